This is an optimization exercise on Yosys and OpenROAD, whose aim is small area and a short achievable clock period, not a production implementation. Function was checked by simulation only, so behaviour that the tests miss may differ from the original. Runs are listed by start time; runs that overlapped did not see each other's results, and the first one shown may already differ from the original design. The series may have gaps, and a smaller design here may also do less where the tests do not look.

**flow/constraint.sdc**
```tcl
create_clock -name core_clock -period 360.0 [get_ports {clk}]
set_input_delay 72.0000 -clock core_clock [delete_from_list [all_inputs] [get_ports {clk}]]
set_output_delay 72.0000 -clock core_clock [all_outputs]
set_load 0.01 [all_outputs]
```
**flow/config.mk**
```make
export PLATFORM = sky130hd
export DESIGN_NAME = RNN_Node
export DESIGN_NICKNAME = RNN_Node
export VERILOG_FILES = /design/flow/design.v
export SDC_FILE = /design/flow/constraint.sdc
export NUM_CORES = 4
export LEC_CHECK = 0
export ABC_AREA = 1
export CAP_MARGIN = 20
export CORE_MARGIN = 2
export CORE_UTILIZATION = 40
export SLEW_MARGIN = 20
```
**flow/design.v**
```verilog
`timescale 1 ns / 1 ns
module nfp_add_single
          (nfp_in1,
           nfp_in2,
           nfp_out);
  input   [31:0] nfp_in1;   
  input   [31:0] nfp_in2;   
  output  [31:0] nfp_out;   
  wire AS;   
  wire [7:0] AE;   
  wire [22:0] AM;   
  wire BS;   
  wire [7:0] BE;   
  wire [22:0] BM;   
  wire Relational_Operator1_relop1;
  wire Relational_Operator_relop1;
  wire bitconcat_aExponent_aMantissa_relop1;
  wire Logical_Operator_out1;   
  wire Logical_Operator1_out1;   
  wire [7:0] if_bitconcat_aExponent_aMantiss_out1;   
  wire aExponent_cfType_Exponent_I_out1;   
  wire Exponent_0_out1;   
  wire [7:0] C_out1;   
  wire [7:0] if_Exponent_0_out1;   
  wire exp_norm_cfType_Exponent_In_out1;   
  wire alphaExponent_0_cfType_Exp_out1;   
  wire [2:0] alpha1_out1;   
  wire [2:0] alpha0_out1;   
  wire [2:0] if_Exponent_0_cfType_Exp_out1;   
  wire [22:0] if_bitconcat_aExponent_aMantiss_1_out1;   
  wire [25:0] Bit_Concat_out1;   
  wire [1:0] alpha0_1_out1;   
  wire [27:0] Bit_Concat1_out1;   
  wire signed [27:0] Data_Type_Conversion_out1;   
  wire if_bitconcat_aExponent_aMantiss_2_out1;   
  wire if_bitconcat_aExponent_aMantiss_5_out1;   
  wire bitxor_out1;   
  wire [7:0] if_bitconcat_aExponent_aMantiss_3_out1;   
  wire exp_b_cfType_Exponent_Inf_o_out1;   
  wire Exponent_0_out1_1;   
  wire alphaExponent_0_cfType_Exp_out1_1;   
  wire [2:0] alpha1_out1_1;   
  wire [2:0] alpha0_out1_1;   
  wire [2:0] if_Exponent_0_cfType_Exp_out1_1;   
  wire [22:0] if_bitconcat_aExponent_aMantiss_4_out1;   
  wire [25:0] Bit_Concat_out1_1;   
  wire [1:0] alpha0_1_out1_1;   
  wire [27:0] Bit_Concat1_out1_1;   
  wire signed [27:0] Data_Type_Conversion_out1_1;   
  wire signed [28:0] alphamant_b_ext_in0;   
  wire signed [28:0] alphamant_b_ext_1;   
  wire signed [27:0] alphamant_b_ext_out1;   
  wire signed [27:0] if_opp_Sign_out1;   
  wire [7:0] C_out1_1;   
  wire [7:0] if_Exponent_0_out1_1;   
  wire signed [31:0] storedInteger_exp_a_cor_sto_1;   
  wire signed [31:0] storedInteger_exp_a_cor_sto_2;   
  wire signed [31:0] storedInteger_exp_a_cor_sto_out1;   
  wire [2:0] Bit_Slice2_out1;   
  wire Compare_To_Zero_out1;   
  wire [4:0] Constant_out1;   
  wire [4:0] Bit_Slice_out1;   
  wire [4:0] if_opp_Sign_1_out1;   
  wire [7:0] dynamic_shift_1;   
  wire signed [27:0] bitsra_mant_b_ext_shift_lengt_out1;   
  wire signed [31:0] mant_a_ext_mant_b_shifted_add_temp;   
  wire signed [31:0] mant_a_ext_mant_b_shifted_1;   
  wire signed [31:0] mant_a_ext_mant_b_shifted_2;   
  wire [26:0] mant_a_ext_mant_b_shifted_out1;   
  wire BitSlice_out1;   
  wire Logical_Operator_out1_1;   
  wire [25:0] BitSlice3_out1;   
  wire Bit_Slice5_out1;   
  wire Bit_Slice3_out1;   
  wire Logical_Operator1_out1_1;   
  wire [7:0] Bit_Slice2_out1_1;   
  wire Bit_Slice16_out1;   
  wire Bit_Slice15_out1;   
  wire Logical_Operator5_out1;   
  wire Bit_Slice14_out1;   
  wire Bit_Slice13_out1;   
  wire Logical_Operator7_out1;   
  wire Logical_Operator6_out1;   
  wire Bit_Slice12_out1;   
  wire Bit_Slice11_out1;   
  wire Logical_Operator4_out1;   
  wire Bit_Slice10_out1;   
  wire Bit_Slice9_out1;   
  wire Logical_Operator14_out1;   
  wire Logical_Operator13_out1;   
  wire Logical_Operator12_out1;   
  wire [7:0] Bit_Slice1_out1;   
  wire Bit_Slice16_out1_1;   
  wire Bit_Slice15_out1_1;   
  wire Logical_Operator5_out1_1;   
  wire Bit_Slice14_out1_1;   
  wire Bit_Slice13_out1_1;   
  wire Logical_Operator7_out1_1;   
  wire Logical_Operator6_out1_1;   
  wire Bit_Slice12_out1_1;   
  wire Bit_Slice11_out1_1;   
  wire Logical_Operator4_out1_1;   
  wire Bit_Slice10_out1_1;   
  wire Bit_Slice9_out1_1;   
  wire Logical_Operator14_out1_1;   
  wire Logical_Operator13_out1_1;   
  wire [7:0] Bit_Slice4_out1;   
  wire Bit_Slice8_out1;   
  wire Bit_Slice7_out1;   
  wire Logical_Operator1_out1_2;   
  wire Bit_Slice6_out1;   
  wire Bit_Slice5_out1_1;   
  wire Logical_Operator3_out1;   
  wire Bit_Slice3_out1_1;   
  wire Bit_Slice2_out1_2;   
  wire Bit_Slice1_out1_1;   
  wire Bit_Slice_out1_1;   
  wire [4:0] Constant_out1_1;   
  wire [4:0] Constant1_out1;   
  wire [4:0] Switch_out1;   
  wire Logical_Operator_out1_2;   
  wire [4:0] Constant2_out1;   
  wire [4:0] Switch1_out1;   
  wire [4:0] Constant3_out1;   
  wire [4:0] Switch2_out1;   
  wire [4:0] Constant4_out1;   
  wire Logical_Operator2_out1;   
  wire [4:0] Switch3_out1;   
  wire [4:0] Switch4_out1;   
  wire [4:0] Constant5_out1;   
  wire [4:0] Switch5_out1;   
  wire [4:0] Constant6_out1;   
  wire [4:0] Switch6_out1;   
  wire [4:0] Constant7_out1;   
  wire [4:0] Switch7_out1;   
  wire [4:0] Constant8_out1;   
  wire [4:0] Switch8_out1;   
  wire Logical_Operator12_out1_1;   
  wire [4:0] Switch9_out1;   
  wire [4:0] Switch10_out1;   
  wire [4:0] Constant9_out1;   
  wire [4:0] Switch11_out1;   
  wire [4:0] Constant10_out1;   
  wire [4:0] Switch12_out1;   
  wire [4:0] Constant11_out1;   
  wire [4:0] Switch14_out1;   
  wire [4:0] Constant12_out1;   
  wire [4:0] Switch15_out1;   
  wire [4:0] Switch16_out1;   
  wire [4:0] Constant13_out1;   
  wire [4:0] Switch17_out1;   
  wire [4:0] Constant14_out1;   
  wire [4:0] Switch18_out1;   
  wire [4:0] Constant15_out1;   
  wire [4:0] Switch19_out1;   
  wire [4:0] Constant16_out1;   
  wire [4:0] Switch20_out1;   
  wire [4:0] Switch21_out1;   
  wire Logical_Operator_out1_3;   
  wire [4:0] Switch13_out1;   
  wire [4:0] Switch33_out1;   
  wire [4:0] Constant9_out1_1;   
  wire [4:0] Switch11_out1_1;   
  wire [4:0] Constant10_out1_1;   
  wire [4:0] Switch12_out1_1;   
  wire [4:0] Constant11_out1_1;   
  wire [4:0] Switch14_out1_1;   
  wire [4:0] Constant12_out1_1;   
  wire [4:0] Switch15_out1_1;   
  wire [4:0] Switch16_out1_1;   
  wire [4:0] Constant13_out1_1;   
  wire [4:0] Switch17_out1_1;   
  wire [4:0] Constant14_out1_1;   
  wire [4:0] Switch18_out1_1;   
  wire [4:0] Constant15_out1_1;   
  wire [4:0] Switch19_out1_1;   
  wire [4:0] Constant16_out1_1;   
  wire [4:0] Switch20_out1_1;   
  wire [4:0] Switch21_out1_1;   
  wire [4:0] Switch13_out1_1;   
  wire [4:0] Constant1_out1_1;   
  wire [4:0] Switch3_out1_1;   
  wire [4:0] Constant2_out1_1;   
  wire [4:0] Switch2_out1_1;   
  wire [4:0] Switch1_out1_1;   
  wire [4:0] Switch34_out1;   
  wire [4:0] Bit_Slice_out1_2;   
  wire shift_length_exp_a_cor_relop1;
  wire [2:0] Bit_Slice1_out1_2;   
  wire Compare_To_Zero_out1_1;   
  wire Logical_Operator1_out1_3;   
  wire [7:0] C1_out1;   
  wire [4:0] exp_a_cor_1_sub_cast;   
  wire [4:0] exp_a_cor_1_out1;   
  wire [4:0] if_shift_length_exp_a_cor_1_out1;   
  wire [7:0] dynamic_shift_3;   
  wire [26:0] bitsll_Sum_shift_length_out1;   
  wire [26:0] bitsrl_Sum_1_out1;   
  wire [26:0] if_bitget_Sum_Sum_WordLength_out1;   
  wire [26:0] C5_out1;   
  wire [26:0] if_exp_norm_cfType_Exponent_I_out1;   
  wire [23:0] BitSlice6_out1;   
  wire BitSlice5_out1;   
  wire Bit_Slice13_out1_2;   
  wire Bit_Slice12_out1_2;   
  wire Bit_Slice10_out1_2;   
  wire Bit_Slice11_out1_2;   
  wire Bit_Slice14_out1_2;   
  wire [2:0] Bit_Slice7_out1_1;   
  wire Constant1_out1_2;   
  wire [3:0] Bit_Concat_out1_2;   
  wire Bit_Slice_out1_3;   
  wire Data_Type_Conversion_out1_2;   
  wire Bit_Slice1_out1_3;   
  wire Logical_Operator_out1_4;   
  wire Switch6_out1_1;   
  wire Bit_Slice2_out1_3;   
  wire Logical_Operator1_out1_4;   
  wire Bit_Slice3_out1_2;   
  wire Logical_Operator2_out1_1;   
  wire Switch7_out1_1;   
  wire Switch3_out1_2;   
  wire [3:0] Bit_Slice8_out1_1;   
  wire Bit_Slice_out1_4;   
  wire Logical_Operator3_out1_1;   
  wire Bit_Slice1_out1_4;   
  wire Logical_Operator_out1_5;   
  wire Switch6_out1_2;   
  wire Bit_Slice2_out1_4;   
  wire Logical_Operator1_out1_5;   
  wire Bit_Slice3_out1_3;   
  wire Logical_Operator2_out1_2;   
  wire Switch7_out1_2;   
  wire Switch3_out1_3;   
  wire Switch6_out1_3;   
  wire [3:0] Bit_Slice9_out1_2;   
  wire Bit_Slice_out1_5;   
  wire Logical_Operator3_out1_2;   
  wire Bit_Slice1_out1_5;   
  wire Logical_Operator_out1_6;   
  wire Switch6_out1_4;   
  wire Bit_Slice2_out1_5;   
  wire Logical_Operator1_out1_6;   
  wire Bit_Slice3_out1_4;   
  wire Logical_Operator2_out1_3;   
  wire Switch7_out1_3;   
  wire Switch3_out1_4;   
  wire [3:0] Bit_Slice3_out1_5;   
  wire Bit_Slice_out1_6;   
  wire Logical_Operator3_out1_3;   
  wire Bit_Slice1_out1_6;   
  wire Logical_Operator_out1_7;   
  wire Switch6_out1_5;   
  wire Bit_Slice2_out1_6;   
  wire Logical_Operator1_out1_7;   
  wire Bit_Slice3_out1_6;   
  wire Logical_Operator2_out1_4;   
  wire Switch7_out1_4;   
  wire Switch3_out1_5;   
  wire Switch7_out1_5;   
  wire Switch3_out1_6;   
  wire [3:0] Bit_Slice4_out1_1;   
  wire Bit_Slice_out1_7;   
  wire Logical_Operator3_out1_4;   
  wire Bit_Slice1_out1_7;   
  wire Logical_Operator_out1_8;   
  wire Switch6_out1_6;   
  wire Bit_Slice2_out1_7;   
  wire Logical_Operator1_out1_8;   
  wire Bit_Slice3_out1_7;   
  wire Logical_Operator2_out1_5;   
  wire Switch7_out1_6;   
  wire Switch3_out1_7;   
  wire [3:0] Bit_Slice5_out1_2;   
  wire Bit_Slice_out1_8;   
  wire Logical_Operator3_out1_5;   
  wire Bit_Slice1_out1_8;   
  wire Logical_Operator_out1_9;   
  wire Switch6_out1_7;   
  wire Bit_Slice2_out1_8;   
  wire Logical_Operator1_out1_9;   
  wire Bit_Slice3_out1_8;   
  wire Logical_Operator2_out1_6;   
  wire Switch7_out1_7;   
  wire Switch3_out1_8;   
  wire Switch6_out1_8;   
  wire [3:0] Bit_Slice6_out1_1;   
  wire Bit_Slice_out1_9;   
  wire Logical_Operator3_out1_6;   
  wire Bit_Slice1_out1_9;   
  wire Logical_Operator_out1_10;   
  wire Switch6_out1_9;   
  wire Bit_Slice2_out1_9;   
  wire Logical_Operator1_out1_10;   
  wire Bit_Slice3_out1_9;   
  wire Logical_Operator2_out1_7;   
  wire Switch7_out1_8;   
  wire Switch3_out1_9;   
  wire Bit_Slice1_out1_10;   
  wire Logical_Operator_out1_11;   
  wire Logical_Operator1_out1_11;   
  wire Switch7_out1_9;   
  wire Switch3_out1_10;   
  wire Switch2_out1_2;   
  wire BitSlice1_out1;   
  wire sticky_bitget_Sum_1_out1;   
  wire BitSlice_out1_1;   
  wire BitSlice1_out1_1;   
  wire if_bitget_Sum_Sum_WordLength_2_out1;   
  wire sticky_bitget_Sum_1_out1_1;   
  wire alphabitget_Mant_tmp_2_0_out1;   
  wire alphabitget_Mant_tmp_1_0_out1;   
  wire alpha0_out1_2;   
  wire [22:0] BitSlice4_out1;   
  wire [23:0] Bit_Concat_out1_3;   
  wire [23:0] cast_2_like_Mant_tmp_out1;   
  wire [23:0] Mant_tmp_cast_2_like_Man_out1;   
  wire [23:0] if_bitget_Mant_tmp_1_0_out1;   
  wire BitSlice2_out1;   
  wire BitSlice4_out1_1;   
  wire [7:0] C4_out1;   
  wire Sum_0_out1;   
  wire [7:0] exp_a_cor_shift_length_1;   
  wire [7:0] exp_a_cor_shift_length_out1;   
  wire [7:0] C2_out1;   
  wire [7:0] if_shift_length_exp_a_cor_out1;   
  wire BitSlice2_out1_1;   
  wire [7:0] C3_out1;   
  wire [7:0] if_Sum_0_out1;   
  wire [7:0] if_bitget_Sum_Sum_WordLength_1_out1;   
  wire [7:0] C_out1_2;   
  wire [7:0] exp_a_cor_1_out1_1;   
  wire [7:0] if_bitget_Sum_Sum_WordLength_1_out1_1;   
  wire [7:0] if_bitget_Sum_Sum_WordLength_out1_1;   
  wire [7:0] cast_1_like_Exp_out1;   
  wire [7:0] Exp_cast_1_like_Exp_out1;   
  wire [7:0] if_bitget_Mant_tmp_Mant_tmp_Wor_out1;   
  wire Exponent_0_out1_2;   
  wire [22:0] BitSlice3_out1_1;   
  wire Mantissa_0_out1;   
  wire alphaExponent_0_Mantissa_out1;   
  wire Constant_out1_2;   
  wire Switch_out1_1;   
  wire alphaaSign_1_bSign_1_out1;   
  wire if_Exponent_0_Mantissa_out1;   
  wire [7:0] if_aExponent_cfType_Exponent_out1;   
  wire opp_signs_exp_b_cfType_out1;   
  wire mant_a_0_out1;   
  wire alphamant_a_0_opp_signs_out1;   
  wire [22:0] BitSet_out1;   
  wire [22:0] if_mant_a_0_opp_signs_out1;   
  wire [22:0] if_aExponent_cfType_Exponent_1_out1;   
  wire [31:0] nfp_out_pack;   
  assign AS = nfp_in1[31];
  assign AE = nfp_in1[30:23];
  assign AM = nfp_in1[22:0];
  assign BS = nfp_in2[31];
  assign BE = nfp_in2[30:23];
  assign BM = nfp_in2[22:0];
  assign Relational_Operator1_relop1 = AE == BE;
  assign Relational_Operator_relop1 = AE > BE;
  assign bitconcat_aExponent_aMantissa_relop1 = AM >= BM;
  assign Logical_Operator_out1 = Relational_Operator1_relop1 & bitconcat_aExponent_aMantissa_relop1;
  assign Logical_Operator1_out1 = Relational_Operator_relop1 | Logical_Operator_out1;
  assign if_bitconcat_aExponent_aMantiss_out1 = (Logical_Operator1_out1 == 1'b0 ? BE :
              AE);
  assign aExponent_cfType_Exponent_I_out1 = if_bitconcat_aExponent_aMantiss_out1 == 8'b11111111;
  assign Exponent_0_out1 = if_bitconcat_aExponent_aMantiss_out1 == 8'b00000000;
  assign C_out1 = 8'b00000001;
  assign if_Exponent_0_out1 = (Exponent_0_out1 == 1'b0 ? if_bitconcat_aExponent_aMantiss_out1 :
              C_out1);
  assign exp_norm_cfType_Exponent_In_out1 = if_Exponent_0_out1 == 8'b11111110;
  assign alphaExponent_0_cfType_Exp_out1 = aExponent_cfType_Exponent_I_out1 | Exponent_0_out1;
  assign alpha1_out1 = 3'b001;
  assign alpha0_out1 = 3'b000;
  assign if_Exponent_0_cfType_Exp_out1 = (alphaExponent_0_cfType_Exp_out1 == 1'b0 ? alpha1_out1 :
              alpha0_out1);
  assign if_bitconcat_aExponent_aMantiss_1_out1 = (Logical_Operator1_out1 == 1'b0 ? BM :
              AM);
  assign Bit_Concat_out1 = {if_Exponent_0_cfType_Exp_out1, if_bitconcat_aExponent_aMantiss_1_out1};
  assign alpha0_1_out1 = 2'b00;
  assign Bit_Concat1_out1 = {Bit_Concat_out1, alpha0_1_out1};
  assign Data_Type_Conversion_out1 = Bit_Concat1_out1;
  assign if_bitconcat_aExponent_aMantiss_2_out1 = (Logical_Operator1_out1 == 1'b0 ? BS :
              AS);
  assign if_bitconcat_aExponent_aMantiss_5_out1 = (Logical_Operator1_out1 == 1'b0 ? AS :
              BS);
  assign bitxor_out1 = if_bitconcat_aExponent_aMantiss_2_out1 ^ if_bitconcat_aExponent_aMantiss_5_out1;
  assign if_bitconcat_aExponent_aMantiss_3_out1 = (Logical_Operator1_out1 == 1'b0 ? AE :
              BE);
  assign exp_b_cfType_Exponent_Inf_o_out1 = if_bitconcat_aExponent_aMantiss_3_out1 == 8'b11111111;
  assign Exponent_0_out1_1 = if_bitconcat_aExponent_aMantiss_3_out1 == 8'b00000000;
  assign alphaExponent_0_cfType_Exp_out1_1 = exp_b_cfType_Exponent_Inf_o_out1 | Exponent_0_out1_1;
  assign alpha1_out1_1 = 3'b001;
  assign alpha0_out1_1 = 3'b000;
  assign if_Exponent_0_cfType_Exp_out1_1 = (alphaExponent_0_cfType_Exp_out1_1 == 1'b0 ? alpha1_out1_1 :
              alpha0_out1_1);
  assign if_bitconcat_aExponent_aMantiss_4_out1 = (Logical_Operator1_out1 == 1'b0 ? AM :
              BM);
  assign Bit_Concat_out1_1 = {if_Exponent_0_cfType_Exp_out1_1, if_bitconcat_aExponent_aMantiss_4_out1};
  assign alpha0_1_out1_1 = 2'b00;
  assign Bit_Concat1_out1_1 = {Bit_Concat_out1_1, alpha0_1_out1_1};
  assign Data_Type_Conversion_out1_1 = Bit_Concat1_out1_1;
  assign alphamant_b_ext_1 = {Data_Type_Conversion_out1_1[27], Data_Type_Conversion_out1_1};
  assign alphamant_b_ext_in0 =  - (alphamant_b_ext_1);
  assign alphamant_b_ext_out1 = alphamant_b_ext_in0[27:0];
  assign if_opp_Sign_out1 = (bitxor_out1 == 1'b0 ? Data_Type_Conversion_out1_1 :
              alphamant_b_ext_out1);
  assign C_out1_1 = 8'b00000001;
  assign if_Exponent_0_out1_1 = (Exponent_0_out1_1 == 1'b0 ? if_bitconcat_aExponent_aMantiss_3_out1 :
              C_out1_1);
  assign storedInteger_exp_a_cor_sto_1 = {24'b0, if_Exponent_0_out1};
  assign storedInteger_exp_a_cor_sto_2 = {24'b0, if_Exponent_0_out1_1};
  assign storedInteger_exp_a_cor_sto_out1 = storedInteger_exp_a_cor_sto_1 - storedInteger_exp_a_cor_sto_2;
  assign Bit_Slice2_out1 = storedInteger_exp_a_cor_sto_out1[7:5];
  assign Compare_To_Zero_out1 = Bit_Slice2_out1 == 3'b000;
  assign Constant_out1 = 5'b11111;
  assign Bit_Slice_out1 = storedInteger_exp_a_cor_sto_out1[4:0];
  assign if_opp_Sign_1_out1 = (Compare_To_Zero_out1 == 1'b0 ? Constant_out1 :
              Bit_Slice_out1);
  assign dynamic_shift_1 = {3'b0, if_opp_Sign_1_out1};
  assign bitsra_mant_b_ext_shift_lengt_out1 = if_opp_Sign_out1 >>> dynamic_shift_1;
  assign mant_a_ext_mant_b_shifted_1 = {{4{Data_Type_Conversion_out1[27]}}, Data_Type_Conversion_out1};
  assign mant_a_ext_mant_b_shifted_2 = {{4{bitsra_mant_b_ext_shift_lengt_out1[27]}}, bitsra_mant_b_ext_shift_lengt_out1};
  assign mant_a_ext_mant_b_shifted_add_temp = mant_a_ext_mant_b_shifted_1 + mant_a_ext_mant_b_shifted_2;
  assign mant_a_ext_mant_b_shifted_out1 = mant_a_ext_mant_b_shifted_add_temp[26:0];
  assign BitSlice_out1 = mant_a_ext_mant_b_shifted_out1[26];
  assign Logical_Operator_out1_1 = exp_norm_cfType_Exponent_In_out1 & BitSlice_out1;
  assign BitSlice3_out1 = mant_a_ext_mant_b_shifted_out1[25:0];
  assign Bit_Slice5_out1 = BitSlice3_out1[25];
  assign Bit_Slice3_out1 = BitSlice3_out1[24];
  assign Logical_Operator1_out1_1 = Bit_Slice5_out1 | Bit_Slice3_out1;
  assign Bit_Slice2_out1_1 = BitSlice3_out1[23:16];
  assign Bit_Slice16_out1 = Bit_Slice2_out1_1[7];
  assign Bit_Slice15_out1 = Bit_Slice2_out1_1[6];
  assign Logical_Operator5_out1 = Bit_Slice16_out1 | Bit_Slice15_out1;
  assign Bit_Slice14_out1 = Bit_Slice2_out1_1[5];
  assign Bit_Slice13_out1 = Bit_Slice2_out1_1[4];
  assign Logical_Operator7_out1 = Bit_Slice14_out1 | Bit_Slice13_out1;
  assign Logical_Operator6_out1 = Logical_Operator5_out1 | Logical_Operator7_out1;
  assign Bit_Slice12_out1 = Bit_Slice2_out1_1[3];
  assign Bit_Slice11_out1 = Bit_Slice2_out1_1[2];
  assign Logical_Operator4_out1 = Bit_Slice12_out1 | Bit_Slice11_out1;
  assign Bit_Slice10_out1 = Bit_Slice2_out1_1[1];
  assign Bit_Slice9_out1 = Bit_Slice2_out1_1[0];
  assign Logical_Operator14_out1 = Bit_Slice10_out1 | Bit_Slice9_out1;
  assign Logical_Operator13_out1 = Logical_Operator4_out1 | Logical_Operator14_out1;
  assign Logical_Operator12_out1 = Logical_Operator6_out1 | Logical_Operator13_out1;
  assign Bit_Slice1_out1 = BitSlice3_out1[15:8];
  assign Bit_Slice16_out1_1 = Bit_Slice1_out1[7];
  assign Bit_Slice15_out1_1 = Bit_Slice1_out1[6];
  assign Logical_Operator5_out1_1 = Bit_Slice16_out1_1 | Bit_Slice15_out1_1;
  assign Bit_Slice14_out1_1 = Bit_Slice1_out1[5];
  assign Bit_Slice13_out1_1 = Bit_Slice1_out1[4];
  assign Logical_Operator7_out1_1 = Bit_Slice14_out1_1 | Bit_Slice13_out1_1;
  assign Logical_Operator6_out1_1 = Logical_Operator5_out1_1 | Logical_Operator7_out1_1;
  assign Bit_Slice12_out1_1 = Bit_Slice1_out1[3];
  assign Bit_Slice11_out1_1 = Bit_Slice1_out1[2];
  assign Logical_Operator4_out1_1 = Bit_Slice12_out1_1 | Bit_Slice11_out1_1;
  assign Bit_Slice10_out1_1 = Bit_Slice1_out1[1];
  assign Bit_Slice9_out1_1 = Bit_Slice1_out1[0];
  assign Logical_Operator14_out1_1 = Bit_Slice10_out1_1 | Bit_Slice9_out1_1;
  assign Logical_Operator13_out1_1 = Logical_Operator4_out1_1 | Logical_Operator14_out1_1;
  assign Bit_Slice4_out1 = BitSlice3_out1[7:0];
  assign Bit_Slice8_out1 = Bit_Slice4_out1[7];
  assign Bit_Slice7_out1 = Bit_Slice4_out1[6];
  assign Logical_Operator1_out1_2 = Bit_Slice8_out1 | Bit_Slice7_out1;
  assign Bit_Slice6_out1 = Bit_Slice4_out1[5];
  assign Bit_Slice5_out1_1 = Bit_Slice4_out1[4];
  assign Logical_Operator3_out1 = Bit_Slice6_out1 | Bit_Slice5_out1_1;
  assign Bit_Slice3_out1_1 = Bit_Slice4_out1[3];
  assign Bit_Slice2_out1_2 = Bit_Slice4_out1[2];
  assign Bit_Slice1_out1_1 = Bit_Slice4_out1[1];
  assign Bit_Slice_out1_1 = Bit_Slice4_out1[0];
  assign Constant_out1_1 = 5'b11010;
  assign Constant1_out1 = 5'b11001;
  assign Switch_out1 = (Bit_Slice_out1_1 == 1'b0 ? Constant_out1_1 :
              Constant1_out1);
  assign Logical_Operator_out1_2 = Bit_Slice3_out1_1 | Bit_Slice2_out1_2;
  assign Constant2_out1 = 5'b11000;
  assign Switch1_out1 = (Bit_Slice1_out1_1 == 1'b0 ? Switch_out1 :
              Constant2_out1);
  assign Constant3_out1 = 5'b10111;
  assign Switch2_out1 = (Bit_Slice2_out1_2 == 1'b0 ? Constant_out1_1 :
              Constant3_out1);
  assign Constant4_out1 = 5'b10110;
  assign Logical_Operator2_out1 = Logical_Operator1_out1_2 | Logical_Operator3_out1;
  assign Switch3_out1 = (Bit_Slice3_out1_1 == 1'b0 ? Switch2_out1 :
              Constant4_out1);
  assign Switch4_out1 = (Logical_Operator_out1_2 == 1'b0 ? Switch1_out1 :
              Switch3_out1);
  assign Constant5_out1 = 5'b10101;
  assign Switch5_out1 = (Bit_Slice5_out1_1 == 1'b0 ? Constant_out1_1 :
              Constant5_out1);
  assign Constant6_out1 = 5'b10100;
  assign Switch6_out1 = (Bit_Slice6_out1 == 1'b0 ? Switch5_out1 :
              Constant6_out1);
  assign Constant7_out1 = 5'b10011;
  assign Switch7_out1 = (Bit_Slice7_out1 == 1'b0 ? Constant_out1_1 :
              Constant7_out1);
  assign Constant8_out1 = 5'b10010;
  assign Switch8_out1 = (Bit_Slice8_out1 == 1'b0 ? Switch7_out1 :
              Constant8_out1);
  assign Logical_Operator12_out1_1 = Logical_Operator6_out1_1 | Logical_Operator13_out1_1;
  assign Switch9_out1 = (Logical_Operator1_out1_2 == 1'b0 ? Switch6_out1 :
              Switch8_out1);
  assign Switch10_out1 = (Logical_Operator2_out1 == 1'b0 ? Switch4_out1 :
              Switch9_out1);
  assign Constant9_out1 = 5'b10001;
  assign Switch11_out1 = (Bit_Slice9_out1_1 == 1'b0 ? Constant_out1_1 :
              Constant9_out1);
  assign Constant10_out1 = 5'b10000;
  assign Switch12_out1 = (Bit_Slice10_out1_1 == 1'b0 ? Switch11_out1 :
              Constant10_out1);
  assign Constant11_out1 = 5'b01111;
  assign Switch14_out1 = (Bit_Slice11_out1_1 == 1'b0 ? Constant_out1_1 :
              Constant11_out1);
  assign Constant12_out1 = 5'b01110;
  assign Switch15_out1 = (Bit_Slice12_out1_1 == 1'b0 ? Switch14_out1 :
              Constant12_out1);
  assign Switch16_out1 = (Logical_Operator4_out1_1 == 1'b0 ? Switch12_out1 :
              Switch15_out1);
  assign Constant13_out1 = 5'b01101;
  assign Switch17_out1 = (Bit_Slice13_out1_1 == 1'b0 ? Constant_out1_1 :
              Constant13_out1);
  assign Constant14_out1 = 5'b01100;
  assign Switch18_out1 = (Bit_Slice14_out1_1 == 1'b0 ? Switch17_out1 :
              Constant14_out1);
  assign Constant15_out1 = 5'b01011;
  assign Switch19_out1 = (Bit_Slice15_out1_1 == 1'b0 ? Constant_out1_1 :
              Constant15_out1);
  assign Constant16_out1 = 5'b01010;
  assign Switch20_out1 = (Bit_Slice16_out1_1 == 1'b0 ? Switch19_out1 :
              Constant16_out1);
  assign Switch21_out1 = (Logical_Operator5_out1_1 == 1'b0 ? Switch18_out1 :
              Switch20_out1);
  assign Logical_Operator_out1_3 = Logical_Operator1_out1_1 | Logical_Operator12_out1;
  assign Switch13_out1 = (Logical_Operator6_out1_1 == 1'b0 ? Switch16_out1 :
              Switch21_out1);
  assign Switch33_out1 = (Logical_Operator12_out1_1 == 1'b0 ? Switch10_out1 :
              Switch13_out1);
  assign Constant9_out1_1 = 5'b01001;
  assign Switch11_out1_1 = (Bit_Slice9_out1 == 1'b0 ? Constant_out1_1 :
              Constant9_out1_1);
  assign Constant10_out1_1 = 5'b01000;
  assign Switch12_out1_1 = (Bit_Slice10_out1 == 1'b0 ? Switch11_out1_1 :
              Constant10_out1_1);
  assign Constant11_out1_1 = 5'b00111;
  assign Switch14_out1_1 = (Bit_Slice11_out1 == 1'b0 ? Constant_out1_1 :
              Constant11_out1_1);
  assign Constant12_out1_1 = 5'b00110;
  assign Switch15_out1_1 = (Bit_Slice12_out1 == 1'b0 ? Switch14_out1_1 :
              Constant12_out1_1);
  assign Switch16_out1_1 = (Logical_Operator4_out1 == 1'b0 ? Switch12_out1_1 :
              Switch15_out1_1);
  assign Constant13_out1_1 = 5'b00101;
  assign Switch17_out1_1 = (Bit_Slice13_out1 == 1'b0 ? Constant_out1_1 :
              Constant13_out1_1);
  assign Constant14_out1_1 = 5'b00100;
  assign Switch18_out1_1 = (Bit_Slice14_out1 == 1'b0 ? Switch17_out1_1 :
              Constant14_out1_1);
  assign Constant15_out1_1 = 5'b00011;
  assign Switch19_out1_1 = (Bit_Slice15_out1 == 1'b0 ? Constant_out1_1 :
              Constant15_out1_1);
  assign Constant16_out1_1 = 5'b00010;
  assign Switch20_out1_1 = (Bit_Slice16_out1 == 1'b0 ? Switch19_out1_1 :
              Constant16_out1_1);
  assign Switch21_out1_1 = (Logical_Operator5_out1 == 1'b0 ? Switch18_out1_1 :
              Switch20_out1_1);
  assign Switch13_out1_1 = (Logical_Operator6_out1 == 1'b0 ? Switch16_out1_1 :
              Switch21_out1_1);
  assign Constant1_out1_1 = 5'b00001;
  assign Switch3_out1_1 = (Bit_Slice3_out1 == 1'b0 ? Constant_out1_1 :
              Constant1_out1_1);
  assign Constant2_out1_1 = 5'b00000;
  assign Switch2_out1_1 = (Bit_Slice5_out1 == 1'b0 ? Switch3_out1_1 :
              Constant2_out1_1);
  assign Switch1_out1_1 = (Logical_Operator1_out1_1 == 1'b0 ? Switch13_out1_1 :
              Switch2_out1_1);
  assign Switch34_out1 = (Logical_Operator_out1_3 == 1'b0 ? Switch33_out1 :
              Switch1_out1_1);
  assign Bit_Slice_out1_2 = if_Exponent_0_out1[4:0];
  assign shift_length_exp_a_cor_relop1 = Switch34_out1 >= Bit_Slice_out1_2;
  assign Bit_Slice1_out1_2 = if_Exponent_0_out1[7:5];
  assign Compare_To_Zero_out1_1 = Bit_Slice1_out1_2 == 3'b000;
  assign Logical_Operator1_out1_3 = shift_length_exp_a_cor_relop1 & Compare_To_Zero_out1_1;
  assign C1_out1 = 8'b00000001;
  assign exp_a_cor_1_sub_cast = C1_out1[4:0];
  assign exp_a_cor_1_out1 = Bit_Slice_out1_2 - exp_a_cor_1_sub_cast;
  assign if_shift_length_exp_a_cor_1_out1 = (Logical_Operator1_out1_3 == 1'b0 ? Switch34_out1 :
              exp_a_cor_1_out1);
  assign dynamic_shift_3 = {3'b0, if_shift_length_exp_a_cor_1_out1};
  assign bitsll_Sum_shift_length_out1 = mant_a_ext_mant_b_shifted_out1 <<< dynamic_shift_3;
  assign bitsrl_Sum_1_out1 = mant_a_ext_mant_b_shifted_out1 >> 8'd1;
  assign if_bitget_Sum_Sum_WordLength_out1 = (BitSlice_out1 == 1'b0 ? bitsll_Sum_shift_length_out1 :
              bitsrl_Sum_1_out1);
  assign C5_out1 = 27'b000000000000000000000000000;
  assign if_exp_norm_cfType_Exponent_I_out1 = (Logical_Operator_out1_1 == 1'b0 ? if_bitget_Sum_Sum_WordLength_out1 :
              C5_out1);
  assign BitSlice6_out1 = if_exp_norm_cfType_Exponent_I_out1[24:1];
  assign BitSlice5_out1 = if_exp_norm_cfType_Exponent_I_out1[0];
  assign Bit_Slice13_out1_2 = if_opp_Sign_1_out1[4];
  assign Bit_Slice12_out1_2 = if_opp_Sign_1_out1[3];
  assign Bit_Slice10_out1_2 = if_opp_Sign_1_out1[2];
  assign Bit_Slice11_out1_2 = if_opp_Sign_1_out1[1];
  assign Bit_Slice14_out1_2 = if_opp_Sign_1_out1[0];
  assign Bit_Slice7_out1_1 = if_opp_Sign_out1[2:0];
  assign Constant1_out1_2 = 1'b0;
  assign Bit_Concat_out1_2 = {Bit_Slice7_out1_1, Constant1_out1_2};
  assign Bit_Slice_out1_3 = Bit_Concat_out1_2[0];
  assign Data_Type_Conversion_out1_2 = Bit_Slice_out1_3;
  assign Bit_Slice1_out1_3 = Bit_Concat_out1_2[1];
  assign Logical_Operator_out1_4 = Bit_Slice1_out1_3 | Data_Type_Conversion_out1_2;
  assign Switch6_out1_1 = (Bit_Slice14_out1_2 == 1'b0 ? Data_Type_Conversion_out1_2 :
              Logical_Operator_out1_4);
  assign Bit_Slice2_out1_3 = Bit_Concat_out1_2[2];
  assign Logical_Operator1_out1_4 = Bit_Slice2_out1_3 | Logical_Operator_out1_4;
  assign Bit_Slice3_out1_2 = Bit_Concat_out1_2[3];
  assign Logical_Operator2_out1_1 = Bit_Slice3_out1_2 | Logical_Operator1_out1_4;
  assign Switch7_out1_1 = (Bit_Slice14_out1_2 == 1'b0 ? Logical_Operator1_out1_4 :
              Logical_Operator2_out1_1);
  assign Switch3_out1_2 = (Bit_Slice11_out1_2 == 1'b0 ? Switch6_out1_1 :
              Switch7_out1_1);
  assign Bit_Slice8_out1_1 = if_opp_Sign_out1[6:3];
  assign Bit_Slice_out1_4 = Bit_Slice8_out1_1[0];
  assign Logical_Operator3_out1_1 = Bit_Slice_out1_4 | Logical_Operator2_out1_1;
  assign Bit_Slice1_out1_4 = Bit_Slice8_out1_1[1];
  assign Logical_Operator_out1_5 = Bit_Slice1_out1_4 | Logical_Operator3_out1_1;
  assign Switch6_out1_2 = (Bit_Slice14_out1_2 == 1'b0 ? Logical_Operator3_out1_1 :
              Logical_Operator_out1_5);
  assign Bit_Slice2_out1_4 = Bit_Slice8_out1_1[2];
  assign Logical_Operator1_out1_5 = Bit_Slice2_out1_4 | Logical_Operator_out1_5;
  assign Bit_Slice3_out1_3 = Bit_Slice8_out1_1[3];
  assign Logical_Operator2_out1_2 = Bit_Slice3_out1_3 | Logical_Operator1_out1_5;
  assign Switch7_out1_2 = (Bit_Slice14_out1_2 == 1'b0 ? Logical_Operator1_out1_5 :
              Logical_Operator2_out1_2);
  assign Switch3_out1_3 = (Bit_Slice11_out1_2 == 1'b0 ? Switch6_out1_2 :
              Switch7_out1_2);
  assign Switch6_out1_3 = (Bit_Slice10_out1_2 == 1'b0 ? Switch3_out1_2 :
              Switch3_out1_3);
  assign Bit_Slice9_out1_2 = if_opp_Sign_out1[10:7];
  assign Bit_Slice_out1_5 = Bit_Slice9_out1_2[0];
  assign Logical_Operator3_out1_2 = Bit_Slice_out1_5 | Logical_Operator2_out1_2;
  assign Bit_Slice1_out1_5 = Bit_Slice9_out1_2[1];
  assign Logical_Operator_out1_6 = Bit_Slice1_out1_5 | Logical_Operator3_out1_2;
  assign Switch6_out1_4 = (Bit_Slice14_out1_2 == 1'b0 ? Logical_Operator3_out1_2 :
              Logical_Operator_out1_6);
  assign Bit_Slice2_out1_5 = Bit_Slice9_out1_2[2];
  assign Logical_Operator1_out1_6 = Bit_Slice2_out1_5 | Logical_Operator_out1_6;
  assign Bit_Slice3_out1_4 = Bit_Slice9_out1_2[3];
  assign Logical_Operator2_out1_3 = Bit_Slice3_out1_4 | Logical_Operator1_out1_6;
  assign Switch7_out1_3 = (Bit_Slice14_out1_2 == 1'b0 ? Logical_Operator1_out1_6 :
              Logical_Operator2_out1_3);
  assign Switch3_out1_4 = (Bit_Slice11_out1_2 == 1'b0 ? Switch6_out1_4 :
              Switch7_out1_3);
  assign Bit_Slice3_out1_5 = if_opp_Sign_out1[14:11];
  assign Bit_Slice_out1_6 = Bit_Slice3_out1_5[0];
  assign Logical_Operator3_out1_3 = Bit_Slice_out1_6 | Logical_Operator2_out1_3;
  assign Bit_Slice1_out1_6 = Bit_Slice3_out1_5[1];
  assign Logical_Operator_out1_7 = Bit_Slice1_out1_6 | Logical_Operator3_out1_3;
  assign Switch6_out1_5 = (Bit_Slice14_out1_2 == 1'b0 ? Logical_Operator3_out1_3 :
              Logical_Operator_out1_7);
  assign Bit_Slice2_out1_6 = Bit_Slice3_out1_5[2];
  assign Logical_Operator1_out1_7 = Bit_Slice2_out1_6 | Logical_Operator_out1_7;
  assign Bit_Slice3_out1_6 = Bit_Slice3_out1_5[3];
  assign Logical_Operator2_out1_4 = Bit_Slice3_out1_6 | Logical_Operator1_out1_7;
  assign Switch7_out1_4 = (Bit_Slice14_out1_2 == 1'b0 ? Logical_Operator1_out1_7 :
              Logical_Operator2_out1_4);
  assign Switch3_out1_5 = (Bit_Slice11_out1_2 == 1'b0 ? Switch6_out1_5 :
              Switch7_out1_4);
  assign Switch7_out1_5 = (Bit_Slice10_out1_2 == 1'b0 ? Switch3_out1_4 :
              Switch3_out1_5);
  assign Switch3_out1_6 = (Bit_Slice12_out1_2 == 1'b0 ? Switch6_out1_3 :
              Switch7_out1_5);
  assign Bit_Slice4_out1_1 = if_opp_Sign_out1[18:15];
  assign Bit_Slice_out1_7 = Bit_Slice4_out1_1[0];
  assign Logical_Operator3_out1_4 = Bit_Slice_out1_7 | Logical_Operator2_out1_4;
  assign Bit_Slice1_out1_7 = Bit_Slice4_out1_1[1];
  assign Logical_Operator_out1_8 = Bit_Slice1_out1_7 | Logical_Operator3_out1_4;
  assign Switch6_out1_6 = (Bit_Slice14_out1_2 == 1'b0 ? Logical_Operator3_out1_4 :
              Logical_Operator_out1_8);
  assign Bit_Slice2_out1_7 = Bit_Slice4_out1_1[2];
  assign Logical_Operator1_out1_8 = Bit_Slice2_out1_7 | Logical_Operator_out1_8;
  assign Bit_Slice3_out1_7 = Bit_Slice4_out1_1[3];
  assign Logical_Operator2_out1_5 = Bit_Slice3_out1_7 | Logical_Operator1_out1_8;
  assign Switch7_out1_6 = (Bit_Slice14_out1_2 == 1'b0 ? Logical_Operator1_out1_8 :
              Logical_Operator2_out1_5);
  assign Switch3_out1_7 = (Bit_Slice11_out1_2 == 1'b0 ? Switch6_out1_6 :
              Switch7_out1_6);
  assign Bit_Slice5_out1_2 = if_opp_Sign_out1[22:19];
  assign Bit_Slice_out1_8 = Bit_Slice5_out1_2[0];
  assign Logical_Operator3_out1_5 = Bit_Slice_out1_8 | Logical_Operator2_out1_5;
  assign Bit_Slice1_out1_8 = Bit_Slice5_out1_2[1];
  assign Logical_Operator_out1_9 = Bit_Slice1_out1_8 | Logical_Operator3_out1_5;
  assign Switch6_out1_7 = (Bit_Slice14_out1_2 == 1'b0 ? Logical_Operator3_out1_5 :
              Logical_Operator_out1_9);
  assign Bit_Slice2_out1_8 = Bit_Slice5_out1_2[2];
  assign Logical_Operator1_out1_9 = Bit_Slice2_out1_8 | Logical_Operator_out1_9;
  assign Bit_Slice3_out1_8 = Bit_Slice5_out1_2[3];
  assign Logical_Operator2_out1_6 = Bit_Slice3_out1_8 | Logical_Operator1_out1_9;
  assign Switch7_out1_7 = (Bit_Slice14_out1_2 == 1'b0 ? Logical_Operator1_out1_9 :
              Logical_Operator2_out1_6);
  assign Switch3_out1_8 = (Bit_Slice11_out1_2 == 1'b0 ? Switch6_out1_7 :
              Switch7_out1_7);
  assign Switch6_out1_8 = (Bit_Slice10_out1_2 == 1'b0 ? Switch3_out1_7 :
              Switch3_out1_8);
  assign Bit_Slice6_out1_1 = if_opp_Sign_out1[26:23];
  assign Bit_Slice_out1_9 = Bit_Slice6_out1_1[0];
  assign Logical_Operator3_out1_6 = Bit_Slice_out1_9 | Logical_Operator2_out1_6;
  assign Bit_Slice1_out1_9 = Bit_Slice6_out1_1[1];
  assign Logical_Operator_out1_10 = Bit_Slice1_out1_9 | Logical_Operator3_out1_6;
  assign Switch6_out1_9 = (Bit_Slice14_out1_2 == 1'b0 ? Logical_Operator3_out1_6 :
              Logical_Operator_out1_10);
  assign Bit_Slice2_out1_9 = Bit_Slice6_out1_1[2];
  assign Logical_Operator1_out1_10 = Bit_Slice2_out1_9 | Logical_Operator_out1_10;
  assign Bit_Slice3_out1_9 = Bit_Slice6_out1_1[3];
  assign Logical_Operator2_out1_7 = Bit_Slice3_out1_9 | Logical_Operator1_out1_10;
  assign Switch7_out1_8 = (Bit_Slice14_out1_2 == 1'b0 ? Logical_Operator1_out1_10 :
              Logical_Operator2_out1_7);
  assign Switch3_out1_9 = (Bit_Slice11_out1_2 == 1'b0 ? Switch6_out1_9 :
              Switch7_out1_8);
  assign Bit_Slice1_out1_10 = if_opp_Sign_out1[27];
  assign Logical_Operator_out1_11 =  ~ Bit_Slice1_out1_10;
  assign Logical_Operator1_out1_11 = Logical_Operator_out1_11 & Logical_Operator2_out1_7;
  assign Switch7_out1_9 = (Bit_Slice10_out1_2 == 1'b0 ? Switch3_out1_9 :
              Logical_Operator1_out1_11);
  assign Switch3_out1_10 = (Bit_Slice12_out1_2 == 1'b0 ? Switch6_out1_8 :
              Switch7_out1_9);
  assign Switch2_out1_2 = (Bit_Slice13_out1_2 == 1'b0 ? Switch3_out1_6 :
              Switch3_out1_10);
  assign BitSlice1_out1 = mant_a_ext_mant_b_shifted_out1[0];
  assign sticky_bitget_Sum_1_out1 = BitSlice1_out1 | Switch2_out1_2;
  assign BitSlice_out1_1 = BitSlice6_out1[0];
  assign BitSlice1_out1_1 = BitSlice6_out1[1];
  assign if_bitget_Sum_Sum_WordLength_2_out1 = (BitSlice_out1 == 1'b0 ? Switch2_out1_2 :
              sticky_bitget_Sum_1_out1);
  assign sticky_bitget_Sum_1_out1_1 = BitSlice5_out1 | if_bitget_Sum_Sum_WordLength_2_out1;
  assign alphabitget_Mant_tmp_2_0_out1 = BitSlice1_out1_1 | sticky_bitget_Sum_1_out1_1;
  assign alphabitget_Mant_tmp_1_0_out1 = BitSlice_out1_1 & alphabitget_Mant_tmp_2_0_out1;
  assign alpha0_out1_2 = 1'b0;
  assign BitSlice4_out1 = BitSlice6_out1[23:1];
  assign Bit_Concat_out1_3 = {alpha0_out1_2, BitSlice4_out1};
  assign cast_2_like_Mant_tmp_out1 = 24'b000000000000000000000001;
  assign Mant_tmp_cast_2_like_Man_out1 = Bit_Concat_out1_3 + cast_2_like_Mant_tmp_out1;
  assign if_bitget_Mant_tmp_1_0_out1 = (alphabitget_Mant_tmp_1_0_out1 == 1'b0 ? Bit_Concat_out1_3 :
              Mant_tmp_cast_2_like_Man_out1);
  assign BitSlice2_out1 = if_bitget_Mant_tmp_1_0_out1[23];
  assign BitSlice4_out1_1 = if_bitget_Sum_Sum_WordLength_out1[25];
  assign C4_out1 = 8'b00000000;
  assign Sum_0_out1 = mant_a_ext_mant_b_shifted_out1 == 27'b000000000000000000000000000;
  assign exp_a_cor_shift_length_1 = {3'b0, Switch34_out1};
  assign exp_a_cor_shift_length_out1 = if_Exponent_0_out1 - exp_a_cor_shift_length_1;
  assign C2_out1 = 8'b00000001;
  assign if_shift_length_exp_a_cor_out1 = (Logical_Operator1_out1_3 == 1'b0 ? exp_a_cor_shift_length_out1 :
              C2_out1);
  assign BitSlice2_out1_1 = mant_a_ext_mant_b_shifted_out1[25];
  assign C3_out1 = 8'b00000000;
  assign if_Sum_0_out1 = (Sum_0_out1 == 1'b0 ? if_shift_length_exp_a_cor_out1 :
              C3_out1);
  assign if_bitget_Sum_Sum_WordLength_1_out1 = (BitSlice2_out1_1 == 1'b0 ? if_Sum_0_out1 :
              if_Exponent_0_out1);
  assign C_out1_2 = 8'b00000001;
  assign exp_a_cor_1_out1_1 = C_out1_2 + if_Exponent_0_out1;
  assign if_bitget_Sum_Sum_WordLength_1_out1_1 = (BitSlice_out1 == 1'b0 ? if_bitget_Sum_Sum_WordLength_1_out1 :
              exp_a_cor_1_out1_1);
  assign if_bitget_Sum_Sum_WordLength_out1_1 = (BitSlice4_out1_1 == 1'b0 ? C4_out1 :
              if_bitget_Sum_Sum_WordLength_1_out1_1);
  assign cast_1_like_Exp_out1 = 8'b00000001;
  assign Exp_cast_1_like_Exp_out1 = if_bitget_Sum_Sum_WordLength_out1_1 + cast_1_like_Exp_out1;
  assign if_bitget_Mant_tmp_Mant_tmp_Wor_out1 = (BitSlice2_out1 == 1'b0 ? if_bitget_Sum_Sum_WordLength_out1_1 :
              Exp_cast_1_like_Exp_out1);
  assign Exponent_0_out1_2 = if_bitget_Mant_tmp_Mant_tmp_Wor_out1 == 8'b00000000;
  assign BitSlice3_out1_1 = if_bitget_Mant_tmp_1_0_out1[22:0];
  assign Mantissa_0_out1 = BitSlice3_out1_1 == 23'b00000000000000000000000;
  assign alphaExponent_0_Mantissa_out1 = Exponent_0_out1_2 & Mantissa_0_out1;
  assign Constant_out1_2 = 1'b0;
  assign Switch_out1_1 = (aExponent_cfType_Exponent_I_out1 == 1'b0 ? alphaExponent_0_Mantissa_out1 :
              Constant_out1_2);
  assign alphaaSign_1_bSign_1_out1 = if_bitconcat_aExponent_aMantiss_2_out1 & if_bitconcat_aExponent_aMantiss_5_out1;
  assign if_Exponent_0_Mantissa_out1 = (Switch_out1_1 == 1'b0 ? if_bitconcat_aExponent_aMantiss_2_out1 :
              alphaaSign_1_bSign_1_out1);
  assign if_aExponent_cfType_Exponent_out1 = (aExponent_cfType_Exponent_I_out1 == 1'b0 ? if_bitget_Mant_tmp_Mant_tmp_Wor_out1 :
              if_bitconcat_aExponent_aMantiss_out1);
  assign opp_signs_exp_b_cfType_out1 = bitxor_out1 & exp_b_cfType_Exponent_Inf_o_out1;
  assign mant_a_0_out1 = if_bitconcat_aExponent_aMantiss_1_out1 != 23'b00000000000000000000000;
  assign alphamant_a_0_opp_signs_out1 = opp_signs_exp_b_cfType_out1 | mant_a_0_out1;
  assign BitSet_out1 = if_bitconcat_aExponent_aMantiss_1_out1 | 23'b10000000000000000000000;
  assign if_mant_a_0_opp_signs_out1 = (alphamant_a_0_opp_signs_out1 == 1'b0 ? if_bitconcat_aExponent_aMantiss_1_out1 :
              BitSet_out1);
  assign if_aExponent_cfType_Exponent_1_out1 = (aExponent_cfType_Exponent_I_out1 == 1'b0 ? BitSlice3_out1_1 :
              if_mant_a_0_opp_signs_out1);
  assign nfp_out_pack = {if_Exponent_0_Mantissa_out1, if_aExponent_cfType_Exponent_out1, if_aExponent_cfType_Exponent_1_out1};
  assign nfp_out = nfp_out_pack;
endmodule   
`timescale 1 ns / 1 ns
module nfp_mul_single
          (nfp_in1,
           nfp_in2,
           nfp_out);
  input   [31:0] nfp_in1;   
  input   [31:0] nfp_in2;   
  output  [31:0] nfp_out;   
  wire BS;   
  wire [7:0] BE;   
  wire [22:0] BM;   
  wire Compare_To_Constant1_out1;
  wire Compare_To_Zero3_out1;
  wire Logical_Operator1_out1;
  wire AS;   
  wire [7:0] AE;   
  wire [22:0] AM;   
  wire Compare_To_Constant_out1;
  wire Compare_To_Zero2_out1;
  wire Logical_Operator_out1;
  wire Logical_Operator_out1_1;
  wire Switch_out1;
  wire Constant8_out1;   
  wire [7:0] Constant6_out1;   
  wire Compare_To_Zero_out1;
  wire Constant1_out1;   
  wire Constant_out1;   
  wire Switch1_out1;   
  wire [23:0] Bit_Concat_out1;   
  wire [23:0] Constant5_out1;   
  wire Logical_Operator3_out1;
  wire Logical_Operator_out1_2;
  wire Compare_To_Zero1_out1;
  wire Constant3_out1;   
  wire Constant2_out1;   
  wire Switch2_out1;   
  wire [23:0] Bit_Concat1_out1;   
  wire [23:0] Switch_out1_1;   
  wire [23:0] Constant4_out1;   
  wire [23:0] Switch3_out1;   
  wire [47:0] Product_out1;   
  wire Constant1_out1_1;
  wire [48:0] Bit_Concat_out1_1;   
  wire Bit_Slice1_out1;   
  wire Logical_Operator1_out1_1;
  wire Logical_Operator3_out1_1;
  wire Logical_Operator_out1_3;
  wire Logical_Operator2_out1;
  wire [6:0] Constant2_out1_1;   
  wire Constant1_out1_2;
  wire Constant3_out1_1;
  wire Switch_out1_2;
  wire [7:0] Bit_Concat1_out1_1;   
  wire Switch1_out1_1;
  wire [31:0] Subtract_add_temp;   
  wire [31:0] Subtract_1;   
  wire [31:0] Subtract_2;   
  wire [8:0] Subtract_out1;   
  wire [7:0] Bit_Concat_out1_2;   
  wire [31:0] Add1_add_temp;   
  wire [31:0] Add1_1;   
  wire [31:0] Add1_2;   
  wire [8:0] Add1_out1;   
  wire signed [31:0] Subtract2_sub_temp;   
  wire signed [31:0] Subtract2_1;   
  wire signed [31:0] Subtract2_2;   
  wire signed [9:0] Subtract2_out1;   
  wire signed [9:0] Constant4_out1_1;   
  wire signed [9:0] Switch2_out1_1;   
  wire signed [9:0] Constant_out1_1;   
  wire signed [9:0] Switch1_out1_2;   
  wire signed [31:0] Add_add_temp;   
  wire signed [31:0] Add_1;   
  wire signed [31:0] Add_2;   
  wire signed [9:0] Add_out1;   
  wire Compare_To_Constant_out1_1;
  wire signed [9:0] Constant1_out1_3;   
  wire signed [9:0] Switch2_out1_2;   
  wire Compare_To_Constant1_out1_1;
  wire Logical_Operator1_out1_2;
  wire Logical_Operator4_out1;
  wire Logical_Operator7_out1;
  wire Logical_Operator5_out1;
  wire Logical_Operator6_out1;
  wire Logical_Operator8_out1;
  wire Inf_Zero_out1;
  wire Logical_Operator2_out1_1;
  wire Logical_Operator10_out1;
  wire Logical_Operator_out1_4;
  wire Compare_To_Constant_out1_2;
  wire [7:0] Constant1_out1_4;   
  wire [48:0] Bit_Shift_out1;   
  wire [48:0] Switch_out1_3;   
  wire [47:0] Bit_Slice_out1;   
  wire [1:0] Bit_Slice2_out1;   
  wire Bit_Slice4_out1;   
  wire [21:0] Bit_Slice1_out1_1;   
  wire Bit_Reduce_out1;   
  wire Bit_Slice5_out1;   
  wire Bit_Slice3_out1;   
  wire Logical_Operator1_out1_3;
  wire Logical_Operator_out1_5;
  wire [22:0] Bit_Slice1_out1_2;   
  wire [23:0] Delay2_out1_dtc;   
  wire Constant_out1_2;
  wire [31:0] Add_add_temp_1;   
  wire [31:0] Add_4;   
  wire [31:0] Add_5;   
  wire [23:0] Add_out1_1;   
  wire [23:0] Switch_out1_4;   
  wire Bit_Slice2_out1_1;   
  wire [31:0] Add1_add_temp_1;   
  wire [31:0] Add1_4;   
  wire [31:0] Add1_5;   
  wire [7:0] Add1_out1_1;   
  wire signed [31:0] Add_add_temp_2;   
  wire signed [31:0] Add_7;   
  wire signed [31:0] Add_8;   
  wire [7:0] Add_out1_2;   
  wire [7:0] Constant1_out1_5;   
  wire [7:0] Switch1_out1_3;   
  wire [7:0] Constant4_out1_2;   
  wire Switch1_out1_4;
  wire [7:0] Switch4_out1;   
  wire [7:0] Switch6_out1;   
  wire [22:0] Bit_Slice4_out1_1;   
  wire [22:0] Bit_Shift_out1_1;   
  wire [22:0] Switch1_out1_5;   
  wire [22:0] Constant2_out1_2;   
  wire [22:0] Switch2_out1_3;   
  wire [22:0] Constant5_out1_1;   
  wire [22:0] Bit_Set_out1;   
  wire [22:0] Switch7_out1;   
  wire [22:0] Switch5_out1;   
  wire [31:0] nfp_out_pack;   
  assign BS = nfp_in2[31];
  assign BE = nfp_in2[30:23];
  assign BM = nfp_in2[22:0];
  assign Compare_To_Constant1_out1 = BE == 8'b11111111;
  assign Compare_To_Zero3_out1 = BM != 23'b00000000000000000000000;
  assign Logical_Operator1_out1 = Compare_To_Constant1_out1 & Compare_To_Zero3_out1;
  assign AS = nfp_in1[31];
  assign AE = nfp_in1[30:23];
  assign AM = nfp_in1[22:0];
  assign Compare_To_Constant_out1 = AE == 8'b11111111;
  assign Compare_To_Zero2_out1 = AM != 23'b00000000000000000000000;
  assign Logical_Operator_out1 = Compare_To_Constant_out1 & Compare_To_Zero2_out1;
  assign Logical_Operator_out1_1 = AS ^ BS;
  assign Switch_out1 = (Logical_Operator_out1 == 1'b0 ? Logical_Operator_out1_1 :
              AS);
  assign Constant8_out1 = 1'b1;
  assign Constant6_out1 = 8'b00000000;
  assign Compare_To_Zero_out1 = AE == 8'b00000000;
  assign Constant1_out1 = 1'b1;
  assign Constant_out1 = 1'b0;
  assign Switch1_out1 = (Compare_To_Zero_out1 == 1'b0 ? Constant1_out1 :
              Constant_out1);
  assign Bit_Concat_out1 = {Switch1_out1, AM};
  assign Constant5_out1 = 24'b100000000000000000000000;
  assign Logical_Operator3_out1 =  ~ Logical_Operator1_out1;
  assign Logical_Operator_out1_2 = Logical_Operator_out1 & Logical_Operator3_out1;
  assign Compare_To_Zero1_out1 = BE == 8'b00000000;
  assign Constant3_out1 = 1'b1;
  assign Constant2_out1 = 1'b0;
  assign Switch2_out1 = (Compare_To_Zero1_out1 == 1'b0 ? Constant3_out1 :
              Constant2_out1);
  assign Bit_Concat1_out1 = {Switch2_out1, BM};
  assign Switch_out1_1 = (Logical_Operator1_out1 == 1'b0 ? Bit_Concat_out1 :
              Constant5_out1);
  assign Constant4_out1 = 24'b100000000000000000000000;
  assign Switch3_out1 = (Logical_Operator_out1_2 == 1'b0 ? Bit_Concat1_out1 :
              Constant4_out1);
  assign Product_out1 = Switch_out1_1 * Switch3_out1;
  assign Constant1_out1_1 = 1'b0;
  assign Bit_Concat_out1_1 = {Product_out1, Constant1_out1_1};
  assign Bit_Slice1_out1 = Bit_Concat_out1_1[48];
  assign Logical_Operator1_out1_1 = Compare_To_Constant_out1 | Compare_To_Constant1_out1;
  assign Logical_Operator3_out1_1 =  ~ Logical_Operator1_out1_1;
  assign Logical_Operator_out1_3 = Compare_To_Zero_out1 | Compare_To_Zero1_out1;
  assign Logical_Operator2_out1 = Logical_Operator3_out1_1 & Logical_Operator_out1_3;
  assign Constant2_out1_1 = 7'b0111111;
  assign Constant1_out1_2 = 1'b1;
  assign Constant3_out1_1 = 1'b0;
  assign Switch_out1_2 = (Compare_To_Zero_out1 == 1'b0 ? Constant1_out1_2 :
              Constant3_out1_1);
  assign Bit_Concat1_out1_1 = {Constant2_out1_1, Switch_out1_2};
  assign Switch1_out1_1 = (Compare_To_Zero1_out1 == 1'b0 ? Constant1_out1_2 :
              Constant3_out1_1);
  assign Subtract_1 = {24'b0, AE};
  assign Subtract_2 = {24'b0, BE};
  assign Subtract_add_temp = Subtract_1 + Subtract_2;
  assign Subtract_out1 = Subtract_add_temp[8:0];
  assign Bit_Concat_out1_2 = {Constant2_out1_1, Switch1_out1_1};
  assign Add1_1 = {24'b0, Bit_Concat1_out1_1};
  assign Add1_2 = {24'b0, Bit_Concat_out1_2};
  assign Add1_add_temp = Add1_1 + Add1_2;
  assign Add1_out1 = Add1_add_temp[8:0];
  assign Subtract2_1 = {23'b0, Subtract_out1};
  assign Subtract2_2 = {23'b0, Add1_out1};
  assign Subtract2_sub_temp = Subtract2_1 - Subtract2_2;
  assign Subtract2_out1 = Subtract2_sub_temp[9:0];
  assign Constant4_out1_1 = 10'sb0011111111;
  assign Switch2_out1_1 = (Logical_Operator1_out1_1 == 1'b0 ? Subtract2_out1 :
              Constant4_out1_1);
  assign Constant_out1_1 = 10'sb1000000001;
  assign Switch1_out1_2 = (Logical_Operator2_out1 == 1'b0 ? Switch2_out1_1 :
              Constant_out1_1);
  assign Add_1 = {31'b0, Bit_Slice1_out1};
  assign Add_2 = {{22{Switch1_out1_2[9]}}, Switch1_out1_2};
  assign Add_add_temp = Add_1 + Add_2;
  assign Add_out1 = Add_add_temp[9:0];
  assign Compare_To_Constant_out1_1 = Add_out1 > 10'sb1110000001;
  assign Constant1_out1_3 = 10'sb1110000000;
  assign Switch2_out1_2 = (Compare_To_Constant_out1_1 == 1'b0 ? Constant1_out1_3 :
              Add_out1);
  assign Compare_To_Constant1_out1_1 = Switch2_out1_2 > 10'sb0001111111;
  assign Logical_Operator1_out1_2 =  ~ Compare_To_Zero3_out1;
  assign Logical_Operator4_out1 = Logical_Operator1_out1_2 & Compare_To_Zero1_out1;
  assign Logical_Operator7_out1 = Logical_Operator4_out1 & Compare_To_Constant_out1;
  assign Logical_Operator5_out1 =  ~ Compare_To_Zero2_out1;
  assign Logical_Operator6_out1 = Logical_Operator5_out1 & Compare_To_Zero_out1;
  assign Logical_Operator8_out1 = Logical_Operator6_out1 & Compare_To_Constant1_out1;
  assign Inf_Zero_out1 = Logical_Operator7_out1 | Logical_Operator8_out1;
  assign Logical_Operator2_out1_1 = Logical_Operator_out1 | Logical_Operator1_out1;
  assign Logical_Operator10_out1 = Inf_Zero_out1 | Logical_Operator2_out1_1;
  assign Logical_Operator_out1_4 = Compare_To_Constant1_out1_1 | Logical_Operator10_out1;
  assign Compare_To_Constant_out1_2 = Switch2_out1_2 < 10'sb1110000001;
  assign Constant1_out1_4 = 8'b01111111;
  assign Bit_Shift_out1 = Bit_Concat_out1_1 >> 8'd1;
  assign Switch_out1_3 = (Bit_Slice1_out1 == 1'b0 ? Bit_Concat_out1_1 :
              Bit_Shift_out1);
  assign Bit_Slice_out1 = Switch_out1_3[47:0];
  assign Bit_Slice2_out1 = Bit_Slice_out1[23:22];
  assign Bit_Slice4_out1 = Bit_Slice2_out1[0];
  assign Bit_Slice1_out1_1 = Bit_Slice_out1[21:0];
  assign Bit_Reduce_out1 = (|Bit_Slice1_out1_1[21:0]);
  assign Bit_Slice5_out1 = Bit_Slice2_out1[1];
  assign Bit_Slice3_out1 = Bit_Slice_out1[24];
  assign Logical_Operator1_out1_3 = Bit_Slice3_out1 | (Bit_Slice4_out1 | Bit_Reduce_out1);
  assign Logical_Operator_out1_5 = Bit_Slice5_out1 & Logical_Operator1_out1_3;
  assign Bit_Slice1_out1_2 = Bit_Slice_out1[46:24];
  assign Delay2_out1_dtc = {1'b0, Bit_Slice1_out1_2};
  assign Constant_out1_2 = 1'b1;
  assign Add_4 = {9'b0, Bit_Slice1_out1_2};
  assign Add_5 = {31'b0, Constant_out1_2};
  assign Add_add_temp_1 = Add_4 + Add_5;
  assign Add_out1_1 = Add_add_temp_1[23:0];
  assign Switch_out1_4 = (Logical_Operator_out1_5 == 1'b0 ? Delay2_out1_dtc :
              Add_out1_1);
  assign Bit_Slice2_out1_1 = Switch_out1_4[23];
  assign Add1_4 = {24'b0, Constant1_out1_4};
  assign Add1_5 = {31'b0, Bit_Slice2_out1_1};
  assign Add1_add_temp_1 = Add1_4 + Add1_5;
  assign Add1_out1_1 = Add1_add_temp_1[7:0];
  assign Add_7 = {24'b0, Add1_out1_1};
  assign Add_8 = {{22{Switch2_out1_2[9]}}, Switch2_out1_2};
  assign Add_add_temp_2 = Add_7 + Add_8;
  assign Add_out1_2 = Add_add_temp_2[7:0];
  assign Constant1_out1_5 = 8'b00000000;
  assign Switch1_out1_3 = (Compare_To_Constant_out1_2 == 1'b0 ? Add_out1_2 :
              Constant1_out1_5);
  assign Constant4_out1_2 = 8'b11111111;
  assign Switch1_out1_4 = (Logical_Operator1_out1 == 1'b0 ? Switch_out1 :
              BS);
  assign Switch4_out1 = (Logical_Operator_out1_4 == 1'b0 ? Switch1_out1_3 :
              Constant4_out1_2);
  assign Switch6_out1 = (Constant8_out1 == 1'b0 ? Constant6_out1 :
              Switch4_out1);
  assign Bit_Slice4_out1_1 = Switch_out1_4[22:0];
  assign Bit_Shift_out1_1 = Bit_Slice4_out1_1 >> 8'd1;
  assign Switch1_out1_5 = (Bit_Slice2_out1_1 == 1'b0 ? Bit_Slice4_out1_1 :
              Bit_Shift_out1_1);
  assign Constant2_out1_2 = 23'b00000000000000000000000;
  assign Switch2_out1_3 = (Compare_To_Constant_out1_2 == 1'b0 ? Switch1_out1_5 :
              Constant2_out1_2);
  assign Constant5_out1_1 = 23'b00000000000000000000000;
  assign Bit_Set_out1 = Switch2_out1_3 | 23'b10000000000000000000000;
  assign Switch7_out1 = (Logical_Operator10_out1 == 1'b0 ? Constant5_out1_1 :
              Bit_Set_out1);
  assign Switch5_out1 = (Logical_Operator_out1_4 == 1'b0 ? Switch2_out1_3 :
              Switch7_out1);
  assign nfp_out_pack = {Switch1_out1_4, Switch6_out1, Switch5_out1};
  assign nfp_out = nfp_out_pack;
endmodule   
`timescale 1 ns / 1 ns
module tanh_p1 (c_in, c_out);
  input  [31:0] c_in;
  output [154:0] c_out;
  wire signed [35:0] Add1_out1;
  wire signed [36:0] Add1_out1_1;
  wire signed [36:0] Add1_out1_2;
  wire signed [36:0] Add1_out1_3;
  wire signed [36:0] Add1_out1_4;
  wire signed [36:0] Add1_out1_5;
  wire signed [36:0] Add1_out1_6;
  wire signed [36:0] Add2_out1;
  wire signed [36:0] Add2_out1_1;
  wire signed [36:0] Add2_out1_2;
  wire signed [36:0] Add2_out1_3;
  wire signed [36:0] Add2_out1_4;
  wire signed [36:0] Add2_out1_5;
  wire signed [35:0] Add_out1;
  wire signed [36:0] Add_out1_1;
  wire signed [36:0] Add_out1_2;
  wire signed [36:0] Add_out1_3;
  wire signed [36:0] Add_out1_4;
  wire signed [36:0] Add_out1_5;
  wire signed [36:0] Add_out1_6;
  wire signed [36:0] Add_out1_7;
  wire [33:0] BitSlice1_out1;
  wire BitSlice1_out1_1;
  wire BitSlice1_out1_10;
  wire BitSlice1_out1_11;
  wire BitSlice1_out1_12;
  wire BitSlice1_out1_13;
  wire BitSlice1_out1_14;
  wire BitSlice1_out1_2;
  wire BitSlice1_out1_3;
  wire BitSlice1_out1_4;
  wire BitSlice1_out1_5;
  wire BitSlice1_out1_6;
  wire BitSlice1_out1_7;
  wire BitSlice1_out1_8;
  wire BitSlice1_out1_9;
  wire [33:0] BitSlice2_out1;
  wire [5:0] BitSlice2_out1_1;
  wire BitSlice_out1;
  wire BitSlice_out1_1;
  wire BitSlice_out1_10;
  wire BitSlice_out1_11;
  wire BitSlice_out1_12;
  wire BitSlice_out1_13;
  wire BitSlice_out1_14;
  wire BitSlice_out1_15;
  wire BitSlice_out1_16;
  wire [32:0] BitSlice_out1_2;
  wire BitSlice_out1_3;
  wire BitSlice_out1_4;
  wire BitSlice_out1_5;
  wire BitSlice_out1_6;
  wire BitSlice_out1_7;
  wire BitSlice_out1_8;
  wire BitSlice_out1_9;
  wire [35:0] Bit_Concat1_out1;
  wire [35:0] Bit_Concat1_out1_1;
  wire [7:0] Bit_Concat1_out1_2;
  wire [36:0] Bit_Concat1_out1_3;
  wire [35:0] Bit_Concat2_out1;
  wire [41:0] Bit_Concat3_out1;
  wire [22:0] Bit_Concat3_out1_1;
  wire [23:0] Bit_Concat_out1;
  wire [33:0] Bit_Concat_out1_1;
  wire [35:0] Bit_Concat_out1_10;
  wire [35:0] Bit_Concat_out1_11;
  wire [36:0] Bit_Concat_out1_12;
  wire [2:0] Bit_Concat_out1_13;
  wire [4:0] Bit_Concat_out1_14;
  wire [6:0] Bit_Concat_out1_15;
  wire [8:0] Bit_Concat_out1_16;
  wire [10:0] Bit_Concat_out1_17;
  wire [12:0] Bit_Concat_out1_18;
  wire [10:0] Bit_Concat_out1_2;
  wire [34:0] Bit_Concat_out1_3;
  wire [5:0] Bit_Concat_out1_4;
  wire [8:0] Bit_Concat_out1_5;
  wire [12:0] Bit_Concat_out1_6;
  wire [17:0] Bit_Concat_out1_7;
  wire [23:0] Bit_Concat_out1_8;
  wire [30:0] Bit_Concat_out1_9;
  wire signed [36:0] Bit_Shift1_out1;
  wire signed [36:0] Bit_Shift1_out1_1;
  wire signed [36:0] Bit_Shift1_out1_2;
  wire signed [36:0] Bit_Shift1_out1_3;
  wire signed [36:0] Bit_Shift1_out1_4;
  wire signed [36:0] Bit_Shift1_out1_5;
  wire signed [36:0] Bit_Shift2_out1;
  wire signed [36:0] Bit_Shift2_out1_1;
  wire signed [36:0] Bit_Shift2_out1_2;
  wire signed [36:0] Bit_Shift2_out1_3;
  wire signed [36:0] Bit_Shift2_out1_4;
  wire signed [36:0] Bit_Shift2_out1_5;
  wire signed [36:0] Bit_Shift3_out1;
  wire signed [36:0] Bit_Shift3_out1_1;
  wire signed [36:0] Bit_Shift3_out1_2;
  wire signed [36:0] Bit_Shift3_out1_3;
  wire signed [36:0] Bit_Shift3_out1_4;
  wire signed [36:0] Bit_Shift3_out1_5;
  wire [34:0] Bit_Shift_out1;
  wire signed [35:0] Bit_Shift_out1_1;
  wire signed [36:0] Bit_Shift_out1_2;
  wire signed [36:0] Bit_Shift_out1_3;
  wire Bit_Slice1_out1;
  wire [6:0] Bit_Slice1_out1_1;
  wire Bit_Slice1_out1_2;
  wire Bit_Slice1_out1_3;
  wire Bit_Slice1_out1_4;
  wire Bit_Slice1_out1_5;
  wire Bit_Slice1_out1_6;
  wire Bit_Slice1_out1_7;
  wire Bit_Slice1_out1_8;
  wire Bit_Slice1_out1_9;
  wire [19:0] Bit_Slice2_out1;
  wire Bit_Slice2_out1_1;
  wire Bit_Slice2_out1_2;
  wire Bit_Slice2_out1_3;
  wire Bit_Slice2_out1_4;
  wire Bit_Slice2_out1_5;
  wire Bit_Slice2_out1_6;
  wire Bit_Slice2_out1_7;
  wire Bit_Slice2_out1_8;
  wire [21:0] Bit_Slice3_out1;
  wire Bit_Slice3_out1_1;
  wire Bit_Slice4_out1;
  wire Bit_Slice5_out1;
  wire Bit_Slice6_out1;
  wire Bit_Slice7_out1;
  wire [22:0] Bit_Slice_out1;
  wire Bit_Slice_out1_1;
  wire [23:0] Bit_Slice_out1_17;
  wire Bit_Slice_out1_2;
  wire Bit_Slice_out1_3;
  wire Bit_Slice_out1_4;
  wire Bit_Slice_out1_5;
  wire Bit_Slice_out1_6;
  wire Bit_Slice_out1_7;
  wire Bit_Slice_out1_8;
  wire Bit_Slice_out1_9;
  wire signed [3:0] C1_out1;
  wire signed [3:0] C_out1;
  wire signed [14:0] Constant1_out1;
  wire [13:0] Constant2_out1;
  wire signed [35:0] Constant2_out1_1;
  wire signed [35:0] Constant3_out1;
  wire [1:0] Constant3_out1_1;
  wire [9:0] Constant4_out1;
  wire Constant5_out1;
  wire Constant_out1;
  wire Constant_out1_1;
  wire [1:0] Constant_out1_2;
  wire [2:0] Constant_out1_3;
  wire [3:0] Constant_out1_4;
  wire [4:0] Constant_out1_5;
  wire [5:0] Constant_out1_6;
  wire [6:0] Constant_out1_7;
  wire [4:0] Constant_out1_8;
  wire signed [14:0] Constant_out1_9;
  wire [5:0] DTC1_out1;
  wire signed [35:0] DTC1_out1_8;
  wire [5:0] DTC2_out1;
  wire signed [35:0] DTC2_out1_1;
  wire [7:0] DTC_out1;
  wire signed [19:0] Data_Type_Conversion1_out1;
  wire signed [36:0] Data_Type_Conversion1_out1_1;
  wire signed [35:0] Data_Type_Conversion2_out1;
  wire signed [22:0] Data_Type_Conversion3_out1;
  wire [33:0] Data_Type_Conversion_out1;
  wire signed [34:0] Data_Type_Conversion_out1_1;
  wire signed [22:0] Data_Type_Conversion_out1_2;
  wire signed [36:0] Data_Type_Conversion_out1_3;
  wire signed [34:0] Log2MinusTable_int32_10_out1;
  wire signed [34:0] Log2MinusTable_int32_11_out1;
  wire signed [34:0] Log2MinusTable_int32_12_out1;
  wire signed [34:0] Log2MinusTable_int32_13_out1;
  wire signed [22:0] Log2MinusTable_int32_14_out1;
  wire signed [34:0] Log2MinusTable_int32_2_out1;
  wire signed [34:0] Log2MinusTable_int32_3_out1;
  wire signed [34:0] Log2MinusTable_int32_4_out1;
  wire signed [34:0] Log2MinusTable_int32_5_out1;
  wire signed [34:0] Log2MinusTable_int32_6_out1;
  wire signed [34:0] Log2MinusTable_int32_7_out1;
  wire signed [34:0] Log2MinusTable_int32_8_out1;
  wire signed [34:0] Log2MinusTable_int32_9_out1;
  wire signed [34:0] Log2Table_1_out1;
  wire signed [34:0] Log2Table_int32_10_out1;
  wire signed [34:0] Log2Table_int32_11_out1;
  wire signed [34:0] Log2Table_int32_12_out1;
  wire signed [34:0] Log2Table_int32_13_out1;
  wire signed [22:0] Log2Table_int32_14_out1;
  wire signed [34:0] Log2Table_int32_2_out1;
  wire signed [34:0] Log2Table_int32_3_out1;
  wire signed [34:0] Log2Table_int32_4_out1;
  wire signed [34:0] Log2Table_int32_5_out1;
  wire signed [34:0] Log2Table_int32_6_out1;
  wire signed [34:0] Log2Table_int32_7_out1;
  wire signed [34:0] Log2Table_int32_8_out1;
  wire signed [34:0] Log2Table_int32_9_out1;
  wire [33:0] Log2_E_out1;
  wire Logical_Operator1_out1;
  wire Logical_Operator1_out1_1;
  wire Logical_Operator1_out1_2;
  wire Logical_Operator1_out1_3;
  wire Logical_Operator1_out1_4;
  wire Logical_Operator1_out1_5;
  wire Logical_Operator1_out1_6;
  wire Logical_Operator2_out1;
  wire Logical_Operator2_out1_1;
  wire Logical_Operator2_out1_2;
  wire Logical_Operator2_out1_3;
  wire Logical_Operator2_out1_4;
  wire Logical_Operator2_out1_5;
  wire Logical_Operator3_out1;
  wire Logical_Operator3_out1_1;
  wire Logical_Operator3_out1_2;
  wire Logical_Operator3_out1_3;
  wire Logical_Operator3_out1_4;
  wire Logical_Operator3_out1_5;
  wire Logical_Operator3_out1_6;
  wire Logical_Operator4_out1;
  wire Logical_Operator4_out1_1;
  wire Logical_Operator4_out1_2;
  wire Logical_Operator4_out1_3;
  wire Logical_Operator4_out1_4;
  wire Logical_Operator4_out1_5;
  wire Logical_Operator4_out1_6;
  wire Logical_Operator_out1_1;
  wire Logical_Operator_out1_2;
  wire Logical_Operator_out1_3;
  wire Logical_Operator_out1_4;
  wire Logical_Operator_out1_5;
  wire Logical_Operator_out1_6;
  wire Logical_Operator_out1_7;
  wire Logical_Operator_out1_8;
  wire signed [36:0] R_mant_b_norm1_out1;
  wire signed [36:0] R_mant_b_norm_out1;
  wire signed [35:0] Shift_Arithmetic1_out1;
  wire [38:0] Shift_Arithmetic_out1;
  wire signed [35:0] Shift_Arithmetic_out1_1;
  wire signed [7:0] Start_1_out1;
  wire signed [7:0] Start_2_out1;
  wire signed [7:0] Start_3_out1;
  wire signed [7:0] Start_4_out1;
  wire signed [7:0] Start_5_out1;
  wire signed [7:0] Start_6_out1;
  wire signed [7:0] Start_7_out1;
  wire signed [7:0] Start_out1;
  wire signed [35:0] Switch1_out1;
  wire signed [7:0] Switch1_out1_1;
  wire signed [36:0] Switch1_out1_2;
  wire signed [36:0] Switch1_out1_3;
  wire signed [36:0] Switch1_out1_4;
  wire signed [36:0] Switch1_out1_5;
  wire signed [36:0] Switch1_out1_6;
  wire signed [36:0] Switch1_out1_7;
  wire signed [35:0] Switch2_out1;
  wire signed [7:0] Switch2_out1_1;
  wire signed [36:0] Switch2_out1_2;
  wire signed [36:0] Switch2_out1_3;
  wire signed [36:0] Switch2_out1_4;
  wire signed [36:0] Switch2_out1_5;
  wire signed [36:0] Switch2_out1_6;
  wire signed [36:0] Switch2_out1_7;
  wire signed [19:0] Switch3_out1;
  wire signed [35:0] Switch4_out1;
  wire signed [22:0] Switch4_out1_1;
  wire signed [7:0] Switch4_out1_2;
  wire signed [7:0] Switch5_out1;
  wire signed [7:0] Switch6_out1;
  wire signed [7:0] Switch7_out1;
  wire [33:0] Switch_out1;
  wire signed [14:0] Switch_out1_1;
  wire signed [36:0] Switch_out1_10;
  wire signed [7:0] Switch_out1_2;
  wire signed [35:0] Switch_out1_3;
  wire signed [36:0] Switch_out1_4;
  wire signed [36:0] Switch_out1_5;
  wire signed [36:0] Switch_out1_6;
  wire signed [36:0] Switch_out1_7;
  wire signed [36:0] Switch_out1_8;
  wire signed [36:0] Switch_out1_9;
  wire signed [36:0] Unary_Minus_cast;
  wire signed [36:0] Unary_Minus_cast_1;
  wire signed [35:0] Unary_Minus_out1;
  wire [7:0] aExponent;
  wire [22:0] aMantissa;
  wire signed [19:0] alpha0_33333_out1;
  wire signed [19:0] alpha0_693147182464600_out1;
  wire [1:0] alpha0_out1_1;
  wire [2:0] alpha0_out1_2;
  wire [7:0] alpha127_1_out1;
  wire alpha127_6_out1;
  wire [7:0] alpha127_exp_tmp_out1;
  wire [7:0] alpha1_out1;
  wire [1:0] alpha1_out1_1;
  wire [1:0] alpha1_out1_2;
  wire [9:0] alpha2_out1;
  wire [7:0] alpha3_out1;
  wire alphabitget_w_w_WordLength_1_out1;
  wire alphabitget_w_w_WordLength_1_out1_1;
  wire alphabitget_w_w_WordLength_1_out1_10;
  wire alphabitget_w_w_WordLength_1_out1_11;
  wire alphabitget_w_w_WordLength_1_out1_12;
  wire alphabitget_w_w_WordLength_1_out1_2;
  wire alphabitget_w_w_WordLength_1_out1_3;
  wire alphabitget_w_w_WordLength_1_out1_4;
  wire alphabitget_w_w_WordLength_1_out1_5;
  wire alphabitget_w_w_WordLength_1_out1_6;
  wire alphabitget_w_w_WordLength_1_out1_7;
  wire alphabitget_w_w_WordLength_1_out1_8;
  wire alphabitget_w_w_WordLength_1_out1_9;
  wire [38:0] bitsll_tmp1_shift_length_out1;
  wire signed [34:0] bitsll_w_1_out1;
  wire signed [34:0] bitsll_w_1_out1_1;
  wire signed [34:0] bitsll_w_1_out1_10;
  wire signed [34:0] bitsll_w_1_out1_11;
  wire signed [34:0] bitsll_w_1_out1_2;
  wire signed [34:0] bitsll_w_1_out1_3;
  wire signed [34:0] bitsll_w_1_out1_4;
  wire signed [34:0] bitsll_w_1_out1_5;
  wire signed [34:0] bitsll_w_1_out1_6;
  wire signed [34:0] bitsll_w_1_out1_7;
  wire signed [34:0] bitsll_w_1_out1_8;
  wire signed [34:0] bitsll_w_1_out1_9;
  wire signed [5:0] bitsrl_y_int32_2_out1;
  wire signed [8:0] bitsrl_y_int32_2_out1_1;
  wire signed [35:0] bitsrl_y_int32_2_out1_10;
  wire signed [35:0] bitsrl_y_int32_2_out1_11;
  wire signed [35:0] bitsrl_y_int32_2_out1_12;
  wire signed [12:0] bitsrl_y_int32_2_out1_2;
  wire signed [17:0] bitsrl_y_int32_2_out1_3;
  wire signed [23:0] bitsrl_y_int32_2_out1_4;
  wire signed [30:0] bitsrl_y_int32_2_out1_5;
  wire signed [35:0] bitsrl_y_int32_2_out1_6;
  wire signed [35:0] bitsrl_y_int32_2_out1_7;
  wire signed [35:0] bitsrl_y_int32_2_out1_8;
  wire signed [35:0] bitsrl_y_int32_2_out1_9;
  wire [34:0] cast_1_like_mant_frac_m_out1;
  wire [34:0] cast_1_like_mant_frac_out1;
  wire [7:0] cast_cfType_ExponentBias_lik_1_out1;
  wire [7:0] cast_cfType_ExponentBias_lik_1_out1_1;
  wire [7:0] cast_cfType_ExponentBias_lik_2_out1;
  wire signed [10:0] cast_cfType_ExponentBias_lik_out1;
  wire [7:0] cast_cfType_ExponentBias_lik_out1_1;
  wire [7:0] cast_cfType_ExponentBias_lik_out1_2;
  wire signed [5:0] dtc1_out1_1;
  wire signed [8:0] dtc1_out1_2;
  wire signed [12:0] dtc1_out1_3;
  wire signed [17:0] dtc1_out1_4;
  wire signed [23:0] dtc1_out1_5;
  wire signed [30:0] dtc1_out1_6;
  wire signed [35:0] dtc1_out1_7;
  wire [7:0] dynamic_shift_cast;
  wire [7:0] dynamic_shift_cast_1;
  wire [31:0] exp_cor_1_1;
  wire [31:0] exp_cor_1_2;
  wire [31:0] exp_cor_1_add_temp;
  wire [7:0] exp_cor_1_out1;
  wire signed [10:0] exp_tmp_cast_cfType_Exponent_out1;
  wire [33:0] if_bitget_tmp2_tmp2_WordLength_1_out1;
  wire [7:0] if_bitget_tmp2_tmp2_WordLength_out1;
  wire signed [5:0] if_bitget_w_w_WordLength_0_1_out1;
  wire signed [8:0] if_bitget_w_w_WordLength_0_1_out1_1;
  wire signed [35:0] if_bitget_w_w_WordLength_0_1_out1_10;
  wire signed [35:0] if_bitget_w_w_WordLength_0_1_out1_11;
  wire signed [35:0] if_bitget_w_w_WordLength_0_1_out1_12;
  wire signed [12:0] if_bitget_w_w_WordLength_0_1_out1_2;
  wire signed [17:0] if_bitget_w_w_WordLength_0_1_out1_3;
  wire signed [23:0] if_bitget_w_w_WordLength_0_1_out1_4;
  wire signed [30:0] if_bitget_w_w_WordLength_0_1_out1_5;
  wire signed [35:0] if_bitget_w_w_WordLength_0_1_out1_6;
  wire signed [35:0] if_bitget_w_w_WordLength_0_1_out1_7;
  wire signed [35:0] if_bitget_w_w_WordLength_0_1_out1_8;
  wire signed [35:0] if_bitget_w_w_WordLength_0_1_out1_9;
  wire signed [34:0] if_bitget_w_w_WordLength_0_out1;
  wire signed [34:0] if_bitget_w_w_WordLength_0_out1_1;
  wire signed [34:0] if_bitget_w_w_WordLength_0_out1_10;
  wire signed [34:0] if_bitget_w_w_WordLength_0_out1_11;
  wire signed [22:0] if_bitget_w_w_WordLength_0_out1_12;
  wire signed [34:0] if_bitget_w_w_WordLength_0_out1_2;
  wire signed [34:0] if_bitget_w_w_WordLength_0_out1_3;
  wire signed [34:0] if_bitget_w_w_WordLength_0_out1_4;
  wire signed [34:0] if_bitget_w_w_WordLength_0_out1_5;
  wire signed [34:0] if_bitget_w_w_WordLength_0_out1_6;
  wire signed [34:0] if_bitget_w_w_WordLength_0_out1_7;
  wire signed [34:0] if_bitget_w_w_WordLength_0_out1_8;
  wire signed [34:0] if_bitget_w_w_WordLength_0_out1_9;
  wire signed [3:0] if_bitget_w_w_WordLength_1_1_out1;
  wire signed [5:0] if_bitget_w_w_WordLength_1_1_out1_1;
  wire signed [35:0] if_bitget_w_w_WordLength_1_1_out1_10;
  wire signed [35:0] if_bitget_w_w_WordLength_1_1_out1_11;
  wire signed [35:0] if_bitget_w_w_WordLength_1_1_out1_12;
  wire signed [35:0] if_bitget_w_w_WordLength_1_1_out1_13;
  wire signed [8:0] if_bitget_w_w_WordLength_1_1_out1_2;
  wire signed [12:0] if_bitget_w_w_WordLength_1_1_out1_3;
  wire signed [17:0] if_bitget_w_w_WordLength_1_1_out1_4;
  wire signed [23:0] if_bitget_w_w_WordLength_1_1_out1_5;
  wire signed [30:0] if_bitget_w_w_WordLength_1_1_out1_6;
  wire signed [35:0] if_bitget_w_w_WordLength_1_1_out1_7;
  wire signed [35:0] if_bitget_w_w_WordLength_1_1_out1_8;
  wire signed [35:0] if_bitget_w_w_WordLength_1_1_out1_9;
  wire signed [34:0] if_bitget_w_w_WordLength_1_out1;
  wire signed [34:0] if_bitget_w_w_WordLength_1_out1_1;
  wire signed [34:0] if_bitget_w_w_WordLength_1_out1_10;
  wire signed [34:0] if_bitget_w_w_WordLength_1_out1_11;
  wire signed [34:0] if_bitget_w_w_WordLength_1_out1_12;
  wire signed [22:0] if_bitget_w_w_WordLength_1_out1_13;
  wire signed [34:0] if_bitget_w_w_WordLength_1_out1_2;
  wire signed [34:0] if_bitget_w_w_WordLength_1_out1_3;
  wire signed [34:0] if_bitget_w_w_WordLength_1_out1_4;
  wire signed [34:0] if_bitget_w_w_WordLength_1_out1_5;
  wire signed [34:0] if_bitget_w_w_WordLength_1_out1_6;
  wire signed [34:0] if_bitget_w_w_WordLength_1_out1_7;
  wire signed [34:0] if_bitget_w_w_WordLength_1_out1_8;
  wire signed [34:0] if_bitget_w_w_WordLength_1_out1_9;
  wire [38:0] if_shift_sign_out1;
  wire [34:0] if_sticky_1_out1;
  wire [7:0] if_sticky_2_out1;
  wire [7:0] if_sticky_4_out1;
  wire [31:0] nfp_in;
  wire signed [35:0] reinterpretcast_bitconcat_fi_0_1_out1;
  wire signed [10:0] reinterpretcast_bitconcat_fi_0_out1;
  wire [38:0] reinterpretcast_bitconcat_fi_0_out1_1;
  wire [34:0] reinterpretcast_bitconcat_fi_0_out1_2;
  wire [33:0] reinterpretcast_bitsliceget_t_out1;
  wire [33:0] reinterpretcast_bitsliceget_t_out1_1;
  wire [23:0] reinterpretcast_mant_cor_nume_out1;
  wire signed [42:0] tmp1_0_69314717873930931_mul_temp;
  wire signed [22:0] tmp1_0_69314717873930931_out1;
  wire [57:0] tmp1_1_66096404753625392914_mul_temp;
  wire [34:0] tmp1_1_66096404753625392914_out1;
  wire signed [42:0] tmp2_y_mul_temp;
  wire signed [20:0] tmp2_y_out1;
  wire signed [34:0] w_Log2MinusTable_int32_2_1_out1;
  wire signed [34:0] w_Log2MinusTable_int32_2_out1;
  wire signed [34:0] w_Log2MinusTable_int32_2_out1_1;
  wire signed [34:0] w_Log2MinusTable_int32_2_out1_10;
  wire signed [22:0] w_Log2MinusTable_int32_2_out1_11;
  wire signed [34:0] w_Log2MinusTable_int32_2_out1_2;
  wire signed [34:0] w_Log2MinusTable_int32_2_out1_3;
  wire signed [34:0] w_Log2MinusTable_int32_2_out1_4;
  wire signed [34:0] w_Log2MinusTable_int32_2_out1_5;
  wire signed [34:0] w_Log2MinusTable_int32_2_out1_6;
  wire signed [34:0] w_Log2MinusTable_int32_2_out1_7;
  wire signed [34:0] w_Log2MinusTable_int32_2_out1_8;
  wire signed [34:0] w_Log2MinusTable_int32_2_out1_9;
  wire signed [34:0] w_Log2Table_1_out1;
  wire signed [5:0] y_tmp1_out1;
  wire signed [5:0] y_tmp1_out1_1;
  wire signed [30:0] y_tmp1_out1_10;
  wire signed [30:0] y_tmp1_out1_11;
  wire signed [35:0] y_tmp1_out1_12;
  wire signed [35:0] y_tmp1_out1_13;
  wire signed [35:0] y_tmp1_out1_14;
  wire signed [35:0] y_tmp1_out1_15;
  wire signed [35:0] y_tmp1_out1_16;
  wire signed [35:0] y_tmp1_out1_17;
  wire signed [35:0] y_tmp1_out1_18;
  wire signed [35:0] y_tmp1_out1_19;
  wire signed [8:0] y_tmp1_out1_2;
  wire signed [35:0] y_tmp1_out1_20;
  wire signed [35:0] y_tmp1_out1_21;
  wire signed [35:0] y_tmp1_out1_22;
  wire signed [35:0] y_tmp1_out1_23;
  wire signed [35:0] y_tmp1_out1_24;
  wire signed [35:0] y_tmp1_out1_25;
  wire signed [8:0] y_tmp1_out1_3;
  wire signed [12:0] y_tmp1_out1_4;
  wire signed [12:0] y_tmp1_out1_5;
  wire signed [17:0] y_tmp1_out1_6;
  wire signed [17:0] y_tmp1_out1_7;
  wire signed [23:0] y_tmp1_out1_8;
  wire signed [23:0] y_tmp1_out1_9;
  wire signed [35:0] y_tmp3_out1;
  assign nfp_in = c_in[31:0];
  assign aExponent = nfp_in[30:23];
  assign aMantissa = nfp_in[22:0];
  assign alpha127_6_out1 = aExponent < 8'b01111001;
  assign Constant_out1 = 1'b1;
  assign Constant3_out1 = 36'sh200000000;
  assign Constant3_out1_1 = 2'b00;
  assign Constant_out1_1 = 1'b1;
  assign Bit_Concat_out1 = {Constant_out1_1, aMantissa};
  assign reinterpretcast_mant_cor_nume_out1 = Bit_Concat_out1;
  assign Constant4_out1 = 10'b0000000000;
  assign Bit_Concat2_out1 = {Constant3_out1_1, reinterpretcast_mant_cor_nume_out1, Constant4_out1};
  assign Data_Type_Conversion2_out1 = Bit_Concat2_out1;
  assign Switch4_out1 = (alpha127_6_out1 == 1'b0 ? Constant3_out1 :
              Data_Type_Conversion2_out1);
  assign cast_1_like_mant_frac_out1 = 35'h200000000;
  assign alpha0_out1_1 = 2'b00;
  assign alpha0_out1_2 = 3'b000;
  assign Log2_E_out1 = 34'h2E2A8ECA5;
  assign alpha2_out1 = 10'b0000000000;
  assign Bit_Concat_out1_1 = {reinterpretcast_mant_cor_nume_out1, alpha2_out1};
  assign Data_Type_Conversion_out1 = Bit_Concat_out1_1;
  assign Switch_out1 = (alpha127_6_out1 == 1'b0 ? Log2_E_out1 :
              Data_Type_Conversion_out1);
  assign tmp1_1_66096404753625392914_mul_temp = reinterpretcast_mant_cor_nume_out1 * Switch_out1;
  assign tmp1_1_66096404753625392914_out1 = tmp1_1_66096404753625392914_mul_temp[57:23];
  assign BitSlice_out1 = tmp1_1_66096404753625392914_out1[34];
  assign alpha1_out1 = 8'b00000001;
  assign exp_cor_1_1 = {24'b0, aExponent};
  assign exp_cor_1_2 = {24'b0, alpha1_out1};
  assign exp_cor_1_add_temp = exp_cor_1_1 + exp_cor_1_2;
  assign exp_cor_1_out1 = (exp_cor_1_add_temp[31:8] != 24'b000000000000000000000000 ? 8'b11111111 :
              exp_cor_1_add_temp[7:0]);
  assign if_bitget_tmp2_tmp2_WordLength_out1 = (BitSlice_out1 == 1'b0 ? aExponent :
              exp_cor_1_out1);
  assign Bit_Concat_out1_2 = {alpha0_out1_2, if_bitget_tmp2_tmp2_WordLength_out1};
  assign reinterpretcast_bitconcat_fi_0_out1 = Bit_Concat_out1_2;
  assign cast_cfType_ExponentBias_lik_out1 = 11'sb11110000010;
  assign exp_tmp_cast_cfType_Exponent_out1 = reinterpretcast_bitconcat_fi_0_out1 + cast_cfType_ExponentBias_lik_out1;
  assign BitSlice_out1_1 = exp_tmp_cast_cfType_Exponent_out1[10];
  assign alpha3_out1 = 8'b00000000;
  assign BitSlice2_out1 = tmp1_1_66096404753625392914_out1[33:0];
  assign reinterpretcast_bitsliceget_t_out1 = BitSlice2_out1;
  assign BitSlice1_out1 = tmp1_1_66096404753625392914_out1[34:1];
  assign reinterpretcast_bitsliceget_t_out1_1 = BitSlice1_out1;
  assign if_bitget_tmp2_tmp2_WordLength_1_out1 = (BitSlice_out1 == 1'b0 ? reinterpretcast_bitsliceget_t_out1 :
              reinterpretcast_bitsliceget_t_out1_1);
  assign Bit_Concat3_out1 = {alpha3_out1, if_bitget_tmp2_tmp2_WordLength_1_out1};
  assign reinterpretcast_bitconcat_fi_0_out1_1 = Bit_Concat3_out1[38:0];
  assign DTC2_out1 = ((exp_tmp_cast_cfType_Exponent_out1[10] == 1'b0) && (exp_tmp_cast_cfType_Exponent_out1[9:6] != 4'b0000) ? 6'b111111 :
              (exp_tmp_cast_cfType_Exponent_out1[10] == 1'b1 ? 6'b000000 :
              exp_tmp_cast_cfType_Exponent_out1[5:0]));
  assign dynamic_shift_cast = {2'b0, DTC2_out1};
  assign bitsll_tmp1_shift_length_out1 = reinterpretcast_bitconcat_fi_0_out1_1 <<< dynamic_shift_cast;
  assign cast_cfType_ExponentBias_lik_out1_1 = 8'b01111110;
  assign cast_cfType_ExponentBias_lik_out1_2 = cast_cfType_ExponentBias_lik_out1_1 - if_bitget_tmp2_tmp2_WordLength_out1;
  assign DTC1_out1 = (cast_cfType_ExponentBias_lik_out1_2[7:6] != 2'b00 ? 6'b111111 :
              cast_cfType_ExponentBias_lik_out1_2[5:0]);
  assign dynamic_shift_cast_1 = {2'b0, DTC1_out1};
  assign Shift_Arithmetic_out1 = reinterpretcast_bitconcat_fi_0_out1_1 >>> dynamic_shift_cast_1;
  assign if_shift_sign_out1 = (BitSlice_out1_1 == 1'b0 ? bitsll_tmp1_shift_length_out1 :
              Shift_Arithmetic_out1);
  assign BitSlice_out1_2 = if_shift_sign_out1[32:0];
  assign Bit_Concat_out1_3 = {alpha0_out1_1, BitSlice_out1_2};
  assign reinterpretcast_bitconcat_fi_0_out1_2 = Bit_Concat_out1_3;
  assign cast_1_like_mant_frac_m_out1 = cast_1_like_mant_frac_out1 - reinterpretcast_bitconcat_fi_0_out1_2;
  assign BitSlice1_out1_1 = cast_1_like_mant_frac_m_out1[33];
  assign Logical_Operator_out1_1 =  ~ BitSlice1_out1_1;
  assign if_sticky_1_out1 = (Logical_Operator_out1_1 == 1'b0 ? reinterpretcast_bitconcat_fi_0_out1_2 :
              cast_1_like_mant_frac_m_out1);
  assign Bit_Shift_out1 = if_sticky_1_out1 <<< 8'd1;
  assign Data_Type_Conversion_out1_1 = Bit_Shift_out1;
  assign BitSlice_out1_3 = Data_Type_Conversion_out1_1[33];
  assign Log2Table_1_out1 = 35'sh5A8FF9718;
  assign w_Log2Table_1_out1 = Data_Type_Conversion_out1_1 + Log2Table_1_out1;
  assign if_bitget_w_w_WordLength_1_out1 = (BitSlice_out1_3 == 1'b0 ? Data_Type_Conversion_out1_1 :
              w_Log2Table_1_out1);
  assign bitsll_w_1_out1 = if_bitget_w_w_WordLength_1_out1 <<< 8'd1;
  assign BitSlice1_out1_2 = bitsll_w_1_out1[33];
  assign BitSlice_out1_4 = bitsll_w_1_out1[34];
  assign alphabitget_w_w_WordLength_1_out1 = BitSlice1_out1_2 ^ BitSlice_out1_4;
  assign Log2Table_int32_2_out1 = 35'sh56CB0F687;
  assign Log2MinusTable_int32_2_out1 = 35'sh351FF2E30;
  assign if_bitget_w_w_WordLength_0_out1 = (BitSlice_out1_4 == 1'b0 ? Log2Table_int32_2_out1 :
              Log2MinusTable_int32_2_out1);
  assign w_Log2MinusTable_int32_2_1_out1 = bitsll_w_1_out1 + if_bitget_w_w_WordLength_0_out1;
  assign if_bitget_w_w_WordLength_1_out1_1 = (alphabitget_w_w_WordLength_1_out1 == 1'b0 ? bitsll_w_1_out1 :
              w_Log2MinusTable_int32_2_1_out1);
  assign bitsll_w_1_out1_1 = if_bitget_w_w_WordLength_1_out1_1 <<< 8'd1;
  assign BitSlice1_out1_3 = bitsll_w_1_out1_1[33];
  assign BitSlice_out1_5 = bitsll_w_1_out1_1[34];
  assign alphabitget_w_w_WordLength_1_out1_1 = BitSlice1_out1_3 ^ BitSlice_out1_5;
  assign Log2Table_int32_3_out1 = 35'sh547FCB8C1;
  assign Log2MinusTable_int32_3_out1 = 35'sh315130158;
  assign if_bitget_w_w_WordLength_0_out1_1 = (BitSlice_out1_5 == 1'b0 ? Log2Table_int32_3_out1 :
              Log2MinusTable_int32_3_out1);
  assign w_Log2MinusTable_int32_2_out1 = bitsll_w_1_out1_1 + if_bitget_w_w_WordLength_0_out1_1;
  assign if_bitget_w_w_WordLength_1_out1_2 = (alphabitget_w_w_WordLength_1_out1_1 == 1'b0 ? bitsll_w_1_out1_1 :
              w_Log2MinusTable_int32_2_out1);
  assign bitsll_w_1_out1_2 = if_bitget_w_w_WordLength_1_out1_2 <<< 8'd1;
  assign BitSlice1_out1_4 = bitsll_w_1_out1_2[33];
  assign BitSlice_out1_6 = bitsll_w_1_out1_2[34];
  assign alphabitget_w_w_WordLength_1_out1_2 = BitSlice1_out1_4 ^ BitSlice_out1_6;
  assign Log2Table_int32_4_out1 = 35'sh5338120A7;
  assign Log2MinusTable_int32_4_out1 = 35'sh2FAC092DA;
  assign if_bitget_w_w_WordLength_0_out1_2 = (BitSlice_out1_6 == 1'b0 ? Log2Table_int32_4_out1 :
              Log2MinusTable_int32_4_out1);
  assign w_Log2MinusTable_int32_2_out1_1 = bitsll_w_1_out1_2 + if_bitget_w_w_WordLength_0_out1_2;
  assign if_bitget_w_w_WordLength_1_out1_3 = (alphabitget_w_w_WordLength_1_out1_2 == 1'b0 ? bitsll_w_1_out1_2 :
              w_Log2MinusTable_int32_2_out1_1);
  assign bitsll_w_1_out1_3 = if_bitget_w_w_WordLength_1_out1_3 <<< 8'd1;
  assign BitSlice1_out1_5 = bitsll_w_1_out1_3[33];
  assign BitSlice_out1_7 = bitsll_w_1_out1_3[34];
  assign alphabitget_w_w_WordLength_1_out1_3 = BitSlice1_out1_5 ^ BitSlice_out1_7;
  assign Log2Table_int32_5_out1 = 35'sh528A5914E;
  assign Log2MinusTable_int32_5_out1 = 35'sh2EE72993B;
  assign if_bitget_w_w_WordLength_0_out1_3 = (BitSlice_out1_7 == 1'b0 ? Log2Table_int32_5_out1 :
              Log2MinusTable_int32_5_out1);
  assign w_Log2MinusTable_int32_2_out1_2 = bitsll_w_1_out1_3 + if_bitget_w_w_WordLength_0_out1_3;
  assign if_bitget_w_w_WordLength_1_out1_4 = (alphabitget_w_w_WordLength_1_out1_3 == 1'b0 ? bitsll_w_1_out1_3 :
              w_Log2MinusTable_int32_2_out1_2);
  assign bitsll_w_1_out1_4 = if_bitget_w_w_WordLength_1_out1_4 <<< 8'd1;
  assign BitSlice1_out1_6 = bitsll_w_1_out1_4[33];
  assign BitSlice_out1_8 = bitsll_w_1_out1_4[34];
  assign alphabitget_w_w_WordLength_1_out1_4 = BitSlice1_out1_6 ^ BitSlice_out1_8;
  assign Log2Table_int32_6_out1 = 35'sh5230D2F48;
  assign Log2MinusTable_int32_6_out1 = 35'sh2E87DD0C4;
  assign if_bitget_w_w_WordLength_0_out1_4 = (BitSlice_out1_8 == 1'b0 ? Log2Table_int32_6_out1 :
              Log2MinusTable_int32_6_out1);
  assign w_Log2MinusTable_int32_2_out1_3 = bitsll_w_1_out1_4 + if_bitget_w_w_WordLength_0_out1_4;
  assign if_bitget_w_w_WordLength_1_out1_5 = (alphabitget_w_w_WordLength_1_out1_4 == 1'b0 ? bitsll_w_1_out1_4 :
              w_Log2MinusTable_int32_2_out1_3);
  assign bitsll_w_1_out1_5 = if_bitget_w_w_WordLength_1_out1_5 <<< 8'd1;
  assign BitSlice1_out1_7 = bitsll_w_1_out1_5[33];
  assign BitSlice_out1_9 = bitsll_w_1_out1_5[34];
  assign alphabitget_w_w_WordLength_1_out1_5 = BitSlice1_out1_7 ^ BitSlice_out1_9;
  assign Log2Table_int32_7_out1 = 35'sh52035E922;
  assign Log2MinusTable_int32_7_out1 = 35'sh2E58F7442;
  assign if_bitget_w_w_WordLength_0_out1_5 = (BitSlice_out1_9 == 1'b0 ? Log2Table_int32_7_out1 :
              Log2MinusTable_int32_7_out1);
  assign w_Log2MinusTable_int32_2_out1_4 = bitsll_w_1_out1_5 + if_bitget_w_w_WordLength_0_out1_5;
  assign if_bitget_w_w_WordLength_1_out1_6 = (alphabitget_w_w_WordLength_1_out1_5 == 1'b0 ? bitsll_w_1_out1_5 :
              w_Log2MinusTable_int32_2_out1_4);
  assign bitsll_w_1_out1_6 = if_bitget_w_w_WordLength_1_out1_6 <<< 8'd1;
  assign BitSlice1_out1_8 = bitsll_w_1_out1_6[33];
  assign BitSlice_out1_10 = bitsll_w_1_out1_6[34];
  assign alphabitget_w_w_WordLength_1_out1_6 = BitSlice1_out1_8 ^ BitSlice_out1_10;
  assign Log2Table_int32_8_out1 = 35'sh51EC77251;
  assign Log2MinusTable_int32_8_out1 = 35'sh2E41B380E;
  assign if_bitget_w_w_WordLength_0_out1_6 = (BitSlice_out1_10 == 1'b0 ? Log2Table_int32_8_out1 :
              Log2MinusTable_int32_8_out1);
  assign w_Log2MinusTable_int32_2_out1_5 = bitsll_w_1_out1_6 + if_bitget_w_w_WordLength_0_out1_6;
  assign if_bitget_w_w_WordLength_1_out1_7 = (alphabitget_w_w_WordLength_1_out1_6 == 1'b0 ? bitsll_w_1_out1_6 :
              w_Log2MinusTable_int32_2_out1_5);
  assign bitsll_w_1_out1_7 = if_bitget_w_w_WordLength_1_out1_7 <<< 8'd1;
  assign BitSlice1_out1_9 = bitsll_w_1_out1_7[33];
  assign BitSlice_out1_11 = bitsll_w_1_out1_7[34];
  assign alphabitget_w_w_WordLength_1_out1_7 = BitSlice1_out1_9 ^ BitSlice_out1_11;
  assign Log2Table_int32_9_out1 = 35'sh51E0F801F;
  assign Log2MinusTable_int32_9_out1 = 35'sh2E361D486;
  assign if_bitget_w_w_WordLength_0_out1_7 = (BitSlice_out1_11 == 1'b0 ? Log2Table_int32_9_out1 :
              Log2MinusTable_int32_9_out1);
  assign w_Log2MinusTable_int32_2_out1_6 = bitsll_w_1_out1_7 + if_bitget_w_w_WordLength_0_out1_7;
  assign if_bitget_w_w_WordLength_1_out1_8 = (alphabitget_w_w_WordLength_1_out1_7 == 1'b0 ? bitsll_w_1_out1_7 :
              w_Log2MinusTable_int32_2_out1_6);
  assign bitsll_w_1_out1_8 = if_bitget_w_w_WordLength_1_out1_8 <<< 8'd1;
  assign BitSlice1_out1_10 = bitsll_w_1_out1_8[33];
  assign BitSlice_out1_12 = bitsll_w_1_out1_8[34];
  assign alphabitget_w_w_WordLength_1_out1_8 = BitSlice1_out1_10 ^ BitSlice_out1_12;
  assign Log2Table_int32_10_out1 = 35'sh51DB35918;
  assign Log2MinusTable_int32_10_out1 = 35'sh2E305512A;
  assign if_bitget_w_w_WordLength_0_out1_8 = (BitSlice_out1_12 == 1'b0 ? Log2Table_int32_10_out1 :
              Log2MinusTable_int32_10_out1);
  assign w_Log2MinusTable_int32_2_out1_7 = bitsll_w_1_out1_8 + if_bitget_w_w_WordLength_0_out1_8;
  assign if_bitget_w_w_WordLength_1_out1_9 = (alphabitget_w_w_WordLength_1_out1_8 == 1'b0 ? bitsll_w_1_out1_8 :
              w_Log2MinusTable_int32_2_out1_7);
  assign bitsll_w_1_out1_9 = if_bitget_w_w_WordLength_1_out1_9 <<< 8'd1;
  assign BitSlice1_out1_11 = bitsll_w_1_out1_9[33];
  assign BitSlice_out1_13 = bitsll_w_1_out1_9[34];
  assign alphabitget_w_w_WordLength_1_out1_9 = BitSlice1_out1_11 ^ BitSlice_out1_13;
  assign Log2Table_int32_11_out1 = 35'sh51D853A11;
  assign Log2MinusTable_int32_11_out1 = 35'sh2E2D71B0E;
  assign if_bitget_w_w_WordLength_0_out1_9 = (BitSlice_out1_13 == 1'b0 ? Log2Table_int32_11_out1 :
              Log2MinusTable_int32_11_out1);
  assign w_Log2MinusTable_int32_2_out1_8 = bitsll_w_1_out1_9 + if_bitget_w_w_WordLength_0_out1_9;
  assign if_bitget_w_w_WordLength_1_out1_10 = (alphabitget_w_w_WordLength_1_out1_9 == 1'b0 ? bitsll_w_1_out1_9 :
              w_Log2MinusTable_int32_2_out1_8);
  assign bitsll_w_1_out1_10 = if_bitget_w_w_WordLength_1_out1_10 <<< 8'd1;
  assign BitSlice1_out1_12 = bitsll_w_1_out1_10[33];
  assign BitSlice_out1_14 = bitsll_w_1_out1_10[34];
  assign alphabitget_w_w_WordLength_1_out1_10 = BitSlice1_out1_12 ^ BitSlice_out1_14;
  assign Log2Table_int32_12_out1 = 35'sh51D6E27AC;
  assign Log2MinusTable_int32_12_out1 = 35'sh2E2C002E3;
  assign if_bitget_w_w_WordLength_0_out1_10 = (BitSlice_out1_14 == 1'b0 ? Log2Table_int32_12_out1 :
              Log2MinusTable_int32_12_out1);
  assign w_Log2MinusTable_int32_2_out1_9 = bitsll_w_1_out1_10 + if_bitget_w_w_WordLength_0_out1_10;
  assign if_bitget_w_w_WordLength_1_out1_11 = (alphabitget_w_w_WordLength_1_out1_10 == 1'b0 ? bitsll_w_1_out1_10 :
              w_Log2MinusTable_int32_2_out1_9);
  assign bitsll_w_1_out1_11 = if_bitget_w_w_WordLength_1_out1_11 <<< 8'd1;
  assign BitSlice1_out1_13 = bitsll_w_1_out1_11[33];
  assign BitSlice_out1_15 = bitsll_w_1_out1_11[34];
  assign alphabitget_w_w_WordLength_1_out1_11 = BitSlice1_out1_13 ^ BitSlice_out1_15;
  assign Log2Table_int32_13_out1 = 35'sh51D629DC1;
  assign Log2MinusTable_int32_13_out1 = 35'sh2E2B47787;
  assign if_bitget_w_w_WordLength_0_out1_11 = (BitSlice_out1_15 == 1'b0 ? Log2Table_int32_13_out1 :
              Log2MinusTable_int32_13_out1);
  assign w_Log2MinusTable_int32_2_out1_10 = bitsll_w_1_out1_11 + if_bitget_w_w_WordLength_0_out1_11;
  assign if_bitget_w_w_WordLength_1_out1_12 = (alphabitget_w_w_WordLength_1_out1_11 == 1'b0 ? bitsll_w_1_out1_11 :
              w_Log2MinusTable_int32_2_out1_10);
  assign BitSlice1_out1_14 = if_bitget_w_w_WordLength_1_out1_12[32];
  assign BitSlice_out1_16 = if_bitget_w_w_WordLength_1_out1_12[33];
  assign alphabitget_w_w_WordLength_1_out1_12 = BitSlice1_out1_14 ^ BitSlice_out1_16;
  assign C1_out1 = 4'sb0010;
  assign C_out1 = 4'sb0011;
  assign if_bitget_w_w_WordLength_1_1_out1 = (BitSlice_out1_3 == 1'b0 ? C1_out1 :
              C_out1);
  assign Constant_out1_2 = 2'b00;
  assign Bit_Concat_out1_4 = {if_bitget_w_w_WordLength_1_1_out1, Constant_out1_2};
  assign dtc1_out1_1 = Bit_Concat_out1_4;
  assign bitsrl_y_int32_2_out1 = dtc1_out1_1 >> 8'd2;
  assign y_tmp1_out1 = dtc1_out1_1 - bitsrl_y_int32_2_out1;
  assign y_tmp1_out1_1 = dtc1_out1_1 + bitsrl_y_int32_2_out1;
  assign if_bitget_w_w_WordLength_0_1_out1 = (BitSlice1_out1_2 == 1'b0 ? y_tmp1_out1 :
              y_tmp1_out1_1);
  assign if_bitget_w_w_WordLength_1_1_out1_1 = (alphabitget_w_w_WordLength_1_out1 == 1'b0 ? dtc1_out1_1 :
              if_bitget_w_w_WordLength_0_1_out1);
  assign Constant_out1_3 = 3'b000;
  assign Bit_Concat_out1_5 = {if_bitget_w_w_WordLength_1_1_out1_1, Constant_out1_3};
  assign dtc1_out1_2 = Bit_Concat_out1_5;
  assign bitsrl_y_int32_2_out1_1 = dtc1_out1_2 >> 8'd3;
  assign y_tmp1_out1_2 = dtc1_out1_2 - bitsrl_y_int32_2_out1_1;
  assign y_tmp1_out1_3 = dtc1_out1_2 + bitsrl_y_int32_2_out1_1;
  assign if_bitget_w_w_WordLength_0_1_out1_1 = (BitSlice1_out1_3 == 1'b0 ? y_tmp1_out1_2 :
              y_tmp1_out1_3);
  assign if_bitget_w_w_WordLength_1_1_out1_2 = (alphabitget_w_w_WordLength_1_out1_1 == 1'b0 ? dtc1_out1_2 :
              if_bitget_w_w_WordLength_0_1_out1_1);
  assign Constant_out1_4 = 4'b0000;
  assign Bit_Concat_out1_6 = {if_bitget_w_w_WordLength_1_1_out1_2, Constant_out1_4};
  assign dtc1_out1_3 = Bit_Concat_out1_6;
  assign bitsrl_y_int32_2_out1_2 = dtc1_out1_3 >> 8'd4;
  assign y_tmp1_out1_4 = dtc1_out1_3 - bitsrl_y_int32_2_out1_2;
  assign y_tmp1_out1_5 = dtc1_out1_3 + bitsrl_y_int32_2_out1_2;
  assign if_bitget_w_w_WordLength_0_1_out1_2 = (BitSlice1_out1_4 == 1'b0 ? y_tmp1_out1_4 :
              y_tmp1_out1_5);
  assign if_bitget_w_w_WordLength_1_1_out1_3 = (alphabitget_w_w_WordLength_1_out1_2 == 1'b0 ? dtc1_out1_3 :
              if_bitget_w_w_WordLength_0_1_out1_2);
  assign Constant_out1_5 = 5'b00000;
  assign Bit_Concat_out1_7 = {if_bitget_w_w_WordLength_1_1_out1_3, Constant_out1_5};
  assign dtc1_out1_4 = Bit_Concat_out1_7;
  assign bitsrl_y_int32_2_out1_3 = dtc1_out1_4 >> 8'd5;
  assign y_tmp1_out1_6 = dtc1_out1_4 - bitsrl_y_int32_2_out1_3;
  assign y_tmp1_out1_7 = dtc1_out1_4 + bitsrl_y_int32_2_out1_3;
  assign if_bitget_w_w_WordLength_0_1_out1_3 = (BitSlice1_out1_5 == 1'b0 ? y_tmp1_out1_6 :
              y_tmp1_out1_7);
  assign if_bitget_w_w_WordLength_1_1_out1_4 = (alphabitget_w_w_WordLength_1_out1_3 == 1'b0 ? dtc1_out1_4 :
              if_bitget_w_w_WordLength_0_1_out1_3);
  assign Constant_out1_6 = 6'b000000;
  assign Bit_Concat_out1_8 = {if_bitget_w_w_WordLength_1_1_out1_4, Constant_out1_6};
  assign dtc1_out1_5 = Bit_Concat_out1_8;
  assign bitsrl_y_int32_2_out1_4 = dtc1_out1_5 >> 8'd6;
  assign y_tmp1_out1_8 = dtc1_out1_5 - bitsrl_y_int32_2_out1_4;
  assign y_tmp1_out1_9 = dtc1_out1_5 + bitsrl_y_int32_2_out1_4;
  assign if_bitget_w_w_WordLength_0_1_out1_4 = (BitSlice1_out1_6 == 1'b0 ? y_tmp1_out1_8 :
              y_tmp1_out1_9);
  assign if_bitget_w_w_WordLength_1_1_out1_5 = (alphabitget_w_w_WordLength_1_out1_4 == 1'b0 ? dtc1_out1_5 :
              if_bitget_w_w_WordLength_0_1_out1_4);
  assign Constant_out1_7 = 7'b0000000;
  assign Bit_Concat_out1_9 = {if_bitget_w_w_WordLength_1_1_out1_5, Constant_out1_7};
  assign dtc1_out1_6 = Bit_Concat_out1_9;
  assign bitsrl_y_int32_2_out1_5 = dtc1_out1_6 >> 8'd7;
  assign y_tmp1_out1_10 = dtc1_out1_6 - bitsrl_y_int32_2_out1_5;
  assign y_tmp1_out1_11 = dtc1_out1_6 + bitsrl_y_int32_2_out1_5;
  assign if_bitget_w_w_WordLength_0_1_out1_5 = (BitSlice1_out1_7 == 1'b0 ? y_tmp1_out1_10 :
              y_tmp1_out1_11);
  assign if_bitget_w_w_WordLength_1_1_out1_6 = (alphabitget_w_w_WordLength_1_out1_5 == 1'b0 ? dtc1_out1_6 :
              if_bitget_w_w_WordLength_0_1_out1_5);
  assign Constant_out1_8 = 5'b00000;
  assign Bit_Concat_out1_10 = {if_bitget_w_w_WordLength_1_1_out1_6, Constant_out1_8};
  assign dtc1_out1_7 = Bit_Concat_out1_10;
  assign bitsrl_y_int32_2_out1_6 = dtc1_out1_7 >> 8'd8;
  assign y_tmp1_out1_12 = dtc1_out1_7 - bitsrl_y_int32_2_out1_6;
  assign y_tmp1_out1_13 = dtc1_out1_7 + bitsrl_y_int32_2_out1_6;
  assign if_bitget_w_w_WordLength_0_1_out1_6 = (BitSlice1_out1_8 == 1'b0 ? y_tmp1_out1_12 :
              y_tmp1_out1_13);
  assign if_bitget_w_w_WordLength_1_1_out1_7 = (alphabitget_w_w_WordLength_1_out1_6 == 1'b0 ? dtc1_out1_7 :
              if_bitget_w_w_WordLength_0_1_out1_6);
  assign bitsrl_y_int32_2_out1_7 = if_bitget_w_w_WordLength_1_1_out1_7 >> 8'd9;
  assign y_tmp1_out1_14 = if_bitget_w_w_WordLength_1_1_out1_7 - bitsrl_y_int32_2_out1_7;
  assign y_tmp1_out1_15 = if_bitget_w_w_WordLength_1_1_out1_7 + bitsrl_y_int32_2_out1_7;
  assign if_bitget_w_w_WordLength_0_1_out1_7 = (BitSlice1_out1_9 == 1'b0 ? y_tmp1_out1_14 :
              y_tmp1_out1_15);
  assign if_bitget_w_w_WordLength_1_1_out1_8 = (alphabitget_w_w_WordLength_1_out1_7 == 1'b0 ? if_bitget_w_w_WordLength_1_1_out1_7 :
              if_bitget_w_w_WordLength_0_1_out1_7);
  assign bitsrl_y_int32_2_out1_8 = if_bitget_w_w_WordLength_1_1_out1_8 >> 8'd10;
  assign y_tmp1_out1_16 = if_bitget_w_w_WordLength_1_1_out1_8 - bitsrl_y_int32_2_out1_8;
  assign y_tmp1_out1_17 = if_bitget_w_w_WordLength_1_1_out1_8 + bitsrl_y_int32_2_out1_8;
  assign if_bitget_w_w_WordLength_0_1_out1_8 = (BitSlice1_out1_10 == 1'b0 ? y_tmp1_out1_16 :
              y_tmp1_out1_17);
  assign if_bitget_w_w_WordLength_1_1_out1_9 = (alphabitget_w_w_WordLength_1_out1_8 == 1'b0 ? if_bitget_w_w_WordLength_1_1_out1_8 :
              if_bitget_w_w_WordLength_0_1_out1_8);
  assign bitsrl_y_int32_2_out1_9 = if_bitget_w_w_WordLength_1_1_out1_9 >> 8'd11;
  assign y_tmp1_out1_18 = if_bitget_w_w_WordLength_1_1_out1_9 - bitsrl_y_int32_2_out1_9;
  assign y_tmp1_out1_19 = if_bitget_w_w_WordLength_1_1_out1_9 + bitsrl_y_int32_2_out1_9;
  assign if_bitget_w_w_WordLength_0_1_out1_9 = (BitSlice1_out1_11 == 1'b0 ? y_tmp1_out1_18 :
              y_tmp1_out1_19);
  assign if_bitget_w_w_WordLength_1_1_out1_10 = (alphabitget_w_w_WordLength_1_out1_9 == 1'b0 ? if_bitget_w_w_WordLength_1_1_out1_9 :
              if_bitget_w_w_WordLength_0_1_out1_9);
  assign bitsrl_y_int32_2_out1_10 = if_bitget_w_w_WordLength_1_1_out1_10 >> 8'd12;
  assign y_tmp1_out1_20 = if_bitget_w_w_WordLength_1_1_out1_10 - bitsrl_y_int32_2_out1_10;
  assign y_tmp1_out1_21 = if_bitget_w_w_WordLength_1_1_out1_10 + bitsrl_y_int32_2_out1_10;
  assign if_bitget_w_w_WordLength_0_1_out1_10 = (BitSlice1_out1_12 == 1'b0 ? y_tmp1_out1_20 :
              y_tmp1_out1_21);
  assign if_bitget_w_w_WordLength_1_1_out1_11 = (alphabitget_w_w_WordLength_1_out1_10 == 1'b0 ? if_bitget_w_w_WordLength_1_1_out1_10 :
              if_bitget_w_w_WordLength_0_1_out1_10);
  assign bitsrl_y_int32_2_out1_11 = if_bitget_w_w_WordLength_1_1_out1_11 >> 8'd13;
  assign y_tmp1_out1_22 = if_bitget_w_w_WordLength_1_1_out1_11 - bitsrl_y_int32_2_out1_11;
  assign y_tmp1_out1_23 = if_bitget_w_w_WordLength_1_1_out1_11 + bitsrl_y_int32_2_out1_11;
  assign if_bitget_w_w_WordLength_0_1_out1_11 = (BitSlice1_out1_13 == 1'b0 ? y_tmp1_out1_22 :
              y_tmp1_out1_23);
  assign if_bitget_w_w_WordLength_1_1_out1_12 = (alphabitget_w_w_WordLength_1_out1_11 == 1'b0 ? if_bitget_w_w_WordLength_1_1_out1_11 :
              if_bitget_w_w_WordLength_0_1_out1_11);
  assign bitsrl_y_int32_2_out1_12 = if_bitget_w_w_WordLength_1_1_out1_12 >> 8'd14;
  assign y_tmp1_out1_24 = if_bitget_w_w_WordLength_1_1_out1_12 - bitsrl_y_int32_2_out1_12;
  assign y_tmp1_out1_25 = if_bitget_w_w_WordLength_1_1_out1_12 + bitsrl_y_int32_2_out1_12;
  assign if_bitget_w_w_WordLength_0_1_out1_12 = (BitSlice1_out1_14 == 1'b0 ? y_tmp1_out1_24 :
              y_tmp1_out1_25);
  assign if_bitget_w_w_WordLength_1_1_out1_13 = (alphabitget_w_w_WordLength_1_out1_12 == 1'b0 ? if_bitget_w_w_WordLength_1_1_out1_12 :
              if_bitget_w_w_WordLength_0_1_out1_12);
  assign alpha1_out1_1 = 2'b00;
  assign Bit_Concat1_out1 = {alpha1_out1_1, if_bitget_tmp2_tmp2_WordLength_1_out1};
  assign reinterpretcast_bitconcat_fi_0_1_out1 = Bit_Concat1_out1;
  assign Switch1_out1 = (alpha127_6_out1 == 1'b0 ? if_bitget_w_w_WordLength_1_1_out1_13 :
              reinterpretcast_bitconcat_fi_0_1_out1);
  assign Bit_Slice_out1 = if_bitget_w_w_WordLength_1_out1_12[33:11];
  assign Data_Type_Conversion_out1_2 = Bit_Slice_out1;
  assign Log2Table_int32_14_out1 = 23'sb10100011101010111001110;
  assign Log2MinusTable_int32_14_out1 = 23'sb01011100010101011101011;
  assign if_bitget_w_w_WordLength_0_out1_12 = (BitSlice_out1_16 == 1'b0 ? Log2Table_int32_14_out1 :
              Log2MinusTable_int32_14_out1);
  assign w_Log2MinusTable_int32_2_out1_11 = Data_Type_Conversion_out1_2 + if_bitget_w_w_WordLength_0_out1_12;
  assign if_bitget_w_w_WordLength_1_out1_13 = (alphabitget_w_w_WordLength_1_out1_12 == 1'b0 ? Data_Type_Conversion_out1_2 :
              w_Log2MinusTable_int32_2_out1_11);
  assign Constant5_out1 = 1'b0;
  assign Bit_Slice3_out1 = reinterpretcast_mant_cor_nume_out1[23:2];
  assign Bit_Concat3_out1_1 = {Constant5_out1, Bit_Slice3_out1};
  assign Data_Type_Conversion3_out1 = Bit_Concat3_out1_1;
  assign Switch4_out1_1 = (alpha127_6_out1 == 1'b0 ? if_bitget_w_w_WordLength_1_out1_13 :
              Data_Type_Conversion3_out1);
  assign alpha0_693147182464600_out1 = 20'sb11010011101000111000;
  assign alpha0_33333_out1 = 20'sb11101010101010101011;
  assign Bit_Slice2_out1 = Switch1_out1[34:15];
  assign Data_Type_Conversion1_out1 = Bit_Slice2_out1;
  assign Switch3_out1 = (alpha127_6_out1 == 1'b0 ? alpha0_693147182464600_out1 :
              alpha0_33333_out1);
  assign tmp1_0_69314717873930931_mul_temp = Switch4_out1_1 * Switch3_out1;
  assign tmp1_0_69314717873930931_out1 = tmp1_0_69314717873930931_mul_temp[40:18];
  assign tmp2_y_mul_temp = Data_Type_Conversion1_out1 * tmp1_0_69314717873930931_out1;
  assign tmp2_y_out1 = tmp2_y_mul_temp[40:20];
  assign Bit_Slice1_out1 = tmp2_y_out1[20];
  assign Constant1_out1 = 15'sb000000000000000;
  assign Constant_out1_9 = 15'sb111111111111111;
  assign Switch_out1_1 = (Bit_Slice1_out1 == 1'b0 ? Constant1_out1 :
              Constant_out1_9);
  assign Unary_Minus_cast = {Switch1_out1[35], Switch1_out1};
  assign Unary_Minus_cast_1 =  - (Unary_Minus_cast);
  assign Unary_Minus_out1 = Unary_Minus_cast_1[35:0];
  assign Bit_Concat_out1_11 = {Switch_out1_1, tmp2_y_out1};
  assign DTC2_out1_1 = Bit_Concat_out1_11;
  assign y_tmp3_out1 = Unary_Minus_out1 + DTC2_out1_1;
  assign Bit_Slice4_out1 = tmp2_y_out1[20];
  assign Constant2_out1 = 14'b00000000000000;
  assign Bit_Concat1_out1_1 = {Bit_Slice4_out1, tmp2_y_out1, Constant2_out1};
  assign DTC1_out1_8 = Bit_Concat1_out1_1;
  assign Switch2_out1 = (alpha127_6_out1 == 1'b0 ? y_tmp3_out1 :
              DTC1_out1_8);
  assign alpha1_out1_2 = 2'b00;
  assign BitSlice2_out1_1 = if_shift_sign_out1[38:33];
  assign Bit_Concat1_out1_2 = {alpha1_out1_2, BitSlice2_out1_1};
  assign alpha127_1_out1 = 8'b00000001;
  assign alpha127_exp_tmp_out1 = Bit_Concat1_out1_2 + alpha127_1_out1;
  assign if_sticky_4_out1 = (Logical_Operator_out1_1 == 1'b0 ? Bit_Concat1_out1_2 :
              alpha127_exp_tmp_out1);
  assign cast_cfType_ExponentBias_lik_1_out1 = 8'b10000000;
  assign cast_cfType_ExponentBias_lik_1_out1_1 = cast_cfType_ExponentBias_lik_1_out1 - aExponent;
  assign cast_cfType_ExponentBias_lik_2_out1 = cast_cfType_ExponentBias_lik_out1_2 + cast_cfType_ExponentBias_lik_1_out1_1;
  assign if_sticky_2_out1 = (alpha127_6_out1 == 1'b0 ? if_sticky_4_out1 :
              cast_cfType_ExponentBias_lik_2_out1);
  assign Shift_Arithmetic_out1_1 = Switch2_out1 >>> if_sticky_2_out1;
  assign Add_out1 = Switch4_out1 + Shift_Arithmetic_out1_1;
  assign Bit_Slice_out1_1 = Add_out1[34];
  assign Bit_Slice1_out1_1 = Add_out1[33:27];
  assign Bit_Slice7_out1 = Bit_Slice1_out1_1[6];
  assign Bit_Slice6_out1 = Bit_Slice1_out1_1[5];
  assign Logical_Operator3_out1 = Bit_Slice7_out1 | Bit_Slice6_out1;
  assign Bit_Slice5_out1 = Bit_Slice1_out1_1[4];
  assign Bit_Slice3_out1_1 = Bit_Slice1_out1_1[3];
  assign Logical_Operator_out1_2 = Bit_Slice5_out1 | Bit_Slice3_out1_1;
  assign Bit_Slice2_out1_1 = Bit_Slice1_out1_1[2];
  assign Bit_Slice1_out1_2 = Bit_Slice1_out1_1[1];
  assign Bit_Slice_out1_2 = Bit_Slice1_out1_1[0];
  assign Start_out1 = 8'sb00000111;
  assign Logical_Operator4_out1 = Bit_Slice2_out1_1 | Bit_Slice1_out1_2;
  assign Start_1_out1 = 8'sb00000110;
  assign Switch_out1_2 = (Bit_Slice_out1_2 == 1'b0 ? Start_out1 :
              Start_1_out1);
  assign Start_2_out1 = 8'sb00000101;
  assign Start_3_out1 = 8'sb00000100;
  assign Logical_Operator1_out1 = Logical_Operator3_out1 | Logical_Operator_out1_2;
  assign Switch2_out1_1 = (Bit_Slice2_out1_1 == 1'b0 ? Start_2_out1 :
              Start_3_out1);
  assign Switch1_out1_1 = (Logical_Operator4_out1 == 1'b0 ? Switch_out1_2 :
              Switch2_out1_1);
  assign Start_4_out1 = 8'sb00000011;
  assign Start_5_out1 = 8'sb00000010;
  assign Switch5_out1 = (Bit_Slice5_out1 == 1'b0 ? Start_4_out1 :
              Start_5_out1);
  assign Start_6_out1 = 8'sb00000001;
  assign Start_7_out1 = 8'sb00000000;
  assign Switch7_out1 = (Bit_Slice7_out1 == 1'b0 ? Start_6_out1 :
              Start_7_out1);
  assign Switch6_out1 = (Logical_Operator3_out1 == 1'b0 ? Switch5_out1 :
              Switch7_out1);
  assign Switch4_out1_2 = (Logical_Operator1_out1 == 1'b0 ? Switch1_out1_1 :
              Switch6_out1);
  assign DTC_out1 = Switch4_out1_2;
  assign Shift_Arithmetic1_out1 = Add_out1 <<< DTC_out1;
  assign Bit_Shift_out1_1 = Add_out1 >>> 8'd1;
  assign Switch_out1_3 = (Bit_Slice_out1_1 == 1'b0 ? Shift_Arithmetic1_out1 :
              Bit_Shift_out1_1);
  assign Bit_Slice1_out1_3 = Switch_out1_3[35];
  assign Bit_Concat_out1_12 = {Bit_Slice1_out1_3, Switch_out1_3};
  assign Data_Type_Conversion_out1_3 = Bit_Concat_out1_12;
  assign Constant2_out1_1 = 36'shE00000000;
  assign Add1_out1 = Shift_Arithmetic_out1_1 + Constant2_out1_1;
  assign Bit_Slice2_out1_2 = Add1_out1[35];
  assign Bit_Concat1_out1_3 = {Bit_Slice2_out1_2, Add1_out1};
  assign Data_Type_Conversion1_out1_1 = Bit_Concat1_out1_3;
  assign R_mant_b_norm_out1 = Data_Type_Conversion_out1_3 + Data_Type_Conversion1_out1_1;
  assign Bit_Slice_out1_3 = R_mant_b_norm_out1[36];
  assign Bit_Shift_out1_2 = Data_Type_Conversion_out1_3 <<< 8'd1;
  assign R_mant_b_norm1_out1 = Bit_Shift_out1_2 + Data_Type_Conversion1_out1_1;
  assign Switch_out1_4 = (Bit_Slice_out1_3 == 1'b0 ? R_mant_b_norm_out1 :
              R_mant_b_norm1_out1);
  assign Bit_Shift2_out1 = Switch_out1_4 <<< 8'd1;
  assign Add1_out1_1 = Bit_Shift2_out1 + Data_Type_Conversion1_out1_1;
  assign Bit_Slice1_out1_4 = Add1_out1_1[36];
  assign Bit_Shift1_out1 = Switch_out1_4 <<< 8'd2;
  assign Add_out1_1 = Bit_Shift1_out1 + Data_Type_Conversion1_out1_1;
  assign Bit_Slice_out1_4 = Add_out1_1[36];
  assign Logical_Operator1_out1_1 =  ~ Bit_Slice_out1_4;
  assign Logical_Operator4_out1_1 = Logical_Operator1_out1_1 & Bit_Slice1_out1_4;
  assign Bit_Shift_out1_3 = Data_Type_Conversion1_out1_1 <<< 8'd1;
  assign Add_out1_2 = Bit_Shift_out1_3 + Data_Type_Conversion1_out1_1;
  assign Add2_out1 = Bit_Shift1_out1 + Add_out1_2;
  assign Bit_Slice2_out1_3 = Add2_out1[36];
  assign Logical_Operator_out1_3 =  ~ Bit_Slice1_out1_4;
  assign Logical_Operator2_out1 =  ~ Bit_Slice2_out1_3;
  assign Logical_Operator3_out1_1 = Logical_Operator4_out1_1 | Logical_Operator2_out1;
  assign Bit_Concat_out1_13 = {Constant_out1, Logical_Operator_out1_3, Logical_Operator3_out1_1};
  assign Bit_Shift3_out1 = Add1_out1_1 <<< 8'd1;
  assign Switch1_out1_2 = (Bit_Slice2_out1_3 == 1'b0 ? Add2_out1 :
              Bit_Shift3_out1);
  assign Switch_out1_5 = (Bit_Slice_out1_4 == 1'b0 ? Add_out1_1 :
              Bit_Shift1_out1);
  assign Switch2_out1_2 = (Bit_Slice1_out1_4 == 1'b0 ? Switch1_out1_2 :
              Switch_out1_5);
  assign Bit_Shift2_out1_1 = Switch2_out1_2 <<< 8'd1;
  assign Add1_out1_2 = Bit_Shift2_out1_1 + Data_Type_Conversion1_out1_1;
  assign Bit_Slice1_out1_5 = Add1_out1_2[36];
  assign Bit_Shift1_out1_1 = Switch2_out1_2 <<< 8'd2;
  assign Add_out1_3 = Bit_Shift1_out1_1 + Data_Type_Conversion1_out1_1;
  assign Bit_Slice_out1_5 = Add_out1_3[36];
  assign Logical_Operator1_out1_2 =  ~ Bit_Slice_out1_5;
  assign Logical_Operator4_out1_2 = Logical_Operator1_out1_2 & Bit_Slice1_out1_5;
  assign Add2_out1_1 = Bit_Shift1_out1_1 + Add_out1_2;
  assign Bit_Slice2_out1_4 = Add2_out1_1[36];
  assign Logical_Operator_out1_4 =  ~ Bit_Slice1_out1_5;
  assign Logical_Operator2_out1_1 =  ~ Bit_Slice2_out1_4;
  assign Logical_Operator3_out1_2 = Logical_Operator4_out1_2 | Logical_Operator2_out1_1;
  assign Bit_Concat_out1_14 = {Bit_Concat_out1_13, {Logical_Operator_out1_4, Logical_Operator3_out1_2}};
  assign Bit_Shift3_out1_1 = Add1_out1_2 <<< 8'd1;
  assign Switch1_out1_3 = (Bit_Slice2_out1_4 == 1'b0 ? Add2_out1_1 :
              Bit_Shift3_out1_1);
  assign Switch_out1_6 = (Bit_Slice_out1_5 == 1'b0 ? Add_out1_3 :
              Bit_Shift1_out1_1);
  assign Switch2_out1_3 = (Bit_Slice1_out1_5 == 1'b0 ? Switch1_out1_3 :
              Switch_out1_6);
  assign Bit_Shift2_out1_2 = Switch2_out1_3 <<< 8'd1;
  assign Add1_out1_3 = Bit_Shift2_out1_2 + Data_Type_Conversion1_out1_1;
  assign Bit_Slice1_out1_6 = Add1_out1_3[36];
  assign Bit_Shift1_out1_2 = Switch2_out1_3 <<< 8'd2;
  assign Add_out1_4 = Bit_Shift1_out1_2 + Data_Type_Conversion1_out1_1;
  assign Bit_Slice_out1_6 = Add_out1_4[36];
  assign Logical_Operator1_out1_3 =  ~ Bit_Slice_out1_6;
  assign Logical_Operator4_out1_3 = Logical_Operator1_out1_3 & Bit_Slice1_out1_6;
  assign Add2_out1_2 = Bit_Shift1_out1_2 + Add_out1_2;
  assign Bit_Slice2_out1_5 = Add2_out1_2[36];
  assign Logical_Operator_out1_5 =  ~ Bit_Slice1_out1_6;
  assign Logical_Operator2_out1_2 =  ~ Bit_Slice2_out1_5;
  assign Logical_Operator3_out1_3 = Logical_Operator4_out1_3 | Logical_Operator2_out1_2;
  assign Bit_Concat_out1_15 = {Bit_Concat_out1_14, {Logical_Operator_out1_5, Logical_Operator3_out1_3}};
  assign Bit_Shift3_out1_2 = Add1_out1_3 <<< 8'd1;
  assign Switch1_out1_4 = (Bit_Slice2_out1_5 == 1'b0 ? Add2_out1_2 :
              Bit_Shift3_out1_2);
  assign Switch_out1_7 = (Bit_Slice_out1_6 == 1'b0 ? Add_out1_4 :
              Bit_Shift1_out1_2);
  assign Switch2_out1_4 = (Bit_Slice1_out1_6 == 1'b0 ? Switch1_out1_4 :
              Switch_out1_7);
  assign Bit_Shift2_out1_3 = Switch2_out1_4 <<< 8'd1;
  assign Add1_out1_4 = Bit_Shift2_out1_3 + Data_Type_Conversion1_out1_1;
  assign Bit_Slice1_out1_7 = Add1_out1_4[36];
  assign Bit_Shift1_out1_3 = Switch2_out1_4 <<< 8'd2;
  assign Add_out1_5 = Bit_Shift1_out1_3 + Data_Type_Conversion1_out1_1;
  assign Bit_Slice_out1_7 = Add_out1_5[36];
  assign Logical_Operator1_out1_4 =  ~ Bit_Slice_out1_7;
  assign Logical_Operator4_out1_4 = Logical_Operator1_out1_4 & Bit_Slice1_out1_7;
  assign Add2_out1_3 = Bit_Shift1_out1_3 + Add_out1_2;
  assign Bit_Slice2_out1_6 = Add2_out1_3[36];
  assign Logical_Operator_out1_6 =  ~ Bit_Slice1_out1_7;
  assign Logical_Operator2_out1_3 =  ~ Bit_Slice2_out1_6;
  assign Logical_Operator3_out1_4 = Logical_Operator4_out1_4 | Logical_Operator2_out1_3;
  assign Bit_Concat_out1_16 = {Bit_Concat_out1_15, {Logical_Operator_out1_6, Logical_Operator3_out1_4}};
  assign Bit_Shift3_out1_3 = Add1_out1_4 <<< 8'd1;
  assign Switch1_out1_5 = (Bit_Slice2_out1_6 == 1'b0 ? Add2_out1_3 :
              Bit_Shift3_out1_3);
  assign Switch_out1_8 = (Bit_Slice_out1_7 == 1'b0 ? Add_out1_5 :
              Bit_Shift1_out1_3);
  assign Switch2_out1_5 = (Bit_Slice1_out1_7 == 1'b0 ? Switch1_out1_5 :
              Switch_out1_8);
  assign Bit_Shift2_out1_4 = Switch2_out1_5 <<< 8'd1;
  assign Add1_out1_5 = Bit_Shift2_out1_4 + Data_Type_Conversion1_out1_1;
  assign Bit_Slice1_out1_8 = Add1_out1_5[36];
  assign Bit_Shift1_out1_4 = Switch2_out1_5 <<< 8'd2;
  assign Add_out1_6 = Bit_Shift1_out1_4 + Data_Type_Conversion1_out1_1;
  assign Bit_Slice_out1_8 = Add_out1_6[36];
  assign Logical_Operator1_out1_5 =  ~ Bit_Slice_out1_8;
  assign Logical_Operator4_out1_5 = Logical_Operator1_out1_5 & Bit_Slice1_out1_8;
  assign Add2_out1_4 = Bit_Shift1_out1_4 + Add_out1_2;
  assign Bit_Slice2_out1_7 = Add2_out1_4[36];
  assign Logical_Operator_out1_7 =  ~ Bit_Slice1_out1_8;
  assign Logical_Operator2_out1_4 =  ~ Bit_Slice2_out1_7;
  assign Logical_Operator3_out1_5 = Logical_Operator4_out1_5 | Logical_Operator2_out1_4;
  assign Bit_Concat_out1_17 = {Bit_Concat_out1_16, {Logical_Operator_out1_7, Logical_Operator3_out1_5}};
  assign Bit_Shift3_out1_4 = Add1_out1_5 <<< 8'd1;
  assign Switch1_out1_6 = (Bit_Slice2_out1_7 == 1'b0 ? Add2_out1_4 :
              Bit_Shift3_out1_4);
  assign Switch_out1_9 = (Bit_Slice_out1_8 == 1'b0 ? Add_out1_6 :
              Bit_Shift1_out1_4);
  assign Switch2_out1_6 = (Bit_Slice1_out1_8 == 1'b0 ? Switch1_out1_6 :
              Switch_out1_9);
  assign Bit_Shift2_out1_5 = Switch2_out1_6 <<< 8'd1;
  assign Add1_out1_6 = Bit_Shift2_out1_5 + Data_Type_Conversion1_out1_1;
  assign Bit_Slice1_out1_9 = Add1_out1_6[36];
  assign Bit_Shift1_out1_5 = Switch2_out1_6 <<< 8'd2;
  assign Add_out1_7 = Bit_Shift1_out1_5 + Data_Type_Conversion1_out1_1;
  assign Bit_Slice_out1_9 = Add_out1_7[36];
  assign Logical_Operator1_out1_6 =  ~ Bit_Slice_out1_9;
  assign Logical_Operator4_out1_6 = Logical_Operator1_out1_6 & Bit_Slice1_out1_9;
  assign Add2_out1_5 = Bit_Shift1_out1_5 + Add_out1_2;
  assign Bit_Slice2_out1_8 = Add2_out1_5[36];
  assign Logical_Operator_out1_8 =  ~ Bit_Slice1_out1_9;
  assign Logical_Operator2_out1_5 =  ~ Bit_Slice2_out1_8;
  assign Logical_Operator3_out1_6 = Logical_Operator4_out1_6 | Logical_Operator2_out1_5;
  assign Bit_Concat_out1_18 = {Bit_Concat_out1_17, {Logical_Operator_out1_8, Logical_Operator3_out1_6}};
  assign Bit_Shift3_out1_5 = Add1_out1_6 <<< 8'd1;
  assign Switch1_out1_7 = (Bit_Slice2_out1_8 == 1'b0 ? Add2_out1_5 :
              Bit_Shift3_out1_5);
  assign Switch_out1_10 = (Bit_Slice_out1_9 == 1'b0 ? Add_out1_7 :
              Bit_Shift1_out1_5);
  assign Switch2_out1_7 = (Bit_Slice1_out1_9 == 1'b0 ? Switch1_out1_7 :
              Switch_out1_10);
  assign Bit_Slice_out1_17 = Switch_out1_3[32:9];
  assign c_out[31:0] = nfp_in;
  assign c_out[32:32] = alpha127_6_out1;
  assign c_out[69:33] = Switch2_out1_7;
  assign c_out[70:70] = Logical_Operator_out1_1;
  assign c_out[107:71] = Data_Type_Conversion1_out1_1;
  assign c_out[115:108] = DTC_out1;
  assign c_out[116:116] = Bit_Slice_out1_3;
  assign c_out[140:117] = Bit_Slice_out1_17;
  assign c_out[141:141] = Bit_Slice_out1_1;
  assign c_out[154:142] = Bit_Concat_out1_18;
endmodule
module tanh_p2 (c_in, c_out);
  input  [154:0] c_in;
  output [31:0] c_out;
  wire signed [36:0] Add1_out1_10;
  wire signed [36:0] Add1_out1_11;
  wire signed [36:0] Add1_out1_12;
  wire signed [36:0] Add1_out1_7;
  wire signed [36:0] Add1_out1_8;
  wire signed [36:0] Add1_out1_9;
  wire signed [36:0] Add2_out1_10;
  wire signed [36:0] Add2_out1_11;
  wire [7:0] Add2_out1_12;
  wire signed [36:0] Add2_out1_6;
  wire signed [36:0] Add2_out1_7;
  wire signed [36:0] Add2_out1_8;
  wire signed [36:0] Add2_out1_9;
  wire [7:0] Add3_out1;
  wire signed [36:0] Add_out1_10;
  wire signed [36:0] Add_out1_11;
  wire signed [36:0] Add_out1_12;
  wire signed [36:0] Add_out1_13;
  wire signed [36:0] Add_out1_2;
  wire signed [36:0] Add_out1_8;
  wire signed [36:0] Add_out1_9;
  wire BitSlice1_out1_15;
  wire BitSlice2_out1_2;
  wire [22:0] BitSlice3_out1;
  wire BitSlice_out1_17;
  wire [12:0] Bit_Concat_out1_18;
  wire [14:0] Bit_Concat_out1_19;
  wire [16:0] Bit_Concat_out1_20;
  wire [18:0] Bit_Concat_out1_21;
  wire [20:0] Bit_Concat_out1_22;
  wire [22:0] Bit_Concat_out1_23;
  wire [24:0] Bit_Concat_out1_24;
  wire [24:0] Bit_Concat_out1_25;
  wire signed [36:0] Bit_Shift1_out1_10;
  wire signed [36:0] Bit_Shift1_out1_11;
  wire signed [36:0] Bit_Shift1_out1_6;
  wire signed [36:0] Bit_Shift1_out1_7;
  wire signed [36:0] Bit_Shift1_out1_8;
  wire signed [36:0] Bit_Shift1_out1_9;
  wire signed [36:0] Bit_Shift2_out1_10;
  wire signed [36:0] Bit_Shift2_out1_11;
  wire signed [36:0] Bit_Shift2_out1_6;
  wire signed [36:0] Bit_Shift2_out1_7;
  wire signed [36:0] Bit_Shift2_out1_8;
  wire signed [36:0] Bit_Shift2_out1_9;
  wire signed [36:0] Bit_Shift3_out1_10;
  wire signed [36:0] Bit_Shift3_out1_6;
  wire signed [36:0] Bit_Shift3_out1_7;
  wire signed [36:0] Bit_Shift3_out1_8;
  wire signed [36:0] Bit_Shift3_out1_9;
  wire signed [36:0] Bit_Shift_out1_3;
  wire Bit_Slice1_out1_10;
  wire Bit_Slice1_out1_11;
  wire Bit_Slice1_out1_12;
  wire Bit_Slice1_out1_13;
  wire Bit_Slice1_out1_14;
  wire Bit_Slice1_out1_15;
  wire Bit_Slice2_out1_10;
  wire Bit_Slice2_out1_11;
  wire Bit_Slice2_out1_12;
  wire Bit_Slice2_out1_13;
  wire Bit_Slice2_out1_14;
  wire Bit_Slice2_out1_9;
  wire Bit_Slice_out1_1;
  wire Bit_Slice_out1_10;
  wire Bit_Slice_out1_11;
  wire Bit_Slice_out1_12;
  wire Bit_Slice_out1_13;
  wire Bit_Slice_out1_14;
  wire Bit_Slice_out1_15;
  wire [23:0] Bit_Slice_out1_16;
  wire [23:0] Bit_Slice_out1_17;
  wire Bit_Slice_out1_3;
  wire [22:0] C_out1_1;
  wire [7:0] Constant1_out1_1;
  wire [7:0] Constant1_out1_2;
  wire [22:0] Constant1_out1_3;
  wire [7:0] Constant_out1_10;
  wire [7:0] DTC_out1;
  wire signed [36:0] Data_Type_Conversion1_out1_1;
  wire [7:0] Exp_cast_1_like_Exp_out1;
  wire Logical_Operator1_out1_10;
  wire Logical_Operator1_out1_11;
  wire Logical_Operator1_out1_12;
  wire Logical_Operator1_out1_13;
  wire Logical_Operator1_out1_14;
  wire Logical_Operator1_out1_7;
  wire Logical_Operator1_out1_8;
  wire Logical_Operator1_out1_9;
  wire Logical_Operator2_out1_10;
  wire Logical_Operator2_out1_11;
  wire Logical_Operator2_out1_12;
  wire Logical_Operator2_out1_6;
  wire Logical_Operator2_out1_7;
  wire Logical_Operator2_out1_8;
  wire Logical_Operator2_out1_9;
  wire Logical_Operator3_out1_10;
  wire Logical_Operator3_out1_11;
  wire Logical_Operator3_out1_12;
  wire Logical_Operator3_out1_7;
  wire Logical_Operator3_out1_8;
  wire Logical_Operator3_out1_9;
  wire Logical_Operator4_out1_10;
  wire Logical_Operator4_out1_11;
  wire Logical_Operator4_out1_12;
  wire Logical_Operator4_out1_7;
  wire Logical_Operator4_out1_8;
  wire Logical_Operator4_out1_9;
  wire Logical_Operator_out1;
  wire Logical_Operator_out1_1;
  wire Logical_Operator_out1_10;
  wire Logical_Operator_out1_11;
  wire Logical_Operator_out1_12;
  wire Logical_Operator_out1_13;
  wire Logical_Operator_out1_14;
  wire Logical_Operator_out1_9;
  wire [31:0] Mant_tmp_cast_2_like_Man_1;
  wire [31:0] Mant_tmp_cast_2_like_Man_2;
  wire [31:0] Mant_tmp_cast_2_like_Man_add_temp;
  wire [24:0] Mant_tmp_cast_2_like_Man_out1;
  wire signed [36:0] Switch1_out1_10;
  wire signed [36:0] Switch1_out1_11;
  wire signed [36:0] Switch1_out1_12;
  wire [23:0] Switch1_out1_13;
  wire [7:0] Switch1_out1_14;
  wire [7:0] Switch1_out1_15;
  wire [22:0] Switch1_out1_16;
  wire signed [36:0] Switch1_out1_8;
  wire signed [36:0] Switch1_out1_9;
  wire signed [36:0] Switch2_out1_10;
  wire signed [36:0] Switch2_out1_11;
  wire signed [36:0] Switch2_out1_12;
  wire signed [36:0] Switch2_out1_7;
  wire signed [36:0] Switch2_out1_8;
  wire signed [36:0] Switch2_out1_9;
  wire signed [36:0] Switch_out1_11;
  wire signed [36:0] Switch_out1_12;
  wire signed [36:0] Switch_out1_13;
  wire signed [36:0] Switch_out1_14;
  wire signed [36:0] Switch_out1_15;
  wire [7:0] Switch_out1_16;
  wire [7:0] Switch_out1_17;
  wire [7:0] aExponent;
  wire aExponent_cfType_Exponent_I_1_out1;
  wire aExponent_cfType_Exponent_I_2_out1;
  wire aExponent_cfType_Exponent_I_out1;
  wire [22:0] aMantissa;
  wire aMantissa_0_out1;
  wire aSign;
  wire alpha0_out1;
  wire alpha127_6_out1;
  wire [7:0] alpha127_out1;
  wire alphabitget_Mant_tmp_1_0_out1;
  wire alphabitget_Mant_tmp_2_0_out1;
  wire [7:0] cast_1_like_Exp_out1;
  wire [24:0] cast_2_like_Mant_tmp_out1;
  wire [7:0] exp_1_out1;
  wire [22:0] if_aExponent_cfType_Exponent_1_out1;
  wire [7:0] if_aExponent_cfType_Exponent_out1;
  wire [24:0] if_bitget_Mant_tmp_1_0_out1;
  wire [22:0] if_bitget_Mant_tmp_Mant_tmp_Wor_1_out1;
  wire [7:0] if_bitget_Mant_tmp_Mant_tmp_Wor_out1;
  wire [7:0] if_sticky_3_out1;
  wire [31:0] nfp_in;
  wire [31:0] nfp_out;
  wire [31:0] nfp_out_pack;
  assign nfp_in = c_in[31:0];
  assign alpha127_6_out1 = c_in[32:32];
  assign Switch2_out1_7 = c_in[69:33];
  assign Logical_Operator_out1_1 = c_in[70:70];
  assign Data_Type_Conversion1_out1_1 = c_in[107:71];
  assign DTC_out1 = c_in[115:108];
  assign Bit_Slice_out1_3 = c_in[116:116];
  assign Bit_Slice_out1_17 = c_in[140:117];
  assign Bit_Slice_out1_1 = c_in[141:141];
  assign Bit_Concat_out1_18 = c_in[154:142];
  assign aSign = nfp_in[31];
  assign aExponent = nfp_in[30:23];
  assign aMantissa = nfp_in[22:0];
  assign aExponent_cfType_Exponent_I_1_out1 = aExponent < 8'b01110011;
  assign aExponent_cfType_Exponent_I_2_out1 = aExponent > 8'b10000010;
  assign Logical_Operator_out1 = aExponent_cfType_Exponent_I_1_out1 | aExponent_cfType_Exponent_I_2_out1;
  assign alpha0_out1 = 1'b0;
  assign Bit_Shift_out1_3 = Data_Type_Conversion1_out1_1 <<< 8'd1;
  assign Add_out1_2 = Bit_Shift_out1_3 + Data_Type_Conversion1_out1_1;
  assign Bit_Shift2_out1_6 = Switch2_out1_7 <<< 8'd1;
  assign Add1_out1_7 = Bit_Shift2_out1_6 + Data_Type_Conversion1_out1_1;
  assign Bit_Slice1_out1_10 = Add1_out1_7[36];
  assign Bit_Shift1_out1_6 = Switch2_out1_7 <<< 8'd2;
  assign Add_out1_8 = Bit_Shift1_out1_6 + Data_Type_Conversion1_out1_1;
  assign Bit_Slice_out1_10 = Add_out1_8[36];
  assign Logical_Operator1_out1_7 =  ~ Bit_Slice_out1_10;
  assign Logical_Operator4_out1_7 = Logical_Operator1_out1_7 & Bit_Slice1_out1_10;
  assign Add2_out1_6 = Bit_Shift1_out1_6 + Add_out1_2;
  assign Bit_Slice2_out1_9 = Add2_out1_6[36];
  assign Logical_Operator_out1_9 =  ~ Bit_Slice1_out1_10;
  assign Logical_Operator2_out1_6 =  ~ Bit_Slice2_out1_9;
  assign Logical_Operator3_out1_7 = Logical_Operator4_out1_7 | Logical_Operator2_out1_6;
  assign Bit_Concat_out1_19 = {Bit_Concat_out1_18, {Logical_Operator_out1_9, Logical_Operator3_out1_7}};
  assign Bit_Shift3_out1_6 = Add1_out1_7 <<< 8'd1;
  assign Switch1_out1_8 = (Bit_Slice2_out1_9 == 1'b0 ? Add2_out1_6 :
              Bit_Shift3_out1_6);
  assign Switch_out1_11 = (Bit_Slice_out1_10 == 1'b0 ? Add_out1_8 :
              Bit_Shift1_out1_6);
  assign Switch2_out1_8 = (Bit_Slice1_out1_10 == 1'b0 ? Switch1_out1_8 :
              Switch_out1_11);
  assign Bit_Shift2_out1_7 = Switch2_out1_8 <<< 8'd1;
  assign Add1_out1_8 = Bit_Shift2_out1_7 + Data_Type_Conversion1_out1_1;
  assign Bit_Slice1_out1_11 = Add1_out1_8[36];
  assign Bit_Shift1_out1_7 = Switch2_out1_8 <<< 8'd2;
  assign Add_out1_9 = Bit_Shift1_out1_7 + Data_Type_Conversion1_out1_1;
  assign Bit_Slice_out1_11 = Add_out1_9[36];
  assign Logical_Operator1_out1_8 =  ~ Bit_Slice_out1_11;
  assign Logical_Operator4_out1_8 = Logical_Operator1_out1_8 & Bit_Slice1_out1_11;
  assign Add2_out1_7 = Bit_Shift1_out1_7 + Add_out1_2;
  assign Bit_Slice2_out1_10 = Add2_out1_7[36];
  assign Logical_Operator_out1_10 =  ~ Bit_Slice1_out1_11;
  assign Logical_Operator2_out1_7 =  ~ Bit_Slice2_out1_10;
  assign Logical_Operator3_out1_8 = Logical_Operator4_out1_8 | Logical_Operator2_out1_7;
  assign Bit_Concat_out1_20 = {Bit_Concat_out1_19, {Logical_Operator_out1_10, Logical_Operator3_out1_8}};
  assign Bit_Shift3_out1_7 = Add1_out1_8 <<< 8'd1;
  assign Switch1_out1_9 = (Bit_Slice2_out1_10 == 1'b0 ? Add2_out1_7 :
              Bit_Shift3_out1_7);
  assign Switch_out1_12 = (Bit_Slice_out1_11 == 1'b0 ? Add_out1_9 :
              Bit_Shift1_out1_7);
  assign Switch2_out1_9 = (Bit_Slice1_out1_11 == 1'b0 ? Switch1_out1_9 :
              Switch_out1_12);
  assign Bit_Shift2_out1_8 = Switch2_out1_9 <<< 8'd1;
  assign Add1_out1_9 = Bit_Shift2_out1_8 + Data_Type_Conversion1_out1_1;
  assign Bit_Slice1_out1_12 = Add1_out1_9[36];
  assign Bit_Shift1_out1_8 = Switch2_out1_9 <<< 8'd2;
  assign Add_out1_10 = Bit_Shift1_out1_8 + Data_Type_Conversion1_out1_1;
  assign Bit_Slice_out1_12 = Add_out1_10[36];
  assign Logical_Operator1_out1_9 =  ~ Bit_Slice_out1_12;
  assign Logical_Operator4_out1_9 = Logical_Operator1_out1_9 & Bit_Slice1_out1_12;
  assign Add2_out1_8 = Bit_Shift1_out1_8 + Add_out1_2;
  assign Bit_Slice2_out1_11 = Add2_out1_8[36];
  assign Logical_Operator_out1_11 =  ~ Bit_Slice1_out1_12;
  assign Logical_Operator2_out1_8 =  ~ Bit_Slice2_out1_11;
  assign Logical_Operator3_out1_9 = Logical_Operator4_out1_9 | Logical_Operator2_out1_8;
  assign Bit_Concat_out1_21 = {Bit_Concat_out1_20, {Logical_Operator_out1_11, Logical_Operator3_out1_9}};
  assign Bit_Shift3_out1_8 = Add1_out1_9 <<< 8'd1;
  assign Switch1_out1_10 = (Bit_Slice2_out1_11 == 1'b0 ? Add2_out1_8 :
              Bit_Shift3_out1_8);
  assign Switch_out1_13 = (Bit_Slice_out1_12 == 1'b0 ? Add_out1_10 :
              Bit_Shift1_out1_8);
  assign Switch2_out1_10 = (Bit_Slice1_out1_12 == 1'b0 ? Switch1_out1_10 :
              Switch_out1_13);
  assign Bit_Shift2_out1_9 = Switch2_out1_10 <<< 8'd1;
  assign Add1_out1_10 = Bit_Shift2_out1_9 + Data_Type_Conversion1_out1_1;
  assign Bit_Slice1_out1_13 = Add1_out1_10[36];
  assign Bit_Shift1_out1_9 = Switch2_out1_10 <<< 8'd2;
  assign Add_out1_11 = Bit_Shift1_out1_9 + Data_Type_Conversion1_out1_1;
  assign Bit_Slice_out1_13 = Add_out1_11[36];
  assign Logical_Operator1_out1_10 =  ~ Bit_Slice_out1_13;
  assign Logical_Operator4_out1_10 = Logical_Operator1_out1_10 & Bit_Slice1_out1_13;
  assign Add2_out1_9 = Bit_Shift1_out1_9 + Add_out1_2;
  assign Bit_Slice2_out1_12 = Add2_out1_9[36];
  assign Logical_Operator_out1_12 =  ~ Bit_Slice1_out1_13;
  assign Logical_Operator2_out1_9 =  ~ Bit_Slice2_out1_12;
  assign Logical_Operator3_out1_10 = Logical_Operator4_out1_10 | Logical_Operator2_out1_9;
  assign Bit_Concat_out1_22 = {Bit_Concat_out1_21, {Logical_Operator_out1_12, Logical_Operator3_out1_10}};
  assign Bit_Shift3_out1_9 = Add1_out1_10 <<< 8'd1;
  assign Switch1_out1_11 = (Bit_Slice2_out1_12 == 1'b0 ? Add2_out1_9 :
              Bit_Shift3_out1_9);
  assign Switch_out1_14 = (Bit_Slice_out1_13 == 1'b0 ? Add_out1_11 :
              Bit_Shift1_out1_9);
  assign Switch2_out1_11 = (Bit_Slice1_out1_13 == 1'b0 ? Switch1_out1_11 :
              Switch_out1_14);
  assign Bit_Shift2_out1_10 = Switch2_out1_11 <<< 8'd1;
  assign Add1_out1_11 = Bit_Shift2_out1_10 + Data_Type_Conversion1_out1_1;
  assign Bit_Slice1_out1_14 = Add1_out1_11[36];
  assign Bit_Shift1_out1_10 = Switch2_out1_11 <<< 8'd2;
  assign Add_out1_12 = Bit_Shift1_out1_10 + Data_Type_Conversion1_out1_1;
  assign Bit_Slice_out1_14 = Add_out1_12[36];
  assign Logical_Operator1_out1_11 =  ~ Bit_Slice_out1_14;
  assign Logical_Operator4_out1_11 = Logical_Operator1_out1_11 & Bit_Slice1_out1_14;
  assign Add2_out1_10 = Bit_Shift1_out1_10 + Add_out1_2;
  assign Bit_Slice2_out1_13 = Add2_out1_10[36];
  assign Logical_Operator_out1_13 =  ~ Bit_Slice1_out1_14;
  assign Logical_Operator2_out1_10 =  ~ Bit_Slice2_out1_13;
  assign Logical_Operator3_out1_11 = Logical_Operator4_out1_11 | Logical_Operator2_out1_10;
  assign Bit_Concat_out1_23 = {Bit_Concat_out1_22, {Logical_Operator_out1_13, Logical_Operator3_out1_11}};
  assign Bit_Shift3_out1_10 = Add1_out1_11 <<< 8'd1;
  assign Switch1_out1_12 = (Bit_Slice2_out1_13 == 1'b0 ? Add2_out1_10 :
              Bit_Shift3_out1_10);
  assign Switch_out1_15 = (Bit_Slice_out1_14 == 1'b0 ? Add_out1_12 :
              Bit_Shift1_out1_10);
  assign Switch2_out1_12 = (Bit_Slice1_out1_14 == 1'b0 ? Switch1_out1_12 :
              Switch_out1_15);
  assign Bit_Shift2_out1_11 = Switch2_out1_12 <<< 8'd1;
  assign Add1_out1_12 = Bit_Shift2_out1_11 + Data_Type_Conversion1_out1_1;
  assign Bit_Slice1_out1_15 = Add1_out1_12[36];
  assign Bit_Shift1_out1_11 = Switch2_out1_12 <<< 8'd2;
  assign Add_out1_13 = Bit_Shift1_out1_11 + Data_Type_Conversion1_out1_1;
  assign Bit_Slice_out1_15 = Add_out1_13[36];
  assign Logical_Operator1_out1_12 =  ~ Bit_Slice_out1_15;
  assign Logical_Operator_out1_14 =  ~ Bit_Slice1_out1_15;
  assign Logical_Operator4_out1_12 = Logical_Operator1_out1_12 & Bit_Slice1_out1_15;
  assign Add2_out1_11 = Bit_Shift1_out1_11 + Add_out1_2;
  assign Bit_Slice2_out1_14 = Add2_out1_11[36];
  assign Logical_Operator2_out1_11 =  ~ Bit_Slice2_out1_14;
  assign Logical_Operator3_out1_12 = Logical_Operator4_out1_12 | Logical_Operator2_out1_11;
  assign Bit_Concat_out1_24 = {Bit_Concat_out1_23, {Logical_Operator_out1_14, Logical_Operator3_out1_12}};
  assign Bit_Slice_out1_16 = Bit_Concat_out1_24[23:0];
  assign Switch1_out1_13 = (alpha127_6_out1 == 1'b0 ? Bit_Slice_out1_16 :
              Bit_Slice_out1_17);
  assign Bit_Concat_out1_25 = {alpha0_out1, Switch1_out1_13};
  assign BitSlice1_out1_15 = Bit_Concat_out1_25[1];
  assign BitSlice_out1_17 = Bit_Concat_out1_25[0];
  assign Logical_Operator1_out1_13 = Logical_Operator_out1_1 | alpha127_6_out1;
  assign alphabitget_Mant_tmp_2_0_out1 = BitSlice1_out1_15 | Logical_Operator1_out1_13;
  assign alphabitget_Mant_tmp_1_0_out1 = BitSlice_out1_17 & alphabitget_Mant_tmp_2_0_out1;
  assign cast_2_like_Mant_tmp_out1 = 25'b0000000000000000000000010;
  assign Mant_tmp_cast_2_like_Man_1 = {7'b0, Bit_Concat_out1_25};
  assign Mant_tmp_cast_2_like_Man_2 = {7'b0, cast_2_like_Mant_tmp_out1};
  assign Mant_tmp_cast_2_like_Man_add_temp = Mant_tmp_cast_2_like_Man_1 + Mant_tmp_cast_2_like_Man_2;
  assign Mant_tmp_cast_2_like_Man_out1 = Mant_tmp_cast_2_like_Man_add_temp[24:0];
  assign if_bitget_Mant_tmp_1_0_out1 = (alphabitget_Mant_tmp_1_0_out1 == 1'b0 ? Bit_Concat_out1_25 :
              Mant_tmp_cast_2_like_Man_out1);
  assign BitSlice2_out1_2 = if_bitget_Mant_tmp_1_0_out1[24];
  assign alpha127_out1 = 8'b01111111;
  assign if_sticky_3_out1 = (alpha127_6_out1 == 1'b0 ? alpha127_out1 :
              aExponent);
  assign Add3_out1 = if_sticky_3_out1 - DTC_out1;
  assign Constant1_out1_1 = 8'b00000001;
  assign Add2_out1_12 = Constant1_out1_1 + if_sticky_3_out1;
  assign Switch1_out1_14 = (Bit_Slice_out1_1 == 1'b0 ? Add3_out1 :
              Add2_out1_12);
  assign Constant1_out1_2 = 8'b00000001;
  assign exp_1_out1 = Switch1_out1_14 - Constant1_out1_2;
  assign Switch1_out1_15 = (Bit_Slice_out1_3 == 1'b0 ? Switch1_out1_14 :
              exp_1_out1);
  assign Switch_out1_16 = (alpha127_6_out1 == 1'b0 ? Switch1_out1_15 :
              Switch1_out1_14);
  assign cast_1_like_Exp_out1 = 8'b00000001;
  assign Exp_cast_1_like_Exp_out1 = Switch_out1_16 + cast_1_like_Exp_out1;
  assign if_bitget_Mant_tmp_Mant_tmp_Wor_out1 = (BitSlice2_out1_2 == 1'b0 ? Switch_out1_16 :
              Exp_cast_1_like_Exp_out1);
  assign aExponent_cfType_Exponent_I_out1 = aExponent == 8'b11111111;
  assign aMantissa_0_out1 = aMantissa != 23'b00000000000000000000000;
  assign Logical_Operator2_out1_12 = aExponent_cfType_Exponent_I_out1 & aMantissa_0_out1;
  assign Logical_Operator1_out1_14 = Logical_Operator2_out1_12 | aExponent_cfType_Exponent_I_1_out1;
  assign Constant_out1_10 = 8'b01111111;
  assign Switch_out1_17 = (Logical_Operator1_out1_14 == 1'b0 ? Constant_out1_10 :
              aExponent);
  assign if_aExponent_cfType_Exponent_out1 = (Logical_Operator_out1 == 1'b0 ? if_bitget_Mant_tmp_Mant_tmp_Wor_out1 :
              Switch_out1_17);
  assign BitSlice3_out1 = if_bitget_Mant_tmp_1_0_out1[23:1];
  assign C_out1_1 = 23'b00000000000000000000000;
  assign if_bitget_Mant_tmp_Mant_tmp_Wor_1_out1 = (BitSlice2_out1_2 == 1'b0 ? BitSlice3_out1 :
              C_out1_1);
  assign Constant1_out1_3 = 23'b00000000000000000000000;
  assign Switch1_out1_16 = (Logical_Operator1_out1_14 == 1'b0 ? Constant1_out1_3 :
              aMantissa);
  assign if_aExponent_cfType_Exponent_1_out1 = (Logical_Operator_out1 == 1'b0 ? if_bitget_Mant_tmp_Mant_tmp_Wor_1_out1 :
              Switch1_out1_16);
  assign nfp_out_pack = {aSign, if_aExponent_cfType_Exponent_out1, if_aExponent_cfType_Exponent_1_out1};
  assign nfp_out = nfp_out_pack;
  assign c_out[31:0] = nfp_out;
endmodule
`timescale 1 ns / 1 ns
module RNN_MAC
          (clk,
           reset,
           clk_enable,
           W,
           h_t_1,
           U,
           x_t,
           t_in);
  input   clk;
  input   reset;
  input   clk_enable;
  input   [31:0] W;   
  input   [31:0] h_t_1;   
  input   [31:0] U;   
  input   [31:0] x_t;   
  output  reg [31:0] t_in;
  reg [31:0] accH;   
  reg [31:0] accX;   
  wire [31:0] mulH;   
  wire [31:0] mulX;   
  wire [31:0] sumH;   
  wire [31:0] sumX;   
  wire [31:0] sum;   
  wire [31:0] t_next;
  nfp_mul_single u_mul_H (.nfp_in1(W), .nfp_in2(h_t_1), .nfp_out(mulH));
  nfp_mul_single u_mul_X (.nfp_in1(U), .nfp_in2(x_t), .nfp_out(mulX));
  nfp_add_single u_add_H (.nfp_in1(accH), .nfp_in2(mulH), .nfp_out(sumH));
  nfp_add_single u_add_X (.nfp_in1(accX), .nfp_in2(mulX), .nfp_out(sumX));
  nfp_add_single u_add_S (.nfp_in1(sumH), .nfp_in2(sumX), .nfp_out(sum));
  assign t_next = sum;
  always @(posedge clk or posedge reset)
    begin : acc_process
      if (reset == 1'b1) begin
        accH <= 32'h00000000;
        accX <= 32'h00000000;
        t_in <= 32'h00000000;
      end
      else begin
        if (clk_enable) begin
          accH <= sumH;
          accX <= sumX;
          t_in <= t_next;
        end
      end
    end
endmodule   
`timescale 1 ns / 1 ns
module RNN_Activation
          (clk,
           reset,
           clk_enable,
           t_in,
           V,
           y_t,
           h_t);
  input   clk;
  input   reset;
  input   clk_enable;
  input   [31:0] t_in;
  input   [31:0] V;   
  output  [31:0] y_t;   
  output  [31:0] h_t;   
  reg [154:0] t_mid;
  reg [31:0] V_r;   
  wire [154:0] t_mid_next;
  tanh_p1 u_tanh_1 (.c_in(t_in), .c_out(t_mid_next));
  always @(posedge clk or posedge reset)
    begin : mid_process
      if (reset == 1'b1) begin
        t_mid <= 155'h7ffdfffffe01effffffff83ffff800300000000;
        V_r <= 32'h00000000;
      end
      else begin
        if (clk_enable) begin
          t_mid <= t_mid_next;
          V_r <= V;
        end
      end
    end
  tanh_p2 u_tanh_2 (.c_in(t_mid), .c_out(h_t));
  nfp_add_single u_add_V (.nfp_in1(h_t), .nfp_in2(V_r), .nfp_out(y_t));
endmodule   
`timescale 1 ns / 1 ns
module RNN_Node
          (clk,
           reset,
           clk_enable,
           W,
           h_t_1,
           U,
           x_t,
           V,
           ce_out,
           y_t,
           h_t);
  input   clk;
  input   reset;
  input   clk_enable;
  input   [31:0] W;   
  input   [31:0] h_t_1;   
  input   [31:0] U;   
  input   [31:0] x_t;   
  input   [31:0] V;   
  output  ce_out;
  output  [31:0] y_t;   
  output  [31:0] h_t;   
  wire [31:0] t_in;
  RNN_MAC u_RNN_MAC (.clk(clk),
                     .reset(reset),
                     .clk_enable(clk_enable),
                     .W(W),
                     .h_t_1(h_t_1),
                     .U(U),
                     .x_t(x_t),
                     .t_in(t_in));
  RNN_Activation u_RNN_Activation (.clk(clk),
                                   .reset(reset),
                                   .clk_enable(clk_enable),
                                   .t_in(t_in),
                                   .V(V),
                                   .y_t(y_t),
                                   .h_t(h_t));
  assign ce_out = clk_enable;
endmodule   
```
**flow/run.sh**
```bash
#!/bin/bash
# synth_recipe.tcl (not shown) runs the flow's synth.tcl, then flattens the netlist and writes it again
# the make line also repeats each setting of config.mk as NAME=value (left out here)
make -C /OpenROAD-flow-scripts/flow DESIGN_CONFIG=/design/flow/config.mk WORK_HOME=/design/flow/orfs CLKGATE_MAP_FILE= SYNTH_SCRIPT=/design/flow/synth_recipe.tcl finish
```
==> summary.txt, run 1 <==
CTS Root Cell clkbuf_16; total core area 0.658 sq mm; max-slew violation count 0; Hold Fails Final Rpt 0; area leader, netlist fa_1; PortBufs between 200 and 250; Tcrit/Tclk final 0.402; Max transition margin 0.138; Post-synth ARST share 1.00; grt ovf 0; Initial DRT Pass Iterations 9; CTS tree yes; die area 0.667 sq mm; Die Span Y 817 um; flops & latches, synth 275; Peak Freq approximately 0.0069 GHz; vias in the first global route around 250k; synth warn 2; WL/cell 19.0 um; ys flop type dfrtp_1; die width 817 um; post-synth top area share 0.178; DRT iter0 DRCs around 23,000; Global Route Usage Sum 0.270; setup_tns 0 ns; drt drc 0; Setup Fix Bufs, Post-CTS 0; Max-Cap Viols 0; Setup Skew 0.0421 ns; post-synthesis cell count 40,684; synthesized area per cell roughly 6.5 sq um; Setup-failing EPs final 0; CP Class primary input to primary output; synth top area cells fa_1 18%, ha_1 16%, nand2_1 13%; Hold Crit Class flip-flop to flip-flop; status no timing/DRC/antenna violations; Filler cells 70,192; Vias roughly 260k; later-pin clock latency in the skew report about 0.70 ns; Critical Path AT 72.82 ns; vias per cell 5.40; antenna violations before repair 29; critical path's slowest cell clkdlybuf4s50_1; critical-path maximum fanout 22; crit start category primary input; largest net degree at the start of global routing 97; fin util 0.420; CP Buf/Inv Count 2; final antenna-violating net count 0; Post-synth EDFFs 0; Seq/Total Area, Yosys 0.0265; Min Clock Period, post-route 144.82 ns; CP delay by family, top buffers and inverters; CTS buffer count 43; CTS resizes 0; Netlist Area Pre-Place between 0.2 and 0.3 sq mm; clk sinks 275; Worst path max stage delay 0.61 ns; H-tree Lvls 2; dpl hpwl 770 mm; Area Overhead vs Synth 4.61%; RSZ-0062 raised after global routing false; Cell variety after synth 113; Starting Density 0.401; # IOs 228; Max Root-Sink Buffers 3; clock slew at reported path FFs 0.06 ns; Worst EP required 288.00 ns; worst slew pin tran 1.29 ns; nets 46,019; hold_buf cts 0; critical-path cell list buf_8, clkdlybuf4s50_1; layout cells sized above 1 0.0578; critical path capture point type primary output; gpl congestion 0.985; routed wire length 930 mm; first-pass GRT wire length 1450 mm; FP Rows 298
==> per-layer routing <==
layer / up-vias / GRT usage / wire length [um]
met5: - / 0 / 59
li1: 129879 / - / -
met1: 125024 / 0.392 / 441000
met3: 1112 / 0.0282 / 62100
met4: 10 / 0.0692 / 26400
met2: 8269 / 0.427 / 401000
==> through the flow <==
stage	hold slack, ns	cell area, sq um	instances	setup slack (ns)
detailed placement	0.457	275000	48870	215.15
global route	0.474	276000	48956	215.13
floorplan	0.446	264000	40717	215.88
finish	0.472	276000	48962	215.18
CTS	0.468	276000	48948	215.15
global placement	0.455	275000	48868	215.15
==> cell families after synthesis <==
logic type / after synthesis / synth area share
AOI/OAI and AO/OA: 7479 / 0.160
and+or+nand+nor: 16411 / 0.273
muxes: 87 / 0.00331
buffers and inverters: 8597 / 0.131
DFF: 275 / 0.0265
other: 2 / 0.0000284
adders and majority gates: 5640 / 0.334
xor gates and xnor gates: 2193 / 0.0729
==> final timing paths <==
check,startpoint,to,slack [ns],cells after the start
max,clk_enable,ce_out,215.18,2
min,u_RNN_Activation.t_mid[118],u_RNN_Activation.t_mid[118],0.47,2
max reg2reg,u_RNN_MAC.t_in[24],u_RNN_Activation.t_mid[34],233.75,722
min reg2reg,u_RNN_Activation.t_mid[118],u_RNN_Activation.t_mid[118],0.47,2
max in group asynchronous,reset,u_RNN_Activation.t_mid[104],284.73,6
min in group asynchronous,reset,u_RNN_MAC.accX[25],71.90,2
==> placed cells by master, fill, tap and decap left out, drive strengths merged, types with 132 or more instances in the layout <==
cell	netlist	routed
dfrtp	182	182
nor4	132	132
nand4	403	403
o21bai	246	246
fa	2348	2348
clkdlybuf4s50	1	226
or2	271	271
buf	272	498
nand3	2563	2563
ha	3292	3292
a21oi	2942	2942
xor2	1457	1457
xnor2	736	736
nor2	2643	2643
inv	7238	7246
a31oi	191	191
o21ai	2871	2871
nor3	316	316
o211ai	405	405
nand2	9947	9947
==> state kept, by name (all words and copies together) (netlist names) <==
register	flops
u_RNN_Activation.V_r	32
u_RNN_Activation.t_mid	147
u_RNN_MAC.accH	32
u_RNN_MAC.accX	32
u_RNN_MAC.t_in	32
==> cell usage after synthesis (35+ instances only) <==
master,number
a211oi_1,104
a21o_1,124
a21oi_1,2867
a21oi_2,71
a31oi_1,191
buf_1,97
buf_2,41
buf_6,52
clkbuf_1,907
clkbuf_8,66
clkinv_1,78
dfrtp_1,182
dfstp_2,93
fa_1,2348
ha_1,3292
inv_1,7080
inv_2,130
mux2i_1,83
nand2_1,9395
nand2_2,378
nand2_4,163
nand3_1,2350
nand3_2,191
nand3b_1,47
nand4_1,386
nor2_1,2512
nor2_2,92
nor2_4,35
nor3_1,304
nor4_1,130
o211ai_1,401
o21a_1,58
o21ai_0,2644
o21ai_1,160
o21ai_2,52
o21bai_1,246
o221ai_1,64
o22ai_1,124
o31ai_1,119
or2_2,260
xnor2_1,734
xor2_1,1451
==> area by class of cell <==
type,count,area [sq um],area share
multi-input cells,31845,223000,0.808
clock buffers,54,1150,0.00415
clock inverters,24,324,0.00117
diodes,13,32.5,0.000118
flip-flops and latches,275,7000,0.0253
repair buffers,724,6050,0.0219
well taps,8700,10900,0.0394
inverters,7327,27700,0.100
Power of run 1 is not shown: default switching activity piles up to over one toggle a cycle in this logic, so the estimate is an artifact.
==> run 2: too many edits to list; what changed since run 1 <==
flow/design.v: 2629 -> 5591 lines; modules unchanged: 5
  nfp_mul_single: edited, 283 -> 283 lines
  bmul24x24: new, 986 lines, not shown
  bmul34x24: new, 1356 lines, shown in part
  smul23x20: new, 724 lines, not shown
  tanh_p1: edited, 1060 -> 956 lines
==> module nfp_mul_single, changes in run 2 <==
@@ -170,5 +170,5 @@
   assign Switch3_out1 = (Logical_Operator_out1_2 == 1'b0 ? Bit_Concat1_out1 :
               Constant4_out1);
-  assign Product_out1 = Switch_out1_1 * Switch3_out1;
+  bmul24x24 u_prod (.a(Switch_out1_1), .b(Switch3_out1), .p(Product_out1));
   assign Constant1_out1_1 = 1'b0;
   assign Bit_Concat_out1_1 = {Product_out1, Constant1_out1_1};
==> module bmul34x24 as of run 2, first 40 of 1356 lines <==
module bmul34x24 (a, b, p);
  input  [33:0] a;
  input  [23:0] b;
  output [57:0] p;
  wire w1 = b[0] ^ 1'b0;
  wire w2 = (b[1] & ~b[0] & ~1'b0) | (~b[1] & b[0] & 1'b0);
  wire w3 = b[1] & ~(b[0] & 1'b0);
  wire w4 = ((w1 & a[0]) | (w2 & 1'b0)) ^ w3;
  wire w5 = ((w1 & a[1]) | (w2 & a[0])) ^ w3;
  wire w6 = ((w1 & a[2]) | (w2 & a[1])) ^ w3;
  wire w7 = ((w1 & a[3]) | (w2 & a[2])) ^ w3;
  wire w8 = ((w1 & a[4]) | (w2 & a[3])) ^ w3;
  wire w9 = ((w1 & a[5]) | (w2 & a[4])) ^ w3;
  wire w10 = ((w1 & a[6]) | (w2 & a[5])) ^ w3;
  wire w11 = ((w1 & a[7]) | (w2 & a[6])) ^ w3;
  wire w12 = ((w1 & a[8]) | (w2 & a[7])) ^ w3;
  wire w13 = ((w1 & a[9]) | (w2 & a[8])) ^ w3;
  wire w14 = ((w1 & a[10]) | (w2 & a[9])) ^ w3;
  wire w15 = ((w1 & a[11]) | (w2 & a[10])) ^ w3;
  wire w16 = ((w1 & a[12]) | (w2 & a[11])) ^ w3;
  wire w17 = ((w1 & a[13]) | (w2 & a[12])) ^ w3;
  wire w18 = ((w1 & a[14]) | (w2 & a[13])) ^ w3;
  wire w19 = ((w1 & a[15]) | (w2 & a[14])) ^ w3;
  wire w20 = ((w1 & a[16]) | (w2 & a[15])) ^ w3;
  wire w21 = ((w1 & a[17]) | (w2 & a[16])) ^ w3;
  wire w22 = ((w1 & a[18]) | (w2 & a[17])) ^ w3;
  wire w23 = ((w1 & a[19]) | (w2 & a[18])) ^ w3;
  wire w24 = ((w1 & a[20]) | (w2 & a[19])) ^ w3;
  wire w25 = ((w1 & a[21]) | (w2 & a[20])) ^ w3;
  wire w26 = ((w1 & a[22]) | (w2 & a[21])) ^ w3;
  wire w27 = ((w1 & a[23]) | (w2 & a[22])) ^ w3;
  wire w28 = ((w1 & a[24]) | (w2 & a[23])) ^ w3;
  wire w29 = ((w1 & a[25]) | (w2 & a[24])) ^ w3;
  wire w30 = ((w1 & a[26]) | (w2 & a[25])) ^ w3;
  wire w31 = ((w1 & a[27]) | (w2 & a[26])) ^ w3;
  wire w32 = ((w1 & a[28]) | (w2 & a[27])) ^ w3;
  wire w33 = ((w1 & a[29]) | (w2 & a[28])) ^ w3;
  wire w34 = ((w1 & a[30]) | (w2 & a[29])) ^ w3;
  wire w35 = ((w1 & a[31]) | (w2 & a[30])) ^ w3;
  wire w36 = ((w1 & a[32]) | (w2 & a[31])) ^ w3;
==> module tanh_p1, changes in run 2 <==
@@ -363,17 +363,4 @@
   wire [33:0] if_bitget_tmp2_tmp2_WordLength_1_out1;
   wire [7:0] if_bitget_tmp2_tmp2_WordLength_out1;
-  wire signed [5:0] if_bitget_w_w_WordLength_0_1_out1;
-  wire signed [8:0] if_bitget_w_w_WordLength_0_1_out1_1;
-  wire signed [35:0] if_bitget_w_w_WordLength_0_1_out1_10;
-  wire signed [35:0] if_bitget_w_w_WordLength_0_1_out1_11;
-  wire signed [35:0] if_bitget_w_w_WordLength_0_1_out1_12;
-  wire signed [12:0] if_bitget_w_w_WordLength_0_1_out1_2;
-  wire signed [17:0] if_bitget_w_w_WordLength_0_1_out1_3;
-  wire signed [23:0] if_bitget_w_w_WordLength_0_1_out1_4;
-  wire signed [30:0] if_bitget_w_w_WordLength_0_1_out1_5;
-  wire signed [35:0] if_bitget_w_w_WordLength_0_1_out1_6;
-  wire signed [35:0] if_bitget_w_w_WordLength_0_1_out1_7;
-  wire signed [35:0] if_bitget_w_w_WordLength_0_1_out1_8;
-  wire signed [35:0] if_bitget_w_w_WordLength_0_1_out1_9;
   wire signed [34:0] if_bitget_w_w_WordLength_0_out1;
   wire signed [34:0] if_bitget_w_w_WordLength_0_out1_1;
@@ -449,30 +436,4 @@
   wire signed [34:0] w_Log2MinusTable_int32_2_out1_9;
   wire signed [34:0] w_Log2Table_1_out1;
-  wire signed [5:0] y_tmp1_out1;
-  wire signed [5:0] y_tmp1_out1_1;
-  wire signed [30:0] y_tmp1_out1_10;
-  wire signed [30:0] y_tmp1_out1_11;
-  wire signed [35:0] y_tmp1_out1_12;
-  wire signed [35:0] y_tmp1_out1_13;
-  wire signed [35:0] y_tmp1_out1_14;
-  wire signed [35:0] y_tmp1_out1_15;
-  wire signed [35:0] y_tmp1_out1_16;
-  wire signed [35:0] y_tmp1_out1_17;
-  wire signed [35:0] y_tmp1_out1_18;
-  wire signed [35:0] y_tmp1_out1_19;
-  wire signed [8:0] y_tmp1_out1_2;
-  wire signed [35:0] y_tmp1_out1_20;
-  wire signed [35:0] y_tmp1_out1_21;
-  wire signed [35:0] y_tmp1_out1_22;
-  wire signed [35:0] y_tmp1_out1_23;
-  wire signed [35:0] y_tmp1_out1_24;
-  wire signed [35:0] y_tmp1_out1_25;
-  wire signed [8:0] y_tmp1_out1_3;
-  wire signed [12:0] y_tmp1_out1_4;
-  wire signed [12:0] y_tmp1_out1_5;
-  wire signed [17:0] y_tmp1_out1_6;
-  wire signed [17:0] y_tmp1_out1_7;
-  wire signed [23:0] y_tmp1_out1_8;
-  wire signed [23:0] y_tmp1_out1_9;
   wire signed [35:0] y_tmp3_out1;
   assign nfp_in = c_in[31:0];
@@ -500,5 +461,4 @@
   assign Switch_out1 = (alpha127_6_out1 == 1'b0 ? Log2_E_out1 :
               Data_Type_Conversion_out1);
-  assign tmp1_1_66096404753625392914_mul_temp = reinterpretcast_mant_cor_nume_out1 * Switch_out1;
   assign tmp1_1_66096404753625392914_out1 = tmp1_1_66096404753625392914_mul_temp[57:23];
   assign BitSlice_out1 = tmp1_1_66096404753625392914_out1[34];
@@ -696,112 +656,47 @@
   assign dtc1_out1_1 = Bit_Concat_out1_4;
   assign bitsrl_y_int32_2_out1 = dtc1_out1_1 >> 8'd2;
-  assign y_tmp1_out1 = dtc1_out1_1 - bitsrl_y_int32_2_out1;
-  assign y_tmp1_out1_1 = dtc1_out1_1 + bitsrl_y_int32_2_out1;
-  assign if_bitget_w_w_WordLength_0_1_out1 = (BitSlice1_out1_2 == 1'b0 ? y_tmp1_out1 :
-              y_tmp1_out1_1);
-  assign if_bitget_w_w_WordLength_1_1_out1_1 = (alphabitget_w_w_WordLength_1_out1 == 1'b0 ? dtc1_out1_1 :
-              if_bitget_w_w_WordLength_0_1_out1);
+  assign if_bitget_w_w_WordLength_1_1_out1_1 = dtc1_out1_1 + (({6{alphabitget_w_w_WordLength_1_out1}} & bitsrl_y_int32_2_out1) ^ {6{alphabitget_w_w_WordLength_1_out1 & ~BitSlice1_out1_2}}) + {5'b0, alphabitget_w_w_WordLength_1_out1 & ~BitSlice1_out1_2};
   assign Constant_out1_3 = 3'b000;
   assign Bit_Concat_out1_5 = {if_bitget_w_w_WordLength_1_1_out1_1, Constant_out1_3};
   assign dtc1_out1_2 = Bit_Concat_out1_5;
   assign bitsrl_y_int32_2_out1_1 = dtc1_out1_2 >> 8'd3;
-  assign y_tmp1_out1_2 = dtc1_out1_2 - bitsrl_y_int32_2_out1_1;
-  assign y_tmp1_out1_3 = dtc1_out1_2 + bitsrl_y_int32_2_out1_1;
-  assign if_bitget_w_w_WordLength_0_1_out1_1 = (BitSlice1_out1_3 == 1'b0 ? y_tmp1_out1_2 :
-              y_tmp1_out1_3);
-  assign if_bitget_w_w_WordLength_1_1_out1_2 = (alphabitget_w_w_WordLength_1_out1_1 == 1'b0 ? dtc1_out1_2 :
-              if_bitget_w_w_WordLength_0_1_out1_1);
+  assign if_bitget_w_w_WordLength_1_1_out1_2 = dtc1_out1_2 + (({9{alphabitget_w_w_WordLength_1_out1_1}} & bitsrl_y_int32_2_out1_1) ^ {9{alphabitget_w_w_WordLength_1_out1_1 & ~BitSlice1_out1_3}}) + {8'b0, alphabitget_w_w_WordLength_1_out1_1 & ~BitSlice1_out1_3};
   assign Constant_out1_4 = 4'b0000;
   assign Bit_Concat_out1_6 = {if_bitget_w_w_WordLength_1_1_out1_2, Constant_out1_4};
   assign dtc1_out1_3 = Bit_Concat_out1_6;
   assign bitsrl_y_int32_2_out1_2 = dtc1_out1_3 >> 8'd4;
-  assign y_tmp1_out1_4 = dtc1_out1_3 - bitsrl_y_int32_2_out1_2;
-  assign y_tmp1_out1_5 = dtc1_out1_3 + bitsrl_y_int32_2_out1_2;
-  assign if_bitget_w_w_WordLength_0_1_out1_2 = (BitSlice1_out1_4 == 1'b0 ? y_tmp1_out1_4 :
-              y_tmp1_out1_5);
-  assign if_bitget_w_w_WordLength_1_1_out1_3 = (alphabitget_w_w_WordLength_1_out1_2 == 1'b0 ? dtc1_out1_3 :
-              if_bitget_w_w_WordLength_0_1_out1_2);
+  assign if_bitget_w_w_WordLength_1_1_out1_3 = dtc1_out1_3 + (({13{alphabitget_w_w_WordLength_1_out1_2}} & bitsrl_y_int32_2_out1_2) ^ {13{alphabitget_w_w_WordLength_1_out1_2 & ~BitSlice1_out1_4}}) + {12'b0, alphabitget_w_w_WordLength_1_out1_2 & ~BitSlice1_out1_4};
   assign Constant_out1_5 = 5'b00000;
   assign Bit_Concat_out1_7 = {if_bitget_w_w_WordLength_1_1_out1_3, Constant_out1_5};
   assign dtc1_out1_4 = Bit_Concat_out1_7;
   assign bitsrl_y_int32_2_out1_3 = dtc1_out1_4 >> 8'd5;
-  assign y_tmp1_out1_6 = dtc1_out1_4 - bitsrl_y_int32_2_out1_3;
-  assign y_tmp1_out1_7 = dtc1_out1_4 + bitsrl_y_int32_2_out1_3;
-  assign if_bitget_w_w_WordLength_0_1_out1_3 = (BitSlice1_out1_5 == 1'b0 ? y_tmp1_out1_6 :
-              y_tmp1_out1_7);
-  assign if_bitget_w_w_WordLength_1_1_out1_4 = (alphabitget_w_w_WordLength_1_out1_3 == 1'b0 ? dtc1_out1_4 :
-              if_bitget_w_w_WordLength_0_1_out1_3);
+  assign if_bitget_w_w_WordLength_1_1_out1_4 = dtc1_out1_4 + (({18{alphabitget_w_w_WordLength_1_out1_3}} & bitsrl_y_int32_2_out1_3) ^ {18{alphabitget_w_w_WordLength_1_out1_3 & ~BitSlice1_out1_5}}) + {17'b0, alphabitget_w_w_WordLength_1_out1_3 & ~BitSlice1_out1_5};
   assign Constant_out1_6 = 6'b000000;
   assign Bit_Concat_out1_8 = {if_bitget_w_w_WordLength_1_1_out1_4, Constant_out1_6};
   assign dtc1_out1_5 = Bit_Concat_out1_8;
   assign bitsrl_y_int32_2_out1_4 = dtc1_out1_5 >> 8'd6;
-  assign y_tmp1_out1_8 = dtc1_out1_5 - bitsrl_y_int32_2_out1_4;
-  assign y_tmp1_out1_9 = dtc1_out1_5 + bitsrl_y_int32_2_out1_4;
-  assign if_bitget_w_w_WordLength_0_1_out1_4 = (BitSlice1_out1_6 == 1'b0 ? y_tmp1_out1_8 :
-              y_tmp1_out1_9);
-  assign if_bitget_w_w_WordLength_1_1_out1_5 = (alphabitget_w_w_WordLength_1_out1_4 == 1'b0 ? dtc1_out1_5 :
-              if_bitget_w_w_WordLength_0_1_out1_4);
+  assign if_bitget_w_w_WordLength_1_1_out1_5 = dtc1_out1_5 + (({24{alphabitget_w_w_WordLength_1_out1_4}} & bitsrl_y_int32_2_out1_4) ^ {24{alphabitget_w_w_WordLength_1_out1_4 & ~BitSlice1_out1_6}}) + {23'b0, alphabitget_w_w_WordLength_1_out1_4 & ~BitSlice1_out1_6};
   assign Constant_out1_7 = 7'b0000000;
   assign Bit_Concat_out1_9 = {if_bitget_w_w_WordLength_1_1_out1_5, Constant_out1_7};
   assign dtc1_out1_6 = Bit_Concat_out1_9;
   assign bitsrl_y_int32_2_out1_5 = dtc1_out1_6 >> 8'd7;
-  assign y_tmp1_out1_10 = dtc1_out1_6 - bitsrl_y_int32_2_out1_5;
-  assign y_tmp1_out1_11 = dtc1_out1_6 + bitsrl_y_int32_2_out1_5;
-  assign if_bitget_w_w_WordLength_0_1_out1_5 = (BitSlice1_out1_7 == 1'b0 ? y_tmp1_out1_10 :
-              y_tmp1_out1_11);
-  assign if_bitget_w_w_WordLength_1_1_out1_6 = (alphabitget_w_w_WordLength_1_out1_5 == 1'b0 ? dtc1_out1_6 :
-              if_bitget_w_w_WordLength_0_1_out1_5);
+  assign if_bitget_w_w_WordLength_1_1_out1_6 = dtc1_out1_6 + (({31{alphabitget_w_w_WordLength_1_out1_5}} & bitsrl_y_int32_2_out1_5) ^ {31{alphabitget_w_w_WordLength_1_out1_5 & ~BitSlice1_out1_7}}) + {30'b0, alphabitget_w_w_WordLength_1_out1_5 & ~BitSlice1_out1_7};
   assign Constant_out1_8 = 5'b00000;
   assign Bit_Concat_out1_10 = {if_bitget_w_w_WordLength_1_1_out1_6, Constant_out1_8};
   assign dtc1_out1_7 = Bit_Concat_out1_10;
   assign bitsrl_y_int32_2_out1_6 = dtc1_out1_7 >> 8'd8;
-  assign y_tmp1_out1_12 = dtc1_out1_7 - bitsrl_y_int32_2_out1_6;
-  assign y_tmp1_out1_13 = dtc1_out1_7 + bitsrl_y_int32_2_out1_6;
-  assign if_bitget_w_w_WordLength_0_1_out1_6 = (BitSlice1_out1_8 == 1'b0 ? y_tmp1_out1_12 :
-              y_tmp1_out1_13);
-  assign if_bitget_w_w_WordLength_1_1_out1_7 = (alphabitget_w_w_WordLength_1_out1_6 == 1'b0 ? dtc1_out1_7 :
-              if_bitget_w_w_WordLength_0_1_out1_6);
+  assign if_bitget_w_w_WordLength_1_1_out1_7 = dtc1_out1_7 + (({36{alphabitget_w_w_WordLength_1_out1_6}} & bitsrl_y_int32_2_out1_6) ^ {36{alphabitget_w_w_WordLength_1_out1_6 & ~BitSlice1_out1_8}}) + {35'b0, alphabitget_w_w_WordLength_1_out1_6 & ~BitSlice1_out1_8};
   assign bitsrl_y_int32_2_out1_7 = if_bitget_w_w_WordLength_1_1_out1_7 >> 8'd9;
-  assign y_tmp1_out1_14 = if_bitget_w_w_WordLength_1_1_out1_7 - bitsrl_y_int32_2_out1_7;
-  assign y_tmp1_out1_15 = if_bitget_w_w_WordLength_1_1_out1_7 + bitsrl_y_int32_2_out1_7;
-  assign if_bitget_w_w_WordLength_0_1_out1_7 = (BitSlice1_out1_9 == 1'b0 ? y_tmp1_out1_14 :
-              y_tmp1_out1_15);
-  assign if_bitget_w_w_WordLength_1_1_out1_8 = (alphabitget_w_w_WordLength_1_out1_7 == 1'b0 ? if_bitget_w_w_WordLength_1_1_out1_7 :
-              if_bitget_w_w_WordLength_0_1_out1_7);
+  assign if_bitget_w_w_WordLength_1_1_out1_8 = if_bitget_w_w_WordLength_1_1_out1_7 + (({36{alphabitget_w_w_WordLength_1_out1_7}} & bitsrl_y_int32_2_out1_7) ^ {36{alphabitget_w_w_WordLength_1_out1_7 & ~BitSlice1_out1_9}}) + {35'b0, alphabitget_w_w_WordLength_1_out1_7 & ~BitSlice1_out1_9};
   assign bitsrl_y_int32_2_out1_8 = if_bitget_w_w_WordLength_1_1_out1_8 >> 8'd10;
-  assign y_tmp1_out1_16 = if_bitget_w_w_WordLength_1_1_out1_8 - bitsrl_y_int32_2_out1_8;
-  assign y_tmp1_out1_17 = if_bitget_w_w_WordLength_1_1_out1_8 + bitsrl_y_int32_2_out1_8;
-  assign if_bitget_w_w_WordLength_0_1_out1_8 = (BitSlice1_out1_10 == 1'b0 ? y_tmp1_out1_16 :
-              y_tmp1_out1_17);
-  assign if_bitget_w_w_WordLength_1_1_out1_9 = (alphabitget_w_w_WordLength_1_out1_8 == 1'b0 ? if_bitget_w_w_WordLength_1_1_out1_8 :
-              if_bitget_w_w_WordLength_0_1_out1_8);
+  assign if_bitget_w_w_WordLength_1_1_out1_9 = if_bitget_w_w_WordLength_1_1_out1_8 + (({36{alphabitget_w_w_WordLength_1_out1_8}} & bitsrl_y_int32_2_out1_8) ^ {36{alphabitget_w_w_WordLength_1_out1_8 & ~BitSlice1_out1_10}}) + {35'b0, alphabitget_w_w_WordLength_1_out1_8 & ~BitSlice1_out1_10};
   assign bitsrl_y_int32_2_out1_9 = if_bitget_w_w_WordLength_1_1_out1_9 >> 8'd11;
-  assign y_tmp1_out1_18 = if_bitget_w_w_WordLength_1_1_out1_9 - bitsrl_y_int32_2_out1_9;
-  assign y_tmp1_out1_19 = if_bitget_w_w_WordLength_1_1_out1_9 + bitsrl_y_int32_2_out1_9;
-  assign if_bitget_w_w_WordLength_0_1_out1_9 = (BitSlice1_out1_11 == 1'b0 ? y_tmp1_out1_18 :
-              y_tmp1_out1_19);
-  assign if_bitget_w_w_WordLength_1_1_out1_10 = (alphabitget_w_w_WordLength_1_out1_9 == 1'b0 ? if_bitget_w_w_WordLength_1_1_out1_9 :
-              if_bitget_w_w_WordLength_0_1_out1_9);
+  assign if_bitget_w_w_WordLength_1_1_out1_10 = if_bitget_w_w_WordLength_1_1_out1_9 + (({36{alphabitget_w_w_WordLength_1_out1_9}} & bitsrl_y_int32_2_out1_9) ^ {36{alphabitget_w_w_WordLength_1_out1_9 & ~BitSlice1_out1_11}}) + {35'b0, alphabitget_w_w_WordLength_1_out1_9 & ~BitSlice1_out1_11};
   assign bitsrl_y_int32_2_out1_10 = if_bitget_w_w_WordLength_1_1_out1_10 >> 8'd12;
-  assign y_tmp1_out1_20 = if_bitget_w_w_WordLength_1_1_out1_10 - bitsrl_y_int32_2_out1_10;
-  assign y_tmp1_out1_21 = if_bitget_w_w_WordLength_1_1_out1_10 + bitsrl_y_int32_2_out1_10;
-  assign if_bitget_w_w_WordLength_0_1_out1_10 = (BitSlice1_out1_12 == 1'b0 ? y_tmp1_out1_20 :
-              y_tmp1_out1_21);
-  assign if_bitget_w_w_WordLength_1_1_out1_11 = (alphabitget_w_w_WordLength_1_out1_10 == 1'b0 ? if_bitget_w_w_WordLength_1_1_out1_10 :
-              if_bitget_w_w_WordLength_0_1_out1_10);
+  assign if_bitget_w_w_WordLength_1_1_out1_11 = if_bitget_w_w_WordLength_1_1_out1_10 + (({36{alphabitget_w_w_WordLength_1_out1_10}} & bitsrl_y_int32_2_out1_10) ^ {36{alphabitget_w_w_WordLength_1_out1_10 & ~BitSlice1_out1_12}}) + {35'b0, alphabitget_w_w_WordLength_1_out1_10 & ~BitSlice1_out1_12};
   assign bitsrl_y_int32_2_out1_11 = if_bitget_w_w_WordLength_1_1_out1_11 >> 8'd13;
-  assign y_tmp1_out1_22 = if_bitget_w_w_WordLength_1_1_out1_11 - bitsrl_y_int32_2_out1_11;
-  assign y_tmp1_out1_23 = if_bitget_w_w_WordLength_1_1_out1_11 + bitsrl_y_int32_2_out1_11;
-  assign if_bitget_w_w_WordLength_0_1_out1_11 = (BitSlice1_out1_13 == 1'b0 ? y_tmp1_out1_22 :
-              y_tmp1_out1_23);
-  assign if_bitget_w_w_WordLength_1_1_out1_12 = (alphabitget_w_w_WordLength_1_out1_11 == 1'b0 ? if_bitget_w_w_WordLength_1_1_out1_11 :
-              if_bitget_w_w_WordLength_0_1_out1_11);
+  assign if_bitget_w_w_WordLength_1_1_out1_12 = if_bitget_w_w_WordLength_1_1_out1_11 + (({36{alphabitget_w_w_WordLength_1_out1_11}} & bitsrl_y_int32_2_out1_11) ^ {36{alphabitget_w_w_WordLength_1_out1_11 & ~BitSlice1_out1_13}}) + {35'b0, alphabitget_w_w_WordLength_1_out1_11 & ~BitSlice1_out1_13};
   assign bitsrl_y_int32_2_out1_12 = if_bitget_w_w_WordLength_1_1_out1_12 >> 8'd14;
-  assign y_tmp1_out1_24 = if_bitget_w_w_WordLength_1_1_out1_12 - bitsrl_y_int32_2_out1_12;
-  assign y_tmp1_out1_25 = if_bitget_w_w_WordLength_1_1_out1_12 + bitsrl_y_int32_2_out1_12;
-  assign if_bitget_w_w_WordLength_0_1_out1_12 = (BitSlice1_out1_14 == 1'b0 ? y_tmp1_out1_24 :
-              y_tmp1_out1_25);
-  assign if_bitget_w_w_WordLength_1_1_out1_13 = (alphabitget_w_w_WordLength_1_out1_12 == 1'b0 ? if_bitget_w_w_WordLength_1_1_out1_12 :
-              if_bitget_w_w_WordLength_0_1_out1_12);
+  assign if_bitget_w_w_WordLength_1_1_out1_13 = if_bitget_w_w_WordLength_1_1_out1_12 + (({36{alphabitget_w_w_WordLength_1_out1_12}} & bitsrl_y_int32_2_out1_12) ^ {36{alphabitget_w_w_WordLength_1_out1_12 & ~BitSlice1_out1_14}}) + {35'b0, alphabitget_w_w_WordLength_1_out1_12 & ~BitSlice1_out1_14};
   assign alpha1_out1_1 = 2'b00;
   assign Bit_Concat1_out1 = {alpha1_out1_1, if_bitget_tmp2_tmp2_WordLength_1_out1};
@@ -830,7 +725,5 @@
   assign Switch3_out1 = (alpha127_6_out1 == 1'b0 ? alpha0_693147182464600_out1 :
               alpha0_33333_out1);
-  assign tmp1_0_69314717873930931_mul_temp = Switch4_out1_1 * Switch3_out1;
   assign tmp1_0_69314717873930931_out1 = tmp1_0_69314717873930931_mul_temp[40:18];
-  assign tmp2_y_mul_temp = Data_Type_Conversion1_out1 * tmp1_0_69314717873930931_out1;
   assign tmp2_y_out1 = tmp2_y_mul_temp[40:20];
   assign Bit_Slice1_out1 = tmp2_y_out1[20];
@@ -1048,4 +941,7 @@
               Switch_out1_10);
   assign Bit_Slice_out1_17 = Switch_out1_3[32:9];
+  bmul34x24 u_mul_log2e (.a(Switch_out1), .b(reinterpretcast_mant_cor_nume_out1), .p(tmp1_1_66096404753625392914_mul_temp));
+  smul23x20 u_mul_c (.a(Switch4_out1_1), .b(Switch3_out1), .p(tmp1_0_69314717873930931_mul_temp));
+  smul23x20 u_mul_y (.a(tmp1_0_69314717873930931_out1), .b(Data_Type_Conversion1_out1), .p(tmp2_y_mul_temp));
   assign c_out[31:0] = nfp_in;
   assign c_out[32:32] = alpha127_6_out1;
==> summary.txt, run 2 <==
Hold Path Stages 2; Post-synth ARST share 1.00; area leader, netlist ha_1; RSZ-0062 raised after global routing false; Post-synth EDFFs 0; Global Route Usage Sum 0.289; commonest cells after routing, fill and taps aside 7,330 x nand2_1, 5,023 x inv_1, 2,921 x a21oi_1, 2,880 x ha_1, 2,616 x nand3_1; Reg2Reg Setup Slack 226.68 ns; Initial DRT Pass Iterations 7; post-synth top area share 0.154; setup_tns 0 ns; Setup Fix Bufs, Post-CTS 0; layout cells sized above 1 0.0514; later-pin clock latency in the skew report 0.72 ns; CP delay by family, top buffers and inverters; final antenna-violating net count 0; synthesized area per cell 6.39 sq um; flops & latches, synth 275; first-pass GRT wire length 1370 mm; FP Rows 280; Max Root-Sink Buffers 3; Hold Crit Class flip-flop to flip-flop; Multi-input gate area 0.200 sq mm; Setup Skew 0.0845 ns; nets 40,325; CTS resizes 0; total core area 0.582 sq mm; Cell variety after synth 121; dpl hpwl 725 mm; vias per cell 5.57; hold_buf cts 0; gpl congestion 0.990; critical path capture point type primary output; Max-Cap Viols 0; CTS tree yes; vias in the first global route 233,698; synth warn 2; status no timing/DRC/antenna violations; drt drc 0; Worst EP required 288.00 ns; Area Overhead vs Synth 4.54%; critical-path cell list buf_8, clkdlybuf4s50_1; antenna violations before repair 26; R2R Path End u_RNN_Activation.t_mid[50]; Vias about 240k; hold endpoint u_RNN_Activation.t_mid[121]; placed cell areas 0.243 sq mm; synth top area cells ha_1 15%, nand2_1 12%, fa_1 11%; Setup-failing EPs final 0; Min Clock Period, post-route between 100 and 150 ns; critical path's slowest cell clkdlybuf4s50_1; Starting Density 0.402; Critical Path AT 72.91 ns; Die Span Y 768 um; top-count cell post-synth nand2_1; max-slew violation count 0; HP Start u_RNN_Activation.t_mid[121]; post-route insts no fill 43,843; R2R Path Start u_RNN_MAC.t_in[24]; largest net degree at the start of global routing 89; Peak Freq roughly 0.0069 GHz; ys flop type dfrtp_1; Filler cells ~62,000; routed wire length roughly 890 mm; critical-path maximum fanout 52; die area about 0.59 sq mm; Tcrit/Tclk final 0.403; clock slew at reported path FFs about 0.060 ns; post-synthesis cell count ~37,000; CP Class primary input to primary output; placed cells 43,731; Register Area 0.00700 sq mm; synth cell count leaders 7,342 x nand2_1, 5,029 x inv_1, 2,932 x a21oi_1, 2,880 x ha_1, 2,616 x nand3_1; most flop-heavy register u_RNN_Activation.t_mid; R2R depth 775; CTS buffer count 40; clk sinks 275; worst slew pin tran 1.21 ns; DRT iter0 DRCs 20,909; crit start category primary input; Netlist Area Pre-Place 0.234 sq mm; CP Buf/Inv Count 2; WL/cell a little over 20 um; commonest non-fill, non-tap cell in the layout nand2_1; Post-Layout Inst Area 0.244 sq mm; H-tree Lvls 2; CTS Root Cell clkbuf_16; Worst path max stage delay 0.61 ns; grt ovf 0; Hold Fails Final Rpt 0; Max transition margin 0.189; Largest register FFs 147; die width 768 um; Seq/Total Area, Yosys 0.0299; PortBufs 227; # IOs 228
-- run 2: layout make-up --
cell class	count	share of cell area
multi-input combinational	29725	0.820
inverter	5226	0.0805
tap	7755	0.0397
sequential	275	0.0286
timing repair buffer	751	0.0255
clock buffer	58	0.00471
clock inverter	14	0.000906
antenna	39	0.000399
-- run 2: layer usage --
metal  GRT usage  part of all wire  wire (um)  vias up
met1       0.380              0.44     390000   113717
met5           0           0.00016        143        -
met3      0.0382             0.065      58000     1641
met4       0.118             0.049      43000       22
met2       0.475              0.45     395000     7915
li1            -                 -          -   120871
-- run 2: how the worst max path moves through the flow --
stage,from,depth (start not counted),slack (ns),to
6_report,clk_enable,2,215.09,ce_out
4_1_cts,clk_enable,2,215.08,ce_out
3_5_place_dp,clk_enable,2,215.08,ce_out
3_3_place_gp,clk_enable,2,215.08,ce_out
2_1_floorplan,clk_enable,1,215.88,ce_out
-- run 2: through the flow --
| stage | hold slack (ns) | util | worst slack, ns |
|---|---|---|---|
| 2_1_floorplan | 0.446 | - | 215.88 |
| 3_3_place_gp | 0.455 | 0.417 | 215.08 |
| 3_5_place_dp | 0.458 | 0.417 | 215.08 |
| 4_1_cts | 0.466 | 0.420 | 215.08 |
| 5_1_grt | 0.483 | 0.420 | 212.81 |
| 6_report | 0.469 | 0.420 | 215.09 |
-- run 2: cell families after synthesis --
group                      synth area share
xor gates and xnor gates              0.130
and+or+nand+nor                       0.257
DFF                                  0.0299
AOI/OAI and AO/OA                     0.202
other                             0.0000160
muxes                               0.00313
adders and majority gates             0.262
buffers and inverters                 0.116
Power of run 2 is left out for the same reason.
==> run 3: changes to the inputs <==
--- a/flow/design.v
+++ b/flow/design.v
@@ -4146,26 +4146,7 @@
 module tanh_p1 (c_in, c_out);
   input  [31:0] c_in;
-  output [154:0] c_out;
+  output [189:0] c_out;
   wire signed [35:0] Add1_out1;
-  wire signed [36:0] Add1_out1_1;
-  wire signed [36:0] Add1_out1_2;
-  wire signed [36:0] Add1_out1_3;
-  wire signed [36:0] Add1_out1_4;
-  wire signed [36:0] Add1_out1_5;
-  wire signed [36:0] Add1_out1_6;
-  wire signed [36:0] Add2_out1;
-  wire signed [36:0] Add2_out1_1;
-  wire signed [36:0] Add2_out1_2;
-  wire signed [36:0] Add2_out1_3;
-  wire signed [36:0] Add2_out1_4;
-  wire signed [36:0] Add2_out1_5;
   wire signed [35:0] Add_out1;
-  wire signed [36:0] Add_out1_1;
-  wire signed [36:0] Add_out1_2;
-  wire signed [36:0] Add_out1_3;
-  wire signed [36:0] Add_out1_4;
-  wire signed [36:0] Add_out1_5;
-  wire signed [36:0] Add_out1_6;
-  wire signed [36:0] Add_out1_7;
   wire [33:0] BitSlice1_out1;
   wire BitSlice1_out1_1;
@@ -4214,10 +4195,4 @@
   wire [35:0] Bit_Concat_out1_11;
   wire [36:0] Bit_Concat_out1_12;
-  wire [2:0] Bit_Concat_out1_13;
-  wire [4:0] Bit_Concat_out1_14;
-  wire [6:0] Bit_Concat_out1_15;
-  wire [8:0] Bit_Concat_out1_16;
-  wire [10:0] Bit_Concat_out1_17;
-  wire [12:0] Bit_Concat_out1_18;
   wire [10:0] Bit_Concat_out1_2;
   wire [34:0] Bit_Concat_out1_3;
@@ -4228,45 +4203,14 @@
   wire [23:0] Bit_Concat_out1_8;
   wire [30:0] Bit_Concat_out1_9;
-  wire signed [36:0] Bit_Shift1_out1;
-  wire signed [36:0] Bit_Shift1_out1_1;
-  wire signed [36:0] Bit_Shift1_out1_2;
-  wire signed [36:0] Bit_Shift1_out1_3;
-  wire signed [36:0] Bit_Shift1_out1_4;
-  wire signed [36:0] Bit_Shift1_out1_5;
-  wire signed [36:0] Bit_Shift2_out1;
-  wire signed [36:0] Bit_Shift2_out1_1;
-  wire signed [36:0] Bit_Shift2_out1_2;
-  wire signed [36:0] Bit_Shift2_out1_3;
-  wire signed [36:0] Bit_Shift2_out1_4;
-  wire signed [36:0] Bit_Shift2_out1_5;
-  wire signed [36:0] Bit_Shift3_out1;
-  wire signed [36:0] Bit_Shift3_out1_1;
-  wire signed [36:0] Bit_Shift3_out1_2;
-  wire signed [36:0] Bit_Shift3_out1_3;
-  wire signed [36:0] Bit_Shift3_out1_4;
-  wire signed [36:0] Bit_Shift3_out1_5;
   wire [34:0] Bit_Shift_out1;
   wire signed [35:0] Bit_Shift_out1_1;
   wire signed [36:0] Bit_Shift_out1_2;
-  wire signed [36:0] Bit_Shift_out1_3;
   wire Bit_Slice1_out1;
   wire [6:0] Bit_Slice1_out1_1;
   wire Bit_Slice1_out1_2;
   wire Bit_Slice1_out1_3;
-  wire Bit_Slice1_out1_4;
-  wire Bit_Slice1_out1_5;
-  wire Bit_Slice1_out1_6;
-  wire Bit_Slice1_out1_7;
-  wire Bit_Slice1_out1_8;
-  wire Bit_Slice1_out1_9;
   wire [19:0] Bit_Slice2_out1;
   wire Bit_Slice2_out1_1;
   wire Bit_Slice2_out1_2;
-  wire Bit_Slice2_out1_3;
-  wire Bit_Slice2_out1_4;
-  wire Bit_Slice2_out1_5;
-  wire Bit_Slice2_out1_6;
-  wire Bit_Slice2_out1_7;
-  wire Bit_Slice2_out1_8;
   wire [21:0] Bit_Slice3_out1;
   wire Bit_Slice3_out1_1;
@@ -4280,10 +4224,4 @@
   wire Bit_Slice_out1_2;
   wire Bit_Slice_out1_3;
-  wire Bit_Slice_out1_4;
-  wire Bit_Slice_out1_5;
-  wire Bit_Slice_out1_6;
-  wire Bit_Slice_out1_7;
-  wire Bit_Slice_out1_8;
-  wire Bit_Slice_out1_9;
   wire signed [3:0] C1_out1;
   wire signed [3:0] C_out1;
@@ -4295,5 +4233,4 @@
   wire [9:0] Constant4_out1;
   wire Constant5_out1;
-  wire Constant_out1;
   wire Constant_out1_1;
   wire [1:0] Constant_out1_2;
@@ -4347,38 +4284,8 @@
   wire [33:0] Log2_E_out1;
   wire Logical_Operator1_out1;
-  wire Logical_Operator1_out1_1;
-  wire Logical_Operator1_out1_2;
-  wire Logical_Operator1_out1_3;
-  wire Logical_Operator1_out1_4;
-  wire Logical_Operator1_out1_5;
-  wire Logical_Operator1_out1_6;
-  wire Logical_Operator2_out1;
-  wire Logical_Operator2_out1_1;
-  wire Logical_Operator2_out1_2;
-  wire Logical_Operator2_out1_3;
-  wire Logical_Operator2_out1_4;
-  wire Logical_Operator2_out1_5;
   wire Logical_Operator3_out1;
-  wire Logical_Operator3_out1_1;
-  wire Logical_Operator3_out1_2;
-  wire Logical_Operator3_out1_3;
-  wire Logical_Operator3_out1_4;
-  wire Logical_Operator3_out1_5;
-  wire Logical_Operator3_out1_6;
   wire Logical_Operator4_out1;
-  wire Logical_Operator4_out1_1;
-  wire Logical_Operator4_out1_2;
-  wire Logical_Operator4_out1_3;
-  wire Logical_Operator4_out1_4;
-  wire Logical_Operator4_out1_5;
-  wire Logical_Operator4_out1_6;
   wire Logical_Operator_out1_1;
   wire Logical_Operator_out1_2;
-  wire Logical_Operator_out1_3;
-  wire Logical_Operator_out1_4;
-  wire Logical_Operator_out1_5;
-  wire Logical_Operator_out1_6;
-  wire Logical_Operator_out1_7;
-  wire Logical_Operator_out1_8;
   wire signed [36:0] R_mant_b_norm1_out1;
   wire signed [36:0] R_mant_b_norm_out1;
@@ -4396,18 +4303,6 @@
   wire signed [35:0] Switch1_out1;
   wire signed [7:0] Switch1_out1_1;
-  wire signed [36:0] Switch1_out1_2;
-  wire signed [36:0] Switch1_out1_3;
-  wire signed [36:0] Switch1_out1_4;
-  wire signed [36:0] Switch1_out1_5;
-  wire signed [36:0] Switch1_out1_6;
-  wire signed [36:0] Switch1_out1_7;
   wire signed [35:0] Switch2_out1;
   wire signed [7:0] Switch2_out1_1;
-  wire signed [36:0] Switch2_out1_2;
-  wire signed [36:0] Switch2_out1_3;
-  wire signed [36:0] Switch2_out1_4;
-  wire signed [36:0] Switch2_out1_5;
-  wire signed [36:0] Switch2_out1_6;
-  wire signed [36:0] Switch2_out1_7;
   wire signed [19:0] Switch3_out1;
   wire signed [35:0] Switch4_out1;
@@ -4419,13 +4314,7 @@
   wire [33:0] Switch_out1;
   wire signed [14:0] Switch_out1_1;
-  wire signed [36:0] Switch_out1_10;
   wire signed [7:0] Switch_out1_2;
   wire signed [35:0] Switch_out1_3;
   wire signed [36:0] Switch_out1_4;
-  wire signed [36:0] Switch_out1_5;
-  wire signed [36:0] Switch_out1_6;
-  wire signed [36:0] Switch_out1_7;
-  wire signed [36:0] Switch_out1_8;
-  wire signed [36:0] Switch_out1_9;
   wire signed [36:0] Unary_Minus_cast;
   wire signed [36:0] Unary_Minus_cast_1;
@@ -4561,4 +4450,163 @@
   wire [33:0] reinterpretcast_bitsliceget_t_out1_1;
   wire [23:0] reinterpretcast_mant_cor_nume_out1;
+  wire [36:0] srt_a1;
+  wire [36:0] srt_a10;
+  wire [36:0] srt_a11;
+  wire [36:0] srt_a12;
+  wire [36:0] srt_a13;
+  wire [36:0] srt_a14;
+  wire [36:0] srt_a2;
+  wire [36:0] srt_a3;
+  wire [36:0] srt_a4;
+  wire [36:0] srt_a5;
+  wire [36:0] srt_a6;
+  wire [36:0] srt_a7;
+  wire [36:0] srt_a8;
+  wire [36:0] srt_a9;
+  wire [36:0] srt_b1;
+  wire [36:0] srt_b10;
+  wire [36:0] srt_b11;
+  wire [36:0] srt_b12;
+  wire [36:0] srt_b13;
+  wire [36:0] srt_b14;
+  wire [36:0] srt_b2;
+  wire [36:0] srt_b3;
+  wire [36:0] srt_b4;
+  wire [36:0] srt_b5;
+  wire [36:0] srt_b6;
+  wire [36:0] srt_b7;
+  wire [36:0] srt_b8;
+  wire [36:0] srt_b9;
+  wire [36:0] srt_c0;
+  wire [36:0] srt_c1;
+  wire [36:0] srt_c10;
+  wire [36:0] srt_c11;
+  wire [36:0] srt_c12;
+  wire [36:0] srt_c13;
+  wire [36:0] srt_c14;
+  wire [36:0] srt_c2;
+  wire [36:0] srt_c3;
+  wire [36:0] srt_c4;
+  wire [36:0] srt_c5;
+  wire [36:0] srt_c6;
+  wire [36:0] srt_c7;
+  wire [36:0] srt_c8;
+  wire [36:0] srt_c9;
+  wire [36:0] srt_k1;
+  wire [36:0] srt_k10;
+  wire [36:0] srt_k11;
+  wire [36:0] srt_k12;
+  wire [36:0] srt_k13;
+  wire [36:0] srt_k14;
+  wire [36:0] srt_k2;
+  wire [36:0] srt_k3;
+  wire [36:0] srt_k4;
+  wire [36:0] srt_k5;
+  wire [36:0] srt_k6;
+  wire [36:0] srt_k7;
+  wire [36:0] srt_k8;
+  wire [36:0] srt_k9;
+  wire [23:0] srt_m0;
+  wire [23:0] srt_m1;
+  wire [23:0] srt_m10;
+  wire [23:0] srt_m11;
+  wire [23:0] srt_m12;
+  wire [23:0] srt_m13;
+  wire [23:0] srt_m14;
+  wire [23:0] srt_m2;
+  wire [23:0] srt_m3;
+  wire [23:0] srt_m4;
+  wire [23:0] srt_m5;
+  wire [23:0] srt_m6;
+  wire [23:0] srt_m7;
+  wire [23:0] srt_m8;
+  wire [23:0] srt_m9;
+  wire [23:0] srt_p0;
+  wire [23:0] srt_p1;
+  wire [23:0] srt_p10;
+  wire [23:0] srt_p11;
+  wire [23:0] srt_p12;
+  wire [23:0] srt_p13;
+  wire [23:0] srt_p14;
+  wire [23:0] srt_p2;
+  wire [23:0] srt_p3;
+  wire [23:0] srt_p4;
+  wire [23:0] srt_p5;
+  wire [23:0] srt_p6;
+  wire [23:0] srt_p7;
+  wire [23:0] srt_p8;
+  wire [23:0] srt_p9;
+  wire srt_qm1;
+  wire srt_qm10;
+  wire srt_qm11;
+  wire srt_qm12;
+  wire srt_qm13;
+  wire srt_qm14;
+  wire srt_qm2;
+  wire srt_qm3;
+  wire srt_qm4;
+  wire srt_qm5;
+  wire srt_qm6;
+  wire srt_qm7;
+  wire srt_qm8;
+  wire srt_qm9;
+  wire srt_qp1;
+  wire srt_qp10;
+  wire srt_qp11;
+  wire srt_qp12;
+  wire srt_qp13;
+  wire srt_qp14;
+  wire srt_qp2;
+  wire srt_qp3;
+  wire srt_qp4;
+  wire srt_qp5;
+  wire srt_qp6;
+  wire srt_qp7;
+  wire srt_qp8;
+  wire srt_qp9;
+  wire [36:0] srt_rr;
+  wire [36:0] srt_s0;
+  wire [36:0] srt_s1;
+  wire [36:0] srt_s10;
+  wire [36:0] srt_s11;
+  wire [36:0] srt_s12;
+  wire [36:0] srt_s13;
+  wire [36:0] srt_s14;
+  wire [36:0] srt_s2;
+  wire [36:0] srt_s3;
+  wire [36:0] srt_s4;
+  wire [36:0] srt_s5;
+  wire [36:0] srt_s6;
+  wire [36:0] srt_s7;
+  wire [36:0] srt_s8;
+  wire [36:0] srt_s9;
+  wire [36:0] srt_x1;
+  wire [36:0] srt_x10;
+  wire [36:0] srt_x11;
+  wire [36:0] srt_x12;
+  wire [36:0] srt_x13;
+  wire [36:0] srt_x14;
+  wire [36:0] srt_x2;
+  wire [36:0] srt_x3;
+  wire [36:0] srt_x4;
+  wire [36:0] srt_x5;
+  wire [36:0] srt_x6;
+  wire [36:0] srt_x7;
+  wire [36:0] srt_x8;
+  wire [36:0] srt_x9;
+  wire [3:0] srt_y1;
+  wire [3:0] srt_y10;
+  wire [3:0] srt_y11;
+  wire [3:0] srt_y12;
+  wire [3:0] srt_y13;
+  wire [3:0] srt_y14;
+  wire [3:0] srt_y2;
+  wire [3:0] srt_y3;
+  wire [3:0] srt_y4;
+  wire [3:0] srt_y5;
+  wire [3:0] srt_y6;
+  wire [3:0] srt_y7;
+  wire [3:0] srt_y8;
+  wire [3:0] srt_y9;
   wire signed [42:0] tmp1_0_69314717873930931_mul_temp;
   wire signed [22:0] tmp1_0_69314717873930931_out1;
@@ -4586,5 +4634,4 @@
   assign aMantissa = nfp_in[22:0];
   assign alpha127_6_out1 = aExponent < 8'b01111001;
-  assign Constant_out1 = 1'b1;
   assign Constant3_out1 = 36'sh200000000;
   assign Constant3_out1_1 = 2'b00;
@@ -4957,220 +5004,191 @@
   assign Switch_out1_4 = (Bit_Slice_out1_3 == 1'b0 ? R_mant_b_norm_out1 :
               R_mant_b_norm1_out1);
-  assign Bit_Shift2_out1 = Switch_out1_4 <<< 8'd1;
-  assign Add1_out1_1 = Bit_Shift2_out1 + Data_Type_Conversion1_out1_1;
-  assign Bit_Slice1_out1_4 = Add1_out1_1[36];
-  assign Bit_Shift1_out1 = Switch_out1_4 <<< 8'd2;
-  assign Add_out1_1 = Bit_Shift1_out1 + Data_Type_Conversion1_out1_1;
-  assign Bit_Slice_out1_4 = Add_out1_1[36];
-  assign Logical_Operator1_out1_1 =  ~ Bit_Slice_out1_4;
-  assign Logical_Operator4_out1_1 = Logical_Operator1_out1_1 & Bit_Slice1_out1_4;
-  assign Bit_Shift_out1_3 = Data_Type_Conversion1_out1_1 <<< 8'd1;
-  assign Add_out1_2 = Bit_Shift_out1_3 + Data_Type_Conversion1_out1_1;
-  assign Add2_out1 = Bit_Shift1_out1 + Add_out1_2;
-  assign Bit_Slice2_out1_3 = Add2_out1[36];
-  assign Logical_Operator_out1_3 =  ~ Bit_Slice1_out1_4;
-  assign Logical_Operator2_out1 =  ~ Bit_Slice2_out1_3;
-  assign Logical_Operator3_out1_1 = Logical_Operator4_out1_1 | Logical_Operator2_out1;
-  assign Bit_Concat_out1_13 = {Constant_out1, Logical_Operator_out1_3, Logical_Operator3_out1_1};
-  assign Bit_Shift3_out1 = Add1_out1_1 <<< 8'd1;
-  assign Switch1_out1_2 = (Bit_Slice2_out1_3 == 1'b0 ? Add2_out1 :
-              Bit_Shift3_out1);
-  assign Switch_out1_5 = (Bit_Slice_out1_4 == 1'b0 ? Add_out1_1 :
-              Bit_Shift1_out1);
-  assign Switch2_out1_2 = (Bit_Slice1_out1_4 == 1'b0 ? Switch1_out1_2 :
-              Switch_out1_5);
-  assign Bit_Shift2_out1_1 = Switch2_out1_2 <<< 8'd1;
-  assign Add1_out1_2 = Bit_Shift2_out1_1 + Data_Type_Conversion1_out1_1;
-  assign Bit_Slice1_out1_5 = Add1_out1_2[36];
-  assign Bit_Shift1_out1_1 = Switch2_out1_2 <<< 8'd2;
-  assign Add_out1_3 = Bit_Shift1_out1_1 + Data_Type_Conversion1_out1_1;
-  assign Bit_Slice_out1_5 = Add_out1_3[36];
-  assign Logical_Operator1_out1_2 =  ~ Bit_Slice_out1_5;
-  assign Logical_Operator4_out1_2 = Logical_Operator1_out1_2 & Bit_Slice1_out1_5;
-  assign Add2_out1_1 = Bit_Shift1_out1_1 + Add_out1_2;
-  assign Bit_Slice2_out1_4 = Add2_out1_1[36];
-  assign Logical_Operator_out1_4 =  ~ Bit_Slice1_out1_5;
-  assign Logical_Operator2_out1_1 =  ~ Bit_Slice2_out1_4;
-  assign Logical_Operator3_out1_2 = Logical_Operator4_out1_2 | Logical_Operator2_out1_1;
-  assign Bit_Concat_out1_14 = {Bit_Concat_out1_13, {Logical_Operator_out1_4, Logical_Operator3_out1_2}};
-  assign Bit_Shift3_out1_1 = Add1_out1_2 <<< 8'd1;
-  assign Switch1_out1_3 = (Bit_Slice2_out1_4 == 1'b0 ? Add2_out1_1 :
-              Bit_Shift3_out1_1);
-  assign Switch_out1_6 = (Bit_Slice_out1_5 == 1'b0 ? Add_out1_3 :
-              Bit_Shift1_out1_1);
-  assign Switch2_out1_3 = (Bit_Slice1_out1_5 == 1'b0 ? Switch1_out1_3 :
-              Switch_out1_6);
-  assign Bit_Shift2_out1_2 = Switch2_out1_3 <<< 8'd1;
-  assign Add1_out1_3 = Bit_Shift2_out1_2 + Data_Type_Conversion1_out1_1;
-  assign Bit_Slice1_out1_6 = Add1_out1_3[36];
-  assign Bit_Shift1_out1_2 = Switch2_out1_3 <<< 8'd2;
-  assign Add_out1_4 = Bit_Shift1_out1_2 + Data_Type_Conversion1_out1_1;
-  assign Bit_Slice_out1_6 = Add_out1_4[36];
-  assign Logical_Operator1_out1_3 =  ~ Bit_Slice_out1_6;
-  assign Logical_Operator4_out1_3 = Logical_Operator1_out1_3 & Bit_Slice1_out1_6;
-  assign Add2_out1_2 = Bit_Shift1_out1_2 + Add_out1_2;
-  assign Bit_Slice2_out1_5 = Add2_out1_2[36];
-  assign Logical_Operator_out1_5 =  ~ Bit_Slice1_out1_6;
-  assign Logical_Operator2_out1_2 =  ~ Bit_Slice2_out1_5;
-  assign Logical_Operator3_out1_3 = Logical_Operator4_out1_3 | Logical_Operator2_out1_2;
-  assign Bit_Concat_out1_15 = {Bit_Concat_out1_14, {Logical_Operator_out1_5, Logical_Operator3_out1_3}};
-  assign Bit_Shift3_out1_2 = Add1_out1_3 <<< 8'd1;
-  assign Switch1_out1_4 = (Bit_Slice2_out1_5 == 1'b0 ? Add2_out1_2 :
-              Bit_Shift3_out1_2);
-  assign Switch_out1_7 = (Bit_Slice_out1_6 == 1'b0 ? Add_out1_4 :
-              Bit_Shift1_out1_2);
-  assign Switch2_out1_4 = (Bit_Slice1_out1_6 == 1'b0 ? Switch1_out1_4 :
-              Switch_out1_7);
-  assign Bit_Shift2_out1_3 = Switch2_out1_4 <<< 8'd1;
-  assign Add1_out1_4 = Bit_Shift2_out1_3 + Data_Type_Conversion1_out1_1;
-  assign Bit_Slice1_out1_7 = Add1_out1_4[36];
-  assign Bit_Shift1_out1_3 = Switch2_out1_4 <<< 8'd2;
-  assign Add_out1_5 = Bit_Shift1_out1_3 + Data_Type_Conversion1_out1_1;
-  assign Bit_Slice_out1_7 = Add_out1_5[36];
-  assign Logical_Operator1_out1_4 =  ~ Bit_Slice_out1_7;
-  assign Logical_Operator4_out1_4 = Logical_Operator1_out1_4 & Bit_Slice1_out1_7;
-  assign Add2_out1_3 = Bit_Shift1_out1_3 + Add_out1_2;
-  assign Bit_Slice2_out1_6 = Add2_out1_3[36];
-  assign Logical_Operator_out1_6 =  ~ Bit_Slice1_out1_7;
-  assign Logical_Operator2_out1_3 =  ~ Bit_Slice2_out1_6;
-  assign Logical_Operator3_out1_4 = Logical_Operator4_out1_4 | Logical_Operator2_out1_3;
-  assign Bit_Concat_out1_16 = {Bit_Concat_out1_15, {Logical_Operator_out1_6, Logical_Operator3_out1_4}};
-  assign Bit_Shift3_out1_3 = Add1_out1_4 <<< 8'd1;
-  assign Switch1_out1_5 = (Bit_Slice2_out1_6 == 1'b0 ? Add2_out1_3 :
-              Bit_Shift3_out1_3);
-  assign Switch_out1_8 = (Bit_Slice_out1_7 == 1'b0 ? Add_out1_5 :
-              Bit_Shift1_out1_3);
-  assign Switch2_out1_5 = (Bit_Slice1_out1_7 == 1'b0 ? Switch1_out1_5 :
-              Switch_out1_8);
-  assign Bit_Shift2_out1_4 = Switch2_out1_5 <<< 8'd1;
-  assign Add1_out1_5 = Bit_Shift2_out1_4 + Data_Type_Conversion1_out1_1;
-  assign Bit_Slice1_out1_8 = Add1_out1_5[36];
-  assign Bit_Shift1_out1_4 = Switch2_out1_5 <<< 8'd2;
-  assign Add_out1_6 = Bit_Shift1_out1_4 + Data_Type_Conversion1_out1_1;
-  assign Bit_Slice_out1_8 = Add_out1_6[36];
-  assign Logical_Operator1_out1_5 =  ~ Bit_Slice_out1_8;
-  assign Logical_Operator4_out1_5 = Logical_Operator1_out1_5 & Bit_Slice1_out1_8;
-  assign Add2_out1_4 = Bit_Shift1_out1_4 + Add_out1_2;
-  assign Bit_Slice2_out1_7 = Add2_out1_4[36];
-  assign Logical_Operator_out1_7 =  ~ Bit_Slice1_out1_8;
-  assign Logical_Operator2_out1_4 =  ~ Bit_Slice2_out1_7;
-  assign Logical_Operator3_out1_5 = Logical_Operator4_out1_5 | Logical_Operator2_out1_4;
-  assign Bit_Concat_out1_17 = {Bit_Concat_out1_16, {Logical_Operator_out1_7, Logical_Operator3_out1_5}};
-  assign Bit_Shift3_out1_4 = Add1_out1_5 <<< 8'd1;
-  assign Switch1_out1_6 = (Bit_Slice2_out1_7 == 1'b0 ? Add2_out1_4 :
-              Bit_Shift3_out1_4);
-  assign Switch_out1_9 = (Bit_Slice_out1_8 == 1'b0 ? Add_out1_6 :
-              Bit_Shift1_out1_4);
-  assign Switch2_out1_6 = (Bit_Slice1_out1_8 == 1'b0 ? Switch1_out1_6 :
-              Switch_out1_9);
-  assign Bit_Shift2_out1_5 = Switch2_out1_6 <<< 8'd1;
-  assign Add1_out1_6 = Bit_Shift2_out1_5 + Data_Type_Conversion1_out1_1;
-  assign Bit_Slice1_out1_9 = Add1_out1_6[36];
-  assign Bit_Shift1_out1_5 = Switch2_out1_6 <<< 8'd2;
-  assign Add_out1_7 = Bit_Shift1_out1_5 + Data_Type_Conversion1_out1_1;
-  assign Bit_Slice_out1_9 = Add_out1_7[36];
-  assign Logical_Operator1_out1_6 =  ~ Bit_Slice_out1_9;
-  assign Logical_Operator4_out1_6 = Logical_Operator1_out1_6 & Bit_Slice1_out1_9;
-  assign Add2_out1_5 = Bit_Shift1_out1_5 + Add_out1_2;
-  assign Bit_Slice2_out1_8 = Add2_out1_5[36];
-  assign Logical_Operator_out1_8 =  ~ Bit_Slice1_out1_9;
-  assign Logical_Operator2_out1_5 =  ~ Bit_Slice2_out1_8;
-  assign Logical_Operator3_out1_6 = Logical_Operator4_out1_6 | Logical_Operator2_out1_5;
-  assign Bit_Concat_out1_18 = {Bit_Concat_out1_17, {Logical_Operator_out1_8, Logical_Operator3_out1_6}};
-  assign Bit_Shift3_out1_5 = Add1_out1_6 <<< 8'd1;
-  assign Switch1_out1_7 = (Bit_Slice2_out1_8 == 1'b0 ? Add2_out1_5 :
-              Bit_Shift3_out1_5);
-  assign Switch_out1_10 = (Bit_Slice_out1_9 == 1'b0 ? Add_out1_7 :
-              Bit_Shift1_out1_5);
-  assign Switch2_out1_7 = (Bit_Slice1_out1_9 == 1'b0 ? Switch1_out1_7 :
-              Switch_out1_10);
   assign Bit_Slice_out1_17 = Switch_out1_3[32:9];
+  assign srt_s0 = Switch_out1_4;
+  assign srt_c0 = 37'b0;
+  assign srt_p0 = 24'b0;
+  assign srt_m0 = 24'b0;
+  assign srt_y1 = srt_s0[35:32] + srt_c0[35:32];
+  assign srt_qp1 = ~srt_y1[3];
+  assign srt_qm1 = srt_y1[3] & ~(srt_y1 == 4'b1111);
+  assign srt_x1 = ({37{srt_qp1}} & Data_Type_Conversion1_out1_1) | ({37{srt_qm1}} & ~Data_Type_Conversion1_out1_1);
+  assign srt_a1 = {srt_s0[35:0], 1'b0};
+  assign srt_b1 = {srt_c0[35:0], 1'b0};
+  assign srt_s1 = srt_a1 ^ srt_b1 ^ srt_x1;
+  assign srt_k1 = (srt_a1 & srt_b1) | (srt_x1 & (srt_a1 ^ srt_b1));
+  assign srt_c1 = {srt_k1[35:0], srt_qm1};
+  assign srt_p1 = srt_p0 | { srt_qp1, 23'b0};
+  assign srt_m1 = srt_m0 | { srt_qm1, 23'b0};
+  assign srt_y2 = srt_s1[35:32] + srt_c1[35:32];
+  assign srt_qp2 = ~srt_y2[3];
+  assign srt_qm2 = srt_y2[3] & ~(srt_y2 == 4'b1111);
+  assign srt_x2 = ({37{srt_qp2}} & Data_Type_Conversion1_out1_1) | ({37{srt_qm2}} & ~Data_Type_Conversion1_out1_1);
+  assign srt_a2 = {srt_s1[35:0], 1'b0};
+  assign srt_b2 = {srt_c1[35:0], 1'b0};
+  assign srt_s2 = srt_a2 ^ srt_b2 ^ srt_x2;
+  assign srt_k2 = (srt_a2 & srt_b2) | (srt_x2 & (srt_a2 ^ srt_b2));
+  assign srt_c2 = {srt_k2[35:0], srt_qm2};
+  assign srt_p2 = srt_p1 | {1'b0, srt_qp2, 22'b0};
+  assign srt_m2 = srt_m1 | {1'b0, srt_qm2, 22'b0};
+  assign srt_y3 = srt_s2[35:32] + srt_c2[35:32];
+  assign srt_qp3 = ~srt_y3[3];
+  assign srt_qm3 = srt_y3[3] & ~(srt_y3 == 4'b1111);
+  assign srt_x3 = ({37{srt_qp3}} & Data_Type_Conversion1_out1_1) | ({37{srt_qm3}} & ~Data_Type_Conversion1_out1_1);
+  assign srt_a3 = {srt_s2[35:0], 1'b0};
+  assign srt_b3 = {srt_c2[35:0], 1'b0};
+  assign srt_s3 = srt_a3 ^ srt_b3 ^ srt_x3;
+  assign srt_k3 = (srt_a3 & srt_b3) | (srt_x3 & (srt_a3 ^ srt_b3));
+  assign srt_c3 = {srt_k3[35:0], srt_qm3};
+  assign srt_p3 = srt_p2 | {2'b0, srt_qp3, 21'b0};
+  assign srt_m3 = srt_m2 | {2'b0, srt_qm3, 21'b0};
+  assign srt_y4 = srt_s3[35:32] + srt_c3[35:32];
+  assign srt_qp4 = ~srt_y4[3];
+  assign srt_qm4 = srt_y4[3] & ~(srt_y4 == 4'b1111);
+  assign srt_x4 = ({37{srt_qp4}} & Data_Type_Conversion1_out1_1) | ({37{srt_qm4}} & ~Data_Type_Conversion1_out1_1);
+  assign srt_a4 = {srt_s3[35:0], 1'b0};
+  assign srt_b4 = {srt_c3[35:0], 1'b0};
+  assign srt_s4 = srt_a4 ^ srt_b4 ^ srt_x4;
+  assign srt_k4 = (srt_a4 & srt_b4) | (srt_x4 & (srt_a4 ^ srt_b4));
+  assign srt_c4 = {srt_k4[35:0], srt_qm4};
+  assign srt_p4 = srt_p3 | {3'b0, srt_qp4, 20'b0};
+  assign srt_m4 = srt_m3 | {3'b0, srt_qm4, 20'b0};
+  assign srt_y5 = srt_s4[35:32] + srt_c4[35:32];
+  assign srt_qp5 = ~srt_y5[3];
+  assign srt_qm5 = srt_y5[3] & ~(srt_y5 == 4'b1111);
+  assign srt_x5 = ({37{srt_qp5}} & Data_Type_Conversion1_out1_1) | ({37{srt_qm5}} & ~Data_Type_Conversion1_out1_1);
+  assign srt_a5 = {srt_s4[35:0], 1'b0};
+  assign srt_b5 = {srt_c4[35:0], 1'b0};
+  assign srt_s5 = srt_a5 ^ srt_b5 ^ srt_x5;
+  assign srt_k5 = (srt_a5 & srt_b5) | (srt_x5 & (srt_a5 ^ srt_b5));
+  assign srt_c5 = {srt_k5[35:0], srt_qm5};
+  assign srt_p5 = srt_p4 | {4'b0, srt_qp5, 19'b0};
+  assign srt_m5 = srt_m4 | {4'b0, srt_qm5, 19'b0};
+  assign srt_y6 = srt_s5[35:32] + srt_c5[35:32];
+  assign srt_qp6 = ~srt_y6[3];
+  assign srt_qm6 = srt_y6[3] & ~(srt_y6 == 4'b1111);
+  assign srt_x6 = ({37{srt_qp6}} & Data_Type_Conversion1_out1_1) | ({37{srt_qm6}} & ~Data_Type_Conversion1_out1_1);
+  assign srt_a6 = {srt_s5[35:0], 1'b0};
+  assign srt_b6 = {srt_c5[35:0], 1'b0};
+  assign srt_s6 = srt_a6 ^ srt_b6 ^ srt_x6;
+  assign srt_k6 = (srt_a6 & srt_b6) | (srt_x6 & (srt_a6 ^ srt_b6));
+  assign srt_c6 = {srt_k6[35:0], srt_qm6};
+  assign srt_p6 = srt_p5 | {5'b0, srt_qp6, 18'b0};
+  assign srt_m6 = srt_m5 | {5'b0, srt_qm6, 18'b0};
+  assign srt_y7 = srt_s6[35:32] + srt_c6[35:32];
+  assign srt_qp7 = ~srt_y7[3];
+  assign srt_qm7 = srt_y7[3] & ~(srt_y7 == 4'b1111);
+  assign srt_x7 = ({37{srt_qp7}} & Data_Type_Conversion1_out1_1) | ({37{srt_qm7}} & ~Data_Type_Conversion1_out1_1);
+  assign srt_a7 = {srt_s6[35:0], 1'b0};
+  assign srt_b7 = {srt_c6[35:0], 1'b0};
+  assign srt_s7 = srt_a7 ^ srt_b7 ^ srt_x7;
+  assign srt_k7 = (srt_a7 & srt_b7) | (srt_x7 & (srt_a7 ^ srt_b7));
+  assign srt_c7 = {srt_k7[35:0], srt_qm7};
+  assign srt_p7 = srt_p6 | {6'b0, srt_qp7, 17'b0};
+  assign srt_m7 = srt_m6 | {6'b0, srt_qm7, 17'b0};
+  assign srt_y8 = srt_s7[35:32] + srt_c7[35:32];
+  assign srt_qp8 = ~srt_y8[3];
+  assign srt_qm8 = srt_y8[3] & ~(srt_y8 == 4'b1111);
+  assign srt_x8 = ({37{srt_qp8}} & Data_Type_Conversion1_out1_1) | ({37{srt_qm8}} & ~Data_Type_Conversion1_out1_1);
+  assign srt_a8 = {srt_s7[35:0], 1'b0};
+  assign srt_b8 = {srt_c7[35:0], 1'b0};
+  assign srt_s8 = srt_a8 ^ srt_b8 ^ srt_x8;
+  assign srt_k8 = (srt_a8 & srt_b8) | (srt_x8 & (srt_a8 ^ srt_b8));
+  assign srt_c8 = {srt_k8[35:0], srt_qm8};
+  assign srt_p8 = srt_p7 | {7'b0, srt_qp8, 16'b0};
+  assign srt_m8 = srt_m7 | {7'b0, srt_qm8, 16'b0};
+  assign srt_y9 = srt_s8[35:32] + srt_c8[35:32];
+  assign srt_qp9 = ~srt_y9[3];
+  assign srt_qm9 = srt_y9[3] & ~(srt_y9 == 4'b1111);
+  assign srt_x9 = ({37{srt_qp9}} & Data_Type_Conversion1_out1_1) | ({37{srt_qm9}} & ~Data_Type_Conversion1_out1_1);
+  assign srt_a9 = {srt_s8[35:0], 1'b0};
+  assign srt_b9 = {srt_c8[35:0], 1'b0};
+  assign srt_s9 = srt_a9 ^ srt_b9 ^ srt_x9;
+  assign srt_k9 = (srt_a9 & srt_b9) | (srt_x9 & (srt_a9 ^ srt_b9));
+  assign srt_c9 = {srt_k9[35:0], srt_qm9};
+  assign srt_p9 = srt_p8 | {8'b0, srt_qp9, 15'b0};
+  assign srt_m9 = srt_m8 | {8'b0, srt_qm9, 15'b0};
+  assign srt_y10 = srt_s9[35:32] + srt_c9[35:32];
+  assign srt_qp10 = ~srt_y10[3];
+  assign srt_qm10 = srt_y10[3] & ~(srt_y10 == 4'b1111);
+  assign srt_x10 = ({37{srt_qp10}} & Data_Type_Conversion1_out1_1) | ({37{srt_qm10}} & ~Data_Type_Conversion1_out1_1);
+  assign srt_a10 = {srt_s9[35:0], 1'b0};
+  assign srt_b10 = {srt_c9[35:0], 1'b0};
+  assign srt_s10 = srt_a10 ^ srt_b10 ^ srt_x10;
+  assign srt_k10 = (srt_a10 & srt_b10) | (srt_x10 & (srt_a10 ^ srt_b10));
+  assign srt_c10 = {srt_k10[35:0], srt_qm10};
+  assign srt_p10 = srt_p9 | {9'b0, srt_qp10, 14'b0};
+  assign srt_m10 = srt_m9 | {9'b0, srt_qm10, 14'b0};
+  assign srt_y11 = srt_s10[35:32] + srt_c10[35:32];
+  assign srt_qp11 = ~srt_y11[3];
+  assign srt_qm11 = srt_y11[3] & ~(srt_y11 == 4'b1111);
+  assign srt_x11 = ({37{srt_qp11}} & Data_Type_Conversion1_out1_1) | ({37{srt_qm11}} & ~Data_Type_Conversion1_out1_1);
+  assign srt_a11 = {srt_s10[35:0], 1'b0};
+  assign srt_b11 = {srt_c10[35:0], 1'b0};
+  assign srt_s11 = srt_a11 ^ srt_b11 ^ srt_x11;
+  assign srt_k11 = (srt_a11 & srt_b11) | (srt_x11 & (srt_a11 ^ srt_b11));
+  assign srt_c11 = {srt_k11[35:0], srt_qm11};
+  assign srt_p11 = srt_p10 | {10'b0, srt_qp11, 13'b0};
+  assign srt_m11 = srt_m10 | {10'b0, srt_qm11, 13'b0};
+  assign srt_y12 = srt_s11[35:32] + srt_c11[35:32];
+  assign srt_qp12 = ~srt_y12[3];
+  assign srt_qm12 = srt_y12[3] & ~(srt_y12 == 4'b1111);
+  assign srt_x12 = ({37{srt_qp12}} & Data_Type_Conversion1_out1_1) | ({37{srt_qm12}} & ~Data_Type_Conversion1_out1_1);
+  assign srt_a12 = {srt_s11[35:0], 1'b0};
+  assign srt_b12 = {srt_c11[35:0], 1'b0};
+  assign srt_s12 = srt_a12 ^ srt_b12 ^ srt_x12;
+  assign srt_k12 = (srt_a12 & srt_b12) | (srt_x12 & (srt_a12 ^ srt_b12));
+  assign srt_c12 = {srt_k12[35:0], srt_qm12};
+  assign srt_p12 = srt_p11 | {11'b0, srt_qp12, 12'b0};
+  assign srt_m12 = srt_m11 | {11'b0, srt_qm12, 12'b0};
+  assign srt_y13 = srt_s12[35:32] + srt_c12[35:32];
+  assign srt_qp13 = ~srt_y13[3];
+  assign srt_qm13 = srt_y13[3] & ~(srt_y13 == 4'b1111);
+  assign srt_x13 = ({37{srt_qp13}} & Data_Type_Conversion1_out1_1) | ({37{srt_qm13}} & ~Data_Type_Conversion1_out1_1);
+  assign srt_a13 = {srt_s12[35:0], 1'b0};
+  assign srt_b13 = {srt_c12[35:0], 1'b0};
+  assign srt_s13 = srt_a13 ^ srt_b13 ^ srt_x13;
+  assign srt_k13 = (srt_a13 & srt_b13) | (srt_x13 & (srt_a13 ^ srt_b13));
+  assign srt_c13 = {srt_k13[35:0], srt_qm13};
+  assign srt_p13 = srt_p12 | {12'b0, srt_qp13, 11'b0};
+  assign srt_m13 = srt_m12 | {12'b0, srt_qm13, 11'b0};
+  assign srt_y14 = srt_s13[35:32] + srt_c13[35:32];
+  assign srt_qp14 = ~srt_y14[3];
+  assign srt_qm14 = srt_y14[3] & ~(srt_y14 == 4'b1111);
+  assign srt_x14 = ({37{srt_qp14}} & Data_Type_Conversion1_out1_1) | ({37{srt_qm14}} & ~Data_Type_Conversion1_out1_1);
+  assign srt_a14 = {srt_s13[35:0], 1'b0};
+  assign srt_b14 = {srt_c13[35:0], 1'b0};
+  assign srt_s14 = srt_a14 ^ srt_b14 ^ srt_x14;
+  assign srt_k14 = (srt_a14 & srt_b14) | (srt_x14 & (srt_a14 ^ srt_b14));
+  assign srt_c14 = {srt_k14[35:0], srt_qm14};
+  assign srt_p14 = srt_p13 | {13'b0, srt_qp14, 10'b0};
+  assign srt_m14 = srt_m13 | {13'b0, srt_qm14, 10'b0};
+  assign srt_rr = srt_s14 + srt_c14;
   bmul34x24 u_mul_log2e (.a(Switch_out1), .b(reinterpretcast_mant_cor_nume_out1), .p(tmp1_1_66096404753625392914_mul_temp));
   smul23x20 u_mul_c (.a(Switch4_out1_1), .b(Switch3_out1), .p(tmp1_0_69314717873930931_mul_temp));
   smul23x20 u_mul_y (.a(tmp1_0_69314717873930931_out1), .b(Data_Type_Conversion1_out1), .p(tmp2_y_mul_temp));
-  assign c_out[31:0] = nfp_in;
-  assign c_out[32:32] = alpha127_6_out1;
-  assign c_out[69:33] = Switch2_out1_7;
-  assign c_out[70:70] = Logical_Operator_out1_1;
-  assign c_out[107:71] = Data_Type_Conversion1_out1_1;
-  assign c_out[115:108] = DTC_out1;
-  assign c_out[116:116] = Bit_Slice_out1_3;
-  assign c_out[140:117] = Bit_Slice_out1_17;
-  assign c_out[141:141] = Bit_Slice_out1_1;
-  assign c_out[154:142] = Bit_Concat_out1_18;
+  assign c_out[36:0] = srt_rr;
+  assign c_out[60:37] = srt_p14;
+  assign c_out[84:61] = srt_m14;
+  assign c_out[116:85] = nfp_in;
+  assign c_out[117:117] = alpha127_6_out1;
+  assign c_out[118:118] = Logical_Operator_out1_1;
+  assign c_out[155:119] = Data_Type_Conversion1_out1_1;
+  assign c_out[163:156] = DTC_out1;
+  assign c_out[164:164] = Bit_Slice_out1_3;
+  assign c_out[188:165] = Bit_Slice_out1_17;
+  assign c_out[189:189] = Bit_Slice_out1_1;
 endmodule
 module tanh_p2 (c_in, c_out);
-  input  [154:0] c_in;
+  input  [189:0] c_in;
   output [31:0] c_out;
-  wire signed [36:0] Add1_out1_10;
-  wire signed [36:0] Add1_out1_11;
-  wire signed [36:0] Add1_out1_12;
-  wire signed [36:0] Add1_out1_7;
-  wire signed [36:0] Add1_out1_8;
-  wire signed [36:0] Add1_out1_9;
-  wire signed [36:0] Add2_out1_10;
-  wire signed [36:0] Add2_out1_11;
   wire [7:0] Add2_out1_12;
-  wire signed [36:0] Add2_out1_6;
-  wire signed [36:0] Add2_out1_7;
-  wire signed [36:0] Add2_out1_8;
-  wire signed [36:0] Add2_out1_9;
   wire [7:0] Add3_out1;
-  wire signed [36:0] Add_out1_10;
-  wire signed [36:0] Add_out1_11;
-  wire signed [36:0] Add_out1_12;
-  wire signed [36:0] Add_out1_13;
-  wire signed [36:0] Add_out1_2;
-  wire signed [36:0] Add_out1_8;
-  wire signed [36:0] Add_out1_9;
   wire BitSlice1_out1_15;
   wire BitSlice2_out1_2;
   wire [22:0] BitSlice3_out1;
   wire BitSlice_out1_17;
-  wire [12:0] Bit_Concat_out1_18;
-  wire [14:0] Bit_Concat_out1_19;
-  wire [16:0] Bit_Concat_out1_20;
-  wire [18:0] Bit_Concat_out1_21;
-  wire [20:0] Bit_Concat_out1_22;
-  wire [22:0] Bit_Concat_out1_23;
   wire [24:0] Bit_Concat_out1_24;
   wire [24:0] Bit_Concat_out1_25;
-  wire signed [36:0] Bit_Shift1_out1_10;
-  wire signed [36:0] Bit_Shift1_out1_11;
-  wire signed [36:0] Bit_Shift1_out1_6;
-  wire signed [36:0] Bit_Shift1_out1_7;
-  wire signed [36:0] Bit_Shift1_out1_8;
-  wire signed [36:0] Bit_Shift1_out1_9;
-  wire signed [36:0] Bit_Shift2_out1_10;
-  wire signed [36:0] Bit_Shift2_out1_11;
-  wire signed [36:0] Bit_Shift2_out1_6;
-  wire signed [36:0] Bit_Shift2_out1_7;
-  wire signed [36:0] Bit_Shift2_out1_8;
-  wire signed [36:0] Bit_Shift2_out1_9;
-  wire signed [36:0] Bit_Shift3_out1_10;
-  wire signed [36:0] Bit_Shift3_out1_6;
-  wire signed [36:0] Bit_Shift3_out1_7;
-  wire signed [36:0] Bit_Shift3_out1_8;
-  wire signed [36:0] Bit_Shift3_out1_9;
-  wire signed [36:0] Bit_Shift_out1_3;
-  wire Bit_Slice1_out1_10;
-  wire Bit_Slice1_out1_11;
-  wire Bit_Slice1_out1_12;
-  wire Bit_Slice1_out1_13;
-  wire Bit_Slice1_out1_14;
-  wire Bit_Slice1_out1_15;
-  wire Bit_Slice2_out1_10;
-  wire Bit_Slice2_out1_11;
-  wire Bit_Slice2_out1_12;
-  wire Bit_Slice2_out1_13;
-  wire Bit_Slice2_out1_14;
-  wire Bit_Slice2_out1_9;
   wire Bit_Slice_out1_1;
-  wire Bit_Slice_out1_10;
-  wire Bit_Slice_out1_11;
-  wire Bit_Slice_out1_12;
-  wire Bit_Slice_out1_13;
-  wire Bit_Slice_out1_14;
-  wire Bit_Slice_out1_15;
   wire [23:0] Bit_Slice_out1_16;
   wire [23:0] Bit_Slice_out1_17;
@@ -5184,63 +5202,17 @@
   wire signed [36:0] Data_Type_Conversion1_out1_1;
   wire [7:0] Exp_cast_1_like_Exp_out1;
-  wire Logical_Operator1_out1_10;
-  wire Logical_Operator1_out1_11;
-  wire Logical_Operator1_out1_12;
   wire Logical_Operator1_out1_13;
   wire Logical_Operator1_out1_14;
-  wire Logical_Operator1_out1_7;
-  wire Logical_Operator1_out1_8;
-  wire Logical_Operator1_out1_9;
-  wire Logical_Operator2_out1_10;
-  wire Logical_Operator2_out1_11;
   wire Logical_Operator2_out1_12;
-  wire Logical_Operator2_out1_6;
-  wire Logical_Operator2_out1_7;
-  wire Logical_Operator2_out1_8;
-  wire Logical_Operator2_out1_9;
-  wire Logical_Operator3_out1_10;
-  wire Logical_Operator3_out1_11;
-  wire Logical_Operator3_out1_12;
-  wire Logical_Operator3_out1_7;
-  wire Logical_Operator3_out1_8;
-  wire Logical_Operator3_out1_9;
-  wire Logical_Operator4_out1_10;
-  wire Logical_Operator4_out1_11;
-  wire Logical_Operator4_out1_12;
-  wire Logical_Operator4_out1_7;
-  wire Logical_Operator4_out1_8;
-  wire Logical_Operator4_out1_9;
   wire Logical_Operator_out1;
   wire Logical_Operator_out1_1;
-  wire Logical_Operator_out1_10;
-  wire Logical_Operator_out1_11;
-  wire Logical_Operator_out1_12;
-  wire Logical_Operator_out1_13;
-  wire Logical_Operator_out1_14;
-  wire Logical_Operator_out1_9;
   wire [31:0] Mant_tmp_cast_2_like_Man_1;
   wire [31:0] Mant_tmp_cast_2_like_Man_2;
   wire [31:0] Mant_tmp_cast_2_like_Man_add_temp;
   wire [24:0] Mant_tmp_cast_2_like_Man_out1;
-  wire signed [36:0] Switch1_out1_10;
-  wire signed [36:0] Switch1_out1_11;
-  wire signed [36:0] Switch1_out1_12;
   wire [23:0] Switch1_out1_13;
   wire [7:0] Switch1_out1_14;
   wire [7:0] Switch1_out1_15;
   wire [22:0] Switch1_out1_16;
-  wire signed [36:0] Switch1_out1_8;
-  wire signed [36:0] Switch1_out1_9;
-  wire signed [36:0] Switch2_out1_10;
-  wire signed [36:0] Switch2_out1_11;
-  wire signed [36:0] Switch2_out1_12;
-  wire signed [36:0] Switch2_out1_7;
-  wire signed [36:0] Switch2_out1_8;
-  wire signed [36:0] Switch2_out1_9;
-  wire signed [36:0] Switch_out1_11;
-  wire signed [36:0] Switch_out1_12;
-  wire signed [36:0] Switch_out1_13;
-  wire signed [36:0] Switch_out1_14;
-  wire signed [36:0] Switch_out1_15;
   wire [7:0] Switch_out1_16;
   wire [7:0] Switch_out1_17;
@@ -5269,14 +5241,131 @@
   wire [31:0] nfp_out;
   wire [31:0] nfp_out_pack;
-  assign nfp_in = c_in[31:0];
-  assign alpha127_6_out1 = c_in[32:32];
-  assign Switch2_out1_7 = c_in[69:33];
-  assign Logical_Operator_out1_1 = c_in[70:70];
-  assign Data_Type_Conversion1_out1_1 = c_in[107:71];
-  assign DTC_out1 = c_in[115:108];
-  assign Bit_Slice_out1_3 = c_in[116:116];
-  assign Bit_Slice_out1_17 = c_in[140:117];
-  assign Bit_Slice_out1_1 = c_in[141:141];
-  assign Bit_Concat_out1_18 = c_in[154:142];
+  wire [36:0] srt_a15;
+  wire [36:0] srt_a16;
+  wire [36:0] srt_a17;
+  wire [36:0] srt_a18;
+  wire [36:0] srt_a19;
+  wire [36:0] srt_a20;
+  wire [36:0] srt_a21;
+  wire [36:0] srt_a22;
+  wire [36:0] srt_a23;
+  wire [36:0] srt_a24;
+  wire [36:0] srt_b15;
+  wire [36:0] srt_b16;
+  wire [36:0] srt_b17;
+  wire [36:0] srt_b18;
+  wire [36:0] srt_b19;
+  wire [36:0] srt_b20;
+  wire [36:0] srt_b21;
+  wire [36:0] srt_b22;
+  wire [36:0] srt_b23;
+  wire [36:0] srt_b24;
+  wire [36:0] srt_c15;
+  wire [36:0] srt_c16;
+  wire [36:0] srt_c17;
+  wire [36:0] srt_c18;
+  wire [36:0] srt_c19;
+  wire [36:0] srt_c20;
+  wire [36:0] srt_c21;
+  wire [36:0] srt_c22;
+  wire [36:0] srt_c23;
+  wire [36:0] srt_c24;
+  wire [36:0] srt_k15;
+  wire [36:0] srt_k16;
+  wire [36:0] srt_k17;
+  wire [36:0] srt_k18;
+  wire [36:0] srt_k19;
+  wire [36:0] srt_k20;
+  wire [36:0] srt_k21;
+  wire [36:0] srt_k22;
+  wire [36:0] srt_k23;
+  wire [36:0] srt_k24;
+  wire [23:0] srt_m14;
+  wire [23:0] srt_m15;
+  wire [23:0] srt_m16;
+  wire [23:0] srt_m17;
+  wire [23:0] srt_m18;
+  wire [23:0] srt_m19;
+  wire [23:0] srt_m20;
+  wire [23:0] srt_m21;
+  wire [23:0] srt_m22;
+  wire [23:0] srt_m23;
+  wire [23:0] srt_m24;
+  wire [23:0] srt_p14;
+  wire [23:0] srt_p15;
+  wire [23:0] srt_p16;
+  wire [23:0] srt_p17;
+  wire [23:0] srt_p18;
+  wire [23:0] srt_p19;
+  wire [23:0] srt_p20;
+  wire [23:0] srt_p21;
+  wire [23:0] srt_p22;
+  wire [23:0] srt_p23;
+  wire [23:0] srt_p24;
+  wire [23:0] srt_q;
+  wire srt_qm15;
+  wire srt_qm16;
+  wire srt_qm17;
+  wire srt_qm18;
+  wire srt_qm19;
+  wire srt_qm20;
+  wire srt_qm21;
+  wire srt_qm22;
+  wire srt_qm23;
+  wire srt_qm24;
+  wire srt_qp15;
+  wire srt_qp16;
+  wire srt_qp17;
+  wire srt_qp18;
+  wire srt_qp19;
+  wire srt_qp20;
+  wire srt_qp21;
+  wire srt_qp22;
+  wire srt_qp23;
+  wire srt_qp24;
+  wire [36:0] srt_r;
+  wire [36:0] srt_rr;
+  wire [36:0] srt_s15;
+  wire [36:0] srt_s16;
+  wire [36:0] srt_s17;
+  wire [36:0] srt_s18;
+  wire [36:0] srt_s19;
+  wire [36:0] srt_s20;
+  wire [36:0] srt_s21;
+  wire [36:0] srt_s22;
+  wire [36:0] srt_s23;
+  wire [36:0] srt_s24;
+  wire [36:0] srt_x15;
+  wire [36:0] srt_x16;
+  wire [36:0] srt_x17;
+  wire [36:0] srt_x18;
+  wire [36:0] srt_x19;
+  wire [36:0] srt_x20;
+  wire [36:0] srt_x21;
+  wire [36:0] srt_x22;
+  wire [36:0] srt_x23;
+  wire [36:0] srt_x24;
+  wire [3:0] srt_y15;
+  wire [3:0] srt_y16;
+  wire [3:0] srt_y17;
+  wire [3:0] srt_y18;
+  wire [3:0] srt_y19;
+  wire [3:0] srt_y20;
+  wire [3:0] srt_y21;
+  wire [3:0] srt_y22;
+  wire [3:0] srt_y23;
+  wire [3:0] srt_y24;
+  wire [36:0] srt_z;
+  assign srt_rr = c_in[36:0];
+  assign srt_p14 = c_in[60:37];
+  assign srt_m14 = c_in[84:61];
+  assign nfp_in = c_in[116:85];
+  assign alpha127_6_out1 = c_in[117:117];
+  assign Logical_Operator_out1_1 = c_in[118:118];
+  assign Data_Type_Conversion1_out1_1 = c_in[155:119];
+  assign DTC_out1 = c_in[163:156];
+  assign Bit_Slice_out1_3 = c_in[164:164];
+  assign Bit_Slice_out1_17 = c_in[188:165];
+  assign Bit_Slice_out1_1 = c_in[189:189];
   assign aSign = nfp_in[31];
   assign aExponent = nfp_in[30:23];
@@ -5286,125 +5375,5 @@
   assign Logical_Operator_out1 = aExponent_cfType_Exponent_I_1_out1 | aExponent_cfType_Exponent_I_2_out1;
   assign alpha0_out1 = 1'b0;
-  assign Bit_Shift_out1_3 = Data_Type_Conversion1_out1_1 <<< 8'd1;
-  assign Add_out1_2 = Bit_Shift_out1_3 + Data_Type_Conversion1_out1_1;
-  assign Bit_Shift2_out1_6 = Switch2_out1_7 <<< 8'd1;
-  assign Add1_out1_7 = Bit_Shift2_out1_6 + Data_Type_Conversion1_out1_1;
-  assign Bit_Slice1_out1_10 = Add1_out1_7[36];
-  assign Bit_Shift1_out1_6 = Switch2_out1_7 <<< 8'd2;
-  assign Add_out1_8 = Bit_Shift1_out1_6 + Data_Type_Conversion1_out1_1;
-  assign Bit_Slice_out1_10 = Add_out1_8[36];
-  assign Logical_Operator1_out1_7 =  ~ Bit_Slice_out1_10;
-  assign Logical_Operator4_out1_7 = Logical_Operator1_out1_7 & Bit_Slice1_out1_10;
-  assign Add2_out1_6 = Bit_Shift1_out1_6 + Add_out1_2;
-  assign Bit_Slice2_out1_9 = Add2_out1_6[36];
-  assign Logical_Operator_out1_9 =  ~ Bit_Slice1_out1_10;
-  assign Logical_Operator2_out1_6 =  ~ Bit_Slice2_out1_9;
-  assign Logical_Operator3_out1_7 = Logical_Operator4_out1_7 | Logical_Operator2_out1_6;
-  assign Bit_Concat_out1_19 = {Bit_Concat_out1_18, {Logical_Operator_out1_9, Logical_Operator3_out1_7}};
-  assign Bit_Shift3_out1_6 = Add1_out1_7 <<< 8'd1;
-  assign Switch1_out1_8 = (Bit_Slice2_out1_9 == 1'b0 ? Add2_out1_6 :
-              Bit_Shift3_out1_6);
-  assign Switch_out1_11 = (Bit_Slice_out1_10 == 1'b0 ? Add_out1_8 :
-              Bit_Shift1_out1_6);
-  assign Switch2_out1_8 = (Bit_Slice1_out1_10 == 1'b0 ? Switch1_out1_8 :
-              Switch_out1_11);
-  assign Bit_Shift2_out1_7 = Switch2_out1_8 <<< 8'd1;
-  assign Add1_out1_8 = Bit_Shift2_out1_7 + Data_Type_Conversion1_out1_1;
-  assign Bit_Slice1_out1_11 = Add1_out1_8[36];
-  assign Bit_Shift1_out1_7 = Switch2_out1_8 <<< 8'd2;
-  assign Add_out1_9 = Bit_Shift1_out1_7 + Data_Type_Conversion1_out1_1;
-  assign Bit_Slice_out1_11 = Add_out1_9[36];
-  assign Logical_Operator1_out1_8 =  ~ Bit_Slice_out1_11;
-  assign Logical_Operator4_out1_8 = Logical_Operator1_out1_8 & Bit_Slice1_out1_11;
-  assign Add2_out1_7 = Bit_Shift1_out1_7 + Add_out1_2;
-  assign Bit_Slice2_out1_10 = Add2_out1_7[36];
-  assign Logical_Operator_out1_10 =  ~ Bit_Slice1_out1_11;
-  assign Logical_Operator2_out1_7 =  ~ Bit_Slice2_out1_10;
-  assign Logical_Operator3_out1_8 = Logical_Operator4_out1_8 | Logical_Operator2_out1_7;
-  assign Bit_Concat_out1_20 = {Bit_Concat_out1_19, {Logical_Operator_out1_10, Logical_Operator3_out1_8}};
-  assign Bit_Shift3_out1_7 = Add1_out1_8 <<< 8'd1;
-  assign Switch1_out1_9 = (Bit_Slice2_out1_10 == 1'b0 ? Add2_out1_7 :
-              Bit_Shift3_out1_7);
-  assign Switch_out1_12 = (Bit_Slice_out1_11 == 1'b0 ? Add_out1_9 :
-              Bit_Shift1_out1_7);
-  assign Switch2_out1_9 = (Bit_Slice1_out1_11 == 1'b0 ? Switch1_out1_9 :
-              Switch_out1_12);
-  assign Bit_Shift2_out1_8 = Switch2_out1_9 <<< 8'd1;
-  assign Add1_out1_9 = Bit_Shift2_out1_8 + Data_Type_Conversion1_out1_1;
-  assign Bit_Slice1_out1_12 = Add1_out1_9[36];
-  assign Bit_Shift1_out1_8 = Switch2_out1_9 <<< 8'd2;
-  assign Add_out1_10 = Bit_Shift1_out1_8 + Data_Type_Conversion1_out1_1;
-  assign Bit_Slice_out1_12 = Add_out1_10[36];
-  assign Logical_Operator1_out1_9 =  ~ Bit_Slice_out1_12;
-  assign Logical_Operator4_out1_9 = Logical_Operator1_out1_9 & Bit_Slice1_out1_12;
-  assign Add2_out1_8 = Bit_Shift1_out1_8 + Add_out1_2;
-  assign Bit_Slice2_out1_11 = Add2_out1_8[36];
-  assign Logical_Operator_out1_11 =  ~ Bit_Slice1_out1_12;
-  assign Logical_Operator2_out1_8 =  ~ Bit_Slice2_out1_11;
-  assign Logical_Operator3_out1_9 = Logical_Operator4_out1_9 | Logical_Operator2_out1_8;
-  assign Bit_Concat_out1_21 = {Bit_Concat_out1_20, {Logical_Operator_out1_11, Logical_Operator3_out1_9}};
-  assign Bit_Shift3_out1_8 = Add1_out1_9 <<< 8'd1;
-  assign Switch1_out1_10 = (Bit_Slice2_out1_11 == 1'b0 ? Add2_out1_8 :
-              Bit_Shift3_out1_8);
-  assign Switch_out1_13 = (Bit_Slice_out1_12 == 1'b0 ? Add_out1_10 :
-              Bit_Shift1_out1_8);
-  assign Switch2_out1_10 = (Bit_Slice1_out1_12 == 1'b0 ? Switch1_out1_10 :
-              Switch_out1_13);
-  assign Bit_Shift2_out1_9 = Switch2_out1_10 <<< 8'd1;
-  assign Add1_out1_10 = Bit_Shift2_out1_9 + Data_Type_Conversion1_out1_1;
-  assign Bit_Slice1_out1_13 = Add1_out1_10[36];
-  assign Bit_Shift1_out1_9 = Switch2_out1_10 <<< 8'd2;
-  assign Add_out1_11 = Bit_Shift1_out1_9 + Data_Type_Conversion1_out1_1;
-  assign Bit_Slice_out1_13 = Add_out1_11[36];
-  assign Logical_Operator1_out1_10 =  ~ Bit_Slice_out1_13;
-  assign Logical_Operator4_out1_10 = Logical_Operator1_out1_10 & Bit_Slice1_out1_13;
-  assign Add2_out1_9 = Bit_Shift1_out1_9 + Add_out1_2;
-  assign Bit_Slice2_out1_12 = Add2_out1_9[36];
-  assign Logical_Operator_out1_12 =  ~ Bit_Slice1_out1_13;
-  assign Logical_Operator2_out1_9 =  ~ Bit_Slice2_out1_12;
-  assign Logical_Operator3_out1_10 = Logical_Operator4_out1_10 | Logical_Operator2_out1_9;
-  assign Bit_Concat_out1_22 = {Bit_Concat_out1_21, {Logical_Operator_out1_12, Logical_Operator3_out1_10}};
-  assign Bit_Shift3_out1_9 = Add1_out1_10 <<< 8'd1;
-  assign Switch1_out1_11 = (Bit_Slice2_out1_12 == 1'b0 ? Add2_out1_9 :
-              Bit_Shift3_out1_9);
-  assign Switch_out1_14 = (Bit_Slice_out1_13 == 1'b0 ? Add_out1_11 :
-              Bit_Shift1_out1_9);
-  assign Switch2_out1_11 = (Bit_Slice1_out1_13 == 1'b0 ? Switch1_out1_11 :
-              Switch_out1_14);
-  assign Bit_Shift2_out1_10 = Switch2_out1_11 <<< 8'd1;
-  assign Add1_out1_11 = Bit_Shift2_out1_10 + Data_Type_Conversion1_out1_1;
-  assign Bit_Slice1_out1_14 = Add1_out1_11[36];
-  assign Bit_Shift1_out1_10 = Switch2_out1_11 <<< 8'd2;
-  assign Add_out1_12 = Bit_Shift1_out1_10 + Data_Type_Conversion1_out1_1;
-  assign Bit_Slice_out1_14 = Add_out1_12[36];
-  assign Logical_Operator1_out1_11 =  ~ Bit_Slice_out1_14;
-  assign Logical_Operator4_out1_11 = Logical_Operator1_out1_11 & Bit_Slice1_out1_14;
-  assign Add2_out1_10 = Bit_Shift1_out1_10 + Add_out1_2;
-  assign Bit_Slice2_out1_13 = Add2_out1_10[36];
-  assign Logical_Operator_out1_13 =  ~ Bit_Slice1_out1_14;
-  assign Logical_Operator2_out1_10 =  ~ Bit_Slice2_out1_13;
-  assign Logical_Operator3_out1_11 = Logical_Operator4_out1_11 | Logical_Operator2_out1_10;
-  assign Bit_Concat_out1_23 = {Bit_Concat_out1_22, {Logical_Operator_out1_13, Logical_Operator3_out1_11}};
-  assign Bit_Shift3_out1_10 = Add1_out1_11 <<< 8'd1;
-  assign Switch1_out1_12 = (Bit_Slice2_out1_13 == 1'b0 ? Add2_out1_10 :
-              Bit_Shift3_out1_10);
-  assign Switch_out1_15 = (Bit_Slice_out1_14 == 1'b0 ? Add_out1_12 :
-              Bit_Shift1_out1_10);
-  assign Switch2_out1_12 = (Bit_Slice1_out1_14 == 1'b0 ? Switch1_out1_12 :
-              Switch_out1_15);
-  assign Bit_Shift2_out1_11 = Switch2_out1_12 <<< 8'd1;
-  assign Add1_out1_12 = Bit_Shift2_out1_11 + Data_Type_Conversion1_out1_1;
-  assign Bit_Slice1_out1_15 = Add1_out1_12[36];
-  assign Bit_Shift1_out1_11 = Switch2_out1_12 <<< 8'd2;
-  assign Add_out1_13 = Bit_Shift1_out1_11 + Data_Type_Conversion1_out1_1;
-  assign Bit_Slice_out1_15 = Add_out1_13[36];
-  assign Logical_Operator1_out1_12 =  ~ Bit_Slice_out1_15;
-  assign Logical_Operator_out1_14 =  ~ Bit_Slice1_out1_15;
-  assign Logical_Operator4_out1_12 = Logical_Operator1_out1_12 & Bit_Slice1_out1_15;
-  assign Add2_out1_11 = Bit_Shift1_out1_11 + Add_out1_2;
-  assign Bit_Slice2_out1_14 = Add2_out1_11[36];
-  assign Logical_Operator2_out1_11 =  ~ Bit_Slice2_out1_14;
-  assign Logical_Operator3_out1_12 = Logical_Operator4_out1_12 | Logical_Operator2_out1_11;
-  assign Bit_Concat_out1_24 = {Bit_Concat_out1_23, {Logical_Operator_out1_14, Logical_Operator3_out1_12}};
+  assign Bit_Concat_out1_24 = {1'b1, srt_q};
   assign Bit_Slice_out1_16 = Bit_Concat_out1_24[23:0];
   assign Switch1_out1_13 = (alpha127_6_out1 == 1'b0 ? Bit_Slice_out1_16 :
@@ -5462,4 +5431,117 @@
   assign nfp_out_pack = {aSign, if_aExponent_cfType_Exponent_out1, if_aExponent_cfType_Exponent_1_out1};
   assign nfp_out = nfp_out_pack;
+  assign srt_z = 37'b0;
+  assign srt_y15 = srt_rr[35:32] + srt_z[35:32];
+  assign srt_qp15 = ~srt_y15[3];
+  assign srt_qm15 = srt_y15[3] & ~(srt_y15 == 4'b1111);
+  assign srt_x15 = ({37{srt_qp15}} & Data_Type_Conversion1_out1_1) | ({37{srt_qm15}} & ~Data_Type_Conversion1_out1_1);
+  assign srt_a15 = {srt_rr[35:0], 1'b0};
+  assign srt_b15 = {srt_z[35:0], 1'b0};
+  assign srt_s15 = srt_a15 ^ srt_b15 ^ srt_x15;
+  assign srt_k15 = (srt_a15 & srt_b15) | (srt_x15 & (srt_a15 ^ srt_b15));
+  assign srt_c15 = {srt_k15[35:0], srt_qm15};
+  assign srt_p15 = srt_p14 | {14'b0, srt_qp15, 9'b0};
+  assign srt_m15 = srt_m14 | {14'b0, srt_qm15, 9'b0};
+  assign srt_y16 = srt_s15[35:32] + srt_c15[35:32];
+  assign srt_qp16 = ~srt_y16[3];
+  assign srt_qm16 = srt_y16[3] & ~(srt_y16 == 4'b1111);
+  assign srt_x16 = ({37{srt_qp16}} & Data_Type_Conversion1_out1_1) | ({37{srt_qm16}} & ~Data_Type_Conversion1_out1_1);
+  assign srt_a16 = {srt_s15[35:0], 1'b0};
+  assign srt_b16 = {srt_c15[35:0], 1'b0};
+  assign srt_s16 = srt_a16 ^ srt_b16 ^ srt_x16;
+  assign srt_k16 = (srt_a16 & srt_b16) | (srt_x16 & (srt_a16 ^ srt_b16));
+  assign srt_c16 = {srt_k16[35:0], srt_qm16};
+  assign srt_p16 = srt_p15 | {15'b0, srt_qp16, 8'b0};
+  assign srt_m16 = srt_m15 | {15'b0, srt_qm16, 8'b0};
+  assign srt_y17 = srt_s16[35:32] + srt_c16[35:32];
+  assign srt_qp17 = ~srt_y17[3];
+  assign srt_qm17 = srt_y17[3] & ~(srt_y17 == 4'b1111);
+  assign srt_x17 = ({37{srt_qp17}} & Data_Type_Conversion1_out1_1) | ({37{srt_qm17}} & ~Data_Type_Conversion1_out1_1);
+  assign srt_a17 = {srt_s16[35:0], 1'b0};
+  assign srt_b17 = {srt_c16[35:0], 1'b0};
+  assign srt_s17 = srt_a17 ^ srt_b17 ^ srt_x17;
+  assign srt_k17 = (srt_a17 & srt_b17) | (srt_x17 & (srt_a17 ^ srt_b17));
+  assign srt_c17 = {srt_k17[35:0], srt_qm17};
+  assign srt_p17 = srt_p16 | {16'b0, srt_qp17, 7'b0};
+  assign srt_m17 = srt_m16 | {16'b0, srt_qm17, 7'b0};
+  assign srt_y18 = srt_s17[35:32] + srt_c17[35:32];
+  assign srt_qp18 = ~srt_y18[3];
+  assign srt_qm18 = srt_y18[3] & ~(srt_y18 == 4'b1111);
+  assign srt_x18 = ({37{srt_qp18}} & Data_Type_Conversion1_out1_1) | ({37{srt_qm18}} & ~Data_Type_Conversion1_out1_1);
+  assign srt_a18 = {srt_s17[35:0], 1'b0};
+  assign srt_b18 = {srt_c17[35:0], 1'b0};
+  assign srt_s18 = srt_a18 ^ srt_b18 ^ srt_x18;
+  assign srt_k18 = (srt_a18 & srt_b18) | (srt_x18 & (srt_a18 ^ srt_b18));
+  assign srt_c18 = {srt_k18[35:0], srt_qm18};
+  assign srt_p18 = srt_p17 | {17'b0, srt_qp18, 6'b0};
+  assign srt_m18 = srt_m17 | {17'b0, srt_qm18, 6'b0};
+  assign srt_y19 = srt_s18[35:32] + srt_c18[35:32];
+  assign srt_qp19 = ~srt_y19[3];
+  assign srt_qm19 = srt_y19[3] & ~(srt_y19 == 4'b1111);
+  assign srt_x19 = ({37{srt_qp19}} & Data_Type_Conversion1_out1_1) | ({37{srt_qm19}} & ~Data_Type_Conversion1_out1_1);
+  assign srt_a19 = {srt_s18[35:0], 1'b0};
+  assign srt_b19 = {srt_c18[35:0], 1'b0};
+  assign srt_s19 = srt_a19 ^ srt_b19 ^ srt_x19;
+  assign srt_k19 = (srt_a19 & srt_b19) | (srt_x19 & (srt_a19 ^ srt_b19));
+  assign srt_c19 = {srt_k19[35:0], srt_qm19};
+  assign srt_p19 = srt_p18 | {18'b0, srt_qp19, 5'b0};
+  assign srt_m19 = srt_m18 | {18'b0, srt_qm19, 5'b0};
+  assign srt_y20 = srt_s19[35:32] + srt_c19[35:32];
+  assign srt_qp20 = ~srt_y20[3];
+  assign srt_qm20 = srt_y20[3] & ~(srt_y20 == 4'b1111);
+  assign srt_x20 = ({37{srt_qp20}} & Data_Type_Conversion1_out1_1) | ({37{srt_qm20}} & ~Data_Type_Conversion1_out1_1);
+  assign srt_a20 = {srt_s19[35:0], 1'b0};
+  assign srt_b20 = {srt_c19[35:0], 1'b0};
+  assign srt_s20 = srt_a20 ^ srt_b20 ^ srt_x20;
+  assign srt_k20 = (srt_a20 & srt_b20) | (srt_x20 & (srt_a20 ^ srt_b20));
+  assign srt_c20 = {srt_k20[35:0], srt_qm20};
+  assign srt_p20 = srt_p19 | {19'b0, srt_qp20, 4'b0};
+  assign srt_m20 = srt_m19 | {19'b0, srt_qm20, 4'b0};
+  assign srt_y21 = srt_s20[35:32] + srt_c20[35:32];
+  assign srt_qp21 = ~srt_y21[3];
+  assign srt_qm21 = srt_y21[3] & ~(srt_y21 == 4'b1111);
+  assign srt_x21 = ({37{srt_qp21}} & Data_Type_Conversion1_out1_1) | ({37{srt_qm21}} & ~Data_Type_Conversion1_out1_1);
+  assign srt_a21 = {srt_s20[35:0], 1'b0};
+  assign srt_b21 = {srt_c20[35:0], 1'b0};
+  assign srt_s21 = srt_a21 ^ srt_b21 ^ srt_x21;
+  assign srt_k21 = (srt_a21 & srt_b21) | (srt_x21 & (srt_a21 ^ srt_b21));
+  assign srt_c21 = {srt_k21[35:0], srt_qm21};
+  assign srt_p21 = srt_p20 | {20'b0, srt_qp21, 3'b0};
+  assign srt_m21 = srt_m20 | {20'b0, srt_qm21, 3'b0};
+  assign srt_y22 = srt_s21[35:32] + srt_c21[35:32];
+  assign srt_qp22 = ~srt_y22[3];
+  assign srt_qm22 = srt_y22[3] & ~(srt_y22 == 4'b1111);
+  assign srt_x22 = ({37{srt_qp22}} & Data_Type_Conversion1_out1_1) | ({37{srt_qm22}} & ~Data_Type_Conversion1_out1_1);
+  assign srt_a22 = {srt_s21[35:0], 1'b0};
+  assign srt_b22 = {srt_c21[35:0], 1'b0};
+  assign srt_s22 = srt_a22 ^ srt_b22 ^ srt_x22;
+  assign srt_k22 = (srt_a22 & srt_b22) | (srt_x22 & (srt_a22 ^ srt_b22));
+  assign srt_c22 = {srt_k22[35:0], srt_qm22};
+  assign srt_p22 = srt_p21 | {21'b0, srt_qp22, 2'b0};
+  assign srt_m22 = srt_m21 | {21'b0, srt_qm22, 2'b0};
+  assign srt_y23 = srt_s22[35:32] + srt_c22[35:32];
+  assign srt_qp23 = ~srt_y23[3];
+  assign srt_qm23 = srt_y23[3] & ~(srt_y23 == 4'b1111);
+  assign srt_x23 = ({37{srt_qp23}} & Data_Type_Conversion1_out1_1) | ({37{srt_qm23}} & ~Data_Type_Conversion1_out1_1);
+  assign srt_a23 = {srt_s22[35:0], 1'b0};
+  assign srt_b23 = {srt_c22[35:0], 1'b0};
+  assign srt_s23 = srt_a23 ^ srt_b23 ^ srt_x23;
+  assign srt_k23 = (srt_a23 & srt_b23) | (srt_x23 & (srt_a23 ^ srt_b23));
+  assign srt_c23 = {srt_k23[35:0], srt_qm23};
+  assign srt_p23 = srt_p22 | {22'b0, srt_qp23, 1'b0};
+  assign srt_m23 = srt_m22 | {22'b0, srt_qm23, 1'b0};
+  assign srt_y24 = srt_s23[35:32] + srt_c23[35:32];
+  assign srt_qp24 = ~srt_y24[3];
+  assign srt_qm24 = srt_y24[3] & ~(srt_y24 == 4'b1111);
+  assign srt_x24 = ({37{srt_qp24}} & Data_Type_Conversion1_out1_1) | ({37{srt_qm24}} & ~Data_Type_Conversion1_out1_1);
+  assign srt_a24 = {srt_s23[35:0], 1'b0};
+  assign srt_b24 = {srt_c23[35:0], 1'b0};
+  assign srt_s24 = srt_a24 ^ srt_b24 ^ srt_x24;
+  assign srt_k24 = (srt_a24 & srt_b24) | (srt_x24 & (srt_a24 ^ srt_b24));
+  assign srt_c24 = {srt_k24[35:0], srt_qm24};
+  assign srt_p24 = srt_p23 | {23'b0, srt_qp24};
+  assign srt_m24 = srt_m23 | {23'b0, srt_qm24};
+  assign srt_r = srt_s24 + srt_c24;
+  assign srt_q = srt_p24 + ~srt_m24 + {23'b0, ~srt_r[36]};
   assign c_out[31:0] = nfp_out;
 endmodule
@@ -5528,12 +5610,12 @@
   output  [31:0] y_t;   
   output  [31:0] h_t;   
-  reg [154:0] t_mid;
+  reg [189:0] t_mid;
   reg [31:0] V_r;   
-  wire [154:0] t_mid_next;
+  wire [189:0] t_mid_next;
   tanh_p1 u_tanh_1 (.c_in(t_in), .c_out(t_mid_next));
   always @(posedge clk or posedge reset)
     begin : mid_process
       if (reset == 1'b1) begin
-        t_mid <= 155'h7ffdfffffe01effffffff83ffff800300000000;
+        t_mid <= 190'h1fffffe01effffffffa00000000000001fff8001ffff0001;
         V_r <= 32'h00000000;
       end
==> summary.txt, run 3 <==
hold_buf cts 0; # IOs 228; CTS buffer count 42; antenna violations before repair 38; CTS Root Cell clkbuf_16; flops & latches, synth between 200 and 300; Seq/Total Area, Yosys 0.0366; routed wire length 771 mm; CP Class primary input to primary output; vias in the first global route 195,438; largest net degree at the start of global routing 164; Worst EP required 288.00 ns; nets approximately 34,000; critical path's slowest cell clkdlybuf4s50_1; RSZ-0062 raised after global routing false; die area between 0.5 and 0.6 sq mm; critical-path maximum fanout 85; Post-synth ARST share 1.00; die width approximately 710 um; CP Buf/Inv Count 2; Post-synth EDFFs 0; Vias approximately 200k; CTS tree yes; Worst path max stage delay ~0.64 ns; Setup-failing EPs final 0; Global Route Usage Sum 0.292; ys flop type dfrtp_1; post-synthesis cell count 30,467; Peak Freq 0.00689 GHz; total core area 0.502 sq mm; DRT iter0 DRCs 19,968; WL/cell 21.1 um; Netlist Area Pre-Place 0.202 sq mm; post-synth top area share 0.196; Max transition margin 0.182; Min Clock Period, post-route between 100 and 150 ns; clock slew at reported path FFs about 0.070 ns; dpl hpwl 618 mm; commonest non-fill, non-tap cell in the layout nand2_1; vias per cell around 5.6; Max Root-Sink Buffers 3; final antenna-violating net count 0; clk sinks 291; CP delay by family, top buffers and inverters; Critical Path AT between 70 and 80 ns; FP Rows 260; layout cells sized above 1 0.0479; PortBufs 227; CTS resizes 0; crit start category primary input; Hold Fails Final Rpt 0; synthesized area per cell 6.63 sq um; Cell variety after synth 112; setup_tns 0 ns; critical-path cell list buf_8, clkdlybuf4s50_1; Die Span Y 714 um; Area Overhead vs Synth 4.57%; worst slew pin tran 1.22 ns; Hold Crit Class flip-flop to flip-flop; synth top area cells fa_1 20%, nand2_1 12%, ha_1 11%; drt drc 0; Max-Cap Viols 0; grt ovf 0; first-pass GRT wire length 1180 mm; later-pin clock latency in the skew report 0.76 ns; critical path capture point type primary output; Tcrit/Tclk final 0.403; synth cell count leaders 6,470 x nand2_1, 4,487 x inv_1, 2,819 x o21ai_0, 2,141 x xor2_1, 1,974 x fa_1; area leader, netlist fa_1; status no timing/DRC/antenna violations; Largest register FFs 163; top-count cell post-synth nand2_1; synth warn 2; most flop-heavy register u_RNN_Activation.t_mid; Starting Density 0.402; max-slew violation count 0; commonest cells after routing, fill and taps aside 6,467 x nand2_1, 4,484 x inv_1, 2,795 x o21ai_0, 2,141 x xor2_1, 1,974 x fa_1; gpl congestion around 1.1; Initial DRT Pass Iterations 9; Setup Fix Bufs, Post-CTS 0; Setup Skew 0.0649 ns; H-tree Lvls 2
run 3: changes by cell type after synthesis, sizes merged, moves of 451 or more:
| cell | before | now |
|---|---|---|
| a21oi | 2969 | 1580 |
| nand3 | 2750 | 1498 |
| ha | 2880 | 1819 |
| nand2 | 7659 | 6655 |
| fa | 1263 | 1974 |
| inv | 5173 | 4607 |
| nor2 | 2213 | 1762 |
run 3: cells by family after synthesis:
kind of cell | synth area share
buf+inv | 0.121
other cells | 0.0000186
flops | 0.0366
compound gates | 0.190
xor+xnor | 0.113
simple gates | 0.228
mux | 0.00338
fa+ha+maj | 0.308
run 3: path summary, 6_finish.rpt:
path                                        startpoint                           to  slack (ns)  depth (start not counted)
max in group asynchronous                        reset           u_RNN_MAC.accH[12]      286.18                          4
min                        u_RNN_Activation.t_mid[185]  u_RNN_Activation.t_mid[185]        0.47                          2
max reg2reg                         u_RNN_MAC.t_in[24]   u_RNN_Activation.t_mid[34]      230.53                        686
min in group asynchronous                        reset      u_RNN_Activation.V_r[7]       71.75                          2
min reg2reg                u_RNN_Activation.t_mid[185]  u_RNN_Activation.t_mid[185]        0.47                          2
max                                         clk_enable                       ce_out      214.93                          2
run 3: through the flow:
| stage | hold WS [ns] | setup WS (ns) | util | area, sq um | instances |
|---|---|---|---|---|---|
| final | 0.466 | 214.93 | 0.421 | 211000 | 36533 |
| after global routing | 0.484 | 214.87 | 0.420 | 211000 | 36516 |
| after CTS | 0.465 | 214.94 | 0.420 | 211000 | 36507 |
| after detailed placement | 0.455 | 214.94 | 0.417 | 210000 | 36429 |
| after global placement | 0.455 | 214.93 | 0.417 | 210000 | 36429 |
| after floorplan | 0.444 | 215.88 | - | 202000 | 30468 |
run 3: cell type report:
class                      count  area [sq um]
antenna                       25          62.6
clock buffer                  48          1080
clock inverter                30           397
fill                       53091        291000
inverter                    4672         17600
multi-input combinational  24103        170000
sequential                   291          7400
tap                         6681          8360
timing repair buffer         683          5760
run 3: per-layer routing:
layer / global-route usage / vias up / part of all wire
met5: 0 / - / 0.00021
met4: 0.120 / 24 / 0.048
met3: 0.0446 / 1539 / 0.080
met2: 0.461 / 8163 / 0.44
met1: 0.398 / 97039 / 0.44
li1: - / 98064 / -
Power of run 3 is left out for the same reason.
==> run 4: changes to the inputs <==
--- a/flow/design.v
+++ b/flow/design.v
@@ -2061,5 +2061,15 @@
   wire [47:0] r0 = {w976, w974, w972, w970, w968, w966, w964, w962, w960, w958, w956, w954, w952, w950, w948, w946, w944, w942, w940, w938, w936, w934, w932, w930, w928, w926, w924, w922, w920, w918, w916, w914, w912, w910, w908, w906, w904, w902, w900, w898, w896, w894, w892, w890, w888, w34, w5, w4};
   wire [47:0] r1 = {w977, w975, w973, w971, w969, w967, w965, w963, w961, w959, w957, w955, w953, w951, w949, w947, w945, w943, w941, w939, w937, w935, w933, w931, w929, w927, w925, w923, w921, w919, w917, w915, w913, w911, w909, w907, w905, w903, w901, w899, w897, w895, w893, w891, w889, w887, 1'b0, w3};
-  assign p = r0 + r1;
+  wire [24:0] rc;
+  assign rc[0] = 1'b0;
+  genvar gi;
+  generate for (gi = 0; gi < 24; gi = gi + 1) begin : rca
+    assign p[gi] = r0[gi] ^ r1[gi] ^ rc[gi];
+    if (gi < 23) begin : c
+      assign rc[gi+1] = (r0[gi] & r1[gi]) | (rc[gi] & (r0[gi] ^ r1[gi]));
+    end
+  end endgenerate
+  wire hc = (r0[23] & r1[23]) | (rc[23] & (r0[23] ^ r1[23]));
+  assign p[47:24] = r0[47:24] + r1[47:24] + hc;
 endmodule
 module bmul34x24 (a, b, p);
@@ -4146,5 +4156,5 @@
 module tanh_p1 (c_in, c_out);
   input  [31:0] c_in;
-  output [189:0] c_out;
+  output [135:0] c_out;
   wire signed [35:0] Add1_out1;
   wire signed [35:0] Add_out1;
@@ -4227,4 +4237,5 @@
   wire signed [3:0] C_out1;
   wire signed [14:0] Constant1_out1;
+  wire [22:0] Constant1_out1_3;
   wire [13:0] Constant2_out1;
   wire signed [35:0] Constant2_out1_1;
@@ -4234,4 +4245,5 @@
   wire Constant5_out1;
   wire Constant_out1_1;
+  wire [7:0] Constant_out1_10;
   wire [1:0] Constant_out1_2;
   wire [2:0] Constant_out1_3;
@@ -4284,6 +4296,9 @@
   wire [33:0] Log2_E_out1;
   wire Logical_Operator1_out1;
+  wire Logical_Operator1_out1_14;
+  wire Logical_Operator2_out1_12;
   wire Logical_Operator3_out1;
   wire Logical_Operator4_out1;
+  wire Logical_Operator_out1;
   wire Logical_Operator_out1_1;
   wire Logical_Operator_out1_2;
@@ -4303,4 +4318,5 @@
   wire signed [35:0] Switch1_out1;
   wire signed [7:0] Switch1_out1_1;
+  wire [22:0] Switch1_out1_16;
   wire signed [35:0] Switch2_out1;
   wire signed [7:0] Switch2_out1_1;
@@ -4314,4 +4330,5 @@
   wire [33:0] Switch_out1;
   wire signed [14:0] Switch_out1_1;
+  wire [7:0] Switch_out1_17;
   wire signed [7:0] Switch_out1_2;
   wire signed [35:0] Switch_out1_3;
@@ -4321,5 +4338,10 @@
   wire signed [35:0] Unary_Minus_out1;
   wire [7:0] aExponent;
+  wire aExponent_cfType_Exponent_I_1_out1;
+  wire aExponent_cfType_Exponent_I_2_out1;
+  wire aExponent_cfType_Exponent_I_out1;
   wire [22:0] aMantissa;
+  wire aMantissa_0_out1;
+  wire aSign;
   wire signed [19:0] alpha0_33333_out1;
   wire signed [19:0] alpha0_693147182464600_out1;
@@ -4566,4 +4588,5 @@
   wire srt_qp9;
   wire [36:0] srt_rr;
+  wire [36:0] srt_rrm;
   wire [36:0] srt_s0;
   wire [36:0] srt_s1;
@@ -4631,6 +4654,10 @@
   wire signed [35:0] y_tmp3_out1;
   assign nfp_in = c_in[31:0];
+  assign aSign = nfp_in[31];
   assign aExponent = nfp_in[30:23];
   assign aMantissa = nfp_in[22:0];
+  assign aExponent_cfType_Exponent_I_1_out1 = aExponent < 8'b01110011;
+  assign aExponent_cfType_Exponent_I_2_out1 = aExponent > 8'b10000010;
+  assign Logical_Operator_out1 = aExponent_cfType_Exponent_I_1_out1 | aExponent_cfType_Exponent_I_2_out1;
   assign alpha127_6_out1 = aExponent < 8'b01111001;
   assign Constant3_out1 = 36'sh200000000;
@@ -5005,4 +5032,14 @@
               R_mant_b_norm1_out1);
   assign Bit_Slice_out1_17 = Switch_out1_3[32:9];
+  assign aExponent_cfType_Exponent_I_out1 = aExponent == 8'b11111111;
+  assign aMantissa_0_out1 = aMantissa != 23'b00000000000000000000000;
+  assign Logical_Operator2_out1_12 = aExponent_cfType_Exponent_I_out1 & aMantissa_0_out1;
+  assign Logical_Operator1_out1_14 = Logical_Operator2_out1_12 | aExponent_cfType_Exponent_I_1_out1;
+  assign Constant_out1_10 = 8'b01111111;
+  assign Switch_out1_17 = (Logical_Operator1_out1_14 == 1'b0 ? Constant_out1_10 :
+              aExponent);
+  assign Constant1_out1_3 = 23'b00000000000000000000000;
+  assign Switch1_out1_16 = (Logical_Operator1_out1_14 == 1'b0 ? Constant1_out1_3 :
+              aMantissa);
   assign srt_s0 = Switch_out1_4;
   assign srt_c0 = 37'b0;
@@ -5164,21 +5201,22 @@
   assign srt_m14 = srt_m13 | {13'b0, srt_qm14, 10'b0};
   assign srt_rr = srt_s14 + srt_c14;
+  assign srt_rrm = Logical_Operator_out1 ? {6'b0, Switch_out1_17, Switch1_out1_16} : (alpha127_6_out1 ? {5'b0, aExponent, Bit_Slice_out1_17} : srt_rr);
   bmul34x24 u_mul_log2e (.a(Switch_out1), .b(reinterpretcast_mant_cor_nume_out1), .p(tmp1_1_66096404753625392914_mul_temp));
   smul23x20 u_mul_c (.a(Switch4_out1_1), .b(Switch3_out1), .p(tmp1_0_69314717873930931_mul_temp));
   smul23x20 u_mul_y (.a(tmp1_0_69314717873930931_out1), .b(Data_Type_Conversion1_out1), .p(tmp2_y_mul_temp));
-  assign c_out[36:0] = srt_rr;
+  assign c_out[36:0] = srt_rrm;
   assign c_out[60:37] = srt_p14;
   assign c_out[84:61] = srt_m14;
-  assign c_out[116:85] = nfp_in;
-  assign c_out[117:117] = alpha127_6_out1;
-  assign c_out[118:118] = Logical_Operator_out1_1;
-  assign c_out[155:119] = Data_Type_Conversion1_out1_1;
-  assign c_out[163:156] = DTC_out1;
-  assign c_out[164:164] = Bit_Slice_out1_3;
-  assign c_out[188:165] = Bit_Slice_out1_17;
-  assign c_out[189:189] = Bit_Slice_out1_1;
+  assign c_out[85:85] = alpha127_6_out1;
+  assign c_out[86:86] = aSign;
+  assign c_out[87:87] = Logical_Operator_out1_1;
+  assign c_out[88:88] = Logical_Operator_out1;
+  assign c_out[125:89] = Data_Type_Conversion1_out1_1;
+  assign c_out[133:126] = DTC_out1;
+  assign c_out[134:134] = Bit_Slice_out1_3;
+  assign c_out[135:135] = Bit_Slice_out1_1;
 endmodule
 module tanh_p2 (c_in, c_out);
-  input  [189:0] c_in;
+  input  [135:0] c_in;
   output [31:0] c_out;
   wire [7:0] Add2_out1_12;
@@ -5192,17 +5230,12 @@
   wire Bit_Slice_out1_1;
   wire [23:0] Bit_Slice_out1_16;
-  wire [23:0] Bit_Slice_out1_17;
   wire Bit_Slice_out1_3;
   wire [22:0] C_out1_1;
   wire [7:0] Constant1_out1_1;
   wire [7:0] Constant1_out1_2;
-  wire [22:0] Constant1_out1_3;
-  wire [7:0] Constant_out1_10;
   wire [7:0] DTC_out1;
   wire signed [36:0] Data_Type_Conversion1_out1_1;
   wire [7:0] Exp_cast_1_like_Exp_out1;
   wire Logical_Operator1_out1_13;
-  wire Logical_Operator1_out1_14;
-  wire Logical_Operator2_out1_12;
   wire Logical_Operator_out1;
   wire Logical_Operator_out1_1;
@@ -5214,13 +5247,5 @@
   wire [7:0] Switch1_out1_14;
   wire [7:0] Switch1_out1_15;
-  wire [22:0] Switch1_out1_16;
   wire [7:0] Switch_out1_16;
-  wire [7:0] Switch_out1_17;
-  wire [7:0] aExponent;
-  wire aExponent_cfType_Exponent_I_1_out1;
-  wire aExponent_cfType_Exponent_I_2_out1;
-  wire aExponent_cfType_Exponent_I_out1;
-  wire [22:0] aMantissa;
-  wire aMantissa_0_out1;
   wire aSign;
   wire alpha0_out1;
@@ -5238,5 +5263,8 @@
   wire [7:0] if_bitget_Mant_tmp_Mant_tmp_Wor_out1;
   wire [7:0] if_sticky_3_out1;
-  wire [31:0] nfp_in;
+  wire [7:0] mg_aexp;
+  wire [23:0] mg_bs17;
+  wire [7:0] mg_sexp;
+  wire [22:0] mg_smant;
   wire [31:0] nfp_out;
   wire [31:0] nfp_out_pack;
@@ -5325,5 +5353,5 @@
   wire srt_qp24;
   wire [36:0] srt_r;
-  wire [36:0] srt_rr;
+  wire [36:0] srt_rrm;
   wire [36:0] srt_s15;
   wire [36:0] srt_s16;
@@ -5357,26 +5385,20 @@
   wire [3:0] srt_y24;
   wire [36:0] srt_z;
-  assign srt_rr = c_in[36:0];
+  assign srt_rrm = c_in[36:0];
   assign srt_p14 = c_in[60:37];
   assign srt_m14 = c_in[84:61];
-  assign nfp_in = c_in[116:85];
-  assign alpha127_6_out1 = c_in[117:117];
-  assign Logical_Operator_out1_1 = c_in[118:118];
-  assign Data_Type_Conversion1_out1_1 = c_in[155:119];
-  assign DTC_out1 = c_in[163:156];
-  assign Bit_Slice_out1_3 = c_in[164:164];
-  assign Bit_Slice_out1_17 = c_in[188:165];
-  assign Bit_Slice_out1_1 = c_in[189:189];
-  assign aSign = nfp_in[31];
-  assign aExponent = nfp_in[30:23];
-  assign aMantissa = nfp_in[22:0];
-  assign aExponent_cfType_Exponent_I_1_out1 = aExponent < 8'b01110011;
-  assign aExponent_cfType_Exponent_I_2_out1 = aExponent > 8'b10000010;
-  assign Logical_Operator_out1 = aExponent_cfType_Exponent_I_1_out1 | aExponent_cfType_Exponent_I_2_out1;
+  assign alpha127_6_out1 = c_in[85:85];
+  assign aSign = c_in[86:86];
+  assign Logical_Operator_out1_1 = c_in[87:87];
+  assign Logical_Operator_out1 = c_in[88:88];
+  assign Data_Type_Conversion1_out1_1 = c_in[125:89];
+  assign DTC_out1 = c_in[133:126];
+  assign Bit_Slice_out1_3 = c_in[134:134];
+  assign Bit_Slice_out1_1 = c_in[135:135];
   assign alpha0_out1 = 1'b0;
   assign Bit_Concat_out1_24 = {1'b1, srt_q};
   assign Bit_Slice_out1_16 = Bit_Concat_out1_24[23:0];
   assign Switch1_out1_13 = (alpha127_6_out1 == 1'b0 ? Bit_Slice_out1_16 :
-              Bit_Slice_out1_17);
+              mg_bs17);
   assign Bit_Concat_out1_25 = {alpha0_out1, Switch1_out1_13};
   assign BitSlice1_out1_15 = Bit_Concat_out1_25[1];
@@ -5395,5 +5417,5 @@
   assign alpha127_out1 = 8'b01111111;
   assign if_sticky_3_out1 = (alpha127_6_out1 == 1'b0 ? alpha127_out1 :
-              aExponent);
+              mg_aexp);
   assign Add3_out1 = if_sticky_3_out1 - DTC_out1;
   assign Constant1_out1_1 = 8'b00000001;
@@ -5411,30 +5433,24 @@
   assign if_bitget_Mant_tmp_Mant_tmp_Wor_out1 = (BitSlice2_out1_2 == 1'b0 ? Switch_out1_16 :
               Exp_cast_1_like_Exp_out1);
-  assign aExponent_cfType_Exponent_I_out1 = aExponent == 8'b11111111;
-  assign aMantissa_0_out1 = aMantissa != 23'b00000000000000000000000;
-  assign Logical_Operator2_out1_12 = aExponent_cfType_Exponent_I_out1 & aMantissa_0_out1;
-  assign Logical_Operator1_out1_14 = Logical_Operator2_out1_12 | aExponent_cfType_Exponent_I_1_out1;
-  assign Constant_out1_10 = 8'b01111111;
-  assign Switch_out1_17 = (Logical_Operator1_out1_14 == 1'b0 ? Constant_out1_10 :
-              aExponent);
   assign if_aExponent_cfType_Exponent_out1 = (Logical_Operator_out1 == 1'b0 ? if_bitget_Mant_tmp_Mant_tmp_Wor_out1 :
-              Switch_out1_17);
+              mg_sexp);
   assign BitSlice3_out1 = if_bitget_Mant_tmp_1_0_out1[23:1];
   assign C_out1_1 = 23'b00000000000000000000000;
   assign if_bitget_Mant_tmp_Mant_tmp_Wor_1_out1 = (BitSlice2_out1_2 == 1'b0 ? BitSlice3_out1 :
               C_out1_1);
-  assign Constant1_out1_3 = 23'b00000000000000000000000;
-  assign Switch1_out1_16 = (Logical_Operator1_out1_14 == 1'b0 ? Constant1_out1_3 :
-              aMantissa);
   assign if_aExponent_cfType_Exponent_1_out1 = (Logical_Operator_out1 == 1'b0 ? if_bitget_Mant_tmp_Mant_tmp_Wor_1_out1 :
-              Switch1_out1_16);
+              mg_smant);
   assign nfp_out_pack = {aSign, if_aExponent_cfType_Exponent_out1, if_aExponent_cfType_Exponent_1_out1};
   assign nfp_out = nfp_out_pack;
   assign srt_z = 37'b0;
-  assign srt_y15 = srt_rr[35:32] + srt_z[35:32];
+  assign mg_bs17 = srt_rrm[23:0];
+  assign mg_aexp = srt_rrm[31:24];
+  assign mg_sexp = srt_rrm[30:23];
+  assign mg_smant = srt_rrm[22:0];
+  assign srt_y15 = srt_rrm[35:32] + srt_z[35:32];
   assign srt_qp15 = ~srt_y15[3];
   assign srt_qm15 = srt_y15[3] & ~(srt_y15 == 4'b1111);
   assign srt_x15 = ({37{srt_qp15}} & Data_Type_Conversion1_out1_1) | ({37{srt_qm15}} & ~Data_Type_Conversion1_out1_1);
-  assign srt_a15 = {srt_rr[35:0], 1'b0};
+  assign srt_a15 = {srt_rrm[35:0], 1'b0};
   assign srt_b15 = {srt_z[35:0], 1'b0};
   assign srt_s15 = srt_a15 ^ srt_b15 ^ srt_x15;
@@ -5610,12 +5626,12 @@
   output  [31:0] y_t;   
   output  [31:0] h_t;   
-  reg [189:0] t_mid;
+  reg [135:0] t_mid;
   reg [31:0] V_r;   
-  wire [189:0] t_mid_next;
+  wire [135:0] t_mid_next;
   tanh_p1 u_tanh_1 (.c_in(t_in), .c_out(t_mid_next));
   always @(posedge clk or posedge reset)
     begin : mid_process
       if (reset == 1'b1) begin
-        t_mid <= 190'h1fffffe01effffffffa00000000000001fff8001ffff0001;
+        t_mid <= 136'h007bffffffff2000001fff800000000000;
         V_r <= 32'h00000000;
       end
==> summary.txt, run 4 <==
Starting Density 0.401; CP delay by family, top buffers and inverters; most flop-heavy register u_RNN_Activation.t_mid; layout cells sized above 1 0.0436; Min Clock Period, post-route 145.22 ns; critical path's slowest cell clkdlybuf4s50_1; mux cell area share after synthesis 0.00361; grt ovf 0; Post-Layout Inst Area slightly above 0.2 sq mm; CP Class primary input to primary output; nets 33,463; Reg2Reg Setup Slack between 200 and 250 ns; crit start category primary input; area leader, netlist fa_1; status no timing/DRC/antenna violations; Post-synth ARST share 1.00; placed cell areas approximately 0.21 sq mm; Global Route Usage Sum 0.295; synth cell count leaders 6,262 x nand2_1, 4,486 x inv_1, 2,821 x o21ai_0, 2,164 x xor2_1, 2,022 x fa_1; largest net degree at the start of global routing approximately 120; Die Span Y 707 um; Critical Path Stages 2; vias per cell 5.62; drt drc 0; post-synth top area share 0.205; clock slew at reported path FFs 0.06 ns; PortBufs about 230; dpl hpwl 610 mm; Hold Crit Class flip-flop to flip-flop; CTS buffer count 35; Max-Cap Viols 0; gpl congestion roughly 1; critical path capture point type primary output; later-pin clock latency in the skew report 0.69 ns; # IOs 228; Max Root-Sink Buffers 3; top-count cell post-synth nand2_1; WL/cell 21.0 um; Post-synth EDFFs 0; routed wire length 758 mm; Post-Synth XOR/XNOR Area 0.114; Post-Synth Adder-Cell Area 0.317; Cell variety after synth 99; Area Overhead vs Synth 5.09%; clk sinks 237; final antenna-violating net count 0; R2R depth 743; ys flop type dfrtp_1; Tcrit/Tclk final 0.403; DRT iter0 DRCs 19,169; Worst path max stage delay 0.67 ns; Critical Path AT 73.22 ns; hold_buf cts 0; H-tree Lvls 2; worst slew pin tran between 1 and 1.5 ns; die area 0.500 sq mm; commonest non-fill, non-tap cell in the layout nand2_1; synth top area cells fa_1 20%, nand2_1 12%, ha_1 11%; synth warn 2; CTS Root Cell clkbuf_16; Hold Path Stages 2; Worst EP required 288.00 ns; total core area 0.493 sq mm; Setup Fix Bufs, Post-CTS 0; CTS resizes 0; Hold Fails Final Rpt 0; vias in the first global route 195,133; Setup Skew roughly 0.067 ns; die width 707 um; pre-CTS setup slack around 210 ns; Seq/Total Area, Yosys 0.0303; Vias 202,581; Synth Area in Compound Gates 0.191; max-slew violation count 0; Initial DRT Pass Iterations 8; RSZ-0062 raised after global routing false; commonest cells after routing, fill and taps aside 6,257 x nand2_1, 4,482 x inv_1, 2,804 x o21ai_0, 2,162 x xor2_1, 2,022 x fa_1; Peak Freq between 0.006 and 0.007 GHz; flops & latches, synth 237; worst setup margin 214.78 ns; synthesized area per cell 6.57 sq um; Setup-failing EPs final 0; critical-path maximum fanout 99; antenna violations before repair 19; post-synthesis cell count 30,094; Largest register FFs 109; FP Rows 258; simple-gate share of the synthesized area 0.224; CP Buf/Inv Count 2; Max transition margin 0.208; critical-path cell list clkbuf_8, clkdlybuf4s50_1; setup_tns 0 ns; largest family of logic cells by synthesized area adder cells; CTS tree yes; Netlist Area Pre-Place 0.198 sq mm; first-pass GRT wire length 1170 mm
run 4: logic make-up after synthesis:
family          after synthesis
simple gates              10593
fa+ha+maj                  3795
other cells                   1
mux                          71
flops                       237
xor+xnor                   2575
compound gates             6743
buf+inv                    6079
run 4: final cells by class:
type | instances | area [sq um]
flip-flops and latches | 237 | 6000
multi-input cells | 23779 | 169000
clock inverters | 22 | 268
fillers | 52550 | 285000
repair buffers | 780 | 6500
well taps | 6500 | 8130
clock buffers | 42 | 912
inverters | 4672 | 17600
diodes | 11 | 27.5
run 4: per-layer routing:
layer	GRT usage	up-vias	routed length (um)
met4	0.0995	12	30200
met5	0	-	98
li1	-	96886	-
met2	0.453	8184	322000
met3	0.0554	1420	68900
met1	0.414	96079	337000
run 4: path summary, 6_finish.rpt:
| path | startpoint | endpoint |
|---|---|---|
| worst min register to register | u_RNN_Activation.t_mid[76] | u_RNN_Activation.t_mid[76] |
| min in group asynchronous | reset | u_RNN_Activation.t_mid[87] |
| worst max-delay path | clk_enable | ce_out |
| worst min-delay path | u_RNN_Activation.t_mid[76] | u_RNN_Activation.t_mid[76] |
| max in group asynchronous | reset | u_RNN_Activation.t_mid[128] |
| worst max register to register | u_RNN_MAC.t_in[24] | u_RNN_Activation.t_mid[35] |
run 4: per-stage QoR:
| stage | hold WS, ns | utilization | std cells |
|---|---|---|---|
| finish | 0.484 | 0.422 | 36043 |
| global route | 0.514 | 0.421 | 36033 |
| CTS | 0.489 | 0.421 | 36026 |
| detailed placement | 0.475 | 0.419 | 35962 |
| global placement | 0.468 | 0.419 | 35960 |
| floorplan | 0.449 | - | 30095 |
Power of run 4 is left out for the same reason.
==> run 5: changes to the inputs <==
--- a/flow/design.v
+++ b/flow/design.v
@@ -3427,7 +3427,17 @@
   wire [57:0] r0 = {w1346, w1344, w1342, w1340, w1338, w1336, w1334, w1332, w1330, w1328, w1326, w1324, w1322, w1320, w1318, w1316, w1314, w1312, w1310, w1308, w1306, w1304, w1302, w1300, w1298, w1296, w1294, w1292, w1290, w1288, w1286, w1284, w1282, w1280, w1278, w1276, w1274, w1272, w1270, w1268, w1266, w1264, w1262, w1260, w1258, w1256, w1254, w1252, w1250, w1248, w1246, w1244, w1242, w1240, w1238, w44, w5, w4};
   wire [57:0] r1 = {w1347, w1345, w1343, w1341, w1339, w1337, w1335, w1333, w1331, w1329, w1327, w1325, w1323, w1321, w1319, w1317, w1315, w1313, w1311, w1309, w1307, w1305, w1303, w1301, w1299, w1297, w1295, w1293, w1291, w1289, w1287, w1285, w1283, w1281, w1279, w1277, w1275, w1273, w1271, w1269, w1267, w1265, w1263, w1261, w1259, w1257, w1255, w1253, w1251, w1249, w1247, w1245, w1243, w1241, w1239, w1237, 1'b0, w3};
-  assign p = r0 + r1;
+  wire [23:0] rc;
+  assign rc[0] = 1'b0;
+  genvar gi;
+  generate for (gi = 0; gi < 23; gi = gi + 1) begin : rca
+    assign p[gi] = r0[gi] ^ r1[gi] ^ rc[gi];
+    if (gi < 22) begin : c
+      assign rc[gi+1] = (r0[gi] & r1[gi]) | (rc[gi] & (r0[gi] ^ r1[gi]));
+    end
+  end endgenerate
+  wire hc = (r0[22] & r1[22]) | (rc[22] & (r0[22] ^ r1[22]));
+  assign p[57:23] = r0[57:23] + r1[57:23] + hc;
 endmodule
-module smul23x20 (a, b, p);
+module smul23x20a (a, b, p);
   input  [22:0] a;
   input  [19:0] b;
@@ -4151,5 +4161,749 @@
   wire [42:0] r0 = {w282, w714, w712, w710, w708, w706, w704, w702, w700, w698, w696, w694, w692, w690, w688, w686, w684, w682, w680, w678, w676, w674, w672, w670, w668, w666, w664, w662, w660, w658, w656, w654, w652, w650, w648, w646, w644, w642, w640, w638, w33, w5, w4};
   wire [42:0] r1 = {w716, w715, w713, w711, w709, w707, w705, w703, w701, w699, w697, w695, w693, w691, w689, w687, w685, w683, w681, w679, w677, w675, w673, w671, w669, w667, w665, w663, w661, w659, w657, w655, w653, w651, w649, w647, w645, w643, w641, w639, w637, 1'b0, w3};
-  assign p = r0 + r1;
+  wire [18:0] rc;
+  assign rc[0] = 1'b0;
+  genvar gi;
+  generate for (gi = 0; gi < 18; gi = gi + 1) begin : rca
+    assign p[gi] = r0[gi] ^ r1[gi] ^ rc[gi];
+    if (gi < 17) begin : c
+      assign rc[gi+1] = (r0[gi] & r1[gi]) | (rc[gi] & (r0[gi] ^ r1[gi]));
+    end
+  end endgenerate
+  wire hc = (r0[17] & r1[17]) | (rc[17] & (r0[17] ^ r1[17]));
+  assign p[42:18] = r0[42:18] + r1[42:18] + hc;
+endmodule
+module smul23x20b (a, b, p);
+  input  [22:0] a;
+  input  [19:0] b;
+  output [42:0] p;
+  wire w1 = b[0] ^ 1'b0;
+  wire w2 = (b[1] & ~b[0] & ~1'b0) | (~b[1] & b[0] & 1'b0);
+  wire w3 = b[1] & ~(b[0] & 1'b0);
+  wire w4 = ((w1 & a[0]) | (w2 & 1'b0)) ^ w3;
+  wire w5 = ((w1 & a[1]) | (w2 & a[0])) ^ w3;
+  wire w6 = ((w1 & a[2]) | (w2 & a[1])) ^ w3;
+  wire w7 = ((w1 & a[3]) | (w2 & a[2])) ^ w3;
+  wire w8 = ((w1 & a[4]) | (w2 & a[3])) ^ w3;
+  wire w9 = ((w1 & a[5]) | (w2 & a[4])) ^ w3;
+  wire w10 = ((w1 & a[6]) | (w2 & a[5])) ^ w3;
+  wire w11 = ((w1 & a[7]) | (w2 & a[6])) ^ w3;
+  wire w12 = ((w1 & a[8]) | (w2 & a[7])) ^ w3;
+  wire w13 = ((w1 & a[9]) | (w2 & a[8])) ^ w3;
+  wire w14 = ((w1 & a[10]) | (w2 & a[9])) ^ w3;
+  wire w15 = ((w1 & a[11]) | (w2 & a[10])) ^ w3;
+  wire w16 = ((w1 & a[12]) | (w2 & a[11])) ^ w3;
+  wire w17 = ((w1 & a[13]) | (w2 & a[12])) ^ w3;
+  wire w18 = ((w1 & a[14]) | (w2 & a[13])) ^ w3;
+  wire w19 = ((w1 & a[15]) | (w2 & a[14])) ^ w3;
+  wire w20 = ((w1 & a[16]) | (w2 & a[15])) ^ w3;
+  wire w21 = ((w1 & a[17]) | (w2 & a[16])) ^ w3;
+  wire w22 = ((w1 & a[18]) | (w2 & a[17])) ^ w3;
+  wire w23 = ((w1 & a[19]) | (w2 & a[18])) ^ w3;
+  wire w24 = ((w1 & a[20]) | (w2 & a[19])) ^ w3;
+  wire w25 = ((w1 & a[21]) | (w2 & a[20])) ^ w3;
+  wire w26 = ((w1 & a[22]) | (w2 & a[21])) ^ w3;
+  wire w27 = ((w1 & a[22]) | (w2 & a[22])) ^ w3;
+  wire w28 = w27;
+  wire w29 = w27;
+  wire w30 = ~w27;
+  wire w31 = b[2] ^ b[1];
+  wire w32 = (b[3] & ~b[2] & ~b[1]) | (~b[3] & b[2] & b[1]);
+  wire w33 = b[3] & ~(b[2] & b[1]);
+  wire w34 = ((w31 & a[0]) | (w32 & 1'b0)) ^ w33;
+  wire w35 = ((w31 & a[1]) | (w32 & a[0])) ^ w33;
+  wire w36 = ((w31 & a[2]) | (w32 & a[1])) ^ w33;
+  wire w37 = ((w31 & a[3]) | (w32 & a[2])) ^ w33;
+  wire w38 = ((w31 & a[4]) | (w32 & a[3])) ^ w33;
+  wire w39 = ((w31 & a[5]) | (w32 & a[4])) ^ w33;
+  wire w40 = ((w31 & a[6]) | (w32 & a[5])) ^ w33;
+  wire w41 = ((w31 & a[7]) | (w32 & a[6])) ^ w33;
+  wire w42 = ((w31 & a[8]) | (w32 & a[7])) ^ w33;
+  wire w43 = ((w31 & a[9]) | (w32 & a[8])) ^ w33;
+  wire w44 = ((w31 & a[10]) | (w32 & a[9])) ^ w33;
+  wire w45 = ((w31 & a[11]) | (w32 & a[10])) ^ w33;
+  wire w46 = ((w31 & a[12]) | (w32 & a[11])) ^ w33;
+  wire w47 = ((w31 & a[13]) | (w32 & a[12])) ^ w33;
+  wire w48 = ((w31 & a[14]) | (w32 & a[13])) ^ w33;
+  wire w49 = ((w31 & a[15]) | (w32 & a[14])) ^ w33;
+  wire w50 = ((w31 & a[16]) | (w32 & a[15])) ^ w33;
+  wire w51 = ((w31 & a[17]) | (w32 & a[16])) ^ w33;
+  wire w52 = ((w31 & a[18]) | (w32 & a[17])) ^ w33;
+  wire w53 = ((w31 & a[19]) | (w32 & a[18])) ^ w33;
+  wire w54 = ((w31 & a[20]) | (w32 & a[19])) ^ w33;
+  wire w55 = ((w31 & a[21]) | (w32 & a[20])) ^ w33;
+  wire w56 = ((w31 & a[22]) | (w32 & a[21])) ^ w33;
+  wire w57 = ((w31 & a[22]) | (w32 & a[22])) ^ w33;
+  wire w58 = ~w57;
+  wire w59 = b[4] ^ b[3];
+  wire w60 = (b[5] & ~b[4] & ~b[3]) | (~b[5] & b[4] & b[3]);
+  wire w61 = b[5] & ~(b[4] & b[3]);
+  wire w62 = ((w59 & a[0]) | (w60 & 1'b0)) ^ w61;
+  wire w63 = ((w59 & a[1]) | (w60 & a[0])) ^ w61;
+  wire w64 = ((w59 & a[2]) | (w60 & a[1])) ^ w61;
+  wire w65 = ((w59 & a[3]) | (w60 & a[2])) ^ w61;
+  wire w66 = ((w59 & a[4]) | (w60 & a[3])) ^ w61;
+  wire w67 = ((w59 & a[5]) | (w60 & a[4])) ^ w61;
+  wire w68 = ((w59 & a[6]) | (w60 & a[5])) ^ w61;
+  wire w69 = ((w59 & a[7]) | (w60 & a[6])) ^ w61;
+  wire w70 = ((w59 & a[8]) | (w60 & a[7])) ^ w61;
+  wire w71 = ((w59 & a[9]) | (w60 & a[8])) ^ w61;
+  wire w72 = ((w59 & a[10]) | (w60 & a[9])) ^ w61;
+  wire w73 = ((w59 & a[11]) | (w60 & a[10])) ^ w61;
+  wire w74 = ((w59 & a[12]) | (w60 & a[11])) ^ w61;
+  wire w75 = ((w59 & a[13]) | (w60 & a[12])) ^ w61;
+  wire w76 = ((w59 & a[14]) | (w60 & a[13])) ^ w61;
+  wire w77 = ((w59 & a[15]) | (w60 & a[14])) ^ w61;
+  wire w78 = ((w59 & a[16]) | (w60 & a[15])) ^ w61;
+  wire w79 = ((w59 & a[17]) | (w60 & a[16])) ^ w61;
+  wire w80 = ((w59 & a[18]) | (w60 & a[17])) ^ w61;
+  wire w81 = ((w59 & a[19]) | (w60 & a[18])) ^ w61;
+  wire w82 = ((w59 & a[20]) | (w60 & a[19])) ^ w61;
+  wire w83 = ((w59 & a[21]) | (w60 & a[20])) ^ w61;
+  wire w84 = ((w59 & a[22]) | (w60 & a[21])) ^ w61;
+  wire w85 = ((w59 & a[22]) | (w60 & a[22])) ^ w61;
+  wire w86 = ~w85;
+  wire w87 = b[6] ^ b[5];
+  wire w88 = (b[7] & ~b[6] & ~b[5]) | (~b[7] & b[6] & b[5]);
+  wire w89 = b[7] & ~(b[6] & b[5]);
+  wire w90 = ((w87 & a[0]) | (w88 & 1'b0)) ^ w89;
+  wire w91 = ((w87 & a[1]) | (w88 & a[0])) ^ w89;
+  wire w92 = ((w87 & a[2]) | (w88 & a[1])) ^ w89;
+  wire w93 = ((w87 & a[3]) | (w88 & a[2])) ^ w89;
+  wire w94 = ((w87 & a[4]) | (w88 & a[3])) ^ w89;
+  wire w95 = ((w87 & a[5]) | (w88 & a[4])) ^ w89;
+  wire w96 = ((w87 & a[6]) | (w88 & a[5])) ^ w89;
+  wire w97 = ((w87 & a[7]) | (w88 & a[6])) ^ w89;
+  wire w98 = ((w87 & a[8]) | (w88 & a[7])) ^ w89;
+  wire w99 = ((w87 & a[9]) | (w88 & a[8])) ^ w89;
+  wire w100 = ((w87 & a[10]) | (w88 & a[9])) ^ w89;
+  wire w101 = ((w87 & a[11]) | (w88 & a[10])) ^ w89;
+  wire w102 = ((w87 & a[12]) | (w88 & a[11])) ^ w89;
+  wire w103 = ((w87 & a[13]) | (w88 & a[12])) ^ w89;
+  wire w104 = ((w87 & a[14]) | (w88 & a[13])) ^ w89;
+  wire w105 = ((w87 & a[15]) | (w88 & a[14])) ^ w89;
+  wire w106 = ((w87 & a[16]) | (w88 & a[15])) ^ w89;
+  wire w107 = ((w87 & a[17]) | (w88 & a[16])) ^ w89;
+  wire w108 = ((w87 & a[18]) | (w88 & a[17])) ^ w89;
+  wire w109 = ((w87 & a[19]) | (w88 & a[18])) ^ w89;
+  wire w110 = ((w87 & a[20]) | (w88 & a[19])) ^ w89;
+  wire w111 = ((w87 & a[21]) | (w88 & a[20])) ^ w89;
+  wire w112 = ((w87 & a[22]) | (w88 & a[21])) ^ w89;
+  wire w113 = ((w87 & a[22]) | (w88 & a[22])) ^ w89;
+  wire w114 = ~w113;
+  wire w115 = b[8] ^ b[7];
+  wire w116 = (b[9] & ~b[8] & ~b[7]) | (~b[9] & b[8] & b[7]);
+  wire w117 = b[9] & ~(b[8] & b[7]);
+  wire w118 = ((w115 & a[0]) | (w116 & 1'b0)) ^ w117;
+  wire w119 = ((w115 & a[1]) | (w116 & a[0])) ^ w117;
+  wire w120 = ((w115 & a[2]) | (w116 & a[1])) ^ w117;
+  wire w121 = ((w115 & a[3]) | (w116 & a[2])) ^ w117;
+  wire w122 = ((w115 & a[4]) | (w116 & a[3])) ^ w117;
+  wire w123 = ((w115 & a[5]) | (w116 & a[4])) ^ w117;
+  wire w124 = ((w115 & a[6]) | (w116 & a[5])) ^ w117;
+  wire w125 = ((w115 & a[7]) | (w116 & a[6])) ^ w117;
+  wire w126 = ((w115 & a[8]) | (w116 & a[7])) ^ w117;
+  wire w127 = ((w115 & a[9]) | (w116 & a[8])) ^ w117;
+  wire w128 = ((w115 & a[10]) | (w116 & a[9])) ^ w117;
+  wire w129 = ((w115 & a[11]) | (w116 & a[10])) ^ w117;
+  wire w130 = ((w115 & a[12]) | (w116 & a[11])) ^ w117;
+  wire w131 = ((w115 & a[13]) | (w116 & a[12])) ^ w117;
+  wire w132 = ((w115 & a[14]) | (w116 & a[13])) ^ w117;
+  wire w133 = ((w115 & a[15]) | (w116 & a[14])) ^ w117;
+  wire w134 = ((w115 & a[16]) | (w116 & a[15])) ^ w117;
+  wire w135 = ((w115 & a[17]) | (w116 & a[16])) ^ w117;
+  wire w136 = ((w115 & a[18]) | (w116 & a[17])) ^ w117;
+  wire w137 = ((w115 & a[19]) | (w116 & a[18])) ^ w117;
+  wire w138 = ((w115 & a[20]) | (w116 & a[19])) ^ w117;
+  wire w139 = ((w115 & a[21]) | (w116 & a[20])) ^ w117;
+  wire w140 = ((w115 & a[22]) | (w116 & a[21])) ^ w117;
+  wire w141 = ((w115 & a[22]) | (w116 & a[22])) ^ w117;
+  wire w142 = ~w141;
+  wire w143 = b[10] ^ b[9];
+  wire w144 = (b[11] & ~b[10] & ~b[9]) | (~b[11] & b[10] & b[9]);
+  wire w145 = b[11] & ~(b[10] & b[9]);
+  wire w146 = ((w143 & a[0]) | (w144 & 1'b0)) ^ w145;
+  wire w147 = ((w143 & a[1]) | (w144 & a[0])) ^ w145;
+  wire w148 = ((w143 & a[2]) | (w144 & a[1])) ^ w145;
+  wire w149 = ((w143 & a[3]) | (w144 & a[2])) ^ w145;
+  wire w150 = ((w143 & a[4]) | (w144 & a[3])) ^ w145;
+  wire w151 = ((w143 & a[5]) | (w144 & a[4])) ^ w145;
+  wire w152 = ((w143 & a[6]) | (w144 & a[5])) ^ w145;
+  wire w153 = ((w143 & a[7]) | (w144 & a[6])) ^ w145;
+  wire w154 = ((w143 & a[8]) | (w144 & a[7])) ^ w145;
+  wire w155 = ((w143 & a[9]) | (w144 & a[8])) ^ w145;
+  wire w156 = ((w143 & a[10]) | (w144 & a[9])) ^ w145;
+  wire w157 = ((w143 & a[11]) | (w144 & a[10])) ^ w145;
+  wire w158 = ((w143 & a[12]) | (w144 & a[11])) ^ w145;
+  wire w159 = ((w143 & a[13]) | (w144 & a[12])) ^ w145;
+  wire w160 = ((w143 & a[14]) | (w144 & a[13])) ^ w145;
+  wire w161 = ((w143 & a[15]) | (w144 & a[14])) ^ w145;
+  wire w162 = ((w143 & a[16]) | (w144 & a[15])) ^ w145;
+  wire w163 = ((w143 & a[17]) | (w144 & a[16])) ^ w145;
+  wire w164 = ((w143 & a[18]) | (w144 & a[17])) ^ w145;
+  wire w165 = ((w143 & a[19]) | (w144 & a[18])) ^ w145;
+  wire w166 = ((w143 & a[20]) | (w144 & a[19])) ^ w145;
+  wire w167 = ((w143 & a[21]) | (w144 & a[20])) ^ w145;
+  wire w168 = ((w143 & a[22]) | (w144 & a[21])) ^ w145;
+  wire w169 = ((w143 & a[22]) | (w144 & a[22])) ^ w145;
+  wire w170 = ~w169;
+  wire w171 = b[12] ^ b[11];
+  wire w172 = (b[13] & ~b[12] & ~b[11]) | (~b[13] & b[12] & b[11]);
+  wire w173 = b[13] & ~(b[12] & b[11]);
+  wire w174 = ((w171 & a[0]) | (w172 & 1'b0)) ^ w173;
+  wire w175 = ((w171 & a[1]) | (w172 & a[0])) ^ w173;
+  wire w176 = ((w171 & a[2]) | (w172 & a[1])) ^ w173;
+  wire w177 = ((w171 & a[3]) | (w172 & a[2])) ^ w173;
+  wire w178 = ((w171 & a[4]) | (w172 & a[3])) ^ w173;
+  wire w179 = ((w171 & a[5]) | (w172 & a[4])) ^ w173;
+  wire w180 = ((w171 & a[6]) | (w172 & a[5])) ^ w173;
+  wire w181 = ((w171 & a[7]) | (w172 & a[6])) ^ w173;
+  wire w182 = ((w171 & a[8]) | (w172 & a[7])) ^ w173;
+  wire w183 = ((w171 & a[9]) | (w172 & a[8])) ^ w173;
+  wire w184 = ((w171 & a[10]) | (w172 & a[9])) ^ w173;
+  wire w185 = ((w171 & a[11]) | (w172 & a[10])) ^ w173;
+  wire w186 = ((w171 & a[12]) | (w172 & a[11])) ^ w173;
+  wire w187 = ((w171 & a[13]) | (w172 & a[12])) ^ w173;
+  wire w188 = ((w171 & a[14]) | (w172 & a[13])) ^ w173;
+  wire w189 = ((w171 & a[15]) | (w172 & a[14])) ^ w173;
+  wire w190 = ((w171 & a[16]) | (w172 & a[15])) ^ w173;
+  wire w191 = ((w171 & a[17]) | (w172 & a[16])) ^ w173;
+  wire w192 = ((w171 & a[18]) | (w172 & a[17])) ^ w173;
+  wire w193 = ((w171 & a[19]) | (w172 & a[18])) ^ w173;
+  wire w194 = ((w171 & a[20]) | (w172 & a[19])) ^ w173;
+  wire w195 = ((w171 & a[21]) | (w172 & a[20])) ^ w173;
+  wire w196 = ((w171 & a[22]) | (w172 & a[21])) ^ w173;
+  wire w197 = ((w171 & a[22]) | (w172 & a[22])) ^ w173;
+  wire w198 = ~w197;
+  wire w199 = b[14] ^ b[13];
+  wire w200 = (b[15] & ~b[14] & ~b[13]) | (~b[15] & b[14] & b[13]);
+  wire w201 = b[15] & ~(b[14] & b[13]);
+  wire w202 = ((w199 & a[0]) | (w200 & 1'b0)) ^ w201;
+  wire w203 = ((w199 & a[1]) | (w200 & a[0])) ^ w201;
+  wire w204 = ((w199 & a[2]) | (w200 & a[1])) ^ w201;
+  wire w205 = ((w199 & a[3]) | (w200 & a[2])) ^ w201;
+  wire w206 = ((w199 & a[4]) | (w200 & a[3])) ^ w201;
+  wire w207 = ((w199 & a[5]) | (w200 & a[4])) ^ w201;
+  wire w208 = ((w199 & a[6]) | (w200 & a[5])) ^ w201;
+  wire w209 = ((w199 & a[7]) | (w200 & a[6])) ^ w201;
+  wire w210 = ((w199 & a[8]) | (w200 & a[7])) ^ w201;
+  wire w211 = ((w199 & a[9]) | (w200 & a[8])) ^ w201;
+  wire w212 = ((w199 & a[10]) | (w200 & a[9])) ^ w201;
+  wire w213 = ((w199 & a[11]) | (w200 & a[10])) ^ w201;
+  wire w214 = ((w199 & a[12]) | (w200 & a[11])) ^ w201;
+  wire w215 = ((w199 & a[13]) | (w200 & a[12])) ^ w201;
+  wire w216 = ((w199 & a[14]) | (w200 & a[13])) ^ w201;
+  wire w217 = ((w199 & a[15]) | (w200 & a[14])) ^ w201;
+  wire w218 = ((w199 & a[16]) | (w200 & a[15])) ^ w201;
+  wire w219 = ((w199 & a[17]) | (w200 & a[16])) ^ w201;
+  wire w220 = ((w199 & a[18]) | (w200 & a[17])) ^ w201;
+  wire w221 = ((w199 & a[19]) | (w200 & a[18])) ^ w201;
+  wire w222 = ((w199 & a[20]) | (w200 & a[19])) ^ w201;
+  wire w223 = ((w199 & a[21]) | (w200 & a[20])) ^ w201;
+  wire w224 = ((w199 & a[22]) | (w200 & a[21])) ^ w201;
+  wire w225 = ((w199 & a[22]) | (w200 & a[22])) ^ w201;
+  wire w226 = ~w225;
+  wire w227 = b[16] ^ b[15];
+  wire w228 = (b[17] & ~b[16] & ~b[15]) | (~b[17] & b[16] & b[15]);
+  wire w229 = b[17] & ~(b[16] & b[15]);
+  wire w230 = ((w227 & a[0]) | (w228 & 1'b0)) ^ w229;
+  wire w231 = ((w227 & a[1]) | (w228 & a[0])) ^ w229;
+  wire w232 = ((w227 & a[2]) | (w228 & a[1])) ^ w229;
+  wire w233 = ((w227 & a[3]) | (w228 & a[2])) ^ w229;
+  wire w234 = ((w227 & a[4]) | (w228 & a[3])) ^ w229;
+  wire w235 = ((w227 & a[5]) | (w228 & a[4])) ^ w229;
+  wire w236 = ((w227 & a[6]) | (w228 & a[5])) ^ w229;
+  wire w237 = ((w227 & a[7]) | (w228 & a[6])) ^ w229;
+  wire w238 = ((w227 & a[8]) | (w228 & a[7])) ^ w229;
+  wire w239 = ((w227 & a[9]) | (w228 & a[8])) ^ w229;
+  wire w240 = ((w227 & a[10]) | (w228 & a[9])) ^ w229;
+  wire w241 = ((w227 & a[11]) | (w228 & a[10])) ^ w229;
+  wire w242 = ((w227 & a[12]) | (w228 & a[11])) ^ w229;
+  wire w243 = ((w227 & a[13]) | (w228 & a[12])) ^ w229;
+  wire w244 = ((w227 & a[14]) | (w228 & a[13])) ^ w229;
+  wire w245 = ((w227 & a[15]) | (w228 & a[14])) ^ w229;
+  wire w246 = ((w227 & a[16]) | (w228 & a[15])) ^ w229;
+  wire w247 = ((w227 & a[17]) | (w228 & a[16])) ^ w229;
+  wire w248 = ((w227 & a[18]) | (w228 & a[17])) ^ w229;
+  wire w249 = ((w227 & a[19]) | (w228 & a[18])) ^ w229;
+  wire w250 = ((w227 & a[20]) | (w228 & a[19])) ^ w229;
+  wire w251 = ((w227 & a[21]) | (w228 & a[20])) ^ w229;
+  wire w252 = ((w227 & a[22]) | (w228 & a[21])) ^ w229;
+  wire w253 = ((w227 & a[22]) | (w228 & a[22])) ^ w229;
+  wire w254 = ~w253;
+  wire w255 = b[18] ^ b[17];
+  wire w256 = (b[19] & ~b[18] & ~b[17]) | (~b[19] & b[18] & b[17]);
+  wire w257 = b[19] & ~(b[18] & b[17]);
+  wire w258 = ((w255 & a[0]) | (w256 & 1'b0)) ^ w257;
+  wire w259 = ((w255 & a[1]) | (w256 & a[0])) ^ w257;
+  wire w260 = ((w255 & a[2]) | (w256 & a[1])) ^ w257;
+  wire w261 = ((w255 & a[3]) | (w256 & a[2])) ^ w257;
+  wire w262 = ((w255 & a[4]) | (w256 & a[3])) ^ w257;
+  wire w263 = ((w255 & a[5]) | (w256 & a[4])) ^ w257;
+  wire w264 = ((w255 & a[6]) | (w256 & a[5])) ^ w257;
+  wire w265 = ((w255 & a[7]) | (w256 & a[6])) ^ w257;
+  wire w266 = ((w255 & a[8]) | (w256 & a[7])) ^ w257;
+  wire w267 = ((w255 & a[9]) | (w256 & a[8])) ^ w257;
+  wire w268 = ((w255 & a[10]) | (w256 & a[9])) ^ w257;
+  wire w269 = ((w255 & a[11]) | (w256 & a[10])) ^ w257;
+  wire w270 = ((w255 & a[12]) | (w256 & a[11])) ^ w257;
+  wire w271 = ((w255 & a[13]) | (w256 & a[12])) ^ w257;
+  wire w272 = ((w255 & a[14]) | (w256 & a[13])) ^ w257;
+  wire w273 = ((w255 & a[15]) | (w256 & a[14])) ^ w257;
+  wire w274 = ((w255 & a[16]) | (w256 & a[15])) ^ w257;
+  wire w275 = ((w255 & a[17]) | (w256 & a[16])) ^ w257;
+  wire w276 = ((w255 & a[18]) | (w256 & a[17])) ^ w257;
+  wire w277 = ((w255 & a[19]) | (w256 & a[18])) ^ w257;
+  wire w278 = ((w255 & a[20]) | (w256 & a[19])) ^ w257;
+  wire w279 = ((w255 & a[21]) | (w256 & a[20])) ^ w257;
+  wire w280 = ((w255 & a[22]) | (w256 & a[21])) ^ w257;
+  wire w281 = ((w255 & a[22]) | (w256 & a[22])) ^ w257;
+  wire w282 = ~w281;
+  wire w283 = w20 ^ w48;
+  wire w284 = w20 & w48;
+  wire w285 = w21 ^ w49;
+  wire w286 = w21 & w49;
+  wire w287 = w22 ^ w50 ^ w76;
+  wire w288 = (w22 & w50) | (w76 & (w22 ^ w50));
+  wire w289 = w102 ^ w128;
+  wire w290 = w102 & w128;
+  wire w291 = w23 ^ w51 ^ w77;
+  wire w292 = (w23 & w51) | (w77 & (w23 ^ w51));
+  wire w293 = w103 ^ w129;
+  wire w294 = w103 & w129;
+  wire w295 = w24 ^ w52 ^ w78;
+  wire w296 = (w24 & w52) | (w78 & (w24 ^ w52));
+  wire w297 = w104 ^ w130;
+  wire w298 = w104 & w130;
+  wire w299 = w25 ^ w53 ^ w79;
+  wire w300 = (w25 & w53) | (w79 & (w25 ^ w53));
+  wire w301 = w105 ^ w131;
+  wire w302 = w105 & w131;
+  wire w303 = w26 ^ w54 ^ w80;
+  wire w304 = (w26 & w54) | (w80 & (w26 ^ w54));
+  wire w305 = w106 ^ w132;
+  wire w306 = w106 & w132;
+  wire w307 = w27 ^ w55 ^ w81;
+  wire w308 = (w27 & w55) | (w81 & (w27 ^ w55));
+  wire w309 = w107 ^ w133;
+  wire w310 = w107 & w133;
+  wire w311 = w28 ^ w56 ^ w82;
+  wire w312 = (w28 & w56) | (w82 & (w28 ^ w56));
+  wire w313 = w108 ^ w134;
+  wire w314 = w108 & w134;
+  wire w315 = w29 ^ w57 ^ w83;
+  wire w316 = (w29 & w57) | (w83 & (w29 ^ w57));
+  wire w317 = w109 ^ w135;
+  wire w318 = w109 & w135;
+  wire w319 = w30 ^ w58 ^ w84;
+  wire w320 = (w30 & w58) | (w84 & (w30 ^ w58));
+  wire w321 = w110 ^ w136;
+  wire w322 = w110 & w136;
+  wire w323 = 1'b1 ^ w85 ^ w111;
+  wire w324 = (1'b1 & w85) | (w111 & (1'b1 ^ w85));
+  wire w325 = w14 ^ w42;
+  wire w326 = w14 & w42;
+  wire w327 = w15 ^ w43;
+  wire w328 = w15 & w43;
+  wire w329 = w16 ^ w44 ^ w70;
+  wire w330 = (w16 & w44) | (w70 & (w16 ^ w44));
+  wire w331 = w96 ^ w122;
+  wire w332 = w96 & w122;
+  wire w333 = w17 ^ w45 ^ w71;
+  wire w334 = (w17 & w45) | (w71 & (w17 ^ w45));
+  wire w335 = w97 ^ w123;
+  wire w336 = w97 & w123;
+  wire w337 = w18 ^ w46 ^ w72;
+  wire w338 = (w18 & w46) | (w72 & (w18 ^ w46));
+  wire w339 = w98 ^ w124 ^ w150;
+  wire w340 = (w98 & w124) | (w150 & (w98 ^ w124));
+  wire w341 = w176 ^ w202;
+  wire w342 = w176 & w202;
+  wire w343 = w19 ^ w47 ^ w73;
+  wire w344 = (w19 & w47) | (w73 & (w19 ^ w47));
+  wire w345 = w99 ^ w125 ^ w151;
+  wire w346 = (w99 & w125) | (w151 & (w99 ^ w125));
+  wire w347 = w177 ^ w203;
+  wire w348 = w177 & w203;
+  wire w349 = w74 ^ w100 ^ w126;
+  wire w350 = (w74 & w100) | (w126 & (w74 ^ w100));
+  wire w351 = w152 ^ w178 ^ w204;
+  wire w352 = (w152 & w178) | (w204 & (w152 ^ w178));
+  wire w353 = w230 ^ w229 ^ w283;
+  wire w354 = (w230 & w229) | (w283 & (w230 ^ w229));
+  wire w355 = w75 ^ w101 ^ w127;
+  wire w356 = (w75 & w101) | (w127 & (w75 ^ w101));
+  wire w357 = w153 ^ w179 ^ w205;
+  wire w358 = (w153 & w179) | (w205 & (w153 ^ w179));
+  wire w359 = w231 ^ w284 ^ w285;
+  wire w360 = (w231 & w284) | (w285 & (w231 ^ w284));
+  wire w361 = w154 ^ w180 ^ w206;
+  wire w362 = (w154 & w180) | (w206 & (w154 ^ w180));
+  wire w363 = w232 ^ w258 ^ w257;
+  wire w364 = (w232 & w258) | (w257 & (w232 ^ w258));
+  wire w365 = w286 ^ w287 ^ w289;
+  wire w366 = (w286 & w287) | (w289 & (w286 ^ w287));
+  wire w367 = w155 ^ w181 ^ w207;
+  wire w368 = (w155 & w181) | (w207 & (w155 ^ w181));
+  wire w369 = w233 ^ w259 ^ w288;
+  wire w370 = (w233 & w259) | (w288 & (w233 ^ w259));
+  wire w371 = w290 ^ w291 ^ w293;
+  wire w372 = (w290 & w291) | (w293 & (w290 ^ w291));
+  wire w373 = w156 ^ w182 ^ w208;
+  wire w374 = (w156 & w182) | (w208 & (w156 ^ w182));
+  wire w375 = w234 ^ w260 ^ w292;
+  wire w376 = (w234 & w260) | (w292 & (w234 ^ w260));
+  wire w377 = w294 ^ w295 ^ w297;
+  wire w378 = (w294 & w295) | (w297 & (w294 ^ w295));
+  wire w379 = w157 ^ w183 ^ w209;
+  wire w380 = (w157 & w183) | (w209 & (w157 ^ w183));
+  wire w381 = w235 ^ w261 ^ w296;
+  wire w382 = (w235 & w261) | (w296 & (w235 ^ w261));
+  wire w383 = w298 ^ w299 ^ w301;
+  wire w384 = (w298 & w299) | (w301 & (w298 ^ w299));
+  wire w385 = w158 ^ w184 ^ w210;
+  wire w386 = (w158 & w184) | (w210 & (w158 ^ w184));
+  wire w387 = w236 ^ w262 ^ w300;
+  wire w388 = (w236 & w262) | (w300 & (w236 ^ w262));
+  wire w389 = w302 ^ w303 ^ w305;
+  wire w390 = (w302 & w303) | (w305 & (w302 ^ w303));
+  wire w391 = w159 ^ w185 ^ w211;
+  wire w392 = (w159 & w185) | (w211 & (w159 ^ w185));
+  wire w393 = w237 ^ w263 ^ w304;
+  wire w394 = (w237 & w263) | (w304 & (w237 ^ w263));
+  wire w395 = w306 ^ w307 ^ w309;
+  wire w396 = (w306 & w307) | (w309 & (w306 ^ w307));
+  wire w397 = w160 ^ w186 ^ w212;
+  wire w398 = (w160 & w186) | (w212 & (w160 ^ w186));
+  wire w399 = w238 ^ w264 ^ w308;
+  wire w400 = (w238 & w264) | (w308 & (w238 ^ w264));
+  wire w401 = w310 ^ w311 ^ w313;
+  wire w402 = (w310 & w311) | (w313 & (w310 ^ w311));
+  wire w403 = w161 ^ w187 ^ w213;
+  wire w404 = (w161 & w187) | (w213 & (w161 ^ w187));
+  wire w405 = w239 ^ w265 ^ w312;
+  wire w406 = (w239 & w265) | (w312 & (w239 ^ w265));
+  wire w407 = w314 ^ w315 ^ w317;
+  wire w408 = (w314 & w315) | (w317 & (w314 ^ w315));
+  wire w409 = w162 ^ w188 ^ w214;
+  wire w410 = (w162 & w188) | (w214 & (w162 ^ w188));
+  wire w411 = w240 ^ w266 ^ w316;
+  wire w412 = (w240 & w266) | (w316 & (w240 ^ w266));
+  wire w413 = w318 ^ w319 ^ w321;
+  wire w414 = (w318 & w319) | (w321 & (w318 ^ w319));
+  wire w415 = w137 ^ w163 ^ w189;
+  wire w416 = (w137 & w163) | (w189 & (w137 ^ w163));
+  wire w417 = w215 ^ w241 ^ w267;
+  wire w418 = (w215 & w241) | (w267 & (w215 ^ w241));
+  wire w419 = w320 ^ w322 ^ w323;
+  wire w420 = (w320 & w322) | (w323 & (w320 ^ w322));
+  wire w421 = w86 ^ w112 ^ w138;
+  wire w422 = (w86 & w112) | (w138 & (w86 ^ w112));
+  wire w423 = w164 ^ w190 ^ w216;
+  wire w424 = (w164 & w190) | (w216 & (w164 ^ w190));
+  wire w425 = w242 ^ w268 ^ w324;
+  wire w426 = (w242 & w268) | (w324 & (w242 ^ w268));
+  wire w427 = 1'b1 ^ w113 ^ w139;
+  wire w428 = (1'b1 & w113) | (w139 & (1'b1 ^ w113));
+  wire w429 = w165 ^ w191 ^ w217;
+  wire w430 = (w165 & w191) | (w217 & (w165 ^ w191));
+  wire w431 = w243 ^ w269;
+  wire w432 = w243 & w269;
+  wire w433 = w114 ^ w140 ^ w166;
+  wire w434 = (w114 & w140) | (w166 & (w114 ^ w140));
+  wire w435 = w192 ^ w218 ^ w244;
+  wire w436 = (w192 & w218) | (w244 & (w192 ^ w218));
+  wire w437 = 1'b1 ^ w141 ^ w167;
+  wire w438 = (1'b1 & w141) | (w167 & (1'b1 ^ w141));
+  wire w439 = w193 ^ w219;
+  wire w440 = w193 & w219;
+  wire w441 = w142 ^ w168 ^ w194;
+  wire w442 = (w142 & w168) | (w194 & (w142 ^ w168));
+  wire w443 = 1'b1 ^ w169;
+  wire w444 = 1'b1 & w169;
+  wire w445 = w10 ^ w38;
+  wire w446 = w10 & w38;
+  wire w447 = w11 ^ w39;
+  wire w448 = w11 & w39;
+  wire w449 = w12 ^ w40 ^ w66;
+  wire w450 = (w12 & w40) | (w66 & (w12 ^ w40));
+  wire w451 = w92 ^ w118;
+  wire w452 = w92 & w118;
+  wire w453 = w13 ^ w41 ^ w67;
+  wire w454 = (w13 & w41) | (w67 & (w13 ^ w41));
+  wire w455 = w93 ^ w119;
+  wire w456 = w93 & w119;
+  wire w457 = w68 ^ w94 ^ w120;
+  wire w458 = (w68 & w94) | (w120 & (w68 ^ w94));
+  wire w459 = w146 ^ w145 ^ w325;
+  wire w460 = (w146 & w145) | (w325 & (w146 ^ w145));
+  wire w461 = w69 ^ w95 ^ w121;
+  wire w462 = (w69 & w95) | (w121 & (w69 ^ w95));
+  wire w463 = w147 ^ w326 ^ w327;
+  wire w464 = (w147 & w326) | (w327 & (w147 ^ w326));
+  wire w465 = w148 ^ w174 ^ w173;
+  wire w466 = (w148 & w174) | (w173 & (w148 ^ w174));
+  wire w467 = w328 ^ w329 ^ w331;
+  wire w468 = (w328 & w329) | (w331 & (w328 ^ w329));
+  wire w469 = w149 ^ w175 ^ w330;
+  wire w470 = (w149 & w175) | (w330 & (w149 ^ w175));
+  wire w471 = w332 ^ w333 ^ w335;
+  wire w472 = (w332 & w333) | (w335 & (w332 ^ w333));
+  wire w473 = w201 ^ w334 ^ w336;
+  wire w474 = (w201 & w334) | (w336 & (w201 ^ w334));
+  wire w475 = w337 ^ w339 ^ w341;
+  wire w476 = (w337 & w339) | (w341 & (w337 ^ w339));
+  wire w477 = w338 ^ w340 ^ w342;
+  wire w478 = (w338 & w340) | (w342 & (w338 ^ w340));
+  wire w479 = w343 ^ w345 ^ w347;
+  wire w480 = (w343 & w345) | (w347 & (w343 ^ w345));
+  wire w481 = w344 ^ w346 ^ w348;
+  wire w482 = (w344 & w346) | (w348 & (w344 ^ w346));
+  wire w483 = w349 ^ w351 ^ w353;
+  wire w484 = (w349 & w351) | (w353 & (w349 ^ w351));
+  wire w485 = w350 ^ w352 ^ w354;
+  wire w486 = (w350 & w352) | (w354 & (w350 ^ w352));
+  wire w487 = w355 ^ w357 ^ w359;
+  wire w488 = (w355 & w357) | (w359 & (w355 ^ w357));
+  wire w489 = w356 ^ w358 ^ w360;
+  wire w490 = (w356 & w358) | (w360 & (w356 ^ w358));
+  wire w491 = w361 ^ w363 ^ w365;
+  wire w492 = (w361 & w363) | (w365 & (w361 ^ w363));
+  wire w493 = w362 ^ w364 ^ w366;
+  wire w494 = (w362 & w364) | (w366 & (w362 ^ w364));
+  wire w495 = w367 ^ w369 ^ w371;
+  wire w496 = (w367 & w369) | (w371 & (w367 ^ w369));
+  wire w497 = w368 ^ w370 ^ w372;
+  wire w498 = (w368 & w370) | (w372 & (w368 ^ w370));
+  wire w499 = w373 ^ w375 ^ w377;
+  wire w500 = (w373 & w375) | (w377 & (w373 ^ w375));
+  wire w501 = w374 ^ w376 ^ w378;
+  wire w502 = (w374 & w376) | (w378 & (w374 ^ w376));
+  wire w503 = w379 ^ w381 ^ w383;
+  wire w504 = (w379 & w381) | (w383 & (w379 ^ w381));
+  wire w505 = w380 ^ w382 ^ w384;
+  wire w506 = (w380 & w382) | (w384 & (w380 ^ w382));
+  wire w507 = w385 ^ w387 ^ w389;
+  wire w508 = (w385 & w387) | (w389 & (w385 ^ w387));
+  wire w509 = w386 ^ w388 ^ w390;
+  wire w510 = (w386 & w388) | (w390 & (w386 ^ w388));
+  wire w511 = w391 ^ w393 ^ w395;
+  wire w512 = (w391 & w393) | (w395 & (w391 ^ w393));
+  wire w513 = w392 ^ w394 ^ w396;
+  wire w514 = (w392 & w394) | (w396 & (w392 ^ w394));
+  wire w515 = w397 ^ w399 ^ w401;
+  wire w516 = (w397 & w399) | (w401 & (w397 ^ w399));
+  wire w517 = w398 ^ w400 ^ w402;
+  wire w518 = (w398 & w400) | (w402 & (w398 ^ w400));
+  wire w519 = w403 ^ w405 ^ w407;
+  wire w520 = (w403 & w405) | (w407 & (w403 ^ w405));
+  wire w521 = w404 ^ w406 ^ w408;
+  wire w522 = (w404 & w406) | (w408 & (w404 ^ w406));
+  wire w523 = w409 ^ w411 ^ w413;
+  wire w524 = (w409 & w411) | (w413 & (w409 ^ w411));
+  wire w525 = w410 ^ w412 ^ w414;
+  wire w526 = (w410 & w412) | (w414 & (w410 ^ w412));
+  wire w527 = w415 ^ w417 ^ w419;
+  wire w528 = (w415 & w417) | (w419 & (w415 ^ w417));
+  wire w529 = w416 ^ w418 ^ w420;
+  wire w530 = (w416 & w418) | (w420 & (w416 ^ w418));
+  wire w531 = w421 ^ w423 ^ w425;
+  wire w532 = (w421 & w423) | (w425 & (w421 ^ w423));
+  wire w533 = w422 ^ w424 ^ w426;
+  wire w534 = (w422 & w424) | (w426 & (w422 ^ w424));
+  wire w535 = w427 ^ w429 ^ w431;
+  wire w536 = (w427 & w429) | (w431 & (w427 ^ w429));
+  wire w537 = w270 ^ w428 ^ w430;
+  wire w538 = (w270 & w428) | (w430 & (w270 ^ w428));
+  wire w539 = w432 ^ w433 ^ w435;
+  wire w540 = (w432 & w433) | (w435 & (w432 ^ w433));
+  wire w541 = w245 ^ w271 ^ w434;
+  wire w542 = (w245 & w271) | (w434 & (w245 ^ w271));
+  wire w543 = w436 ^ w437 ^ w439;
+  wire w544 = (w436 & w437) | (w439 & (w436 ^ w437));
+  wire w545 = w220 ^ w246 ^ w272;
+  wire w546 = (w220 & w246) | (w272 & (w220 ^ w246));
+  wire w547 = w438 ^ w440 ^ w441;
+  wire w548 = (w438 & w440) | (w441 & (w438 ^ w440));
+  wire w549 = w195 ^ w221 ^ w247;
+  wire w550 = (w195 & w221) | (w247 & (w195 ^ w221));
+  wire w551 = w273 ^ w442 ^ w443;
+  wire w552 = (w273 & w442) | (w443 & (w273 ^ w442));
+  wire w553 = w170 ^ w196 ^ w222;
+  wire w554 = (w170 & w196) | (w222 & (w170 ^ w196));
+  wire w555 = w248 ^ w274 ^ w444;
+  wire w556 = (w248 & w274) | (w444 & (w248 ^ w274));
+  wire w557 = 1'b1 ^ w197 ^ w223;
+  wire w558 = (1'b1 & w197) | (w223 & (1'b1 ^ w197));
+  wire w559 = w249 ^ w275;
+  wire w560 = w249 & w275;
+  wire w561 = w198 ^ w224 ^ w250;
+  wire w562 = (w198 & w224) | (w250 & (w198 ^ w224));
+  wire w563 = 1'b1 ^ w225;
+  wire w564 = 1'b1 & w225;
+  wire w565 = w8 ^ w36;
+  wire w566 = w8 & w36;
+  wire w567 = w9 ^ w37;
+  wire w568 = w9 & w37;
+  wire w569 = w64 ^ w90 ^ w89;
+  wire w570 = (w64 & w90) | (w89 & (w64 ^ w90));
+  wire w571 = w65 ^ w91 ^ w446;
+  wire w572 = (w65 & w91) | (w446 & (w65 ^ w91));
+  wire w573 = w117 ^ w448 ^ w449;
+  wire w574 = (w117 & w448) | (w449 & (w117 ^ w448));
+  wire w575 = w450 ^ w452 ^ w453;
+  wire w576 = (w450 & w452) | (w453 & (w450 ^ w452));
+  wire w577 = w454 ^ w456 ^ w457;
+  wire w578 = (w454 & w456) | (w457 & (w454 ^ w456));
+  wire w579 = w458 ^ w460 ^ w461;
+  wire w580 = (w458 & w460) | (w461 & (w458 ^ w460));
+  wire w581 = w462 ^ w464 ^ w465;
+  wire w582 = (w462 & w464) | (w465 & (w462 ^ w464));
+  wire w583 = w466 ^ w468 ^ w469;
+  wire w584 = (w466 & w468) | (w469 & (w466 ^ w468));
+  wire w585 = w470 ^ w472 ^ w473;
+  wire w586 = (w470 & w472) | (w473 & (w470 ^ w472));
+  wire w587 = w474 ^ w476 ^ w477;
+  wire w588 = (w474 & w476) | (w477 & (w474 ^ w476));
+  wire w589 = w478 ^ w480 ^ w481;
+  wire w590 = (w478 & w480) | (w481 & (w478 ^ w480));
+  wire w591 = w482 ^ w484 ^ w485;
+  wire w592 = (w482 & w484) | (w485 & (w482 ^ w484));
+  wire w593 = w486 ^ w488 ^ w489;
+  wire w594 = (w486 & w488) | (w489 & (w486 ^ w488));
+  wire w595 = w490 ^ w492 ^ w493;
+  wire w596 = (w490 & w492) | (w493 & (w490 ^ w492));
+  wire w597 = w494 ^ w496 ^ w497;
+  wire w598 = (w494 & w496) | (w497 & (w494 ^ w496));
+  wire w599 = w498 ^ w500 ^ w501;
+  wire w600 = (w498 & w500) | (w501 & (w498 ^ w500));
+  wire w601 = w502 ^ w504 ^ w505;
+  wire w602 = (w502 & w504) | (w505 & (w502 ^ w504));
+  wire w603 = w506 ^ w508 ^ w509;
+  wire w604 = (w506 & w508) | (w509 & (w506 ^ w508));
+  wire w605 = w510 ^ w512 ^ w513;
+  wire w606 = (w510 & w512) | (w513 & (w510 ^ w512));
+  wire w607 = w514 ^ w516 ^ w517;
+  wire w608 = (w514 & w516) | (w517 & (w514 ^ w516));
+  wire w609 = w518 ^ w520 ^ w521;
+  wire w610 = (w518 & w520) | (w521 & (w518 ^ w520));
+  wire w611 = w522 ^ w524 ^ w525;
+  wire w612 = (w522 & w524) | (w525 & (w522 ^ w524));
+  wire w613 = w526 ^ w528 ^ w529;
+  wire w614 = (w526 & w528) | (w529 & (w526 ^ w528));
+  wire w615 = w530 ^ w532 ^ w533;
+  wire w616 = (w530 & w532) | (w533 & (w530 ^ w532));
+  wire w617 = w534 ^ w536 ^ w537;
+  wire w618 = (w534 & w536) | (w537 & (w534 ^ w536));
+  wire w619 = w538 ^ w540 ^ w541;
+  wire w620 = (w538 & w540) | (w541 & (w538 ^ w540));
+  wire w621 = w542 ^ w544 ^ w545;
+  wire w622 = (w542 & w544) | (w545 & (w542 ^ w544));
+  wire w623 = w546 ^ w548 ^ w549;
+  wire w624 = (w546 & w548) | (w549 & (w546 ^ w548));
+  wire w625 = w550 ^ w552 ^ w553;
+  wire w626 = (w550 & w552) | (w553 & (w550 ^ w552));
+  wire w627 = w554 ^ w556 ^ w557;
+  wire w628 = (w554 & w556) | (w557 & (w554 ^ w556));
+  wire w629 = w276 ^ w558 ^ w560;
+  wire w630 = (w276 & w558) | (w560 & (w276 ^ w558));
+  wire w631 = w251 ^ w277 ^ w562;
+  wire w632 = (w251 & w277) | (w562 & (w251 ^ w277));
+  wire w633 = w226 ^ w252 ^ w278;
+  wire w634 = (w226 & w252) | (w278 & (w226 ^ w252));
+  wire w635 = 1'b1 ^ w253;
+  wire w636 = 1'b1 & w253;
+  wire w637 = w6 ^ w34;
+  wire w638 = w6 & w34;
+  wire w639 = w7 ^ w35;
+  wire w640 = w7 & w35;
+  wire w641 = w62 ^ w61 ^ w565;
+  wire w642 = (w62 & w61) | (w565 & (w62 ^ w61));
+  wire w643 = w63 ^ w566 ^ w567;
+  wire w644 = (w63 & w566) | (w567 & (w63 ^ w566));
+  wire w645 = w445 ^ w568 ^ w569;
+  wire w646 = (w445 & w568) | (w569 & (w445 ^ w568));
+  wire w647 = w447 ^ w570 ^ w571;
+  wire w648 = (w447 & w570) | (w571 & (w447 ^ w570));
+  wire w649 = w451 ^ w572 ^ w573;
+  wire w650 = (w451 & w572) | (w573 & (w451 ^ w572));
+  wire w651 = w455 ^ w574 ^ w575;
+  wire w652 = (w455 & w574) | (w575 & (w455 ^ w574));
+  wire w653 = w459 ^ w576 ^ w577;
+  wire w654 = (w459 & w576) | (w577 & (w459 ^ w576));
+  wire w655 = w463 ^ w578 ^ w579;
+  wire w656 = (w463 & w578) | (w579 & (w463 ^ w578));
+  wire w657 = w467 ^ w580 ^ w581;
+  wire w658 = (w467 & w580) | (w581 & (w467 ^ w580));
+  wire w659 = w471 ^ w582 ^ w583;
+  wire w660 = (w471 & w582) | (w583 & (w471 ^ w582));
+  wire w661 = w475 ^ w584 ^ w585;
+  wire w662 = (w475 & w584) | (w585 & (w475 ^ w584));
+  wire w663 = w479 ^ w586 ^ w587;
+  wire w664 = (w479 & w586) | (w587 & (w479 ^ w586));
+  wire w665 = w483 ^ w588 ^ w589;
+  wire w666 = (w483 & w588) | (w589 & (w483 ^ w588));
+  wire w667 = w487 ^ w590 ^ w591;
+  wire w668 = (w487 & w590) | (w591 & (w487 ^ w590));
+  wire w669 = w491 ^ w592 ^ w593;
+  wire w670 = (w491 & w592) | (w593 & (w491 ^ w592));
+  wire w671 = w495 ^ w594 ^ w595;
+  wire w672 = (w495 & w594) | (w595 & (w495 ^ w594));
+  wire w673 = w499 ^ w596 ^ w597;
+  wire w674 = (w499 & w596) | (w597 & (w499 ^ w596));
+  wire w675 = w503 ^ w598 ^ w599;
+  wire w676 = (w503 & w598) | (w599 & (w503 ^ w598));
+  wire w677 = w507 ^ w600 ^ w601;
+  wire w678 = (w507 & w600) | (w601 & (w507 ^ w600));
+  wire w679 = w511 ^ w602 ^ w603;
+  wire w680 = (w511 & w602) | (w603 & (w511 ^ w602));
+  wire w681 = w515 ^ w604 ^ w605;
+  wire w682 = (w515 & w604) | (w605 & (w515 ^ w604));
+  wire w683 = w519 ^ w606 ^ w607;
+  wire w684 = (w519 & w606) | (w607 & (w519 ^ w606));
+  wire w685 = w523 ^ w608 ^ w609;
+  wire w686 = (w523 & w608) | (w609 & (w523 ^ w608));
+  wire w687 = w527 ^ w610 ^ w611;
+  wire w688 = (w527 & w610) | (w611 & (w527 ^ w610));
+  wire w689 = w531 ^ w612 ^ w613;
+  wire w690 = (w531 & w612) | (w613 & (w531 ^ w612));
+  wire w691 = w535 ^ w614 ^ w615;
+  wire w692 = (w535 & w614) | (w615 & (w535 ^ w614));
+  wire w693 = w539 ^ w616 ^ w617;
+  wire w694 = (w539 & w616) | (w617 & (w539 ^ w616));
+  wire w695 = w543 ^ w618 ^ w619;
+  wire w696 = (w543 & w618) | (w619 & (w543 ^ w618));
+  wire w697 = w547 ^ w620 ^ w621;
+  wire w698 = (w547 & w620) | (w621 & (w547 ^ w620));
+  wire w699 = w551 ^ w622 ^ w623;
+  wire w700 = (w551 & w622) | (w623 & (w551 ^ w622));
+  wire w701 = w555 ^ w624 ^ w625;
+  wire w702 = (w555 & w624) | (w625 & (w555 ^ w624));
+  wire w703 = w559 ^ w626 ^ w627;
+  wire w704 = (w559 & w626) | (w627 & (w559 ^ w626));
+  wire w705 = w561 ^ w628 ^ w629;
+  wire w706 = (w561 & w628) | (w629 & (w561 ^ w628));
+  wire w707 = w563 ^ w630 ^ w631;
+  wire w708 = (w563 & w630) | (w631 & (w563 ^ w630));
+  wire w709 = w564 ^ w632 ^ w633;
+  wire w710 = (w564 & w632) | (w633 & (w564 ^ w632));
+  wire w711 = w279 ^ w634 ^ w635;
+  wire w712 = (w279 & w634) | (w635 & (w279 ^ w634));
+  wire w713 = w254 ^ w280 ^ w636;
+  wire w714 = (w254 & w280) | (w636 & (w254 ^ w280));
+  wire w715 = 1'b1 ^ w281;
+  wire w716 = 1'b1 & w281;
+  wire [42:0] r0 = {w282, w714, w712, w710, w708, w706, w704, w702, w700, w698, w696, w694, w692, w690, w688, w686, w684, w682, w680, w678, w676, w674, w672, w670, w668, w666, w664, w662, w660, w658, w656, w654, w652, w650, w648, w646, w644, w642, w640, w638, w33, w5, w4};
+  wire [42:0] r1 = {w716, w715, w713, w711, w709, w707, w705, w703, w701, w699, w697, w695, w693, w691, w689, w687, w685, w683, w681, w679, w677, w675, w673, w671, w669, w667, w665, w663, w661, w659, w657, w655, w653, w651, w649, w647, w645, w643, w641, w639, w637, 1'b0, w3};
+  wire [20:0] rc;
+  assign rc[0] = 1'b0;
+  genvar gi;
+  generate for (gi = 0; gi < 20; gi = gi + 1) begin : rca
+    assign p[gi] = r0[gi] ^ r1[gi] ^ rc[gi];
+    if (gi < 19) begin : c
+      assign rc[gi+1] = (r0[gi] & r1[gi]) | (rc[gi] & (r0[gi] ^ r1[gi]));
+    end
+  end endgenerate
+  wire hc = (r0[19] & r1[19]) | (rc[19] & (r0[19] ^ r1[19]));
+  assign p[42:20] = r0[42:20] + r1[42:20] + hc;
 endmodule
 `timescale 1 ns / 1 ns
@@ -4476,6 +5230,4 @@
   wire [36:0] srt_a11;
   wire [36:0] srt_a12;
-  wire [36:0] srt_a13;
-  wire [36:0] srt_a14;
   wire [36:0] srt_a2;
   wire [36:0] srt_a3;
@@ -4490,6 +5242,4 @@
   wire [36:0] srt_b11;
   wire [36:0] srt_b12;
-  wire [36:0] srt_b13;
-  wire [36:0] srt_b14;
   wire [36:0] srt_b2;
   wire [36:0] srt_b3;
@@ -4505,6 +5255,4 @@
   wire [36:0] srt_c11;
   wire [36:0] srt_c12;
-  wire [36:0] srt_c13;
-  wire [36:0] srt_c14;
   wire [36:0] srt_c2;
   wire [36:0] srt_c3;
@@ -4519,6 +5267,4 @@
   wire [36:0] srt_k11;
   wire [36:0] srt_k12;
-  wire [36:0] srt_k13;
-  wire [36:0] srt_k14;
   wire [36:0] srt_k2;
   wire [36:0] srt_k3;
@@ -4534,6 +5280,4 @@
   wire [23:0] srt_m11;
   wire [23:0] srt_m12;
-  wire [23:0] srt_m13;
-  wire [23:0] srt_m14;
   wire [23:0] srt_m2;
   wire [23:0] srt_m3;
@@ -4549,6 +5293,4 @@
   wire [23:0] srt_p11;
   wire [23:0] srt_p12;
-  wire [23:0] srt_p13;
-  wire [23:0] srt_p14;
   wire [23:0] srt_p2;
   wire [23:0] srt_p3;
@@ -4563,6 +5305,4 @@
   wire srt_qm11;
   wire srt_qm12;
-  wire srt_qm13;
-  wire srt_qm14;
   wire srt_qm2;
   wire srt_qm3;
@@ -4577,6 +5317,4 @@
   wire srt_qp11;
   wire srt_qp12;
-  wire srt_qp13;
-  wire srt_qp14;
   wire srt_qp2;
   wire srt_qp3;
@@ -4594,6 +5332,4 @@
   wire [36:0] srt_s11;
   wire [36:0] srt_s12;
-  wire [36:0] srt_s13;
-  wire [36:0] srt_s14;
   wire [36:0] srt_s2;
   wire [36:0] srt_s3;
@@ -4608,6 +5344,4 @@
   wire [36:0] srt_x11;
   wire [36:0] srt_x12;
-  wire [36:0] srt_x13;
-  wire [36:0] srt_x14;
   wire [36:0] srt_x2;
   wire [36:0] srt_x3;
@@ -4622,6 +5356,4 @@
   wire [3:0] srt_y11;
   wire [3:0] srt_y12;
-  wire [3:0] srt_y13;
-  wire [3:0] srt_y14;
   wire [3:0] srt_y2;
   wire [3:0] srt_y3;
@@ -5178,34 +5910,12 @@
   assign srt_p12 = srt_p11 | {11'b0, srt_qp12, 12'b0};
   assign srt_m12 = srt_m11 | {11'b0, srt_qm12, 12'b0};
-  assign srt_y13 = srt_s12[35:32] + srt_c12[35:32];
-  assign srt_qp13 = ~srt_y13[3];
-  assign srt_qm13 = srt_y13[3] & ~(srt_y13 == 4'b1111);
-  assign srt_x13 = ({37{srt_qp13}} & Data_Type_Conversion1_out1_1) | ({37{srt_qm13}} & ~Data_Type_Conversion1_out1_1);
-  assign srt_a13 = {srt_s12[35:0], 1'b0};
-  assign srt_b13 = {srt_c12[35:0], 1'b0};
-  assign srt_s13 = srt_a13 ^ srt_b13 ^ srt_x13;
-  assign srt_k13 = (srt_a13 & srt_b13) | (srt_x13 & (srt_a13 ^ srt_b13));
-  assign srt_c13 = {srt_k13[35:0], srt_qm13};
-  assign srt_p13 = srt_p12 | {12'b0, srt_qp13, 11'b0};
-  assign srt_m13 = srt_m12 | {12'b0, srt_qm13, 11'b0};
-  assign srt_y14 = srt_s13[35:32] + srt_c13[35:32];
-  assign srt_qp14 = ~srt_y14[3];
-  assign srt_qm14 = srt_y14[3] & ~(srt_y14 == 4'b1111);
-  assign srt_x14 = ({37{srt_qp14}} & Data_Type_Conversion1_out1_1) | ({37{srt_qm14}} & ~Data_Type_Conversion1_out1_1);
-  assign srt_a14 = {srt_s13[35:0], 1'b0};
-  assign srt_b14 = {srt_c13[35:0], 1'b0};
-  assign srt_s14 = srt_a14 ^ srt_b14 ^ srt_x14;
-  assign srt_k14 = (srt_a14 & srt_b14) | (srt_x14 & (srt_a14 ^ srt_b14));
-  assign srt_c14 = {srt_k14[35:0], srt_qm14};
-  assign srt_p14 = srt_p13 | {13'b0, srt_qp14, 10'b0};
-  assign srt_m14 = srt_m13 | {13'b0, srt_qm14, 10'b0};
-  assign srt_rr = srt_s14 + srt_c14;
+  assign srt_rr = srt_s12 + srt_c12;
   assign srt_rrm = Logical_Operator_out1 ? {6'b0, Switch_out1_17, Switch1_out1_16} : (alpha127_6_out1 ? {5'b0, aExponent, Bit_Slice_out1_17} : srt_rr);
   bmul34x24 u_mul_log2e (.a(Switch_out1), .b(reinterpretcast_mant_cor_nume_out1), .p(tmp1_1_66096404753625392914_mul_temp));
-  smul23x20 u_mul_c (.a(Switch4_out1_1), .b(Switch3_out1), .p(tmp1_0_69314717873930931_mul_temp));
-  smul23x20 u_mul_y (.a(tmp1_0_69314717873930931_out1), .b(Data_Type_Conversion1_out1), .p(tmp2_y_mul_temp));
+  smul23x20a u_mul_c (.a(Switch4_out1_1), .b(Switch3_out1), .p(tmp1_0_69314717873930931_mul_temp));
+  smul23x20b u_mul_y (.a(tmp1_0_69314717873930931_out1), .b(Data_Type_Conversion1_out1), .p(tmp2_y_mul_temp));
   assign c_out[36:0] = srt_rrm;
-  assign c_out[60:37] = srt_p14;
-  assign c_out[84:61] = srt_m14;
+  assign c_out[60:37] = srt_p12;
+  assign c_out[84:61] = srt_m12;
   assign c_out[85:85] = alpha127_6_out1;
   assign c_out[86:86] = aSign;
@@ -5269,4 +5979,6 @@
   wire [31:0] nfp_out;
   wire [31:0] nfp_out_pack;
+  wire [36:0] srt_a13;
+  wire [36:0] srt_a14;
   wire [36:0] srt_a15;
   wire [36:0] srt_a16;
@@ -5279,4 +5991,6 @@
   wire [36:0] srt_a23;
   wire [36:0] srt_a24;
+  wire [36:0] srt_b13;
+  wire [36:0] srt_b14;
   wire [36:0] srt_b15;
   wire [36:0] srt_b16;
@@ -5289,4 +6003,6 @@
   wire [36:0] srt_b23;
   wire [36:0] srt_b24;
+  wire [36:0] srt_c13;
+  wire [36:0] srt_c14;
   wire [36:0] srt_c15;
   wire [36:0] srt_c16;
@@ -5299,4 +6015,6 @@
   wire [36:0] srt_c23;
   wire [36:0] srt_c24;
+  wire [36:0] srt_k13;
+  wire [36:0] srt_k14;
   wire [36:0] srt_k15;
   wire [36:0] srt_k16;
@@ -5309,4 +6027,6 @@
   wire [36:0] srt_k23;
   wire [36:0] srt_k24;
+  wire [23:0] srt_m12;
+  wire [23:0] srt_m13;
   wire [23:0] srt_m14;
   wire [23:0] srt_m15;
@@ -5320,4 +6040,6 @@
   wire [23:0] srt_m23;
   wire [23:0] srt_m24;
+  wire [23:0] srt_p12;
+  wire [23:0] srt_p13;
   wire [23:0] srt_p14;
   wire [23:0] srt_p15;
@@ -5332,4 +6054,6 @@
   wire [23:0] srt_p24;
   wire [23:0] srt_q;
+  wire srt_qm13;
+  wire srt_qm14;
   wire srt_qm15;
   wire srt_qm16;
@@ -5342,4 +6066,6 @@
   wire srt_qm23;
   wire srt_qm24;
+  wire srt_qp13;
+  wire srt_qp14;
   wire srt_qp15;
   wire srt_qp16;
@@ -5354,4 +6080,6 @@
   wire [36:0] srt_r;
   wire [36:0] srt_rrm;
+  wire [36:0] srt_s13;
+  wire [36:0] srt_s14;
   wire [36:0] srt_s15;
   wire [36:0] srt_s16;
@@ -5364,4 +6092,6 @@
   wire [36:0] srt_s23;
   wire [36:0] srt_s24;
+  wire [36:0] srt_x13;
+  wire [36:0] srt_x14;
   wire [36:0] srt_x15;
   wire [36:0] srt_x16;
@@ -5374,4 +6104,6 @@
   wire [36:0] srt_x23;
   wire [36:0] srt_x24;
+  wire [3:0] srt_y13;
+  wire [3:0] srt_y14;
   wire [3:0] srt_y15;
   wire [3:0] srt_y16;
@@ -5386,6 +6118,6 @@
   wire [36:0] srt_z;
   assign srt_rrm = c_in[36:0];
-  assign srt_p14 = c_in[60:37];
-  assign srt_m14 = c_in[84:61];
+  assign srt_p12 = c_in[60:37];
+  assign srt_m12 = c_in[84:61];
   assign alpha127_6_out1 = c_in[85:85];
   assign aSign = c_in[86:86];
@@ -5448,10 +6180,32 @@
   assign mg_sexp = srt_rrm[30:23];
   assign mg_smant = srt_rrm[22:0];
-  assign srt_y15 = srt_rrm[35:32] + srt_z[35:32];
+  assign srt_y13 = srt_rrm[35:32] + srt_z[35:32];
+  assign srt_qp13 = ~srt_y13[3];
+  assign srt_qm13 = srt_y13[3] & ~(srt_y13 == 4'b1111);
+  assign srt_x13 = ({37{srt_qp13}} & Data_Type_Conversion1_out1_1) | ({37{srt_qm13}} & ~Data_Type_Conversion1_out1_1);
+  assign srt_a13 = {srt_rrm[35:0], 1'b0};
+  assign srt_b13 = {srt_z[35:0], 1'b0};
+  assign srt_s13 = srt_a13 ^ srt_b13 ^ srt_x13;
+  assign srt_k13 = (srt_a13 & srt_b13) | (srt_x13 & (srt_a13 ^ srt_b13));
+  assign srt_c13 = {srt_k13[35:0], srt_qm13};
+  assign srt_p13 = srt_p12 | {12'b0, srt_qp13, 11'b0};
+  assign srt_m13 = srt_m12 | {12'b0, srt_qm13, 11'b0};
+  assign srt_y14 = srt_s13[35:32] + srt_c13[35:32];
+  assign srt_qp14 = ~srt_y14[3];
+  assign srt_qm14 = srt_y14[3] & ~(srt_y14 == 4'b1111);
+  assign srt_x14 = ({37{srt_qp14}} & Data_Type_Conversion1_out1_1) | ({37{srt_qm14}} & ~Data_Type_Conversion1_out1_1);
+  assign srt_a14 = {srt_s13[35:0], 1'b0};
+  assign srt_b14 = {srt_c13[35:0], 1'b0};
+  assign srt_s14 = srt_a14 ^ srt_b14 ^ srt_x14;
+  assign srt_k14 = (srt_a14 & srt_b14) | (srt_x14 & (srt_a14 ^ srt_b14));
+  assign srt_c14 = {srt_k14[35:0], srt_qm14};
+  assign srt_p14 = srt_p13 | {13'b0, srt_qp14, 10'b0};
+  assign srt_m14 = srt_m13 | {13'b0, srt_qm14, 10'b0};
+  assign srt_y15 = srt_s14[35:32] + srt_c14[35:32];
   assign srt_qp15 = ~srt_y15[3];
   assign srt_qm15 = srt_y15[3] & ~(srt_y15 == 4'b1111);
   assign srt_x15 = ({37{srt_qp15}} & Data_Type_Conversion1_out1_1) | ({37{srt_qm15}} & ~Data_Type_Conversion1_out1_1);
-  assign srt_a15 = {srt_rrm[35:0], 1'b0};
-  assign srt_b15 = {srt_z[35:0], 1'b0};
+  assign srt_a15 = {srt_s14[35:0], 1'b0};
+  assign srt_b15 = {srt_c14[35:0], 1'b0};
   assign srt_s15 = srt_a15 ^ srt_b15 ^ srt_x15;
   assign srt_k15 = (srt_a15 & srt_b15) | (srt_x15 & (srt_a15 ^ srt_b15));
@@ -5633,5 +6387,5 @@
     begin : mid_process
       if (reset == 1'b1) begin
-        t_mid <= 136'h007bffffffff2000001fff800000000000;
+        t_mid <= 136'h007bffffffff2000001ffe000000000000;
         V_r <= 32'h00000000;
       end
==> summary.txt, run 5 <==
Die Span Y between 700 and 800 um; CP delay by family, top buffers and inverters; status no timing/DRC/antenna violations; Post-synth EDFFs 0; worst slew pin tran between 1 and 1.5 ns; first-pass GRT wire length 1100 mm; Max Root-Sink Buffers 3; CP Class primary input to primary output; DRT iter0 DRCs 17,132; Seq/Total Area, Yosys 0.0299; CTS buffer count 37; Max-Cap Viols 0; layout cells sized above 1 0.0498; total core area roughly 0.49 sq mm; final antenna-violating net count 0; Worst path max stage delay approximately 0.63 ns; WL/cell 20.1 um; synthesized area per cell between 6 and 7 sq um; vias per cell between 5 and 6; PortBufs 227; Global Route Usage Sum 0.276; Hold Crit Class flip-flop to flip-flop; grt ovf 0; clock slew at reported path FFs 0.05 ns; Critical Path AT 72.99 ns; Initial DRT Pass Iterations 7; Worst EP required 288.00 ns; area leader, netlist fa_1; setup_tns 0 ns; placed cells approximately 35,000; critical path capture point type primary output; Setup Fix Bufs, Post-CTS 0; later-pin clock latency in the skew report ~0.7 ns; critical-path maximum fanout 49; Max transition margin 0.176; max-slew violation count 0; Peak Freq roughly 0.0069 GHz; CTS tree yes; ys flop type dfrtp_1; die area 0.498 sq mm; die width 706 um; antenna violations before repair 13; Netlist Area Pre-Place 0.197 sq mm; vias in the first global route 190,380; Vias 196,311; top-count cell post-synth nand2_1; routed wire length 708 mm; Hold Fails Final Rpt 0; Largest register FFs 105; post-synth top area share 0.206; clk sinks about 230; Starting Density 0.402; commonest non-fill, non-tap cell in the layout nand2_1; synth top area cells fa_1 21%, nand2_1 11%, ha_1 11%; Min Clock Period, post-route between 100 and 150 ns; critical path's slowest cell clkdlybuf4s50_1; Post-synth ARST share 1.00; largest net degree at the start of global routing 101; commonest cells after routing, fill and taps aside 5,949 x nand2_1, 4,357 x inv_1, 2,680 x o21ai_0, 2,121 x xor2_1, 2,031 x fa_1; crit start category primary input; flops & latches, synth 233; RSZ-0062 raised after global routing false; CTS resizes 0; FP Rows 257; Cell variety after synth 112; CP Buf/Inv Count 2; post-route insts no fill 35,237; gpl congestion 0.977; Filler cells 52,009; Tcrit/Tclk final 0.403; synth warn 2; Area Overhead vs Synth 4.35%; hold_buf cts 0; synth cell count leaders 5,955 x nand2_1, 4,362 x inv_1, 2,686 x o21ai_0, 2,121 x xor2_1, 2,031 x fa_1; post-synthesis cell count 29,443; dpl hpwl 567 mm; Setup Skew 0.0448 ns; CTS Root Cell clkbuf_16; drt drc 0; H-tree Lvls 2; # IOs between 200 and 250; nets roughly 33,000; most flop-heavy register u_RNN_Activation.t_mid; Setup-failing EPs final 0; critical-path cell list clkbuf_8, clkdlybuf4s50_1
run 5: cell count changes after synthesis, sizes merged, moves of 79 or more:
cell    previous run  this run
nand2           6358      6160
nor2            1840      1690
buf              326       426
inv             4606      4509
o21ai           3127      3043
clkbuf          1066       987
run 5: worst paths after layout:
kind / start / to / slack [ns] / depth (start not counted)
min in group asynchronous: reset / u_RNN_MAC.accX[25] / 71.82 / 2
max reg2reg: u_RNN_MAC.t_in[24] / u_RNN_Activation.t_mid[34] / 233.01 / 703
min reg2reg: u_RNN_Activation.t_mid[78] / u_RNN_Activation.t_mid[78] / 0.49 / 2
max: clk_enable / ce_out / 215.01 / 2
min: u_RNN_Activation.t_mid[78] / u_RNN_Activation.t_mid[78] / 0.49 / 2
max in group asynchronous: reset / u_RNN_Activation.V_r[6] / 285.11 / 5
run 5: cell families after synthesis:
family                   count (synthesis)  share of synthesized area
XOR/XNOR                              2572                      0.115
other                                    1                  0.0000190
adder cells (fa/ha/maj)               3793                      0.318
buffers and inverters                 6001                      0.123
multiplexers                            83                    0.00422
flip-flops                             233                     0.0299
AND/OR/NAND/NOR                      10201                      0.223
AO/OA/AOI/OAI                         6559                      0.188
run 5: area by class of cell:
cell class                 count  area, sq um  share of cell area
antenna                        7         17.5           0.0000852
clock buffer                  46         1000             0.00486
clock inverter                21          263             0.00128
inverter                    4576        17200              0.0838
multi-input combinational  23210       167000               0.814
sequential                   233         5890              0.0287
tap                         6475         8100              0.0394
timing repair buffer         669         5670              0.0276
run 5: worst reg2reg max path: cells and delay by family, from the launching register on:
| family | cells | cell delay [ns] |
|---|---|---|
| and+or+nand+nor | 294 | 37.82 |
| xor gates and xnor gates | 15 | 3.55 |
| adders and majority gates | 72 | 27.25 |
| DFF | 1 | 0.78 |
| AOI/OAI and AO/OA | 202 | 37.51 |
| buffers and inverters | 120 | 19.83 |
run 5: metrics by stage:
| stage | utilization | setup slack [ns] | cell area, sq um | hold WS, ns |
|---|---|---|---|---|
| 2_1_floorplan | - | 215.88 | 197000 | 0.449 |
| 3_3_place_gp | 0.416 | 214.98 | 204000 | 0.467 |
| 3_5_place_dp | 0.416 | 214.98 | 204000 | 0.473 |
| 4_1_cts | 0.419 | 214.98 | 205000 | 0.487 |
| 5_1_grt | 0.419 | 214.96 | 206000 | 0.506 |
| 6_report | 0.419 | 215.01 | 206000 | 0.485 |
run 5: routing by layer:
layer	vias up	part of all wire	track usage	wire, um
met5	-	0.00010	0	73
met1	93031	0.43	0.370	307000
met4	10	0.045	0.107	31800
li1	94444	-	-	-
met2	7386	0.45	0.449	316000
met3	1440	0.075	0.0373	52900
Power of run 5 is left out for the same reason.

what the ideal ports hide:
Ports are ideal in the flow. The routed layouts listed here were re-timed in OpenROAD.
Step 1, drivers: a clkbuf_16 drives clk and a buf_2 each remaining input, both assumed.
Step 2 times the ports against the registers' clock, not the clock port: input delays grow and output delays shrink by t, the midpoint of the rising clock arrivals with the driver on.
Three values: no drivers, after step 1, after step 2; two values: the first two.
run | shift t [ns] | setup slack, ns | worst setup path after step 2
run 1 | 0.800 | 215.176 / 215.125 / 215.125 | input to output
run 2 | 0.762 | 215.090 / 215.041 / 215.041 | input to output
run 3 | 0.824 | 214.932 / 214.879 / 214.879 | input to output
run 4 | 0.744 | 214.783 / 214.745 / 214.745 | input to output
run 5 | 0.785 | 215.006 / 214.971 / 214.971 | input to output
After both steps setup and hold are still met in every run listed. The setup slack of run 3, which loses most, moves by -0.053 ns with the drivers and by -0.053 ns with both steps.
